Background: an optimization exercise with open tools, aiming at small area and a short achievable clock period. Do not read the settings as production practice.
Where RTL was checked, it was by simulation tests only, not by an equivalence proof against the original.
Runs are listed by start time; runs that overlapped did not see each other's results, and the first one shown may already differ from the original design.
The series may have gaps, and a smaller design here may also do less where the tests do not look.
For runs 2 to 10, 18 to 21, 23 to 30, 36 to 43, 48, 49, 52, 56, 57, 64, 65, 69, 70 and 73 to 85, only the layout was checked, not whether the RTL still works.
No activity file was given, so power comes from the tool's default toggle rates.

==> design/flow/config.mk <==
export PLATFORM = sky130hd
export DESIGN_NAME = axis_Gauss_1x5
export DESIGN_NICKNAME = axis_Gauss_1x5
export VERILOG_FILES = /design/flow/design.v
export SDC_FILE = /design/flow/constraint.sdc
export NUM_CORES = 4
export LEC_CHECK = 0
export CAP_MARGIN = 20
export CORE_MARGIN = 2
export CORE_UTILIZATION = 40
export SLEW_MARGIN = 20
==> design/flow/constraint.sdc <==
create_clock -name core_clock -period 8.0 [get_ports {s_axis_aclk}]
set_input_delay 1.6000 -clock core_clock [delete_from_list [all_inputs] [get_ports {s_axis_aclk}]]
set_output_delay 1.6000 -clock core_clock [all_outputs]
set_load 0.01 [all_outputs]
==> design/flow/design.v <==
`timescale 1ns/1ns
module mult_coeff #(parameter COEFF_WIDTH = 10
                    )
				    (input  logic [3:0] a,
                     input  logic [COEFF_WIDTH - 1:0] coeff,
				     output logic [COEFF_WIDTH + 4 - 1:0] result);
always_comb begin
  result = a * coeff;
end
endmodule
module axis_Gauss_1x5 #(
                parameter DATA_WIDTH = 8,
                parameter COEFF_WIDTH = 10 
                )(
				  input  logic s_axis_aclk,
				  input  logic s_axis_arstn,
				  input  logic [DATA_WIDTH - 1:0] s_axis_tdata,
				  input  logic s_axis_tvalid,
				  input  logic s_axis_tlast,
				  output logic [DATA_WIDTH - 1:0] m_axis_tdata,
				  output logic m_axis_tvalid,
				  output logic m_axis_tlast
				);
logic [DATA_WIDTH - 1:0] s_axis_tdata_delayed [3:0];
logic s_axis_tvalid_delayed [3:0];
logic s_axis_tlast_delayed [3:0];
always @(posedge s_axis_aclk) begin
s_axis_tdata_delayed[0] <= s_axis_tdata;
s_axis_tvalid_delayed[0] <= s_axis_tvalid;
s_axis_tlast_delayed[0] <= s_axis_tlast;
  for (int i = 0; i < 3; i++) begin
    s_axis_tdata_delayed[i + 1] <= s_axis_tdata_delayed[i];
    s_axis_tvalid_delayed[i + 1] <= s_axis_tvalid_delayed[i];
    s_axis_tlast_delayed[i + 1] <= s_axis_tlast_delayed[i];
  end
end
logic [DATA_WIDTH + COEFF_WIDTH - 4 - 1:0] s5_low_d29;
logic [DATA_WIDTH + COEFF_WIDTH - 4 - 1:0] s5_high_d29;
logic [DATA_WIDTH + COEFF_WIDTH - 1:0] s5_d29;
logic [DATA_WIDTH + COEFF_WIDTH - 4 - 1:0] s4_low_d240;
logic [DATA_WIDTH + COEFF_WIDTH - 4 - 1:0] s4_high_d240;
logic [DATA_WIDTH + COEFF_WIDTH - 1:0] s4_d240;
logic [DATA_WIDTH + COEFF_WIDTH - 4 - 1:0] s3_low_d486;
logic [DATA_WIDTH + COEFF_WIDTH - 4 - 1:0] s3_high_d486;
logic [DATA_WIDTH + COEFF_WIDTH - 1:0] s3_d486;
logic [DATA_WIDTH + COEFF_WIDTH - 4 - 1:0] s2_low_d240;
logic [DATA_WIDTH + COEFF_WIDTH - 4 - 1:0] s2_high_d240;
logic [DATA_WIDTH + COEFF_WIDTH - 1:0] s2_d240;
logic [DATA_WIDTH + COEFF_WIDTH - 4 - 1:0] s1_low_d29;
logic [DATA_WIDTH + COEFF_WIDTH - 4 - 1:0] s1_high_d29;
logic [DATA_WIDTH + COEFF_WIDTH - 1:0] s1_d29;
logic [13:0] byte_cnt; 
 mult_coeff #(.COEFF_WIDTH(COEFF_WIDTH)
              ) mult_coeff_s5_low_d29(
			  .a(s_axis_tdata[DATA_WIDTH - 4 - 1:0]),
			  .coeff(10'd29),
			  .result(s5_low_d29)
			  );
 mult_coeff #(.COEFF_WIDTH(COEFF_WIDTH)
              ) mult_coeff_s5_high_d29(
			  .a(s_axis_tdata[DATA_WIDTH - 1:DATA_WIDTH - 4]),
			  .coeff(10'd29),
			  .result(s5_high_d29)
			  );
assign s5_d29 = (s5_high_d29 << 4) + s5_low_d29;
 mult_coeff #(.COEFF_WIDTH(COEFF_WIDTH)
              ) mult_coeff_s4_low_d240(
			  .a(s_axis_tdata_delayed[0][DATA_WIDTH - 4 - 1:0]),
			  .coeff(10'd240),
			  .result(s4_low_d240)
			  );
 mult_coeff #(.COEFF_WIDTH(COEFF_WIDTH)
              ) mult_coeff_s4_high_d240(
			  .a(s_axis_tdata_delayed[0][DATA_WIDTH - 1:DATA_WIDTH - 4]),
			  .coeff(10'd240),
			  .result(s4_high_d240)
			  );
assign s4_d240 = (s4_high_d240 << 4) + s4_low_d240;
 mult_coeff #(.COEFF_WIDTH(COEFF_WIDTH)
              ) mult_coeff_s3_low_d486(
			  .a(s_axis_tdata_delayed[1][DATA_WIDTH - 4 - 1:0]),
			  .coeff(10'd486),
			  .result(s3_low_d486)
			  );
 mult_coeff #(.COEFF_WIDTH(COEFF_WIDTH)
              ) mult_coeff_s3_high_d486(
			  .a(s_axis_tdata_delayed[1][DATA_WIDTH - 1:DATA_WIDTH - 4]),
			  .coeff(10'd486),
			  .result(s3_high_d486)
			  );
assign s3_d486 = (s3_high_d486 << 4) + s3_low_d486;
 mult_coeff #(.COEFF_WIDTH(COEFF_WIDTH)
              ) mult_coeff_s2_low_d240(
			  .a(s_axis_tdata_delayed[2][DATA_WIDTH - 4 - 1:0]),
			  .coeff(10'd240),
			  .result(s2_low_d240)
			  );
 mult_coeff #(.COEFF_WIDTH(COEFF_WIDTH)
              ) mult_coeff_s2_high_d240(
			  .a(s_axis_tdata_delayed[2][DATA_WIDTH - 1:DATA_WIDTH - 4]),
			  .coeff(10'd240),
			  .result(s2_high_d240)
			  );
assign s2_d240 = (s2_high_d240 << 4) + s2_low_d240;
 mult_coeff #(.COEFF_WIDTH(COEFF_WIDTH)
              ) mult_coeff_s1_low_d29(
			  .a(s_axis_tdata_delayed[3][DATA_WIDTH - 4 - 1:0]),
			  .coeff(10'd29),
			  .result(s1_low_d29)
			  );
 mult_coeff #(.COEFF_WIDTH(COEFF_WIDTH)
              ) mult_coeff_s1_high_d29(
			  .a(s_axis_tdata_delayed[3][DATA_WIDTH - 1:DATA_WIDTH - 4]),
			  .coeff(10'd29),
			  .result(s1_high_d29)
			  );
assign s1_d29 = (s1_high_d29 << 4) + s1_low_d29;
always @(posedge s_axis_aclk) begin
  if (!s_axis_arstn) begin
    byte_cnt <= 0;
  end else begin
    if (!s_axis_tlast) begin
	  if (s_axis_tvalid) begin
	    byte_cnt <= byte_cnt + 1;
	  end
	end else begin
	  byte_cnt <= 0;
	end
    if ((byte_cnt == 2) || (byte_cnt == 3)) begin
	  m_axis_tdata <= s_axis_tdata_delayed[1]; 
	  m_axis_tvalid <= s_axis_tvalid_delayed[1]; 
	  m_axis_tlast  <= 1'b0;
	end else begin
	  m_axis_tdata <= (s5_d29 + s4_d240 + s3_d486 + s2_d240 + s1_d29) >> 10; 
	  m_axis_tvalid <= s_axis_tvalid_delayed[1]; 
	  m_axis_tlast  <= s_axis_tlast_delayed[1];
	end
  end
end
endmodule
==> design/flow/run.sh <==
#!/bin/bash
# synth_recipe.tcl (not shown) runs the flow's synth.tcl, then flattens the netlist and writes it again
# the make line also repeats each setting of config.mk as NAME=value (left out here)
make -C /OpenROAD-flow-scripts/flow DESIGN_CONFIG=/design/flow/config.mk WORK_HOME=/design/flow/orfs CLKGATE_MAP_FILE= SYNTH_SCRIPT=/design/flow/synth_recipe.tcl finish
==> results of run 1 <==
[logic make-up after synthesis]
family                     count (synthesis)  share of synthesized area
adders and majority gates                278                      0.540
buffers and inverters                    163                     0.0783
AOI/OAI and AO/OA                        106                     0.0894
and+or+nand+nor                           77                     0.0508
xor gates and xnor gates                  66                     0.0735
DFF                                       60                      0.165
muxes                                      2                    0.00271
[path summary, 6_finish.rpt]
path / start / end / slack (ns) / cells past startpoint
setup / recovery: s_axis_tdata[2] / m_axis_tdata[4] / 0.30 / 24
hold / removal: s_axis_tvalid_delayed[0] / s_axis_tvalid_delayed[1] / 0.33 / 0
setup reg to reg: s_axis_tdata_delayed[1][2] / m_axis_tdata[7] / 1.26 / 24
hold reg to reg: s_axis_tvalid_delayed[0] / s_axis_tvalid_delayed[1] / 0.33 / 0
[worst max-delay path: stages]
cell and delay (ns):
dlygate4sd2_1 0.31, inv_1 0.11, fa_1 0.51, inv_1 0.04
ha_1 0.28, ha_1 0.33, buf_4 0.15, a21o_1 0.16
a21oi_2 0.16, xnor2_1 0.10, fa_1 0.54, inv_1 0.06
fa_1 0.48, fa_1 0.55, inv_1 0.06, fa_1 0.44
fa_2 0.55, ha_2 0.18, a211oi_2 0.06, o21a_1 0.14
o31ai_4 0.35, a21oi_2 0.12, and4b_1 0.19, or3_1 0.33
[layer usage]
layer / up-vias / wire length [um] / global-route usage / share of wire
met5: - / 0 / 0 / 0
li1: 2590 / - / - / -
met1: 2444 / 7270 / 0.230 / 0.48
met4: 0 / 261 / 0.0511 / 0.017
met2: 40 / 7090 / 0.273 / 0.47
met3: 16 / 396 / 0.0278 / 0.026
[Yosys cell counts, drive strengths merged, types with 2 or more instances]
cell type,count
a211oi,4
nand4,5
clkbuf,2
xor2,25
nand3,7
and3,4
nand2,8
fa,102
o21ai,8
a21oi,43
edfxtp,10
a21o,21
inv,160
o21a,4
and2,2
a31oi,4
nor4,4
dfxtp,50
nor2,27
or3,3
nor3,4
and4,3
o21bai,13
nor2b,3
ha,176
or2,2
o211ai,2
xnor2,41
[state kept, by name (all words and copies together), names as in the netlist]
signal                 count
m_axis_tlast               1
s_axis_tvalid_delayed      2
s_axis_tdata_delayed      32
m_axis_tvalid              1
byte_cnt                  14
s_axis_tlast_delayed       2
m_axis_tdata               8
[what timing repair did]
item,in CTS,in global routing
hold buffers,0,0
resized for setup,2,11
buffers inserted,1,0
pin swaps,3,10
endpoints found under the setup margin,2,7
[layout make-up]
type,count,area [sq um],area share
multi-input combinational,529,5990,0.665
sequential,60,1300,0.144
inverter,160,601,0.0666
timing repair buffer,58,492,0.0546
tap,265,332,0.0368
clock buffer,11,233,0.0258
clock inverter,5,62.6,0.00694
[per-stage QoR]
step	cells	setup WS [ns]	TNS, ns
after floorplan	752	0.353	0
after global placement	1071	-0.376	-1.78
after detailed placement	1071	-0.377	-1.97
after CTS	1088	0.000440	0
after global routing	1088	0.00304	0
final	1088	0.302	0
==> metrics list, run 1 <==
* Hold Vio Cnt, Final: 0
* First-pass DRT Iterations: 4
- The die covers 20800 sq um.
* Max-cap violations: 0
* Final-report setup violation count: 0
* Crit path DAT: around 8 ns
* Final global-route overflow total: 0
- After detailed routing, the number of vias per cell comes to 4.68.
- Counting along the longest clock path gives a buffer depth of 2.
- Total clock buffers created by CTS: 9
- Post-DP HPWL: 12.6 mm
- Flops & latches, synth: 60
* Cell Area, Synth: 7860 sq um
- Effective utilization at floorplan: 0.405
- In this run the clock root is driven by a clkbuf_16.
- Startpoint type of the worst setup path: input pin
* Leading cell type in the layout, fill and taps excluded: ha_1
- The net count of the finished layout is between 1k and 1.5k.
- For this run, the share of the core covered by cells in the final layout is 0.465.
* Share of layout cells above drive strength 1: 0.0838
* Clock tree from TritonCTS: built
- Share of the synthesized area in the top cell type: 0.280
* Chip Width: about 140 um
- Counting every net in the synthesized netlist gives 1042.
* Total Routed Length: 15.0 mm
- Commonest non-fill, non-tap cells in the layout: 174 x ha_1, 160 x inv_1, 100 x fa_1, 50 x dfxtp_1, 40 x xnor2_1
- Once layout is done, the placed cells without fillers occupy roughly 9000 sq um.
* Cell taking the most area after synthesis: ha_1
- Yosys Warn Count: 8
- The initial antenna violation count was 0.
- Chip Height: 144 um
- Worst hold slack: 0.328 ns
* Post-DR wirelength/cell: 13.8 um
- The layout has 1930 filler cells.
- The first routing iteration left 167 violations.
* Global routing usage summed across all routing layers: 0.168
* Highest clock rate: 130 MHz
* Layout overhead on the synthesized area: 14.6%
* Number of flops mapped to enable cells by yosys: 10
- By area the synthesized netlist is led by ha_1 28%, fa_1 26%, dfxtp_1 13%.
* Number of antenna cells inserted: 0
- Via total after detailed routing: 5090
* Mapped Cells: ~750
- In the routed design, unresolved DRC markers number 0.
- The clock reaches the later pin of the worst-skew pair after about 0.35 ns.
* Asr flop ratio synth: 0
* Slew at the pin closest to its max-slew limit: 0.520 ns
- The number of global-route vias before repair came to 5347.
- Final max-slew violation count: 0
* Number of clock sinks: 60
* Crit path required time: 8.10 ns
- Setup repair after global routing missed its margin: false
* Final worst path period need: 7.70 ns
* Average instance area after synthesis: 10.5 sq um
* Sequential-to-total area share from yosys stat: 0.165
* Area of the core: 19400 sq um
- Worst rel slew slack: 0.653
- Entering global routing, the biggest net connects 22 pins.
- Summing all placed instances gives a cell area of 8660 sq um.
- Buffers placed on the I/O ports in this run total 21.
* Count of standard-cell rows: 51
- Clk slew on worst S/H paths: 0.06 ns
- The flow ran to the end and the layout has no timing, DRC or antenna violations.
- In this run the worst hold path is classified as flip-flop to flip-flop.
- Largest clock skew in the final design: 0.00748 ns
- In the synthesized netlist the dominant register cell turns out to be dfxtp_1.
* H-Tree Level Count: 3
* Wire length of the first global-routing pass: between 20 and 30 mm
- Maximum net fanout on the critical path: 5
* Residual antenna-violating net count after detailed routing: 0
* CP endpoint kind: flip-flop
- Unique cell type count in the Yosys netlist: 45
- Top Ports: 22
* Placer's final routability congestion estimate: ~0.77
- In the finished design, the share of the clock period the worst path needs comes to 0.962.
- The critical path is of the input pin to flip-flop type.
Power of run 1 is not shown: default switching activity piles up to over one toggle a cycle in this logic, so the estimate is an artifact.
==> run 2, diff against run 1 <==
==> design/flow/design.v (replaced) <==
`timescale 1ns/1ns
module axis_Gauss_1x5 (
  input  logic       s_axis_aclk,
  input  logic       s_axis_arstn,
  input  logic [7:0] s_axis_tdata,
  input  logic       s_axis_tvalid,
  input  logic       s_axis_tlast,
  output logic [7:0] m_axis_tdata,
  output logic       m_axis_tvalid,
  output logic       m_axis_tlast
);
logic [7:0]  d1, d2, d3, d4;
logic        v1, v2, l1, l2;
logic [13:0] cnt;
always_ff @(posedge s_axis_aclk) begin
  d1 <= s_axis_tdata;
  d2 <= d1;
  d3 <= d2;
  d4 <= d3;
  v1 <= s_axis_tvalid;
  v2 <= v1;
  l1 <= s_axis_tlast;
  l2 <= l1;
end
always_ff @(posedge s_axis_aclk) begin
  if (!s_axis_arstn || s_axis_tlast)
    cnt <= '0;
  else if (s_axis_tvalid)
    cnt <= cnt + 14'd1;
end
wire edge_pt = (cnt[13:1] == 13'd1);
wire [8:0]  a = s_axis_tdata + d4;
wire [8:0]  b = d1 + d3;
wire [17:0] sum = 18'd29 * a + 18'd240 * b + 18'd486 * d2;
always_ff @(posedge s_axis_aclk) begin
  m_axis_tdata  <= edge_pt ? d2 : sum[17:10];
  m_axis_tvalid <= v2;
  m_axis_tlast  <= l2 & ~edge_pt;
end
endmodule
--- a/design/flow/config.mk
+++ b/design/flow/config.mk
@@ -7,2 +7,3 @@
 export LEC_CHECK = 0
+export ABC_CLOCK_PERIOD_IN_PS = 3000
 export CAP_MARGIN = 20
@@ -10,2 +11,3 @@
 export CORE_UTILIZATION = 40
+export SETUP_SLACK_MARGIN = 5
 export SLEW_MARGIN = 20
==> run 2 against run 1 <==
Critical path depth is 1 higher; sequential share of layout area is 1.9 points higher; flip-flop and latch count stayed put; register-to-register slack better by 0.35 ns; clock skew is 0.0013 ns lower; global-route usage hardly changed; synthesized cell count is 17% lower; design area is 17% lower; critical path type unchanged; critical endpoint is now m_axis_tdata[7]; largest cell class unchanged; highest routed layer unchanged.
==> metrics list, run 2 <==
- Critical path class: input pin to flip-flop
- Worst rel slew slack: 0.353 (-0.300)
- Well-Tap Cells: 184 (-31%)
- Clk slew on worst S/H paths: 0.06 ns (about the same)
* Non-clk buf share: 0.0591 (+0.00458)
- The global-route congestion overflow total is 0 (unchanged).
- The worst clock skew on the final layout is 0.00618 ns (-0.00129 ns).
- The number of sequential storage elements came to 60 (unchanged).
- The sequential cell area was 1220 sq um (-6.2%).
- Number of gates resized after CTS: 60 (+58)
* Most flop-heavy register: cnt
- Number of multi-input combinational cells: 413 (-22%)
- Cell type taking the most area: multi-input gates
- Gate family responsible for the most delay along the worst path: adder cells
- Share of layout cells above drive strength 1: 0.201 (+0.117)
- The multi-input gate area in the final layout was 4730 sq um (-21%).
- Final worst slack: 1.49 ns (+1.18 ns)
- Setup WS pre-CTS: 0.698 ns (+1.08 ns)
- Most instantiated flip-flop cell in the synthesis netlist: dfxtp_1
- The run finished with no timing, DRC or antenna violations.
- The share of Yosys cell area claimed by the top area cell type is 0.225 (-0.0555).
- The half-perimeter wire length after detailed placement was 9.96 mm (-21%).
* Wire length of the first global-routing pass: 21.2 mm (-21%)
- The initial core utilization was 0.411 (+0.00558).
* Met3 Routed Length: 389 um (-1.8%)
- Global routing usage summed across all routing layers: 0.168 (about the same)
* Net Count, Synth: 810 (-22%)
* Maximum buffer depth of the clock tree: 2 (unchanged)
- The detailed-routed wire length on met2 came to 6.57 mm (-7.3%).
- Hold Vio Cnt, Final: 0 (unchanged)
- Final-report setup violation count: 0 (unchanged)
* Via total after detailed routing: 4286 (-16%)
- Design area: 7470 sq um (-17%)
- Worst setup slack for register-to-register paths: 1.61 ns (+0.35 ns)
-- run 2: changes by cell type in the layout (fill, tap and decap cells not counted), sizes merged, moves of 11 or more --
cell	change
a21oi	-17
ha	-71
nor2	+11
fa	-35
xnor2	-19
-- run 2: worst register-to-register path: cells and delay by family (launching register included) --
family | cells | cell delay, ns
fa+ha+maj | 9 | 2.91
compound gates | 6 | 1.16
simple gates | 4 | 0.94
buf+inv | 6 | 0.48
flops | 1 | 0.36
mux | 1 | 0.25
xor+xnor | 2 | 0.16
-- run 2: logic make-up after synthesis --
| logic type | share of synthesized area |
|---|---|
| adders and majority gates | 0.445 |
| buffers and inverters | 0.0962 |
| and+or+nand+nor | 0.0880 |
| AOI/OAI and AO/OA | 0.0899 |
| DFF | 0.201 |
| xor gates and xnor gates | 0.0689 |
| muxes | 0.0113 |
-- run 2: worst paths after layout --
path                                       from               to  cells past startpoint
worst max-delay path            s_axis_tdata[2]  m_axis_tdata[7]                     25
worst max register to register            d2[5]  m_axis_tdata[7]                     28
worst min register to register               v2    m_axis_tvalid                      0
worst min-delay path                         v2    m_axis_tvalid                      0
-- run 2: metal layers --
layer	global-route usage	vias up
met5	0	-
met4	0.0569	0
met3	0.0370	19
met2	0.278	57
met1	0.217	2105
li1	-	2105
Power of run 2 is left out for the same reason.
==> run 3, diff against run 2 <==
--- a/design/flow/config.mk
+++ b/design/flow/config.mk
@@ -7,3 +7,2 @@
 export LEC_CHECK = 0
-export ABC_CLOCK_PERIOD_IN_PS = 3000
 export CAP_MARGIN = 20
@@ -11,3 +10,2 @@
 export CORE_UTILIZATION = 40
-export SETUP_SLACK_MARGIN = 5
 export SLEW_MARGIN = 20
==> run 3 against run 2 <==
Cell count is 2.9% lower; critical path depth is 1 higher; still clean; non-clock buffer count is 25 lower; first-iteration DRC count is 21% lower; area after synthesis stayed put; routed wire length is 9.1% lower; global-route usage is 0.83 points lower; critical endpoint unchanged; fmax is 13% lower; largest cell class unchanged; clock skew is 0.0030 ns lower; via count is 4.6% lower.
==> metrics list, run 3 <==
- The flow ran to the end and the layout has no timing, DRC or antenna violations.
- Most instantiated flip-flop cell in the synthesis netlist: dfxtp_1
- Post-DP HPWL: 9.92 mm (-0.40%)
- The critical path is of the input pin to flip-flop type.
- Maximum buffer depth of the clock tree: 2 (unchanged)
- Sequential-to-total area share from yosys stat: 0.201
* Worst setup slack for register-to-register paths: 1.06 ns (-0.55 ns)
- The share of Yosys cell area claimed by the top area cell type is 0.225 (unchanged).
- The worst clock skew on the final layout was 0.00316 ns (-0.00303 ns).
- STA classifies the critical path endpoint as a flip-flop.
- On the critical path the largest part of the delay comes from adder cells.
* Final-report setup violation count: 0 (unchanged)
* Worst rel slew slack: 0.428 (+0.0752)
* Count of input and output buffers: 21
* Clk slew on worst S/H paths: 0.06 ns (about the same)
- The fraction of final layout cells sized beyond drive strength 1 was 0.0424 (-0.159).
- The global-route congestion overflow total came to 0 (unchanged).
* Largest net degree at the start of global routing: 16
* Most flop-heavy register: cnt
* Crit path DAT: 7.72 ns
* Setup WS pre-CTS: 0.0646 ns (-0.633 ns)
- Number of gates resized after CTS: 0 (-100%)
* Global routing usage summed across all routing layers: 0.159 (-0.00827)
* Hold Vio Cnt, Final: 0 (unchanged)
- The setup slack after layout was 0.501 ns (-0.985 ns).
- The H-tree generated during clock tree synthesis spans 3 levels.
- After floorplanning, the core was divided into 44 placement rows.
* Net Count, Synth: 810 (unchanged)
- Via total after detailed routing: 4089 (-4.6%)
* Final max-slew violation count: 0
- The initial antenna violation count is 0.
* Wire length of the first global-routing pass: 20.0 mm (-5.6%)
* Design area: 6740 sq um (-9.8%)
* Effective utilization at floorplan: 0.411 (unchanged)
-- run 3: cell counts after synthesis --
No cell type changed its count.
-- run 3: cell type report --
| cell class | instances | area [sq um] |
|---|---|---|
| fill | 1414 | 7790 |
| multi-input combinational | 413 | 4200 |
| sequential | 60 | 1200 |
| inverter | 150 | 563 |
| tap | 184 | 230 |
| clock buffer | 9 | 225 |
| timing repair buffer | 22 | 218 |
| clock inverter | 7 | 98.8 |
-- run 3: worst paths after layout --
path | from | endpoint | cells past startpoint
min | v2 | m_axis_tvalid | 0
min reg2reg | v2 | m_axis_tvalid | 0
max reg2reg | d2[6] | m_axis_tdata[7] | 23
max | s_axis_tdata[0] | m_axis_tdata[7] | 26
-- run 3: kinds of logic (layout without fill, tap and decap cells) --
family	Yosys count	after routing	share of synthesized area
adder cells (fa/ha/maj)	172	172	0.445
multiplexers	6	6	0.0113
flip-flops	60	60	0.201
buffers and inverters	153	188	0.0962
AO/OA/AOI/OAI	82	82	0.0899
XOR/XNOR	47	47	0.0689
AND/OR/NAND/NOR	106	106	0.0880
-- run 3: routing by layer --
metal,share of wire,wire length [um],global-route usage
met4,0.019,218,0.0485
met3,0.033,387,0.0344
met2,0.47,5490,0.256
met5,0,0,0
met1,0.48,5660,0.216
Power of run 3 is left out for the same reason.
--- run 4: outline of the changes from run 3 ---
design/flow/design.v: 40 -> 366 lines; modules unchanged: 0
  axis_Gauss_1x5: edited, 39 -> 346 lines, not shown
  gha: new, 9 lines
  gfa: new, 10 lines, not shown
==> module gha as of run 4 <==
module gha (
  input  logic a,
  input  logic b,
  output logic s,
  output logic co
);
assign s  = a ^ b;
assign co = a & b;
endmodule
--- a/design/flow/config.mk
+++ b/design/flow/config.mk
@@ -10,2 +10,5 @@
 export CORE_UTILIZATION = 40
+export SETUP_SLACK_MARGIN = 5
 export SLEW_MARGIN = 20
+export SYNTH_HIERARCHICAL = 1
+export SYNTH_MINIMUM_KEEP_SIZE = 0
==> run 4 against run 3 <==
Cell count is 34% lower; core utilization rose by 2.2 points; die area is 27% lower; flip-flop and latch count up 19; fmax up 84%; critical path depth decreased by 11; area after synthesis decreased by 27%; setup slack better by 3.4 ns; routed wire length is 29% lower; design area fell by 23%; largest cell class unchanged.
==> metrics list, run 4 <==
* Setup WS pre-CTS: 3.47 ns (+3.41 ns)
- The max-slew headroom at the worst pin is 0.444 (+0.0156).
- Final worst slack: 3.93 ns (+3.42 ns)
* Layer with the highest usage after global routing: met2
- Post-synthesis simple-gate area fraction: 0.0916 (+0.00365)
- Adder and majority cell fraction of the synthesized area: 0.393 (-0.0521)
* Crit path DAT: 4.35 ns (-3.37 ns)
- Final global-route overflow total: 0 (unchanged)
* Metal2 WL: 3.76 mm (-31%)
- The half-perimeter wire length after detailed placement came to 6.69 mm (-33%).
* Sum of routed wire segments on met1: 4.15 mm (-27%)
* Final-report setup violation count: 0 (unchanged)
- Sequential-to-total area share from yosys stat: 0.364 (+0.163)
- Effective utilization at floorplan: 0.406 (-0.00505)
- Share of the synthesized area in the top cell type: 0.364 (+0.140)
- The maximum root-to-sink buffer count came to 2 (unchanged).
- Result of the run: complete, no violations
- The met3 track utilization from global routing is 0.0452 (+0.0108).
- The met2 demand-to-capacity share in global routing is 0.252 (-0.00351).
- Counting flops per register, the top entry is cnt.
- The maximum number of pins on one net before global-route repair came to 23 (+7).
- Met3 Routed Length: 377 um (-2.6%)
- The initial antenna violation count came to 0 (unchanged).
- Final max-slew violation count: 0 (unchanged)
- Share of layout cells above drive strength 1: 0.261 (+0.219)
* Count of standard-cell rows: 38 (-14%)
* Global routing usage summed across all routing layers: 0.168 (+0.00900)
* Count of input and output buffers: 21 (unchanged)
* Clk slew on worst S/H paths: 0.08 ns (+0.02 ns)
- Critical path class: flip-flop to flip-flop
- H-Tree Level Count: 3 (unchanged)
- The number of hold violations in the final report came to 0 (unchanged).
* Most instantiated flip-flop cell in the synthesis netlist: dfxtp_1
- Net Count, Synth: 480 (-41%)
[run 4: cell count changes after synthesis, moves of 13 or more]
cell | before | now
xor2_1 | 25 | 9
ha_1 | 105 | 29
nor2_1 | 38 | 25
dfxtp_1 | 60 | 79
inv_1 | 150 | 59
xnor2_1 | 22 | 9
a21oi_1 | 25 | 10
[run 4: path summary, 6_finish.rpt]
check | startpoint | to | slack (ns) | depth (start not counted)
worst max-delay path | d2[3] | oc | 3.93 | 15
worst min-delay path | d3[3] | d4[3] | 0.33 | 0
worst max register to register | d2[3] | oc | 3.93 | 15
worst min register to register | d3[3] | d4[3] | 0.33 | 0
[run 4: timing repair]
action / 4_1_cts / 5_1_grt
gates resized for setup: 72 / 24
gates cloned: 0 / 0
buffers inserted: 9 / 7
pin swaps: 21 / 13
endpoints found under the setup margin: 21 / 18
[run 4: layout make-up]
type / instances / area, sq um / area share
clock buffer: 10 / 138 / 0.0265
multi-input combinational: 230 / 2710 / 0.521
clock inverter: 6 / 43.8 / 0.00842
inverter: 59 / 221 / 0.0426
tap: 140 / 175 / 0.0337
sequential: 79 / 1620 / 0.311
timing repair buffer: 37 / 295 / 0.0568
[run 4: modules after synthesis (local to each module, per instance)]
module	times used	cells inside
gha	6	1
gfa	61	1
axis_Gauss_1x5	1	305
Power of run 4 is not shown: the default activity estimate is doubtful for this run.
==> run 5, diff against run 4 <==
--- a/design/flow/config.mk
+++ b/design/flow/config.mk
@@ -10,3 +10,2 @@
 export CORE_UTILIZATION = 40
-export SETUP_SLACK_MARGIN = 5
 export SLEW_MARGIN = 20
==> run 5 against run 4 <==
Still clean on timing, DRC and antenna; critical path depth down 7; design area down 4.8%; clock-buffer cell count unchanged; flip-flop and latch count unchanged; die area unchanged; fmax down 9.3%; non-clock buffer count down 16; synthesized cell count unchanged; first-iteration DRC count down 31%; via count down 2.2%; hold slack better by 0.0031 ns; routed wire length down 3.1%; critical path type is now flip-flop to output pin; critical endpoint is now m_axis_tdata[6]; largest cell class unchanged.
==> metrics list, run 5 <==
* Share of the synthesized area in the top cell type: 0.364 (unchanged)
- The total global routing track utilization was 0.160 (-0.00884).
- The run finished with no timing, DRC or antenna violations.
* Worst setup slack for register-to-register paths: 3.61 ns (-0.32 ns)
* Final-report setup violation count: 0 (unchanged)
- Final global-route overflow total: 0 (unchanged)
- The number of levels in the clock H-tree is 3 (unchanged).
* Largest net degree at the start of global routing: 23 (unchanged)
* Antenna violations before repair: 0 (unchanged)
* Endpoint of the most critical setup path: m_axis_tdata[6]
- Final max-slew violation count: 0 (unchanged)
- Path depth of the worst reg2reg path: 15 (unchanged)
- Met3 usage: 0.0356 (-0.00964)
* Endpoint of the lowest-slack register-to-register path: oc
* Floorplan die area: 11700 sq um
- Start point of the critical path: oa[0]
- The fraction of final layout cells sized beyond drive strength 1 came to 0.0545 (-0.207).
- Post-synthesis simple-gate area fraction: 0.0916 (unchanged)
* Post-DP HPWL: 6.67 mm (-0.38%)
- Max-cap violations: 0
- The path with the worst hold slack has its endpoint at v2.
* Multi-input gate area in the final layout: 2520 sq um (-7.0%)
- The number of hold violations in the final report came to 0 (unchanged).
* Crit path required time: ~6.4 ns
- Startpoint type of the worst setup path: flip-flop
- The initial core utilization is 0.406 (unchanged).
- Number of clock sinks: 79
- Number of cells on the worst hold path: 0 (unchanged)
- Adder and majority cell fraction of the synthesized area: 0.393 (unchanged)
- Worst rel slew slack: 0.441 (-0.00278)
- Count of standard-cell rows: 38 (unchanged)
* Number of flops mapped to enable cells by yosys: 0
- Critical path class: flip-flop to output pin
- The met2 demand-to-capacity share in global routing is 0.235 (-0.0166).
- The synthesized netlist net count was 480 (unchanged).
* Critical path depth: 8 (-7)
- Count of input and output buffers: 21 (unchanged)
- In this run the most critical hold path is launched from v1.
- P per Cell Area: 427 nW/um^2
- Most instantiated flip-flop cell in the synthesis netlist: dfxtp_1
- Layer with the highest usage after global routing: met1
- Origin of the critical flop-to-flop path: d2[2]
- Maximum buffer depth of the clock tree: 2 (unchanged)
- Sequential cell area: 1580 sq um (-2.2%)
- Highest clock rate: 222 MHz
- Most flop-heavy register: cnt
- Max FFs per register: 14
* Sequential-to-total area share from yosys stat: 0.364 (unchanged)
- The critical path data arrival time came to 2.89 ns (-1.46 ns).
[run 5: cell counts after synthesis]
No cell type changed its count.
[run 5: cell type report]
type                            count  share of cell area
Multi-Input combinational cell    230               0.509
Sequential cell                    79               0.319
Inverter                           59              0.0447
Timing Repair Buffer               21              0.0425
Tap cell                          140              0.0354
Clock buffer                       10              0.0278
Clock inverter                      5              0.0215
[run 5: per-stage QoR]
step	setup slack [ns]	util	hold WS, ns	cells
floorplan	4.01	-	0.310	372
global placement	3.53	0.440	0.310	529
detailed placement	3.43	0.440	0.312	529
CTS	3.41	0.463	0.331	544
global route	3.22	0.463	0.336	544
finish	3.51	0.463	0.329	544
[run 5: modules after synthesis (local to each module, per instance)]
module,cell area (sq um),flip-flops and latches,times used
gha,12.5,0,6
gfa,20.0,0,61
axis_Gauss_1x5,3050,79,1
[run 5: power breakdown]
part           total, mW  switching [mW]  internal (mW)
Sequential         0.525          0.0499          0.475
Clock              0.358           0.144          0.214
Combinational       1.23           0.613          0.620
[run 5: layer usage]
layer,wire [um],vias to the layer above
li1,-,1242
met3,353,11
met4,95,0
met5,0,-
met1,4050,1295
met2,3620,43
--- run 6: outline of the changes from run 5 ---
design/flow/design.v: 366 -> 554 lines; modules unchanged: 2
  axis_Gauss_1x5: edited, 346 -> 534 lines, not shown
removed: design/flow/run.sh
==> design/flow/flow/run.sh (new file) <==
#!/bin/bash
# Layout flow: the standard flow, with the port buffers made from plain buffers.
export BUFFER_PORTS_ARGS="-buffer_cell sky130_fd_sc_hd__buf_2"
bash standard.sh > standard.log 2>&1
==> design/flow/standard.sh (new file) <==
#!/bin/bash
# synth_recipe.tcl (not shown) runs the flow's synth.tcl, then flattens the netlist and writes it again
# the make line also repeats each setting of config.mk as NAME=value (left out here)
make -C /OpenROAD-flow-scripts/flow DESIGN_CONFIG=/design/flow/config.mk WORK_HOME=/design/flow/orfs CLKGATE_MAP_FILE= SYNTH_SCRIPT=/design/flow/synth_recipe.tcl "${@:-finish}"
--- a/design/flow/config.mk
+++ b/design/flow/config.mk
@@ -10,2 +10,3 @@
 export CORE_UTILIZATION = 40
+export SETUP_SLACK_MARGIN = 5
 export SLEW_MARGIN = 20
==> run 6 against run 5 <==
Synthesized cell count grew 25%; non-clock buffer count grew 31; via count grew 32%; register-to-register slack lost 0.03 ns; setup slack lost 0.087 ns; cell count grew 29%; largest cell class unchanged.
==> metrics list, run 6 <==
- The total global routing track utilization is 0.169 (+0.00972).
- The setup slack of the worst register-to-register path was 3.58 ns (-0.03 ns).
* Worst rel slew slack: 0.626 (+0.185)
* Endpoint of the most critical setup path: oc[2]
- Startpoint type of the worst setup path: input pin
- The share of Yosys cell area claimed by the top area cell type was 0.316 (-0.0478).
- Count of standard-cell rows: 41 (+7.9%)
- The initial antenna violation count came to 0 (unchanged).
- Hold Vio Cnt, Final: 0 (unchanged)
- H-Tree Level Count: 3 (unchanged)
* Hold Crit Endpoint: l2
- Critical path depth: 16 (+8)
- The multi-input gate area in the final layout came to 3650 sq um (+45%).
* Endpoint of the lowest-slack register-to-register path: oc[2]
- Final global-route overflow total: 0 (unchanged)
- Start point of the critical path: s_axis_tdata[6]
* Met2 track utilization from global routing: 0.300 (+0.0642)
- The maximum root-to-sink buffer count is 2 (unchanged).
- Met3 usage: 0.0332 (-0.00235)
- Number of clock sinks: 80 (+1.3%)
- The synthesized netlist net count is 596 (+24%).
- Metal2 WL: 5.49 mm (+52%)
- Result of the run: complete, no violations
- The final number of max-transition violations came to 0 (unchanged).
- Crit path DAT: 4.81 ns (+1.92 ns)
- Layer with the highest usage after global routing: met2
* Max-cap violations: 0 (unchanged)
* Sum of routed wire segments on met1: 4.57 mm (+13%)
- The worst setup path is of the input pin to flip-flop kind.
- The total met3 wirelength after detailed routing is 231 um (-35%).
- Post-Layout Cell Count: 703 (+29%)
* Number of flops mapped to enable cells by yosys: 0 (unchanged)
* Share of layout cells above drive strength 1: 0.321 (+0.266)
- The startpoint identified for the worst hold timing path is l1.
- The cell count of the worst hold path came to 0 (unchanged).
- Highest clock rate: 218 MHz (-1.9%)
- The initial core utilization was 0.406 (about the same).
- The sequential cell area was 1650 sq um (+4.3%).
* Largest net degree at the start of global routing: 15 (-35%)
- The required time at the endpoint of the critical path came to 8.22 ns (+1.82 ns).
- For this run, the leading register cell type out of synthesis is dfxtp_1.
* Final core utilization: 0.518 (+0.0547)
* Sequential-to-total area share from yosys stat: 0.316 (-0.0478)
- Path depth of the worst reg2reg path: 18 (+3)
- Origin of the critical flop-to-flop path: f[5]
- Setup WS pre-CTS: 2.87 ns (-0.554 ns)
* Final-report setup violation count: 0 (unchanged)
- The worst slack on hold paths was 0.327 ns (-0.00280 ns).
* Placed cells: 655 (+24%)
## run 6: cell count changes in the layout (fill, tap and decap cells not counted), sizes merged, moves of 9 or more
cell | previous run | this run
xnor2 | 9 | 18
nand2 | 9 | 19
a21oi | 10 | 21
xor2 | 9 | 23
buf | 0 | 51
ha | 29 | 60
a21o | 0 | 10
clkdlybuf4s50 | 21 | 0
## run 6: timing repair
action,in CTS,in global routing
setup endpoints to repair,22,21
cloned,0,0
gates resized for setup,65,45
pin swaps,42,27
hold endpoints to repair,0,0
hold buffers,0,0
setup buffers,22,9
## run 6: layout make-up
cell class	count	share of cell area
Inverter	65	0.0386
Clock buffer	12	0.0367
Timing Repair Buffer	52	0.0615
Multi-Input combinational cell	317	0.566
Sequential cell	80	0.256
Clock inverter	4	0.00834
Antenna cell	1	0.000388
Tap cell	172	0.0334
## run 6: Yosys stat by module, one instance, submodules excluded
| module | cells | times used |
|---|---|---|
| axis_Gauss_1x5 | 403 | 1 |
| gha | 1 | 13 |
| gfa | 1 | 48 |
## run 6: cells by family after synthesis
logic type | count (synthesis)
AO/OA/AOI/OAI | 66
XOR/XNOR | 41
adder cells (fa/ha/maj) | 120
buffers and inverters | 67
flip-flops | 80
multiplexers | 3
AND/OR/NAND/NOR | 87
Power of run 6 is not shown: default switching activity piles up to over one toggle a cycle in this logic, so the estimate is an artifact.
## Run 7: large edit since run 6, in outline
design/flow/design.v: 554 -> 404 lines; modules unchanged: 2
  axis_Gauss_1x5: edited, 534 -> 384 lines, not shown
==> design/flow/flow/run.sh (replaced) <==
#!/bin/bash
# Layout flow: the standard flow, with plain buffers on the ports and a clock
# tree without dummy loads.
export BUFFER_PORTS_ARGS="-buffer_cell sky130_fd_sc_hd__buf_2"
export CTS_ARGS="-sink_clustering_enable -repair_clock_nets -dont_use_dummy_load"
bash standard.sh > standard.log 2>&1
==> run 7 against run 6 <==
First-iteration DRC count is 13% lower; core utilization down 4.6 points; cell count decreased by 23%; clock skew rose by 0.0089 ns; still clean; register-to-register slack better by 0.37 ns; synthesized cell count decreased by 20%; flip-flop and latch count increased by 6; die area fell by 10%; area after synthesis down 11%; fmax rose by 13%.
==> metrics list, run 7 <==
- The required time at the endpoint of the critical path is 8.21 ns (about the same).
- Highest clock rate: 247 MHz (+13%)
- Sequential-to-total area share from yosys stat: 0.382 (+0.0651)
* Net Count, Synth: 484 (-19%)
- Hold Crit Endpoint: l2
* Endpoint of the most critical setup path: olo[0]
- Share of layout cells above drive strength 1: 0.179 (-0.142)
- In the synthesized netlist the dominant register cell turns out to be dfxtp_1.
* Origin of the critical flop-to-flop path: b[1]
* Count of standard-cell rows: 38 (-7.3%)
* Critical path depth: 13 (-3)
- The multi-input gate area in the final layout came to 2680 sq um (-26%).
* Worst setup slack for register-to-register paths: 3.95 ns (+0.37 ns)
* Result of the run: complete, no violations
* Sequential cell area: 1730 sq um (+4.7%)
- Final max-slew violation count: 0 (unchanged)
* Worst min-delay path startpoint: l1
* Share of the synthesized area in the top cell type: 0.382 (+0.0651)
* Number of flops mapped to enable cells by yosys: 0 (unchanged)
- The critical path is of the flip-flop to flip-flop type.
- Number of clock sinks: 86 (+7.5%)
- The final core utilization came to 0.472 (-0.0458).
- Start point of the critical path: b[1]
- The number of antenna cells inserted came to 0 (-1).
* Endpoint of the lowest-slack register-to-register path: olo[0]
- The post-cts sizing count is 18 (-72%).
* Number of buffers inserted for hold repair after clock tree synthesis: 0 (unchanged)
- H-Tree Level Count: 3 (unchanged)
* Hold Vio Cnt, Final: 0 (unchanged)
- Crit path DAT: 4.27 ns (-0.54 ns)
- The initial core utilization came to 0.413 (+0.00658).
- Path depth of the worst reg2reg path: 13 (-5)
* Max-cap violations: 0 (unchanged)
- Antenna violations before repair: 0 (unchanged)
## run 7: changes by cell type after synthesis, sizes merged, moves of 5 or more
| cell | delta |
|---|---|
| a21oi | -6 |
| inv | -24 |
| xor2 | -9 |
| ha | -22 |
| fa | +5 |
| dfxtp | +6 |
| xnor2 | -11 |
## run 7: metal layers
metal / wire [um] / vias to the layer above / GRT usage / part of all wire
li1: - / 1270 / - / -
met1: 3980 / 1278 / 0.207 / 0.49
met2: 3810 / 31 / 0.254 / 0.47
met3: 227 / 8 / 0.0370 / 0.028
met4: 100 / 0 / 0.0455 / 0.012
met5: 0 / - / 0 / 0
## run 7: through the flow
stage               setup WS [ns]  std cells
floorplan                    4.06        369
global placement             3.74        527
detailed placement           3.70        527
CTS                          3.91        540
global route                 3.76        543
finish                       3.95        543
## run 7: cell type report
class                           instances  share of cell area
Inverter                               41              0.0298
Clock buffer                            9              0.0437
Multi-Input combinational cell        239               0.520
Sequential cell                        86               0.335
Tap cell                              140              0.0340
Timing Repair Buffer                   28              0.0376
## run 7: modules after synthesis (local to each module, per instance)
module | cells inside | flops+latches | copies in the design | area, sq um
axis_Gauss_1x5 | 294 | 86 | 1 | 3120
gfa | 1 | 0 | 60 | 20.0
gha | 1 | 0 | 15 | 12.5
Power of run 7 is left out for the same reason.
==> run 8, diff against run 7 <==
==> design/flow/flow/run.sh (replaced) <==
#!/bin/bash
# Layout flow: the standard flow, with the port buffers made from plain buffers.
export BUFFER_PORTS_ARGS="-buffer_cell sky130_fd_sc_hd__buf_2"
bash standard.sh > standard.log 2>&1
==> run 8 against run 7 <==
Flip-flop and latch count stayed put; design area is 1.8% higher; highest routed layer unchanged; critical endpoint unchanged; first-iteration DRC count is 8.3% lower; core utilization is 0.84 points higher; hold slack better by 0.0014 ns; cell count is 1.3% higher; register-to-register slack hardly changed; setup slack better by 0.0092 ns.
==> metrics list, run 8 <==
* Most instantiated flip-flop cell in the synthesis netlist: dfxtp_1
- Number of antenna cells inserted: 0 (unchanged)
- The final number of max-transition violations came to 0 (unchanged).
- Number of flops mapped to enable cells by yosys: 0 (unchanged)
- Tightest Hold Check Type: flip-flop to flip-flop
- The final standard cell count with taps included and fillers excluded was 550 (+1.3%).
- In this design, the largest share of critical-path delay is due to adder cells.
* Critical path depth: 13 (unchanged)
- Hold Vio Cnt, Final: 0 (unchanged)
- After routing, the total negative slack on setup checks comes to 0 ns.
- Share of layout cells above drive strength 1: 0.193 (+0.0140)
- Largest net degree at the start of global routing: 17
- Crit path DAT: 4.27 ns (about the same)
- Placed cells: 527 (unchanged)
- Crit path required time: 8.23 ns (+0.02 ns)
- The flow ran to the end and the layout has no timing, DRC or antenna violations.
- The number of global-route vias before repair was 2834.
- Placer's final routability congestion estimate: 0.806
- Path depth of the worst reg2reg path: 13 (unchanged)
- After detailed routing, the average wire length per cell comes to 14.9 um.
- Share of the synthesized area in the top cell type: 0.382 (unchanged)
* Origin of the critical flop-to-flop path: b[1]
- Synth Area in XOR/XNOR: 0.0408
- Antenna violations before repair: 0 (unchanged)
* Effective utilization at floorplan: 0.413 (unchanged)
* Count of standard-cell rows: 38 (unchanged)
* Max-cap violations: 0 (unchanged)
- Measured along the y axis, the die boundary spans 110 um.
* Mapped Cells: ~370
- Number of nets in the finished design: 520
- In this run the cell area of the synthesized design comes to 4510 sq um.
- Final worst slack: 3.96 ns (+0.00918 ns)
* Clock tree from TritonCTS: built
* Worst min-delay path startpoint: l1
- After synthesis, the share of flip-flops with an asynchronous set or reset is 0.
- The synthesized netlist net count came to 484 (unchanged).
- Highest clock rate: 247 MHz (+0.23%)
- Clock tree root driver cell: clkbuf_16
- Start point of the critical path: b[1]
- Total clock buffers created by CTS: 9
- Setup WS pre-CTS: 3.70 ns (unchanged)
- Clock latency on the worst-skew pair, taken at its later pin, is roughly 0.34 ns.
- Mux cell area share after synthesis: 0.00693
* Average instance area after synthesis: 12.2 sq um
- Final core utilization: 0.480 (+0.00835)
* Number of clock sinks: 86 (unchanged)
* Top-count cell post-synth: dfxtp_1
* Sequential-to-total area share from yosys stat: 0.382 (unchanged)
- Critical path class: flip-flop to flip-flop
==> run 8: routing by layer <==
metal	up-vias	share of wire	track usage
li1	1276	-	-
met1	1302	0.48	0.207
met2	44	0.47	0.255
met3	8	0.040	0.0423
met4	0	0.010	0.0375
met5	-	0	0
==> run 8: cell type report <==
cell class / count / area (sq um) / share of cell area
Inverter: 41 / 154 / 0.0293
Sequential cell: 86 / 1730 / 0.329
Clock inverter: 6 / 76.3 / 0.0145
Tap cell: 140 / 175 / 0.0334
Timing Repair Buffer: 28 / 194 / 0.0369
Clock buffer: 10 / 239 / 0.0455
Multi-Input combinational cell: 239 / 2690 / 0.512
==> run 8: worst paths after layout <==
| check | end | slack, ns |
|---|---|---|
| min reg2reg | l2 | 0.33 |
| max reg2reg | olo[0] | 3.96 |
| min | l2 | 0.33 |
| max | olo[0] | 3.96 |
==> run 8: modules after synthesis (local to each module, per instance) <==
module / cells / area, sq um
axis_Gauss_1x5: 294 / 3120
gfa: 1 / 20.0
gha: 1 / 12.5
==> run 8: repair_timing <==
| action | 4_1_cts | 5_1_grt |
|---|---|---|
| setup endpoints to repair | 12 | 13 |
| hold buffers | 0 | 0 |
| pin swaps | 13 | 14 |
| gates resized for setup | 18 | 12 |
| setup buffers | 4 | 3 |
Power of run 8 is left out for the same reason.
## Run 9: large edit since run 8, in outline
design/flow/design.v: 404 -> 398 lines; modules unchanged: 2
  axis_Gauss_1x5: edited, 384 -> 378 lines, not shown
==> design/flow/flow/run.sh (replaced) <==
#!/bin/bash
# Layout flow: the standard flow, with plain buffers on the ports and a clock
# tree of small buffers without dummy loads.
export BUFFER_PORTS_ARGS="-buffer_cell sky130_fd_sc_hd__buf_2"
export CTS_ARGS="-sink_clustering_enable -repair_clock_nets -dont_use_dummy_load -buf_list sky130_fd_sc_hd__clkbuf_4"
bash standard.sh > standard.log 2>&1
==> run 9 against run 8 <==
Non-clock buffer count rose by 9; via count fell by 9.0%; synthesized cell count decreased by 12%; register-to-register slack got worse by 0.91 ns; flip-flop and latch count shrank 15; core utilization grew 1.5 points; routed wire length fell by 2.8%; clock skew up 0.034 ns; die area decreased by 9.3%; largest cell class unchanged.
==> metrics list, run 9 <==
- Placed cells: 474 (-10%)
- The maximum number of pins on one net before global-route repair came to 15 (-2).
- The clock latency on the worst-skew pair is 0.44 ns (+0.10 ns).
- Crit path DAT: 5.31 ns (+1.04 ns)
* Placer's final routability congestion estimate: 0.820 (+1.7%)
- The number of global-route vias before repair was 2575 (-9.1%).
- Share of layout cells above drive strength 1: 0.287 (+0.0942)
* Critical path depth: 14 (+1)
- The final core utilization came to 0.495 (+0.0151).
* Final max-slew violation count: 0 (unchanged)
* Tightest Hold Check Type: flip-flop to flip-flop
* Origin of the critical flop-to-flop path: b[0]
* Number of flops mapped to enable cells by yosys: 0 (unchanged)
- Count of standard-cell rows: 36 (-5.3%)
* Chip Height: 105 um (-4.8%)
- Endpoint of the most critical setup path: olo[6]
- The critical path starts at b[0].
- Post-Layout Cell Count: 499 (-9.3%)
- Hold Crit Endpoint: d2[3]
- The number of nets in the layout came to 475 (-8.7%).
- Most instantiated flip-flop cell in the synthesis netlist: dfxtp_1
- The required time at the endpoint of the critical path was 8.35 ns (+0.12 ns).
- The share of Yosys cell area claimed by the top area cell type came to 0.349 (-0.0329).
- Met3 usage: 0.0487 (+0.00633)
- The worst register-to-register path ends at olo[6].
* Result of the run: complete, no violations
* Synth Area in XOR/XNOR: 0.0516 (+0.0108)
* Setup WS pre-CTS: 2.77 ns (-0.924 ns)
- Among cell families on the critical path, the largest total delay comes from adder cells.
- Mapped Cells: 323 (-12%)
- Met2 track utilization from global routing: 0.247 (-0.00785)
- The routing usage on met1 came to 0.213 (+0.00530).
* Clock tree from TritonCTS: built
- The cell area after technology mapping came to 4080 sq um (-9.7%).
==> run 9: changes by cell type in the layout (fill, tap and decap cells not counted), moves of 7 or more <==
cell and delta:
mux2_4 +8, dfxtp_1 -28, a21oi_1 -10, dfxtp_4 +9
buf_4 +10, o21ai_0 -7, nand2_1 -9, clkbuf_4 +9
buf_2 -7, buf_6 +7, clkbuf_16 -9, ha_1 -14
==> run 9: per-module statistics from Yosys, one instance, submodules excluded <==
module          cells inside  cell area, sq um  times used
gha                        1              12.5           6
gfa                        1              20.0          61
axis_Gauss_1x5           256              2780           1
==> run 9: routing by layer <==
layer | up-vias | routed length, um
met1 | 1212 | 3590
li1 | 1125 | -
met4 | 0 | 178
met2 | 44 | 3770
met3 | 12 | 415
met5 | - | 0
==> run 9: final cells by class <==
class / count / area [sq um] / share of cell area
clock buffer: 9 / 67.6 / 0.0139
inverter: 44 / 165 / 0.0340
multi-input combinational: 205 / 2710 / 0.557
sequential: 71 / 1460 / 0.301
tap: 133 / 166 / 0.0342
timing repair buffer: 37 / 293 / 0.0602
==> run 9: repair_timing <==
action	CTS	global route
pin swaps	15	21
setup buffers	9	7
setup endpoints to repair	19	19
resized for setup	48	21
Power of run 9 is left out for the same reason.
==> run 10, diff against run 9 <==
--- a/design/flow/design.v
+++ b/design/flow/design.v
@@ -273,101 +273,42 @@
 wire p171 = h121_c ^ f130_s;
-wire g172 = f137_s & f130_c;
-wire p173 = f137_s ^ f130_c;
-wire g174 = f140_s & f137_c;
-wire p175 = f140_s ^ f137_c;
-wire g176 = f144_s & f140_c;
-wire p177 = f144_s ^ f140_c;
-wire g178 = f147_s & f144_c;
-wire p179 = f147_s ^ f144_c;
-wire g180 = f149_s & f147_c;
-wire p181 = f149_s ^ f147_c;
-wire g182 = i142 & f149_c;
-wire p183 = i142 ^ f149_c;
-wire g184 = i145 & b[7];
-wire p185 = i145 ^ b[7];
-wire g186 = i148 & b[8];
-wire p187 = i148 ^ b[8];
-wire G188 = g154 | (p155 & g152);
-wire P189 = p155 & p153;
-wire G190 = g158 | (p159 & g156);
-wire P191 = p159 & p157;
-wire G192 = g162 | (p163 & g160);
-wire P193 = p163 & p161;
-wire G194 = g166 | (p167 & g164);
-wire P195 = p167 & p165;
-wire G196 = g170 | (p171 & g168);
-wire P197 = p171 & p169;
-wire G198 = g174 | (p175 & g172);
-wire P199 = p175 & p173;
-wire G200 = g178 | (p179 & g176);
-wire P201 = p179 & p177;
-wire G202 = g182 | (p183 & g180);
-wire P203 = p183 & p181;
-wire G204 = g186 | (p187 & g184);
-wire P205 = p187 & p185;
-wire G206 = g156 | (p157 & G188);
-wire P207 = p157 & P189;
-wire G208 = G190 | (P191 & G188);
-wire P209 = P191 & P189;
-wire G210 = g164 | (p165 & G192);
-wire P211 = p165 & P193;
-wire G212 = G194 | (P195 & G192);
-wire P213 = P195 & P193;
-wire G214 = g172 | (p173 & G196);
-wire P215 = p173 & P197;
-wire G216 = G198 | (P199 & G196);
-wire P217 = P199 & P197;
-wire G218 = g180 | (p181 & G200);
-wire P219 = p181 & P201;
-wire G220 = G202 | (P203 & G200);
-wire P221 = P203 & P201;
-wire G222 = g160 | (p161 & G208);
-wire P223 = p161 & P209;
-wire G224 = G192 | (P193 & G208);
-wire P225 = P193 & P209;
-wire G226 = G210 | (P211 & G208);
-wire P227 = P211 & P209;
-wire G228 = G212 | (P213 & G208);
-wire P229 = P213 & P209;
-wire G230 = g176 | (p177 & G216);
-wire P231 = p177 & P217;
-wire G232 = G200 | (P201 & G216);
-wire P233 = P201 & P217;
-wire G234 = G218 | (P219 & G216);
-wire P235 = P219 & P217;
-wire G236 = G220 | (P221 & G216);
-wire P237 = P221 & P217;
-wire G238 = g168 | (p169 & G228);
-wire P239 = p169 & P229;
-wire G240 = G196 | (P197 & G228);
-wire P241 = P197 & P229;
-wire G242 = G214 | (P215 & G228);
-wire P243 = P215 & P229;
-wire G244 = G216 | (P217 & G228);
-wire P245 = P217 & P229;
-wire G246 = G230 | (P231 & G228);
-wire P247 = P231 & P229;
-wire G248 = G232 | (P233 & G228);
-wire P249 = P233 & P229;
-wire G250 = G234 | (P235 & G228);
-wire P251 = P235 & P229;
-wire G252 = G236 | (P237 & G228);
-wire P253 = P237 & P229;
-wire G254 = g184 | (p185 & G252);
-wire P255 = p185 & P253;
-wire G256 = G204 | (P205 & G252);
-wire P257 = P205 & P253;
-wire r258 = p173 ^ G240;
-wire r259 = p175 ^ G242;
-wire r260 = p177 ^ G244;
-wire r261 = p179 ^ G246;
-wire r262 = p181 ^ G248;
-wire r263 = p183 ^ G250;
-wire r264 = p185 ^ G252;
-wire r265 = p187 ^ G254;
-wire [7:0] lo = {r265, r264, r263, r262, r261, r260, r259, r258};
-logic [7:0] olo;
+wire G172 = g154 | (p155 & g152);
+wire P173 = p155 & p153;
+wire G174 = g158 | (p159 & g156);
+wire P175 = p159 & p157;
+wire G176 = g162 | (p163 & g160);
+wire P177 = p163 & p161;
+wire G178 = g166 | (p167 & g164);
+wire P179 = p167 & p165;
+wire G180 = g170 | (p171 & g168);
+wire P181 = p171 & p169;
+wire G182 = g156 | (p157 & G172);
+wire P183 = p157 & P173;
+wire G184 = G174 | (P175 & G172);
+wire P185 = P175 & P173;
+wire G186 = g164 | (p165 & G176);
+wire P187 = p165 & P177;
+wire G188 = G178 | (P179 & G176);
+wire P189 = P179 & P177;
+wire G190 = g160 | (p161 & G184);
+wire P191 = p161 & P185;
+wire G192 = G176 | (P177 & G184);
+wire P193 = P177 & P185;
+wire G194 = G186 | (P187 & G184);
+wire P195 = P187 & P185;
+wire G196 = G188 | (P189 & G184);
+wire P197 = P189 & P185;
+wire G198 = g168 | (p169 & G196);
+wire P199 = p169 & P197;
+wire G200 = G180 | (P181 & G196);
+wire P201 = P181 & P197;
+wire [7:0] ua = {i148, i145, i142, f149_s, f147_s, f144_s, f140_s, f137_s};
+wire [7:0] ub = {b[8], b[7], f149_c, f147_c, f144_c, f140_c, f137_c, f130_c};
+wire uc = G200;
+logic [7:0] oa, ob;
+logic oc;
 logic       ept;
 always_ff @(posedge s_axis_aclk) begin
-  olo <= lo;
+  oa <= ua;
+  ob <= ub;
+  oc <= uc;
   ept <= edge_pt;
@@ -376,3 +317,3 @@
 end
-wire [7:0] fsum = olo;
+wire [7:0] fsum = {(oa[7] ^ ob[7]) ^ ((oa[6] & ob[6]) | (oa[6] ^ ob[6]) & (oa[5] & ob[5]) | (oa[6] ^ ob[6]) & (oa[5] ^ ob[5]) & (oa[4] & ob[4]) | (oa[6] ^ ob[6]) & (oa[5] ^ ob[5]) & (oa[4] ^ ob[4]) & (oa[3] & ob[3]) | (oa[6] ^ ob[6]) & (oa[5] ^ ob[5]) & (oa[4] ^ ob[4]) & (oa[3] ^ ob[3]) & (oa[2] & ob[2]) | (oa[6] ^ ob[6]) & (oa[5] ^ ob[5]) & (oa[4] ^ ob[4]) & (oa[3] ^ ob[3]) & (oa[2] ^ ob[2]) & (oa[1] & ob[1]) | (oa[6] ^ ob[6]) & (oa[5] ^ ob[5]) & (oa[4] ^ ob[4]) & (oa[3] ^ ob[3]) & (oa[2] ^ ob[2]) & (oa[1] ^ ob[1]) & (oa[0] & ob[0]) | (oa[6] ^ ob[6]) & (oa[5] ^ ob[5]) & (oa[4] ^ ob[4]) & (oa[3] ^ ob[3]) & (oa[2] ^ ob[2]) & (oa[1] ^ ob[1]) & (oa[0] ^ ob[0]) & oc), (oa[6] ^ ob[6]) ^ ((oa[5] & ob[5]) | (oa[5] ^ ob[5]) & (oa[4] & ob[4]) | (oa[5] ^ ob[5]) & (oa[4] ^ ob[4]) & (oa[3] & ob[3]) | (oa[5] ^ ob[5]) & (oa[4] ^ ob[4]) & (oa[3] ^ ob[3]) & (oa[2] & ob[2]) | (oa[5] ^ ob[5]) & (oa[4] ^ ob[4]) & (oa[3] ^ ob[3]) & (oa[2] ^ ob[2]) & (oa[1] & ob[1]) | (oa[5] ^ ob[5]) & (oa[4] ^ ob[4]) & (oa[3] ^ ob[3]) & (oa[2] ^ ob[2]) & (oa[1] ^ ob[1]) & (oa[0] & ob[0]) | (oa[5] ^ ob[5]) & (oa[4] ^ ob[4]) & (oa[3] ^ ob[3]) & (oa[2] ^ ob[2]) & (oa[1] ^ ob[1]) & (oa[0] ^ ob[0]) & oc), (oa[5] ^ ob[5]) ^ ((oa[4] & ob[4]) | (oa[4] ^ ob[4]) & (oa[3] & ob[3]) | (oa[4] ^ ob[4]) & (oa[3] ^ ob[3]) & (oa[2] & ob[2]) | (oa[4] ^ ob[4]) & (oa[3] ^ ob[3]) & (oa[2] ^ ob[2]) & (oa[1] & ob[1]) | (oa[4] ^ ob[4]) & (oa[3] ^ ob[3]) & (oa[2] ^ ob[2]) & (oa[1] ^ ob[1]) & (oa[0] & ob[0]) | (oa[4] ^ ob[4]) & (oa[3] ^ ob[3]) & (oa[2] ^ ob[2]) & (oa[1] ^ ob[1]) & (oa[0] ^ ob[0]) & oc), (oa[4] ^ ob[4]) ^ ((oa[3] & ob[3]) | (oa[3] ^ ob[3]) & (oa[2] & ob[2]) | (oa[3] ^ ob[3]) & (oa[2] ^ ob[2]) & (oa[1] & ob[1]) | (oa[3] ^ ob[3]) & (oa[2] ^ ob[2]) & (oa[1] ^ ob[1]) & (oa[0] & ob[0]) | (oa[3] ^ ob[3]) & (oa[2] ^ ob[2]) & (oa[1] ^ ob[1]) & (oa[0] ^ ob[0]) & oc), (oa[3] ^ ob[3]) ^ ((oa[2] & ob[2]) | (oa[2] ^ ob[2]) & (oa[1] & ob[1]) | (oa[2] ^ ob[2]) & (oa[1] ^ ob[1]) & (oa[0] & ob[0]) | (oa[2] ^ ob[2]) & (oa[1] ^ ob[1]) & (oa[0] ^ ob[0]) & oc), (oa[2] ^ ob[2]) ^ ((oa[1] & ob[1]) | (oa[1] ^ ob[1]) & (oa[0] & ob[0]) | (oa[1] ^ ob[1]) & (oa[0] ^ ob[0]) & oc), (oa[1] ^ ob[1]) ^ ((oa[0] & ob[0]) | (oa[0] ^ ob[0]) & oc), (oa[0] ^ ob[0]) ^ oc};
 assign m_axis_tdata = ept ? d3 : fsum;
==> design/flow/flow/run.sh (replaced) <==
#!/bin/bash
# Layout flow: the standard flow, with plain buffers on the ports and a clock
# tree of small buffers without dummy loads.
export BUFFER_PORTS_ARGS="-buffer_cell sky130_fd_sc_hd__buf_2"
export CTS_ARGS="-sink_clustering_enable -repair_clock_nets -dont_use_dummy_load -buf_list \"sky130_fd_sc_hd__clkbuf_4 sky130_fd_sc_hd__clkbuf_8\""
bash standard.sh > standard.log 2>&1
==> run 10 against run 9 <==
Still clean; non-clock buffer count is 4 lower; core utilization down 0.86 points; cell count is 7.0% higher; area after synthesis up 6.1%; clock skew fell by 0.0051 ns; clock-buffer cell count did not move; flip-flop and latch count is 9 higher; sequential share of layout area is 2.2 points higher.
==> metrics list, run 10 <==
* Sum of routed wire segments on met1: 3.50 mm (-2.3%)
- Crit path required time: 8.21 ns (-0.14 ns)
- The instance count after placement with tap cells included was 513 (+8.2%).
* Hold Crit Endpoint: m_axis_tvalid
* Met3 Routed Length: 193 um (-53%)
- The cell area after technology mapping was 4330 sq um (+6.1%).
- By area, the combinational part of the netlist is dominated by adder cells.
- Origin of the critical flop-to-flop path: d4[7]
- The fraction of final layout cells sized beyond drive strength 1 is 0.259 (-0.0281).
- Result of the run: complete, no violations
- Setup WS pre-CTS: 3.78 ns (+1.01 ns)
- In the synthesized netlist the dominant register cell turns out to be dfxtp_1.
- Max layer used: met4
* Final max-slew violation count: 0 (unchanged)
- Worst rel slew slack: 0.656
* Met2 track utilization from global routing: 0.278 (+0.0309)
* Share of the synthesized area in the top cell type: 0.370 (+0.0216)
- Crit path DAT: 4.08 ns (-1.23 ns)
- Commonest non-fill, non-tap cells in the layout: 60 x dfxtp_1, 53 x fa_1, 40 x inv_1, 22 x ha_1
* Cell taking the most area after synthesis: dfxtp_1
* Start point of the critical path: d4[7]
- Largest net degree at the start of global routing: 24 (+9)
* Number of nets in the finished design: 508 (+6.9%)
- The final standard cell count with taps included and fillers excluded is 534 (+7.0%).
- Met1 track utilization from global routing: 0.194 (-0.0190)
* Clock tree from TritonCTS: built
* Vias in the first global route: 2884 (+12%)
- The final core utilization is 0.487 (-0.00855).
* Endpoint of the lowest-slack register-to-register path: oc
- Met3 usage: 0.0344 (-0.0143)
- The clock latency on the worst-skew pair is 0.35 ns (-0.09 ns).
- The die extent in y was 108 um (+2.9%).
- In this run the worst hold path is classified as flip-flop to flip-flop.
* Number of flops mapped to enable cells by yosys: 0 (unchanged)
## run 10: repair_timing
action	in CTS	in global routing
resized for setup	43	23
endpoints found under the setup margin	12	13
cloned	0	0
pin swaps	21	15
hold endpoints to repair	0	0
setup buffers	7	5
## run 10: per-module statistics from Yosys (local to each module, per instance)
module / area (sq um) / copies in the design / flip-flops and latches / cells inside
gfa: 20.0 / 61 / 0 / 1
gha: 12.5 / 6 / 0 / 1
axis_Gauss_1x5: 3030 / 1 / 80 / 294
## run 10: area by class of cell
class,instances,area (sq um)
inverter,44,168
clock buffer,9,124
multi-input combinational,232,2760
timing repair buffer,33,206
fill,942,5350
sequential,80,1640
tap,136,170
## run 10: cell families after synthesis
group,count (synthesis)
buf+inv,49
compound gates,48
flops,80
xor+xnor,17
simple gates,70
mux,1
fa+ha+maj,96
## run 10: critical path: stages (launching register included)
cell and delay, ns:
dfxtp_4 0.36, fa_1 0.55, fa_1 0.44, fa_2 0.38
fa_1 0.46, fa_2 0.36, fa_2 0.54, ha_1 0.27
a2111oi_4 0.29, a21oi_1 0.10
## run 10: power by group
part	internal, mW	total, mW	leakage [nW]	switching [mW]
combinational	0.660	1.30	1.36	0.636
clock	0.101	0.224	0.0647	0.123
sequential	0.484	0.549	0.672	0.0651
## Run 11: large edit since run 10, in outline
design/flow/design.v: 339 -> 428 lines; modules unchanged: 2
  axis_Gauss_1x5: edited, 319 -> 386 lines, shown in part
  g_and2: new, 7 lines
  g_xor2: new, 7 lines
  g_ao21: new, 8 lines
==> module axis_Gauss_1x5 as of run 11, first 12 of 386 lines <==
module axis_Gauss_1x5 (
  input  logic       s_axis_aclk,
  input  logic       s_axis_arstn,
  input  logic [7:0] s_axis_tdata,
  input  logic       s_axis_tvalid,
  input  logic       s_axis_tlast,
  output logic [7:0] m_axis_tdata,
  output logic       m_axis_tvalid,
  output logic       m_axis_tlast
);
logic [7:0]  d1, d2, d3, d4;
logic        v1, v2, l1, l2;
==> module g_and2 as of run 11 <==
module g_and2 (
  input  logic a,
  input  logic b,
  output logic x
);
assign x = a & b;
endmodule
==> module g_xor2 as of run 11 <==
module g_xor2 (
  input  logic a,
  input  logic b,
  output logic x
);
assign x = a ^ b;
endmodule
==> module g_ao21 as of run 11 <==
module g_ao21 (
  input  logic a,
  input  logic b,
  input  logic c,
  output logic x
);
assign x = a | (b & c);
endmodule
==> run 11 against run 10 <==
Cell count rose by 0.75%; largest power group unchanged; non-clock buffer count down 2; total power decreased by 0.32%; sequential power rose by 1%; flip-flop and latch count is the same; setup slack better by 0.084 ns; largest cell class unchanged; clock skew fell by 0.016 ns; clock-buffer cell count unchanged; core utilization fell by 0.66 points; clock power hardly changed; critical endpoint unchanged; area after synthesis increased by 0.95%; hold slack worse by 0.0019 ns.
==> metrics list, run 11 <==
* Vias in the first global route: 2830 (-1.9%)
- The cell area after technology mapping is 4370 sq um (+0.95%).
- The reported net switching power came to 801 uW (-2.8%).
- Clock network fraction of total power: 0.109 (about the same)
- The fraction of final layout cells sized beyond drive strength 1 was 0.241 (-0.0176).
- The number of nets in the layout came to 507 (-0.20%).
* Fraction of power spent switching nets: 0.389 (-0.00972)
* Largest net degree at the start of global routing: 18 (-25%)
- Endpoint of the lowest-slack register-to-register path: oc
* Hold Crit Endpoint: m_axis_tvalid
- Clk pwr: 225 uW (about the same)
- Sum of routed wire segments on met1: 3.75 mm (+6.9%)
- Clock tree from TritonCTS: built
- The number of flops mapped to enable cells by yosys came to 0 (unchanged).
* Commonest non-fill, non-tap cells in the layout: 65 x dfxtp_1, 51 x fa_1, 36 x inv_1, 24 x ha_1, 23 x a21o_1
* Crit path required time: 8.23 ns (+0.02 ns)
* Proportion of power drawn by combinational gates: 0.622 (-0.004)
- The highest layer touched by signal routing is met4.
- Cell taking the most area after synthesis: dfxtp_1
- Chain of cells forming the critical path: buf_4 -> inv_2 -> fa_2 -> fa_2 -> fa_1 -> ha_4 -> and2_1 -> and2_1 -> a21o_1 -> a21o_1
- Sequential cell fraction of total power: 0.269 (+0.003)
- Pint: 1.26 mW (+1.3%)
- The die extent in y is 108 um (+0.46%).
- Result of the run: complete, no violations
* Slowest Stage Delay on Critical Path: 0.54 ns (about the same)
- Number of setup buffers added after CTS: 4 (-3)
* Combinational family with the most area after synthesis: adder cells
- The total met3 wirelength after detailed routing was 224 um (+16%).
- The routing usage on met1 came to 0.203 (+0.00945).
- Met2 track utilization from global routing: 0.266 (-0.0120)
* Total buffers and inverters traversed by the critical path: 2 (+2)
- Origin of the critical flop-to-flop path: d4[2]
- In the synthesized netlist the dominant register cell turns out to be dfxtp_1.
- Sequential Power: 555 uW (+1%)
## run 11: changes by cell type after synthesis, sizes merged, moves of 5 or more
cell	change
and2	+11
xor2	+5
o21ai	-5
a21o	+21
inv	-5
a21oi	-8
## run 11: worst max path at each step
stage | start | to | depth (start not counted)
2_1_floorplan | s_axis_tdata[7] | oc | 8
3_3_place_gp | s_axis_tdata[7] | oc | 8
3_5_place_dp | s_axis_tdata[4] | oc | 9
4_1_cts | s_axis_tdata[6] | oc | 8
5_1_grt | d2[2] | oc | 12
6_report | s_axis_tdata[4] | oc | 10
## run 11: final cells by class
cell class / instances / area [sq um]
flip-flops and latches: 80 / 1620
repair buffers: 31 / 233
multi-input cells: 239 / 2860
inverters: 39 / 146
fillers: 1008 / 5590
well taps: 140 / 175
clock buffers: 9 / 124
## run 11: metrics by stage
stage,util,instance area (sq um),setup WS (ns),std cells,hold WS (ns)
after floorplan,-,4500,4.05,362,0.310
after global placement,0.443,4760,3.79,519,0.312
after detailed placement,0.443,4760,3.78,519,0.312
after CTS,0.469,5040,4.18,532,0.330
after global routing,0.480,5160,4.11,538,0.341
final,0.480,5160,4.21,538,0.328
==> run 12, diff against run 11 <==
--- a/design/flow/config.mk
+++ b/design/flow/config.mk
@@ -10,3 +10,3 @@
 export CORE_UTILIZATION = 40
-export SETUP_SLACK_MARGIN = 5
+export SETUP_SLACK_MARGIN = 3
 export SLEW_MARGIN = 20
==> run 12 against run 11 <==
Still clean on timing, DRC and antenna; non-clock buffer count down 10; clock power about the same; register-to-register slack worse by 0.16 ns; routed wire length down 5.9%; clock skew up 0.0098 ns; fmax down 5.0%; critical endpoint unchanged; largest cell class unchanged.
==> metrics list, run 12 <==
* Result of the run: complete, no violations
- Layer with the highest usage after global routing: met2
- The die extent in y was 108 um (unchanged).
- Met1 track utilization from global routing: 0.182 (-0.0208)
- The number of flops mapped to enable cells by yosys was 0 (unchanged).
- The critical path goes through buf_2 -> inv_1 -> fa_1 -> fa_1 -> fa_1 -> fa_1 -> ha_1 -> a21o_1 -> a21o_1.
- Placed cells: 519 (unchanged)
- CP endpoint kind: flip-flop
* Hold Crit Endpoint: l2
- Clock tree from TritonCTS: built
- Summed over all instances, the cell type with the most area after synthesis is dfxtp_1.
- Cell Area, Synth: 4370 sq um (unchanged)
- Largest net degree at the start of global routing: 18 (unchanged)
- The layout filler cell count came to 1041 (+3.3%).
- The total met3 wirelength after detailed routing came to 163 um (-27%).
* Origin of the critical flop-to-flop path: d4[2]
* Post-DR wirelength/cell: between 10 and 15 um
- Combinational family with the most area after synthesis: adder cells
- Crit path required time: 8.23 ns (about the same)
- The met1 routed wirelength after detailed routing came to 3.36 mm (-10%).
- In this run the top signal layer used is met4.
* Number of setup buffers added after CTS: 0 (-4)
* Endpoint of the lowest-slack register-to-register path: oc
* Floorplan die area: 11800 sq um
- For this run, the leading register cell type out of synthesis is dfxtp_1.
- Asr flop ratio synth: 0
- Total buffers and inverters traversed by the critical path: 2 (unchanged)
* Met2 track utilization from global routing: 0.267 (+0.000893)
- The number of global-route vias before repair is 2831 (+0.035%).
- The library cells used most frequently in the layout, excluding fill and tap cells, are 80 x dfxtp_1, 62 x fa_1, 39 x inv_1, 33 x ha_1, 23 x a21o_1.
- Number of nets in the finished design: 497 (-2.0%)
* Mapped Cells: 362
- The fraction of final layout cells sized beyond drive strength 1 came to 0.0876 (-0.154).
- Highest clock rate: between 200 and 300 MHz
## run 12: final cells by class
class / count / area [sq um] / share of cell area
clock buffer: 9 / 124 / 0.0261
inverter: 39 / 146 / 0.0308
multi-input combinational: 239 / 2600 / 0.547
timing repair buffer: 21 / 105 / 0.0221
tap: 140 / 175 / 0.0368
sequential: 80 / 1600 / 0.337
## run 12: metrics by stage
stage               worst slack, ns   util  hold slack [ns]  area, sq um
floorplan                      3.98      -            0.310         4370
global placement               3.71  0.431            0.311         4630
detailed placement             3.66  0.431            0.314         4630
CTS                            4.03  0.442            0.338         4750
global route                   3.91  0.442            0.346         4750
finish                         4.01  0.442            0.334         4750
## run 12: report_power, final
group	switching (mW)	total (mW)	leakage (nW)	internal [mW]
Clock	0.122	0.223	0.0647	0.100
Combinational	0.507	1.00	1.44	0.495
Sequential	0.0550	0.538	0.669	0.483
## run 12: worst max-delay path by stage
stage / cells past startpoint / from / to
2_1_floorplan: 9 / s_axis_tdata[4] / oc
3_3_place_gp: 9 / s_axis_tdata[4] / oc
3_5_place_dp: 9 / s_axis_tdata[4] / oc
4_1_cts: 9 / s_axis_tdata[4] / oc
5_1_grt: 10 / s_axis_tdata[4] / oc
6_report: 9 / s_axis_tdata[4] / oc
==> run 13, diff against run 12 <==
==> design/flow/flow/run.sh (replaced) <==
#!/bin/bash
# Layout flow: the standard flow, with plain buffers on the ports and a clock
# tree of small buffers without dummy loads.
export BUFFER_PORTS_ARGS="-buffer_cell sky130_fd_sc_hd__buf_2"
export CTS_ARGS="-sink_clustering_enable -repair_clock_nets -dont_use_dummy_load -sink_clustering_size 30 -buf_list \"sky130_fd_sc_hd__clkbuf_4 sky130_fd_sc_hd__clkbuf_8\""
bash standard.sh > standard.log 2>&1
--- a/design/flow/config.mk
+++ b/design/flow/config.mk
@@ -10,3 +10,3 @@
 export CORE_UTILIZATION = 40
-export SETUP_SLACK_MARGIN = 3
+export SETUP_SLACK_MARGIN = 5
 export SLEW_MARGIN = 20
==> run 13 against run 12 <==
Design area is 8.5% higher; core utilization up 3.7 points; via count up 4.1%; still clean on timing, DRC and antenna; fmax is 5.3% higher; area after synthesis is the same; routed wire length rose by 6.3%; cell count increased by 1.9%; flip-flop and latch count did not move; synthesized cell count unchanged; clock-buffer cell count is the same; first-iteration DRC count up 53%; largest power group unchanged; sequential share of layout area down 2.2 points.
==> metrics list, run 13 <==
- Layer with the highest usage after global routing: met2
- The maximum number of pins on one net before global-route repair was 18 (unchanged).
- The fraction of final layout cells sized beyond drive strength 1 came to 0.241 (+0.154).
* Clk pwr: 225 uW (about the same)
- The combinational gate power is 1.28 mW (+28%).
- The cell area after technology mapping came to 4370 sq um (unchanged).
- Top Consumer: combinational cells
* Sequential cell fraction of total power: 0.269 (-0.036)
- The switching part of the total is 0.389 (about the same).
* Commonest non-fill, non-tap cells in the layout: 65 x dfxtp_1, 51 x fa_1, 36 x inv_1, 24 x ha_1, 23 x a21o_1
- The number of global-route vias before repair was 2830 (-0.035%).
* Worst hold slack: 0.328 ns (-0.00639 ns)
- The worst slack at placement came to 3.78 ns (+0.113 ns).
- The gate count after technology mapping came to 362 (unchanged).
- The number of nets in the layout came to 507 (+2.0%).
* Design area: 5160 sq um (+8.5%)
- Crit path required time: 8.23 ns (about the same)
- Fill cell instance count of the final layout: 1008 (-3.2%)
- The total met3 wirelength after detailed routing is 224 um (+37%).
- Floorplan die area: 11800 sq um (unchanged)
- Total buffers and inverters traversed by the critical path: 2 (unchanged)
- The number of flops mapped to enable cells by yosys came to 0 (unchanged).
* Chain of cells forming the critical path: buf_4 -> inv_2 -> fa_2 -> fa_2 -> fa_1 -> ha_4 -> and2_1 -> and2_1 -> a21o_1 -> a21o_1
- Proportion of power drawn by combinational gates: 0.622 (+0.054)
* Sequential Power: 555 uW (+3%)
* Asr flop ratio synth: 0 (unchanged)
- The setup slack after layout is 4.21 ns (+0.199 ns).
- Result of the run: complete, no violations
- The synthesized design spends more area on one cell type than any other, namely dfxtp_1.
- Number of setup buffers added after CTS: 4 (+4)
- TritonCTS built the clock tree.
- The met2 demand-to-capacity share in global routing came to 0.266 (-0.000893).
- Max layer used: met4
* Met1 track utilization from global routing: 0.203 (+0.0208)
==> run 13: kinds of logic (layout without fill, tap and decap cells) <==
kind of cell,Yosys count,after routing,synth area share
xor gates and xnor gates,24,24,0.0481
other,1,1,0.000859
AOI/OAI and AO/OA,46,46,0.0765
muxes,1,1,0.00229
and+or+nand+nor,72,72,0.0894
DFF,80,80,0.367
buffers and inverters,43,79,0.0372
adders and majority gates,95,95,0.379
==> run 13: stage by stage <==
step	total power, mW	util
3_3_place_gp	1.64	0.443
6_report	2.06	0.480
4_1_cts	2.03	0.469
5_1_grt	2.29	0.480
3_5_place_dp	1.67	0.443
2_1_floorplan	1.38	-
==> run 13: final timing paths <==
kind	start	endpoint	cells past startpoint
min	v2	m_axis_tvalid	0
max reg2reg	d4[2]	oc	11
min reg2reg	v2	m_axis_tvalid	0
max	s_axis_tdata[4]	oc	10
==> run 13: area by class of cell <==
type / instances / area, sq um / area share
flip-flops and latches: 80 / 1620 / 0.315
repair buffers: 31 / 233 / 0.0451
multi-input cells: 239 / 2860 / 0.554
clock buffers: 9 / 124 / 0.0240
well taps: 140 / 175 / 0.0340
inverters: 39 / 146 / 0.0284
==> run 14, diff against run 13 <==
==> design/flow/flow/run.sh (replaced) <==
#!/bin/bash
# Layout flow: the standard flow, with plain buffers on the ports and a clock
# tree of small buffers without dummy loads.
export BUFFER_PORTS_ARGS="-buffer_cell sky130_fd_sc_hd__buf_2"
export CTS_ARGS="-sink_clustering_enable -repair_clock_nets -dont_use_dummy_load -buf_list \"sky130_fd_sc_hd__clkbuf_4 sky130_fd_sc_hd__clkbuf_8\""
bash standard.sh > standard.log 2>&1
--- a/design/flow/config.mk
+++ b/design/flow/config.mk
@@ -9,3 +9,3 @@
 export CORE_MARGIN = 2
-export CORE_UTILIZATION = 40
+export CORE_UTILIZATION = 60
 export SETUP_SLACK_MARGIN = 5
==> run 14 against run 13 <==
Still clean; first-iteration DRC count increased by 43%; critical path depth down 1; clock-buffer cell count unchanged; critical path type unchanged; global-route usage up 6.6 points; die area shrank 32%; area after synthesis is the same; design area shrank 0.92%; clock skew grew 0.011 ns; via count increased by 1.6%; hold slack lost 0.0098 ns.
==> metrics list, run 14 <==
- Total buffers and inverters traversed by the critical path: 1 (-1)
* Vias in the first global route: 2670 (-5.7%)
- Well-Tap Cells: 99 (-29%)
- Count of inverters other than clock inverters in the layout: 39 (unchanged)
- The total met3 wirelength after detailed routing is 382 um (+71%).
- Total clock buffers created by CTS: 9
- The critical path goes through buf_4 -> fa_2 -> fa_1 -> fa_1 -> ha_1 -> and2_4 -> and2_1 -> a21o_1 -> a21o_1.
- Path depth of the worst reg2reg path: 10 (-1)
- The number of flops mapped to enable cells by yosys was 0 (unchanged).
- The sequential cell area share was 0.318 (+0.00366).
- The met2 demand-to-capacity share in global routing is 0.343 (+0.0778).
* Non-clk buf share: 0.0507 (+0.00556)
- The flow ran to the end and the layout has no timing, DRC or antenna violations.
- Asr flop ratio synth: 0 (unchanged)
* Non-clock buffer total of the final layout: 33 (+6.5%)
* Cell taking the most area after synthesis: dfxtp_1
* Commonest non-fill, non-tap cells in the layout: 64 x dfxtp_1, 51 x fa_1, 34 x inv_1, 25 x ha_1, 23 x a21o_1
- The maximum number of pins on one net before global-route repair was 18 (unchanged).
- Critical path depth: 9 (-1)
* Cell type taking the most area: multi-input gates
* Number of multi-input combinational cells: 239 (unchanged)
- Met1 track utilization from global routing: 0.331 (+0.128)
* Clock-cell share of area: 0.0242 (+0.000223)
* Sequential cell area: 1630 sq um (+0.23%)
- Layer with the highest usage after global routing: met2
- Number of clock buffers in the layout: 9 (unchanged)
* Share of layout cells above drive strength 1: 0.250 (+0.00879)
- Clock tree from TritonCTS: built
- The total die area came to 7980 sq um (-32%).
- Fill cell instance count of the final layout: 545 (-46%)
- Mapped Cells: 362 (unchanged)
- The fraction of area in multi-input gates is 0.553 (about the same).
- The required time at the endpoint of the critical path came to 8.23 ns (about the same).
- Post-layout power: 2.06 mW (-0.10%)
-- run 14: cell families after synthesis --
logic type | share of synthesized area
xor gates and xnor gates | 0.0481
muxes | 0.00229
other | 0.000859
and+or+nand+nor | 0.0894
adders and majority gates | 0.379
AOI/OAI and AO/OA | 0.0765
buffers and inverters | 0.0372
DFF | 0.367
-- run 14: timing repair --
item | 4_1_cts | 5_1_grt
setup endpoints to repair | 13 | 13
hold buffers | 0 | 0
pin swaps | 11 | 22
gates resized for setup | 29 | 31
buffers inserted | 5 | 7
-- run 14: per-stage QoR --
| step | worst slack, ns | instances | cell area, sq um |
|---|---|---|---|
| 6_report | 4.15 | 499 | 5110 |
| 5_1_grt | 4.12 | 499 | 5110 |
| 4_1_cts | 4.16 | 492 | 4990 |
| 3_5_place_dp | 3.75 | 478 | 4710 |
| 3_3_place_gp | 3.79 | 478 | 4710 |
| 2_1_floorplan | 4.05 | 362 | 4500 |
-- run 14: where the power goes --
part           internal, mW  total (mW)  switching (mW)  leakage (nW)
logic                 0.678        1.28           0.599          1.54
clock network         0.100       0.223           0.123        0.0647
registers             0.489       0.559          0.0700         0.671
-- run 14: final timing paths --
check / from / to
hold / removal: l1 / l2
setup reg to reg: d4[1] / oc
hold reg to reg: l1 / l2
setup / recovery: s_axis_tdata[6] / oc
--- run 15: outline of the changes from run 14 ---
design/flow/design.v: 428 -> 413 lines; modules unchanged: 5
  axis_Gauss_1x5: edited, 386 -> 356 lines, not shown
  g_maj3: new, 8 lines
  g_or2: new, 7 lines
==> module g_maj3 as of run 15 <==
module g_maj3 (
  input  logic a,
  input  logic b,
  input  logic c,
  output logic x
);
assign x = (a & b) | (a & c) | (b & c);
endmodule
==> module g_or2 as of run 15 <==
module g_or2 (
  input  logic a,
  input  logic b,
  output logic x
);
assign x = a | b;
endmodule
--- a/design/flow/config.mk
+++ b/design/flow/config.mk
@@ -9,4 +9,4 @@
 export CORE_MARGIN = 2
-export CORE_UTILIZATION = 60
-export SETUP_SLACK_MARGIN = 5
+export CORE_UTILIZATION = 40
+export SETUP_SLACK_MARGIN = 3
 export SLEW_MARGIN = 20
==> run 15 against run 14 <==
Register-to-register slack got worse by 0.10 ns; critical path type unchanged; highest routed layer unchanged; still clean on timing, DRC and antenna; sequential power is 4.1% lower; routed wire length shrank 9.0%.
==> metrics list, run 15 <==
* Result of the run: complete, no violations
- Largest net degree at the start of global routing: 18 (unchanged)
- Vias in the first global route: 2839 (+6.3%)
- The setup fix buffers added after clock tree synthesis came to 0 (-5).
* Floorplan die area: 11700 sq um (+47%)
- TritonCTS built the clock tree.
- The clock buffer instance count of the final layout was 9 (unchanged).
- The setup slack after layout was 4.00 ns (-0.152 ns).
* Cell taking the most area after synthesis: dfxtp_1
- The gate count after technology mapping came to 356 (-1.7%).
- Non-clock buffer total of the final layout: 21 (-36%)
- By area, multi-input gates come first.
* Chain of cells forming the critical path: buf_2 -> inv_1 -> fa_1 -> fa_1 -> fa_1 -> fa_1 -> ha_1 -> a21o_1 -> a21o_1
- The layout filler cell count is 1014 (+86%).
- The clock distribution area overhead in the final layout is 0.0262 (+0.00198).
- The fraction of final layout cells sized beyond drive strength 1 came to 0.0890 (-0.161).
- Worst min-delay path startpoint: v2
* Well-Tap Cells: 140 (+41%)
- The number of buffers and inverters on the critical path was 2 (+1).
* Post-layout power: 1.73 mW (-16%)
- Commonest non-fill, non-tap cells in the layout: 80 x dfxtp_1, 66 x fa_1, 39 x inv_1, 26 x ha_1, 21 x buf_2
- The instance count after placement with tap cells included is 513 (+7.3%).
- The final standard cell count with taps included and fillers excluded is 522 (+4.6%).
* Non-clk buf share: 0.0223 (-0.0284)
- Design area: 4720 sq um (-7.6%)
* Number of flops mapped to enable cells by yosys: 0 (unchanged)
* Number of gates resized after CTS: 0 (-100%)
* Origin of the critical flop-to-flop path: d4[2]
* Total placed instance area: 4600 sq um (-2.4%)
- The sequential cell area share was 0.339 (+0.0208).
- The fraction of area in multi-input gates is 0.544 (-0.00901).
- Setup WS pre-CTS: 3.63 ns (-0.115 ns)
* Start point of the critical path: s_axis_tdata[4]
* Crit path required time: 8.23 ns (about the same)
run 15: cell types whose count changed in the layout (fill, tap and decap cells not counted), sizes merged:
cell,before,now
a21o,24,20
and2,11,12
buf,33,21
fa,62,66
ha,33,26
run 15: final timing paths:
check	endpoint	slack (ns)	cells after the start
min	m_axis_tvalid	0.33	0
max	oc	4.00	9
max reg2reg	oc	4.11	10
min reg2reg	m_axis_tvalid	0.33	0
run 15: logic make-up (layout without fill, tap and decap cells):
family / after synthesis / count (layout) / share of synthesized area
multiplexers: 1 / 1 / 0.00231
buffers and inverters: 43 / 69 / 0.0375
AND/OR/NAND/NOR: 73 / 73 / 0.0915
flip-flops: 80 / 80 / 0.369
other: 1 / 1 / 0.000865
AO/OA/AOI/OAI: 42 / 42 / 0.0701
XOR/XNOR: 24 / 24 / 0.0485
adder cells (fa/ha/maj): 92 / 92 / 0.380
run 15: per-layer routing:
metal | GRT usage | share of wire
met5 | 0 | 0
met4 | 0.0476 | 0.015
met3 | 0.0332 | 0.025
met2 | 0.266 | 0.52
met1 | 0.169 | 0.44
run 15: power by group:
part           leakage [nW]  total [mW]  switching (mW)  internal [mW]
clock                0.0647       0.224           0.123          0.101
combinational          1.38       0.971           0.494          0.477
sequential            0.669       0.536          0.0534          0.483
==> run 16, diff against run 15 <==
--- a/design/flow/config.mk
+++ b/design/flow/config.mk
@@ -10,3 +10,3 @@
 export CORE_UTILIZATION = 40
-export SETUP_SLACK_MARGIN = 3
+export SETUP_SLACK_MARGIN = 4
 export SLEW_MARGIN = 20
==> run 16 against run 15 <==
Still clean; non-clock buffer count stayed put; global-route usage is 0.26 points higher; synthesized cell count stayed put; first-iteration DRC count is 21% lower; fmax is 2.5% higher; clock power hardly changed; combinational power is 1% higher; area after synthesis stayed put; die area stayed put; register-to-register slack better by 0.07 ns; routed wire length is 0.67% higher; clock-buffer cell count stayed put; largest power group unchanged.
==> metrics list, run 16 <==
- VDD sags by at most 191 uV.
- The met2 demand-to-capacity share in global routing is 0.270 (+0.00449).
* Sequential Power: 536 uW (about the same)
* Floorplan die area: 11700 sq um (unchanged)
- The post-place instance area was 4600 sq um (about the same).
* Clock network fraction of total power: 0.129 (about the same)
- The setup slack of the worst register-to-register path came to 4.18 ns (+0.07 ns).
- Design area: 4730 sq um (+0.13%)
- The group that draws the most power in this run is combinational cells.
- Number of flops mapped to enable cells by yosys: 0 (unchanged)
- The maximum number of pins on one net before global-route repair was 18 (unchanged).
- Fraction of power spent switching nets: 0.390 (+0.00233)
- The gate count after technology mapping came to 356 (unchanged).
* Met3 Routed Length: 148 um (-19%)
* Sum of routed wire segments on met1: 3.30 mm (+0.98%)
- Total buffers and inverters traversed by the critical path: 1 (-1)
- Cell taking the most area after synthesis: dfxtp_1
* Fill cell instance count of the final layout: 1015 (+0.099%)
- Commonest non-fill, non-tap cells in the layout: 79 x dfxtp_1, 65 x fa_1, 38 x inv_1, 26 x ha_1, 20 x buf_2
* Result of the run: complete, no violations
- The required time at the endpoint of the critical path was 8.23 ns (about the same).
- Layer with the highest usage after global routing: met2
- Sequential cell fraction of total power: 0.307 (-0.003)
* Metal2 WL: 3.90 mm (+1.2%)
- Traced cell by cell, the critical path runs through buf_2 -> fa_1 -> fa_1 -> fa_1 -> fa_1 -> ha_1 -> and2_1 -> a21o_1.
- In this run the top signal layer used is met4.
- Most instantiated flip-flop cell in the synthesis netlist: dfxtp_1
* Share of layout cells above drive strength 1: 0.0969 (+0.00785)
- Number of gates resized after CTS: 0 (unchanged)
- Summing all multi-input logic gate instances after layout gives ~2600 sq um.
- Proportion of power drawn by combinational gates: 0.563 (+0.002)
- Switching component of the power: 680 uW (+1.5%)
* Met1 track utilization from global routing: 0.172 (+0.00233)
* Vias in the first global route: 2794 (-1.6%)
[run 16: cell counts after synthesis]
Identical to the previous run, type by type.
[run 16: area by class of cell]
cell class / count / area share
multi-input combinational: 233 / 0.544
clock buffer: 9 / 0.0262
sequential: 80 / 0.339
timing repair buffer: 21 / 0.0228
tap: 140 / 0.0370
inverter: 39 / 0.0310
[run 16: cell families after synthesis]
group	count (synthesis)	synth area share
AO/OA/AOI/OAI	42	0.0701
XOR/XNOR	24	0.0485
adder cells (fa/ha/maj)	92	0.380
buffers and inverters	43	0.0375
flip-flops	80	0.369
multiplexers	1	0.00231
other	1	0.000865
AND/OR/NAND/NOR	73	0.0915
[run 16: path summary, 6_finish.rpt]
kind | start | to | cells after the start
worst max-delay path | s_axis_tdata[7] | oc | 8
worst min-delay path | v2 | m_axis_tvalid | 0
worst max register to register | d4[2] | oc | 10
worst min register to register | v2 | m_axis_tvalid | 0
[run 16: metrics by stage]
step | worst slack, ns | utilization | cells | power [mW]
2_1_floorplan | 4.03 | - | 356 | 1.28
3_3_place_gp | 3.73 | 0.430 | 513 | 1.51
3_5_place_dp | 3.67 | 0.430 | 513 | 1.55
4_1_cts | 4.04 | 0.442 | 522 | 1.78
5_1_grt | 4.03 | 0.442 | 522 | 1.95
6_report | 4.09 | 0.442 | 522 | 1.75
==> run 17, diff against run 16 <==
--- a/design/flow/config.mk
+++ b/design/flow/config.mk
@@ -10,3 +10,3 @@
 export CORE_UTILIZATION = 40
-export SETUP_SLACK_MARGIN = 4
+export SETUP_SLACK_MARGIN = 4.6
 export SLEW_MARGIN = 20
==> run 17 against run 16 <==
Global-route usage is 0.10 points lower; sequential power is 3% higher; flip-flop and latch count stayed put; register-to-register slack better by 0.19 ns; non-clock buffer count is 5 higher; first-iteration DRC count is 23% higher; synthesized cell count stayed put; still clean on timing, DRC and antenna; via count is 2.1% higher; core utilization is 2.2 points higher; die area stayed put; setup slack better by 0.21 ns.
==> metrics list, run 17 <==
* Post-Layout Cell Count: 527 (+0.96%)
- The simple-gate share of the synthesized area was 0.0915 (unchanged).
- Layer with the highest usage after global routing: met2
- Worst min-delay path startpoint: v2
* Most instantiated flip-flop cell in the synthesis netlist: dfxtp_1
- The cell depth of the worst setup path was 8 (unchanged).
* Result of the run: complete, no violations
- Origin of the critical flop-to-flop path: d4[6]
- The routing usage on met1 was 0.175 (+0.00351).
* Area fraction in compound gates after synthesis: 0.0701 (unchanged)
- Metal2 WL: 4.00 mm (+2.6%)
- Path depth of the worst reg2reg path: 9 (-1)
- The area share of fa/ha/maj cells after synthesis was 0.380 (unchanged).
- The multiplexer share of the synthesized area came to 0.00231 (unchanged).
- The worst vdd rail ir drop is 244 uV (+27%).
- The share of the synthesized netlist area taken by xor and xnor gates came to 0.0485 (unchanged).
- Total buffers and inverters traversed by the critical path: 1 (unchanged)
- The highest layer touched by signal routing is met4.
* Commonest non-fill, non-tap cells in the layout: 67 x dfxtp_1, 57 x fa_1, 38 x inv_1, 21 x ha_1, 19 x a21o_1
- The met1 routed wirelength after detailed routing came to 3.19 mm (-3.2%).
- Final core utilization: 0.464 (+0.0219)
- Chain of cells forming the critical path: buf_12 -> fa_1 -> fa_2 -> fa_2 -> fa_1 -> ha_4 -> a21o_1 -> a21o_1
* Hold Crit Endpoint: m_axis_tvalid
- Combinational family with the most area after synthesis: adder cells
* Start point of the critical path: s_axis_tdata[7]
- Largest net degree at the start of global routing: 18 (unchanged)
- Endpoint of the most critical setup path: oc
- The total die area came to 11700 sq um (unchanged).
* Endpoint of the lowest-slack register-to-register path: oc
- Met3 Routed Length: 300 um (+100%)
* Share of layout cells above drive strength 1: 0.194 (+0.0969)
* Number of flops mapped to enable cells by yosys: 0 (unchanged)
- Of all cell types, the one taking the most synthesized area is dfxtp_1.
- Crit path required time: 8.23 ns (about the same)
## run 17: cell counts after synthesis
Identical to the previous run, type by type.
## run 17: metrics by stage
stage | setup slack [ns] | power [mW] | area (sq um)
CTS | 4.31 | 1.84 | 4850
detailed placement | 3.85 | 1.54 | 4610
floorplan | 4.13 | 1.28 | 4340
global route | 4.23 | 2.16 | 4960
finish | 4.30 | 1.93 | 4960
global placement | 3.86 | 1.51 | 4610
## run 17: cell families after synthesis
family                   after synthesis
other                                  1
AO/OA/AOI/OAI                         42
flip-flops                            80
AND/OR/NAND/NOR                       73
multiplexers                           1
XOR/XNOR                              24
buffers and inverters                 43
adder cells (fa/ha/maj)               92
## run 17: repair_timing
item	4_1_cts	5_1_grt
setup endpoints to repair	7	7
hold endpoints to repair	0	0
gates resized for setup	28	25
buffers inserted	2	3
cloned	0	0
pin swaps	7	10
## run 17: cell type report
class | count | area, sq um
well taps | 140 | 175
repair buffers | 26 | 186
multi-input cells | 233 | 2710
inverters | 39 | 149
fillers | 1005 | 5730
flip-flops and latches | 80 | 1620
clock buffers | 9 | 124
## run 17: where the power goes
group          internal (mW)  total (mW)  switching [mW]
registers              0.487       0.552          0.0659
logic                  0.602        1.16           0.554
clock network          0.100       0.220           0.120
total                   1.19        1.93           0.740
--- run 18: outline of the changes from run 17 ---
design/flow/design.v: 413 -> 572 lines; modules unchanged: 7
  axis_Gauss_1x5: edited, 356 -> 515 lines, not shown
--- a/design/flow/config.mk
+++ b/design/flow/config.mk
@@ -10,3 +10,3 @@
 export CORE_UTILIZATION = 40
-export SETUP_SLACK_MARGIN = 4.6
+export SETUP_SLACK_MARGIN = 3
 export SLEW_MARGIN = 20
==> run 18 against run 17 <==
Setup slack got worse by 0.19 ns; via count grew 14%; die area grew 12%; clock-buffer cell count unchanged; cell count is 12% higher; area after synthesis grew 12%; combinational power barely moved; core utilization fell by 2.3 points; sequential power up 13%; largest cell class unchanged; largest power group unchanged.
==> metrics list, run 18 <==
* Critical path depth: 6 (-2)
- Crit path required time: 6.40 ns (-1.83 ns)
- The fraction of final layout cells sized beyond drive strength 1 is 0.0809 (-0.113).
* Post-Layout Cell Count: 592 (+12%)
- Total buffers and inverters traversed by the critical path: 1 (unchanged)
- In this run the worst setup path terminates at m_axis_tdata[7].
- The setup slack after layout is 4.11 ns (-0.193 ns).
* Reported combinational group power: 1.18 mW (about the same)
- Start point of the critical path: oa[0]
* Total placed instance area: 5150 sq um (+12%)
* Worst min-delay path startpoint: v2
- The count of cells along the worst register-to-register path was 11 (+2).
* Proportion of power drawn by combinational gates: 0.579 (-0.020)
- Leaving out fill and tap cells, the most frequent cells in the layout are 86 x dfxtp_1, 55 x fa_1, 49 x ha_1, 41 x a21o_1, 39 x inv_1.
- Clk pwr: 237 uW (+8%)
- Endpoint of the lowest-slack register-to-register path: gg[13]
- Among all flip-flop cells after synthesis, the most frequent one is dfxtp_1.
* Largest net degree at the start of global routing: 15 (-3)
* Sequential cell fraction of total power: 0.304 (+0.018)
* Chain of cells forming the critical path: ha_1 -> a211oi_4 -> nor3_2 -> or4_1 -> a31oi_1 -> buf_2
- Per report_power, the top consumer among the power groups is combinational cells.
* Hold Crit Endpoint: m_axis_tvalid
- In the synthesized netlist, the number of instances is 418.
* Number of setup buffers added after CTS: 0 (-2)
* Cell taking the most area after synthesis: dfxtp_1
* Final core utilization: 0.441 (-0.0232)
- Final global-route overflow total: 0
- Clock network fraction of total power: 0.116 (+0.002)
* Design area: 5270 sq um (+6.2%)
- In this run the critical register-to-register path is launched from d1[6].
- The flow ran to the end and the layout has no timing, DRC or antenna violations.
* Floorplan die area: 13100 sq um (+12%)
- The worst vdd rail ir drop is 117 uV (-52%).
* Pint: 1.22 mW (+2.4%)
[run 18: cell families (layout without fill, tap and decap cells)]
family,count (synthesis),in the layout,synth area share
mux,1,1,0.00205
flops,86,86,0.353
xor+xnor,36,36,0.0647
fa+ha+maj,105,105,0.354
other cells,1,1,0.000770
compound gates,65,65,0.0986
simple gates,82,82,0.0937
buf+inv,42,69,0.0326
[run 18: Yosys stat by module (local to each module, per instance)]
| module | cells inside | flip-flops and latches | cell area, sq um |
|---|---|---|---|
| g_and2 | 1 | 0 | 6.26 |
| gfa | 1 | 0 | 20.0 |
| g_maj3 | 1 | 0 | 11.3 |
| gha | 1 | 0 | 12.5 |
| g_ao21 | 1 | 0 | 7.51 |
| axis_Gauss_1x5 | 241 | 86 | 2660 |
| g_xor2 | 1 | 0 | 8.76 |
[run 18: cell type report]
type | instances | area [sq um]
Clock buffer | 9 | 124
Fill cell | 1084 | 6690
Inverter | 39 | 146
Multi-Input combinational cell | 290 | 2990
Sequential cell | 86 | 1720
Tap cell | 147 | 184
Timing Repair Buffer | 21 | 105
[run 18: routing by layer]
metal / wire length, um / share of wire / track usage
met1: 4260 / 0.47 / 0.204
met2: 4160 / 0.46 / 0.239
met3: 346 / 0.038 / 0.0381
met4: 231 / 0.026 / 0.0724
met5: 0 / 0 / 0
==> run 19, diff against run 18 <==
--- a/design/flow/config.mk
+++ b/design/flow/config.mk
@@ -10,3 +10,3 @@
 export CORE_UTILIZATION = 40
-export SETUP_SLACK_MARGIN = 3
+export SETUP_SLACK_MARGIN = 4.3
 export SLEW_MARGIN = 20
==> run 19 against run 18 <==
Clock skew about the same; synthesized cell count stayed put; hold slack barely moved; register-to-register slack about the same; core utilization is 1.5 points higher; sequential power rose by 3%; setup slack improved by 0.23 ns; cell count increased by 0.68%; fmax up 6.3%; sequential share of layout area decreased by 0.97 points.
==> metrics list, run 19 <==
* Final worst slack: 4.34 ns (+0.229 ns)
- The total die area was 13100 sq um (unchanged).
- The cell family contributing the most delay on the critical path is simple AND/OR/NAND/NOR gates.
* Pint: 1.32 mW (+8.5%)
* Number of setup buffers added after CTS: 3 (+3)
- dfxtp_1 takes more of the synthesized area than any other cell.
- Post-Layout Cell Count: 596 (+0.68%)
- The detailed router placed approximately 3k vias in this run.
- Data arrives at the worst endpoint at 2.06 ns.
- The number of buffers and inverters on the critical path is 1 (unchanged).
- Maximum ir drop on the vdd rail: 125 uV (+6.4%)
* Proportion of power drawn by combinational gates: 0.603 (+0.024)
- Traced cell by cell, the critical path runs through ha_4 -> a21oi_4 -> a21oi_2 -> or4_4 -> a31oi_4 -> buf_6.
- DRC errors left: 0
* Largest net degree at the start of global routing: 15 (unchanged)
* Final core utilization: 0.456 (+0.0147)
- Endpoint of the most critical setup path: m_axis_tdata[7]
- Among all flip-flop cells after synthesis, the most frequent one is dfxtp_1.
* Final global-route overflow total: 0 (unchanged)
* Total clock buffers created by CTS: 9
- Sequential cell fraction of total power: 0.289 (-0.015)
- The count of cells along the worst register-to-register path came to 11 (unchanged).
- The critical path starts at ob[4].
- The tool flagged a number of max-cap violations equal to 0.
- The flow ran to the end and the layout has no timing, DRC or antenna violations.
* Mapped Cells: 418 (unchanged)
* Design area: 5450 sq um (+3.3%)
* Endpoint of the lowest-slack register-to-register path: gg[13]
- Share of layout cells above drive strength 1: 0.134 (+0.0527)
- The clock group share of total power was 0.108 (-0.008).
- The worst hold path terminates at m_axis_tvalid.
* Total placed instance area: 5150 sq um (unchanged)
- Commonest non-fill, non-tap cells in the layout: 82 x dfxtp_1, 55 x fa_1, 43 x ha_1, 41 x a21o_1, 39 x inv_1
- In this run the critical register-to-register path is launched from d1[6].
[run 19: per-layer routing]
layer  track usage  vias up  wire length [um]
li1              -     1456                 -
met1         0.205     1443              4390
met2         0.244       49              4360
met3        0.0381       14               366
met4        0.0724        0               239
met5             0        -                 0
[run 19: cell type report]
| type | count | area, sq um |
|---|---|---|
| inverters | 39 | 146 |
| well taps | 147 | 184 |
| clock buffers | 9 | 124 |
| flip-flops and latches | 86 | 1730 |
| multi-input cells | 290 | 3120 |
| fillers | 1069 | 6510 |
| repair buffers | 25 | 148 |
[run 19: kinds of logic after synthesis]
logic type | share of synthesized area
compound gates | 0.0986
buf+inv | 0.0326
mux | 0.00205
xor+xnor | 0.0647
other cells | 0.000770
flops | 0.353
simple gates | 0.0937
fa+ha+maj | 0.354
[run 19: power groups by stage]
| stage | sequential [mW] | combinational [mW] | clock, mW |
|---|---|---|---|
| floorplan | 0.606 | 0.882 | 0 |
| global placement | 0.635 | 1.15 | 0 |
| detailed placement | 0.635 | 1.19 | 0 |
| CTS | 0.634 | 1.26 | 0.247 |
| global route | 0.652 | 1.51 | 0.265 |
| finish | 0.639 | 1.33 | 0.238 |
==> run 20: too many edits to list; what changed since run 19 <==
design/flow/design.v: 572 -> 465 lines; modules unchanged: 7
  axis_Gauss_1x5: edited, 515 -> 408 lines, not shown
==> run 20 against run 19 <==
Still clean; hold slack got worse by 0.0051 ns; register-to-register slack got worse by 0.21 ns; core utilization decreased by 0.072 points; die area is 10% lower; fmax down 2.1%; total power is 15% lower; synthesized cell count shrank 14%; critical endpoint is now oc; largest cell class unchanged; highest routed layer unchanged.
==> metrics list, run 20 <==
- Endpoint of the lowest-slack register-to-register path: oc
- The worst hold path terminates at v2.
* Max layer used: met4
- Synth Area in XOR/XNOR: 0.0483 (-0.0164)
* Total placed instance area: 4620 sq um (-10%)
* Fill cell instance count of the final layout: 1017 (-4.9%)
* Metal2 WL: 3.93 mm (-9.8%)
- The simple-gate share of the synthesized area came to 0.0855 (-0.00827).
* Sequential cell fraction of total power: 0.290 (about the same)
- The critical path data arrival time was 3.97 ns (+1.91 ns).
- The count of cells along the worst register-to-register path was 10 (-1).
- In this run the critical register-to-register path is launched from d4[2].
- DRC errors left: 0 (unchanged)
- Mapped Cells: 359 (-14%)
- Cell taking the most area after synthesis: dfxtp_1
- Final global-route overflow total: 0 (unchanged)
- Largest net degree at the start of global routing: 18 (+3)
- Met3 usage: 0.0488 (+0.0107)
- Total clock buffers created by CTS: 9 (unchanged)
- The fraction of final layout cells sized beyond drive strength 1 was 0.159 (+0.0258).
* Most instantiated flip-flop cell in the synthesis netlist: dfxtp_1
* Met3 Routed Length: 291 um (-20%)
- Chain of cells forming the critical path: buf_2 -> fa_2 -> fa_2 -> fa_1 -> ha_1 -> and2_1 -> a21o_1 -> a21o_1
- The run finished with no timing, DRC or antenna violations.
- The met2 demand-to-capacity share in global routing came to 0.262 (+0.0175).
- The number of violations of the max-capacitance limit is 0 (unchanged).
- The clock group share of total power was 0.118 (+0.010).
* Proportion of power drawn by combinational gates: 0.592 (-0.011)
- Start point of the critical path: s_axis_tdata[6]
- Sum of routed wire segments on met1: 3.46 mm (-21%)
- After synthesis, the largest family of logic cells by area is adder cells.
- The number of buffers and inverters on the critical path came to 1 (unchanged).
- Design area: 4890 sq um (-10%)
- The design internal power came to 1.16 mW (-12%).
-- run 20: cell count changes after synthesis, sizes merged, moves of 2 or more --
| cell | previous run | this run |
|---|---|---|
| xor2 | 29 | 17 |
| and2 | 21 | 8 |
| a21o | 42 | 24 |
| ha | 49 | 33 |
| fa | 55 | 62 |
| o21ai | 8 | 6 |
| dfxtp | 86 | 80 |
-- run 20: logic make-up after synthesis --
family,after synthesis
adder cells (fa/ha/maj),95
flip-flops,80
AND/OR/NAND/NOR,69
AO/OA/AOI/OAI,46
buffers and inverters,43
XOR/XNOR,24
other,1
multiplexers,1
-- run 20: layout make-up --
cell class,instances,area (sq um),share of cell area
sequential,80,1610,0.330
multi-input combinational,236,2670,0.546
inverter,39,146,0.0300
clock buffer,9,124,0.0253
tap,140,175,0.0358
timing repair buffer,25,159,0.0325
-- run 20: power groups by stage --
stage | combinational, mW | sequential (mW) | clock (mW)
floorplan | 0.749 | 0.529 | 0
global placement | 0.975 | 0.549 | 0
detailed placement | 1.01 | 0.548 | 0
CTS | 1.04 | 0.543 | 0.233
global route | 1.28 | 0.558 | 0.249
finish | 1.12 | 0.548 | 0.222
-- run 20: per-stage QoR --
step,std cells,utilization
finish,529,0.455
global route,529,0.455
CTS,528,0.448
detailed placement,516,0.430
global placement,516,0.430
floorplan,359,-
## Run 21: large edit since run 20, in outline
design/flow/design.v: 465 -> 433 lines; modules unchanged: 7
  axis_Gauss_1x5: edited, 408 -> 376 lines, not shown
==> run 21 against run 20 <==
Core utilization up 0.61 points; area after synthesis down 0.29%; synthesized cell count down 0.84%; cell count down 0.38%; die area down 0.28%; register-to-register slack worse by 0.11 ns; first-iteration DRC count up 17%; critical path type unchanged; critical endpoint unchanged; largest cell class unchanged; largest power group unchanged.
==> metrics list, run 21 <==
* Number of clock buffers in the layout: 9 (unchanged)
* Met2 track utilization from global routing: 0.255 (-0.00674)
* Proportion of power drawn by combinational gates: 0.598 (+0.006)
- Clock-cell share of area: 0.0251 (-0.000225)
- Sequential cell fraction of total power: 0.285 (-0.005)
- Maximum ir drop on the vdd rail: between 200 and 300 uV
* Fraction of standard cell area that is sequential: 0.327 (-0.00344)
- The clock group share of total power came to 0.118 (about the same).
- The post-place instance area came to 4620 sq um (about the same).
* Share of layout cells above drive strength 1: 0.168 (+0.00858)
- The met1 routed wirelength after detailed routing was 3.31 mm (-4.3%).
- Total buffers and inverters traversed by the critical path: 1 (unchanged)
- The number of multi-input logic gates came to 233 (-1.3%).
* Unique cell type count in the Yosys netlist: 41
- The sequential cell area is 1610 sq um (-0.15%).
* Fill cell instance count of the final layout: 994 (-2.3%)
- The critical path goes through clkbuf_4 -> fa_2 -> fa_1 -> fa_1 -> ha_1 -> and2_1 -> and2_1 -> a21o_1 -> a21o_1.
- The critical path data arrival time came to 4.04 ns (+0.07 ns).
- Most instantiated flip-flop cell in the synthesis netlist: dfxtp_1
- Non-clk buf share: 0.0350 (+0.00250)
- The number of buffers created by CTS was 9 (unchanged).
- Multi-input gate area in the final layout: 2700 sq um (+1.2%)
* Result of the run: complete, no violations
* Count of inverters other than clock inverters in the layout: 39 (unchanged)
* Metal2 WL: 3.96 mm (+0.66%)
* Cell type taking the most area: multi-input gates
* Design area: 4930 sq um (+0.90%)
- The register with the most flip-flops in the layout has 14 of them.
- Seq Cell Count: 80 (unchanged)
* Max layer used: met4
- Fraction of area in multi-input gates: 0.548 (+0.00175)
- Largest net degree at the start of global routing: 18 (unchanged)
* Pint: 1.19 mW (+2.3%)
- Post-Layout Cell Count: 527 (-0.38%)
-- run 21: cell count changes after synthesis, sizes merged --
cell  delta
and2     +4
fa       +4
ha       -7
a21o     -4
-- run 21: power groups by stage --
stage / clock network [mW] / registers, mW / logic (mW)
after floorplan: 0 / 0.529 / 0.774
after global placement: 0 / 0.548 / 1.00
after detailed placement: 0 / 0.549 / 1.04
after CTS: 0.236 / 0.545 / 1.12
after global routing: 0.252 / 0.562 / 1.34
final: 0.228 / 0.552 / 1.16
-- run 21: worst paths after layout --
| check | start | to | slack (ns) | depth (start not counted) |
|---|---|---|---|---|
| min | v2 | m_axis_tvalid | 0.34 | 0 |
| max | s_axis_tdata[6] | oc | 4.18 | 9 |
| min reg2reg | v2 | m_axis_tvalid | 0.34 | 0 |
| max reg2reg | d2[5] | oc | 4.24 | 10 |
-- run 21: cell families after synthesis --
logic type / synth area share
fa+ha+maj: 0.380
flops: 0.369
simple gates: 0.0915
buf+inv: 0.0375
compound gates: 0.0701
xor+xnor: 0.0485
other cells: 0.000865
mux: 0.00231
-- run 21: per-module statistics from Yosys (local to each module, per instance) --
module,flops+latches,cell area (sq um)
axis_Gauss_1x5,80,2530
g_and2,0,6.26
g_ao21,0,7.51
g_xor2,0,8.76
gfa,0,20.0
gha,0,12.5
==> run 22, diff against run 21 <==
--- a/design/flow/design.v
+++ b/design/flow/design.v
@@ -340,25 +340,5 @@
 g_and2 q169 (.a(q161_x), .b(q165_x), .x(q169_x));
-wire q170_x;
-g_ao21 q170 (.a(h153_c), .b(h153_s), .c(h152_c), .x(q170_x));
-wire q171_x;
-g_and2 q171 (.a(h153_s), .b(h152_s), .x(q171_x));
-wire q172_x;
-g_ao21 q172 (.a(h151_c), .b(h151_s), .c(h150_c), .x(q172_x));
-wire q173_x;
-g_and2 q173 (.a(h151_s), .b(h150_s), .x(q173_x));
-wire q174_x;
-g_ao21 q174 (.a(h154_c), .b(h154_s), .c(q170_x), .x(q174_x));
-wire q175_x;
-g_and2 q175 (.a(h154_s), .b(q171_x), .x(q175_x));
-wire q176_x;
-g_ao21 q176 (.a(q174_x), .b(q175_x), .c(q172_x), .x(q176_x));
-wire q177_x;
-g_and2 q177 (.a(q175_x), .b(q173_x), .x(q177_x));
-wire q178_x;
-g_ao21 q178 (.a(h155_c), .b(h155_s), .c(q176_x), .x(q178_x));
-wire q179_x;
-g_and2 q179 (.a(h155_s), .b(q177_x), .x(q179_x));
 wire [7:0] ua = {i148, i145, i142, f149_s, f147_s, f144_s, f137_c, f137_s};
 wire [7:0] ub = {b[8], b[7], f149_c, f147_c, f144_c, f140_c, f140_s, f129_c};
-wire uc = q178_x;
+wire uc = q168_x;
 logic [7:0] oa, ob;
==> run 22 against run 21 <==
Total power down 4.2%; critical path type unchanged; clock skew up 0.0063 ns; register-to-register slack better by 0.13 ns; cell count down 0.57%; critical endpoint unchanged; non-clock buffer count down 3; global-route usage about the same; fmax up 3.2%; critical path depth down 1; synthesized cell count unchanged.
==> metrics list, run 22 <==
* Largest net degree at the start of global routing: 18 (unchanged)
- Most instantiated flip-flop cell in the synthesis netlist: dfxtp_1
* Critical path depth: 8 (-1)
- The setup slack of the worst register-to-register path came to 4.37 ns (+0.13 ns).
- Sequential Power: 549 uW (about the same)
* Synth Area in XOR/XNOR: 0.0485 (unchanged)
- Sequential cell fraction of total power: 0.295 (+0.010)
* Proportion of power drawn by combinational gates: 0.586 (-0.012)
* Number of cells on the worst hold path: 0 (unchanged)
- For the worst-skew pair, the clock arrives at the later sink with an insertion delay of 0.34 ns.
* Area fraction in compound gates after synthesis: 0.0701 (unchanged)
* Endpoint of the lowest-slack register-to-register path: oc
* Pint: 1.14 mW (-3.7%)
- The worst hold path begins at v2.
- Endpoint of the most critical setup path: oc
* Clk pwr: 220 uW (-4%)
- Max FFs per register: 14 (unchanged)
- Mux cell area share after synthesis: 0.00231 (unchanged)
- Adder and majority cell fraction of the synthesized area: 0.380 (unchanged)
* Origin of the critical flop-to-flop path: d4[6]
- Start point of the critical path: s_axis_tdata[7]
- Post-synthesis simple-gate area fraction: 0.0915 (unchanged)
- The slowest stage of the critical path is the fa_1 cell.
* Share of layout cells above drive strength 1: 0.174 (+0.00652)
- The worst vdd rail ir drop is 243 uV (-6.1%).
* Reported combinational group power: 1.09 mW (-6%)
- Top Consumer: combinational cells
- Chain of cells forming the critical path: buf_12 -> fa_1 -> fa_2 -> fa_2 -> fa_1 -> ha_4 -> a21o_1 -> a21o_1
* Total buffers and inverters traversed by the critical path: 1 (unchanged)
- Design area: 4900 sq um (-0.58%)
- The number of unique standard cell types used by synthesis is 41 (unchanged).
- The flow ran to the end and the layout has no timing, DRC or antenna violations.
* Combinational family with the most area after synthesis: adder cells
- Hold Crit Endpoint: m_axis_tvalid
## run 22: changes by cell type in the layout (fill, tap and decap cells not counted), moves of 2 or more
cell	before	now
fa_2	4	10
buf_12	0	2
fa_1	62	56
ha_1	20	22
dfxtp_1	72	69
dfxtp_2	8	10
ha_4	6	4
clkbuf_4	3	0
## run 22: Yosys stat by module (local to each module, per instance)
| module | flip-flops and latches | cells inside | times used | area [sq um] |
|---|---|---|---|---|
| gha | 0 | 1 | 18 | 12.5 |
| g_and2 | 0 | 1 | 11 | 6.26 |
| g_xor2 | 0 | 1 | 9 | 8.76 |
| gfa | 0 | 1 | 65 | 20.0 |
| g_ao21 | 0 | 1 | 18 | 7.51 |
| axis_Gauss_1x5 | 80 | 235 | 1 | 2530 |
## run 22: layout make-up
class	count	area (sq um)
clock buffers	9	124
fillers	1008	5800
inverters	39	149
multi-input cells	233	2670
flip-flops and latches	80	1620
well taps	140	175
repair buffers	23	164
## run 22: per-layer routing
layer	GRT usage	wire (um)
met1	0.174	3220
met2	0.256	3910
met3	0.0380	262
met4	0.0559	136
met5	0	0
## run 22: repair_timing
action	4_1_cts	5_1_grt
pin swaps	5	7
setup buffers	1	1
endpoints found under the setup margin	2	4
gates resized for setup	15	31
## Run 23: large edit since run 22, in outline
design/flow/design.v: 413 -> 448 lines; modules unchanged: 7
  axis_Gauss_1x5: edited, 356 -> 391 lines, not shown
==> run 23 against run 22 <==
Non-clock buffer count shrank 2; critical path type unchanged; global-route usage decreased by 0.053 points; area after synthesis increased by 2.4%; first-iteration DRC count rose by 120%; synthesized cell count up 3.7%; via count down 0.71%; combinational power is 8% higher; largest power group unchanged; routed wire length grew 3.0%; hold slack worse by 0.019 ns; critical endpoint unchanged; setup slack got worse by 0.059 ns; still clean.
==> metrics list, run 23 <==
- The worst vdd rail ir drop came to 291 uV (+20%).
- Design area: 4910 sq um (+0.23%)
- Multi-input gate area in the final layout: 2720 sq um (+1.7%)
- The number of unique standard cell types used by synthesis is 41 (unchanged).
- Synth Area in XOR/XNOR: 0.0533 (+0.00477)
- Total buffers and inverters traversed by the critical path: 1 (unchanged)
- The fraction of area in multi-input gates was 0.553 (+0.00817).
- The count of inverters other than clock inverters in the layout was 37 (-5.1%).
- Worst min-delay path startpoint: l1
- Area fraction in compound gates after synthesis: 0.0665 (-0.00363)
- The cell count of the worst hold path was 0 (unchanged).
- The maximum number of pins on one net before global-route repair was 24 (+6).
- In this run the most used layer during global routing was met1.
- Max FFs per register: 14 (unchanged)
- The combinational gate power is 1.18 mW (+8%).
- The number of multi-input logic gates was 246 (+5.6%).
- The simple-gate share of the synthesized area is 0.0986 (+0.00713).
- The met2 demand-to-capacity share in global routing is 0.209 (-0.0471).
* Max layer used: met4
- Non-clk buf share: 0.0250 (-0.00848)
- By area, the combinational part of the netlist is dominated by adder cells.
- Worst setup slack for register-to-register paths: 4.30 ns (-0.07 ns)
- Proportion of power drawn by combinational gates: 0.604 (+0.018)
- The worst hold path terminates at l2.
* Sum of routed wire segments on met1: 3.96 mm (+23%)
* Met3 Routed Length: 199 um (-24%)
- Share of layout cells above drive strength 1: 0.152 (-0.0222)
- Result of the run: complete, no violations
- The number of sequential storage elements came to 81 (+1.3%).
- The multiplexer share of the synthesized area was 0.00986 (+0.00755).
- Endpoint of the lowest-slack register-to-register path: oc
- The routing usage on met1 was 0.211 (+0.0378).
- Number of setup buffers added after CTS: 0 (-1)
- In this run the worst setup path begins at s_axis_tdata[6].
## run 23: changes by cell type after synthesis, sizes merged, moves of 3 or more
cell / before / now
nor2: 16 / 23
and2: 12 / 19
fa: 66 / 61
ha: 26 / 33
nand2: 12 / 6
nor3: 3 / 8
mux2: 0 / 3
xnor2: 7 / 11
## run 23: worst max-delay path by stage
stage,endpoint,slack (ns),cells after the start
floorplan,oc,4.08,8
global placement,oc,3.83,10
detailed placement,oc,3.82,10
CTS,oc,4.23,9
global route,oc,4.18,9
finish,oc,4.24,9
## run 23: per-stage QoR
stage | hold WS [ns] | utilization | std cells | power [mW]
after global routing | 0.315 | 0.453 | 534 | 2.14
after detailed placement | 0.313 | 0.433 | 525 | 1.65
after CTS | 0.309 | 0.447 | 534 | 1.89
after global placement | 0.310 | 0.433 | 525 | 1.63
final | 0.308 | 0.453 | 534 | 1.95
after floorplan | 0.310 | - | 369 | 1.34
## run 23: per-module statistics from Yosys, one instance, submodules excluded
| module | copies in the design | cells inside | flops+latches |
|---|---|---|---|
| g_and2 | 6 | 1 | 0 |
| g_xor2 | 9 | 1 | 0 |
| gha | 24 | 1 | 0 |
| g_ao21 | 21 | 1 | 0 |
| gfa | 61 | 1 | 0 |
| axis_Gauss_1x5 | 1 | 248 | 81 |
--- run 24: outline of the changes from run 23 ---
design/flow/design.v: 448 -> 512 lines; modules unchanged: 7
  axis_Gauss_1x5: edited, 391 -> 455 lines, not shown
==> run 24 against run 23 <==
Core utilization shrank 0.14 points; still clean; via count decreased by 5.4%; routed wire length down 3.8%; register-to-register slack got worse by 0.13 ns; area after synthesis is 3.8% lower.
==> metrics list, run 24 <==
- Clk slew on worst S/H paths: roughly 0.07 ns
* Largest net degree at the start of global routing: 17 (-29%)
- The instance count after placement with tap cells included was 503 (-4.2%).
* Number of flops mapped to enable cells by yosys: 0
- Area fraction in compound gates after synthesis: 0.0633 (-0.00325)
- Mux cell area share after synthesis: 0.0129 (+0.00302)
- The cell count after synthesis came out at 350.
- Total buffers and inverters traversed by the critical path: 1 (unchanged)
- Average instance area after synthesis: 12.2 sq um
* Wire length of the first global-routing pass: around 13 mm
* Top-count cell post-synth: dfxtp_1
- Worst min-delay path startpoint: d3[5]
- Start point of the critical path: s_axis_tdata[7]
- In the global route stage, overall resource usage came out at 0.152.
- Combinational family with the most area after synthesis: adder cells
* Count of input and output buffers: 21
* Share of layout cells above drive strength 1: 0.152 (-0.000689)
- Number of clock sinks: 73
- Highest clock rate: 259 MHz
* Most instantiated flip-flop cell in the synthesis netlist: dfxtp_1
* Worst hold slack: 0.316 ns (+0.00749 ns)
- Final core utilization: 0.452 (-0.00140)
- Design area: 4690 sq um (-4.6%)
* Net Count, Synth: 458
- In this run the worst hold path is classified as flip-flop to flip-flop.
* Post-synthesis simple-gate area fraction: 0.0852 (-0.0134)
- Sequential cell area: 1470 sq um
- The number of unique standard cell types used by synthesis came to 30 (-27%).
- Most area-consuming cells after synthesis: dfxtp_1 34%, fa_1 29%, ha_1 10%
* Adder and majority cell fraction of the synthesized area: 0.390
- Crit path DAT: 4.11 ns
- DRC errors left: 0
- Summing over every cut layer, the via total after detailed routing is 2385.
* Commonest non-fill, non-tap cells in the layout: 65 x dfxtp_1, 55 x fa_1, 38 x inv_1, 32 x ha_1, 28 x a21o_1
* Clock tree from TritonCTS: built
* Multi-input gate area in the final layout: 2660 sq um (-2.0%)
* Max FFs per register: 14 (unchanged)
* Number of setup buffers added after CTS: 0 (unchanged)
- Counting flops per register, the top entry is cnt.
- Compared with the post-synthesis result, the final layout area differs by 9.66%.
- Antenna violations before repair: 0
- The floorplan step set the die height to between 100 and 150 um.
* Post-Layout Cell Count: 512 (-4.1%)
* Synth Area in XOR/XNOR: 0.0635 (+0.0103)
* Effective utilization at floorplan: 0.412
- Origin of the critical flop-to-flop path: d4[6]
- The flow ran to the end and the layout has no timing, DRC or antenna violations.
- The critical path is of the input pin to flip-flop type.
- For the pin with the worst max-slew slack, the measured transition is 0.554 ns.
[run 24: worst paths after layout]
| path | endpoint | cells past startpoint | slack, ns |
|---|---|---|---|
| max | oc | 9 | 4.13 |
| min reg2reg | d4[5] | 0 | 0.32 |
| min | d4[5] | 0 | 0.32 |
| max reg2reg | oc | 10 | 4.17 |
[run 24: area by class of cell]
class | instances | share of cell area
Multi-Input combinational cell | 234 | 0.568
Sequential cell | 73 | 0.314
Tap cell | 136 | 0.0363
Inverter | 39 | 0.0312
Clock buffer | 9 | 0.0264
Timing Repair Buffer | 21 | 0.0235
[run 24: Yosys stat by module (local to each module, per instance)]
module / flops+latches / area, sq um / cells inside / times used
g_and2: 0 / 6.26 / 1 / 8
g_xor2: 0 / 8.76 / 1 / 14
gha: 0 / 12.5 / 1 / 31
axis_Gauss_1x5: 73 / 2290 / 209 / 1
g_ao21: 0 / 7.51 / 1 / 27
gfa: 0 / 20.0 / 1 / 61
[run 24: metal layers]
metal / wire length [um] / vias up / track usage
met4: 145 / 0 / 0.0604
met2: 3570 / 18 / 0.248
met5: 0 / - / 0
li1: - / 1188 / -
met1: 3600 / 1169 / 0.197
met3: 147 / 10 / 0.0315
Power of run 24 is not shown: the default activity estimate is doubtful for this run.
## Run 25: large edit since run 24, in outline
design/flow/design.v: 512 -> 440 lines; modules unchanged: 7
  axis_Gauss_1x5: edited, 455 -> 383 lines, not shown
==> run 25 against run 24 <==
Still clean; via count up 9.4%; flip-flop and latch count rose by 10; non-clock buffer count is 1 higher; register-to-register slack gained 0.21 ns; first-iteration DRC count is the same; setup slack gained 0.062 ns; critical path depth down 3; core utilization grew 1.0 points; clock-buffer cell count unchanged; routed wire length is 11% higher; synthesized cell count increased by 6.9%; critical path type is now flip-flop to output pin; critical endpoint is now m_axis_tdata[5]; highest routed layer unchanged.
==> metrics list, run 25 <==
- After synthesis, the largest family of logic cells by area is adder cells.
- The total of buffers placed on input and output ports came to 21 (unchanged).
* Adder and majority cell fraction of the synthesized area: 0.365 (-0.0253)
- Max FFs per register: 14 (unchanged)
* Crit path DAT: 2.21 ns (-1.90 ns)
- Met2 track utilization from global routing: 0.250 (+0.00203)
- The number of vias after detailed routing came to 2610 (+9.4%).
- Post-Layout Cell Count: 541 (+5.7%)
* Average instance area after synthesis: 12.0 sq um (-1.9%)
* Origin of the critical flop-to-flop path: d4[6]
* Worst setup slack for register-to-register paths: 4.38 ns (+0.21 ns)
- Layout overhead on the synthesized area: 12.3%
* Met3 Routed Length: 247 um (+68%)
- In this run the top signal layer used is met4.
- DRC errors left: 0 (unchanged)
- In the layout the commonest cells are 72 x dfxtp_1, 59 x fa_1, 35 x inv_1, 27 x ha_1.
- Layer with the highest usage after global routing: met2
- Top-count cell post-synth: dfxtp_1
- The detailed-routed wire length on met2 came to 3.89 mm (+9.0%).
* Synth Area in XOR/XNOR: 0.0508 (-0.0127)
* Result of the run: complete, no violations
- Met1 track utilization from global routing: 0.216 (+0.0188)
- TritonCTS built the clock tree.
* Unique cell type count in the Yosys netlist: 38 (+27%)
- The post-synthesis compound-gate area fraction was 0.0709 (+0.00768).
- The highest clock rate came to 263 MHz (+1.6%).
* Placed cells: 531 (+5.6%)
- The critical path is of the flip-flop to output pin type.
- The met1 routed wirelength after detailed routing was 3.98 mm (+11%).
* Share of layout cells above drive strength 1: 0.160 (+0.00801)
- Wire length of the first global-routing pass: 14.1 mm (+7.8%)
- Post-synthesis simple-gate area fraction: 0.0983 (+0.0131)
- The gate count after technology mapping is 374 (+6.9%).
* Endpoint of the lowest-slack register-to-register path: oc
[run 25: cell types whose count changed after synthesis, moves of 4 or more]
cell / previous run / this run
a21oi_1: 2 / 7
and2_1: 12 / 22
o21ai_1: 4 / 0
dfxtp_1: 73 / 83
nor2_1: 15 / 21
a21o_1: 28 / 22
[run 25: worst max-delay path, delay by kind of cell, from the launching register on]
family                     cells  cell delay, ns
AOI/OAI and AO/OA              3            0.61
adders and majority gates      1            0.25
buffers and inverters          1            0.17
DFF                            1            0.34
and+or+nand+nor                1            0.48
[run 25: layout make-up]
type / count / area, sq um / area share
Timing Repair Buffer: 22 / 120 / 0.0239
Multi-Input combinational cell: 251 / 2800 / 0.556
Sequential cell: 83 / 1680 / 0.333
Inverter: 36 / 135 / 0.0269
Clock buffer: 9 / 124 / 0.0246
Tap cell: 140 / 175 / 0.0348
[run 25: what timing repair did]
action,4_1_cts,5_1_grt
resized for setup,10,24
pin swaps,1,7
gates cloned,0,0
endpoints found under the setup margin,4,6
setup buffers,0,1
[run 25: power breakdown]
part	internal, mW	total [mW]	switching, mW
Sequential	0.514	0.585	0.0710
Clock	0.100	0.224	0.123
Combinational	0.620	1.22	0.597
Total	1.23	2.03	0.791
## Run 26: large edit since run 25, in outline
design/flow/design.v: 440 -> 498 lines; modules unchanged: 7
  axis_Gauss_1x5: edited, 383 -> 441 lines, not shown
==> run 26 against run 25 <==
Total power is 1.2% lower; still clean; combinational power is 3% higher; cell count is 5.9% lower; highest routed layer unchanged; fmax is 1.3% lower; largest cell class unchanged; setup slack worse by 0.051 ns; hold slack worse by 0.011 ns; largest power group unchanged.
==> metrics list, run 26 <==
- The power consumed by the clock network came to 224 uW (about the same).
- Well-Tap Cells: 136 (-2.9%)
* Unique cell type count in the Yosys netlist: 35 (-7.9%)
- The total of buffers placed on input and output ports came to 21 (unchanged).
- The setup fix buffers added after clock tree synthesis was 0 (unchanged).
- Result of the run: complete, no violations
* Mapped Cells: 345 (-7.8%)
* Highest clock rate: 259 MHz (-1.3%)
- Sum of routed wire segments on met1: 3.64 mm (-8.6%)
- Origin of the critical flop-to-flop path: d4[2]
- The count of non-CTS buffers in the layout came to 21 (-4.5%).
- The met2 demand-to-capacity share in global routing is 0.240 (-0.00988).
* Top-count cell post-synth: dfxtp_1
- The number of flip-flops in the largest register came to 14 (unchanged).
- Max layer used: met4
- Reported combinational group power: 1.26 mW (+3%)
- TritonCTS built the clock tree.
- The endpoint identified for the worst register-to-register timing path is oc.
- Proportion of power drawn by combinational gates: 0.631 (+0.030)
- Metal2 WL: 3.65 mm (-6.3%)
- The part of the total power dissipated in sequential elements came to 0.257 (-0.032).
- The design internal power was 1.26 mW (+2.1%).
* Average instance area after synthesis: 12.4 sq um (+3.7%)
- Crit path DAT: 4.08 ns (+1.87 ns)
* Sequential Power: 515 uW (-12%)
* Multi-input gate area in the final layout: 2660 sq um (-5.1%)
* Fraction of standard cell area that is sequential: 0.323 (-0.0106)
- The clock buffer instance count of the final layout came to 9 (unchanged).
- The post-cts sizing count is 9 (-1).
- Fraction of area in multi-input gates: 0.563 (+0.00669)
* Layout overhead on the synthesized area: 10.0%
- Placed cells: 500 (-5.8%)
* Number of multi-input combinational cells: 233 (-7.2%)
* Met1 track utilization from global routing: 0.194 (-0.0216)
-- run 26: cells by family (layout without fill, tap and decap cells) --
| kind of cell | after synthesis | after routing | share of synthesized area |
|---|---|---|---|
| AOI/OAI and AO/OA | 38 | 38 | 0.0616 |
| xor gates and xnor gates | 32 | 32 | 0.0654 |
| adders and majority gates | 95 | 95 | 0.384 |
| buffers and inverters | 37 | 65 | 0.0342 |
| DFF | 75 | 75 | 0.350 |
| muxes | 9 | 9 | 0.0269 |
| other | 1 | 1 | 0.000875 |
| and+or+nand+nor | 58 | 58 | 0.0768 |
-- run 26: critical path, delay by kind of cell --
family | cells | cell delay, ns
AOI/OAI and AO/OA | 2 | 0.32
adders and majority gates | 4 | 1.68
and+or+nand+nor | 2 | 0.32
buffers and inverters | 1 | 0.16
-- run 26: metrics by stage --
step / utilization / total power [mW] / hold WS (ns) / cell area (sq um)
global placement: 0.439 / 1.76 / 0.310 / 4560
floorplan: - / 1.50 / 0.310 / 4300
CTS: 0.453 / 2.02 / 0.314 / 4700
finish: 0.455 / 2.00 / 0.312 / 4720
detailed placement: 0.439 / 1.78 / 0.312 / 4560
global route: 0.455 / 2.22 / 0.312 / 4720
--- run 27: outline of the changes from run 26 ---
design/flow/design.v: 498 -> 490 lines; modules unchanged: 7
  axis_Gauss_1x5: edited, 441 -> 433 lines, not shown
==> run 27 against run 26 <==
First-iteration DRC count grew 4.4%; flip-flop and latch count increased by 2; die area up 0.81%.
==> metrics list, run 27 <==
- TritonCTS built the clock tree.
- Layout overhead on the synthesized area: 11.1%
* Count of input and output buffers: 21 (unchanged)
* H-Tree Level Count: 3
- Largest clock skew in the final design: 0.0217 ns
- The number of buffers and inverters on the critical path was 1 (unchanged).
- The met2 demand-to-capacity share in global routing was 0.234 (-0.00629).
- Signal routing reaches up to met4.
* Leading cell type in the layout, fill and taps excluded: dfxtp_1
* Endpoint of the lowest-slack register-to-register path: oc
* Post-synthesis simple-gate area fraction: 0.0810 (+0.00428)
- Setup repair after global routing could not meet its margin everywhere.
- The worst slack on hold paths came to 0.323 ns (+0.0114 ns).
* Count of standard-cell rows: 37
- The finished layout holds 519 standard cells, fillers aside.
- Fill cell instance count of the final layout: 972
- Clock tree root driver cell: clkbuf_8
- Number of antenna cells inserted: 0
- The cell depth of the worst setup path is 7 (-2).
- Path depth of the worst reg2reg path: 9
* Final max-slew violation count: 0
* Net Count, Synth: ~460
- Synth Area in XOR/XNOR: 0.0648 (-0.000549)
- Commonest non-fill, non-tap cells in the layout: 67 x dfxtp_1, 56 x fa_1, 34 x inv_1, 31 x ha_1, 28 x xor2_1
- Met1 track utilization from global routing: 0.201 (+0.00632)
- Tightest Hold Check Type: flip-flop to flip-flop
- In the post-synthesis netlist, the cell with the most instances is dfxtp_1.
* Metal2 WL: 3.50 mm (-3.9%)
- The critical path data arrival time came to 2.05 ns (-2.03 ns).
- Mux cell area share after synthesis: 0.0162 (-0.0106)
- Average instance area after synthesis: 12.1 sq um (-2.5%)
- Once routing completed, OpenROAD measured the worst setup slack at around 4.3 ns.
- The met1 routed wirelength after detailed routing is 3.62 mm (-0.55%).
* Combinational family with the most area after synthesis: adder cells
- Result of the run: complete, no violations
- Total clock buffers created by CTS: 9
- Unique cell type count in the Yosys netlist: 32 (-8.6%)
- Chip Width: 108 um
* Adder and majority cell fraction of the synthesized area: 0.381 (-0.00322)
* Placed cells: 509 (+1.8%)
- The highest clock rate is 274 MHz (+5.6%).
* Max FFs per register: 14 (unchanged)
* Origin of the critical flop-to-flop path: d4[5]
- Maximum buffer depth of the clock tree: 2
* Most flop-heavy register: cnt
- Among cell families on the critical path, the largest total delay comes from compound AO/OA/AOI/OAI gates.
- Mapped Cells: 357 (+3.5%)
* Area fraction in compound gates after synthesis: 0.0631 (+0.00151)
* Wire length of the first global-routing pass: 12.9 mm
-- run 27: changes by cell type in the layout (fill, tap and decap cells not counted), sizes merged, moves of 3 or more --
cell	previous run	this run
nand3	3	6
a21oi	4	1
xor2	18	28
nor2	16	21
nand2	5	10
xnor2	14	4
mux2	8	4
-- run 27: per-module statistics from Yosys (local to each module, per instance) --
module          cell area (sq um)  flops+latches  cells inside  copies in the design
g_xor2                       8.76              0             1                    14
g_and2                       6.26              0             1                     7
gfa                          20.0              0             1                    61
axis_Gauss_1x5               2380             77           221                     1
gha                          12.5              0             1                    29
g_ao21                       7.51              0             1                    25
-- run 27: per-stage QoR --
| step | instance area [sq um] | utilization |
|---|---|---|
| floorplan | 4330 | - |
| global placement | 4580 | 0.440 |
| detailed placement | 4580 | 0.440 |
| CTS | 4730 | 0.454 |
| global route | 4800 | 0.461 |
| finish | 4800 | 0.461 |
-- run 27: what timing repair did --
item,in CTS,in global routing
setup buffers,0,1
gates resized for setup,8,19
endpoints found under the setup margin,7,8
pin swaps,0,8
-- run 27: cell type report --
class                           instances  area [sq um]  share of cell area
Multi-Input combinational cell        240          2700               0.562
Sequential cell                        77          1560               0.324
Tap cell                              136           170              0.0354
Inverter                               35           134              0.0279
Clock buffer                            9           124              0.0258
Timing Repair Buffer                   22           118              0.0245
Power of run 27 is not shown: the default activity estimate is doubtful for this run.
==> run 28, diff against run 27 <==
==> design/flow/design.v: back to that of run 24 <==
==> design/flow/flow/run.sh (replaced) <==
#!/bin/bash
# Layout flow: the standard flow, with plain buffers on the ports and a clock
# tree of small buffers without dummy loads.
export BUFFER_PORTS_ARGS="-buffer_cell sky130_fd_sc_hd__buf_2"
export CTS_ARGS="-sink_clustering_enable -repair_clock_nets -dont_use_dummy_load -sink_buffer_max_cap_derate 1.0 -sink_clustering_size 25 -sink_clustering_max_diameter 150 -buf_list \"sky130_fd_sc_hd__clkbuf_4 sky130_fd_sc_hd__clkbuf_8\""
bash standard.sh > standard.log 2>&1
==> run 28 against run 27 <==
Clock skew down 0.0015 ns; global-route usage up 0.078 points; still clean on timing, DRC and antenna; hold slack worse by 0.017 ns; flip-flop and latch count decreased by 4; die area decreased by 1.1%; highest routed layer unchanged; non-clock buffer count down 1; first-iteration DRC count down 24%; core utilization fell by 1.1 points; cell count decreased by 1.3%; fmax is 3.7% lower; routed wire length down 0.81%.
==> metrics list, run 28 <==
* Result of the run: complete, no violations
* Placed cells: 503 (-1.2%)
- The cell depth of the worst setup path was 9 (+2).
* Met2 track utilization from global routing: 0.242 (+0.00826)
* Final worst slack: 4.21 ns (-0.138 ns)
- The post-place instance area is 4530 sq um (-1.1%).
- Path depth of the worst reg2reg path: 10 (+1)
- Count of input and output buffers: 21 (unchanged)
- The highest clock rate was 264 MHz (-3.7%).
* Gate family responsible for the most delay along the worst path: adder cells
* Mapped Cells: 350 (-2.0%)
- The layout filler cell count is 1001 (+3.0%).
* Mux cell area share after synthesis: 0.0129 (-0.00332)
* Average instance area after synthesis: 12.2 sq um (+0.82%)
- The number of levels in the clock H-tree is 3 (unchanged).
- Synth Area in XOR/XNOR: 0.0635 (-0.00129)
- Count of standard-cell rows: 37 (unchanged)
- Origin of the critical flop-to-flop path: d4[6]
* Layout overhead on the synthesized area: 9.17%
- The worst slack on hold paths came to 0.306 ns (-0.0168 ns).
- The multi-input gate area in the final layout is 2680 sq um (-0.70%).
- Leaving out fill and tap cells, the most frequent cells in the layout are 61 x dfxtp_1, 51 x fa_1, 38 x inv_1, 32 x ha_1, 28 x a21o_1.
* Combinational family with the most area after synthesis: adder cells
* Met1 track utilization from global routing: 0.196 (-0.00431)
- Total buffers and inverters traversed by the critical path: 1 (unchanged)
* Wire length of the first global-routing pass: 13.1 mm (+1.4%)
* Maximum buffer depth of the clock tree: 2 (unchanged)
- Endpoint of the lowest-slack register-to-register path: oc
- TritonCTS built the clock tree.
- Final max-slew violation count: 0 (unchanged)
- Chip Width: 107 um (-0.56%)
- Top-count cell post-synth: dfxtp_1
* Net Count, Synth: 458 (-1.3%)
- Crit path DAT: 4.11 ns (+2.06 ns)
[run 28: cell types whose count changed in the layout (fill, tap and decap cells not counted), moves of 6 or more]
cell	change
dfxtp_1	-6
clkbuf_4	+7
clkbuf_8	-9
xor2_1	-9
fa_2	+6
xnor2_1	+9
[run 28: modules after synthesis, one instance, submodules excluded]
module          cells  flops+latches  area (sq um)
axis_Gauss_1x5    209             73          2290
g_and2              1              0          6.26
g_ao21              1              0          7.51
g_xor2              1              0          8.76
gfa                 1              0          20.0
gha                 1              0          12.5
[run 28: final cells by class]
| type | instances | area share |
|---|---|---|
| sequential | 73 | 0.319 |
| timing repair buffer | 21 | 0.0236 |
| inverter | 39 | 0.0314 |
| multi-input combinational | 234 | 0.575 |
| clock buffer | 9 | 0.0145 |
| tap | 136 | 0.0365 |
[run 28: kinds of logic after synthesis]
family | after synthesis
buf+inv | 43
fa+ha+maj | 96
flops | 73
mux | 5
xor+xnor | 31
other cells | 1
compound gates | 39
simple gates | 62
[run 28: layer usage]
layer  vias to the layer above  share of wire
met5                         -              0
li1                       1188              -
met1                      1180           0.48
met2                        26           0.47
met4                         0          0.021
met3                        11          0.025
[run 28: timing repair]
item                       CTS  global route
hold buffers                 0             0
resized for setup           16            12
buffers inserted             0             0
setup endpoints to repair    2             4
Power of run 28 is not shown: the default activity estimate is doubtful for this run.
==> run 29: too many edits to list; what changed since run 28 <==
design/flow/design.v: 512 -> 478 lines; modules unchanged: 7
  axis_Gauss_1x5: edited, 455 -> 421 lines, shown in part
==> module axis_Gauss_1x5, changes in run 29, first 11 of 222 lines <==
@@ -305,146 +305,112 @@
 gha h152 (.a(f90_c), .b(f101_s), .s(h152_s), .co(h152_c));
-wire h153_s, h153_c;
-gha h153 (.a(f111_s), .b(h112_s), .s(h153_s), .co(h153_c));
-wire h154_s, h154_c;
-gha h154 (.a(h112_c), .b(f122_s), .s(h154_s), .co(h154_c));
+wire q153_x;
+g_ao21 q153 (.a(h146_c), .b(h146_s), .c(h145_c), .x(q153_x));
+wire q154_x;
+g_and2 q154 (.a(h146_s), .b(h145_s), .x(q154_x));
 wire q155_x;
==> design/flow/flow/run.sh (replaced) <==
#!/bin/bash
# Layout flow: the standard flow, with plain buffers on the ports and a clock
# tree of small buffers without dummy loads.
export BUFFER_PORTS_ARGS="-buffer_cell sky130_fd_sc_hd__buf_2"
export CTS_ARGS="-sink_clustering_enable -repair_clock_nets -dont_use_dummy_load -buf_list \"sky130_fd_sc_hd__clkbuf_4 sky130_fd_sc_hd__clkbuf_8\""
bash standard.sh > standard.log 2>&1
==> run 29 against run 28 <==
Core utilization fell by 0.058 points; area after synthesis rose by 2.6%; hold slack improved by 0.016 ns; register-to-register slack improved by 0.14 ns; setup slack improved by 0.087 ns; still clean on timing, DRC and antenna; highest routed layer unchanged; die area rose by 2.5%; sequential share of layout area rose by 0.58 points; clock skew barely moved; critical path type unchanged; via count rose by 1.7%.
==> metrics list, run 29 <==
- The highest clock rate was 270 MHz (+2.3%).
- The maximum root-to-sink buffer count is 2 (unchanged).
- Among all cell types in the netlist, the one instantiated most often is dfxtp_1.
- The cell family contributing the most delay on the critical path is adder cells.
- The startpoint identified for the worst hold timing path is d3[4].
- Final worst path period need: ~3.7 ns
- Final max-slew violation count: 0 (unchanged)
- The synthesized netlist net count came to 462 (+0.87%).
- Result of the run: complete, no violations
* Average instance area after synthesis: 12.4 sq um (+1.2%)
- Number of buffers inserted for hold repair after clock tree synthesis: 0 (unchanged)
- Count of input and output buffers: 21 (unchanged)
- Path depth of the worst reg2reg path: 9 (-1)
* Layout overhead on the synthesized area: 10.1%
- The critical path data arrival time came to 3.93 ns (-0.18 ns).
- Of the total power, the clock network draws 0.117.
* Sequential-to-total area share from yosys stat: 0.356
- The design draws 1.90 mW.
- The setup slack after layout was 4.30 ns (+0.0867 ns).
- The cell depth of the worst setup path is 8 (-1).
- The count of standard-cell rows is 38 (+2.7%).
* Chip Width: 109 um (+1.3%)
* Total placed instance area: 4650 sq um (+2.6%)
* Wire length of the first global-routing pass: 13.5 mm (+3.3%)
- The number of levels in the clock H-tree was 3 (unchanged).
* Endpoint of the lowest-slack register-to-register path: oc
* Placed cells: 512 (+1.8%)
* Number of flops mapped to enable cells by yosys: 0
- The number of buffers and inverters on the critical path was 1 (unchanged).
- TritonCTS built the clock tree.
- Slowest cell on the critical path: fa_1
- Fill cell instance count of the final layout: 1031 (+3.0%)
- Mapped Cells: 355 (+1.4%)
* Most area-consuming cells after synthesis: dfxtp_1 36%, fa_1 28%, ha_1 9.7%
run 29: layout make-up:
type / instances / area, sq um / area share
inverter: 34 / 128 / 0.0264
tap: 140 / 175 / 0.0363
timing repair buffer: 23 / 143 / 0.0295
multi-input combinational: 239 / 2690 / 0.557
sequential: 78 / 1570 / 0.325
clock buffer: 9 / 124 / 0.0257
run 29: layer usage:
| layer | global-route usage | up-vias | part of all wire |
|---|---|---|---|
| li1 | - | 1206 | - |
| met1 | 0.207 | 1205 | 0.47 |
| met2 | 0.245 | 25 | 0.49 |
| met3 | 0.0311 | 9 | 0.029 |
| met4 | 0.0440 | 0 | 0.014 |
| met5 | 0 | - | 0 |
run 29: logic make-up (layout without fill, tap and decap cells):
logic type,Yosys count,after routing,synth area share
flip-flops,78,78,0.356
AO/OA/AOI/OAI,35,35,0.0554
multiplexers,9,9,0.0237
adder cells (fa/ha/maj),95,95,0.375
buffers and inverters,38,66,0.0342
XOR/XNOR,32,32,0.0639
AND/OR/NAND/NOR,67,67,0.0904
other,1,1,0.000855
run 29: repair_timing:
action	4_1_cts	5_1_grt
buffers inserted	0	2
setup endpoints to repair	5	4
endpoints found under the hold margin	0	0
gates resized for setup	7	12
pin swaps	0	7
==> run 30, diff against run 29 <==
==> design/flow/design.v: back to that of run 27 <==
==> design/flow/flow/run.sh (replaced) <==
#!/bin/bash
# Layout flow: the standard flow, with plain buffers on the ports and a clock
# tree of small buffers without dummy loads.
export BUFFER_PORTS_ARGS="-buffer_cell sky130_fd_sc_hd__buf_2"
export CTS_ARGS="-sink_clustering_enable -repair_clock_nets -dont_use_dummy_load -sink_buffer_max_cap_derate 1.0 -sink_clustering_size 25 -sink_clustering_max_diameter 150 -buf_list \"sky130_fd_sc_hd__clkbuf_4 sky130_fd_sc_hd__clkbuf_8\""
bash standard.sh > standard.log 2>&1
==> run 30 against run 29 <==
Still clean; setup slack improved by 0.018 ns; clock-buffer cell count unchanged; clock power decreased by 25%; critical path depth decreased by 1; area after synthesis decreased by 1.4%; global-route usage decreased by 0.22 points; register-to-register slack improved by 0.04 ns; via count increased by 0.20%; critical path type is now flip-flop to output pin; largest power group unchanged; highest routed layer unchanged.
==> metrics list, run 30 <==
- Count of input and output buffers: 21 (unchanged)
- The setup slack after layout came to 4.31 ns (+0.0182 ns).
* Gate family responsible for the most delay along the worst path: compound AO/OA/AOI/OAI gates
* Commonest non-fill, non-tap cells in the layout: 65 x dfxtp_1, 54 x fa_1, 34 x inv_1, 32 x ha_1, 28 x xor2_1
* Clock network fraction of total power: 0.085 (-0.032)
- The instance count after placement with tap cells included came to 509 (-0.59%).
- Top-count cell post-synth: dfxtp_1
- The horizontal extent of the die is 108 um (-0.69%).
- Final worst path period need: 3.69 ns (-0.0182 ns)
- Sequential Power: 535 uW
- Final-report setup violation count: 0
- Final max-slew violation count: 0 (unchanged)
- H-Tree Level Count: 3 (unchanged)
- Slowest cell on the critical path: dfxtp_2
- Total placed instance area: 4580 sq um (-1.4%)
- The met3 track utilization from global routing came to 0.0332 (+0.00207).
- The number of buffers and inverters on the critical path came to 1 (unchanged).
- The detailed-routed wire length on met2 was 3.55 mm (-2.6%).
- The layout filler cell count came to 992 (-3.8%).
* Layout overhead on the synthesized area: 10.5%
* Post-layout power: 1.96 mW (+3.4%)
- Mapped Cells: 357 (+0.56%)
* Met1 track utilization from global routing: 0.202 (-0.00575)
- The run finished with no timing, DRC or antenna violations.
* Count of standard-cell rows: 37 (-2.6%)
* Setup WS pre-CTS: 3.94 ns
- Average instance area after synthesis: 12.1 sq um (-2.0%)
* Maximum buffer depth of the clock tree: 2 (unchanged)
* Number of flops mapped to enable cells by yosys: 0 (unchanged)
* Post-DP HPWL: 6.15 mm
- Met2 track utilization from global routing: 0.235 (-0.0101)
- Sum of routed wire segments on met1: 3.65 mm (+3.1%)
- Max layer used: met4
* Net Count, Synth: 464 (+0.43%)
run 30: per-module statistics from Yosys (local to each module, per instance):
module          times used  flops+latches  area [sq um]
gfa                     61              0          20.0
gha                     29              0          12.5
g_and2                   7              0          6.26
axis_Gauss_1x5           1             77          2380
g_xor2                  14              0          8.76
g_ao21                  25              0          7.51
run 30: area by class of cell:
class,count,area [sq um],share of cell area
inverters,35,131,0.0275
flip-flops and latches,77,1560,0.327
well taps,136,170,0.0356
clock buffers,9,67.6,0.0141
multi-input cells,240,2700,0.565
repair buffers,26,143,0.0299
run 30: path summary, 6_finish.rpt:
check             startpoint         endpoint  cells after the start
setup / recovery       ob[0]  m_axis_tdata[6]                      7
hold / removal         d3[4]            d4[4]                      0
setup reg to reg        b[0]            oa[9]                     11
hold reg to reg        d3[4]            d4[4]                      0
run 30: kinds of logic after synthesis:
group	count (synthesis)	share of synthesized area
and+or+nand+nor	68	0.0810
DFF	77	0.357
buffers and inverters	40	0.0365
muxes	5	0.0162
AOI/OAI and AO/OA	39	0.0631
other	1	0.000867
xor gates and xnor gates	32	0.0648
adders and majority gates	95	0.381
run 30: timing repair:
| action | CTS | global route |
|---|---|---|
| setup endpoints to repair | 7 | 8 |
| resized for setup | 12 | 20 |
| pin swaps | 1 | 8 |
| buffers inserted | 0 | 5 |
--- run 31: outline of the changes from run 30 ---
design/flow/design.v: 490 -> 472 lines; modules unchanged: 7
  axis_Gauss_1x5: edited, 433 -> 415 lines, not shown
==> design/flow/flow/run.sh (replaced) <==
#!/bin/bash
# Layout flow: the standard flow, with plain buffers on the ports and a clock
# tree of small buffers without dummy loads.
export BUFFER_PORTS_ARGS="-buffer_cell sky130_fd_sc_hd__buf_2"
export CTS_ARGS="-sink_clustering_enable -repair_clock_nets -dont_use_dummy_load -buf_list \"sky130_fd_sc_hd__clkbuf_4 sky130_fd_sc_hd__clkbuf_8\""
bash standard.sh > standard.log 2>&1
--- a/design/flow/config.mk
+++ b/design/flow/config.mk
@@ -10,3 +10,3 @@
 export CORE_UTILIZATION = 40
-export SETUP_SLACK_MARGIN = 4.3
+export SETUP_SLACK_MARGIN = 4.1
 export SLEW_MARGIN = 20
==> run 31 against run 30 <==
Hold slack got worse by 0.0018 ns; routed wire length fell by 7.4%; cell count fell by 0.38%; flip-flop and latch count rose by 2; combinational power fell by 12%; total power fell by 4.1%; largest cell class unchanged; design area fell by 0.26%; register-to-register slack got worse by 0.09 ns; non-clock buffer count fell by 5; clock-buffer cell count did not move; global-route usage fell by 0.58 points.
==> metrics list, run 31 <==
* Start point of the critical path: s_axis_tdata[4]
* Number of setup buffers added after CTS: 0 (unchanged)
* Count of input and output buffers: 21 (unchanged)
- The met1 routed wirelength after detailed routing is 3.19 mm (-13%).
- The clock group share of total power is 0.119 (+0.034).
- Post-DP HPWL: 5.75 mm (-6.4%)
* Path depth of the worst reg2reg path: 11 (unchanged)
- Total buffers and inverters traversed by the critical path: 3 (+2)
* Critical path depth: 12 (+5)
* Most flop-heavy register: cnt
* Commonest non-fill, non-tap cells in the layout: 76 x dfxtp_1, 59 x fa_1, 34 x inv_1, 34 x ha_1, 24 x a21o_1
* Chip Width: 109 um (+0.53%)
* Number of cells on the worst hold path: 0 (unchanged)
- The shortest clock period the worst path allows after layout was 3.74 ns (+0.0520 ns).
* Maximum buffer depth of the clock tree: 2 (unchanged)
* H-Tree Level Count: 3 (unchanged)
* Number of flops mapped to enable cells by yosys: 0 (unchanged)
- The routing usage on met1 was 0.172 (-0.0302).
- The worst register-to-register path begins at d4[3].
* Met3 usage: 0.0380 (+0.00482)
- The final number of max-transition violations is 0 (unchanged).
- Worst min-delay path startpoint: d3[7]
- The post-cts sizing count was 0 (-12).
- Result of the run: complete, no violations
- Sequential Power: 547 uW (+2%)
- Number of buffers inserted for hold repair after clock tree synthesis: 0
* Mapped Cells: 355 (-0.56%)
* Gate family responsible for the most delay along the worst path: adder cells
- Endpoint of the most critical setup path: oa[10]
- Final-report setup violation count: 0 (unchanged)
- Count of standard-cell rows: 38 (+2.7%)
* Top-count cell post-synth: dfxtp_1
- Fill cell instance count of the final layout: 1040 (+4.8%)
- The detailed-routed wire length on met2 came to 3.51 mm (-1.0%).
-- run 31: cell type report --
cell class,count,area [sq um],area share
Tap cell,140,175,0.0368
Sequential cell,79,1590,0.334
Timing Repair Buffer,21,105,0.0221
Inverter,35,131,0.0276
Multi-Input combinational cell,237,2640,0.554
Clock buffer,9,124,0.0260
-- run 31: modules after synthesis, one instance, submodules excluded --
module | cells | flip-flops and latches | area [sq um] | copies in the design
axis_Gauss_1x5 | 222 | 79 | 2460 | 1
g_and2 | 1 | 0 | 6.26 | 6
g_ao21 | 1 | 0 | 7.51 | 24
g_xor2 | 1 | 0 | 8.76 | 14
gfa | 1 | 0 | 20.0 | 61
gha | 1 | 0 | 12.5 | 28
-- run 31: through the flow --
stage / total power, mW / cell area (sq um) / worst slack [ns]
3_3_place_gp: 1.68 / 4630 / 3.86
2_1_floorplan: 1.45 / 4370 / 4.13
5_1_grt: 2.14 / 4760 / 4.12
6_report: 1.88 / 4760 / 4.26
3_5_place_dp: 1.69 / 4630 / 3.85
4_1_cts: 1.92 / 4750 / 4.13
-- run 31: logic make-up after synthesis --
logic type,share of synthesized area
compound gates,0.0530
xor+xnor,0.0701
fa+ha+maj,0.377
buf+inv,0.0358
flops,0.362
mux,0.0143
other cells,0.000858
simple gates,0.0873
==> run 32, diff against run 31 <==
--- a/design/flow/config.mk
+++ b/design/flow/config.mk
@@ -10,3 +10,3 @@
 export CORE_UTILIZATION = 40
-export SETUP_SLACK_MARGIN = 4.1
+export SETUP_SLACK_MARGIN = 4.5
 export SLEW_MARGIN = 20
==> run 32 against run 31 <==
Core utilization is 1.6 points higher; clock power hardly changed; via count is 0.58% lower; still clean; non-clock buffer count is 7 higher; sequential power is 0.7% higher; design area is 3.6% higher; combinational power is 16% higher; first-iteration DRC count is 52% lower; global-route usage is 0.58 points lower; sequential share of layout area is 0.93 points lower; synthesized cell count stayed put; area after synthesis stayed put.
==> metrics list, run 32 <==
- The power after layout is 2.07 mW (+9.6%).
- The flow ran to the end and the layout has no timing, DRC or antenna violations.
* Worst min-delay path startpoint: d3[7]
- The routing usage on met1 was 0.164 (-0.00787).
- Top-count cell post-synth: dfxtp_1
- The total of buffers placed on input and output ports came to 21 (unchanged).
- Origin of the critical flop-to-flop path: b[0]
- The count of cells along the worst register-to-register path was 11 (unchanged).
* Start point of the critical path: ob[0]
* Met3 usage: 0.0368 (-0.00121)
- The cell count of the worst hold path was 0 (unchanged).
- The multi-input gate area in the final layout was 2710 sq um (+2.6%).
- The setup slack after layout was 4.34 ns (+0.0766 ns).
- The hold-fix buffer count after cts came to 0 (unchanged).
- The critical path ends at m_axis_tdata[7].
- Post-DP HPWL: 5.93 mm (+3.1%)
- The number of levels in the clock H-tree is 3 (unchanged).
- Number of flops mapped to enable cells by yosys: 0 (unchanged)
- Ratio of routed vias to standard cells: around 4.5
* Count of standard-cell rows: 38 (unchanged)
* Total placed instance area: 4640 sq um (+0.22%)
- The horizontal extent of the die came to 109 um (unchanged).
* Final max-slew violation count: 0 (unchanged)
* Sequential Power: 551 uW (+0.7%)
* Mapped Cells: 355 (unchanged)
- The met1 routed wirelength after detailed routing is 3.30 mm (+3.6%).
- The detailed-routed wire length on met2 was 3.72 mm (+5.9%).
* Design area: 4930 sq um (+3.6%)
* Number of clock sinks: 79
- For this run, the top clock speed supported by timing is ~270 MHz.
- The register with the most flip-flops in the final layout is cnt.
- The worst slack at placement was 3.96 ns (+0.108 ns).
* Final-report setup violation count: 0 (unchanged)
- The maximum root-to-sink buffer count is 2 (unchanged).
run 32: cell count changes in the layout (fill, tap and decap cells not counted), sizes merged:
cell / previous run / this run
buf: 21 / 26
inv: 35 / 34
clkbuf: 9 / 11
clkinv: 0 / 1
run 32: kinds of logic after synthesis:
kind of cell | after synthesis | share of synthesized area
adder cells (fa/ha/maj) | 95 | 0.377
XOR/XNOR | 35 | 0.0701
AO/OA/AOI/OAI | 32 | 0.0530
flip-flops | 79 | 0.362
AND/OR/NAND/NOR | 69 | 0.0873
buffers and inverters | 39 | 0.0358
other | 1 | 0.000858
multiplexers | 5 | 0.0143
run 32: final cells by class:
type | instances | area share
flip-flops and latches | 79 | 0.325
inverters | 35 | 0.0292
clock buffers | 9 | 0.0251
well taps | 140 | 0.0355
repair buffers | 28 | 0.0373
multi-input cells | 237 | 0.548
run 32: what timing repair did:
action	CTS	global route
endpoints found under the setup margin	10	11
resized for setup	7	35
gates cloned	0	0
pin swaps	4	18
hold endpoints to repair	0	0
buffers inserted	1	6
run 32: critical path: stages (launching register included):
cell      delay (ns)
dfxtp_2         0.33
ha_4            0.24
a211oi_4        0.23
nor2_2          0.06
o41a_1          0.44
nand4_1         0.16
xnor2_1         0.12
buf_2           0.15
==> run 33, diff against run 32 <==
--- a/design/flow/config.mk
+++ b/design/flow/config.mk
@@ -10,3 +10,3 @@
 export CORE_UTILIZATION = 40
-export SETUP_SLACK_MARGIN = 4.5
+export SETUP_SLACK_MARGIN = 4.3
 export SLEW_MARGIN = 20
==> run 33 against run 32 <==
Still clean on timing, DRC and antenna; sequential power about the same; core utilization down 1.1 points; sequential share of layout area up 0.65 points; register-to-register slack better by 0.03 ns; synthesized cell count unchanged; first-iteration DRC count up 110%; total power down 6.3%; clock-buffer cell count unchanged; design area down 2.4%; critical endpoint unchanged; largest cell class unchanged; highest routed layer unchanged.
==> metrics list, run 33 <==
* Top-count cell post-synth: dfxtp_1
* Count of input and output buffers: 21 (unchanged)
- Total buffers and inverters traversed by the critical path: 1 (unchanged)
* Ratio of routed vias to standard cells: 4.50 (-0.69%)
* Most flop-heavy register: cnt
- Multi-input gate area in the final layout: 2670 sq um (-1.4%)
- Origin of the critical flop-to-flop path: d4[2]
* Mapped Cells: 355 (unchanged)
- The routing usage on met1 came to 0.171 (+0.00761).
- Number of clock buffers in the layout: 9 (unchanged)
- The worst hold path begins at d3[3].
* Slowest cell on the critical path: o41a_1
- Result of the run: complete, no violations
- Count of standard-cell rows: 38 (unchanged)
- Number of flops mapped to enable cells by yosys: 0 (unchanged)
- The number of clock sinks seen by CTS was 79 (unchanged).
- The count of non-CTS buffers in the layout came to 23 (-18%).
* Path depth of the worst reg2reg path: 9 (-2)
* H-Tree Level Count: 3 (unchanged)
- Number of cells on the worst hold path: 0 (unchanged)
- Post-synthesis simple-gate area fraction: 0.0873 (unchanged)
- Well-Tap Cells: 140 (unchanged)
- Mux cell area share after synthesis: 0.0143 (unchanged)
- Gate family responsible for the most delay along the worst path: compound AO/OA/AOI/OAI gates
* Number of buffers inserted for hold repair after clock tree synthesis: 0 (unchanged)
- Fraction of standard cell area that is sequential: 0.331 (+0.00654)
* Slowest Stage Delay on Critical Path: 0.43 ns (about the same)
- Chip Width: 109 um (unchanged)
- The sequential-cell power consumption was 551 uW (about the same).
- By area, the combinational part of the netlist is dominated by adder cells.
- The half-perimeter wire length after detailed placement was 5.78 mm (-2.5%).
* Area fraction in compound gates after synthesis: 0.0530 (unchanged)
- Final-report setup violation count: 0 (unchanged)
* Count of inverters other than clock inverters in the layout: 35 (unchanged)
==> run 33: cell counts after synthesis <==
Identical to the previous run, type by type.
==> run 33: worst max path at each step <==
stage	from	cells after the start	end	slack, ns
final	ob[0]	7	m_axis_tdata[7]	4.37
after global routing	ob[0]	7	m_axis_tdata[7]	4.21
after CTS	oa[0]	7	m_axis_tdata[7]	4.27
after detailed placement	s_axis_tdata[4]	12	oa[10]	3.99
after global placement	s_axis_tdata[4]	12	oa[10]	4.01
after floorplan	s_axis_tdata[4]	11	oa[10]	4.26
==> run 33: Yosys stat by module (local to each module, per instance) <==
| module | cells inside | copies in the design | flip-flops and latches |
|---|---|---|---|
| g_and2 | 1 | 6 | 0 |
| g_ao21 | 1 | 24 | 0 |
| gha | 1 | 28 | 0 |
| gfa | 1 | 61 | 0 |
| g_xor2 | 1 | 14 | 0 |
| axis_Gauss_1x5 | 222 | 1 | 79 |
==> run 33: layer usage <==
metal  vias up  wire length (um)
li1       1190                 -
met5         -                 0
met3        13               212
met1      1127              3190
met2        23              3410
met4         0               178
==> run 33: what timing repair did <==
item / in CTS / in global routing
setup endpoints to repair: 6 / 7
gates resized for setup: 4 / 12
pin swaps: 5 / 13
endpoints found under the hold margin: 0 / 0
buffers inserted: 1 / 1
==> run 34, diff against run 33 <==
--- a/design/flow/config.mk
+++ b/design/flow/config.mk
@@ -7,2 +7,3 @@
 export LEC_CHECK = 0
+export ABC_CLOCK_PERIOD_IN_PS = 3000
 export CAP_MARGIN = 20
==> run 34 against run 33 <==
Clock-buffer cell count stayed put; die area stayed put; core utilization stayed put; first-iteration DRC count stayed put; routed wire length stayed put; hold slack stayed put; cell count stayed put; sequential power hardly changed; via count stayed put; critical path depth stayed put.
==> metrics list, run 34 <==
- Result of the run: complete, no violations
* Met3 Routed Length: 212 um (unchanged)
* Slowest cell on the critical path: o41a_1
- Number of clock sinks: 79 (unchanged)
* Start point of the critical path: ob[0]
* Path depth of the worst reg2reg path: 9 (unchanged)
* Number of flops mapped to enable cells by yosys: 0 (unchanged)
- Origin of the critical flop-to-flop path: d4[2]
- Startpoint type of the worst setup path: flip-flop
- The via density per instance was 4.50 (unchanged).
- Highest clock rate: 275 MHz
- In the post-synthesis netlist, the cell with the most instances is dfxtp_1.
- Mapped Cells: 355 (unchanged)
- The detailed-routed wire length on met2 came to 3.41 mm (unchanged).
* Sequential Power: 551 uW (about the same)
- In this run the top signal layer used is met4.
* Multi-input gate area in the final layout: 2670 sq um (unchanged)
* Final-report setup violation count: 0 (unchanged)
- Post-DP HPWL: 5.78 mm (unchanged)
- Maximum ir drop on the vdd rail: roughly 230 uV
- The horizontal extent of the die came to 109 um (unchanged).
- The sequential cell area share came to 0.331 (unchanged).
- Number of clock buffers in the layout: 9 (unchanged)
- The count of inverters other than clock inverters in the layout is 35 (unchanged).
- Number of buffers inserted for hold repair after clock tree synthesis: 0 (unchanged)
- Count of input and output buffers: 21 (unchanged)
- The largest stage delay on the critical path came to 0.43 ns (about the same).
- CP endpoint kind: output pin
- Well-Tap Cells: 140 (unchanged)
* Total placed instance area: approximately 4600 sq um
- H-Tree Level Count: 3 (unchanged)
- The register with the most flip-flops in the final layout is cnt.
* Sum of routed wire segments on met1: 3.19 mm (unchanged)
* Met1 track utilization from global routing: 0.171 (unchanged)
[run 34: cell counts after synthesis]
No cell type changed its count.
[run 34: repair_timing]
action / in CTS / in global routing
setup endpoints to repair: 6 / 7
resized for setup: 4 / 12
pin swaps: 5 / 13
setup buffers: 1 / 1
[run 34: how the worst min path moves through the flow]
stage          start  endpoint  slack (ns)  cells past startpoint
2_1_floorplan  d3[0]     d4[0]        0.31                      0
3_3_place_gp   d3[4]     d4[4]        0.31                      0
3_5_place_dp   d3[2]     d4[2]        0.31                      0
4_1_cts        d3[3]     d4[3]        0.32                      0
5_1_grt        d3[3]     d4[3]        0.32                      0
6_report       d3[3]     d4[3]        0.32                      0
[run 34: logic make-up after synthesis]
family | count (synthesis) | synth area share
other | 1 | 0.000858
multiplexers | 5 | 0.0143
AO/OA/AOI/OAI | 32 | 0.0530
flip-flops | 79 | 0.362
XOR/XNOR | 35 | 0.0701
buffers and inverters | 39 | 0.0358
AND/OR/NAND/NOR | 69 | 0.0873
adder cells (fa/ha/maj) | 95 | 0.377
[run 34: critical path, delay by kind of cell (launching register included)]
family                     cells  cell delay, ns
AOI/OAI and AO/OA              2            0.66
DFF                            1            0.32
adders and majority gates      1            0.23
and+or+nand+nor                2            0.22
buffers and inverters          1            0.15
xor gates and xnor gates       1            0.12
==> run 35, diff against run 34 <==
--- a/design/flow/config.mk
+++ b/design/flow/config.mk
@@ -7,3 +7,2 @@
 export LEC_CHECK = 0
-export ABC_CLOCK_PERIOD_IN_PS = 3000
 export CAP_MARGIN = 20
@@ -11,2 +10,3 @@
 export CORE_UTILIZATION = 40
+export GPL_TIMING_DRIVEN = 1
 export SETUP_SLACK_MARGIN = 4.3
==> run 35 against run 34 <==
Still clean; die area unchanged; first-iteration DRC count is the same; flip-flop and latch count unchanged; critical path depth stayed put; sequential power hardly changed; clock power is essentially flat; non-clock buffer count did not move; combinational power is essentially flat; core utilization is the same; design area stayed put; sequential share of layout area did not move; critical path type unchanged; largest power group unchanged; highest routed layer unchanged.
==> metrics list, run 35 <==
* Sequential Power: 551 uW (about the same)
- Seq Cell Count: 79
- The hold-fix buffer count after cts is 0 (unchanged).
- Highest clock rate: 275 MHz (unchanged)
- Result of the run: complete, no violations
* Slowest Stage Delay on Critical Path: 0.43 ns (about the same)
- The area share of fa/ha/maj cells after synthesis came to 0.377 (unchanged).
- Path depth of the worst reg2reg path: 9 (unchanged)
- Number of gates resized after CTS: 4 (unchanged)
- Number of clock sinks: 79 (unchanged)
- Final-report setup violation count: 0 (unchanged)
- The setup fix buffers added after clock tree synthesis came to 1 (unchanged).
- Mapped Cells: 355 (unchanged)
- The synthesized design contains 79 register bits.
- The multiplexer share of the synthesized area came to 0.0143 (unchanged).
- Slowest cell on the critical path: o41a_1
* Well-Tap Cells: 140 (unchanged)
* Number of flops mapped to enable cells by yosys: 0 (unchanged)
- The worst setup path is captured at an output pin.
* Most frequent cells after synthesis: 79 x dfxtp_1, 61 x fa_1, 35 x inv_1
* Ratio of routed vias to standard cells: 4.50 (unchanged)
- Startpoint type of the worst setup path: flip-flop
* H-Tree Level Count: 3 (unchanged)
- After synthesis, the largest family of logic cells by area is adder cells.
* Origin of the critical flop-to-flop path: d4[2]
- The multi-input gate area in the final layout came to 2670 sq um (unchanged).
- Start point of the critical path: ob[0]
- The share of the synthesized netlist area taken by xor and xnor gates is 0.0701 (unchanged).
- Area fraction in compound gates after synthesis: 0.0530 (unchanged)
- Maximum ir drop on the vdd rail: 230 uV (unchanged)
- Count of inverters other than clock inverters in the layout: 35 (unchanged)
- The clock buffer instance count of the final layout is 9 (unchanged).
* Fraction of standard cell area that is sequential: 0.331 (unchanged)
- The total of buffers placed on input and output ports was 21 (unchanged).
run 35: cell counts after synthesis:
Identical to the previous run, type by type.
run 35: how the worst min path moves through the flow:
stage	to	slack [ns]	cells past startpoint
6_report	d4[3]	0.32	0
5_1_grt	d4[3]	0.32	0
4_1_cts	d4[3]	0.32	0
3_5_place_dp	d4[2]	0.31	0
3_3_place_gp	d4[4]	0.31	0
2_1_floorplan	d4[0]	0.31	0
run 35: stage by stage:
stage                     cell area, sq um  setup WS (ns)
after floorplan                       4380           4.26
after global placement                4630           4.01
after detailed placement              4630           3.99
after CTS                             4770           4.27
after global routing                  4810           4.21
final                                 4810           4.37
run 35: worst max-delay path: cells and delay by family (launching register included):
kind | cells | cell delay, ns
adder cells (fa/ha/maj) | 1 | 0.23
flip-flops | 1 | 0.32
AND/OR/NAND/NOR | 2 | 0.22
XOR/XNOR | 1 | 0.12
AO/OA/AOI/OAI | 2 | 0.66
buffers and inverters | 1 | 0.15
run 35: per-layer routing:
layer,track usage,vias up,share of wire
met1,0.171,1127,0.46
met2,0.221,23,0.49
li1,-,1190,-
met3,0.0386,13,0.030
met4,0.0696,0,0.025
met5,0,-,0
--- run 36: outline of the changes from run 35 ---
design/flow/design.v: 472 -> 482 lines; modules unchanged: 7
  axis_Gauss_1x5: edited, 415 -> 425 lines, not shown
--- a/design/flow/config.mk
+++ b/design/flow/config.mk
@@ -10,3 +10,2 @@
 export CORE_UTILIZATION = 40
-export GPL_TIMING_DRIVEN = 1
 export SETUP_SLACK_MARGIN = 4.3
==> run 36 against run 35 <==
Sequential power is 0.9% higher; non-clock buffer count is 2 lower; fmax hardly changed; first-iteration DRC count is 41% lower; global-route usage hardly changed; clock skew is 0.0050 ns lower; area after synthesis is 0.46% lower; via count is 3.1% higher; clock power is 2% lower; clock-buffer cell count stayed put; combinational power is 3% higher; total power is 1.7% higher; critical path type is now input pin to flip-flop.
==> metrics list, run 36 <==
- Yosys Warn Count: 7
- The total met3 wirelength after detailed routing was 219 um (+3.3%).
- Number of flops mapped to enable cells by yosys: 0 (unchanged)
- The count of cells along the worst register-to-register path is 9 (unchanged).
* Adder and majority cell fraction of the synthesized area: 0.378 (+0.00173)
* Combinational family with the most area after synthesis: adder cells
* Highest clock rate: 275 MHz (about the same)
* CP endpoint kind: flip-flop
* Area fraction in compound gates after synthesis: 0.0661 (+0.0132)
- Multi-input gate area in the final layout: 2660 sq um (-0.28%)
* Startpoint type of the worst setup path: input pin
- Mux cell area share after synthesis: 0.0127 (-0.00166)
- The via density per instance was 4.63 (+2.9%).
- After synthesis, the most frequently instantiated cells are 79 x dfxtp_1, 61 x fa_1, 34 x ha_1.
- Count of input and output buffers: 21 (unchanged)
* Sequential Power: 556 uW (+0.9%)
* Met1 track utilization from global routing: 0.170 (-0.00134)
- The share of the synthesized netlist area taken by xor and xnor gates came to 0.0604 (-0.00974).
- The number of levels in the clock H-tree is 3 (unchanged).
- Sum of routed wire segments on met1: 3.24 mm (+1.8%)
- Number of buffers inserted for hold repair after clock tree synthesis: 0 (unchanged)
* Result of the run: complete, no violations
- Mapped Cells: 359 (+1.1%)
- Final-report setup violation count: 0 (unchanged)
- The die is 108 um wide.
- The met2 demand-to-capacity share in global routing came to 0.229 (+0.00768).
- Met3 usage: 0.0386 (unchanged)
- Final worst path period need: 3.63 ns
- Top Ports: 22
- Hold Crit Endpoint: d4[1]
- The global routing stage identified its most utilized layer as met2.
- The number of clock sinks seen by CTS came to 79 (unchanged).
- The worst vdd rail ir drop was 223 uV (-3.0%).
- The highest layer touched by signal routing is met4.
run 36: critical path, cell delays in order:
cell and delay, ns:
clkbuf_4 0.16, fa_1 0.47, fa_2 0.36, fa_2 0.35, fa_1 0.36, ha_1 0.27, mux2_2 0.27
run 36: timing repair:
| item | CTS | global route |
|---|---|---|
| endpoints found under the setup margin | 2 | 3 |
| pin swaps | 0 | 0 |
| gates resized for setup | 4 | 5 |
| setup buffers | 0 | 0 |
run 36: metrics by stage:
stage / std cells / total power [mW] / cell area (sq um) / worst slack [ns] / utilization
global placement: 515 / 1.76 / 4660 / 3.97 / 0.433
finish: 524 / 1.97 / 4800 / 4.37 / 0.447
detailed placement: 515 / 1.78 / 4660 / 3.93 / 0.433
CTS: 524 / 2.02 / 4790 / 4.33 / 0.446
floorplan: 359 / 1.51 / 4400 / 4.27 / -
global route: 524 / 2.21 / 4800 / 4.31 / 0.447
run 36: cell type report:
| cell class | count | share of cell area |
|---|---|---|
| inverters | 33 | 0.0292 |
| clock buffers | 9 | 0.0258 |
| flip-flops and latches | 79 | 0.331 |
| well taps | 140 | 0.0365 |
| multi-input cells | 242 | 0.554 |
| repair buffers | 21 | 0.0229 |
--- run 37: outline of the changes from run 36 ---
design/flow/design.v: 482 -> 472 lines; modules unchanged: 7
  axis_Gauss_1x5: edited, 425 -> 415 lines, not shown
==> run 37 against run 36 <==
Core utilization increased by 0.24 points; clock power increased by 4%; critical endpoint is now oa[11]; area after synthesis increased by 1.1%; hold slack improved by 0.0018 ns; critical path depth increased by 5; fmax decreased by 1.2%; largest power group unchanged; via count increased by 0.78%; register-to-register slack got worse by 0.04 ns; synthesized cell count increased by 0.56%.
==> metrics list, run 37 <==
- CP endpoint kind: flip-flop
* Number of flops mapped to enable cells by yosys: 0 (unchanged)
- Met1 track utilization from global routing: 0.179 (+0.00906)
* Number of setup buffers added after CTS: 0 (unchanged)
* Startpoint type of the worst setup path: input pin
* Final worst path period need: 3.68 ns (+0.0445 ns)
- Result of the run: complete, no violations
* Multi-input gate area in the final layout: 2660 sq um (about the same)
- Total buffers and inverters traversed by the critical path: 3 (+2)
- The total met3 wirelength after detailed routing is 243 um (+11%).
- The hold-fix buffer count after cts is 0 (unchanged).
- The post-place instance area was 4700 sq um (+0.99%).
* Chain of cells forming the critical path: clkbuf_4 -> inv_16 -> fa_2 -> inv_2 -> fa_2 -> fa_2 -> ha_4 -> a21o_1 -> a21o_1 -> a21o_1 -> xor2_1 -> mux2_4
- Critical path depth: 12 (+5)
* Placed cells: 518 (+0.58%)
* Gate family responsible for the most delay along the worst path: adder cells
* Maximum ir drop on the vdd rail: 235 uV (+5.4%)
* Chip Width: 109 um (+0.54%)
* Top Ports: 22 (unchanged)
- The met2 demand-to-capacity share in global routing came to 0.257 (+0.0282).
* Max layer used: met4
- Sorting the synthesized cells by how often they occur yields 81 x dfxtp_1, 61 x fa_1, 34 x ha_1, 34 x inv_1, 24 x xor2_1.
* Hold Crit Endpoint: d4[1]
- Area fraction in compound gates after synthesis: 0.0538 (-0.0124)
* Highest clock rate: 272 MHz (-1.2%)
- The gate count after technology mapping is 361 (+0.56%).
- The power after layout is 1.99 mW (+1.3%).
- The setup slack after layout came to 4.32 ns (-0.0445 ns).
- After synthesis, the largest family of logic cells by area is adder cells.
- After global routing, the most crowded layer is met2.
* Final-report setup violation count: 0 (unchanged)
- Yosys Warn Count: 7 (unchanged)
- Path depth of the worst reg2reg path: 11 (+2)
- Number of gates resized after CTS: 4 (unchanged)
## run 37: cell count changes in the layout (fill, tap and decap cells not counted), moves of 2 or more
cell	change
or3_1	-2
nand3_1	+5
and3_1	+2
nand2_1	-3
nor3b_1	-2
xor2_1	-2
and2_1	+2
o21ai_0	-2
nor2_1	-4
nand4_1	+2
xnor2_1	+5
## run 37: Yosys stat by module (local to each module, per instance)
module | area [sq um] | flops+latches | cells | times used
g_xor2 | 8.76 | 0 | 1 | 14
g_ao21 | 7.51 | 0 | 1 | 23
axis_Gauss_1x5 | 2430 | 81 | 224 | 1
gfa | 20.0 | 0 | 1 | 61
g_and2 | 6.26 | 0 | 1 | 6
gha | 12.5 | 0 | 1 | 33
## run 37: final cells by class
class / instances / area share
Inverter: 34 / 0.0297
Timing Repair Buffer: 21 / 0.0222
Tap cell: 140 / 0.0361
Sequential cell: 81 / 0.337
Multi-Input combinational cell: 242 / 0.549
Clock buffer: 9 / 0.0256
## run 37: power by group
group / switching [mW] / total (mW) / internal, mW
logic: 0.564 / 1.20 / 0.636
clock network: 0.126 / 0.226 / 0.101
registers: 0.0604 / 0.569 / 0.508
## Run 38: large edit since run 37, in outline
design/flow/design.v: 472 -> 498 lines; modules unchanged: 7
  axis_Gauss_1x5: edited, 415 -> 441 lines, not shown
==> run 38 against run 37 <==
Sequential share of layout area down 0.87 points; first-iteration DRC count down 19%; global-route usage shrank 0.70 points; fmax is 0.57% lower; largest cell class unchanged.
==> metrics list, run 38 <==
- Antenna violations before repair: 0
* Leading cell type in the layout, fill and taps excluded: dfxtp_1
- The setup fix buffers added after clock tree synthesis was 0 (unchanged).
* Top Consumer: combinational cells
* Tightest Hold Check Type: flip-flop to flip-flop
- Number of buffers inserted for hold repair after clock tree synthesis: 0 (unchanged)
- Excluding fillers, the count of instances in the completed layout stands at 518.
- Met2 track utilization from global routing: 0.227 (-0.0305)
- The part of the total power dissipated in sequential elements was 0.274 (-0.011).
- Clock network fraction of total power: 0.112 (about the same)
- In the final timing run, aggregate negative setup slack is 0 ns.
- The net count of the finished layout is 491.
* Met1 track utilization from global routing: 0.189 (+0.00972)
- Sequential Power: 540 uW (-5.1%)
* Top Ports: 22 (unchanged)
- Layer with the highest usage after global routing: met2
- The post-place instance area came to 4580 sq um (-2.6%).
* Result of the run: complete, no violations
- Standby leakage power: 2.23 nW
* Chip Height: approximately 110 um
- The worst setup path is of the input pin to flip-flop kind.
* Startpoint type of the worst setup path: input pin
* Yosys Warn Count: 7 (unchanged)
- Sum of routed wire segments on met1: 3.47 mm
- Multi-input gate area in the final layout: 2650 sq um (-0.38%)
- Highest clock rate: 270 MHz (-0.57%)
* Final worst slack: 4.30 ns (-0.0209 ns)
* Final worst path period need: 3.70 ns (+0.0209 ns)
- Final-report setup violation count: 0 (unchanged)
- The number of global-route vias before repair is 2570.
- The reported net switching power was 739 uW (-1.4%).
* Clk pwr: 221 uW (-2%)
* Number of flops mapped to enable cells by yosys: 0 (unchanged)
- The highest metal layer carrying signal wires in the routed design is met4.
- Average instance area after synthesis: 12.1 sq um
- The combinational gate power came to 1.21 mW (about the same).
- The combinational cell fraction of total power is 0.615 (+0.014).
- Fraction of power spent switching nets: 0.374 (-0.00151)
- CP endpoint kind: flip-flop
- Post-layout power: 1.97 mW (-1.0%)
- Maximum ir drop on the vdd rail: 207 uV (-12%)
- Met3 Routed Length: 181 um (-26%)
- Pint: 1.23 mW (-0.81%)
* Sequential cell area: around 1600 sq um
- Chip Width: 108 um (-0.84%)
- Most frequent cells after synthesis: 77 x dfxtp_1, 61 x fa_1, 35 x inv_1
- Number of gates resized after CTS: 5 (+1)
- Mapped Cells: 357 (-1.1%)
- Placed cells: 509 (-1.7%)
==> run 38: changes by cell type after synthesis, moves of 4 or more <==
cell,before,now
mux2_4,0,4
nor2_1,15,21
dfxtp_1,81,77
xor2_1,24,28
xnor2_1,9,4
mux2_2,4,0
==> run 38: layout make-up <==
type,instances,area share
multi-input combinational,240,0.558
sequential,77,0.328
tap,136,0.0358
inverter,35,0.0277
clock buffer,9,0.0261
timing repair buffer,21,0.0237
==> run 38: worst max-delay path, cell delays in order <==
cell and delay (ns):
buf_4 0.15, fa_1 0.46, fa_1 0.52, fa_1 0.42, ha_1 0.29, and2_1 0.16, a21o_1 0.18, and2_1 0.13
==> run 38: logic make-up after synthesis <==
kind of cell / count (synthesis) / synth area share
AOI/OAI and AO/OA: 39 / 0.0631
xor gates and xnor gates: 32 / 0.0648
adders and majority gates: 95 / 0.381
buffers and inverters: 40 / 0.0365
DFF: 77 / 0.357
muxes: 5 / 0.0162
other: 1 / 0.000867
and+or+nand+nor: 68 / 0.0810
==> run 38: worst paths after layout <==
path                end  slack [ns]  cells after the start
hold reg to reg   d4[1]        0.32                      0
setup reg to reg     oc        4.40                      9
hold / removal    d4[1]        0.32                      0
setup / recovery     oc        4.30                      8
## Run 39: large edit since run 38, in outline
design/flow/design.v: 498 -> 462 lines; modules unchanged: 7
  axis_Gauss_1x5: edited, 441 -> 405 lines, not shown
==> run 39 against run 38 <==
Still clean on timing, DRC and antenna; design area is 1.7% higher; total power shrank 4.1%; non-clock buffer count did not move; cell count increased by 2.7%; setup slack better by 0.071 ns; combinational power is 11% lower.
==> metrics list, run 39 <==
- The flow ran to the end and the layout has no timing, DRC or antenna violations.
* Number of nets in the finished design: 501 (+2.0%)
- Total buffers and inverters traversed by the critical path: 2 (+1)
* Placed cells: 523 (+2.8%)
- Chip Width: 109 um (+1.2%)
* Endpoint of the lowest-slack register-to-register path: oa[4]
- Hold Crit Endpoint: d4[0]
- Clock network fraction of total power: 0.120 (+0.008)
* Highest clock rate: 276 MHz (+2.0%)
- The initial antenna violation count was 0 (unchanged).
- Clock-cell share of area: 0.0256 (-0.000439)
* Yosys Warn Count: 7 (unchanged)
- Non-clock buffer total of the final layout: 21 (unchanged)
- The setup fix buffers added after clock tree synthesis was 0 (unchanged).
- Worst setup slack for register-to-register paths: 4.44 ns (+0.04 ns)
* Met1 track utilization from global routing: 0.186 (-0.00292)
* Post-layout power: 1.89 mW (-4.1%)
- The clock buffer instance count of the final layout is 9 (unchanged).
- The part of the total power dissipated in sequential elements was 0.308 (+0.034).
- Max layer used: met4
* Cell type taking the most area: multi-input gates
- Post-Layout Cell Count: 532 (+2.7%)
* Reported combinational group power: 1.08 mW (-11%)
* Most frequent cells after synthesis: 82 x dfxtp_1, 61 x fa_1, 35 x inv_1
- Number of multi-input combinational cells: 245 (+2.1%)
- Average instance area after synthesis: 12.1 sq um (+0.21%)
- Pint: 1.18 mW (-4.4%)
- Fraction of area in multi-input gates: 0.549 (-0.00966)
* Non-clk buf share: 0.0218 (-0.00195)
* Chain of cells forming the critical path: buf_2 -> inv_1 -> fa_2 -> fa_2 -> fa_2 -> fa_1 -> ha_1 -> mux2_2
- Fraction of standard cell area that is sequential: 0.340 (+0.0121)
- Clk pwr: 228 uW (+3%)
* Path depth of the worst reg2reg path: 9 (unchanged)
- The total negative setup slack came to 0 ns (unchanged).
## run 39: cell types whose count changed after synthesis, sizes merged, moves of 2 or more
cell / delta
nand4: +2
nand2: +5
nor2: -7
nand3: -6
or3: +3
o21ai: +3
a21oi: +6
clkbuf: -2
and2: +4
a211oi: -2
dfxtp: +5
xor2: -4
xnor2: +2
## run 39: kinds of logic (layout without fill, tap and decap cells)
logic type,count (synthesis),count (layout),share of synthesized area
fa+ha+maj,95,95,0.372
flops,82,82,0.371
simple gates,68,68,0.0836
compound gates,46,46,0.0689
buf+inv,38,65,0.0325
xor+xnor,30,30,0.0593
mux,5,5,0.0124
other cells,1,1,0.000847
## run 39: worst register-to-register path: cells and delay by family (launching register included)
family / cells / cell delay (ns)
DFF: 1 / 0.39
adders and majority gates: 7 / 2.74
buffers and inverters: 1 / 0.08
muxes: 1 / 0.26
## run 39: worst max-delay path by stage
stage / start / end / slack, ns / cells after the start
global placement: s_axis_tdata[4] / oa[4] / 4.00 / 8
floorplan: s_axis_tdata[7] / oa[4] / 4.28 / 6
global route: s_axis_tdata[4] / oa[4] / 4.30 / 8
detailed placement: s_axis_tdata[4] / oa[4] / 3.98 / 8
finish: s_axis_tdata[4] / oa[4] / 4.37 / 8
CTS: d4[2] / oa[4] / 4.34 / 9
==> run 40: too many edits to list; what changed since run 39 <==
design/flow/design.v: 462 -> 509 lines; modules unchanged: 7
  axis_Gauss_1x5: edited, 405 -> 452 lines, not shown
==> run 40 against run 39 <==
First-iteration DRC count grew 28%; global-route usage decreased by 0.72 points; register-to-register slack better by 0.11 ns; clock skew rose by 0.0067 ns; routed wire length is 3.8% higher; setup slack better by 0.079 ns; critical path type unchanged; critical endpoint is now oa[9].
==> metrics list, run 40 <==
- Counting every net in the synthesized netlist gives about 480.
- Number of clock sinks: 90
- The count of non-CTS buffers in the layout is 21 (unchanged).
* Number of clock buffers in the layout: 9 (unchanged)
- The area share of fa/ha/maj cells after synthesis came to 0.375 (+0.00281).
- The fraction of area in multi-input gates was 0.541 (-0.00788).
* Fraction of standard cell area that is sequential: 0.357 (+0.0170)
- Of the synthesized area, sequential elements account for 0.388.
- The setup slack of the worst register-to-register path is 4.55 ns (+0.11 ns).
- Combinational family with the most area after synthesis: adder cells
- The simple-gate share of the synthesized area is 0.0698 (-0.0138).
- Number of cells on the worst hold path: 0
- The post-synthesis compound-gate area fraction was 0.0620 (-0.00695).
* Average instance area after synthesis: 12.7 sq um (+4.5%)
* Non-clk buf share: 0.0208 (-0.000912)
* Top Ports: 22
- In this run the critical register-to-register path is captured at oa[9].
- Antenna violations before repair: 0 (unchanged)
- Most frequent cells after synthesis: 90 x dfxtp_1, 60 x fa_1, 43 x ha_1
- Ranked by total cell area, the synthesized netlist is headed by dfxtp_1 39%, fa_1 26%, ha_1 12%.
- The highest clock rate is 282 MHz (+2.2%).
- Number of multi-input combinational cells: 245 (unchanged)
* Yosys Warn Count: 7 (unchanged)
- The horizontal extent of the die is 112 um (+2.3%).
- Residual antenna-violating net count after detailed routing: 0
* Mux cell area share after synthesis: 0.0232 (+0.0107)
- The path with the worst hold slack has its endpoint at m_axis_tvalid.
- Cell type taking the most area: multi-input gates
- Result of the run: complete, no violations
* Chain of cells forming the critical path: buf_2 -> fa_1 -> ha_1 -> ha_1 -> a21o_1 -> a21o_1 -> a21o_1 -> xor2_1 -> mux2_2
- Post-Layout Cell Count: 536 (+0.75%)
* Sum of negative setup slack: 0 ns (unchanged)
* Path depth of the worst reg2reg path: 11 (+2)
- The instance count after placement with tap cells included was 527 (+0.76%).
-- run 40: cell types whose count changed after synthesis, sizes merged, moves of 2 or more --
cell	delta
nand2	-5
dfxtp	+8
a21oi	-3
inv	-7
nand3	+2
and2	-4
xnor2	-2
mux2	+4
o21ai	-4
nand4	-2
ha	+9
nor2	+5
a211oi	+2
-- run 40: how the worst max path moves through the flow --
stage	start	to	slack (ns)
floorplan	s_axis_tdata[7]	oa[9]	4.36
global placement	s_axis_tdata[7]	oa[9]	4.12
detailed placement	s_axis_tdata[7]	oa[9]	4.07
CTS	oc	m_axis_tdata[7]	4.35
global route	oc	m_axis_tdata[7]	4.32
finish	s_axis_tdata[7]	oa[9]	4.45
-- run 40: critical path: cells and delay by family --
kind            cells  cell delay, ns
compound gates      3            0.57
xor+xnor            1            0.15
mux                 1            0.26
fa+ha+maj           3            1.05
buf+inv             1            0.16
-- run 40: routing by layer --
layer,vias up,part of all wire,GRT usage
met5,-,0,0
met4,0,0.016,0.0527
met3,9,0.020,0.0267
met2,22,0.48,0.235
met1,1216,0.48,0.191
li1,1250,-,-
-- run 40: timing repair --
action                     4_1_cts  5_1_grt
setup endpoints to repair        0        5
hold endpoints to repair         0        0
resized for setup                0        2
buffers inserted                 0        0
hold buffers                     0        0
Power of run 40 is not shown: the default activity estimate is doubtful for this run.
--- run 41: outline of the changes from run 40 ---
design/flow/design.v: 509 -> 517 lines; modules unchanged: 7
  axis_Gauss_1x5: edited, 452 -> 460 lines, not shown
==> run 41 against run 40 <==
Sequential share of layout area down 0.49 points; design area down 0.87%; die area down 0.75%; core utilization fell by 0.20 points; clock-buffer cell count did not move; critical endpoint is now oc; largest cell class unchanged.
==> metrics list, run 41 <==
- Top Ports: 22 (unchanged)
* Post-Layout Cell Count: 531 (-0.93%)
* Most frequent cells after synthesis: 88 x dfxtp_1, 60 x fa_1, 43 x ha_1
- The path with the worst hold slack has its endpoint at l2.
- Sequential-to-total area share from yosys stat: 0.382 (-0.00563)
- Final worst slack: approximately 4.5 ns
- Met1 track utilization from global routing: 0.172 (-0.0191)
- The count of cells along the worst register-to-register path was 11 (unchanged).
- The detailed-routed wire length on met2 came to 3.77 mm (-0.84%).
* Residual antenna-violating net count after detailed routing: 0 (unchanged)
* Met3 usage: 0.0284 (+0.00176)
- The cell family contributing the most delay on the critical path is adder cells.
* Average instance area after synthesis: 12.8 sq um (+0.59%)
- Antenna violations before repair: 0 (unchanged)
- Sum of negative setup slack: 0 ns (unchanged)
- Count of standard-cell rows: 39
* Result of the run: complete, no violations
- Yosys Warn Count: 7 (unchanged)
* Number of setup buffers added after CTS: 0 (unchanged)
* Worst setup slack for register-to-register paths: 4.54 ns (about the same)
- Number of cells on the worst hold path: 0 (unchanged)
- Sorting the synthesized cells by area gives the leading types as dfxtp_1 38%, fa_1 26%, ha_1 12%.
- The number of clock sinks seen by CTS is 88 (-2.2%).
- The critical path starts at s_axis_tdata[6].
- Total buffers and inverters traversed by the critical path: 1 (unchanged)
- Routed signal wires occupy layers up through met4.
* Sum of routed wire segments on met1: 3.58 mm (-5.3%)
- Walking the worst path, the cells encountered are buf_2 -> fa_1 -> fa_1 -> fa_1 -> ha_1 -> and2_1 -> a21o_1 -> and2_1.
* Placed cells: 522 (-0.95%)
* Endpoint of the lowest-slack register-to-register path: oa[8]
- The synthesized netlist net count came to 476 (-1.0%).
- Endpoint of the most critical setup path: oc
- Number of buffers inserted for hold repair after clock tree synthesis: 0 (unchanged)
- TritonCTS built the clock tree.
run 41: kinds of logic (layout without fill, tap and decap cells):
| logic type | Yosys count | count (layout) | synth area share |
|---|---|---|---|
| adders and majority gates | 103 | 103 | 0.378 |
| and+or+nand+nor | 60 | 60 | 0.0736 |
| AOI/OAI and AO/OA | 37 | 37 | 0.0546 |
| DFF | 88 | 88 | 0.382 |
| buffers and inverters | 32 | 59 | 0.0272 |
| other | 1 | 1 | 0.000814 |
| muxes | 9 | 9 | 0.0250 |
| xor gates and xnor gates | 31 | 31 | 0.0589 |
run 41: cell type report:
cell class	instances	area, sq um	area share
timing repair buffer	21	105	0.0210
clock buffer	9	124	0.0248
inverter	29	109	0.0218
sequential	88	1760	0.352
multi-input combinational	241	2720	0.544
tap	143	179	0.0358
run 41: per-module statistics from Yosys (local to each module, per instance):
| module | copies in the design | flip-flops and latches | cell area (sq um) | cells inside |
|---|---|---|---|---|
| g_xor2 | 14 | 0 | 8.76 | 1 |
| gha | 42 | 0 | 12.5 | 1 |
| g_ao21 | 26 | 0 | 7.51 | 1 |
| g_and2 | 8 | 0 | 6.26 | 1 |
| axis_Gauss_1x5 | 1 | 88 | 2510 | 211 |
| gfa | 60 | 0 | 20.0 | 1 |
Power of run 41 is not shown: the default activity estimate is doubtful for this run.
--- run 42: outline of the changes from run 41 ---
design/flow/design.v: 517 -> 476 lines; modules unchanged: 7
  axis_Gauss_1x5: edited, 460 -> 413 lines, not shown
  g_lut29: new, 6 lines
==> module g_lut29 as of run 42 <==
module g_lut29 (
  input  logic [3:0] a,
  output logic [8:0] x
);
assign x = 9'd29 * a;
endmodule
==> run 42 against run 41 <==
Clock skew fell by 0.016 ns; register-to-register slack got worse by 1.1 ns; cell count rose by 16%; global-route usage rose by 2.3 points; sequential share of layout area fell by 8.4 points; via count rose by 19%; critical endpoint is now oa[1].
==> metrics list, run 42 <==
- Number of cells on the worst hold path: 0 (unchanged)
- The instance count after placement with tap cells included came to 598 (+15%).
* Number of flops mapped to enable cells by yosys: 0
* Critical path class: flip-flop to flip-flop
* Total buffers and inverters traversed by the critical path: 1 (unchanged)
- Endpoint of the lowest-slack register-to-register path: oa[1]
* Post-Layout Cell Count: 618 (+16%)
- Worst setup slack for register-to-register paths: 3.41 ns (-1.13 ns)
- The setup slack after layout was 3.41 ns (-1.04 ns).
- The flow ran to the end and the layout has no timing, DRC or antenna violations.
- The I/O pin total was 22 (unchanged).
* Area fraction in compound gates after synthesis: 0.0680 (+0.0135)
- Most area-consuming cells after synthesis: dfxtp_1 32%, fa_1 25%, ha_1 16%
- The most critical setup path has its endpoint at oa[1].
- By count the netlist is led by 79 x dfxtp_1, 65 x ha_1, 63 x fa_1.
- Asr flop ratio synth: 0
* Count of standard-cell rows: 40 (+2.6%)
- The share of the synthesized netlist area taken by xor and xnor gates was 0.0680 (+0.00911).
- The area share of fa/ha/maj cells after synthesis came to 0.413 (+0.0357).
- The multiplexer share of the synthesized area came to 0.0177 (-0.00729).
* Sum of negative setup slack: 0 ns (unchanged)
- The total of warnings raised by yosys came to 7 (unchanged).
* Sequential-to-total area share from yosys stat: 0.315 (-0.0673)
- Start point of the critical path: d4[1]
- Gate family responsible for the most delay along the worst path: adder cells
* Post-synthesis simple-gate area fraction: 0.0842 (+0.0106)
- Walking the worst path, the cells encountered are buf_6 -> ha_4 -> fa_2 -> ha_4 -> a211oi_2 -> or4b_1 -> o2111ai_2 -> fa_2 -> fa_2 -> fa_2 -> fa_2 -> ha_1 -> and2_1.
* Residual antenna-violating net count after detailed routing: 0 (unchanged)
- The synthesized netlist net count was 555 (+17%).
- Clock tree from TritonCTS: built
- The number of clock sinks seen by CTS was 79 (-10%).
- The count of cells along the worst register-to-register path is 13 (+2).
- The path with the worst hold slack has its endpoint at d4[0].
- After synthesis, the largest family of logic cells by area is adder cells.
==> run 42: changes by cell type after synthesis, sizes merged, moves of 4 or more <==
| cell | previous run | this run |
|---|---|---|
| nor3b | 0 | 6 |
| dfxtp | 88 | 79 |
| nor2 | 14 | 21 |
| xnor2 | 13 | 9 |
| xor2 | 18 | 30 |
| ha | 43 | 65 |
==> run 42: repair_timing <==
item / in CTS / in global routing
gates resized for setup: 18 / 13
setup buffers: 9 / 2
hold buffers: 0 / 0
setup endpoints to repair: 17 / 23
cloned: 0 / 0
pin swaps: 15 / 23
==> run 42: area by class of cell <==
type	instances	area (sq um)	share of cell area
flip-flops and latches	79	1600	0.268
repair buffers	33	206	0.0345
well taps	168	210	0.0352
multi-input cells	298	3710	0.622
inverters	31	116	0.0195
clock buffers	9	124	0.0207
==> run 42: metal layers <==
layer  routed length (um)  part of all wire  vias up  track usage
met4                  144             0.015        0       0.0492
met3                  294             0.031       12       0.0350
met2                 4750              0.50       43        0.272
li1                     -                 -     1453            -
met5                    0                 0        -            0
met1                 4340              0.46     1503        0.211
Power of run 42 is not shown: the default activity estimate is doubtful for this run.
--- run 43: outline of the changes from run 42 ---
design/flow/design.v: 476 -> 455 lines; modules unchanged: 8
  axis_Gauss_1x5: edited, 413 -> 392 lines, not shown
==> run 43 against run 42 <==
Still clean; core utilization decreased by 0.95 points; clock-buffer cell count did not move; fmax down 12%; sequential share of layout area fell by 3.1 points; first-iteration DRC count is 37% higher; register-to-register slack got worse by 0.65 ns; critical path depth rose by 4; hold slack improved by 0.026 ns.
==> metrics list, run 43 <==
- Sum of routed wire segments on met1: 4.98 mm (+15%)
- Sum of negative setup slack: 0 ns (unchanged)
* Non-clk buf share: 0.0408 (+0.00622)
- Seq Cell Count: 79 (unchanged)
* Layer with the highest usage after global routing: met2
- Residual antenna-violating net count after detailed routing: 0 (unchanged)
- Top Ports: 22 (unchanged)
* Max layer used: met4
- The part of the Yosys area used for sequential elements came to 0.281 (-0.0344).
- The share of flip-flops with an asynchronous set or reset after synthesis is 0 (unchanged).
- The number of buffers and inverters on the critical path came to 0 (-1).
* Critical path class: flip-flop to flip-flop
- Worst setup slack for register-to-register paths: 2.76 ns (-0.65 ns)
- In this run the worst setup path terminates at oa[10].
* Clock-cell share of area: 0.0185 (-0.00221)
- The critical path starts at d4[1].
- The count of standard-cell rows came to 43 (+7.5%).
- The cell count of the worst hold path was 0 (unchanged).
* Number of flops mapped to enable cells by yosys: 0 (unchanged)
* Clock tree from TritonCTS: built
- Result of the run: complete, no violations
- The count of non-CTS buffers in the layout was 38 (+15%).
- Number of clock sinks: 79 (unchanged)
- Multi-input gate area in the final layout: 4370 sq um (+18%)
- The clock buffer instance count of the final layout came to 9 (unchanged).
- Well-Tap Cells: 180 (+7.1%)
- The synthesized netlist net count was 642 (+16%).
- The count of cells along the worst register-to-register path is 17 (+4).
- Cell type taking the most area: multi-input gates
- Met2 track utilization from global routing: 0.265 (-0.00723)
* Met3 usage: 0.0321 (-0.00298)
* Fraction of area in multi-input gates: 0.654 (+0.0320)
- The count of inverters other than clock inverters in the layout is 28 (-9.7%).
- The signal on the critical path passes through fa_1 -> ha_4 -> ha_4 -> o21ai_4 -> or4b_4 -> o2111ai_4 -> fa_1 -> fa_2 -> fa_2 -> fa_2 -> fa_2 -> ha_4 -> a21o_1 -> a21o_1 -> a21o_1 -> xor2_1 -> mux2_2.
[run 43: cell count changes in the layout (fill, tap and decap cells not counted), sizes merged, moves of 3 or more]
cell    change
inv         -3
a21o        +4
xnor2       +4
a21oi       +8
o211ai      +4
and3b       +4
ha         +28
nor3b       -4
buf         +5
nor2        +9
[run 43: what timing repair did]
| action | CTS | global route |
|---|---|---|
| gates resized for setup | 22 | 22 |
| setup endpoints to repair | 17 | 22 |
| hold buffers | 0 | 0 |
| pin swaps | 22 | 15 |
| buffers inserted | 10 | 7 |
[run 43: kinds of logic (layout without fill, tap and decap cells)]
group | count (synthesis) | count (layout) | share of synthesized area
AOI/OAI and AO/OA | 66 | 66 | 0.0839
xor gates and xnor gates | 45 | 45 | 0.0699
adders and majority gates | 154 | 154 | 0.423
buffers and inverters | 39 | 75 | 0.0329
DFF | 79 | 79 | 0.281
muxes | 9 | 9 | 0.0178
other | 1 | 1 | 0.000665
and+or+nand+nor | 83 | 83 | 0.0910
[run 43: per-stage QoR]
stage                     instance area, sq um  setup WS [ns]  std cells  hold WS [ns]
after floorplan                           5950           2.70        476         0.310
after global placement                    6200           2.37        666         0.310
after detailed placement                  6200           2.29        666         0.312
after CTS                                 6520           2.77        685         0.327
after global routing                      6690           2.61        692         0.332
final                                     6690           2.76        692         0.327
Power of run 43 is not shown: the default activity estimate is doubtful for this run.
--- run 44: outline of the changes from run 43 ---
design/flow/design.v: 455 -> 472 lines; modules unchanged: 7
  axis_Gauss_1x5: edited, 392 -> 415 lines, not shown
  removed: g_lut29
==> design/flow/flow/run.sh (replaced) <==
#!/bin/bash
# Layout flow: the standard flow, with plain buffers on the ports and a clock
# tree without dummy loads.
export BUFFER_PORTS_ARGS="-buffer_cell sky130_fd_sc_hd__buf_2"
export CTS_ARGS="-repair_clock_nets -dont_use_dummy_load -buf_list sky130_fd_sc_hd__clkbuf_8"
bash standard.sh > standard.log 2>&1
==> run 44 against run 43 <==
Via count shrank 29%; cell count fell by 24%; still clean; critical path depth is 10 lower; sequential share of layout area is 9.9 points higher; routed wire length is 31% lower; synthesized cell count fell by 25%; largest cell class unchanged; area after synthesis shrank 22%.
==> metrics list, run 44 <==
* Result of the run: complete, no violations
- Met3 usage: 0.0383 (+0.00619)
- Worst hold slack: 0.325 ns (-0.00169 ns)
* Switching component of the power: 699 uW
- Critical path class: input pin to flip-flop
* Multi-input gate area in the final layout: 2640 sq um (-40%)
- The met2 demand-to-capacity share in global routing is 0.250 (-0.0145).
* Clock tree from TritonCTS: built
* Slowest Stage Delay on Critical Path: 0.46 ns
* Worst setup slack for register-to-register paths: 4.42 ns (+1.66 ns)
- Setup WS pre-CTS: 3.99 ns (+1.70 ns)
- Start point of the critical path: s_axis_tdata[7]
* Layer with the highest usage after global routing: met2
- Sequential-to-total area share from yosys stat: 0.365 (+0.0847)
* Placed cells: 515 (-23%)
- Placer's final routability congestion estimate: 0.798
* Clk pwr: 226 uW
* Max layer used: met4
- Largest clock skew in the final design: 0.0334 ns
- Share of the synthesized area in the top cell type: 0.365
- The signal on the critical path passes through buf_2 -> fa_1 -> fa_2 -> fa_2 -> fa_1 -> ha_1 -> mux2_2.
- Path depth of the worst reg2reg path: 9 (-8)
- Number of gates resized after CTS: 0 (-100%)
* Sum of negative setup slack: 0 ns (unchanged)
- Sum of routed wire segments on met1: 3.32 mm (-33%)
- Entering global routing, the biggest net connects 24 pins.
* Number of clock sinks: 80 (+1.3%)
* Count of standard-cell rows: 38 (-12%)
- The share of flip-flops with an asynchronous set or reset after synthesis was 0 (unchanged).
- Final worst slack: 4.37 ns (+1.61 ns)
* Design area: 4780 sq um (-29%)
- Post-Layout Cell Count: 524 (-24%)
- The hold-fix buffer count after cts came to 0 (unchanged).
* Setup repair after global routing missed its margin: false
- Following the worst setup path forward leads to its endpoint at oa[3].
- The cell count of the worst hold path was 0 (unchanged).
* Met1 track utilization from global routing: 0.176
* Net Count, Synth: 465 (-28%)
- Once detailed placement completed, the half-perimeter wirelength came to 6.03 mm.
- Number of flops mapped to enable cells by yosys: 0 (unchanged)
- Clk slew on worst S/H paths: 0.07 ns
- Top Ports: 22 (unchanged)
- Number of setup buffers added after CTS: 0 (-10)
* Residual antenna-violating net count after detailed routing: 0 (unchanged)
- Clock tree synthesis selected as its root buffer the cell clkbuf_8.
- Total buffers and inverters traversed by the critical path: 1 (+1)
- The post-place instance area came to 4650 sq um (-25%).
- Power spread over the standard cell area amounts to roughly 390 nW/um^2.
* Yosys Warn Count: 7
[run 44: changes by cell type in the layout (fill, tap and decap cells not counted), sizes merged, moves of 7 or more]
cell	previous run	this run
a21oi	13	3
buf	38	21
ha	93	34
inv	28	35
nor2	30	17
xor2	32	23
[run 44: modules after synthesis (local to each module, per instance)]
module,cells inside,times used,area [sq um],flops+latches
axis_Gauss_1x5,222,1,2430,80
gfa,1,61,20.0,0
gha,1,33,12.5,0
g_xor2,1,13,8.76,0
g_ao21,1,23,7.51,0
g_and2,1,6,6.26,0
[run 44: area by class of cell]
| cell class | instances | share of cell area |
|---|---|---|
| timing repair buffer | 21 | 0.0220 |
| inverter | 35 | 0.0275 |
| tap | 140 | 0.0367 |
| clock buffer | 9 | 0.0259 |
| multi-input combinational | 239 | 0.552 |
| sequential | 80 | 0.336 |
[run 44: cells by family (layout without fill, tap and decap cells)]
kind of cell               count (synthesis)  in the layout  synth area share
AOI/OAI and AO/OA                         36             36            0.0571
xor gates and xnor gates                  34             34            0.0679
adders and majority gates                 95             95             0.376
buffers and inverters                     39             65            0.0354
DFF                                       80             80             0.365
muxes                                      5              5            0.0134
other                                      1              1          0.000855
and+or+nand+nor                           68             68            0.0845
==> run 45, diff against run 44 <==
==> design/flow/flow/run.sh (replaced) <==
#!/bin/bash
# Layout flow: the standard flow, with plain buffers on the ports and a clock
# tree without dummy loads.
export BUFFER_PORTS_ARGS="-buffer_cell sky130_fd_sc_hd__buf_2"
export CTS_ARGS="-sink_clustering_enable -sink_clustering_size 40 -sink_clustering_levels 1 -repair_clock_nets -dont_use_dummy_load -buf_list sky130_fd_sc_hd__clkbuf_8"
bash standard.sh > standard.log 2>&1
==> run 45 against run 44 <==
Largest power group unchanged; register-to-register slack about the same; cell count unchanged; still clean; non-clock buffer count unchanged; combinational power about the same; critical path depth unchanged; critical endpoint unchanged; sequential power about the same; highest routed layer unchanged.
==> metrics list, run 45 <==
* Non-clk buf share: 0.0220 (unchanged)
* Met3 usage: 0.0383 (unchanged)
- The clock buffer instance count of the final layout was 9 (unchanged).
- Sum of negative setup slack: 0 ns (unchanged)
* Path depth of the worst reg2reg path: 9 (unchanged)
- Cell type taking the most area: multi-input gates
- Setup repair after global routing missed its margin: false
- The cell sitting at the root of the clock tree is a clkbuf_8.
- Yosys Warn Count: 7 (unchanged)
- Max layer used: met4
* Number of clock sinks: 80 (unchanged)
- The number of flops mapped to enable cells by yosys was 0 (unchanged).
- Number of buffers inserted for hold repair after clock tree synthesis: 0 (unchanged)
- The number of well taps is 140 (unchanged).
- Number of gates resized after CTS: 0 (unchanged)
* Result of the run: complete, no violations
- The number of multi-input logic gates was 239 (unchanged).
- The maximum number of pins on one net before global-route repair was 24 (unchanged).
- The part of the Yosys area used for sequential elements came to 0.365 (unchanged).
* Count of standard-cell rows: 38 (unchanged)
* Critical path class: input pin to flip-flop
* Residual antenna-violating net count after detailed routing: 0 (unchanged)
- Total buffers and inverters traversed by the critical path: 1 (unchanged)
- The share of Yosys cell area claimed by the top area cell type was 0.365 (unchanged).
- The met2 demand-to-capacity share in global routing was 0.250 (unchanged).
* Net Count, Synth: 465 (unchanged)
* Clock-cell share of area: 0.0259 (unchanged)
- Endpoint of the most critical setup path: oa[3]
- The sequential cell area share came to 0.336 (unchanged).
* Clk pwr: 226 uW (about the same)
- Met1 track utilization from global routing: 0.176 (unchanged)
- Multi-input gate area in the final layout: 2640 sq um (unchanged)
- Start point of the critical path: s_axis_tdata[7]
- Post-DP HPWL: 6.03 mm (unchanged)
## run 45: cell counts in the layout (fill, tap and decap cells not counted)
No cell type changed its count.
## run 45: modules after synthesis (local to each module, per instance)
module | copies in the design | flops+latches
g_and2 | 6 | 0
gfa | 61 | 0
gha | 33 | 0
g_ao21 | 23 | 0
g_xor2 | 13 | 0
axis_Gauss_1x5 | 1 | 80
## run 45: through the flow
step / instance area [sq um] / setup slack (ns) / instances / hold slack, ns
detailed placement: 4650 / 3.99 / 515 / 0.312
finish: 4780 / 4.37 / 524 / 0.325
global placement: 4650 / 4.01 / 515 / 0.310
global route: 4780 / 4.31 / 524 / 0.335
CTS: 4770 / 4.34 / 524 / 0.326
floorplan: 4390 / 4.28 / 358 / 0.310
## run 45: cell families (layout without fill, tap and decap cells)
| group | after synthesis | in the layout | share of synthesized area |
|---|---|---|---|
| adder cells (fa/ha/maj) | 95 | 95 | 0.376 |
| AND/OR/NAND/NOR | 68 | 68 | 0.0845 |
| buffers and inverters | 39 | 65 | 0.0354 |
| flip-flops | 80 | 80 | 0.365 |
| other | 1 | 1 | 0.000855 |
| multiplexers | 5 | 5 | 0.0134 |
| AO/OA/AOI/OAI | 36 | 36 | 0.0571 |
| XOR/XNOR | 34 | 34 | 0.0679 |
==> run 46, diff against run 45 <==
==> design/flow/flow/run.sh (replaced) <==
#!/bin/bash
# Layout flow: the standard flow, with plain buffers on the ports and a clock
# tree of small buffers without dummy loads.
export BUFFER_PORTS_ARGS="-buffer_cell sky130_fd_sc_hd__buf_2"
export CTS_ARGS="-sink_clustering_enable -repair_clock_nets -dont_use_dummy_load -buf_list \"sky130_fd_sc_hd__clkbuf_4 sky130_fd_sc_hd__clkbuf_8\""
bash standard.sh > standard.log 2>&1
==> run 46 against run 45 <==
Via count unchanged; cell count stayed put; total power unchanged; largest cell class unchanged; flip-flop and latch count unchanged; synthesized cell count is the same; die area stayed put.
==> metrics list, run 46 <==
- The flow ran to the end and the layout has no timing, DRC or antenna violations.
- The post-place instance area came to 4650 sq um (unchanged).
- Post-Layout Cell Count: 524 (unchanged)
- The number of buffers and inverters on the critical path came to 1 (unchanged).
* Path depth of the worst reg2reg path: 9 (unchanged)
- Start point of the critical path: s_axis_tdata[7]
- The total negative setup slack came to 0 ns (unchanged).
- First-pass DRT Iterations: 4
- Met3 usage: 0.0383 (unchanged)
- The setup slack after layout was 4.37 ns (unchanged).
- During placement, the flow inserted port buffers numbering 21.
- Max-cap violations in this run came to 0.
- The share of Yosys cell area claimed by the top area cell type was 0.365 (unchanged).
- Post-DP HPWL: 6.03 mm (unchanged)
* Critical path class: input pin to flip-flop
* Hold Crit Endpoint: d4[0]
- Total Routed Length: 7.31 mm
* Number of flops mapped to enable cells by yosys: 0 (unchanged)
- The core region is 10700 sq um.
- The synthesized netlist net count came to 465 (unchanged).
- Setup repair after global routing missed its margin: false
- Synthesis handed over a netlist of 358 instances.
* Fraction of power spent switching nets: 0.373
* Placed cells: 515 (unchanged)
* Setup WS pre-CTS: 3.99 ns (unchanged)
- The number of different library cells used by synthesis comes to 32.
* Met2 track utilization from global routing: 0.250 (unchanged)
- Initial detailed-routing violation count: a little over 70
- Largest clock skew in the final design: 0.0334 ns
- The part of the Yosys area used for sequential elements came to 0.365 (unchanged).
* Largest net degree at the start of global routing: 24 (unchanged)
* Residual antenna-violating net count after detailed routing: 0 (unchanged)
- Number of clock sinks: 80 (unchanged)
- The count of standard-cell rows is 38 (unchanged).
- The total of warnings raised by yosys is 7 (unchanged).
* Global routing usage summed across all routing layers: 0.148
- In the final layout, the registers with the most flip-flops are cnt (14), oa (11), b (10).
- Number of antenna cells inserted: 0
- Met1 track utilization from global routing: 0.176 (unchanged)
- Clock tree root driver cell: clkbuf_8
* Placer's final routability congestion estimate: 0.798
- Max layer used: met4
- Following the worst setup path forward leads to its endpoint at oa[3].
* Design area: 4780 sq um (unchanged)
- For this run the aggregate overflow at the end of global routing stands at 0.
* Source-to-sink clock delay at the later pin of the worst-skew pair: 0.37 ns
* Clk pwr: 226 uW (about the same)
* Asr flop ratio synth: 0
- Final worst path period need: roughly 3.6 ns
[run 46: cell counts after synthesis]
Identical to the previous run, type by type.
[run 46: layout make-up]
cell class,count,area (sq um),share of cell area
Clock buffer,9,124,0.0259
Inverter,35,131,0.0275
Multi-Input combinational cell,239,2640,0.552
Sequential cell,80,1610,0.336
Tap cell,140,175,0.0367
Timing Repair Buffer,21,105,0.0220
[run 46: cells by family (layout without fill, tap and decap cells)]
| family | Yosys count | in the layout | share of synthesized area |
|---|---|---|---|
| other | 1 | 1 | 0.000855 |
| adders and majority gates | 95 | 95 | 0.376 |
| and+or+nand+nor | 68 | 68 | 0.0845 |
| buffers and inverters | 39 | 65 | 0.0354 |
| DFF | 80 | 80 | 0.365 |
| xor gates and xnor gates | 34 | 34 | 0.0679 |
| muxes | 5 | 5 | 0.0134 |
| AOI/OAI and AO/OA | 36 | 36 | 0.0571 |
[run 46: repair_timing]
action	in CTS	in global routing
setup endpoints to repair	0	3
hold buffers	0	0
resized for setup	0	5
[run 46: per-stage QoR]
step                      hold WS (ns)  total power [mW]  utilization
final                            0.325              1.88        0.445
after global routing             0.335              2.14        0.445
after CTS                        0.326              1.91        0.444
after detailed placement         0.312              1.67        0.433
after global placement           0.310              1.65        0.433
after floorplan                  0.310              1.42            -
==> run 47, diff against run 46 <==
--- a/design/flow/config.mk
+++ b/design/flow/config.mk
@@ -10,3 +10,3 @@
 export CORE_UTILIZATION = 40
-export SETUP_SLACK_MARGIN = 4.3
+export SETUP_SLACK_MARGIN = 4.2
 export SLEW_MARGIN = 20
==> run 47 against run 46 <==
Hold slack about the same; die area is the same; clock-buffer cell count stayed put; setup slack worse by 0.079 ns; cell count stayed put; design area down 0.16%; non-clock buffer count stayed put; largest power group unchanged.
==> metrics list, run 47 <==
- Result of the run: complete, no violations
* Net Count, Synth: 465 (unchanged)
* Mux cell area share after synthesis: 0.0134 (unchanged)
* First-pass DRT Iterations: 4 (unchanged)
- Number of gates resized after CTS: 0 (unchanged)
- Count of standard-cell rows: 38 (unchanged)
- Final global-route overflow total: 0 (unchanged)
- The number of clock sinks seen by CTS came to 80 (unchanged).
- The total of warnings raised by yosys is 7 (unchanged).
* Sum of negative setup slack: 0 ns (unchanged)
- Combinational family with the most area after synthesis: adder cells
- The critical path ends at oa[3].
- The share of the synthesized netlist area taken by xor and xnor gates came to 0.0679 (unchanged).
* Area of the core: 10700 sq um (unchanged)
* Total placed instance area: 4650 sq um (about the same)
- The multi-input gate area in the final layout was 2630 sq um (about the same).
- Initial detailed-routing violation count: 76 (+5.6%)
- Share of the synthesized area in the top cell type: 0.365 (unchanged)
* Fraction of power spent switching nets: 0.373 (about the same)
* Design area: 4770 sq um (-0.16%)
- Mapped Cells: 358 (unchanged)
- The half-perimeter wire length after detailed placement was 5.96 mm (-1.1%).
- The worst clock skew on the final layout was 0.0212 ns (-0.0121 ns).
* Global routing usage summed across all routing layers: 0.145 (-0.00300)
- Critical path class: input pin to flip-flop
- Count of input and output buffers: 21 (unchanged)
- Number of buffers inserted for hold repair after clock tree synthesis: 0 (unchanged)
- The final RePlAce weighted congestion came to 0.795 (-0.39%).
- Hold Crit Endpoint: d4[0]
* Max-cap violations: 0 (unchanged)
- The most critical setup path has its startpoint at s_axis_tdata[4].
- Final worst path period need: 3.71 ns (+0.0793 ns)
- The setup slack after layout came to 4.29 ns (-0.0793 ns).
- Biggest regs: cnt (14), oa (11), b (10)
- The area share of fa/ha/maj cells after synthesis is 0.376 (unchanged).
- The tree is rooted in a clkbuf_8.
- Of the total power, registers draw 0.298.
- The clock latency on the worst-skew pair came to 0.36 ns (about the same).
* Post-synthesis simple-gate area fraction: 0.0845 (unchanged)
* Total Routed Length: 7.25 mm (-0.89%)
* Area fraction in compound gates after synthesis: 0.0571 (unchanged)
- Max layer used: met4
- Startpoint type of the worst setup path: input pin
* Setup repair after global routing missed its margin: false
* Final core utilization: 0.444 (-0.000699)
- Post-layout power: 1.87 mW (-0.23%)
* Unique cell type count in the Yosys netlist: 32 (unchanged)
* Clk pwr: 224 uW (about the same)
* Post-Layout Cell Count: 524 (unchanged)
-- run 47: cell counts after synthesis --
Identical to the previous run, type by type.
-- run 47: cell type report --
class,count,share of cell area
Inverter,35,0.0275
Timing Repair Buffer,21,0.0220
Clock buffer,9,0.0260
Multi-Input combinational cell,239,0.552
Sequential cell,80,0.336
Tap cell,140,0.0367
-- run 47: metal layers --
layer | vias to the layer above | track usage
li1 | 1196 | -
met1 | 1193 | 0.162
met2 | 28 | 0.256
met3 | 13 | 0.0406
met4 | 0 | 0.0623
met5 | - | 0
-- run 47: modules after synthesis, one instance, submodules excluded --
module / cells / flops+latches / cell area, sq um / copies in the design
gfa: 1 / 0 / 20.0 / 61
axis_Gauss_1x5: 222 / 80 / 2430 / 1
g_and2: 1 / 0 / 6.26 / 6
gha: 1 / 0 / 12.5 / 33
g_xor2: 1 / 0 / 8.76 / 13
g_ao21: 1 / 0 / 7.51 / 23
-- run 47: critical path, delay by kind of cell --
family / cells / cell delay [ns]
multiplexers: 1 / 0.26
adder cells (fa/ha/maj): 5 / 1.83
buffers and inverters: 2 / 0.27
## Run 48: large edit since run 47, in outline
design/flow/design.v: 472 -> 405 lines; modules unchanged: 7
  axis_Gauss_1x5: edited, 415 -> 342 lines, shown in part
  g_lut29: new, 6 lines
==> module axis_Gauss_1x5 as of run 48, first 11 of 342 lines <==
module axis_Gauss_1x5 (
  input  logic       s_axis_aclk,
  input  logic       s_axis_arstn,
  input  logic [7:0] s_axis_tdata,
  input  logic       s_axis_tvalid,
  input  logic       s_axis_tlast,
  output logic [7:0] m_axis_tdata,
  output logic       m_axis_tvalid,
  output logic       m_axis_tlast
);
logic [7:0]  d1, d2, d3, d4;
==> module g_lut29 as of run 48 <==
module g_lut29 (
  input  logic [3:0] a,
  output logic [8:0] x
);
assign x = 9'd29 * a;
endmodule
--- a/design/flow/config.mk
+++ b/design/flow/config.mk
@@ -7,2 +7,3 @@
 export LEC_CHECK = 0
+export ABC_CLOCK_PERIOD_IN_PS = 8000
 export CAP_MARGIN = 20
@@ -10,3 +11,3 @@
 export CORE_UTILIZATION = 40
-export SETUP_SLACK_MARGIN = 4.2
+export SETUP_SLACK_MARGIN = 4.3
 export SLEW_MARGIN = 20
==> run 48 against run 47 <==
Critical path depth is the same; sequential power barely moved; cell count grew 0.19%; total power down 3.8%; critical path type unchanged; synthesized cell count up 0.28%; highest routed layer unchanged; still clean on timing, DRC and antenna; clock-buffer cell count did not move; global-route usage shrank 0.20 points; critical endpoint unchanged.
==> metrics list, run 48 <==
- The run finished with no timing, DRC or antenna violations.
- The gate count after technology mapping was 359 (+0.28%).
- The synthesized netlist net count was 467 (+0.43%).
- The routing usage on met1 came to 0.174 (+0.0114).
- Met3 usage: 0.0392 (-0.00147)
* Fraction of standard cell area that is sequential: 0.337 (+0.000969)
* Area fraction in compound gates after synthesis: 0.0327 (-0.0244)
- The fraction of area in multi-input gates came to 0.540 (-0.0115).
- Final worst slack: 4.36 ns (+0.0690 ns)
- The switching part of the total is 0.374 (+0.00112).
- Well-Tap Cells: 140 (unchanged)
- Yosys Warn Count: 7 (unchanged)
* Cell type taking the most area: multi-input gates
* Startpoint type of the worst setup path: input pin
- The number of violations of the max-capacitance limit came to 0 (unchanged).
* Sum of negative setup slack: 0 ns (unchanged)
* Placer's final routability congestion estimate: 0.870 (+9.4%)
- The number of multi-input logic gates was 227 (-5.0%).
* Share of the synthesized area in the top cell type: 0.367 (+0.00168)
- Clock-cell share of area: 0.0260 (+0.0000546)
* Non-clock buffer total of the final layout: 21 (unchanged)
- The portion of the layout cell area used by non-clock buffers came to 0.0221 (+0.0000463).
* Gate family responsible for the most delay along the worst path: adder cells
* Hold Crit Endpoint: v2
* Number of buffers inserted for hold repair after clock tree synthesis: 0 (unchanged)
* Post-DP HPWL: 5.99 mm (+0.61%)
* Count of inverters other than clock inverters in the layout: 48 (+37%)
* Adder and majority cell fraction of the synthesized area: 0.390 (+0.0149)
- The floorplan core area came to 10700 sq um (unchanged).
- Seq Cell Count: 80 (unchanged)
* Biggest regs: cnt (14), oa (11), b (10)
- Clk pwr: 227 uW (about the same)
- Total Routed Length: 7.28 mm (+0.48%)
- Total placed instance area: 4630 sq um (-0.35%)
==> run 48: cell count changes after synthesis, moves of 3 or more <==
cell	previous run	this run
a21oi_1	3	8
and2_1	17	12
a21o_1	26	1
fa_1	61	67
xnor2_1	11	8
nor2b_1	0	5
nor2_1	17	23
inv_1	35	48
ha_1	34	29
xor2_1	23	18
and4_1	1	4
==> run 48: worst reg2reg max path, cell delays in order, from the launching register on <==
cell and delay (ns):
dfxtp_1 0.49, fa_1 0.49, fa_1 0.41, fa_1 0.49
fa_2 0.36, fa_2 0.35, fa_1 0.38, ha_1 0.28
mux2_2 0.26
==> run 48: repair_timing <==
| item | in CTS | in global routing |
|---|---|---|
| resized for setup | 0 | 3 |
| setup endpoints to repair | 0 | 5 |
| hold endpoints to repair | 0 | 0 |
==> run 48: how the worst max path moves through the flow <==
stage | endpoint | slack [ns] | start | depth (start not counted)
after floorplan | oa[3] | 4.28 | s_axis_tdata[7] | 6
after global placement | oa[3] | 4.01 | s_axis_tdata[4] | 8
after detailed placement | oa[3] | 3.97 | s_axis_tdata[4] | 8
after CTS | oa[3] | 4.32 | d4[2] | 9
after global routing | oa[3] | 4.28 | d2[5] | 8
final | oa[3] | 4.36 | s_axis_tdata[4] | 8
==> run 49, diff against run 48 <==
--- a/design/flow/config.mk
+++ b/design/flow/config.mk
@@ -7,3 +7,3 @@
 export LEC_CHECK = 0
-export ABC_CLOCK_PERIOD_IN_PS = 8000
+export ABC_CLOCK_PERIOD_IN_PS = 3000
 export CAP_MARGIN = 20
==> run 49 against run 48 <==
Still clean; total power unchanged; clock power about the same; via count unchanged; cell count unchanged; fmax unchanged; sequential power about the same; combinational power about the same.
==> metrics list, run 49 <==
- Following the worst setup path forward leads to its endpoint at oa[3].
- Of the total power, the clock network draws 0.126.
* Most instantiated flip-flop cell in the synthesis netlist: dfxtp_1
- Met1 track utilization from global routing: 0.174 (unchanged)
- The synthesized netlist net count came to 467 (unchanged).
- Leading cell type in the layout, fill and taps excluded: dfxtp_1
* Post-layout power: 1.80 mW
* Met2 track utilization from global routing: 0.243
- The total negative setup slack came to 0 ns (unchanged).
- The routed wire length is 7.28 mm (unchanged).
- Final-report setup violation count: 0
- Most repeated library cell on the critical path: fa_2
- Number of antenna cells inserted: 0
- The share of Yosys cell area claimed by the top area cell type came to 0.367 (unchanged).
- Fraction of power spent switching nets: 0.374 (unchanged)
- Number of flops mapped to enable cells by yosys: 0
- Data arrives at the worst endpoint at a little under 4 ns.
- Total placed instance area: 4630 sq um (unchanged)
* Clk pwr: 227 uW (about the same)
- The flow ran to the end and the layout has no timing, DRC or antenna violations.
- The cell depth of the worst setup path came to 8 (unchanged).
- Setup repair after global routing could not meet its margin everywhere.
- Biggest regs: cnt (14), oa (11), b (10)
- The worst setup path is launched from an input pin.
* H-Tree Level Count: 3
- Post-DP HPWL: 5.99 mm (unchanged)
- Max FFs per register: 14
* Max layer used: met4
- The path with the worst hold slack has its endpoint at v2.
- The final RePlAce weighted congestion was 0.870 (unchanged).
- IR analysis of the VDD net gives a maximum drop of 144 uV.
* Start point of the critical path: s_axis_tdata[4]
* Metal2 WL: 3.64 mm
* Final worst slack: 4.36 ns (unchanged)
- Hold Vio Cnt, Final: 0
- Counting flops with an async set or reset pin after synthesis yields a share of 0.
* Final global-route overflow total: 0
- Yosys Warn Count: 7 (unchanged)
* Average instance area after synthesis: about 12 sq um
* Mapped Cells: 359 (unchanged)
- Static timing analysis puts the maximum clock frequency at 274 MHz.
- Area of the core: 10700 sq um (unchanged)
- In this run the register-to-register setup slack is 4.39 ns.
* Worst hold slack: roughly 0.30 ns
- P per Cell Area: 378 nW/um^2
* Max-cap violations: 0 (unchanged)
- Sequential cell fraction of total power: 0.309
* Met3 usage: 0.0392 (unchanged)
- In this design, the largest share of critical-path delay is due to adder cells.
-- run 49: cell counts in the layout (fill, tap and decap cells not counted) --
No cell type changed its count.
-- run 49: cell families (layout without fill, tap and decap cells) --
| logic type | count (synthesis) | after routing | share of synthesized area |
|---|---|---|---|
| compound gates | 23 | 23 | 0.0327 |
| xor+xnor | 26 | 26 | 0.0522 |
| fa+ha+maj | 96 | 96 | 0.390 |
| buf+inv | 52 | 78 | 0.0464 |
| flops | 80 | 80 | 0.367 |
| mux | 6 | 6 | 0.0158 |
| simple gates | 76 | 76 | 0.0955 |
-- run 49: per-module statistics from Yosys (local to each module, per instance) --
module / flops+latches / area (sq um) / cells inside
axis_Gauss_1x5: 80 / 2990 / 286
gfa: 0 / 20.0 / 1
gha: 0 / 12.5 / 1
-- run 49: area by class of cell --
class	instances	area, sq um	area share
clock buffers	9	124	0.0260
inverters	48	180	0.0379
multi-input cells	227	2570	0.540
flip-flops and latches	80	1600	0.337
well taps	140	175	0.0368
repair buffers	21	105	0.0221
-- run 49: what timing repair did --
action | CTS | global route
hold buffers | 0 | 0
gates resized for setup | 0 | 3
endpoints found under the setup margin | 0 | 5
endpoints found under the hold margin | 0 | 0
==> run 50, diff against run 49 <==
==> design/flow/design.v: back to that of run 44 <==
--- a/design/flow/config.mk
+++ b/design/flow/config.mk
@@ -7,3 +7,2 @@
 export LEC_CHECK = 0
-export ABC_CLOCK_PERIOD_IN_PS = 3000
 export CAP_MARGIN = 20
@@ -11,3 +10,3 @@
 export CORE_UTILIZATION = 40
-export SETUP_SLACK_MARGIN = 4.3
+export SETUP_SLACK_MARGIN = 4.6
 export SLEW_MARGIN = 20
==> run 50 against run 49 <==
Via count decreased by 1.1%; design area increased by 3.8%; setup slack better by 0.11 ns; non-clock buffer count is 3 higher; total power is 10% higher; global-route usage grew 0.45 points; fmax up 3.0%; critical endpoint unchanged; largest cell class unchanged.
==> metrics list, run 50 <==
- Clk pwr: 227 uW (about the same)
- Non-clock buffer total of the final layout: 24 (+14%)
* Post-layout power: 1.98 mW (+10%)
- The global-route congestion overflow total is 0 (unchanged).
* Fraction of area in multi-input gates: 0.550 (+0.00964)
- The library cell used most frequently in the layout, excluding fill and tap cells, is dfxtp_1.
- The worst vdd rail ir drop was 164 uV (+14%).
- Fraction of standard cell area that is sequential: 0.328 (-0.00916)
* Number of clock buffers in the layout: 9 (unchanged)
* H-Tree Level Count: 3 (unchanged)
* Biggest regs: cnt (14), oa (11), b (10)
- The number of hold violations in the final report came to 0 (unchanged).
- The post-place instance area came to 4700 sq um (+1.6%).
- Met3 usage: 0.0436 (+0.00445)
- Asr flop ratio synth: 0 (unchanged)
- Met2 track utilization from global routing: 0.243 (unchanged)
* Met1 track utilization from global routing: 0.175 (+0.00151)
- The switching part of the total came to 0.372 (-0.00152).
* Count of inverters other than clock inverters in the layout: 35 (-27%)
- The total of warnings raised by yosys is 7 (unchanged).
- The synthesized area per cell came to 12.2 sq um (+0.74%).
- The power density relative to cell area is 401 nW/um^2 (+6.0%).
- Highest clock rate: 283 MHz (+3.0%)
* Clock network fraction of total power: 0.114 (-0.012)
- Result of the run: complete, no violations
- The critical path starts at s_axis_tdata[4].
- Number of buffers inserted for hold repair after clock tree synthesis: 0 (unchanged)
- Worst hold slack: 0.327 ns (+0.0298 ns)
* Final worst slack: 4.46 ns (+0.107 ns)
* Max FFs per register: 14 (unchanged)
- Crit path DAT: 3.78 ns (-0.11 ns)
- Share of the synthesized area in the top cell type: 0.365 (-0.00168)
* Most instantiated flip-flop cell in the synthesis netlist: dfxtp_1
- Max layer used: met4
==> run 50: cell types whose count changed in the layout (fill, tap and decap cells not counted), sizes merged, moves of 5 or more <==
| cell | before | now |
|---|---|---|
| a21oi | 8 | 3 |
| nor2 | 23 | 17 |
| xor2 | 18 | 23 |
| and2 | 12 | 17 |
| a21o | 1 | 26 |
| inv | 48 | 35 |
| ha | 29 | 34 |
| fa | 67 | 61 |
| nor2b | 5 | 0 |
==> run 50: kinds of logic after synthesis <==
family,after synthesis,synth area share
adder cells (fa/ha/maj),95,0.376
other,1,0.000855
AND/OR/NAND/NOR,68,0.0845
buffers and inverters,39,0.0354
AO/OA/AOI/OAI,36,0.0571
XOR/XNOR,34,0.0679
flip-flops,80,0.365
multiplexers,5,0.0134
==> run 50: critical path, stage by stage <==
cell and delay (ns):
buf_8 0.12, inv_12 0.04, fa_2 0.38, fa_2 0.37, fa_2 0.35, fa_1 0.37
ha_1 0.27, mux2_2 0.26
==> run 50: worst min path at each step <==
stage / to / slack (ns) / from
after floorplan: d4[0] / 0.31 / d3[0]
after global placement: d4[0] / 0.31 / d3[0]
after detailed placement: d4[1] / 0.31 / d3[1]
after CTS: d4[1] / 0.33 / d3[1]
after global routing: m_axis_tvalid / 0.34 / v2
final: d4[1] / 0.33 / d3[1]
==> run 51, diff against run 50 <==
--- a/design/flow/config.mk
+++ b/design/flow/config.mk
@@ -10,3 +10,3 @@
 export CORE_UTILIZATION = 40
-export SETUP_SLACK_MARGIN = 4.6
+export SETUP_SLACK_MARGIN = 4.75
 export SLEW_MARGIN = 20
==> run 51 against run 50 <==
Total power is 4.7% higher; first-iteration DRC count is 17% lower; hold slack worse by 0.0017 ns; design area is 2.9% higher; register-to-register slack worse by 0.02 ns; die area stayed put; fmax is 0.15% lower; via count is 1.8% higher; global-route usage is 0.14 points lower; setup slack worse by 0.0055 ns; core utilization is 1.3 points higher; clock-buffer cell count stayed put; largest power group unchanged; highest routed layer unchanged.
==> metrics list, run 51 <==
- Result of the run: complete, no violations
* H-Tree Level Count: 3 (unchanged)
- Post-layout power: 2.08 mW (+4.7%)
- The routing usage on met1 came to 0.177 (+0.00157).
- Area of the core: 10700 sq um
- Chain of cells forming the critical path: buf_12 -> fa_1 -> fa_2 -> fa_2 -> fa_2 -> ha_2 -> and2_1
- Average instance area after synthesis: 12.2 sq um (unchanged)
- Tracing the worst setup path back leads to its startpoint at s_axis_tdata[7].
* Worst min-delay path startpoint: d3[3]
* Max FFs per register: 14 (unchanged)
- Biggest regs: cnt (14), oa (11), b (10)
- The hold-fix buffer count after cts came to 0 (unchanged).
- Post-DP HPWL: 6.03 mm
- The share of Yosys cell area claimed by the top area cell type was 0.365 (unchanged).
- Hold Vio Cnt, Final: 0 (unchanged)
- Met3 usage: 0.0359 (-0.00777)
* Final worst slack: 4.46 ns (-0.00546 ns)
- Yosys Warn Count: 7 (unchanged)
- P per Cell Area: 408 nW/um^2 (+1.7%)
- The met2 demand-to-capacity share in global routing was 0.249 (+0.00536).
- The largest stage delay on the critical path came to 0.53 ns (+0.15 ns).
* Hold Crit Endpoint: d4[3]
- Most instantiated flip-flop cell in the synthesis netlist: dfxtp_1
- Leading cell type in the layout, fill and taps excluded: dfxtp_1
* Number of cells on the worst hold path: 0
- The highest clock rate is 282 MHz (-0.15%).
* Final global-route overflow total: 0 (unchanged)
- The critical path data arrival time was 3.79 ns (about the same).
- Total buffers and inverters traversed by the critical path: 1 (-1)
- Critical path depth: 7 (-1)
- Clock network fraction of total power: 0.108 (-0.006)
* Fraction of power spent switching nets: 0.373 (+0.000729)
- The detailed router used layers up to and including met4.
- Most repeated library cell on the critical path: fa_2
==> run 51: kinds of logic (layout without fill, tap and decap cells) <==
kind of cell,after synthesis,after routing,share of synthesized area
fa+ha+maj,95,95,0.376
other cells,1,1,0.000855
flops,80,80,0.365
xor+xnor,34,34,0.0679
buf+inv,39,71,0.0354
simple gates,68,68,0.0845
compound gates,36,36,0.0571
mux,5,5,0.0134
==> run 51: layout make-up <==
type	count	area, sq um	share of cell area
Sequential cell	80	1630	0.320
Inverter	35	144	0.0283
Tap cell	140	175	0.0344
Clock buffer	9	124	0.0244
Multi-Input combinational cell	239	2810	0.553
Timing Repair Buffer	27	201	0.0396
==> run 51: worst reg2reg max path: cells and delay by family, from the launching register on <==
family	cells	cell delay, ns
AND/OR/NAND/NOR	1	0.13
flip-flops	1	0.35
adder cells (fa/ha/maj)	7	2.90
==> run 51: stage by stage <==
step / hold slack [ns] / instance area (sq um) / instances
after floorplan: 0.310 / 4480 / 358
after global placement: 0.310 / 4740 / 515
after detailed placement: 0.312 / 4740 / 515
after CTS: 0.327 / 4990 / 527
after global routing: 0.333 / 5080 / 530
final: 0.325 / 5080 / 530
==> run 52, diff against run 51 <==
--- a/design/flow/design.v
+++ b/design/flow/design.v
@@ -26,2 +26,21 @@
 end
+wire [14:0] cc;
+wire [13:0] cs;
+wire cc_lo;
+assign cc[0] = s_axis_tvalid;
+gha cnt_ha0 (.a(cnt[0]), .b(cc[0]), .s(cs[0]), .co(cc[1]));
+gha cnt_ha1 (.a(cnt[1]), .b(cc[1]), .s(cs[1]), .co(cc[2]));
+gha cnt_ha2 (.a(cnt[2]), .b(cc[2]), .s(cs[2]), .co(cc[3]));
+gha cnt_ha3 (.a(cnt[3]), .b(cc[3]), .s(cs[3]), .co(cc[4]));
+gha cnt_ha4 (.a(cnt[4]), .b(cc[4]), .s(cs[4]), .co(cc[5]));
+gha cnt_ha5 (.a(cnt[5]), .b(cc[5]), .s(cs[5]), .co(cc[6]));
+gha cnt_ha6 (.a(cnt[6]), .b(cc[6]), .s(cs[6]), .co(cc_lo));
+gha cnt_ha7 (.a(cnt[7]), .b(cc[7]), .s(cs[7]), .co(cc[8]));
+gha cnt_ha8 (.a(cnt[8]), .b(cc[8]), .s(cs[8]), .co(cc[9]));
+gha cnt_ha9 (.a(cnt[9]), .b(cc[9]), .s(cs[9]), .co(cc[10]));
+gha cnt_ha10 (.a(cnt[10]), .b(cc[10]), .s(cs[10]), .co(cc[11]));
+gha cnt_ha11 (.a(cnt[11]), .b(cc[11]), .s(cs[11]), .co(cc[12]));
+gha cnt_ha12 (.a(cnt[12]), .b(cc[12]), .s(cs[12]), .co(cc[13]));
+gha cnt_ha13 (.a(cnt[13]), .b(cc[13]), .s(cs[13]), .co(cc[14]));
+assign cc[7] = s_axis_tvalid & (&cnt[6:0]);
 always_ff @(posedge s_axis_aclk) begin
@@ -29,4 +48,4 @@
     cnt <= '0;
-  else if (s_axis_tvalid)
-    cnt <= cnt + 14'd1;
+  else
+    cnt <= cs;
 end
@@ -416,17 +435,2 @@
 endmodule
-module g_maj3 (
-  input  logic a,
-  input  logic b,
-  input  logic c,
-  output logic x
-);
-assign x = (a & b) | (a & c) | (b & c);
-endmodule
-module g_or2 (
-  input  logic a,
-  input  logic b,
-  output logic x
-);
-assign x = a | b;
-endmodule
 module g_and2 (
--- a/design/flow/config.mk
+++ b/design/flow/config.mk
@@ -10,3 +10,3 @@
 export CORE_UTILIZATION = 40
-export SETUP_SLACK_MARGIN = 4.75
+export SETUP_SLACK_MARGIN = 4.45
 export SLEW_MARGIN = 20
==> run 52 against run 51 <==
Design area shrank 5.2%; sequential power down 1%; largest power group unchanged; cell count down 4.5%; still clean on timing, DRC and antenna; critical endpoint unchanged; largest cell class unchanged.
==> metrics list, run 52 <==
* Result of the run: complete, no violations
- Number of antenna cells inserted: 0
- Final worst slack: 4.45 ns (-0.00222 ns)
* Worst hold slack: 0.326 ns (+0.00109 ns)
- Start point of the critical path: s_axis_tdata[7]
* Fill cell instance count of the final layout: 1022
- H-Tree Level Count: 3 (unchanged)
- The number of flip-flops in the largest register is 14 (unchanged).
* Worst min-delay path startpoint: d3[5]
- Sequential cell area: 1610 sq um (-0.92%)
* Highest clock rate: 282 MHz (about the same)
- The final standard cell count with taps included and fillers excluded came to 506 (-4.5%).
- Hold Vio Cnt, Final: 0 (unchanged)
- The floorplan core area came to 10700 sq um (unchanged).
- The hold-fix buffer count after cts came to 0 (unchanged).
- The synthesized area per cell came to 12.9 sq um (+5.3%).
- Design area: 4820 sq um (-5.2%)
- Crit path DAT: 3.80 ns (about the same)
- Placed cells: 497 (-3.5%)
* Yosys Warn Count: 7 (unchanged)
* Slowest Stage Delay on Critical Path: 0.53 ns (about the same)
- Among the stages of the critical path, the cell type that occurs most often is fa_2.
- Clock network fraction of total power: 0.119 (+0.011)
- The power density relative to cell area came to 396 nW/um^2 (-2.9%).
- Chain of cells forming the critical path: buf_6 -> fa_1 -> fa_2 -> fa_2 -> fa_2 -> ha_2 -> and2_1
- Wire length of the first global-routing pass: 12.3 mm
- Most area-consuming cells after synthesis: dfxtp_1 37%, fa_1 28%, ha_1 13%
- Post-DP HPWL: 5.88 mm (-2.6%)
- Biggest regs: cnt (14), oa (11), b (10)
- Leading cell type in the layout, fill and taps excluded: dfxtp_1
- Post-layout power: 1.91 mW (-8.0%)
- The number of buffers and inverters on the critical path was 1 (unchanged).
- Critical path depth: 7 (unchanged)
- The routing usage on met1 is 0.169 (-0.00743).
[run 52: final cells by class]
cell class,count,area share
repair buffers,21,0.0257
inverters,33,0.0257
well taps,140,0.0364
flip-flops and latches,80,0.335
multi-input cells,223,0.552
clock buffers,9,0.0257
[run 52: worst min path at each step]
stage                  to  slack (ns)  cells after the start
detailed placement  d4[0]        0.31                      0
floorplan           d4[0]        0.31                      0
finish              d4[5]        0.33                      0
global route        d4[6]        0.34                      0
global placement    d4[0]        0.31                      0
CTS                 d4[0]        0.33                      0
[run 52: repair_timing]
action	in CTS	in global routing
setup endpoints to repair	3	3
resized for setup	6	12
pin swaps	0	1
[run 52: cells by family after synthesis]
family | count (synthesis) | synth area share
AOI/OAI and AO/OA | 36 | 0.0572
xor gates and xnor gates | 21 | 0.0421
adders and majority gates | 108 | 0.414
buffers and inverters | 36 | 0.0326
DFF | 80 | 0.366
muxes | 4 | 0.0112
other | 1 | 0.000858
and+or+nand+nor | 53 | 0.0761
[run 52: Yosys stat by module, one instance, submodules excluded]
module / cells / times used / flops+latches
axis_Gauss_1x5: 189 / 1 / 80
gfa: 1 / 61 / 0
g_ao21: 1 / 23 / 0
gha: 1 / 47 / 0
g_xor2: 1 / 13 / 0
g_and2: 1 / 6 / 0
==> run 53, diff against run 52 <==
--- a/design/flow/design.v
+++ b/design/flow/design.v
@@ -26,21 +26,2 @@
 end
-wire [14:0] cc;
-wire [13:0] cs;
-wire cc_lo;
-assign cc[0] = s_axis_tvalid;
-gha cnt_ha0 (.a(cnt[0]), .b(cc[0]), .s(cs[0]), .co(cc[1]));
-gha cnt_ha1 (.a(cnt[1]), .b(cc[1]), .s(cs[1]), .co(cc[2]));
-gha cnt_ha2 (.a(cnt[2]), .b(cc[2]), .s(cs[2]), .co(cc[3]));
-gha cnt_ha3 (.a(cnt[3]), .b(cc[3]), .s(cs[3]), .co(cc[4]));
-gha cnt_ha4 (.a(cnt[4]), .b(cc[4]), .s(cs[4]), .co(cc[5]));
-gha cnt_ha5 (.a(cnt[5]), .b(cc[5]), .s(cs[5]), .co(cc[6]));
-gha cnt_ha6 (.a(cnt[6]), .b(cc[6]), .s(cs[6]), .co(cc_lo));
-gha cnt_ha7 (.a(cnt[7]), .b(cc[7]), .s(cs[7]), .co(cc[8]));
-gha cnt_ha8 (.a(cnt[8]), .b(cc[8]), .s(cs[8]), .co(cc[9]));
-gha cnt_ha9 (.a(cnt[9]), .b(cc[9]), .s(cs[9]), .co(cc[10]));
-gha cnt_ha10 (.a(cnt[10]), .b(cc[10]), .s(cs[10]), .co(cc[11]));
-gha cnt_ha11 (.a(cnt[11]), .b(cc[11]), .s(cs[11]), .co(cc[12]));
-gha cnt_ha12 (.a(cnt[12]), .b(cc[12]), .s(cs[12]), .co(cc[13]));
-gha cnt_ha13 (.a(cnt[13]), .b(cc[13]), .s(cs[13]), .co(cc[14]));
-assign cc[7] = s_axis_tvalid & (&cnt[6:0]);
 always_ff @(posedge s_axis_aclk) begin
@@ -48,4 +29,4 @@
     cnt <= '0;
-  else
-    cnt <= cs;
+  else if (s_axis_tvalid)
+    cnt <= cnt + 14'd1;
 end
@@ -435,2 +416,17 @@
 endmodule
+module g_maj3 (
+  input  logic a,
+  input  logic b,
+  input  logic c,
+  output logic x
+);
+assign x = (a & b) | (a & c) | (b & c);
+endmodule
+module g_or2 (
+  input  logic a,
+  input  logic b,
+  output logic x
+);
+assign x = a | b;
+endmodule
 module g_and2 (
==> run 53 against run 52 <==
Hold slack barely moved; routed wire length rose by 0.73%; fmax fell by 0.43%; synthesized cell count up 5.6%; area after synthesis up 0.26%; highest routed layer unchanged; largest cell class unchanged; critical path type unchanged; sequential share of layout area hardly changed; combinational power hardly changed; core utilization is the same; critical path depth unchanged.
==> metrics list, run 53 <==
- The run finished with no timing, DRC or antenna violations.
* Seq Cell Count: 80 (unchanged)
- The largest stage delay on the critical path was 0.45 ns (-0.08 ns).
- The sequential cell area share is 0.335 (about the same).
* Area of the core: 10700 sq um (unchanged)
* Number of clock buffers in the layout: 9 (unchanged)
- Fill cell instance count of the final layout: 1022 (unchanged)
- Crit path DAT: 3.79 ns (about the same)
- The power density relative to cell area was 392 nW/um^2 (-0.94%).
- Number of cells on the worst hold path: 0 (unchanged)
* Cell type taking the most area: multi-input gates
- Worst min-delay path startpoint: d3[1]
- Fraction of area in multi-input gates: 0.552 (about the same)
* Highest clock rate: 281 MHz (-0.43%)
- The cell depth of the worst setup path was 7 (unchanged).
- The count of inverters other than clock inverters in the layout came to 35 (+6.1%).
* Number of buffers inserted for hold repair after clock tree synthesis: 0 (unchanged)
* Met1 track utilization from global routing: 0.171 (+0.00220)
- The worst hold path terminates at d4[1].
* Total buffers and inverters traversed by the critical path: 1 (unchanged)
- Max FFs per register: 14 (unchanged)
- Leading cell type in the layout, fill and taps excluded: dfxtp_1
- The global-route wire length before repair came to 12.4 mm (+0.72%).
- The final standard cell count with taps included and fillers excluded is 524 (+3.6%).
* Post-layout power: 1.89 mW (-0.94%)
- Hold Vio Cnt, Final: 0 (unchanged)
- Number of gates resized after CTS: 7 (+1)
- The synthesized area per cell was 12.2 sq um (-5.1%).
- Final worst slack: 4.44 ns (-0.0155 ns)
* Number of multi-input combinational cells: 239 (+7.2%)
- After synthesis, the cell types taking the most area are dfxtp_1 37%, fa_1 28%, ha_1 9.7%.
* Biggest regs: cnt (14), oa (11), b (10)
- Clock-cell share of area: 0.0257 (unchanged)
- The number of levels in the clock H-tree is 3 (unchanged).
-- run 53: changes by cell type after synthesis, moves of 4 or more --
cell,delta
xor2_1,+9
xnor2_1,+4
ha_1,-13
nand3_1,+5
nand2_1,+4
and2_1,-14
nor2_1,+14
-- run 53: cells by family (layout without fill, tap and decap cells) --
group | after synthesis | after routing | share of synthesized area
AOI/OAI and AO/OA | 36 | 36 | 0.0571
xor gates and xnor gates | 34 | 34 | 0.0679
adders and majority gates | 95 | 95 | 0.376
buffers and inverters | 39 | 65 | 0.0354
DFF | 80 | 80 | 0.365
muxes | 5 | 5 | 0.0134
other | 1 | 1 | 0.000855
and+or+nand+nor | 68 | 68 | 0.0845
-- run 53: worst register-to-register path, delay by kind of cell, from the launching register on --
family,cells,cell delay (ns)
flops,1,0.44
fa+ha+maj,7,2.72
mux,1,0.26
-- run 53: per-module statistics from Yosys, one instance, submodules excluded --
module | area, sq um | cells | copies in the design | flip-flops and latches
gfa | 20.0 | 1 | 61 | 0
gha | 12.5 | 1 | 33 | 0
g_xor2 | 8.76 | 1 | 13 | 0
axis_Gauss_1x5 | 2430 | 222 | 1 | 80
g_ao21 | 7.51 | 1 | 23 | 0
g_and2 | 6.26 | 1 | 6 | 0
==> run 54, diff against run 53 <==
--- a/design/flow/design.v
+++ b/design/flow/design.v
@@ -26,2 +26,21 @@
 end
+wire [14:0] cc;
+wire [13:0] cs;
+wire cc_lo;
+assign cc[0] = s_axis_tvalid;
+gha cnt_ha0 (.a(cnt[0]), .b(cc[0]), .s(cs[0]), .co(cc[1]));
+gha cnt_ha1 (.a(cnt[1]), .b(cc[1]), .s(cs[1]), .co(cc[2]));
+gha cnt_ha2 (.a(cnt[2]), .b(cc[2]), .s(cs[2]), .co(cc[3]));
+gha cnt_ha3 (.a(cnt[3]), .b(cc[3]), .s(cs[3]), .co(cc[4]));
+gha cnt_ha4 (.a(cnt[4]), .b(cc[4]), .s(cs[4]), .co(cc[5]));
+gha cnt_ha5 (.a(cnt[5]), .b(cc[5]), .s(cs[5]), .co(cc[6]));
+gha cnt_ha6 (.a(cnt[6]), .b(cc[6]), .s(cs[6]), .co(cc_lo));
+gha cnt_ha7 (.a(cnt[7]), .b(cc[7]), .s(cs[7]), .co(cc[8]));
+gha cnt_ha8 (.a(cnt[8]), .b(cc[8]), .s(cs[8]), .co(cc[9]));
+gha cnt_ha9 (.a(cnt[9]), .b(cc[9]), .s(cs[9]), .co(cc[10]));
+gha cnt_ha10 (.a(cnt[10]), .b(cc[10]), .s(cs[10]), .co(cc[11]));
+gha cnt_ha11 (.a(cnt[11]), .b(cc[11]), .s(cs[11]), .co(cc[12]));
+gha cnt_ha12 (.a(cnt[12]), .b(cc[12]), .s(cs[12]), .co(cc[13]));
+gha cnt_ha13 (.a(cnt[13]), .b(cc[13]), .s(cs[13]), .co(cc[14]));
+assign cc[7] = s_axis_tvalid & (&cnt[6:0]);
 always_ff @(posedge s_axis_aclk) begin
@@ -29,4 +48,4 @@
     cnt <= '0;
-  else if (s_axis_tvalid)
-    cnt <= cnt + 14'd1;
+  else
+    cnt <= cs;
 end
@@ -407,6 +426,8 @@
 logic oc;
+logic       ept;
 always_ff @(posedge s_axis_aclk) begin
-  oa <= edge_pt ? {d2, 3'd0} : ua;
-  ob <= edge_pt ? 11'd0 : ub;
-  oc <= ~edge_pt & uc;
+  oa <= ua;
+  ob <= ub;
+  oc <= uc;
+  ept <= edge_pt;
   m_axis_tvalid <= v2;
@@ -414,18 +435,4 @@
 end
-assign m_axis_tdata = {oa[10] ^ (1'b0 | oa[9] & 1'b0 | oa[9] & oa[8] & 1'b0 | oa[9] & oa[8] & oa[7] & 1'b0 | oa[9] & oa[8] & oa[7] & oa[6] & ob[5] | oa[9] & oa[8] & oa[7] & oa[6] & oa[5] & ob[4] | oa[9] & oa[8] & oa[7] & oa[6] & oa[5] & oa[4] & ob[3] | oa[9] & oa[8] & oa[7] & oa[6] & oa[5] & oa[4] & oa[3] & ob[2] | oa[9] & oa[8] & oa[7] & oa[6] & oa[5] & oa[4] & oa[3] & oa[2] & ob[1] | oa[9] & oa[8] & oa[7] & oa[6] & oa[5] & oa[4] & oa[3] & oa[2] & oa[1] & ob[0] | oa[9] & oa[8] & oa[7] & oa[6] & oa[5] & oa[4] & oa[3] & oa[2] & oa[1] & oa[0] & oc), oa[9] ^ (1'b0 | oa[8] & 1'b0 | oa[8] & oa[7] & 1'b0 | oa[8] & oa[7] & oa[6] & ob[5] | oa[8] & oa[7] & oa[6] & oa[5] & ob[4] | oa[8] & oa[7] & oa[6] & oa[5] & oa[4] & ob[3] | oa[8] & oa[7] & oa[6] & oa[5] & oa[4] & oa[3] & ob[2] | oa[8] & oa[7] & oa[6] & oa[5] & oa[4] & oa[3] & oa[2] & ob[1] | oa[8] & oa[7] & oa[6] & oa[5] & oa[4] & oa[3] & oa[2] & oa[1] & ob[0] | oa[8] & oa[7] & oa[6] & oa[5] & oa[4] & oa[3] & oa[2] & oa[1] & oa[0] & oc), oa[8] ^ (1'b0 | oa[7] & 1'b0 | oa[7] & oa[6] & ob[5] | oa[7] & oa[6] & oa[5] & ob[4] | oa[7] & oa[6] & oa[5] & oa[4] & ob[3] | oa[7] & oa[6] & oa[5] & oa[4] & oa[3] & ob[2] | oa[7] & oa[6] & oa[5] & oa[4] & oa[3] & oa[2] & ob[1] | oa[7] & oa[6] & oa[5] & oa[4] & oa[3] & oa[2] & oa[1] & ob[0] | oa[7] & oa[6] & oa[5] & oa[4] & oa[3] & oa[2] & oa[1] & oa[0] & oc), oa[7] ^ (1'b0 | oa[6] & ob[5] | oa[6] & oa[5] & ob[4] | oa[6] & oa[5] & oa[4] & ob[3] | oa[6] & oa[5] & oa[4] & oa[3] & ob[2] | oa[6] & oa[5] & oa[4] & oa[3] & oa[2] & ob[1] | oa[6] & oa[5] & oa[4] & oa[3] & oa[2] & oa[1] & ob[0] | oa[6] & oa[5] & oa[4] & oa[3] & oa[2] & oa[1] & oa[0] & oc), oa[6] ^ (ob[5] | oa[5] & ob[4] | oa[5] & oa[4] & ob[3] | oa[5] & oa[4] & oa[3] & ob[2] | oa[5] & oa[4] & oa[3] & oa[2] & ob[1] | oa[5] & oa[4] & oa[3] & oa[2] & oa[1] & ob[0] | oa[5] & oa[4] & oa[3] & oa[2] & oa[1] & oa[0] & oc), oa[5] ^ (ob[4] | oa[4] & ob[3] | oa[4] & oa[3] & ob[2] | oa[4] & oa[3] & oa[2] & ob[1] | oa[4] & oa[3] & oa[2] & oa[1] & ob[0] | oa[4] & oa[3] & oa[2] & oa[1] & oa[0] & oc), oa[4] ^ (ob[3] | oa[3] & ob[2] | oa[3] & oa[2] & ob[1] | oa[3] & oa[2] & oa[1] & ob[0] | oa[3] & oa[2] & oa[1] & oa[0] & oc), oa[3] ^ (ob[2] | oa[2] & ob[1] | oa[2] & oa[1] & ob[0] | oa[2] & oa[1] & oa[0] & oc)};
-endmodule
-module g_maj3 (
-  input  logic a,
-  input  logic b,
-  input  logic c,
-  output logic x
-);
-assign x = (a & b) | (a & c) | (b & c);
-endmodule
-module g_or2 (
-  input  logic a,
-  input  logic b,
-  output logic x
-);
-assign x = a | b;
+wire [7:0] fsum = {oa[10] ^ (1'b0 | oa[9] & 1'b0 | oa[9] & oa[8] & 1'b0 | oa[9] & oa[8] & oa[7] & 1'b0 | oa[9] & oa[8] & oa[7] & oa[6] & ob[5] | oa[9] & oa[8] & oa[7] & oa[6] & oa[5] & ob[4] | oa[9] & oa[8] & oa[7] & oa[6] & oa[5] & oa[4] & ob[3] | oa[9] & oa[8] & oa[7] & oa[6] & oa[5] & oa[4] & oa[3] & ob[2] | oa[9] & oa[8] & oa[7] & oa[6] & oa[5] & oa[4] & oa[3] & oa[2] & ob[1] | oa[9] & oa[8] & oa[7] & oa[6] & oa[5] & oa[4] & oa[3] & oa[2] & oa[1] & ob[0] | oa[9] & oa[8] & oa[7] & oa[6] & oa[5] & oa[4] & oa[3] & oa[2] & oa[1] & oa[0] & oc), oa[9] ^ (1'b0 | oa[8] & 1'b0 | oa[8] & oa[7] & 1'b0 | oa[8] & oa[7] & oa[6] & ob[5] | oa[8] & oa[7] & oa[6] & oa[5] & ob[4] | oa[8] & oa[7] & oa[6] & oa[5] & oa[4] & ob[3] | oa[8] & oa[7] & oa[6] & oa[5] & oa[4] & oa[3] & ob[2] | oa[8] & oa[7] & oa[6] & oa[5] & oa[4] & oa[3] & oa[2] & ob[1] | oa[8] & oa[7] & oa[6] & oa[5] & oa[4] & oa[3] & oa[2] & oa[1] & ob[0] | oa[8] & oa[7] & oa[6] & oa[5] & oa[4] & oa[3] & oa[2] & oa[1] & oa[0] & oc), oa[8] ^ (1'b0 | oa[7] & 1'b0 | oa[7] & oa[6] & ob[5] | oa[7] & oa[6] & oa[5] & ob[4] | oa[7] & oa[6] & oa[5] & oa[4] & ob[3] | oa[7] & oa[6] & oa[5] & oa[4] & oa[3] & ob[2] | oa[7] & oa[6] & oa[5] & oa[4] & oa[3] & oa[2] & ob[1] | oa[7] & oa[6] & oa[5] & oa[4] & oa[3] & oa[2] & oa[1] & ob[0] | oa[7] & oa[6] & oa[5] & oa[4] & oa[3] & oa[2] & oa[1] & oa[0] & oc), oa[7] ^ (1'b0 | oa[6] & ob[5] | oa[6] & oa[5] & ob[4] | oa[6] & oa[5] & oa[4] & ob[3] | oa[6] & oa[5] & oa[4] & oa[3] & ob[2] | oa[6] & oa[5] & oa[4] & oa[3] & oa[2] & ob[1] | oa[6] & oa[5] & oa[4] & oa[3] & oa[2] & oa[1] & ob[0] | oa[6] & oa[5] & oa[4] & oa[3] & oa[2] & oa[1] & oa[0] & oc), oa[6] ^ (ob[5] | oa[5] & ob[4] | oa[5] & oa[4] & ob[3] | oa[5] & oa[4] & oa[3] & ob[2] | oa[5] & oa[4] & oa[3] & oa[2] & ob[1] | oa[5] & oa[4] & oa[3] & oa[2] & oa[1] & ob[0] | oa[5] & oa[4] & oa[3] & oa[2] & oa[1] & oa[0] & oc), oa[5] ^ (ob[4] | oa[4] & ob[3] | oa[4] & oa[3] & ob[2] | oa[4] & oa[3] & oa[2] & ob[1] | oa[4] & oa[3] & oa[2] & oa[1] & ob[0] | oa[4] & oa[3] & oa[2] & oa[1] & oa[0] & oc), oa[4] ^ (ob[3] | oa[3] & ob[2] | oa[3] & oa[2] & ob[1] | oa[3] & oa[2] & oa[1] & ob[0] | oa[3] & oa[2] & oa[1] & oa[0] & oc), oa[3] ^ (ob[2] | oa[2] & ob[1] | oa[2] & oa[1] & ob[0] | oa[2] & oa[1] & oa[0] & oc)};
+assign m_axis_tdata = ept ? d3 : fsum;
 endmodule
==> run 54 against run 53 <==
Die area fell by 0.68%; sequential share of layout area rose by 0.49 points; routed wire length rose by 1.9%; clock-buffer cell count did not move; via count fell by 1.6%; sequential power rose by 4%; hold slack improved by 0.0090 ns; synthesized cell count fell by 5.9%; combinational power fell by 15%; clock power rose by 2%; still clean on timing, DRC and antenna.
==> metrics list, run 54 <==
* Result of the run: complete, no violations
- Vias in the first global route: 2611
- Cell type taking the most area: multi-input gates
- The clock distribution area overhead in the final layout was 0.0259 (+0.000215).
* Crit path DAT: 1.90 ns (-1.89 ns)
- Biggest regs: cnt (14), oa (11), b (10)
- The clock buffer instance count of the final layout was 9 (unchanged).
- Area of the core: 10700 sq um (unchanged)
* Wire length of the first global-routing pass: 12.9 mm (+3.4%)
- Slowest Stage Delay on Critical Path: 0.35 ns (-0.10 ns)
- The number of sequential storage elements came to 81 (+1.3%).
* Fraction of standard cell area that is sequential: 0.340 (+0.00490)
* Average instance area after synthesis: 12.9 sq um (+5.5%)
- Most area-consuming cells after synthesis: dfxtp_1 37%, fa_1 28%, ha_1 14%
- Fraction of area in multi-input gates: 0.544 (-0.00742)
- Hold Vio Cnt, Final: 0 (unchanged)
- Detailed routing placed a total of 3.72 mm of wire on met2.
- The final standard cell count with taps included and fillers excluded was 506 (-3.4%).
- Global routing usage summed across all routing layers: 0.148
- Total buffers and inverters traversed by the critical path: 2 (+1)
- The highest clock rate is 286 MHz (+1.9%).
- Fill cell instance count of the final layout: 1029 (+0.68%)
- Post-layout power: 1.75 mW (-7.6%)
* Max FFs per register: 14 (unchanged)
- The count of inverters other than clock inverters in the layout was 35 (unchanged).
* H-Tree Level Count: 3 (unchanged)
- For met3 alone, demand over resource in global routing was 0.0350.
- Leading cell type in the layout, fill and taps excluded: dfxtp_1
* Count of input and output buffers: 21
- The number of multi-input logic gates was 218 (-8.8%).
* DRC errors left: 0
* Setup repair after global routing missed its margin: true
- The routing usage on met1 was 0.181 (+0.00974).
* Slowest cell on the critical path: dfxtp_2
[run 54: what timing repair did]
action                     4_1_cts  5_1_grt
buffers inserted                 2        0
hold buffers                     0        0
gates resized for setup          3        1
pin swaps                        3        0
setup endpoints to repair        5        4
cloned                           0        0
[run 54: power by group through the flow]
stage               logic (mW)  clock network (mW)  registers, mW
floorplan                0.705                   0          0.566
global placement         0.915                   0          0.586
detailed placement       0.949                   0          0.588
CTS                      0.970               0.235          0.580
global route              1.12               0.253          0.591
finish                   0.942               0.227          0.578
[run 54: kinds of logic after synthesis]
logic type / Yosys count / synth area share
AO/OA/AOI/OAI: 41 / 0.0765
XOR/XNOR: 17 / 0.0342
adder cells (fa/ha/maj): 108 / 0.416
buffers and inverters: 38 / 0.0331
flip-flops: 81 / 0.373
multiplexers: 2 / 0.00517
other: 1 / 0.000861
AND/OR/NAND/NOR: 49 / 0.0621
[run 54: final timing paths]
| check | startpoint | endpoint | slack [ns] | depth (start not counted) |
|---|---|---|---|---|
| worst max-delay path | oa[3] | m_axis_tdata[5] | 4.50 | 7 |
| worst min-delay path | l1 | l2 | 0.33 | 0 |
| worst max register to register | d4[2] | oa[2] | 4.57 | 8 |
| worst min register to register | l1 | l2 | 0.33 | 0 |
==> run 55, diff against run 54 <==
--- a/design/flow/design.v
+++ b/design/flow/design.v
@@ -435,4 +435,3 @@
 end
-wire [7:0] fsum = {oa[10] ^ (1'b0 | oa[9] & 1'b0 | oa[9] & oa[8] & 1'b0 | oa[9] & oa[8] & oa[7] & 1'b0 | oa[9] & oa[8] & oa[7] & oa[6] & ob[5] | oa[9] & oa[8] & oa[7] & oa[6] & oa[5] & ob[4] | oa[9] & oa[8] & oa[7] & oa[6] & oa[5] & oa[4] & ob[3] | oa[9] & oa[8] & oa[7] & oa[6] & oa[5] & oa[4] & oa[3] & ob[2] | oa[9] & oa[8] & oa[7] & oa[6] & oa[5] & oa[4] & oa[3] & oa[2] & ob[1] | oa[9] & oa[8] & oa[7] & oa[6] & oa[5] & oa[4] & oa[3] & oa[2] & oa[1] & ob[0] | oa[9] & oa[8] & oa[7] & oa[6] & oa[5] & oa[4] & oa[3] & oa[2] & oa[1] & oa[0] & oc), oa[9] ^ (1'b0 | oa[8] & 1'b0 | oa[8] & oa[7] & 1'b0 | oa[8] & oa[7] & oa[6] & ob[5] | oa[8] & oa[7] & oa[6] & oa[5] & ob[4] | oa[8] & oa[7] & oa[6] & oa[5] & oa[4] & ob[3] | oa[8] & oa[7] & oa[6] & oa[5] & oa[4] & oa[3] & ob[2] | oa[8] & oa[7] & oa[6] & oa[5] & oa[4] & oa[3] & oa[2] & ob[1] | oa[8] & oa[7] & oa[6] & oa[5] & oa[4] & oa[3] & oa[2] & oa[1] & ob[0] | oa[8] & oa[7] & oa[6] & oa[5] & oa[4] & oa[3] & oa[2] & oa[1] & oa[0] & oc), oa[8] ^ (1'b0 | oa[7] & 1'b0 | oa[7] & oa[6] & ob[5] | oa[7] & oa[6] & oa[5] & ob[4] | oa[7] & oa[6] & oa[5] & oa[4] & ob[3] | oa[7] & oa[6] & oa[5] & oa[4] & oa[3] & ob[2] | oa[7] & oa[6] & oa[5] & oa[4] & oa[3] & oa[2] & ob[1] | oa[7] & oa[6] & oa[5] & oa[4] & oa[3] & oa[2] & oa[1] & ob[0] | oa[7] & oa[6] & oa[5] & oa[4] & oa[3] & oa[2] & oa[1] & oa[0] & oc), oa[7] ^ (1'b0 | oa[6] & ob[5] | oa[6] & oa[5] & ob[4] | oa[6] & oa[5] & oa[4] & ob[3] | oa[6] & oa[5] & oa[4] & oa[3] & ob[2] | oa[6] & oa[5] & oa[4] & oa[3] & oa[2] & ob[1] | oa[6] & oa[5] & oa[4] & oa[3] & oa[2] & oa[1] & ob[0] | oa[6] & oa[5] & oa[4] & oa[3] & oa[2] & oa[1] & oa[0] & oc), oa[6] ^ (ob[5] | oa[5] & ob[4] | oa[5] & oa[4] & ob[3] | oa[5] & oa[4] & oa[3] & ob[2] | oa[5] & oa[4] & oa[3] & oa[2] & ob[1] | oa[5] & oa[4] & oa[3] & oa[2] & oa[1] & ob[0] | oa[5] & oa[4] & oa[3] & oa[2] & oa[1] & oa[0] & oc), oa[5] ^ (ob[4] | oa[4] & ob[3] | oa[4] & oa[3] & ob[2] | oa[4] & oa[3] & oa[2] & ob[1] | oa[4] & oa[3] & oa[2] & oa[1] & ob[0] | oa[4] & oa[3] & oa[2] & oa[1] & oa[0] & oc), oa[4] ^ (ob[3] | oa[3] & ob[2] | oa[3] & oa[2] & ob[1] | oa[3] & oa[2] & oa[1] & ob[0] | oa[3] & oa[2] & oa[1] & oa[0] & oc), oa[3] ^ (ob[2] | oa[2] & ob[1] | oa[2] & oa[1] & ob[0] | oa[2] & oa[1] & oa[0] & oc)};
-assign m_axis_tdata = ept ? d3 : fsum;
+assign m_axis_tdata = {(ept ? d3[7] : oa[10]) ^ (~ept & (1'b0 | oa[9] & 1'b0 | oa[9] & oa[8] & 1'b0 | oa[9] & oa[8] & oa[7] & 1'b0 | oa[9] & oa[8] & oa[7] & oa[6] & ob[5] | oa[9] & oa[8] & oa[7] & oa[6] & oa[5] & ob[4] | oa[9] & oa[8] & oa[7] & oa[6] & oa[5] & oa[4] & ob[3] | oa[9] & oa[8] & oa[7] & oa[6] & oa[5] & oa[4] & oa[3] & ob[2] | oa[9] & oa[8] & oa[7] & oa[6] & oa[5] & oa[4] & oa[3] & oa[2] & ob[1] | oa[9] & oa[8] & oa[7] & oa[6] & oa[5] & oa[4] & oa[3] & oa[2] & oa[1] & ob[0] | oa[9] & oa[8] & oa[7] & oa[6] & oa[5] & oa[4] & oa[3] & oa[2] & oa[1] & oa[0] & oc)), (ept ? d3[6] : oa[9]) ^ (~ept & (1'b0 | oa[8] & 1'b0 | oa[8] & oa[7] & 1'b0 | oa[8] & oa[7] & oa[6] & ob[5] | oa[8] & oa[7] & oa[6] & oa[5] & ob[4] | oa[8] & oa[7] & oa[6] & oa[5] & oa[4] & ob[3] | oa[8] & oa[7] & oa[6] & oa[5] & oa[4] & oa[3] & ob[2] | oa[8] & oa[7] & oa[6] & oa[5] & oa[4] & oa[3] & oa[2] & ob[1] | oa[8] & oa[7] & oa[6] & oa[5] & oa[4] & oa[3] & oa[2] & oa[1] & ob[0] | oa[8] & oa[7] & oa[6] & oa[5] & oa[4] & oa[3] & oa[2] & oa[1] & oa[0] & oc)), (ept ? d3[5] : oa[8]) ^ (~ept & (1'b0 | oa[7] & 1'b0 | oa[7] & oa[6] & ob[5] | oa[7] & oa[6] & oa[5] & ob[4] | oa[7] & oa[6] & oa[5] & oa[4] & ob[3] | oa[7] & oa[6] & oa[5] & oa[4] & oa[3] & ob[2] | oa[7] & oa[6] & oa[5] & oa[4] & oa[3] & oa[2] & ob[1] | oa[7] & oa[6] & oa[5] & oa[4] & oa[3] & oa[2] & oa[1] & ob[0] | oa[7] & oa[6] & oa[5] & oa[4] & oa[3] & oa[2] & oa[1] & oa[0] & oc)), (ept ? d3[4] : oa[7]) ^ (~ept & (1'b0 | oa[6] & ob[5] | oa[6] & oa[5] & ob[4] | oa[6] & oa[5] & oa[4] & ob[3] | oa[6] & oa[5] & oa[4] & oa[3] & ob[2] | oa[6] & oa[5] & oa[4] & oa[3] & oa[2] & ob[1] | oa[6] & oa[5] & oa[4] & oa[3] & oa[2] & oa[1] & ob[0] | oa[6] & oa[5] & oa[4] & oa[3] & oa[2] & oa[1] & oa[0] & oc)), (ept ? d3[3] : oa[6]) ^ (~ept & (ob[5] | oa[5] & ob[4] | oa[5] & oa[4] & ob[3] | oa[5] & oa[4] & oa[3] & ob[2] | oa[5] & oa[4] & oa[3] & oa[2] & ob[1] | oa[5] & oa[4] & oa[3] & oa[2] & oa[1] & ob[0] | oa[5] & oa[4] & oa[3] & oa[2] & oa[1] & oa[0] & oc)), (ept ? d3[2] : oa[5]) ^ (~ept & (ob[4] | oa[4] & ob[3] | oa[4] & oa[3] & ob[2] | oa[4] & oa[3] & oa[2] & ob[1] | oa[4] & oa[3] & oa[2] & oa[1] & ob[0] | oa[4] & oa[3] & oa[2] & oa[1] & oa[0] & oc)), (ept ? d3[1] : oa[4]) ^ (~ept & (ob[3] | oa[3] & ob[2] | oa[3] & oa[2] & ob[1] | oa[3] & oa[2] & oa[1] & ob[0] | oa[3] & oa[2] & oa[1] & oa[0] & oc)), (ept ? d3[0] : oa[3]) ^ (~ept & (ob[2] | oa[2] & ob[1] | oa[2] & oa[1] & ob[0] | oa[2] & oa[1] & oa[0] & oc))};
 endmodule
==> run 55 against run 54 <==
Design area shrank 0.73%; total power shrank 2.3%; critical path type is now flip-flop to flip-flop; clock skew rose by 0.0090 ns; first-iteration DRC count is 17% lower; synthesized cell count down 1.5%; cell count down 1.8%; still clean; setup slack better by 0.039 ns; fmax up 1.1%; largest cell class unchanged; clock power is essentially flat.
==> metrics list, run 55 <==
* Worst min-delay path startpoint: v2
- The number of sequential storage elements was 81 (unchanged).
- Post-synthesis simple-gate area fraction: 0.0628 (+0.000704)
* Slowest Stage Delay on Critical Path: 0.54 ns (+0.19 ns)
- Mux cell area share after synthesis: 0 (-0.00517)
* Area of the core: 10400 sq um (-3.5%)
- Setup repair after global routing left no endpoint under its margin.
- Path depth of the worst reg2reg path: 8 (unchanged)
- Sequential Power: 576 uW (about the same)
- In this run the critical register-to-register path is launched from d4[2].
- Global routing usage summed across all routing layers: 0.143 (-0.00458)
- The run finished with no timing, DRC or antenna violations.
- The global-route wire length before repair was 12.2 mm (-5.0%).
* Fraction of standard cell area that is sequential: 0.343 (+0.00277)
- The area share of fa/ha/maj cells after synthesis was 0.420 (+0.00471).
* Total buffers and inverters traversed by the critical path: 1 (-1)
* H-Tree Level Count: 3 (unchanged)
- Leaving out fill and tap cells, the most frequent cell in the layout is dfxtp_1.
- Reported combinational group power: 905 uW (-3.9%)
- Post-layout power: 1.71 mW (-2.3%)
- Of all power groups, the one with the highest power is combinational cells.
- The layout filler cell count is 967 (-6.0%).
- The total of buffers placed on input and output ports came to 21 (unchanged).
- Hold Vio Cnt, Final: 0 (unchanged)
- Crit path DAT: 3.67 ns (+1.77 ns)
- The final standard cell count with taps included and fillers excluded is 497 (-1.8%).
* Number of clock buffers in the layout: 9 (unchanged)
* Clock-cell share of area: 0.0261 (+0.000191)
- The setup slack of the worst register-to-register path was 4.54 ns (-0.03 ns).
- Fraction of area in multi-input gates: 0.546 (+0.00138)
- The cell count of the worst hold path came to 0 (unchanged).
* Cell type taking the most area: multi-input gates
* Slowest cell on the critical path: fa_1
* Count of inverters other than clock inverters in the layout: 33 (-5.7%)
## run 55: changes by cell type in the layout (fill, tap and decap cells not counted), moves of 2 or more
cell     change
a31oi_1      -2
mux2_2       -2
inv_1        -2
o21ai_0      -3
nand2_1      +2
nor2_1       -3
a21oi_4      +2
o21ai_1      +6
## run 55: per-module statistics from Yosys, one instance, submodules excluded
| module | cell area [sq um] | flip-flops and latches | times used | cells |
|---|---|---|---|---|
| gfa | 20.0 | 0 | 61 | 1 |
| g_xor2 | 8.76 | 0 | 13 | 1 |
| axis_Gauss_1x5 | 2170 | 81 | 1 | 182 |
| gha | 12.5 | 0 | 47 | 1 |
| g_and2 | 6.26 | 0 | 6 | 1 |
| g_ao21 | 7.51 | 0 | 23 | 1 |
## run 55: per-layer routing
metal  vias up  wire length, um  GRT usage
met2        15             3530      0.241
met3         9              168     0.0387
met5         -                0          0
met4         0              122     0.0549
met1      1131             3190      0.175
li1       1140                -          -
## run 55: repair_timing
action / CTS / global route
gates resized for setup: 0 / 7
setup endpoints to repair: 0 / 5
buffers inserted: 0 / 1
## run 55: worst register-to-register path: cells and delay by family (launching register included)
family	cells	cell delay (ns)
fa+ha+maj	6	2.61
flops	1	0.44
compound gates	1	0.17
buf+inv	1	0.10
==> run 56: too many edits to list; what changed since run 55 <==
design/flow/design.v: 478 -> 468 lines; modules unchanged: 5
  axis_Gauss_1x5: edited, 436 -> 426 lines, not shown
==> run 56 against run 55 <==
Still clean; total power rose by 2.6%; die area up 2.9%; sequential share of layout area down 0.061 points; first-iteration DRC count grew 93%; routed wire length up 8.3%; hold slack got worse by 0.0017 ns; clock skew down 0.0059 ns; sequential power up 4.9%; design area rose by 3.0%; synthesized cell count increased by 4.5%; via count grew 6.8%; area after synthesis up 3.1%; critical path type is now flip-flop to output pin; highest routed layer unchanged.
==> metrics list, run 56 <==
- The total of buffers placed on input and output ports came to 21 (unchanged).
- Worst min-delay path startpoint: v2
- Number of buffers inserted for hold repair after clock tree synthesis: 0
- Origin of the critical flop-to-flop path: b[0]
- The multiplexer share of the synthesized area was 0 (unchanged).
- The met3 track utilization from global routing is 0.0391 (+0.000382).
- The sequential-cell power consumption is 604 uW (+4.9%).
- The largest stage delay on the critical path is 0.36 ns (-0.18 ns).
- Metal2 WL: 3.77 mm (+6.8%)
* Ratio of final minimum period to clock period: 0.432
* Max layer used: met4
- Number of cells on the worst hold path: 0 (unchanged)
* Leading cell type in the layout, fill and taps excluded: dfxtp_1
- The simple-gate share of the synthesized area came to 0.0753 (+0.0125).
- Met1 track utilization from global routing: 0.185 (+0.0104)
- Largest net degree at the start of global routing: 23
- The setup slack of the worst register-to-register path came to 4.63 ns (+0.09 ns).
- Reported combinational group power: 923 uW (+2%)
* Result of the run: complete, no violations
* Area of the core: 10800 sq um (+4.5%)
- Share of the synthesized area in the top cell type: 0.375
- The total global routing track utilization is 0.151 (+0.00749).
- The number of hold violations in the final report is 0 (unchanged).
- Sum of routed wire segments on met1: 3.41 mm (+7.1%)
* Adder and majority cell fraction of the synthesized area: 0.408 (-0.0125)
- The setup fix buffers added after clock tree synthesis is 0 (unchanged).
* Area fraction in compound gates after synthesis: 0.0795
- The count of cells along the worst register-to-register path was 7 (-1).
* Total buffers and inverters traversed by the critical path: 1 (unchanged)
- The global-route wire length before repair is 13.1 mm (+7.1%).
- The layout filler cell count was 1004 (+3.8%).
- For this run, the post-layout net count is ~500.
- Clock tree root driver cell: clkbuf_8
* Met3 Routed Length: 244 um (+45%)
==> run 56: changes by cell type after synthesis, moves of 3 or more <==
cell | previous run | this run
o21ai_1 | 6 | 0
o21ai_0 | 0 | 8
a21o_1 | 26 | 22
nor2_1 | 3 | 6
nand2_1 | 10 | 7
==> run 56: final cells by class <==
class | instances | area, sq um | share of cell area
well taps | 140 | 175 | 0.0359
flip-flops and latches | 83 | 1670 | 0.342
inverters | 35 | 131 | 0.0269
repair buffers | 21 | 105 | 0.0215
clock buffers | 9 | 124 | 0.0254
multi-input cells | 226 | 2680 | 0.548
==> run 56: repair_timing <==
action / 4_1_cts / 5_1_grt
endpoints found under the setup margin: 3 / 5
gates resized for setup: 1 / 12
pin swaps: 0 / 5
==> run 56: per-stage QoR <==
| stage | setup slack, ns | area [sq um] | instances | power [mW] |
|---|---|---|---|---|
| finish | 4.54 | 4880 | 514 | 1.75 |
| global route | 4.45 | 4880 | 514 | 1.96 |
| CTS | 4.48 | 4840 | 514 | 1.77 |
| detailed placement | 4.20 | 4710 | 505 | 1.54 |
| global placement | 4.23 | 4710 | 505 | 1.51 |
| floorplan | 4.45 | 4440 | 347 | 1.28 |
==> run 57: too many edits to list; what changed since run 56 <==
design/flow/design.v: 468 -> 494 lines; modules unchanged: 5
  axis_Gauss_1x5: edited, 426 -> 452 lines, not shown
==> run 57 against run 56 <==
Clock-buffer cell count stayed put; via count increased by 0.29%; first-iteration DRC count down 18%; setup slack worse by 0.063 ns; fmax down 1.8%; sequential power is 5.8% lower; hold slack worse by 0.019 ns; sequential share of layout area fell by 1.0 points; cell count fell by 0.58%; largest power group unchanged.
==> metrics list, run 57 <==
- Result of the run: complete, no violations
* Largest net degree at the start of global routing: 23 (unchanged)
- Global routing usage summed across all routing layers: 0.155 (+0.00430)
- The share of the clock period used by the worst path after layout was 0.440 (+0.00781).
- The highest metal layer carrying signal wires in the routed design is met4.
- The area of all placed cells without fillers came to 4820 sq um (-1.3%).
- The startpoint identified for the worst register-to-register timing path is d4[2].
- The hold-fix buffer count after cts was 0 (unchanged).
- Hold Vio Cnt, Final: 0 (unchanged)
- IR analysis of the VDD net gives a maximum drop of between 200 and 250 uV.
- Met1 track utilization from global routing: 0.187 (+0.00209)
* Wire length of the first global-routing pass: 13.5 mm (+3.4%)
* Vias in the first global route: 2788
* Number of nets in the finished design: 493 (-0.60%)
- The total met3 wirelength after detailed routing was 276 um (+13%).
* Met3 usage: 0.0392 (+0.0000575)
* Sum of routed wire segments on met1: 3.29 mm (-3.8%)
- The setup fix buffers added after clock tree synthesis was 0 (unchanged).
- In this run the most critical hold path is launched from v2.
- Slowest Stage Delay on Critical Path: 0.54 ns (+0.18 ns)
- The count of cells along the worst register-to-register path is 9 (+2).
- Fill cell instance count of the final layout: 1037 (+3.3%)
* Metal2 WL: 3.75 mm (-0.53%)
- The worst slack at placement was 4.06 ns (-0.149 ns).
- Number of gates resized after CTS: 3 (+2)
* Number of cells on the worst hold path: 0 (unchanged)
- Clock tree root driver cell: clkbuf_8
- The final standard cell count with taps included and fillers excluded is 511 (-0.58%).
- The floorplan core area came to 10700 sq um (-0.88%).
* Post-DR wirelength/cell: about 15 um
- The instance count after placement with tap cells included is 502 (-0.59%).
* Leading cell type in the layout, fill and taps excluded: dfxtp_1
- Worst setup slack for register-to-register paths: 4.56 ns (-0.07 ns)
- The share of Yosys cell area claimed by the top area cell type was 0.363 (-0.0117).
## run 57: worst max path at each step
stage	slack, ns	start	end
floorplan	4.34	s_axis_tdata[7]	oc
global placement	4.12	s_axis_tdata[7]	oc
detailed placement	4.06	s_axis_tdata[4]	oa[1]
CTS	4.45	oa[5]	m_axis_tdata[6]
global route	4.40	oa[0]	m_axis_tdata[6]
finish	4.48	s_axis_tdata[6]	oc
## run 57: layout make-up
class                           instances  area (sq um)  share of cell area
Multi-Input combinational cell        228          2670               0.553
Tap cell                              140           175              0.0363
Sequential cell                        79          1600               0.332
Clock buffer                            9           124              0.0257
Inverter                               34           128              0.0265
Timing Repair Buffer                   21           128              0.0265
## run 57: cells by family after synthesis
kind of cell             synth area share
adder cells (fa/ha/maj)             0.415
flip-flops                          0.363
AND/OR/NAND/NOR                    0.0830
AO/OA/AOI/OAI                      0.0749
buffers and inverters              0.0330
XOR/XNOR                           0.0301
other                            0.000861
## run 57: power breakdown
part / switching (mW) / internal [mW]
combinational: 0.487 / 0.476
sequential: 0.0796 / 0.490
clock: 0.121 / 0.101
total: 0.688 / 1.07
## run 57: worst max-delay path, delay by kind of cell
kind                       cells  cell delay [ns]
adders and majority gates      4             1.67
AOI/OAI and AO/OA              2             0.32
buffers and inverters          1             0.16
==> run 58, diff against run 57 <==
==> design/flow/design.v: back to that of run 55 <==
--- a/design/flow/config.mk
+++ b/design/flow/config.mk
@@ -10,3 +10,3 @@
 export CORE_UTILIZATION = 40
-export SETUP_SLACK_MARGIN = 4.45
+export SETUP_SLACK_MARGIN = 4.3
 export SLEW_MARGIN = 20
==> run 58 against run 57 <==
Still clean on timing, DRC and antenna; sequential share of layout area up 1.4 points; first-iteration DRC count down 27%; design area down 2.6%; critical path depth unchanged; fmax down 2.6%; synthesized cell count down 3.8%; setup slack worse by 0.092 ns; register-to-register slack worse by 0.07 ns.
==> metrics list, run 58 <==
- Met1 track utilization from global routing: 0.170 (-0.0170)
- The met1 routed wirelength after detailed routing was 3.20 mm (-2.6%).
- The layout filler cell count was 976 (-5.9%).
- The hold-fix buffer count after cts was 0 (unchanged).
- Post-DR wirelength/cell: 14.4 um (-2.2%)
* Area of the core: 10400 sq um (-3.5%)
- The post-cts sizing count is 0 (-3).
* Wire length of the first global-routing pass: 12.4 mm (-8.6%)
* Path depth of the worst reg2reg path: 8 (-1)
- Sequential cell area: 1620 sq um (+1.4%)
- Met3 usage: 0.0375 (-0.00165)
- The total global routing track utilization was 0.144 (-0.0114).
- Total buffers and inverters traversed by the critical path: 2 (+1)
- Leaving out fill and tap cells, the most frequent cell in the layout is dfxtp_1.
* Start point of the critical path: s_axis_tdata[4]
- Proportion of power drawn by combinational gates: 0.528 (-0.021)
- Ratio of final minimum period to clock period: 0.451 (+0.0115)
* Combinational family with the most area after synthesis: adder cells
- Synth Area in XOR/XNOR: 0.0346 (+0.00445)
- Multi-input gate area in the final layout: 2550 sq um (-4.3%)
- Worst setup slack for register-to-register paths: 4.49 ns (-0.07 ns)
- Clock tree root driver cell: clkbuf_8
- The maximum number of pins on one net before global-route repair was 17 (-26%).
* Endpoint of the most critical setup path: oa[2]
- The switching part of the total is 0.381 (-0.0110).
* Number of nets in the finished design: 482 (-2.2%)
* Maximum ir drop on the vdd rail: 161 uV (-35%)
- The design internal power is 1.04 mW (-2.2%).
- The reported net switching power came to 642 uW (-6.6%).
* Placed cells: 487 (-3.0%)
* Post-synthesis simple-gate area fraction: 0.0628 (-0.0202)
- Result of the run: complete, no violations
- The cell depth of the worst setup path was 7 (unchanged).
- Number of cells on the worst hold path: 0 (unchanged)
-- run 58: power by group through the flow --
stage               clock (mW)  sequential, mW  combinational (mW)
floorplan                    0           0.562               0.675
CTS                      0.235           0.573               0.916
global route             0.254           0.582                1.06
finish                   0.226           0.569               0.889
global placement             0           0.581               0.874
detailed placement           0           0.582               0.902
-- run 58: through the flow --
| stage | worst slack [ns] | total power, mW | util | instance area, sq um |
|---|---|---|---|---|
| CTS | 4.38 | 1.72 | 0.453 | 4700 |
| global route | 4.31 | 1.89 | 0.453 | 4700 |
| finish | 4.39 | 1.68 | 0.453 | 4700 |
| global placement | 4.04 | 1.45 | 0.441 | 4570 |
| floorplan | 4.30 | 1.24 | - | 4300 |
| detailed placement | 4.00 | 1.48 | 0.441 | 4570 |
-- run 58: modules after synthesis (local to each module, per instance) --
module          cells inside  flops+latches
gfa                        1              0
g_ao21                     1              0
axis_Gauss_1x5           182             81
g_xor2                     1              0
gha                        1              0
g_and2                     1              0
-- run 58: final cells by class --
type | count | share of cell area
repair buffers | 21 | 0.0224
inverters | 33 | 0.0264
clock buffers | 9 | 0.0264
flip-flops and latches | 81 | 0.345
multi-input cells | 216 | 0.543
well taps | 136 | 0.0362
==> run 59, diff against run 58 <==
--- a/design/flow/config.mk
+++ b/design/flow/config.mk
@@ -10,3 +10,3 @@
 export CORE_UTILIZATION = 40
-export SETUP_SLACK_MARGIN = 4.3
+export SETUP_SLACK_MARGIN = 4.6
 export SLEW_MARGIN = 20
==> run 59 against run 58 <==
Still clean; critical path depth down 1; die area unchanged; synthesized cell count unchanged; sequential share of layout area down 0.43 points; non-clock buffer count up 2; critical path type unchanged.
==> metrics list, run 59 <==
- The flow ran to the end and the layout has no timing, DRC or antenna violations.
- Worst setup slack for register-to-register paths: 4.68 ns (+0.19 ns)
- Crit path required time: 8.21 ns
- Ratio of final minimum period to clock period: 0.427 (-0.0246)
- Synth Area in XOR/XNOR: 0.0346 (unchanged)
- The post-cts sizing count came to 9 (+9).
- After synthesis, the largest family of logic cells by area is adder cells.
* Area of the core: 10400 sq um (unchanged)
- Total placed instance area: 4580 sq um (+0.22%)
- The critical path is of the input pin to flip-flop type.
- Multi-input gate area in the final layout: 2610 sq um (+2.4%)
- The number of nets in the layout came to 484 (+0.41%).
- Startpoint type of the worst setup path: input pin
- The worst slack at placement was 4.21 ns (+0.211 ns).
- The setup slack after layout was 4.59 ns (+0.196 ns).
* Final core utilization: 0.462 (+0.00965)
- Share of the synthesized area in the top cell type: 0.377
- The hold-fix buffer count after cts is 0 (unchanged).
* Number of antenna cells inserted: 0
* Global routing usage summed across all routing layers: 0.142 (-0.00172)
- The tree is rooted in a clkbuf_8.
* Post-DR wirelength/cell: 14.3 um (-0.64%)
* Design area: 4800 sq um (+2.1%)
- The power after layout came to 1.72 mW (+2.2%).
- Final max-slew violation count: 0
- Leading cell type in the layout, fill and taps excluded: dfxtp_1
- Post-synthesis simple-gate area fraction: 0.0628 (unchanged)
- The layout filler cell count came to 982 (+0.61%).
- Maximum ir drop on the vdd rail: 194 uV (+20%)
- Wire length of the first global-routing pass: 12.2 mm (-1.3%)
- The instance count after placement with tap cells included came to 487 (unchanged).
* Ratio of routed vias to standard cells: 4.61
* Final-report setup violation count: 0
* Sequential cell area: 1640 sq um (+0.85%)
## run 59: cell counts after synthesis
No cell type changed its count.
## run 59: report_power, final
| part | internal, mW | switching (mW) | total [mW] |
|---|---|---|---|
| Combinational | 0.459 | 0.462 | 0.921 |
| Sequential | 0.507 | 0.0713 | 0.578 |
| Clock | 0.100 | 0.122 | 0.223 |
| Total | 1.07 | 0.656 | 1.72 |
## run 59: path summary, 6_finish.rpt
path | depth (start not counted) | start | to
worst max-delay path | 6 | s_axis_tdata[6] | oc
worst min-delay path | 0 | d3[3] | d4[3]
worst max register to register | 8 | d4[2] | oc
worst min register to register | 0 | d3[3] | d4[3]
## run 59: routing by layer
metal / global-route usage / share of wire / up-vias
li1: - / - / 1136
met1: 0.171 / 0.45 / 1125
met2: 0.241 / 0.50 / 22
met3: 0.0291 / 0.019 / 13
met4: 0.0696 / 0.030 / 0
met5: 0 / 0 / -
## run 59: layout make-up
class / count / area share
well taps: 136 / 0.0355
inverters: 33 / 0.0258
repair buffers: 23 / 0.0274
clock buffers: 9 / 0.0258
flip-flops and latches: 81 / 0.341
multi-input cells: 216 / 0.544
## run 59: worst max-delay path, cell delays in order
cell      delay, ns
clkbuf_4       0.16
fa_2           0.54
fa_1           0.42
fa_1           0.45
ha_1           0.28
a21o_1         0.17
==> run 60, diff against run 59 <==
--- a/design/flow/config.mk
+++ b/design/flow/config.mk
@@ -10,3 +10,3 @@
 export CORE_UTILIZATION = 40
-export SETUP_SLACK_MARGIN = 4.6
+export SETUP_SLACK_MARGIN = 4.75
 export SLEW_MARGIN = 20
==> run 60 against run 59 <==
Total power increased by 7.2%; die area unchanged; synthesized cell count unchanged; still clean; critical path depth rose by 1; clock-buffer cell count stayed put; setup slack better by 0.018 ns; highest routed layer unchanged; clock skew down 0.020 ns; fmax rose by 0.53%; routed wire length grew 1.3%; first-iteration DRC count grew 44%; area after synthesis unchanged; cell count is 1.0% higher.
==> metrics list, run 60 <==
* Setup WS pre-CTS: 4.21 ns (-0.00163 ns)
* Clock tree root driver cell: clkbuf_8
- The run finished with no timing, DRC or antenna violations.
* Number of nets in the finished design: 489 (+1.0%)
- The global-route wire length before repair was 12.9 mm (+5.8%).
- The hold-fix buffer count after cts is 0 (unchanged).
- Ratio of routed vias to standard cells: 4.65 (+0.77%)
* Endpoint of the lowest-slack register-to-register path: oa[2]
- Layer with the highest usage after global routing: met2
- The final core utilization was 0.477 (+0.0146).
- Counting stages on the worst path, the most repeated cell is a21oi_4.
- The portion of the layout cell area used by non-clock buffers is 0.0379 (+0.0105).
* Max layer used: met4
* Share of the synthesized area in the top cell type: 0.377 (unchanged)
* Endpoint of the most critical setup path: m_axis_tdata[4]
* Multi-input gate area in the final layout: 2700 sq um (+3.5%)
- The met2 demand-to-capacity share in global routing is 0.247 (+0.00584).
- The clock distribution area overhead in the final layout was 0.0250 (-0.000790).
- The share of the clock period used by the worst path after layout came to 0.424 (-0.00223).
- Fill cell instance count of the final layout: 963 (-1.9%)
- Total buffers and inverters traversed by the critical path: 1 (unchanged)
- Fraction of standard cell area that is sequential: 0.331 (-0.00993)
* Critical path class: flip-flop to output pin
- Number of clock buffers in the layout: 9 (unchanged)
- Area of the core: 10400 sq um (unchanged)
- Total placed instance area: 4610 sq um (+0.66%)
* Final max-slew violation count: 0 (unchanged)
* Maximum ir drop on the vdd rail: 179 uV (-7.4%)
- Global routing usage summed across all routing layers: 0.150 (+0.00774)
* Number of antenna cells inserted: 0 (unchanged)
* Metal2 WL: 3.52 mm (-1.0%)
* Start point of the critical path: oa[2]
* Seq Cell Count: 81 (unchanged)
- The required time at the endpoint of the critical path is 6.40 ns (-1.81 ns).
-- run 60: cell counts after synthesis --
Identical to the previous run, type by type.
-- run 60: logic make-up (layout without fill, tap and decap cells) --
logic type,after synthesis,in the layout,share of synthesized area
AND/OR/NAND/NOR,47,47,0.0628
buffers and inverters,35,70,0.0305
XOR/XNOR,17,17,0.0346
flip-flops,81,81,0.377
other,1,1,0.000871
AO/OA/AOI/OAI,43,43,0.0741
adder cells (fa/ha/maj),108,108,0.420
-- run 60: power by group --
group	internal, mW	switching [mW]	leakage [nW]
combinational	0.535	0.510	1.59
sequential	0.507	0.0710	0.677
clock	0.100	0.123	0.0647
-- run 60: timing repair --
action                                  CTS  global route
resized for setup                        28            12
gates cloned                              0             0
pin swaps                                14            13
setup buffers                             2             5
endpoints found under the setup margin   15            16
-- run 60: how the worst min path moves through the flow --
stage / slack [ns] / to / depth (start not counted) / start
6_report: 0.34 / v2 / 0 / v1
5_1_grt: 0.35 / v2 / 0 / v1
4_1_cts: 0.34 / v2 / 0 / v1
3_5_place_dp: 0.31 / v2 / 0 / v1
3_3_place_gp: 0.31 / v2 / 0 / v1
2_1_floorplan: 0.31 / l2 / 0 / l1
==> run 61, diff against run 60 <==
--- a/design/flow/config.mk
+++ b/design/flow/config.mk
@@ -10,3 +10,3 @@
 export CORE_UTILIZATION = 40
-export SETUP_SLACK_MARGIN = 4.75
+export SETUP_SLACK_MARGIN = 4.9
 export SLEW_MARGIN = 20
==> run 61 against run 60 <==
Clock skew rose by 0.0031 ns; critical path depth fell by 1; total power rose by 0.26%; non-clock buffer count rose by 1; sequential power barely moved; hold slack got worse by 0.0041 ns; cell count rose by 0.20%; synthesized cell count did not move; combinational power barely moved; area after synthesis did not move; design area rose by 3.0%; flip-flop and latch count did not move; critical path type is now input pin to flip-flop; critical endpoint is now oc; largest cell class unchanged.
==> metrics list, run 61 <==
- Result of the run: complete, no violations
- The final core utilization came to 0.491 (+0.0144).
- Setup repair after global routing could not meet its margin everywhere.
- Switching component of the power: 707 uW (+0.50%)
* Synth Area in XOR/XNOR: 0.0346 (unchanged)
- Area of the core: 10400 sq um (unchanged)
- The final number of max-transition violations was 0 (unchanged).
- The post-synthesis compound-gate area fraction is 0.0741 (unchanged).
- Number of nets in the finished design: 490 (+0.20%)
- Tracing the worst setup path back leads to its startpoint at s_axis_tdata[6].
- In this design, the critical path's most frequently occurring cell is fa_2.
- The share of Yosys cell area claimed by the top area cell type is 0.377 (unchanged).
* Critical path class: input pin to flip-flop
* Worst min-delay path startpoint: v1
* Clock network fraction of total power: 0.121 (about the same)
* Ratio of routed vias to standard cells: 4.69 (+0.87%)
- Crit path required time: 8.23 ns (+1.83 ns)
- The power consumed by the clock network came to 224 uW (about the same).
- Maximum ir drop on the vdd rail: 182 uV (+1.5%)
- The smallest clock period supported by the final layout is computed as 3.42 ns.
- Clock tree root driver cell: clkbuf_8
- Sequential Power: 579 uW (about the same)
- The combinational gate power is 1.05 mW (about the same).
* Pint: 1.14 mW (+0.11%)
* Number of antenna cells inserted: 0 (unchanged)
- The global-route wire length before repair is 13.5 mm (+4.7%).
- Ratio of final minimum period to clock period: 0.428 (+0.00315)
- The simple-gate share of the synthesized area is 0.0628 (unchanged).
* Global routing usage summed across all routing layers: 0.157 (+0.00687)
- The part of the total power dissipated in sequential elements is 0.313 (about the same).
* Total Routed Length: 7.62 mm
- The combinational cell fraction of total power was 0.566 (about the same).
* Total placed instance area: 4720 sq um (+2.4%)
- Mux cell area share after synthesis: 0 (unchanged)
[run 61: cell counts after synthesis]
Identical to the previous run, type by type.
[run 61: Yosys stat by module, one instance, submodules excluded]
module / cells inside / times used / flops+latches / cell area, sq um
axis_Gauss_1x5: 182 / 1 / 81 / 2170
gfa: 1 / 61 / 0 / 20.0
gha: 1 / 47 / 0 / 12.5
g_xor2: 1 / 13 / 0 / 8.76
g_ao21: 1 / 23 / 0 / 7.51
g_and2: 1 / 6 / 0 / 6.26
[run 61: layout make-up]
type	count	area (sq um)
clock buffers	9	124
fillers	952	5270
inverters	33	136
multi-input cells	216	2820
flip-flops and latches	81	1640
well taps	136	170
repair buffers	29	208
[run 61: path summary, 6_finish.rpt]
path         end  slack, ns  cells past startpoint
min reg2reg   v2       0.33                      0
min           v2       0.33                      0
max           oc       4.58                      6
max reg2reg   oc       4.69                      9
[run 61: what timing repair did]
item	in CTS	in global routing
pin swaps	20	10
resized for setup	37	10
setup buffers	5	3
endpoints found under the setup margin	18	19
hold buffers	0	0
[run 61: metal layers]
layer,global-route usage,share of wire
met4,0.0568,0.015
met3,0.0333,0.018
met5,0,0
met2,0.269,0.52
met1,0.194,0.45
==> run 62, diff against run 61 <==
--- a/design/flow/config.mk
+++ b/design/flow/config.mk
@@ -9,4 +9,4 @@
 export CORE_MARGIN = 2
-export CORE_UTILIZATION = 40
-export SETUP_SLACK_MARGIN = 4.9
+export CORE_UTILIZATION = 30
+export SETUP_SLACK_MARGIN = 4.6
 export SLEW_MARGIN = 20
==> run 62 against run 61 <==
Critical path type is now flip-flop to output pin; largest power group unchanged; largest cell class unchanged; register-to-register slack lost 0.02 ns; setup slack lost 0.014 ns; clock power is essentially flat; global-route usage shrank 4.5 points; flip-flop and latch count is the same.
==> metrics list, run 62 <==
* Result of the run: complete, no violations
- Final worst path period need: 3.43 ns (+0.0140 ns)
* Number of nets in the finished design: 485 (-1.0%)
- The routed wire length was 7.32 mm (-4.0%).
- The cell count of the worst hold path was 0 (unchanged).
- Endpoint of the lowest-slack register-to-register path: oa[2]
- Met3 Routed Length: 292 um (+120%)
* Max layer used: met4
- Number of gates resized after CTS: 10 (-73%)
* Worst setup slack for register-to-register paths: 4.67 ns (-0.02 ns)
- The met2 demand-to-capacity share in global routing was 0.188 (-0.0816).
- Critical path class: flip-flop to output pin
- Layer with the highest usage after global routing: met2
* Final max-slew violation count: 0 (unchanged)
* Clock network fraction of total power: 0.132 (+0.011)
- The count of cells along the worst register-to-register path is 7 (-2).
* Met3 usage: 0.0366 (+0.00334)
- The via density per instance came to 4.32 (-7.9%).
* Wire length of the first global-routing pass: 12.4 mm (-8.0%)
* Endpoint of the most critical setup path: m_axis_tdata[2]
- Worst min-delay path startpoint: l1
* Switching component of the power: 654 uW (-7.6%)
- Sum of routed wire segments on met1: 3.19 mm (-6.7%)
- Share of the synthesized area in the top cell type: 0.377 (unchanged)
- Metal2 WL: 3.67 mm (-7.2%)
* Area of the core: 13900 sq um (+34%)
- Final core utilization: 0.348 (-0.143)
- Proportion of power drawn by combinational gates: 0.531 (-0.035)
- Hold Crit Endpoint: l2
* Total placed instance area: 4640 sq um (-1.9%)
- Global routing usage summed across all routing layers: 0.111 (-0.0451)
* Number of buffers inserted for hold repair after clock tree synthesis: 0 (unchanged)
- The design internal power came to 1.06 mW (-7.2%).
- The number of antenna cells inserted is 0 (unchanged).
## run 62: cell count changes in the layout (fill, tap and decap cells not counted), sizes merged
| cell | previous run | this run |
|---|---|---|
| clkbuf | 9 | 11 |
| buf | 29 | 22 |
## run 62: power by group through the flow
stage               combinational, mW  sequential (mW)  clock [mW]
floorplan                       0.681            0.562           0
global placement                0.878            0.581           0
detailed placement              0.906            0.583           0
CTS                             0.930            0.578       0.238
global route                     1.10            0.590       0.258
finish                          0.911            0.577       0.227
## run 62: cell families after synthesis
| logic type | count (synthesis) | share of synthesized area |
|---|---|---|
| flip-flops | 81 | 0.377 |
| AO/OA/AOI/OAI | 43 | 0.0741 |
| XOR/XNOR | 17 | 0.0346 |
| AND/OR/NAND/NOR | 47 | 0.0628 |
| buffers and inverters | 35 | 0.0305 |
| adder cells (fa/ha/maj) | 108 | 0.420 |
| other | 1 | 0.000871 |
## run 62: critical path: stages, from the launching register on
cell and delay, ns:
dfxtp_2 0.32, a21o_1 0.20, a21oi_4 0.21, a21boi_2 0.09, o21a_1 0.21, o31ai_1 0.28
buf_2 0.19
## run 62: final cells by class
class	count	area [sq um]
Inverter	33	124
Clock buffer	9	124
Multi-Input combinational cell	216	2610
Sequential cell	81	1630
Timing Repair Buffer	24	135
Fill cell	1377	9080
Tap cell	180	225
==> run 63, diff against run 62 <==
--- a/design/flow/config.mk
+++ b/design/flow/config.mk
@@ -9,3 +9,3 @@
 export CORE_MARGIN = 2
-export CORE_UTILIZATION = 30
+export CORE_UTILIZATION = 50
 export SETUP_SLACK_MARGIN = 4.6
==> run 63 against run 62 <==
Combinational power about the same; clock skew shrank 0.0012 ns; register-to-register slack worse by 0.06 ns; routed wire length shrank 3.0%.
==> metrics list, run 63 <==
- The multiplexer share of the synthesized area was 0 (unchanged).
- The total global routing track utilization was 0.172 (+0.0607).
* Post-synthesis simple-gate area fraction: 0.0628 (unchanged)
- Endpoint of the lowest-slack register-to-register path: oa[2]
* Result of the run: complete, no violations
- Number of nets in the finished design: 484 (-0.21%)
* Clock network fraction of total power: 0.128 (-0.004)
- Number of buffers inserted for hold repair after clock tree synthesis: 0 (unchanged)
- Non-clk buf share: 0.0268 (-0.000993)
* Fraction of area in multi-input gates: 0.550 (+0.0119)
- Slowest Stage Delay on Critical Path: 0.47 ns (+0.15 ns)
- Total buffers and inverters traversed by the critical path: 1 (unchanged)
* Ratio of routed vias to standard cells: 4.92 (+14%)
* Worst setup slack for register-to-register paths: 4.61 ns (-0.06 ns)
- Synth Area in XOR/XNOR: 0.0346 (unchanged)
- Seq Cell Count: 81 (unchanged)
* Total placed instance area: 4540 sq um (-2.0%)
- Slowest cell on the critical path: fa_1
* Non-clock buffer total of the final layout: 23 (-4.2%)
* Area fraction in compound gates after synthesis: 0.0741 (unchanged)
- The multi-input gate area in the final layout came to 2620 sq um (about the same).
* Number of antenna cells inserted: 0 (unchanged)
* Number of gates resized after CTS: 8 (-2)
- Path depth of the worst reg2reg path: 7 (unchanged)
* Critical path depth: 6 (unchanged)
- The critical path is of the input pin to flip-flop type.
- The shortest clock period the worst path allows after layout was 3.46 ns (+0.0289 ns).
- Worst min-delay path startpoint: v1
- Proportion of power drawn by combinational gates: 0.534 (+0.003)
* Final core utilization: 0.573 (+0.224)
- Clock-cell share of area: 0.0261 (+0.000537)
- The layout filler cell count came to 697 (-49%).
- Traced cell by cell, the critical path runs through buf_4 -> fa_1 -> fa_2 -> fa_2 -> fa_1 -> ha_1.
- Count of inverters other than clock inverters in the layout: 33 (unchanged)
[run 63: cell counts after synthesis]
No cell type changed its count.
[run 63: kinds of logic (layout without fill, tap and decap cells)]
| logic type | Yosys count | after routing |
|---|---|---|
| buffers and inverters | 35 | 65 |
| XOR/XNOR | 17 | 17 |
| adder cells (fa/ha/maj) | 108 | 108 |
| AO/OA/AOI/OAI | 43 | 43 |
| AND/OR/NAND/NOR | 47 | 47 |
| flip-flops | 81 | 81 |
| other | 1 | 1 |
[run 63: power by group through the flow]
stage	Clock [mW]	Combinational, mW	Sequential, mW
global route	0.244	1.10	0.592
global placement	0	0.872	0.582
floorplan	0	0.681	0.562
finish	0.218	0.913	0.580
CTS	0.230	0.921	0.580
detailed placement	0	0.889	0.583
[run 63: through the flow]
stage / hold slack, ns / cells
4_1_cts: 0.331 / 466
5_1_grt: 0.335 / 467
6_report: 0.328 / 467
3_3_place_gp: 0.312 / 456
3_5_place_dp: 0.315 / 456
2_1_floorplan: 0.310 / 332
[run 63: metal layers]
layer | share of wire | GRT usage | wire length, um
met4 | 0.019 | 0.0661 | 134
met5 | 0 | 0 | 0
met1 | 0.46 | 0.225 | 3300
met3 | 0.022 | 0.0275 | 153
met2 | 0.50 | 0.290 | 3520
## Run 64: large edit since run 63, in outline
design/flow/design.v: 478 -> 479 lines; modules unchanged: 5
  axis_Gauss_1x5: edited, 436 -> 430 lines, not shown
  g_or2: new, 7 lines
==> module g_or2 as of run 64 <==
module g_or2 (
  input  logic a,
  input  logic b,
  output logic x
);
assign x = a | b;
endmodule
--- a/design/flow/config.mk
+++ b/design/flow/config.mk
@@ -9,3 +9,3 @@
 export CORE_MARGIN = 2
-export CORE_UTILIZATION = 50
+export CORE_UTILIZATION = 40
 export SETUP_SLACK_MARGIN = 4.6
==> run 64 against run 63 <==
Routed wire length rose by 7.1%; sequential share of layout area fell by 1.8 points; design area rose by 5.9%; synthesized cell count rose by 7.5%; combinational power rose by 22%; flip-flop and latch count fell by 1; setup slack got worse by 0.063 ns; fmax fell by 1.8%; critical path type is now flip-flop to output pin; highest routed layer unchanged.
==> metrics list, run 64 <==
- Result of the run: complete, no violations
- Ratio of routed vias to standard cells: 4.70 (-4.4%)
- Layout overhead on the synthesized area: 15.0%
* Final worst path period need: 3.53 ns (+0.0634 ns)
* Worst setup slack for register-to-register paths: 4.69 ns (+0.08 ns)
- For this design the static power due to leakage is 2.36 nW.
- Yosys mapped a number of flops with a built-in enable equal to 0.
- 22 I/O pins were placed.
- Initial detailed-routing violation count: 83
- Number of gates resized after CTS: 19 (+11)
* Number of nets in the finished design: 505 (+4.3%)
* Sequential Power: 580 uW (about the same)
- Critical path class: flip-flop to output pin
* Pint: 1.18 mW
* CP endpoint kind: output pin
- In this run the tightest slew margin relative to its limit is 0.508.
* Number of antenna cells inserted: 0 (unchanged)
* Final core utilization: 0.469 (-0.104)
- Antenna violations before repair: 0
- Clk slew on worst S/H paths: 0.09 ns
* Chain of cells forming the critical path: o21ai_4 -> or4b_4 -> a2111o_1 -> nand3_1 -> buf_2
- Slew at the pin closest to its max-slew limit: around 0.74 ns
- Highest clock rate: 284 MHz
- Global routing usage summed across all routing layers: 0.148 (-0.0244)
- The worst slack on hold paths came to 0.335 ns (+0.00746 ns).
* Total buffers and inverters traversed by the critical path: 1 (unchanged)
- Slowest Stage Delay on Critical Path: 0.55 ns (+0.08 ns)
- Total placed instance area: 4680 sq um (+2.9%)
- The netlist uses 35 different library cells.
- Post-Layout Cell Count: 533 (+14%)
* Count of standard-cell rows: 38
* Flops & latches, synth: 80
- For this design, the slowest cell found on the critical path is or4b_4.
- Reported combinational group power: 1.11 mW (+22%)
- The instance count after placement with tap cells included was 514 (+13%).
- Maximum buffer depth of the clock tree: 2
- Tightest Hold Check Type: flip-flop to flip-flop
* Clock network fraction of total power: 0.116 (-0.012)
- The cell depth of the worst setup path is 5 (-1).
- Effective utilization at floorplan: 0.408
- The number of global-route vias before repair came to 2720.
- The hold-fix buffer count after cts came to 0 (unchanged).
- The combinational cell fraction of total power was 0.580 (+0.046).
* Sum of negative setup slack: 0 ns
- Crit path DAT: 1.93 ns
* Most flop-heavy register: cnt
- Clk pwr: 220 uW (about the same)
* Top Consumer: combinational cells
- Path depth of the worst reg2reg path: 10 (+3)
-- run 64: cell count changes in the layout (fill, tap and decap cells not counted), sizes merged, moves of 3 or more --
cell	delta
a2111o	+3
a21oi	-4
a22oi	+4
and2	+10
buf	+9
ha	-10
nand2	-3
nand3	+5
nand4b	+4
or2	+10
xor2	-3
-- run 64: kinds of logic (layout without fill, tap and decap cells) --
group / Yosys count / after routing / share of synthesized area
AOI/OAI and AO/OA: 42 / 42 / 0.0720
xor gates and xnor gates: 15 / 15 / 0.0300
adders and majority gates: 98 / 98 / 0.385
buffers and inverters: 40 / 76 / 0.0346
DFF: 80 / 80 / 0.366
other: 1 / 1 / 0.000856
and+or+nand+nor: 81 / 81 / 0.112
-- run 64: worst paths after layout --
check | start | endpoint
max | ob[1] | m_axis_tdata[5]
min | l1 | l2
max reg2reg | b[0] | oa[10]
min reg2reg | l1 | l2
-- run 64: routing by layer --
layer | wire (um) | global-route usage
met4 | 80 | 0.0467
met1 | 3540 | 0.185
met2 | 3780 | 0.251
met5 | 0 | 0
met3 | 204 | 0.0371
-- run 64: layout make-up --
cell class,count,area [sq um]
Tap cell,140,175
Fill cell,1025,5710
Timing Repair Buffer,31,218
Sequential cell,80,1640
Multi-Input combinational cell,237,2730
Clock buffer,9,124
Inverter,36,148
--- run 65: outline of the changes from run 64 ---
design/flow/design.v: 479 -> 463 lines; modules unchanged: 6
  axis_Gauss_1x5: edited, 430 -> 414 lines, shown in part
==> module axis_Gauss_1x5, changes in run 65, first 18 of 108 lines <==
@@ -349,69 +349,53 @@
 wire h165_s, h165_c;
-gha h165 (.a(f137_s), .b(f133_c), .s(h165_s), .co(h165_c));
+gha h165 (.a(f142_s), .b(f140_c), .s(h165_s), .co(h165_c));
 wire h166_s, h166_c;
-gha h166 (.a(f140_s), .b(f137_c), .s(h166_s), .co(h166_c));
+gha h166 (.a(i135), .b(f142_c), .s(h166_s), .co(h166_c));
 wire h167_s, h167_c;
-gha h167 (.a(f142_s), .b(f140_c), .s(h167_s), .co(h167_c));
+gha h167 (.a(i138), .b(b[7]), .s(h167_s), .co(h167_c));
 wire h168_s, h168_c;
-gha h168 (.a(i135), .b(f142_c), .s(h168_s), .co(h168_c));
-wire h169_s, h169_c;
-gha h169 (.a(i138), .b(b[7]), .s(h169_s), .co(h169_c));
-wire h170_s, h170_c;
-gha h170 (.a(i141), .b(b[8]), .s(h170_s), .co(h170_c));
+gha h168 (.a(i141), .b(b[8]), .s(h168_s), .co(h168_c));
+wire q169_x;
==> run 65 against run 64 <==
Still clean; register-to-register slack improved by 0.05 ns; clock power grew 5%; hold slack got worse by 0.00080 ns; area after synthesis is 0.66% lower; clock-buffer cell count unchanged; design area down 4.9%; die area shrank 0.63%; via count decreased by 4.4%; total power down 9.0%; first-iteration DRC count decreased by 29%; core utilization shrank 2.3 points; non-clock buffer count fell by 9; critical path type unchanged; critical endpoint is now m_axis_tdata[6]; highest routed layer unchanged.
==> metrics list, run 65 <==
- Worst min-delay path startpoint: v2
- Global routing usage summed across all routing layers: 0.149 (+0.000865)
- Tightest Hold Check Type: flip-flop to flip-flop
- The number of nets in the layout is 486 (-3.8%).
* CP endpoint kind: output pin
- The initial core utilization is 0.405 (-0.00268).
* Top Ports: 22 (unchanged)
* Layout overhead on the synthesized area: 10.1%
- Worst rel slew slack: 0.525 (+0.0176)
- The total negative setup slack was 0 ns (unchanged).
- Slew at the pin closest to its max-slew limit: 0.710 ns (-0.0263 ns)
* Fill cell instance count of the final layout: 1050 (+2.4%)
- Post-Layout Cell Count: 514 (-3.6%)
- Critical path class: flip-flop to output pin
- The cell depth of the worst setup path was 6 (+1).
- Slowest cell on the critical path: a211oi_4
- Non-clock buffer total of the final layout: 22 (-29%)
- Endpoint of the most critical setup path: m_axis_tdata[6]
* Worst setup slack for register-to-register paths: 4.74 ns (+0.05 ns)
- Antenna violations before repair: 0 (unchanged)
* Sequential cell area: 1650 sq um (+0.92%)
* Number of flops mapped to enable cells by yosys: 0 (unchanged)
- In this run the worst setup path begins at oa[2].
- Clk pwr: 230 uW (+5%)
* Number of clock buffers in the layout: 9 (unchanged)
- The clock group share of total power came to 0.133 (+0.017).
- Chain of cells forming the critical path: a21o_1 -> a22o_4 -> a211oi_4 -> o21ai_1 -> a31oi_1 -> buf_2
- The fraction of area in multi-input gates was 0.541 (-0.00172).
- Number of buffers inserted for hold repair after clock tree synthesis: 0 (unchanged)
- The number of multi-input logic gates was 226 (-4.6%).
- The combinational gate power is 922 uW (-17%).
- The count of standard-cell rows was 38 (unchanged).
- The flow ran to the end and the layout has no timing, DRC or antenna violations.
* Top Consumer: combinational cells
[run 65: metrics by stage]
| step | hold WS, ns | utilization |
|---|---|---|
| 2_1_floorplan | 0.310 | - |
| 3_3_place_gp | 0.311 | 0.431 |
| 3_5_place_dp | 0.314 | 0.431 |
| 4_1_cts | 0.340 | 0.444 |
| 5_1_grt | 0.346 | 0.446 |
| 6_report | 0.334 | 0.446 |
[run 65: what timing repair did]
item / 4_1_cts / 5_1_grt
gates resized for setup: 6 / 12
setup buffers: 1 / 0
setup endpoints to repair: 6 / 9
pin swaps: 8 / 3
cloned: 0 / 0
[run 65: kinds of logic (layout without fill, tap and decap cells)]
kind of cell	count (synthesis)	count (layout)	synth area share
AO/OA/AOI/OAI	42	42	0.0802
adder cells (fa/ha/maj)	98	98	0.387
buffers and inverters	37	66	0.0331
XOR/XNOR	16	16	0.0322
AND/OR/NAND/NOR	69	69	0.0892
flip-flops	82	82	0.377
other	1	1	0.000862
[run 65: layer usage]
layer  routed length [um]  GRT usage  share of wire  vias to the layer above
li1                     -          -              -                     1162
met4                  120     0.0577          0.016                        0
met1                 3280      0.176           0.45                     1197
met3                  186     0.0398          0.026                       11
met2                 3700      0.257           0.51                       23
met5                    0          0              0                        -
--- run 66: outline of the changes from run 65 ---
design/flow/design.v: 463 -> 469 lines; modules unchanged: 6
  axis_Gauss_1x5: edited, 414 -> 420 lines, shown in part
==> module axis_Gauss_1x5, changes in run 66, first 18 of 97 lines <==
@@ -349,53 +349,59 @@
 wire h165_s, h165_c;
-gha h165 (.a(f142_s), .b(f140_c), .s(h165_s), .co(h165_c));
+gha h165 (.a(f140_s), .b(f137_c), .s(h165_s), .co(h165_c));
 wire h166_s, h166_c;
-gha h166 (.a(i135), .b(f142_c), .s(h166_s), .co(h166_c));
+gha h166 (.a(f142_s), .b(f140_c), .s(h166_s), .co(h166_c));
 wire h167_s, h167_c;
-gha h167 (.a(i138), .b(b[7]), .s(h167_s), .co(h167_c));
+gha h167 (.a(i135), .b(f142_c), .s(h167_s), .co(h167_c));
 wire h168_s, h168_c;
-gha h168 (.a(i141), .b(b[8]), .s(h168_s), .co(h168_c));
-wire q169_x;
-g_ao21 q169 (.a(h166_c), .b(h166_s), .c(h165_c), .x(q169_x));
+gha h168 (.a(i138), .b(b[7]), .s(h168_s), .co(h168_c));
+wire h169_s, h169_c;
+gha h169 (.a(i141), .b(b[8]), .s(h169_s), .co(h169_c));
 wire q170_x;
==> run 66 against run 65 <==
Flip-flop and latch count down 1; still clean on timing, DRC and antenna; highest routed layer unchanged; combinational power is essentially flat; cell count fell by 1.4%.
==> metrics list, run 66 <==
- The run finished with no timing, DRC or antenna violations.
- The met3 track utilization from global routing is 0.0369 (-0.00286).
* Worst rel slew slack: 0.503 (-0.0221)
* Start point of the critical path: oa[2]
* Sum of routed wire segments on met1: 3.36 mm (+2.3%)
- The area share of fa/ha/maj cells after synthesis is 0.392 (+0.00473).
- Count of standard-cell rows: 37 (-2.6%)
* Fill cell instance count of the final layout: 952 (-9.3%)
- The total negative setup slack came to 0 ns (unchanged).
- The number of nets in the layout was 483 (-0.62%).
- Layout overhead on the synthesized area: 10.6%
- STA classifies the critical path endpoint as an output pin.
- Met2 track utilization from global routing: 0.248 (-0.00943)
- Combinational family with the most area after synthesis: adder cells
- Chain of cells forming the critical path: a21o_1 -> a21oi_4 -> a21oi_4 -> or3_1 -> nand2_1 -> o21ai_1 -> buf_2
- Layer with the highest usage after global routing: met2
- The number of flops mapped to enable cells by yosys is 0 (unchanged).
* Antenna violations before repair: 0 (unchanged)
- Worst setup slack for register-to-register paths: 4.69 ns (-0.05 ns)
- Number of buffers inserted for hold repair after clock tree synthesis: 0 (unchanged)
* Endpoint of the most critical setup path: m_axis_tdata[4]
* Met1 track utilization from global routing: 0.175 (-0.00104)
- Worst min-delay path startpoint: v2
- Max layer used: met4
* Fraction of area in multi-input gates: 0.545 (+0.00334)
- Critical path depth: 7 (+1)
- The initial core utilization was 0.414 (+0.00959).
- In this run the worst hold path is classified as flip-flop to flip-flop.
- Number of multi-input combinational cells: 225 (-0.44%)
* Global routing usage summed across all routing layers: 0.143 (-0.00531)
- The total met3 wirelength after detailed routing was 144 um (-23%).
- Area fraction in compound gates after synthesis: 0.0742 (-0.00601)
* Top Ports: 22 (unchanged)
- The share of the synthesized netlist area taken by xor and xnor gates came to 0.0346 (+0.00243).
run 66: changes by cell type in the layout (fill, tap and decap cells not counted), sizes merged, moves of 2 or more:
cell	delta
a211oi	-2
a21o	+2
a31oi	-2
buf	+2
inv	-2
nor2	-3
nor3	+2
xnor2	-2
xor2	+3
run 66: timing repair:
| item | CTS | global route |
|---|---|---|
| pin swaps | 9 | 6 |
| buffers inserted | 2 | 0 |
| setup endpoints to repair | 6 | 12 |
| resized for setup | 5 | 4 |
run 66: where the power goes:
part	leakage [nW]	switching, mW	total [mW]	internal (mW)
combinational	1.52	0.455	0.924	0.468
clock	0.0647	0.127	0.228	0.101
sequential	0.677	0.0699	0.571	0.502
run 66: logic make-up after synthesis:
kind of cell / count (synthesis)
fa+ha+maj: 98
flops: 81
buf+inv: 35
compound gates: 43
simple gates: 66
other cells: 1
xor+xnor: 17
run 66: per-stage QoR:
stage          setup slack, ns  instance area, sq um  utilization  std cells  hold WS, ns
2_1_floorplan             4.52                  4310            -        341        0.310
3_3_place_gp              4.30                  4580        0.441        496        0.311
3_5_place_dp              4.27                  4580        0.441        496        0.314
4_1_cts                   4.56                  4750        0.458        507        0.339
5_1_grt                   4.45                  4750        0.458        507        0.340
6_report                  4.61                  4750        0.458        507        0.335
==> run 67, diff against run 66 <==
--- a/design/flow/config.mk
+++ b/design/flow/config.mk
@@ -10,3 +10,3 @@
 export CORE_UTILIZATION = 40
-export SETUP_SLACK_MARGIN = 4.6
+export SETUP_SLACK_MARGIN = 4.5
 export SLEW_MARGIN = 20
==> run 67 against run 66 <==
Routed wire length up 0.22%; first-iteration DRC count down 37%; critical path type unchanged; still clean on timing, DRC and antenna; total power up 0.53%; via count up 2.0%; core utilization up 0.060 points; register-to-register slack worse by 0.02 ns; die area unchanged.
==> metrics list, run 67 <==
- The share of the synthesized netlist area taken by xor and xnor gates came to 0.0346 (unchanged).
- The post-synthesis compound-gate area fraction came to 0.0742 (unchanged).
- Endpoint of the most critical setup path: m_axis_tdata[3]
- The post-place instance area came to 4570 sq um (-0.11%).
- The number of flops mapped to enable cells by yosys was 0 (unchanged).
- Critical path depth: 7 (unchanged)
- Count of standard-cell rows: 37 (unchanged)
- Antenna violations before repair: 0 (unchanged)
- The power consumed by the clock network came to 227 uW (about the same).
- Proportion of power drawn by combinational gates: 0.538 (+0.002)
- The flow ran to the end and the layout has no timing, DRC or antenna violations.
- The number of nets in the layout came to 484 (+0.21%).
- Chain of cells forming the critical path: a21o_1 -> nand4_4 -> a21boi_2 -> o21a_1 -> nor3_1 -> o41ai_2 -> buf_2
- Pint: 1.07 mW (+0.22%)
- The sequential-cell power consumption came to 574 uW (about the same).
* Layout overhead on the synthesized area: 10.7%
- CP endpoint kind: output pin
- Clock network fraction of total power: 0.131 (about the same)
- The setup slack after layout was 4.53 ns (-0.0787 ns).
- Combinational family with the most area after synthesis: adder cells
* Top Consumer: combinational cells
- The routing usage on met1 was 0.183 (+0.00844).
* Reported combinational group power: 931 uW (+0.8%)
- Design area: 4760 sq um (+0.13%)
- Met3 Routed Length: 162 um (+13%)
- The setup slack of the worst register-to-register path is 4.67 ns (-0.02 ns).
* Sum of negative setup slack: 0 ns (unchanged)
* Switching component of the power: 659 uW (+1.0%)
- The met3 track utilization from global routing came to 0.0297 (-0.00726).
- Start point of the critical path: oa[0]
- The instance count after placement with tap cells included came to 496 (unchanged).
* Worst hold slack: 0.336 ns (+0.000432 ns)
* Top Ports: 22 (unchanged)
* Sum of routed wire segments on met1: 3.26 mm (-2.9%)
run 67: what timing repair did:
item / 4_1_cts / 5_1_grt
buffers inserted: 2 / 1
endpoints found under the setup margin: 5 / 10
gates resized for setup: 4 / 5
pin swaps: 6 / 11
run 67: worst min path at each step:
stage          startpoint       endpoint  slack, ns
3_3_place_gp           v2  m_axis_tvalid       0.31
2_1_floorplan          l1             l2       0.31
6_report               v2  m_axis_tvalid       0.34
3_5_place_dp           v1             v2       0.31
5_1_grt                v1             v2       0.35
4_1_cts                v1             v2       0.33
run 67: final cells by class:
cell class | instances | area share
clock buffer | 9 | 0.0260
inverter | 33 | 0.0260
multi-input combinational | 225 | 0.544
sequential | 81 | 0.341
tap | 136 | 0.0358
timing repair buffer | 24 | 0.0268
run 67: worst reg2reg max path, delay by kind of cell, from the launching register on:
kind / cells / cell delay (ns)
flip-flops: 1 / 0.52
AND/OR/NAND/NOR: 1 / 0.24
adder cells (fa/ha/maj): 5 / 2.27
AO/OA/AOI/OAI: 1 / 0.17
run 67: per-module statistics from Yosys (local to each module, per instance):
module / cells / flip-flops and latches
axis_Gauss_1x5: 182 / 81
gha: 1 / 0
g_xor2: 1 / 0
gfa: 1 / 0
g_or2: 1 / 0
g_and2: 1 / 0
g_ao21: 1 / 0
==> run 68, diff against run 67 <==
--- a/design/flow/config.mk
+++ b/design/flow/config.mk
@@ -10,3 +10,3 @@
 export CORE_UTILIZATION = 40
-export SETUP_SLACK_MARGIN = 4.5
+export SETUP_SLACK_MARGIN = 4.7
 export SLEW_MARGIN = 20
==> run 68 against run 67 <==
Clock skew grew 0.0080 ns; area after synthesis did not move; setup slack better by 0.056 ns; fmax is 1.6% higher; flip-flop and latch count did not move; synthesized cell count unchanged; design area grew 1.6%; clock power hardly changed.
==> metrics list, run 68 <==
- The flow ran to the end and the layout has no timing, DRC or antenna violations.
- The share of the synthesized netlist area taken by xor and xnor gates was 0.0346 (unchanged).
* Met1 track utilization from global routing: 0.182 (-0.000999)
- The cell depth of the worst setup path was 7 (unchanged).
- The I/O pin total came to 22 (unchanged).
- Source-to-sink clock delay at the later pin of the worst-skew pair: 0.35 ns
- The portion of synthesized area spent on multiplexers is 0.
- Average instance area after synthesis: 12.6 sq um
- Critical path class: flip-flop to output pin
- Flops & latches, synth: 81
- Sum of negative setup slack: 0 ns (unchanged)
- The met3 track utilization from global routing was 0.0363 (+0.00666).
- Final worst slack: 4.59 ns (+0.0558 ns)
- Layout overhead on the synthesized area: 12.5%
- Antenna violations before repair: 0 (unchanged)
* Hold Vio Cnt, Final: 0
- Clk slew on worst S/H paths: roughly 0.09 ns
- Worst min-delay path startpoint: v2
- Total clock buffers created by CTS: 9
- Tightest Hold Check Type: flip-flop to flip-flop
* Area fraction in compound gates after synthesis: 0.0742 (unchanged)
- Number of flops mapped to enable cells by yosys: 0 (unchanged)
- By count the netlist is led by 81 x dfxtp_1, 61 x fa_1, 37 x ha_1.
* Total placed instance area: 4580 sq um (+0.16%)
* Slew at the pin closest to its max-slew limit: 0.701 ns
- The register with the most flip-flops in the layout has 14 of them.
* Asr flop ratio synth: 0
- Setup violations remaining at the end of the flow were counted as 0.
- Max-cap violations: 0
- The slowest stage of the critical path is the dfxtp_2 cell.
* Metal2 WL: between 3 and 4 mm
- Measured in cells, the most critical reg-to-reg path has a length of 8.
- Start point of the critical path: oa[2]
* Placed cells: 496 (unchanged)
* Design area: 4830 sq um (+1.6%)
* Worst hold slack: 0.335 ns (-0.000670 ns)
- Count of standard-cell rows: 37 (unchanged)
- The number of nets in the layout was 485 (+0.21%).
- CP endpoint kind: output pin
- Sum of routed wire segments on met1: 3.22 mm (-1.2%)
* Most area-consuming cells after synthesis: dfxtp_1 38%, fa_1 28%, ha_1 11%
- Total buffers and inverters traversed by the critical path: 1
- Timing analysis after detailed placement gives a worst setup slack of around 4.3 ns.
- Layer with the highest usage after global routing: met2
* DRC errors left: 0
* Combinational family with the most area after synthesis: adder cells
* Met3 Routed Length: 175 um (+8.0%)
- Cell taking the most area after synthesis: dfxtp_1
- Chain of cells forming the critical path: a21o_1 -> a21oi_4 -> a21oi_4 -> o2111ai_2 -> xor2_1 -> o21ai_1 -> buf_2
run 68: power breakdown:
part           switching [mW]  total [mW]  internal (mW)
Clock                   0.123       0.224          0.101
Sequential             0.0715       0.575          0.503
Combinational           0.471       0.958          0.487
Total                   0.666        1.76           1.09
run 68: worst paths after layout:
kind,slack [ns],endpoint
setup / recovery,4.59,m_axis_tdata[7]
hold / removal,0.34,m_axis_tvalid
setup reg to reg,4.71,oc
hold reg to reg,0.34,m_axis_tvalid
run 68: cells by family (layout without fill, tap and decap cells):
logic type	after synthesis	in the layout
compound gates	43	43
buf+inv	35	67
fa+ha+maj	98	98
xor+xnor	17	17
simple gates	66	66
flops	81	81
other cells	1	1
run 68: area by class of cell:
type | count | area, sq um
multi-input cells | 225 | 2620
fillers | 977 | 5540
flip-flops and latches | 81 | 1640
clock buffers | 9 | 124
well taps | 136 | 170
inverters | 33 | 124
repair buffers | 25 | 161
run 68: repair_timing:
| action | in CTS | in global routing |
|---|---|---|
| cloned | 0 | 0 |
| setup buffers | 2 | 2 |
| pin swaps | 11 | 13 |
| setup endpoints to repair | 12 | 13 |
| resized for setup | 20 | 11 |
--- run 69: outline of the changes from run 68 ---
design/flow/design.v: 469 -> 473 lines; modules unchanged: 6
  axis_Gauss_1x5: edited, 420 -> 424 lines, not shown
--- a/design/flow/config.mk
+++ b/design/flow/config.mk
@@ -10,3 +10,3 @@
 export CORE_UTILIZATION = 40
-export SETUP_SLACK_MARGIN = 4.7
+export SETUP_SLACK_MARGIN = 4.6
 export SLEW_MARGIN = 20
==> run 69 against run 68 <==
Highest routed layer unchanged; clock power is 4% lower; routed wire length rose by 0.48%; still clean on timing, DRC and antenna; clock skew increased by 0.00095 ns; core utilization is 1.7 points lower; area after synthesis increased by 1.2%; sequential share of layout area is 0.72 points lower.
==> metrics list, run 69 <==
* Total buffers and inverters traversed by the critical path: 1 (unchanged)
- The number of hold violations in the final report came to 0 (unchanged).
* Number of flops mapped to enable cells by yosys: 0 (unchanged)
- Max FFs per register: 14 (unchanged)
- Worst setup slack for register-to-register paths: 4.57 ns (-0.14 ns)
- The switching part of the total is 0.381 (+0.00176).
- Layout overhead on the synthesized area: 11.0%
- The detailed-routed wire length on met2 was 3.84 mm (-0.18%).
* Switching component of the power: 668 uW (+0.31%)
- Chain of cells forming the critical path: buf_4 -> fa_1 -> fa_1 -> fa_1 -> or2_1 -> and2_1 -> a21o_1
- The number of buffers created by CTS came to 9 (unchanged).
* Layer with the highest usage after global routing: met2
- Sum of negative setup slack: 0 ns (unchanged)
- The post-cts sizing count is 16 (-20%).
- Worst hold slack: 0.350 ns (+0.0144 ns)
* Total placed instance area: 4620 sq um (+0.76%)
* Sum of routed wire segments on met1: 3.24 mm (+0.47%)
- The clock latency on the worst-skew pair is 0.35 ns (about the same).
- In this run the most critical hold path is launched from d3[4].
* Count of standard-cell rows: 38 (+2.7%)
- Result of the run: complete, no violations
- Critical path class: input pin to flip-flop
- Pint: 1.09 mW (-0.44%)
* CP endpoint kind: flip-flop
- Clk slew on worst S/H paths: 0.07 ns (-0.02 ns)
* Flops & latches, synth: 79 (-2.5%)
* Met3 usage: 0.0410 (+0.00467)
- The area of all placed cells without fillers is 4830 sq um (-0.18%).
- The critical path starts at s_axis_tdata[7].
* Number of nets in the finished design: 493 (+1.6%)
* Antenna violations before repair: 0 (unchanged)
* Final-report setup violation count: 0 (unchanged)
- The part of the total power dissipated in sequential elements was 0.322 (-0.005).
- The routing usage on met1 was 0.174 (-0.00887).
[run 69: metrics by stage]
stage	utilization	setup slack, ns	cells
final	0.449	4.52	521
after CTS	0.447	4.54	521
after global placement	0.430	4.14	511
after detailed placement	0.430	4.13	511
after floorplan	-	4.39	354
after global routing	0.449	4.48	521
[run 69: cell families (layout without fill, tap and decap cells)]
| kind of cell | Yosys count | count (layout) | share of synthesized area |
|---|---|---|---|
| AO/OA/AOI/OAI | 45 | 45 | 0.0751 |
| XOR/XNOR | 15 | 15 | 0.0302 |
| adder cells (fa/ha/maj) | 98 | 98 | 0.387 |
| AND/OR/NAND/NOR | 78 | 78 | 0.110 |
| other | 1 | 1 | 0.000862 |
| buffers and inverters | 38 | 65 | 0.0331 |
| flip-flops | 79 | 79 | 0.364 |
[run 69: area by class of cell]
class / count / area (sq um) / area share
Multi-Input combinational cell: 237 / 2680 / 0.554
Sequential cell: 79 / 1600 / 0.331
Tap cell: 140 / 175 / 0.0363
Inverter: 34 / 128 / 0.0264
Timing Repair Buffer: 22 / 126 / 0.0262
Clock buffer: 9 / 124 / 0.0257
[run 69: path summary, 6_finish.rpt]
kind,to,cells after the start
max,oc,7
min reg2reg,d4[4],0
max reg2reg,oc,8
min,d4[4],0
--- run 70: outline of the changes from run 69 ---
design/flow/design.v: 473 -> 450 lines; modules unchanged: 6
  axis_Gauss_1x5: edited, 424 -> 401 lines, not shown
==> run 70 against run 69 <==
Still clean on timing, DRC and antenna; clock-buffer cell count did not move; flip-flop and latch count increased by 2; combinational power hardly changed; sequential share of layout area rose by 0.48 points; clock skew is 0.0068 ns lower; register-to-register slack better by 0.14 ns; first-iteration DRC count up 20%; fmax grew 0.91%; hold slack got worse by 0.015 ns; cell count up 2.1%; design area is 1.3% higher.
==> metrics list, run 70 <==
* Result of the run: complete, no violations
- After synthesis, the largest family of logic cells by area is adder cells.
- The number of well taps came to 136 (-2.9%).
* Non-clock buffer total of the final layout: 27 (+23%)
* Worst hold slack: 0.335 ns (-0.0151 ns)
* Chain of cells forming the critical path: nand4_1 -> a21oi_4 -> o21ai_4 -> or4_4 -> nand3_2 -> buf_6
- The clock buffer instance count of the final layout came to 9 (unchanged).
- The post-cts sizing count was 11 (-5).
- Final core utilization: 0.469 (+0.0201)
- The area of all placed cells without fillers is 4890 sq um (+1.3%).
- Layout overhead on the synthesized area: 13.3%
- Source-to-sink clock delay at the later pin of the worst-skew pair: 0.35 ns (about the same)
* Max FFs per register: 14 (unchanged)
- Multi-input gate area in the final layout: 2650 sq um (-1.1%)
* Critical path class: flip-flop to output pin
- Count of inverters other than clock inverters in the layout: 34 (unchanged)
- The setup slack after layout came to 4.55 ns (+0.0314 ns).
* Clock-cell share of area: 0.0253 (-0.000322)
- The cell depth of the worst setup path came to 6 (-1).
* Setup WS pre-CTS: 4.27 ns (+0.142 ns)
- The multiplexer share of the synthesized area was 0.00232 (+0.00232).
- Endpoint of the most critical setup path: m_axis_tdata[7]
- Total buffers and inverters traversed by the critical path: 1 (unchanged)
* Non-clk buf share: 0.0364 (+0.0102)
* Path depth of the worst reg2reg path: 7 (-1)
- Final-report setup violation count: 0 (unchanged)
* Seq Cell Count: 81 (+2.5%)
* Endpoint of the lowest-slack register-to-register path: oa[2]
* Fraction of standard cell area that is sequential: 0.336 (+0.00481)
* Count of standard-cell rows: 37 (-2.6%)
* Worst setup slack for register-to-register paths: 4.71 ns (+0.14 ns)
- Post-Layout Cell Count: 532 (+2.1%)
* Cell type taking the most area: multi-input gates
- The number of buffers created by CTS is 9 (unchanged).
==> run 70: cell count changes in the layout (fill, tap and decap cells not counted), sizes merged, moves of 3 or more <==
| cell | previous run | this run |
|---|---|---|
| nand4 | 3 | 6 |
| or3 | 0 | 3 |
| nor2 | 6 | 14 |
| xor2 | 14 | 26 |
| a22oi | 3 | 0 |
| and2 | 31 | 16 |
| buf | 21 | 27 |
| o21ai | 7 | 10 |
| ha | 37 | 24 |
| nand2 | 6 | 14 |
| or4b | 3 | 0 |
==> run 70: worst min path at each step <==
stage,startpoint,endpoint,slack (ns),cells past startpoint
3_5_place_dp,v2,m_axis_tvalid,0.31,0
6_report,d3[4],d4[4],0.33,0
4_1_cts,d3[4],d4[4],0.34,0
2_1_floorplan,l1,l2,0.31,0
3_3_place_gp,l1,l2,0.32,0
5_1_grt,d3[4],d4[4],0.34,0
==> run 70: per-layer routing <==
layer  vias to the layer above  wire length [um]  GRT usage
li1                       1243                 -          -
met1                      1257              3690      0.204
met2                        18              3800      0.248
met3                         8               177     0.0351
met4                         0                99     0.0458
met5                         -                 0          0
==> run 70: power breakdown <==
part           switching [mW]  internal, mW  leakage (nW)
Clock                   0.125         0.101        0.0647
Sequential             0.0778         0.506         0.678
Combinational           0.480         0.496          1.43
Total                   0.682          1.10          2.18
==> run 71, diff against run 70 <==
--- a/design/flow/design.v
+++ b/design/flow/design.v
@@ -26,2 +26,21 @@
 end
+wire [14:0] cc;
+wire [13:0] cs;
+wire cc_lo;
+assign cc[0] = s_axis_tvalid;
+gha cnt_ha0 (.a(cnt[0]), .b(cc[0]), .s(cs[0]), .co(cc[1]));
+gha cnt_ha1 (.a(cnt[1]), .b(cc[1]), .s(cs[1]), .co(cc[2]));
+gha cnt_ha2 (.a(cnt[2]), .b(cc[2]), .s(cs[2]), .co(cc[3]));
+gha cnt_ha3 (.a(cnt[3]), .b(cc[3]), .s(cs[3]), .co(cc[4]));
+gha cnt_ha4 (.a(cnt[4]), .b(cc[4]), .s(cs[4]), .co(cc[5]));
+gha cnt_ha5 (.a(cnt[5]), .b(cc[5]), .s(cs[5]), .co(cc[6]));
+gha cnt_ha6 (.a(cnt[6]), .b(cc[6]), .s(cs[6]), .co(cc_lo));
+gha cnt_ha7 (.a(cnt[7]), .b(cc[7]), .s(cs[7]), .co(cc[8]));
+gha cnt_ha8 (.a(cnt[8]), .b(cc[8]), .s(cs[8]), .co(cc[9]));
+gha cnt_ha9 (.a(cnt[9]), .b(cc[9]), .s(cs[9]), .co(cc[10]));
+gha cnt_ha10 (.a(cnt[10]), .b(cc[10]), .s(cs[10]), .co(cc[11]));
+gha cnt_ha11 (.a(cnt[11]), .b(cc[11]), .s(cs[11]), .co(cc[12]));
+gha cnt_ha12 (.a(cnt[12]), .b(cc[12]), .s(cs[12]), .co(cc[13]));
+gha cnt_ha13 (.a(cnt[13]), .b(cc[13]), .s(cs[13]), .co(cc[14]));
+assign cc[7] = s_axis_tvalid & (&cnt[6:0]);
 always_ff @(posedge s_axis_aclk) begin
@@ -29,4 +48,4 @@
     cnt <= '0;
-  else if (s_axis_tvalid)
-    cnt <= cnt + 14'd1;
+  else
+    cnt <= cs;
 end
--- a/design/flow/config.mk
+++ b/design/flow/config.mk
@@ -10,2 +10,3 @@
 export CORE_UTILIZATION = 40
+export PLACE_DENSITY = 0.45
 export SETUP_SLACK_MARGIN = 4.6
==> run 71 against run 70 <==
Register-to-register slack barely moved; global-route usage down 0.20 points; highest routed layer unchanged; first-iteration DRC count decreased by 15%; still clean; combinational power down 4.8%; flip-flop and latch count unchanged; hold slack got worse by 0.0072 ns; critical path type unchanged.
==> metrics list, run 71 <==
* Result of the run: complete, no violations
* Post-Layout Cell Count: 507 (-4.7%)
- The biggest slice of the area belongs to multi-input gates.
- The met3 track utilization from global routing was 0.0387 (+0.00363).
- Non-clock buffer total of the final layout: 23 (-15%)
* Worst setup slack for register-to-register paths: 4.72 ns (about the same)
- After detailed routing, no signal wire sits above met4.
- The combinational gate power was 929 uW (-4.8%).
* Sum of routed wire segments on met1: 3.52 mm (-4.7%)
* Met3 Routed Length: 203 um (+15%)
* Count of inverters other than clock inverters in the layout: 33 (-2.9%)
* Sequential cell fraction of total power: 0.334 (+0.007)
- The final core utilization came to 0.460 (-0.00913).
- Clk pwr: 224 uW (about the same)
- Met1 track utilization from global routing: 0.186 (-0.0173)
- Clock network fraction of total power: 0.129 (+0.003)
- Critical path class: flip-flop to output pin
* Fraction of power spent switching nets: 0.380 (-0.00260)
* Endpoint of the lowest-slack register-to-register path: oa[2]
* Worst min-delay path startpoint: v2
* Met2 track utilization from global routing: 0.247 (-0.00135)
* Well-Tap Cells: 136 (unchanged)
- Switching component of the power: 658 uW (-3.6%)
* Final-report setup violation count: 0 (unchanged)
- Chain of cells forming the critical path: a21o_1 -> a21oi_4 -> a21oi_4 -> or3_1 -> nand2_1 -> o21ai_1 -> buf_2
- Sequential Power: 579 uW (-0.9%)
* Worst hold slack: 0.327 ns (-0.00716 ns)
- Layer with the highest usage after global routing: met2
- Total buffers and inverters traversed by the critical path: 1 (unchanged)
* Hold Crit Endpoint: m_axis_tvalid
- Non-clk buf share: 0.0257 (-0.0107)
- Final worst slack: 4.63 ns (+0.0720 ns)
- Number of clock buffers in the layout: 9 (unchanged)
- The count of standard-cell rows came to 37 (unchanged).
==> run 71: cell count changes after synthesis, sizes merged, moves of 5 or more <==
cell / before / now
and2: 16 / 30
ha: 24 / 37
xor2: 26 / 17
nand3: 7 / 2
nor2: 14 / 3
==> run 71: worst max path at each step <==
stage,end,slack [ns],cells after the start
2_1_floorplan,oa[2],4.52,5
3_3_place_gp,oa[2],4.25,6
3_5_place_dp,oa[2],4.23,6
4_1_cts,m_axis_tdata[4],4.60,7
5_1_grt,m_axis_tdata[4],4.51,7
6_report,m_axis_tdata[4],4.63,7
==> run 71: what timing repair did <==
action	in CTS	in global routing
gates cloned	0	0
gates resized for setup	7	10
buffers inserted	1	1
setup endpoints to repair	6	11
endpoints found under the hold margin	0	0
pin swaps	8	7
==> run 71: cells by family after synthesis <==
logic type	count (synthesis)	share of synthesized area
simple gates	66	0.0905
buf+inv	35	0.0306
flops	81	0.377
fa+ha+maj	98	0.392
compound gates	43	0.0742
xor+xnor	17	0.0346
other cells	1	0.000873
==> run 71: modules after synthesis, one instance, submodules excluded <==
module,flip-flops and latches,cells,cell area [sq um]
gha,0,1,12.5
g_and2,0,1,6.26
g_or2,0,1,6.26
g_ao21,0,1,7.51
gfa,0,1,20.0
axis_Gauss_1x5,81,182,2170
g_xor2,0,1,8.76
==> run 72, diff against run 71 <==
--- a/design/flow/config.mk
+++ b/design/flow/config.mk
@@ -10,3 +10,3 @@
 export CORE_UTILIZATION = 40
-export PLACE_DENSITY = 0.45
+export PLACE_DENSITY = 0.8
 export SETUP_SLACK_MARGIN = 4.6
==> run 72 against run 71 <==
Critical endpoint is now m_axis_tdata[6]; fmax shrank 2.0%; first-iteration DRC count increased by 55%; total power rose by 2.4%; area after synthesis unchanged; still clean on timing, DRC and antenna; flip-flop and latch count is the same; critical path type unchanged; setup slack lost 0.070 ns; routed wire length is 4.6% lower; combinational power up 5.0%.
==> metrics list, run 72 <==
- Clk slew on worst S/H paths: 0.07 ns
* Sequential cell fraction of total power: 0.324 (-0.010)
* Endpoint of the lowest-slack register-to-register path: oa[2]
* Area fraction in compound gates after synthesis: 0.0742 (unchanged)
- The routed design has 7.29 mm of wire.
- Number of gates resized after CTS: 9 (+2)
* Count of standard-cell rows: 37 (unchanged)
- Final core utilization: 0.464 (+0.00350)
- Total buffers and inverters traversed by the critical path: 1 (unchanged)
* Post-synthesis simple-gate area fraction: 0.0905 (unchanged)
- Chain of cells forming the critical path: a21o_1 -> nand4_4 -> a21oi_4 -> o211ai_1 -> xor2_1 -> o21ai_1 -> buf_2
- Sequential Power: 575 uW (-0.7%)
* Clock network fraction of total power: 0.127 (-0.002)
- Switching component of the power: 681 uW (+3.6%)
* Final worst slack: 4.56 ns (-0.0697 ns)
* Most frequent cells after synthesis: 81 x dfxtp_1, 61 x fa_1, 37 x ha_1
- Adder and majority cell fraction of the synthesized area: 0.392 (unchanged)
- Initial detailed-routing violation count: 87
- The power consumed by the clock network came to 225 uW (about the same).
* Yosys Warn Count: 7
* Synth Area in XOR/XNOR: 0.0346 (unchanged)
- H-Tree Level Count: 3
- After synthesis, the largest family of logic cells by area is adder cells.
* Hold Crit Endpoint: m_axis_tvalid
* Fraction of power spent switching nets: 0.384 (+0.00442)
- The min-delay analysis places its worst path in the category flip-flop to flip-flop.
- Worst hold slack: 0.327 ns (-0.000331 ns)
- The combinational gate power is 975 uW (+5.0%).
- Final max-slew violation count: 0
- The repair_antennas step left the layout with diodes totalling 0.
* Result of the run: complete, no violations
- The worst hold path begins at v2.
- Ratio of routed vias to standard cells: 4.72
* Final-report setup violation count: 0 (unchanged)
## run 72: how the worst max path moves through the flow
stage / depth (start not counted) / end
after global placement: 6 / oa[2]
after CTS: 7 / m_axis_tdata[4]
after floorplan: 5 / oa[2]
final: 7 / m_axis_tdata[6]
after detailed placement: 6 / oa[2]
after global routing: 7 / m_axis_tdata[6]
## run 72: Yosys stat by module, one instance, submodules excluded
module          copies in the design  flops+latches
g_or2                              9              0
gfa                               61              0
g_xor2                            13              0
g_and2                            16              0
g_ao21                            23              0
axis_Gauss_1x5                     1             81
gha                               37              0
## run 72: routing by layer
layer | global-route usage | share of wire
met5 | 0 | 0
met4 | 0.0595 | 0.022
met3 | 0.0387 | 0.030
met2 | 0.254 | 0.52
met1 | 0.167 | 0.43
## run 72: through the flow
step           power, mW  cell area, sq um  instances
2_1_floorplan       1.26              4310        341
3_3_place_gp        1.46              4580        496
3_5_place_dp        1.51              4580        496
4_1_cts             1.78              4770        508
5_1_grt             1.96              4810        509
6_report            1.77              4810        509
## run 72: cell type report
cell class | instances | area [sq um]
Inverter | 33 | 124
Multi-Input combinational cell | 225 | 2620
Sequential cell | 81 | 1630
Fill cell | 914 | 5560
Clock buffer | 9 | 124
Tap cell | 136 | 170
Timing Repair Buffer | 25 | 141
--- run 73: outline of the changes from run 72 ---
design/flow/design.v: 469 -> 507 lines; modules unchanged: 6
  axis_Gauss_1x5: edited, 420 -> 430 lines, not shown
  g_inv: new, 6 lines
  g_nand2: new, 7 lines, not shown
  g_nor2: new, 7 lines
  g_oai21: new, 8 lines, not shown
==> module g_inv as of run 73 <==
module g_inv (
  input  logic a,
  output logic x
);
assign x = ~a;
endmodule
==> module g_nor2 as of run 73 <==
module g_nor2 (
  input  logic a,
  input  logic b,
  output logic x
);
assign x = ~(a | b);
endmodule
--- a/design/flow/config.mk
+++ b/design/flow/config.mk
@@ -10,3 +10,2 @@
 export CORE_UTILIZATION = 40
-export PLACE_DENSITY = 0.8
 export SETUP_SLACK_MARGIN = 4.6
==> run 73 against run 72 <==
Sequential power is 0.7% lower; setup slack better by 0.0034 ns; register-to-register slack hardly changed; cell count rose by 0.79%; total power is 3.3% lower; design area decreased by 1.4%; clock power is essentially flat; largest power group unchanged; global-route usage up 0.44 points; via count decreased by 1.4%; fmax hardly changed; routed wire length is 1.0% lower.
==> metrics list, run 73 <==
- Metal2 WL: 3.58 mm (-5.8%)
- Post-synthesis simple-gate area fraction: 0.0835 (-0.00701)
- Adder and majority cell fraction of the synthesized area: 0.394 (+0.00264)
- Clk slew on worst S/H paths: 0.08 ns (about the same)
- Final-report setup violation count: 0 (unchanged)
* Yosys Warn Count: 7 (unchanged)
- Tightest Hold Check Type: flip-flop to flip-flop
- The worst slack on hold paths was 0.317 ns (-0.00997 ns).
* Fraction of power spent switching nets: 0.381 (-0.00278)
- Ratio of routed vias to standard cells: 4.62 (-2.1%)
- Total placed instance area: 4550 sq um (-0.63%)
- The area of all placed cells without fillers came to 4740 sq um (-1.4%).
* Layer with the highest usage after global routing: met2
- Signal routing reaches up to met4.
- Final worst slack: 4.56 ns (+0.00337 ns)
- Met3 Routed Length: 225 um (+2.3%)
- The routed wire length came to 7.21 mm (-1.0%).
- Fill cell instance count of the final layout: 962 (+5.3%)
* Sequential cell area: 1630 sq um (about the same)
- Met1 track utilization from global routing: 0.177 (+0.0102)
* Hold Crit Endpoint: m_axis_tvalid
- Sequential cell fraction of total power: 0.333 (+0.009)
* Chain of cells forming the critical path: a21o_1 -> a21oi_4 -> a21oi_4 -> buf_4 -> o41ai_2 -> buf_2
- Final core utilization: 0.459 (-0.00447)
* Result of the run: complete, no violations
- Sum of routed wire segments on met1: 3.20 mm (+3.0%)
* Critical path depth: 6 (-1)
- Clock network fraction of total power: 0.132 (+0.005)
- Multi-input gate area in the final layout: 2540 sq um (-2.8%)
- The sequential-cell power consumption came to 571 uW (-0.7%).
- Post-layout power: 1.71 mW (-3.3%)
* Final max-slew violation count: 0 (unchanged)
- Met3 usage: 0.0448 (+0.00605)
* Placed cells: 501 (+1.0%)
==> run 73: worst reg2reg max path, cell delays in order (launching register included) <==
cell and delay [ns]:
dfxtp_2 0.39, inv_1 0.08, fa_1 0.45, fa_1 0.42
fa_1 0.46, fa_2 0.42, fa_2 0.35, fa_2 0.41
or2_1 0.23
==> run 73: per-module statistics from Yosys (local to each module, per instance) <==
module | copies in the design | cells inside | area [sq um]
g_ao21 | 17 | 1 | 7.51
gfa | 61 | 1 | 20.0
g_oai21 | 6 | 1 | 5.00
gha | 37 | 1 | 12.5
g_or2 | 3 | 1 | 6.26
axis_Gauss_1x5 | 1 | 182 | 2170
g_nor2 | 6 | 1 | 3.75
g_and2 | 9 | 1 | 6.26
g_nand2 | 7 | 1 | 3.75
g_inv | 5 | 1 | 3.75
g_xor2 | 13 | 1 | 8.76
==> run 73: area by class of cell <==
type,count,share of cell area
repair buffers,24,0.0275
clock buffers,9,0.0261
flip-flops and latches,81,0.343
well taps,136,0.0359
inverters,38,0.0301
multi-input cells,225,0.537
==> run 73: what timing repair did <==
| action | CTS | global route |
|---|---|---|
| endpoints found under the setup margin | 5 | 11 |
| gates resized for setup | 4 | 7 |
| buffers inserted | 1 | 2 |
| gates cloned | 0 | 0 |
| pin swaps | 8 | 7 |
==> run 74, diff against run 73 <==
--- a/design/flow/design.v
+++ b/design/flow/design.v
@@ -398,13 +398,13 @@
 wire q189_x;
-g_or2 q189 (.a(f90_c), .b(f101_s), .x(q189_x));
+g_nor2 q189 (.a(f90_c), .b(f101_s), .x(q189_x));
 wire q190_x;
-g_and2 q190 (.a(f90_c), .b(f101_s), .x(q190_x));
+g_nand2 q190 (.a(f90_c), .b(f101_s), .x(q190_x));
 wire q191_x;
-g_or2 q191 (.a(f111_s), .b(h112_s), .x(q191_x));
+g_nor2 q191 (.a(f111_s), .b(h112_s), .x(q191_x));
 wire q192_x;
-g_and2 q192 (.a(f111_s), .b(h112_s), .x(q192_x));
+g_nand2 q192 (.a(f111_s), .b(h112_s), .x(q192_x));
 wire q193_x;
-g_or2 q193 (.a(h112_c), .b(f122_s), .x(q193_x));
+g_nor2 q193 (.a(h112_c), .b(f122_s), .x(q193_x));
 wire q194_x;
-g_and2 q194 (.a(h112_c), .b(f122_s), .x(q194_x));
+g_nand2 q194 (.a(h112_c), .b(f122_s), .x(q194_x));
 wire h195_s, h195_c;
@@ -429,10 +429,3 @@
 end
-assign m_axis_tdata = {(ept ? d3[7] : oa[10]) ^ (~ept & (1'b0 | oa[9] & 1'b0 | oa[9] & oa[8] & 1'b0 | oa[9] & oa[8] & oa[7] & 1'b0 | oa[9] & oa[8] & oa[7] & oa[6] & ob[5] | oa[9] & oa[8] & oa[7] & oa[6] & oa[5] & ob[4] | oa[9] & oa[8] & oa[7] & oa[6] & oa[5] & oa[4] & ob[3] | oa[9] & oa[8] & oa[7] & oa[6] & oa[5] & oa[4] & oa[3] & ob[2] | oa[9] & oa[8] & oa[7] & oa[6] & oa[5] & oa[4] & oa[3] & oa[2] & ob[1] | oa[9] & oa[8] & oa[7] & oa[6] & oa[5] & oa[4] & oa[3] & oa[2] & oa[1] & ob[0] | oa[9] & oa[8] & oa[7] & oa[6] & oa[5] & oa[4] & oa[3] & oa[2] & oa[1] & oa[0] & oc)), (ept ? d3[6] : oa[9]) ^ (~ept & (1'b0 | oa[8] & 1'b0 | oa[8] & oa[7] & 1'b0 | oa[8] & oa[7] & oa[6] & ob[5] | oa[8] & oa[7] & oa[6] & oa[5] & ob[4] | oa[8] & oa[7] & oa[6] & oa[5] & oa[4] & ob[3] | oa[8] & oa[7] & oa[6] & oa[5] & oa[4] & oa[3] & ob[2] | oa[8] & oa[7] & oa[6] & oa[5] & oa[4] & oa[3] & oa[2] & ob[1] | oa[8] & oa[7] & oa[6] & oa[5] & oa[4] & oa[3] & oa[2] & oa[1] & ob[0] | oa[8] & oa[7] & oa[6] & oa[5] & oa[4] & oa[3] & oa[2] & oa[1] & oa[0] & oc)), (ept ? d3[5] : oa[8]) ^ (~ept & (1'b0 | oa[7] & 1'b0 | oa[7] & oa[6] & ob[5] | oa[7] & oa[6] & oa[5] & ob[4] | oa[7] & oa[6] & oa[5] & oa[4] & ob[3] | oa[7] & oa[6] & oa[5] & oa[4] & oa[3] & ob[2] | oa[7] & oa[6] & oa[5] & oa[4] & oa[3] & oa[2] & ob[1] | oa[7] & oa[6] & oa[5] & oa[4] & oa[3] & oa[2] & oa[1] & ob[0] | oa[7] & oa[6] & oa[5] & oa[4] & oa[3] & oa[2] & oa[1] & oa[0] & oc)), (ept ? d3[4] : oa[7]) ^ (~ept & (1'b0 | oa[6] & ob[5] | oa[6] & oa[5] & ob[4] | oa[6] & oa[5] & oa[4] & ob[3] | oa[6] & oa[5] & oa[4] & oa[3] & ob[2] | oa[6] & oa[5] & oa[4] & oa[3] & oa[2] & ob[1] | oa[6] & oa[5] & oa[4] & oa[3] & oa[2] & oa[1] & ob[0] | oa[6] & oa[5] & oa[4] & oa[3] & oa[2] & oa[1] & oa[0] & oc)), (ept ? d3[3] : oa[6]) ^ (~ept & (ob[5] | oa[5] & ob[4] | oa[5] & oa[4] & ob[3] | oa[5] & oa[4] & oa[3] & ob[2] | oa[5] & oa[4] & oa[3] & oa[2] & ob[1] | oa[5] & oa[4] & oa[3] & oa[2] & oa[1] & ob[0] | oa[5] & oa[4] & oa[3] & oa[2] & oa[1] & oa[0] & oc)), (ept ? d3[2] : oa[5]) ^ (~ept & (ob[4] | oa[4] & ob[3] | oa[4] & oa[3] & ob[2] | oa[4] & oa[3] & oa[2] & ob[1] | oa[4] & oa[3] & oa[2] & oa[1] & ob[0] | oa[4] & oa[3] & oa[2] & oa[1] & oa[0] & oc)), (ept ? d3[1] : oa[4]) ^ (~ept & (ob[3] | oa[3] & ob[2] | oa[3] & oa[2] & ob[1] | oa[3] & oa[2] & oa[1] & ob[0] | oa[3] & oa[2] & oa[1] & oa[0] & oc)), (ept ? d3[0] : oa[3]) ^ (~ept & (ob[2] | oa[2] & ob[1] | oa[2] & oa[1] & ob[0] | oa[2] & oa[1] & oa[0] & oc))};
-endmodule
-module g_or2 (
-  input  logic a,
-  input  logic b,
-  output logic x
-);
-assign x = a | b;
+assign m_axis_tdata = {(ept ? d3[7] : oa[10]) ^ (~ept & (1'b0 | oa[9] & 1'b0 | oa[9] & oa[8] & 1'b0 | oa[9] & oa[8] & oa[7] & 1'b0 | oa[9] & oa[8] & oa[7] & oa[6] & ob[5] | oa[9] & oa[8] & oa[7] & oa[6] & oa[5] & ob[4] | oa[9] & oa[8] & oa[7] & oa[6] & oa[5] & oa[4] & ob[3] | oa[9] & oa[8] & oa[7] & oa[6] & oa[5] & oa[4] & oa[3] & ~ob[2] | oa[9] & oa[8] & oa[7] & oa[6] & oa[5] & oa[4] & oa[3] & ~oa[2] & ~ob[1] | oa[9] & oa[8] & oa[7] & oa[6] & oa[5] & oa[4] & oa[3] & ~oa[2] & ~oa[1] & ~ob[0] | oa[9] & oa[8] & oa[7] & oa[6] & oa[5] & oa[4] & oa[3] & ~oa[2] & ~oa[1] & ~oa[0] & oc)), (ept ? d3[6] : oa[9]) ^ (~ept & (1'b0 | oa[8] & 1'b0 | oa[8] & oa[7] & 1'b0 | oa[8] & oa[7] & oa[6] & ob[5] | oa[8] & oa[7] & oa[6] & oa[5] & ob[4] | oa[8] & oa[7] & oa[6] & oa[5] & oa[4] & ob[3] | oa[8] & oa[7] & oa[6] & oa[5] & oa[4] & oa[3] & ~ob[2] | oa[8] & oa[7] & oa[6] & oa[5] & oa[4] & oa[3] & ~oa[2] & ~ob[1] | oa[8] & oa[7] & oa[6] & oa[5] & oa[4] & oa[3] & ~oa[2] & ~oa[1] & ~ob[0] | oa[8] & oa[7] & oa[6] & oa[5] & oa[4] & oa[3] & ~oa[2] & ~oa[1] & ~oa[0] & oc)), (ept ? d3[5] : oa[8]) ^ (~ept & (1'b0 | oa[7] & 1'b0 | oa[7] & oa[6] & ob[5] | oa[7] & oa[6] & oa[5] & ob[4] | oa[7] & oa[6] & oa[5] & oa[4] & ob[3] | oa[7] & oa[6] & oa[5] & oa[4] & oa[3] & ~ob[2] | oa[7] & oa[6] & oa[5] & oa[4] & oa[3] & ~oa[2] & ~ob[1] | oa[7] & oa[6] & oa[5] & oa[4] & oa[3] & ~oa[2] & ~oa[1] & ~ob[0] | oa[7] & oa[6] & oa[5] & oa[4] & oa[3] & ~oa[2] & ~oa[1] & ~oa[0] & oc)), (ept ? d3[4] : oa[7]) ^ (~ept & (1'b0 | oa[6] & ob[5] | oa[6] & oa[5] & ob[4] | oa[6] & oa[5] & oa[4] & ob[3] | oa[6] & oa[5] & oa[4] & oa[3] & ~ob[2] | oa[6] & oa[5] & oa[4] & oa[3] & ~oa[2] & ~ob[1] | oa[6] & oa[5] & oa[4] & oa[3] & ~oa[2] & ~oa[1] & ~ob[0] | oa[6] & oa[5] & oa[4] & oa[3] & ~oa[2] & ~oa[1] & ~oa[0] & oc)), (ept ? d3[3] : oa[6]) ^ (~ept & (ob[5] | oa[5] & ob[4] | oa[5] & oa[4] & ob[3] | oa[5] & oa[4] & oa[3] & ~ob[2] | oa[5] & oa[4] & oa[3] & ~oa[2] & ~ob[1] | oa[5] & oa[4] & oa[3] & ~oa[2] & ~oa[1] & ~ob[0] | oa[5] & oa[4] & oa[3] & ~oa[2] & ~oa[1] & ~oa[0] & oc)), (ept ? d3[2] : oa[5]) ^ (~ept & (ob[4] | oa[4] & ob[3] | oa[4] & oa[3] & ~ob[2] | oa[4] & oa[3] & ~oa[2] & ~ob[1] | oa[4] & oa[3] & ~oa[2] & ~oa[1] & ~ob[0] | oa[4] & oa[3] & ~oa[2] & ~oa[1] & ~oa[0] & oc)), (ept ? d3[1] : oa[4]) ^ (~ept & (ob[3] | oa[3] & ~ob[2] | oa[3] & ~oa[2] & ~ob[1] | oa[3] & ~oa[2] & ~oa[1] & ~ob[0] | oa[3] & ~oa[2] & ~oa[1] & ~oa[0] & oc)), (ept ? d3[0] : oa[3]) ^ (~ept & (~ob[2] | ~oa[2] & ~ob[1] | ~oa[2] & ~oa[1] & ~ob[0] | ~oa[2] & ~oa[1] & ~oa[0] & oc))};
 endmodule
==> run 74 against run 73 <==
First-iteration DRC count is 19% higher; sequential share of layout area grew 0.28 points; largest power group unchanged; still clean on timing, DRC and antenna; non-clock buffer count is 1 lower; critical endpoint is now m_axis_tdata[6]; fmax down 4.3%; combinational power down 0.9%; clock-buffer cell count unchanged; largest cell class unchanged.
==> metrics list, run 74 <==
* Ratio of routed vias to standard cells: 4.59 (-0.74%)
- STA classifies the critical path endpoint as an output pin.
* Worst hold slack: 0.304 ns (-0.0128 ns)
- The final core utilization came to 0.454 (-0.00473).
* Total placed instance area: 4540 sq um (-0.30%)
* Hold Crit Endpoint: l2
- The area of all placed cells without fillers is 4690 sq um (-1.0%).
* Final-report setup violation count: 0 (unchanged)
- In this run the most used layer during global routing was met2.
* Fraction of standard cell area that is sequential: 0.346 (+0.00277)
- The instance count after placement with tap cells included is 503 (+0.40%).
- Non-clk buf share: 0.0256 (-0.00185)
- The multi-input gate area in the final layout is 2510 sq um (-1.5%).
* Number of setup buffers added after CTS: 1 (unchanged)
- Met3 usage: 0.0315 (-0.0133)
- The layout filler cell count came to 941 (-2.2%).
- The routed wire length came to 7.14 mm (-1.0%).
- The sequential cell area was 1620 sq um (-0.23%).
- The count of non-CTS buffers in the layout was 23 (-4.2%).
- The clock slew seen by the registers of the worst setup and hold paths is 0.10 ns (+0.02 ns).
* Final worst slack: 4.40 ns (-0.155 ns)
- The post-cts sizing count came to 3 (-1).
- Chain of cells forming the critical path: nand2b_4 -> a2111o_1 -> a21oi_4 -> o211ai_1 -> xor2_1 -> o21ai_1 -> buf_2
- Clock-cell share of area: 0.0264 (+0.000272)
- The number of well taps was 136 (unchanged).
* Critical path depth: 7 (+1)
- Number of clock buffers in the layout: 9 (unchanged)
- The count of inverters other than clock inverters in the layout is 39 (+2.6%).
- Result of the run: complete, no violations
- Post-layout power: 1.70 mW (-0.69%)
* Tightest Hold Check Type: flip-flop to flip-flop
- Seq Cell Count: 81 (unchanged)
- The total of warnings raised by yosys was 7 (unchanged).
- Among all cell classes, the greatest summed area belongs to multi-input gates.
## run 74: changes by cell type in the layout (fill, tap and decap cells not counted), sizes merged, moves of 2 or more
cell   previous run  this run
nand2            17        20
and2             23        20
nor2              9        12
or2               3         0
a21o             20        17
o21ai            12        14
## run 74: logic make-up (layout without fill, tap and decap cells)
| group | count (synthesis) | in the layout | synth area share |
|---|---|---|---|
| adders and majority gates | 98 | 98 | 0.395 |
| DFF | 81 | 81 | 0.380 |
| and+or+nand+nor | 67 | 67 | 0.0807 |
| AOI/OAI and AO/OA | 43 | 43 | 0.0713 |
| buffers and inverters | 41 | 71 | 0.0370 |
| xor gates and xnor gates | 17 | 17 | 0.0349 |
| other | 1 | 1 | 0.000879 |
## run 74: where the power goes
group          switching, mW  internal [mW]  total, mW
clock network          0.125          0.100      0.225
registers             0.0662          0.502      0.568
logic                  0.467          0.443      0.910
## run 74: worst reg2reg max path: cells and delay by family (launching register included)
kind	cells	cell delay, ns
adder cells (fa/ha/maj)	7	2.73
flip-flops	1	0.45
## run 74: routing by layer
layer | vias to the layer above | wire [um]
met2 | 16 | 3590
met4 | 0 | 153
met5 | - | 0
met1 | 1159 | 3230
met3 | 12 | 159
li1 | 1170 | -
## Run 75: large edit since run 74, in outline
design/flow/design.v: 500 -> 484 lines; modules unchanged: 5
  axis_Gauss_1x5: edited, 430 -> 435 lines, not shown
  g_or2: new, 7 lines
  removed: g_inv, g_nand2, g_nor2, g_oai21
==> module g_or2 as of run 75 <==
module g_or2 (
  input  logic a,
  input  logic b,
  output logic x
);
assign x = a | b;
endmodule
==> run 75 against run 74 <==
Clock-buffer cell count stayed put; area after synthesis is 9.7% higher; still clean; core utilization is 0.59 points lower; global-route usage down 0.47 points; highest routed layer unchanged; routed wire length rose by 9.4%; non-clock buffer count decreased by 1.
==> metrics list, run 75 <==
- The sequential cell area is 1850 sq um (+14%).
- The met1 routed wirelength after detailed routing is 3.51 mm (+8.7%).
- For this run, global-route usage on met2 was measured as 0.239.
- Non-clock buffer total of the final layout: 22 (-4.3%)
* Layer with the highest usage after global routing: met2
- The layout filler cell count was 1056 (+12%).
- The count of inverters other than clock inverters in the layout was 27 (-31%).
- The post-synthesis compound-gate area fraction is 0.0698 (-0.00146).
* Number of gates resized after CTS: 7 (+4)
- Among all flip-flop cells after synthesis, the most frequent one is dfxtp_1.
- Number of clock buffers in the layout: 9 (unchanged)
- In this run the cell area of the synthesized design comes to 4680 sq um.
- Fraction of standard cell area that is sequential: 0.360 (+0.0141)
* Tightest Hold Check Type: flip-flop to flip-flop
- The portion of the layout cell area used by non-clock buffers is 0.0227 (-0.00288).
- Result of the run: complete, no violations
- Seq Cell Count: 92 (+14%)
- Leading cell type in the layout, fill and taps excluded: dfxtp_1
- Final-report setup violation count: 0 (unchanged)
- Mux cell area share after synthesis: 0 (unchanged)
* Met3 Routed Length: 219 um (+38%)
- The number of well taps is 143 (+5.1%).
- For this run, the detailed router's first-pass iteration total came to 4.
- Cell type taking the most area: multi-input gates
- The total of warnings raised by yosys came to 7 (unchanged).
* Top-count cell post-synth: dfxtp_1
- The clock slew seen by the registers of the worst setup and hold paths came to 0.09 ns (about the same).
- The multi-input gate area in the final layout is 2760 sq um (+9.9%).
- The setup fix buffers added after clock tree synthesis was 1 (unchanged).
- The first routing iteration left between 70 and 80 violations.
- Synth Area in XOR/XNOR: 0.0281 (-0.00682)
- Metal2 WL: 3.90 mm (+8.6%)
* CP endpoint kind: output pin
- Chain of cells forming the critical path: a211oi_4 -> buf_6 -> nor3_4 -> or4b_1 -> nand3_1 -> buf_2
[run 75: cell types whose count changed after synthesis, sizes merged, moves of 7 or more]
| cell | before | now |
|---|---|---|
| or2 | 0 | 9 |
| o21ai | 14 | 7 |
| inv | 39 | 27 |
| nand2 | 20 | 6 |
| and2 | 20 | 31 |
| ha | 37 | 46 |
| a21o | 17 | 25 |
| dfxtp | 81 | 92 |
[run 75: through the flow]
stage	instance area [sq um]	util	hold slack, ns	instances	setup WS [ns]
floorplan	4680	-	0.310	368	4.63
global placement	4940	0.433	0.310	528	4.39
detailed placement	4940	0.433	0.312	528	4.37
CTS	5110	0.448	0.337	538	4.54
global route	5120	0.448	0.353	538	4.47
finish	5120	0.448	0.334	538	4.58
[run 75: cell families (layout without fill, tap and decap cells)]
kind of cell,count (synthesis),in the layout
xor+xnor,15,15
flops,92,92
other cells,1,1
fa+ha+maj,106,106
compound gates,45,45
buf+inv,31,58
simple gates,78,78
[run 75: path summary, 6_finish.rpt]
check        start               to  slack (ns)  cells after the start
max          oa[0]  m_axis_tdata[4]        4.58                      6
min             v1               v2        0.33                      0
max reg2reg   b[8]            oa[9]        4.80                     10
min reg2reg     v1               v2        0.33                      0
Power of run 75 is not shown: the default activity estimate is doubtful for this run.
==> run 76: too many edits to list; what changed since run 75 <==
design/flow/design.v: 484 -> 488 lines; modules unchanged: 6
  axis_Gauss_1x5: edited, 435 -> 439 lines, not shown
==> run 76 against run 75 <==
Hold slack better by 0.0027 ns; design area down 1.6%; critical endpoint is now oc; routed wire length down 2.8%; sequential share of layout area down 0.17 points; flip-flop and latch count down 2; fmax up 1.8%.
==> metrics list, run 76 <==
* Result of the run: complete, no violations
- Area fraction in compound gates after synthesis: 0.0658 (-0.00407)
- The number of well taps was 143 (unchanged).
- The worst slack on hold paths came to 0.337 ns (+0.00275 ns).
- The number of global-route vias before repair is between 2k and 3k.
- First-pass DRT Iterations: 4 (unchanged)
- Final worst path period need: 3.36 ns
- The final setup violation count is 0 (unchanged).
- The count of routing violations after the opening detailed-route iteration came to 90 (+15%).
- Number of gates resized after CTS: 4 (-3)
* Mux cell area share after synthesis: 0 (unchanged)
* Leading cell type in the layout, fill and taps excluded: dfxtp_1
- Layer with the highest usage after global routing: met2
- The met1 routed wirelength after detailed routing was 3.64 mm (+3.4%).
- The total met3 wirelength after detailed routing is 249 um (+14%).
- In the final design, more cell area goes to multi-input gates than to any other class.
* Number of setup buffers added after CTS: 3 (+2)
* Seq Cell Count: 90 (-2.2%)
* Most instantiated flip-flop cell in the synthesis netlist: dfxtp_1
- Multi-input gate area in the final layout: 2650 sq um (-3.8%)
- Top-count cell post-synth: dfxtp_1
- Max FFs per register: 22
- Number of clock buffers in the layout: 9 (unchanged)
- The min-delay analysis places its worst path in the category flip-flop to flip-flop.
- The share of the synthesized netlist area taken by xor and xnor gates is 0.0307 (+0.00260).
* Fraction of standard cell area that is sequential: 0.359 (-0.00172)
- The layout filler cell count is 1042 (-1.3%).
* CP endpoint kind: flip-flop
* Sequential cell area: 1810 sq um (-2.0%)
- The count of non-CTS buffers in the layout is 27 (+23%).
- The clock slew seen by the registers of the worst setup and hold paths was 0.10 ns (about the same).
- The cell area after technology mapping is 4570 sq um (-2.4%).
- The met2 demand-to-capacity share in global routing came to 0.231 (-0.00747).
* Setup repair after global routing missed its margin: true
==> run 76: per-stage QoR <==
step	utilization	power [mW]	instances	worst slack (ns)	area [sq um]
CTS	0.443	2.06	534	4.61	4990
finish	0.447	2.03	537	4.64	5040
floorplan	-	1.51	360	4.53	4570
global placement	0.429	1.74	522	4.31	4840
detailed placement	0.429	1.79	522	4.28	4840
global route	0.447	2.28	537	4.58	5040
==> run 76: worst paths after layout <==
| path | slack, ns | from | to | cells past startpoint |
|---|---|---|---|---|
| worst max-delay path | 4.64 | s_axis_tdata[6] | oc | 7 |
| worst min-delay path | 0.34 | v1 | v2 | 0 |
| worst max register to register | 4.84 | b[1] | oc | 9 |
| worst min register to register | 0.34 | v1 | v2 | 0 |
==> run 76: per-module statistics from Yosys, one instance, submodules excluded <==
module | cell area, sq um | flops+latches | cells inside
g_or2 | 6.26 | 0 | 1
gha | 12.5 | 0 | 1
gfa | 20.0 | 0 | 1
g_and2 | 6.26 | 0 | 1
g_xor2 | 8.76 | 0 | 1
axis_Gauss_1x5 | 2320 | 90 | 189
g_ao21 | 7.51 | 0 | 1
==> run 76: worst max-delay path, cell delays in order <==
cell and delay, ns:
buf_12 0.11, fa_2 0.36, fa_1 0.51, fa_1 0.44
or2_1 0.24, a21o_1 0.19, a21o_1 0.15
## Run 77: large edit since run 76, in outline
design/flow/design.v: 488 -> 474 lines; modules unchanged: 6
  axis_Gauss_1x5: edited, 439 -> 425 lines, not shown
==> run 77 against run 76 <==
Critical path type unchanged; setup slack worse by 0.049 ns; sequential share of layout area shrank 2.3 points; highest routed layer unchanged; clock power shrank 6%.
==> metrics list, run 77 <==
- Total clock buffers created by CTS: 9
- Final-report setup violation count: 0 (unchanged)
* Vias in the first global route: 2701 (-2.7%)
- Post-Layout Cell Count: 522 (-2.8%)
- Slowest Stage Delay on Critical Path: 0.53 ns (+0.02 ns)
- The library cell used most frequently in the layout, excluding fill and tap cells, is dfxtp_1.
- The post-place instance area was 4610 sq um (-4.8%).
- Ratio of final minimum period to clock period: 0.426
* Adder and majority cell fraction of the synthesized area: 0.389
- Max FFs per register: 14 (-36%)
* DRC errors left: 0
- Slew at the pin closest to its max-slew limit: 0.717 ns
* Worst hold slack: 0.314 ns (-0.0226 ns)
- The share of total power dissipated in sequential elements is 0.329.
* Chain of cells forming the critical path: buf_8 -> inv_8 -> fa_2 -> inv_2 -> fa_2 -> fa_1 -> or2_1 -> a21o_1
- Of the total power, the share spent switching nets is 0.383.
* First-pass DRT Iterations: 4 (unchanged)
- The flow ran to the end and the layout has no timing, DRC or antenna violations.
* Post-synthesis simple-gate area fraction: 0.0983
- Among cell families on the critical path, the largest total delay comes from adder cells.
* Most repeated library cell on the critical path: fa_2
- The area of all placed cells without fillers came to 4880 sq um (-3.3%).
* Most instantiated flip-flop cell in the synthesis netlist: dfxtp_1
- Highest clock rate: 294 MHz
* Final core utilization: 0.468 (+0.0210)
- The layout filler cell count is 947 (-9.1%).
- The count of routing violations after the opening detailed-route iteration came to 73 (-19%).
- Placed cells: 507 (-2.9%)
* Setup WS pre-CTS: 4.13 ns (-0.144 ns)
- The post-cts sizing count was 19 (+15).
- Cell Area, Synth: 4330 sq um (-5.2%)
- Top Consumer: combinational cells
* Final worst path period need: 3.41 ns (+0.0488 ns)
- CP endpoint kind: flip-flop
- Number of setup buffers added after CTS: 6 (+3)
- Area fraction in compound gates after synthesis: 0.0668 (+0.00101)
* Mux cell area share after synthesis: 0 (unchanged)
* Setup repair after global routing missed its margin: true
- Synth Area in XOR/XNOR: 0.0344 (+0.00371)
- Effective utilization at floorplan: 0.415
* Slowest cell on the critical path: fa_2
- Final worst slack: 4.59 ns (-0.0488 ns)
* Clk slew on worst S/H paths: 0.09 ns (about the same)
- The power after layout is 1.78 mW (-12%).
* Chip Height: 108 um
- In this run the worst hold path is classified as flip-flop to flip-flop.
- The share of the Yosys chip area taken by registers is 0.375.
- Total buffers and inverters traversed by the critical path: 3 (+2)
* Top-count cell post-synth: dfxtp_1
run 77: cell types whose count changed after synthesis, sizes merged, moves of 3 or more:
cell	previous run	this run
xor2	13	17
inv	30	38
dfxtp	90	81
xnor2	3	0
ha	46	37
run 77: final cells by class:
type | instances | area (sq um) | share of cell area
multi-input cells | 231 | 2620 | 0.538
flip-flops and latches | 81 | 1640 | 0.335
repair buffers | 27 | 171 | 0.0351
well taps | 136 | 170 | 0.0349
inverters | 38 | 153 | 0.0313
clock buffers | 9 | 124 | 0.0254
run 77: worst reg2reg max path: cells and delay by family, from the launching register on:
| kind | cells | cell delay, ns |
|---|---|---|
| AOI/OAI and AO/OA | 1 | 0.15 |
| adders and majority gates | 5 | 2.24 |
| buffers and inverters | 1 | 0.10 |
| DFF | 1 | 0.45 |
| and+or+nand+nor | 1 | 0.22 |
run 77: worst paths after layout:
check	start	to	slack (ns)	cells past startpoint
max	s_axis_tdata[6]	oc	4.59	8
min reg2reg	v2	m_axis_tvalid	0.31	0
min	v2	m_axis_tvalid	0.31	0
max reg2reg	d4[2]	oc	4.74	8
run 77: layer usage:
metal / wire (um) / track usage
met2: 3750 / 0.254
met3: 169 / 0.0338
met4: 79 / 0.0522
met1: 3500 / 0.186
met5: 0 / 0
==> run 78, diff against run 77 <==
--- a/design/flow/design.v
+++ b/design/flow/design.v
@@ -315,100 +315,110 @@
 wire q150_x;
-g_and2 q150 (.a(d4[0]), .b(x0[0]), .x(q150_x));
+g_nand2 q150 (.a(d4[0]), .b(x0[0]), .x(q150_x));
 wire q151_x;
-g_or2 q151 (.a(d4[0]), .b(x0[0]), .x(q151_x));
+g_nor2 q151 (.a(d4[0]), .b(x0[0]), .x(q151_x));
 wire q152_x;
-g_and2 q152 (.a(h52_s), .b(x0[1]), .x(q152_x));
+g_nand2 q152 (.a(h52_s), .b(x0[1]), .x(q152_x));
 wire q153_x;
-g_or2 q153 (.a(h52_s), .b(x0[1]), .x(q153_x));
+g_nor2 q153 (.a(h52_s), .b(x0[1]), .x(q153_x));
 wire q154_x;
-g_and2 q154 (.a(i146), .b(h56_s), .x(q154_x));
+g_nand2 q154 (.a(i146), .b(h56_s), .x(q154_x));
 wire q155_x;
-g_or2 q155 (.a(i146), .b(h56_s), .x(q155_x));
+g_nor2 q155 (.a(i146), .b(h56_s), .x(q155_x));
 wire q156_x;
-g_and2 q156 (.a(f62_s), .b(h63_s), .x(q156_x));
+g_nand2 q156 (.a(f62_s), .b(h63_s), .x(q156_x));
 wire q157_x;
-g_or2 q157 (.a(f62_s), .b(h63_s), .x(q157_x));
+g_nor2 q157 (.a(f62_s), .b(h63_s), .x(q157_x));
 wire q158_x;
-g_and2 q158 (.a(f70_s), .b(f71_s), .x(q158_x));
+g_nand2 q158 (.a(f70_s), .b(f71_s), .x(q158_x));
 wire q159_x;
-g_or2 q159 (.a(f70_s), .b(f71_s), .x(q159_x));
+g_nor2 q159 (.a(f70_s), .b(f71_s), .x(q159_x));
 wire q160_x;
-g_and2 q160 (.a(f79_s), .b(h80_s), .x(q160_x));
+g_nand2 q160 (.a(f79_s), .b(h80_s), .x(q160_x));
 wire q161_x;
-g_or2 q161 (.a(f79_s), .b(h80_s), .x(q161_x));
+g_nor2 q161 (.a(f79_s), .b(h80_s), .x(q161_x));
 wire q162_x;
-g_and2 q162 (.a(h80_c), .b(f91_s), .x(q162_x));
+g_nand2 q162 (.a(h80_c), .b(f91_s), .x(q162_x));
 wire q163_x;
-g_or2 q163 (.a(h80_c), .b(f91_s), .x(q163_x));
+g_nor2 q163 (.a(h80_c), .b(f91_s), .x(q163_x));
 wire q164_x;
-g_ao21 q164 (.a(q152_x), .b(q153_x), .c(q150_x), .x(q164_x));
+g_oai21 q164 (.a(q153_x), .b(q150_x), .c(q152_x), .x(q164_x));
 wire q165_x;
-g_ao21 q165 (.a(q154_x), .b(q155_x), .c(q164_x), .x(q165_x));
+g_inv q165 (.a(q164_x), .x(q165_x));
 wire q166_x;
-g_ao21 q166 (.a(q156_x), .b(q157_x), .c(q165_x), .x(q166_x));
+g_oai21 q166 (.a(q155_x), .b(q165_x), .c(q154_x), .x(q166_x));
 wire q167_x;
-g_ao21 q167 (.a(q158_x), .b(q159_x), .c(q166_x), .x(q167_x));
+g_inv q167 (.a(q166_x), .x(q167_x));
 wire q168_x;
-g_ao21 q168 (.a(q160_x), .b(q161_x), .c(q167_x), .x(q168_x));
+g_oai21 q168 (.a(q157_x), .b(q167_x), .c(q156_x), .x(q168_x));
 wire q169_x;
-g_ao21 q169 (.a(q162_x), .b(q163_x), .c(q168_x), .x(q169_x));
-wire h170_s, h170_c;
-gha h170 (.a(f143_s), .b(f140_c), .s(h170_s), .co(h170_c));
-wire h171_s, h171_c;
-gha h171 (.a(f145_s), .b(f143_c), .s(h171_s), .co(h171_c));
-wire h172_s, h172_c;
-gha h172 (.a(i138), .b(f145_c), .s(h172_s), .co(h172_c));
-wire h173_s, h173_c;
-gha h173 (.a(i141), .b(b[7]), .s(h173_s), .co(h173_c));
-wire h174_s, h174_c;
-gha h174 (.a(i144), .b(b[8]), .s(h174_s), .co(h174_c));
-wire q175_x;
-g_ao21 q175 (.a(h171_c), .b(h171_s), .c(h170_c), .x(q175_x));
-wire q176_x;
-g_and2 q176 (.a(h171_s), .b(h170_s), .x(q176_x));
-wire q177_x;
-g_ao21 q177 (.a(h173_c), .b(h173_s), .c(h172_c), .x(q177_x));
-wire q178_x;
-g_and2 q178 (.a(h173_s), .b(h172_s), .x(q178_x));
-wire q179_x;
-g_ao21 q179 (.a(h172_c), .b(h172_s), .c(q175_x), .x(q179_x));
+g_inv q169 (.a(q168_x), .x(q169_x));
+wire q170_x;
+g_oai21 q170 (.a(q159_x), .b(q169_x), .c(q158_x), .x(q170_x));
+wire q171_x;
+g_inv q171 (.a(q170_x), .x(q171_x));
+wire q172_x;
+g_oai21 q172 (.a(q161_x), .b(q171_x), .c(q160_x), .x(q172_x));
+wire q173_x;
+g_inv q173 (.a(q172_x), .x(q173_x));
+wire q174_x;
+g_oai21 q174 (.a(q163_x), .b(q173_x), .c(q162_x), .x(q174_x));
+wire h175_s, h175_c;
+gha h175 (.a(f143_s), .b(f140_c), .s(h175_s), .co(h175_c));
+wire h176_s, h176_c;
+gha h176 (.a(f145_s), .b(f143_c), .s(h176_s), .co(h176_c));
+wire h177_s, h177_c;
+gha h177 (.a(i138), .b(f145_c), .s(h177_s), .co(h177_c));
+wire h178_s, h178_c;
+gha h178 (.a(i141), .b(b[7]), .s(h178_s), .co(h178_c));
+wire h179_s, h179_c;
+gha h179 (.a(i144), .b(b[8]), .s(h179_s), .co(h179_c));
 wire q180_x;
-g_and2 q180 (.a(h172_s), .b(q176_x), .x(q180_x));
+g_ao21 q180 (.a(h176_c), .b(h176_s), .c(h175_c), .x(q180_x));
 wire q181_x;
-g_ao21 q181 (.a(q177_x), .b(q178_x), .c(q175_x), .x(q181_x));
+g_and2 q181 (.a(h176_s), .b(h175_s), .x(q181_x));
 wire q182_x;
-g_and2 q182 (.a(q178_x), .b(q176_x), .x(q182_x));
+g_ao21 q182 (.a(h178_c), .b(h178_s), .c(h177_c), .x(q182_x));
 wire q183_x;
-g_ao21 q183 (.a(h174_c), .b(h174_s), .c(q181_x), .x(q183_x));
+g_and2 q183 (.a(h178_s), .b(h177_s), .x(q183_x));
 wire q184_x;
-g_and2 q184 (.a(h174_s), .b(q182_x), .x(q184_x));
+g_ao21 q184 (.a(h177_c), .b(h177_s), .c(q180_x), .x(q184_x));
 wire q185_x;
-g_xor2 q185 (.a(h171_s), .b(h170_c), .x(q185_x));
+g_and2 q185 (.a(h177_s), .b(q181_x), .x(q185_x));
 wire q186_x;
-g_xor2 q186 (.a(h172_s), .b(q175_x), .x(q186_x));
+g_ao21 q186 (.a(q182_x), .b(q183_x), .c(q180_x), .x(q186_x));
 wire q187_x;
-g_xor2 q187 (.a(h173_s), .b(q179_x), .x(q187_x));
+g_and2 q187 (.a(q183_x), .b(q181_x), .x(q187_x));
 wire q188_x;
-g_xor2 q188 (.a(h174_s), .b(q181_x), .x(q188_x));
+g_ao21 q188 (.a(h179_c), .b(h179_s), .c(q186_x), .x(q188_x));
 wire q189_x;
-g_or2 q189 (.a(f91_c), .b(f103_s), .x(q189_x));
+g_and2 q189 (.a(h179_s), .b(q187_x), .x(q189_x));
 wire q190_x;
-g_and2 q190 (.a(f91_c), .b(f103_s), .x(q190_x));
+g_xor2 q190 (.a(h176_s), .b(h175_c), .x(q190_x));
 wire q191_x;
-g_or2 q191 (.a(i147), .b(h114_s), .x(q191_x));
+g_xor2 q191 (.a(h177_s), .b(q180_x), .x(q191_x));
 wire q192_x;
-g_and2 q192 (.a(i147), .b(h114_s), .x(q192_x));
+g_xor2 q192 (.a(h178_s), .b(q184_x), .x(q192_x));
 wire q193_x;
-g_or2 q193 (.a(h114_c), .b(f125_s), .x(q193_x));
+g_xor2 q193 (.a(h179_s), .b(q186_x), .x(q193_x));
 wire q194_x;
-g_and2 q194 (.a(h114_c), .b(f125_s), .x(q194_x));
-wire h195_s, h195_c;
-gha h195 (.a(i148), .b(f125_c), .s(h195_s), .co(h195_c));
-wire h196_s, h196_c;
-gha h196 (.a(f136_s), .b(i149), .s(h196_s), .co(h196_c));
-wire h197_s, h197_c;
-gha h197 (.a(f140_s), .b(f136_c), .s(h197_s), .co(h197_c));
-wire [10:0] ua = {q188_x, q187_x, q186_x, q185_x, h170_s, h197_s, h196_s, h195_s, q193_x, q191_x, q189_x};
-wire [10:0] ub = {1'b0, 1'b0, 1'b0, 1'b0, 1'b0, h197_c, h196_c, h195_c, q194_x, q192_x, q190_x};
-wire uc = q169_x;
+g_or2 q194 (.a(f91_c), .b(f103_s), .x(q194_x));
+wire q195_x;
+g_and2 q195 (.a(f91_c), .b(f103_s), .x(q195_x));
+wire q196_x;
+g_or2 q196 (.a(i147), .b(h114_s), .x(q196_x));
+wire q197_x;
+g_and2 q197 (.a(i147), .b(h114_s), .x(q197_x));
+wire q198_x;
+g_or2 q198 (.a(h114_c), .b(f125_s), .x(q198_x));
+wire q199_x;
+g_and2 q199 (.a(h114_c), .b(f125_s), .x(q199_x));
+wire h200_s, h200_c;
+gha h200 (.a(i148), .b(f125_c), .s(h200_s), .co(h200_c));
+wire h201_s, h201_c;
+gha h201 (.a(f136_s), .b(i149), .s(h201_s), .co(h201_c));
+wire h202_s, h202_c;
+gha h202 (.a(f140_s), .b(f136_c), .s(h202_s), .co(h202_c));
+wire [10:0] ua = {q193_x, q192_x, q191_x, q190_x, h175_s, h202_s, h201_s, h200_s, q198_x, q196_x, q194_x};
+wire [10:0] ub = {1'b0, 1'b0, 1'b0, 1'b0, 1'b0, h202_c, h201_c, h200_c, q199_x, q197_x, q195_x};
+wire uc = q174_x;
 logic [10:0] oa, ob;
@@ -433,2 +443,30 @@
 endmodule
+module g_inv (
+  input  logic a,
+  output logic x
+);
+assign x = ~a;
+endmodule
+module g_nand2 (
+  input  logic a,
+  input  logic b,
+  output logic x
+);
+assign x = ~(a & b);
+endmodule
+module g_nor2 (
+  input  logic a,
+  input  logic b,
+  output logic x
+);
+assign x = ~(a | b);
+endmodule
+module g_oai21 (
+  input  logic a,
+  input  logic b,
+  input  logic c,
+  output logic x
+);
+assign x = ~((a | b) & c);
+endmodule
 module g_and2 (
==> run 78 against run 77 <==
Clock power about the same; core utilization up 0.44 points; via count up 2.0%; setup slack better by 0.0013 ns; combinational power up 6%; design area up 0.49%; critical endpoint is now m_axis_tdata[7].
==> metrics list, run 78 <==
- Total buffers and inverters traversed by the critical path: 2 (-1)
- The instance count after placement with tap cells included was 512 (+0.99%).
- Seq Cell Count: 81 (unchanged)
- Cell Area, Synth: 4300 sq um (-0.66%)
- Ratio of final minimum period to clock period: 0.425 (about the same)
- Most instantiated flip-flop cell in the synthesis netlist: dfxtp_1
- For this design, the slowest cell found on the critical path is or4_1.
* Final worst slack: 4.60 ns (+0.00133 ns)
- The power after layout came to 1.83 mW (+2.9%).
* Number of multi-input combinational cells: 231 (unchanged)
- Effective utilization at floorplan: 0.415 (-0.000920)
- The number of global-route vias before repair was 2718 (+0.63%).
- Tightest Hold Check Type: flip-flop to flip-flop
* Result of the run: complete, no violations
- Leaving out fill and tap cells, the most frequent cell in the layout is dfxtp_1.
* DRC errors left: 0 (unchanged)
- The area of all placed cells without fillers came to 4900 sq um (+0.49%).
* Chain of cells forming the critical path: a21oi_2 -> buf_4 -> a21oi_4 -> o21ai_2 -> or4_1 -> nand3_2 -> buf_6
- Well-Tap Cells: 136 (unchanged)
* Sequential-to-total area share from yosys stat: 0.377 (+0.00251)
- Setup repair after global routing missed its margin: true
- The final standard cell count with taps included and fillers excluded is 529 (+1.3%).
- Total placed instance area: 4580 sq um (-0.68%)
* Cell type taking the most area: multi-input gates
- The highest clock rate came to 294 MHz (about the same).
- Top-count cell post-synth: dfxtp_1
- The worst-margin pin slew is 0.687 ns (-0.0297 ns).
- The clock slew seen by the registers of the worst setup and hold paths came to 0.09 ns (about the same).
* Sequential cell area: 1630 sq um (-0.23%)
- Sum of routed wire segments on met1: 3.48 mm (-0.69%)
- The largest stage delay on the critical path was 0.41 ns (-0.12 ns).
- The startpoint identified for the worst register-to-register timing path is d4[3].
- Number of clock buffers in the layout: 9 (unchanged)
- First-pass DRT Iterations: 4 (unchanged)
==> run 78: cell types whose count changed after synthesis <==
cell / before / now
inv_1: 38 / 43
nand2_1: 9 / 16
nor2_1: 4 / 10
or2_1: 9 / 3
and2_1: 30 / 23
a21o_1: 23 / 17
o21ai_1: 0 / 6
==> run 78: routing by layer <==
metal / track usage / up-vias
met1: 0.183 / 1247
met4: 0.0632 / 0
li1: - / 1212
met5: 0 / -
met3: 0.0285 / 9
met2: 0.261 / 26
==> run 78: worst paths after layout <==
| path | cells after the start | slack, ns | end |
|---|---|---|---|
| max | 7 | 4.60 | m_axis_tdata[7] |
| min | 0 | 0.33 | v2 |
| max reg2reg | 8 | 4.76 | oa[2] |
| min reg2reg | 0 | 0.33 | v2 |
==> run 78: kinds of logic after synthesis <==
kind of cell,synth area share
buf+inv,0.0405
xor+xnor,0.0346
simple gates,0.0914
compound gates,0.0637
flops,0.377
fa+ha+maj,0.392
other cells,0.000872
==> run 78: timing repair <==
| item | in CTS | in global routing |
|---|---|---|
| endpoints found under the setup margin | 8 | 11 |
| pin swaps | 3 | 16 |
| gates resized for setup | 17 | 18 |
| setup buffers | 3 | 5 |
==> run 78: power breakdown <==
group	internal (mW)	switching [mW]
sequential	0.506	0.0747
combinational	0.511	0.516
clock	0.101	0.123
## Run 79: large edit since run 78, in outline
design/flow/design.v: 512 -> 477 lines; modules unchanged: 6
  axis_Gauss_1x5: edited, 435 -> 428 lines, not shown
  removed: g_inv, g_nand2, g_nor2, g_oai21
==> run 79 against run 78 <==
Sequential share of layout area rose by 0.45 points; total power is 2.3% lower; largest cell class unchanged; critical path type unchanged; routed wire length is 3.1% lower; still clean; area after synthesis up 0.93%.
==> metrics list, run 79 <==
* Endpoint of the lowest-slack register-to-register path: oa[3]
- The worst-margin pin slew was 0.690 ns (+0.00265 ns).
- The cell count of the worst hold path was 0 (unchanged).
* DRC errors left: 0 (unchanged)
* Result of the run: complete, no violations
- Area fraction in compound gates after synthesis: 0.0666 (+0.00287)
- Placed cells: 514 (+0.39%)
- Tightest Hold Check Type: flip-flop to flip-flop
* Vias in the first global route: 2677 (-1.5%)
- Synth Area in XOR/XNOR: 0.0343 (-0.000320)
* Total placed instance area: 4620 sq um (+0.98%)
- Chain of cells forming the critical path: nand4_1 -> a21oi_4 -> o21ai_2 -> or4_1 -> nand3_2 -> buf_2
- The setup slack after layout came to 4.54 ns (-0.0537 ns).
- Cell Area, Synth: 4340 sq um (+0.93%)
- Ratio of final minimum period to clock period: 0.432 (+0.00672)
- Among all flip-flop cells after synthesis, the most frequent one is dfxtp_1.
* Hold Crit Endpoint: m_axis_tvalid
- The area of all placed cells without fillers is 4870 sq um (-0.71%).
- Post-layout power: 1.79 mW (-2.3%)
* Number of multi-input combinational cells: 231 (unchanged)
- The count of cells along the worst register-to-register path is 8 (unchanged).
* Top-count cell post-synth: dfxtp_1
* Leading cell type in the layout, fill and taps excluded: dfxtp_1
- The first-pass detailed-route iteration total was 4 (unchanged).
- Post-synthesis simple-gate area fraction: 0.0980 (+0.00665)
- Clk slew on worst S/H paths: 0.08 ns (about the same)
- The final standard cell count with taps included and fillers excluded is 526 (-0.57%).
- Slowest Stage Delay on Critical Path: 0.48 ns (+0.07 ns)
- The number of buffers and inverters on the critical path is 1 (-1).
* Seq Cell Count: 81 (unchanged)
- Sequential-to-total area share from yosys stat: 0.374 (-0.00348)
- Effective utilization at floorplan: 0.406 (-0.00896)
* Setup repair after global routing missed its margin: true
- The setup slack of the worst register-to-register path was 4.71 ns (-0.05 ns).
-- run 79: cell count changes after synthesis --
cell     change
inv_1        -2
nor2_1       -6
o21ai_1      -6
a21o_1       +6
and2_1       +7
or2_1        +6
nand2_1      -7
-- run 79: report_power, final --
part / internal (mW) / switching [mW]
registers: 0.506 / 0.0765
clock network: 0.100 / 0.125
logic: 0.490 / 0.490
total: 1.10 / 0.692
-- run 79: worst max path at each step --
stage	startpoint	to	slack [ns]	cells after the start
after floorplan	s_axis_tdata[7]	oa[1]	4.50	7
after global placement	s_axis_tdata[7]	oa[2]	4.24	8
after detailed placement	s_axis_tdata[7]	oa[2]	4.21	8
after CTS	oa[4]	m_axis_tdata[7]	4.54	6
after global routing	oa[5]	m_axis_tdata[7]	4.47	6
final	oa[5]	m_axis_tdata[7]	4.54	6
-- run 79: what timing repair did --
item,in CTS,in global routing
setup endpoints to repair,10,13
buffers inserted,3,0
gates resized for setup,14,18
hold buffers,0,0
pin swaps,5,16
-- run 79: per-layer routing --
layer	global-route usage	up-vias	wire length, um
met1	0.182	1180	3340
met4	0.0604	0	118
li1	-	1199	-
met5	0	-	0
met3	0.0319	12	169
met2	0.253	19	3820
==> run 80, diff against run 79 <==
--- a/design/flow/design.v
+++ b/design/flow/design.v
@@ -318,100 +318,110 @@
 wire q153_x;
-g_and2 q153 (.a(d4[0]), .b(x0[0]), .x(q153_x));
+g_nand2 q153 (.a(d4[0]), .b(x0[0]), .x(q153_x));
 wire q154_x;
-g_or2 q154 (.a(d4[0]), .b(x0[0]), .x(q154_x));
+g_nor2 q154 (.a(d4[0]), .b(x0[0]), .x(q154_x));
 wire q155_x;
-g_and2 q155 (.a(h52_s), .b(x0[1]), .x(q155_x));
+g_nand2 q155 (.a(h52_s), .b(x0[1]), .x(q155_x));
 wire q156_x;
-g_or2 q156 (.a(h52_s), .b(x0[1]), .x(q156_x));
+g_nor2 q156 (.a(h52_s), .b(x0[1]), .x(q156_x));
 wire q157_x;
-g_and2 q157 (.a(i147), .b(h56_s), .x(q157_x));
+g_nand2 q157 (.a(i147), .b(h56_s), .x(q157_x));
 wire q158_x;
-g_or2 q158 (.a(i147), .b(h56_s), .x(q158_x));
+g_nor2 q158 (.a(i147), .b(h56_s), .x(q158_x));
 wire q159_x;
-g_and2 q159 (.a(f62_s), .b(h63_s), .x(q159_x));
+g_nand2 q159 (.a(f62_s), .b(h63_s), .x(q159_x));
 wire q160_x;
-g_or2 q160 (.a(f62_s), .b(h63_s), .x(q160_x));
+g_nor2 q160 (.a(f62_s), .b(h63_s), .x(q160_x));
 wire q161_x;
-g_and2 q161 (.a(i148), .b(f70_s), .x(q161_x));
+g_nand2 q161 (.a(i148), .b(f70_s), .x(q161_x));
 wire q162_x;
-g_or2 q162 (.a(i148), .b(f70_s), .x(q162_x));
+g_nor2 q162 (.a(i148), .b(f70_s), .x(q162_x));
 wire q163_x;
-g_and2 q163 (.a(i149), .b(h79_s), .x(q163_x));
+g_nand2 q163 (.a(i149), .b(h79_s), .x(q163_x));
 wire q164_x;
-g_or2 q164 (.a(i149), .b(h79_s), .x(q164_x));
+g_nor2 q164 (.a(i149), .b(h79_s), .x(q164_x));
 wire q165_x;
-g_and2 q165 (.a(h79_c), .b(f91_s), .x(q165_x));
+g_nand2 q165 (.a(h79_c), .b(f91_s), .x(q165_x));
 wire q166_x;
-g_or2 q166 (.a(h79_c), .b(f91_s), .x(q166_x));
+g_nor2 q166 (.a(h79_c), .b(f91_s), .x(q166_x));
 wire q167_x;
-g_ao21 q167 (.a(q155_x), .b(q156_x), .c(q153_x), .x(q167_x));
+g_oai21 q167 (.a(q156_x), .b(q153_x), .c(q155_x), .x(q167_x));
 wire q168_x;
-g_ao21 q168 (.a(q157_x), .b(q158_x), .c(q167_x), .x(q168_x));
+g_inv q168 (.a(q167_x), .x(q168_x));
 wire q169_x;
-g_ao21 q169 (.a(q159_x), .b(q160_x), .c(q168_x), .x(q169_x));
+g_oai21 q169 (.a(q158_x), .b(q168_x), .c(q157_x), .x(q169_x));
 wire q170_x;
-g_ao21 q170 (.a(q161_x), .b(q162_x), .c(q169_x), .x(q170_x));
+g_inv q170 (.a(q169_x), .x(q170_x));
 wire q171_x;
-g_ao21 q171 (.a(q163_x), .b(q164_x), .c(q170_x), .x(q171_x));
+g_oai21 q171 (.a(q160_x), .b(q170_x), .c(q159_x), .x(q171_x));
 wire q172_x;
-g_ao21 q172 (.a(q165_x), .b(q166_x), .c(q171_x), .x(q172_x));
-wire h173_s, h173_c;
-gha h173 (.a(f144_s), .b(f141_c), .s(h173_s), .co(h173_c));
-wire h174_s, h174_c;
-gha h174 (.a(f146_s), .b(f144_c), .s(h174_s), .co(h174_c));
-wire h175_s, h175_c;
-gha h175 (.a(i139), .b(f146_c), .s(h175_s), .co(h175_c));
-wire h176_s, h176_c;
-gha h176 (.a(i142), .b(b[7]), .s(h176_s), .co(h176_c));
-wire h177_s, h177_c;
-gha h177 (.a(i145), .b(b[8]), .s(h177_s), .co(h177_c));
-wire q178_x;
-g_ao21 q178 (.a(h174_c), .b(h174_s), .c(h173_c), .x(q178_x));
-wire q179_x;
-g_and2 q179 (.a(h174_s), .b(h173_s), .x(q179_x));
-wire q180_x;
-g_ao21 q180 (.a(h176_c), .b(h176_s), .c(h175_c), .x(q180_x));
-wire q181_x;
-g_and2 q181 (.a(h176_s), .b(h175_s), .x(q181_x));
-wire q182_x;
-g_ao21 q182 (.a(h175_c), .b(h175_s), .c(q178_x), .x(q182_x));
+g_inv q172 (.a(q171_x), .x(q172_x));
+wire q173_x;
+g_oai21 q173 (.a(q162_x), .b(q172_x), .c(q161_x), .x(q173_x));
+wire q174_x;
+g_inv q174 (.a(q173_x), .x(q174_x));
+wire q175_x;
+g_oai21 q175 (.a(q164_x), .b(q174_x), .c(q163_x), .x(q175_x));
+wire q176_x;
+g_inv q176 (.a(q175_x), .x(q176_x));
+wire q177_x;
+g_oai21 q177 (.a(q166_x), .b(q176_x), .c(q165_x), .x(q177_x));
+wire h178_s, h178_c;
+gha h178 (.a(f144_s), .b(f141_c), .s(h178_s), .co(h178_c));
+wire h179_s, h179_c;
+gha h179 (.a(f146_s), .b(f144_c), .s(h179_s), .co(h179_c));
+wire h180_s, h180_c;
+gha h180 (.a(i139), .b(f146_c), .s(h180_s), .co(h180_c));
+wire h181_s, h181_c;
+gha h181 (.a(i142), .b(b[7]), .s(h181_s), .co(h181_c));
+wire h182_s, h182_c;
+gha h182 (.a(i145), .b(b[8]), .s(h182_s), .co(h182_c));
 wire q183_x;
-g_and2 q183 (.a(h175_s), .b(q179_x), .x(q183_x));
+g_ao21 q183 (.a(h179_c), .b(h179_s), .c(h178_c), .x(q183_x));
 wire q184_x;
-g_ao21 q184 (.a(q180_x), .b(q181_x), .c(q178_x), .x(q184_x));
+g_and2 q184 (.a(h179_s), .b(h178_s), .x(q184_x));
 wire q185_x;
-g_and2 q185 (.a(q181_x), .b(q179_x), .x(q185_x));
+g_ao21 q185 (.a(h181_c), .b(h181_s), .c(h180_c), .x(q185_x));
 wire q186_x;
-g_ao21 q186 (.a(h177_c), .b(h177_s), .c(q184_x), .x(q186_x));
+g_and2 q186 (.a(h181_s), .b(h180_s), .x(q186_x));
 wire q187_x;
-g_and2 q187 (.a(h177_s), .b(q185_x), .x(q187_x));
+g_ao21 q187 (.a(h180_c), .b(h180_s), .c(q183_x), .x(q187_x));
 wire q188_x;
-g_xor2 q188 (.a(h174_s), .b(h173_c), .x(q188_x));
+g_and2 q188 (.a(h180_s), .b(q184_x), .x(q188_x));
 wire q189_x;
-g_xor2 q189 (.a(h175_s), .b(q178_x), .x(q189_x));
+g_ao21 q189 (.a(q185_x), .b(q186_x), .c(q183_x), .x(q189_x));
 wire q190_x;
-g_xor2 q190 (.a(h176_s), .b(q182_x), .x(q190_x));
+g_and2 q190 (.a(q186_x), .b(q184_x), .x(q190_x));
 wire q191_x;
-g_xor2 q191 (.a(h177_s), .b(q184_x), .x(q191_x));
+g_ao21 q191 (.a(h182_c), .b(h182_s), .c(q189_x), .x(q191_x));
 wire q192_x;
-g_or2 q192 (.a(f91_c), .b(f103_s), .x(q192_x));
+g_and2 q192 (.a(h182_s), .b(q190_x), .x(q192_x));
 wire q193_x;
-g_and2 q193 (.a(f91_c), .b(f103_s), .x(q193_x));
+g_xor2 q193 (.a(h179_s), .b(h178_c), .x(q193_x));
 wire q194_x;
-g_or2 q194 (.a(i150), .b(h115_s), .x(q194_x));
+g_xor2 q194 (.a(h180_s), .b(q183_x), .x(q194_x));
 wire q195_x;
-g_and2 q195 (.a(i150), .b(h115_s), .x(q195_x));
+g_xor2 q195 (.a(h181_s), .b(q187_x), .x(q195_x));
 wire q196_x;
-g_or2 q196 (.a(h115_c), .b(f126_s), .x(q196_x));
+g_xor2 q196 (.a(h182_s), .b(q189_x), .x(q196_x));
 wire q197_x;
-g_and2 q197 (.a(h115_c), .b(f126_s), .x(q197_x));
-wire h198_s, h198_c;
-gha h198 (.a(i151), .b(f126_c), .s(h198_s), .co(h198_c));
-wire h199_s, h199_c;
-gha h199 (.a(f137_s), .b(i152), .s(h199_s), .co(h199_c));
-wire h200_s, h200_c;
-gha h200 (.a(f141_s), .b(f137_c), .s(h200_s), .co(h200_c));
-wire [10:0] ua = {q191_x, q190_x, q189_x, q188_x, h173_s, h200_s, h199_s, h198_s, q196_x, q194_x, q192_x};
-wire [10:0] ub = {1'b0, 1'b0, 1'b0, 1'b0, 1'b0, h200_c, h199_c, h198_c, q197_x, q195_x, q193_x};
-wire uc = q172_x;
+g_or2 q197 (.a(f91_c), .b(f103_s), .x(q197_x));
+wire q198_x;
+g_and2 q198 (.a(f91_c), .b(f103_s), .x(q198_x));
+wire q199_x;
+g_or2 q199 (.a(i150), .b(h115_s), .x(q199_x));
+wire q200_x;
+g_and2 q200 (.a(i150), .b(h115_s), .x(q200_x));
+wire q201_x;
+g_or2 q201 (.a(h115_c), .b(f126_s), .x(q201_x));
+wire q202_x;
+g_and2 q202 (.a(h115_c), .b(f126_s), .x(q202_x));
+wire h203_s, h203_c;
+gha h203 (.a(i151), .b(f126_c), .s(h203_s), .co(h203_c));
+wire h204_s, h204_c;
+gha h204 (.a(f137_s), .b(i152), .s(h204_s), .co(h204_c));
+wire h205_s, h205_c;
+gha h205 (.a(f141_s), .b(f137_c), .s(h205_s), .co(h205_c));
+wire [10:0] ua = {q196_x, q195_x, q194_x, q193_x, h178_s, h205_s, h204_s, h203_s, q201_x, q199_x, q197_x};
+wire [10:0] ub = {1'b0, 1'b0, 1'b0, 1'b0, 1'b0, h205_c, h204_c, h203_c, q202_x, q200_x, q198_x};
+wire uc = q177_x;
 logic [10:0] oa, ob;
@@ -436,2 +446,30 @@
 endmodule
+module g_inv (
+  input  logic a,
+  output logic x
+);
+assign x = ~a;
+endmodule
+module g_nand2 (
+  input  logic a,
+  input  logic b,
+  output logic x
+);
+assign x = ~(a & b);
+endmodule
+module g_nor2 (
+  input  logic a,
+  input  logic b,
+  output logic x
+);
+assign x = ~(a | b);
+endmodule
+module g_oai21 (
+  input  logic a,
+  input  logic b,
+  input  logic c,
+  output logic x
+);
+assign x = ~((a | b) & c);
+endmodule
 module g_and2 (
==> run 80 against run 79 <==
Sequential power rose by 1%; combinational power about the same; critical path depth is the same; global-route usage is 0.57 points higher; area after synthesis is 0.66% lower; routed wire length up 1.2%; clock-buffer cell count unchanged; die area shrank 0.65%; register-to-register slack about the same; via count fell by 0.62%.
==> metrics list, run 80 <==
- The number of sequential storage elements was 81 (unchanged).
* Total placed instance area: 4590 sq um (-0.73%)
* H-Tree Level Count: 3
- Top-count cell post-synth: dfxtp_1
- Start point of the critical path: oa[5]
* Sum of routed wire segments on met1: 3.51 mm (+5.0%)
- The number of global-route vias before repair was 2667 (-0.37%).
- Met3 Routed Length: 133 um (-21%)
* Endpoint of the most critical setup path: m_axis_tdata[7]
- Sequential cell area: 1640 sq um
- The worst hold path terminates at m_axis_tvalid.
- Path depth of the worst reg2reg path: 9 (+1)
* Antenna violations before repair: 0
* Clk slew on worst S/H paths: 0.10 ns (+0.02 ns)
- The cell area after technology mapping is 4310 sq um (-0.66%).
* Total buffers and inverters traversed by the critical path: 1 (unchanged)
* Asr flop ratio synth: 0
* Leading cell type in the layout, fill and taps excluded: dfxtp_1
- Max layer used: met4
- The worst hold path belongs to the class flip-flop to flip-flop.
- The cell depth of the worst setup path is 6 (unchanged).
- Ranked by flip-flop count, first place goes to cnt.
* Synth Area in XOR/XNOR: 0.0345 (+0.000229)
* Met1 track utilization from global routing: 0.192 (+0.0102)
* Number of multi-input combinational cells: 231 (unchanged)
- Post-layout power: 1.79 mW (about the same)
- Number of cells on the worst hold path: 0 (unchanged)
- Metal2 WL: 3.79 mm (-0.79%)
- The instance count after placement with tap cells included was 515 (+0.19%).
- DRC errors left: 0 (unchanged)
- Floorplan die area: 11600 sq um
- The largest stage delay on the critical path came to 0.42 ns (-0.06 ns).
- Number of clock sinks: 81
- In the synthesized netlist the dominant register cell turns out to be dfxtp_1.
- Met3 usage: 0.0315 (-0.000470)
- Number of buffers inserted for hold repair after clock tree synthesis: 0 (unchanged)
* First-pass DRT Iterations: 5 (+1)
- The initial core utilization came to 0.414 (+0.00820).
* Post-Layout Cell Count: 526 (unchanged)
- The setup slack of the worst register-to-register path was 4.70 ns (about the same).
* Maximum ir drop on the vdd rail: about 250 uV
* Layer with the highest usage after global routing: met2
- Area fraction in compound gates after synthesis: 0.0636 (-0.00304)
- Endpoint of the lowest-slack register-to-register path: oa[1]
- Result of the run: complete, no violations
- Post-synthesis simple-gate area fraction: 0.0911 (-0.00689)
- Slowest cell on the critical path: or4_4
- The worst-margin pin slew was 0.721 ns (+0.0312 ns).
- The met2 demand-to-capacity share in global routing was 0.264 (+0.0112).
==> run 80: cell count changes after synthesis <==
cell,delta
and2_1,-7
nand2_1,+7
a21o_1,-6
nor2_1,+6
o21ai_1,+6
or2_1,-6
inv_1,+5
==> run 80: Yosys stat by module (local to each module, per instance), a selection <==
| module | times used | cells | flops+latches | area (sq um) |
|---|---|---|---|---|
| g_or2 | 3 | 1 | 0 | 6.26 |
| g_and2 | 9 | 1 | 0 | 6.26 |
| g_inv | 5 | 1 | 0 | 3.75 |
| axis_Gauss_1x5 | 1 | 196 | 81 | 2210 |
| gfa | 61 | 1 | 0 | 20.0 |
| gha | 37 | 1 | 0 | 12.5 |
| g_nand2 | 7 | 1 | 0 | 3.75 |
| g_oai21 | 6 | 1 | 0 | 5.00 |
| g_ao21 | 17 | 1 | 0 | 7.51 |
| g_xor2 | 13 | 1 | 0 | 8.76 |
==> run 80: report_power, final <==
part	internal, mW	switching (mW)
combinational	0.480	0.496
clock	0.101	0.124
sequential	0.507	0.0821
==> run 80: timing repair <==
item	in CTS	in global routing
setup endpoints to repair	10	12
gates resized for setup	19	16
hold endpoints to repair	0	0
pin swaps	6	10
buffers inserted	2	0
## Run 81: large edit since run 80, in outline
design/flow/design.v: 515 -> 469 lines; modules unchanged: 6
  axis_Gauss_1x5: edited, 438 -> 420 lines, not shown
  removed: g_inv, g_nand2, g_nor2, g_oai21
==> run 81 against run 80 <==
Combinational power is 5.3% lower; still clean; highest routed layer unchanged; sequential share of layout area is 0.11 points higher; sequential power shrank 3%.
==> metrics list, run 81 <==
- Sequential cell area: 1630 sq um (-0.76%)
* Pint: 1.07 mW (-1.3%)
- Max layer used: met4
- Slowest Stage Delay on Critical Path: 0.32 ns (-0.10 ns)
* Sequential Power: 571 uW (-3%)
* Total placed instance area: 4580 sq um (-0.27%)
- The tightest min-delay check is of the flip-flop to flip-flop type.
- The cell count of the worst hold path is 0 (unchanged).
- Post-synthesis simple-gate area fraction: 0.0905 (-0.000608)
* Cell Area, Synth: 4300 sq um (-0.29%)
- The power after layout was 1.72 mW (-3.7%).
* Most flop-heavy register: cnt
- Met2 track utilization from global routing: 0.246 (-0.0184)
- The setup fix buffers added after clock tree synthesis was 2 (unchanged).
* DRC errors left: 0 (unchanged)
- The slowest stage of the critical path belongs to the cell dfxtp_2.
- The setup slack of the worst register-to-register path is 4.72 ns (+0.02 ns).
- Sum of routed wire segments on met1: 3.27 mm (-6.8%)
* Placed cells: 496 (-3.7%)
- The initial antenna violation count was 0 (unchanged).
* Clock network fraction of total power: 0.132 (+0.006)
* Number of clock sinks: 81 (unchanged)
- The cell depth of the worst setup path came to 6 (unchanged).
- Result of the run: complete, no violations
- Total buffers and inverters traversed by the critical path: 2 (+1)
* Top-count cell post-synth: dfxtp_1
* Post-Layout Cell Count: 509 (-3.2%)
- After global routing, the most crowded layer is met2.
* Most instantiated flip-flop cell in the synthesis netlist: dfxtp_1
- Once detail routing completed, the nets flagged for antenna violations numbered 0.
* Endpoint of the lowest-slack register-to-register path: oa[2]
* H-Tree Level Count: 3 (unchanged)
- The routing usage on met1 came to 0.180 (-0.0127).
- The combinational cell fraction of total power is 0.537 (-0.009).
- Effective utilization at floorplan: 0.414 (+0.000641)
- The post-cts sizing count was 9 (-10).
* Floorplan die area: 11600 sq um (-0.28%)
* Sequential cell fraction of total power: 0.331 (+0.002)
- Number of multi-input combinational cells: 225 (-2.6%)
- The combinational gate power is 925 uW (-5.3%).
* Maximum ir drop on the vdd rail: 170 uV (-32%)
- Leaving out fill and tap cells, the most frequent cell in the layout is dfxtp_1.
- Metal2 WL: 3.67 mm (-3.1%)
* Clk pwr: 228 uW (about the same)
- The number of global-route vias before repair came to 2677 (+0.37%).
* Met3 usage: 0.0375 (+0.00605)
- Synth Area in XOR/XNOR: 0.0346 (+0.000101)
* Seq Cell Count: 81 (unchanged)
- For hold timing, the worst endpoint is m_axis_tvalid.
==> run 81: cell types whose count changed in the layout (fill, tap and decap cells not counted), sizes merged, moves of 2 or more <==
cell | previous run | this run
and2 | 23 | 30
inv | 46 | 33
or2 | 3 | 9
nand3 | 6 | 2
a21o | 17 | 26
o21ai | 14 | 6
buf | 23 | 25
nor2 | 10 | 3
nand2 | 16 | 10
==> run 81: worst max-delay path by stage <==
| stage | from | endpoint | slack (ns) |
|---|---|---|---|
| floorplan | s_axis_tdata[7] | oa[2] | 4.52 |
| global placement | s_axis_tdata[4] | oa[2] | 4.30 |
| detailed placement | s_axis_tdata[4] | oa[2] | 4.28 |
| CTS | oa[0] | m_axis_tdata[7] | 4.56 |
| global route | oa[0] | m_axis_tdata[7] | 4.47 |
| finish | ob[1] | m_axis_tdata[1] | 4.57 |
==> run 81: modules after synthesis (local to each module, per instance) <==
module          cells inside  cell area (sq um)  copies in the design  flops+latches
g_or2                      1               6.26                     9              0
gfa                        1               20.0                    61              0
axis_Gauss_1x5           182               2170                     1             81
g_xor2                     1               8.76                    13              0
gha                        1               12.5                    37              0
g_ao21                     1               7.51                    23              0
g_and2                     1               6.26                    16              0
==> run 82, diff against run 81 <==
--- a/design/flow/design.v
+++ b/design/flow/design.v
@@ -310,100 +310,110 @@
 wire q145_x;
-g_and2 q145 (.a(d4[0]), .b(x0[0]), .x(q145_x));
+g_nand2 q145 (.a(d4[0]), .b(x0[0]), .x(q145_x));
 wire q146_x;
-g_or2 q146 (.a(d4[0]), .b(x0[0]), .x(q146_x));
+g_nor2 q146 (.a(d4[0]), .b(x0[0]), .x(q146_x));
 wire q147_x;
-g_and2 q147 (.a(h52_s), .b(x0[1]), .x(q147_x));
+g_nand2 q147 (.a(h52_s), .b(x0[1]), .x(q147_x));
 wire q148_x;
-g_or2 q148 (.a(h52_s), .b(x0[1]), .x(q148_x));
+g_nor2 q148 (.a(h52_s), .b(x0[1]), .x(q148_x));
 wire q149_x;
-g_and2 q149 (.a(i144), .b(h56_s), .x(q149_x));
+g_nand2 q149 (.a(i144), .b(h56_s), .x(q149_x));
 wire q150_x;
-g_or2 q150 (.a(i144), .b(h56_s), .x(q150_x));
+g_nor2 q150 (.a(i144), .b(h56_s), .x(q150_x));
 wire q151_x;
-g_and2 q151 (.a(h63_s), .b(f62_s), .x(q151_x));
+g_nand2 q151 (.a(h63_s), .b(f62_s), .x(q151_x));
 wire q152_x;
-g_or2 q152 (.a(h63_s), .b(f62_s), .x(q152_x));
+g_nor2 q152 (.a(h63_s), .b(f62_s), .x(q152_x));
 wire q153_x;
-g_and2 q153 (.a(f70_s), .b(f71_s), .x(q153_x));
+g_nand2 q153 (.a(f70_s), .b(f71_s), .x(q153_x));
 wire q154_x;
-g_or2 q154 (.a(f70_s), .b(f71_s), .x(q154_x));
+g_nor2 q154 (.a(f70_s), .b(f71_s), .x(q154_x));
 wire q155_x;
-g_and2 q155 (.a(f79_s), .b(h80_s), .x(q155_x));
+g_nand2 q155 (.a(f79_s), .b(h80_s), .x(q155_x));
 wire q156_x;
-g_or2 q156 (.a(f79_s), .b(h80_s), .x(q156_x));
+g_nor2 q156 (.a(f79_s), .b(h80_s), .x(q156_x));
 wire q157_x;
-g_and2 q157 (.a(h80_c), .b(f91_s), .x(q157_x));
+g_nand2 q157 (.a(h80_c), .b(f91_s), .x(q157_x));
 wire q158_x;
-g_or2 q158 (.a(h80_c), .b(f91_s), .x(q158_x));
+g_nor2 q158 (.a(h80_c), .b(f91_s), .x(q158_x));
 wire q159_x;
-g_ao21 q159 (.a(q147_x), .b(q148_x), .c(q145_x), .x(q159_x));
+g_oai21 q159 (.a(q148_x), .b(q145_x), .c(q147_x), .x(q159_x));
 wire q160_x;
-g_ao21 q160 (.a(q149_x), .b(q150_x), .c(q159_x), .x(q160_x));
+g_inv q160 (.a(q159_x), .x(q160_x));
 wire q161_x;
-g_ao21 q161 (.a(q151_x), .b(q152_x), .c(q160_x), .x(q161_x));
+g_oai21 q161 (.a(q150_x), .b(q160_x), .c(q149_x), .x(q161_x));
 wire q162_x;
-g_ao21 q162 (.a(q153_x), .b(q154_x), .c(q161_x), .x(q162_x));
+g_inv q162 (.a(q161_x), .x(q162_x));
 wire q163_x;
-g_ao21 q163 (.a(q155_x), .b(q156_x), .c(q162_x), .x(q163_x));
+g_oai21 q163 (.a(q152_x), .b(q162_x), .c(q151_x), .x(q163_x));
 wire q164_x;
-g_ao21 q164 (.a(q157_x), .b(q158_x), .c(q163_x), .x(q164_x));
-wire h165_s, h165_c;
-gha h165 (.a(f141_s), .b(f138_c), .s(h165_s), .co(h165_c));
-wire h166_s, h166_c;
-gha h166 (.a(f143_s), .b(f141_c), .s(h166_s), .co(h166_c));
-wire h167_s, h167_c;
-gha h167 (.a(i136), .b(f143_c), .s(h167_s), .co(h167_c));
-wire h168_s, h168_c;
-gha h168 (.a(i139), .b(b[7]), .s(h168_s), .co(h168_c));
-wire h169_s, h169_c;
-gha h169 (.a(i142), .b(b[8]), .s(h169_s), .co(h169_c));
-wire q170_x;
-g_ao21 q170 (.a(h166_c), .b(h166_s), .c(h165_c), .x(q170_x));
-wire q171_x;
-g_and2 q171 (.a(h166_s), .b(h165_s), .x(q171_x));
-wire q172_x;
-g_ao21 q172 (.a(h168_c), .b(h168_s), .c(h167_c), .x(q172_x));
-wire q173_x;
-g_and2 q173 (.a(h168_s), .b(h167_s), .x(q173_x));
-wire q174_x;
-g_ao21 q174 (.a(h167_c), .b(h167_s), .c(q170_x), .x(q174_x));
+g_inv q164 (.a(q163_x), .x(q164_x));
+wire q165_x;
+g_oai21 q165 (.a(q154_x), .b(q164_x), .c(q153_x), .x(q165_x));
+wire q166_x;
+g_inv q166 (.a(q165_x), .x(q166_x));
+wire q167_x;
+g_oai21 q167 (.a(q156_x), .b(q166_x), .c(q155_x), .x(q167_x));
+wire q168_x;
+g_inv q168 (.a(q167_x), .x(q168_x));
+wire q169_x;
+g_oai21 q169 (.a(q158_x), .b(q168_x), .c(q157_x), .x(q169_x));
+wire h170_s, h170_c;
+gha h170 (.a(f141_s), .b(f138_c), .s(h170_s), .co(h170_c));
+wire h171_s, h171_c;
+gha h171 (.a(f143_s), .b(f141_c), .s(h171_s), .co(h171_c));
+wire h172_s, h172_c;
+gha h172 (.a(i136), .b(f143_c), .s(h172_s), .co(h172_c));
+wire h173_s, h173_c;
+gha h173 (.a(i139), .b(b[7]), .s(h173_s), .co(h173_c));
+wire h174_s, h174_c;
+gha h174 (.a(i142), .b(b[8]), .s(h174_s), .co(h174_c));
 wire q175_x;
-g_and2 q175 (.a(h167_s), .b(q171_x), .x(q175_x));
+g_ao21 q175 (.a(h171_c), .b(h171_s), .c(h170_c), .x(q175_x));
 wire q176_x;
-g_ao21 q176 (.a(q172_x), .b(q173_x), .c(q170_x), .x(q176_x));
+g_and2 q176 (.a(h171_s), .b(h170_s), .x(q176_x));
 wire q177_x;
-g_and2 q177 (.a(q173_x), .b(q171_x), .x(q177_x));
+g_ao21 q177 (.a(h173_c), .b(h173_s), .c(h172_c), .x(q177_x));
 wire q178_x;
-g_ao21 q178 (.a(h169_c), .b(h169_s), .c(q176_x), .x(q178_x));
+g_and2 q178 (.a(h173_s), .b(h172_s), .x(q178_x));
 wire q179_x;
-g_and2 q179 (.a(h169_s), .b(q177_x), .x(q179_x));
+g_ao21 q179 (.a(h172_c), .b(h172_s), .c(q175_x), .x(q179_x));
 wire q180_x;
-g_xor2 q180 (.a(h166_s), .b(h165_c), .x(q180_x));
+g_and2 q180 (.a(h172_s), .b(q176_x), .x(q180_x));
 wire q181_x;
-g_xor2 q181 (.a(h167_s), .b(q170_x), .x(q181_x));
+g_ao21 q181 (.a(q177_x), .b(q178_x), .c(q175_x), .x(q181_x));
 wire q182_x;
-g_xor2 q182 (.a(h168_s), .b(q174_x), .x(q182_x));
+g_and2 q182 (.a(q178_x), .b(q176_x), .x(q182_x));
 wire q183_x;
-g_xor2 q183 (.a(h169_s), .b(q176_x), .x(q183_x));
+g_ao21 q183 (.a(h174_c), .b(h174_s), .c(q181_x), .x(q183_x));
 wire q184_x;
-g_or2 q184 (.a(f91_c), .b(f102_s), .x(q184_x));
+g_and2 q184 (.a(h174_s), .b(q182_x), .x(q184_x));
 wire q185_x;
-g_and2 q185 (.a(f91_c), .b(f102_s), .x(q185_x));
+g_xor2 q185 (.a(h171_s), .b(h170_c), .x(q185_x));
 wire q186_x;
-g_or2 q186 (.a(f112_s), .b(h113_s), .x(q186_x));
+g_xor2 q186 (.a(h172_s), .b(q175_x), .x(q186_x));
 wire q187_x;
-g_and2 q187 (.a(f112_s), .b(h113_s), .x(q187_x));
+g_xor2 q187 (.a(h173_s), .b(q179_x), .x(q187_x));
 wire q188_x;
-g_or2 q188 (.a(h113_c), .b(f123_s), .x(q188_x));
+g_xor2 q188 (.a(h174_s), .b(q181_x), .x(q188_x));
 wire q189_x;
-g_and2 q189 (.a(h113_c), .b(f123_s), .x(q189_x));
-wire h190_s, h190_c;
-gha h190 (.a(f131_s), .b(f123_c), .s(h190_s), .co(h190_c));
-wire h191_s, h191_c;
-gha h191 (.a(f131_c), .b(f134_s), .s(h191_s), .co(h191_c));
-wire h192_s, h192_c;
-gha h192 (.a(f138_s), .b(f134_c), .s(h192_s), .co(h192_c));
-wire [10:0] ua = {q183_x, q182_x, q181_x, q180_x, h165_s, h192_s, h191_s, h190_s, q188_x, q186_x, q184_x};
-wire [10:0] ub = {1'b0, 1'b0, 1'b0, 1'b0, 1'b0, h192_c, h191_c, h190_c, q189_x, q187_x, q185_x};
-wire uc = q164_x;
+g_or2 q189 (.a(f91_c), .b(f102_s), .x(q189_x));
+wire q190_x;
+g_and2 q190 (.a(f91_c), .b(f102_s), .x(q190_x));
+wire q191_x;
+g_or2 q191 (.a(f112_s), .b(h113_s), .x(q191_x));
+wire q192_x;
+g_and2 q192 (.a(f112_s), .b(h113_s), .x(q192_x));
+wire q193_x;
+g_or2 q193 (.a(h113_c), .b(f123_s), .x(q193_x));
+wire q194_x;
+g_and2 q194 (.a(h113_c), .b(f123_s), .x(q194_x));
+wire h195_s, h195_c;
+gha h195 (.a(f131_s), .b(f123_c), .s(h195_s), .co(h195_c));
+wire h196_s, h196_c;
+gha h196 (.a(f131_c), .b(f134_s), .s(h196_s), .co(h196_c));
+wire h197_s, h197_c;
+gha h197 (.a(f138_s), .b(f134_c), .s(h197_s), .co(h197_c));
+wire [10:0] ua = {q188_x, q187_x, q186_x, q185_x, h170_s, h197_s, h196_s, h195_s, q193_x, q191_x, q189_x};
+wire [10:0] ub = {1'b0, 1'b0, 1'b0, 1'b0, 1'b0, h197_c, h196_c, h195_c, q194_x, q192_x, q190_x};
+wire uc = q169_x;
 logic [10:0] oa, ob;
@@ -428,2 +438,30 @@
 endmodule
+module g_inv (
+  input  logic a,
+  output logic x
+);
+assign x = ~a;
+endmodule
+module g_nand2 (
+  input  logic a,
+  input  logic b,
+  output logic x
+);
+assign x = ~(a & b);
+endmodule
+module g_nor2 (
+  input  logic a,
+  input  logic b,
+  output logic x
+);
+assign x = ~(a | b);
+endmodule
+module g_oai21 (
+  input  logic a,
+  input  logic b,
+  input  logic c,
+  output logic x
+);
+assign x = ~((a | b) & c);
+endmodule
 module g_and2 (
==> run 82 against run 81 <==
Still clean; area after synthesis decreased by 0.67%; register-to-register slack improved by 0.02 ns; fmax increased by 0.21%; sequential share of layout area increased by 0.27 points; design area decreased by 0.94%; flip-flop and latch count unchanged.
==> metrics list, run 82 <==
- Result of the run: complete, no violations
- The power consumed by the clock network came to 226 uW (about the same).
* Layer with the highest usage after global routing: met2
- The largest total area in the synthesized netlist belongs to dfxtp_1.
* Most flop-heavy register: cnt
- Share of the synthesized area in the top cell type: 0.380
- Proportion of power drawn by combinational gates: 0.533 (-0.004)
- The instance count after placement with tap cells included was 501 (+1.0%).
* CP endpoint kind: output pin
- The met3 track utilization from global routing came to 0.0309 (-0.00666).
- The floorplan has 37 rows.
- The worst vdd rail ir drop was 206 uV (+21%).
- Antenna violations before repair: 0 (unchanged)
* Total buffers and inverters traversed by the critical path: 2 (unchanged)
- In this run the critical register-to-register path is captured at oa[2].
- Buffers inserted during clock tree synthesis total 9.
- The detailed-routed wire length on met2 is 3.57 mm (-2.8%).
- Post-Layout Cell Count: 512 (+0.59%)
* Sum of routed wire segments on met1: 3.17 mm (-3.1%)
- The number of clock sinks seen by CTS is 81 (unchanged).
- The library cell used most frequently in the layout, excluding fill and tap cells, is dfxtp_1.
- The slowest stage of the critical path belongs to the cell dfxtp_2.
- H-Tree Level Count: 3 (unchanged)
* Via total after detailed routing: 2362
* Max layer used: met4
- The share of the synthesized netlist area taken by xor and xnor gates came to 0.0349 (+0.000234).
* Worst setup slack for register-to-register paths: 4.74 ns (+0.02 ns)
- Floorplan die area: 11500 sq um (-0.64%)
* Total placed instance area: 4550 sq um (-0.63%)
* Number of gates resized after CTS: 6 (-3)
- The tool flagged a number of max-cap violations equal to 0.
* Post-synthesis simple-gate area fraction: 0.0835 (-0.00701)
* Met1 track utilization from global routing: 0.185 (+0.00507)
- Sequential cell fraction of total power: 0.335 (+0.004)
- Cell Area, Synth: 4270 sq um (-0.67%)
* Sequential Power: 575 uW (+0.7%)
- DRC errors left: 0 (unchanged)
* Start point of the critical path: oa[2]
- Pint: 1.06 mW (-1.4%)
* Residual antenna-violating net count after detailed routing: 0 (unchanged)
- Met2 track utilization from global routing: 0.246 (about the same)
- Most instantiated flip-flop cell in the synthesis netlist: dfxtp_1
- The power after layout was 1.72 mW (-0.42%).
* Number of setup buffers added after CTS: 1 (-1)
- The number of global-route vias before repair came to 2604 (-2.7%).
* Standby leakage power: 2.25 nW
- The combinational gate power came to 915 uW (-1%).
- By instance count, the leading cell after synthesis is dfxtp_1.
- The cell depth of the worst setup path came to 6 (unchanged).
==> run 82: worst min path at each step <==
stage | start | endpoint | slack (ns) | cells past startpoint
2_1_floorplan | l1 | l2 | 0.31 | 0
3_3_place_gp | v1 | v2 | 0.31 | 0
3_5_place_dp | v1 | v2 | 0.32 | 0
4_1_cts | v1 | v2 | 0.34 | 0
5_1_grt | l1 | l2 | 0.35 | 0
6_report | l1 | l2 | 0.34 | 0
==> run 82: layout make-up <==
cell class,instances,area [sq um]
Inverter,38,143
Clock buffer,9,124
Tap cell,136,170
Timing Repair Buffer,23,123
Sequential cell,81,1630
Fill cell,939,5580
Multi-Input combinational cell,225,2560
==> run 82: Yosys stat by module, one instance, submodules excluded, a selection <==
module	copies in the design	flops+latches	cells
g_xor2	13	0	1
gha	37	0	1
g_nor2	6	0	1
g_and2	9	0	1
gfa	61	0	1
g_nand2	7	0	1
axis_Gauss_1x5	1	81	182
g_oai21	6	0	1
g_or2	3	0	1
g_ao21	17	0	1
==> run 82: worst reg2reg max path: stages, from the launching register on <==
cell     delay [ns]
dfxtp_1        0.45
fa_1           0.48
fa_1           0.40
fa_1           0.49
fa_2           0.36
fa_2           0.35
fa_2           0.41
or2_1          0.23
## Run 83: large edit since run 82, in outline
design/flow/design.v: 507 -> 541 lines; modules unchanged: 6
  axis_Gauss_1x5: edited, 430 -> 492 lines, not shown
  removed: g_inv, g_nand2, g_nor2, g_oai21
==> run 83 against run 82 <==
Critical path type is now input pin to flip-flop; cell count rose by 0.59%; highest routed layer unchanged; synthesized cell count did not move; combinational power rose by 3.0%; total power rose by 0.30%; routed wire length fell by 2.0%; critical path depth did not move; first-iteration DRC count rose by 41%.
==> metrics list, run 83 <==
* Leading cell type in the layout, fill and taps excluded: dfxtp_1
- Result of the run: complete, no violations
- Start point of the critical path: s_axis_tdata[7]
* Number of setup buffers added after CTS: 1 (unchanged)
- Sequential Power: 559 uW (-3%)
- Once routing completed, OpenROAD measured the worst setup slack at 4.64 ns.
- The routing usage on met1 came to 0.171 (-0.0141).
- Design area: roughly 4800 sq um
- Sum of routed wire segments on met1: 3.20 mm (+0.85%)
- In the synthesized netlist the dominant register cell turns out to be dfxtp_1.
- H-Tree Level Count: 3 (unchanged)
- Final core utilization: 0.446
* Number of buffers inserted for hold repair after clock tree synthesis: 0
* Maximum ir drop on the vdd rail: 176 uV (-14%)
- By instance count, the leading cell after synthesis is dfxtp_1.
* Cell Area, Synth: 4340 sq um (+1.7%)
- The leakage component of the power came to 2.31 nW (+2.8%).
- Most frequent cells after synthesis: 81 x dfxtp_1, 61 x fa_1, 41 x and2_1
* Via total after detailed routing: 2317 (-1.9%)
* Total placed instance area: 4620 sq um (+1.6%)
- Share of layout cells above drive strength 1: 0.125
- The startpoint identified for the worst hold timing path is l1.
* Count of standard-cell rows: 38 (+2.7%)
- The largest total area in the synthesized netlist belongs to dfxtp_1.
- The met2 demand-to-capacity share in global routing was 0.239 (-0.00649).
* Clk pwr: 221 uW (-2%)
* Max layer used: met4
- Hold Crit Endpoint: l2
* DRC errors left: 0 (unchanged)
- Proportion of power drawn by combinational gates: 0.547 (+0.014)
- The design internal power came to 1.09 mW (+2.8%).
- The post-cts sizing count came to 4 (-2).
* Floorplan die area: 11700 sq um (+1.6%)
- Number of clock sinks: 81 (unchanged)
- Metal2 WL: 3.45 mm (-3.4%)
- Endpoint of the most critical setup path: oa[2]
* Share of the synthesized area in the top cell type: 0.374 (-0.00624)
- The cell count of the worst hold path came to 0 (unchanged).
- Residual antenna-violating net count after detailed routing: 0 (unchanged)
* Worst setup slack for register-to-register paths: 4.72 ns (-0.02 ns)
- The initial antenna violation count came to 0 (unchanged).
- Met3 usage: 0.0313 (+0.000473)
- CP endpoint kind: flip-flop
- The power after layout is 1.72 mW (+0.30%).
- The combinational gate power was 942 uW (+3.0%).
- Placed cells: 505 (+0.80%)
* Sequential cell fraction of total power: 0.325 (-0.010)
- Post-Layout Cell Count: 515 (+0.59%)
* Max-cap violations: 0 (unchanged)
-- run 83: critical path: stages --
cell	delay, ns
clkbuf_4	0.17
fa_1	0.46
fa_2	0.36
fa_2	0.35
fa_2	0.41
or2_1	0.23
-- run 83: cells by family (layout without fill, tap and decap cells) --
family | count (synthesis) | after routing | synth area share
xor+xnor | 21 | 21 | 0.0424
fa+ha+maj | 98 | 98 | 0.388
other cells | 1 | 1 | 0.000864
flops | 81 | 81 | 0.374
simple gates | 67 | 67 | 0.0951
compound gates | 42 | 42 | 0.0683
buf+inv | 36 | 65 | 0.0317
-- run 83: modules after synthesis (local to each module, per instance) --
module | area (sq um) | copies in the design | cells inside
axis_Gauss_1x5 | 2070 | 1 | 166
g_or2 | 6.26 | 9 | 1
g_xor2 | 8.76 | 13 | 1
g_ao21 | 7.51 | 33 | 1
gha | 12.5 | 37 | 1
gfa | 20.0 | 61 | 1
g_and2 | 6.26 | 27 | 1
-- run 83: final cells by class --
type                            count  area [sq um]
Inverter                           34           128
Sequential cell                    81          1630
Timing Repair Buffer               22           118
Multi-Input combinational cell    229          2600
Tap cell                          140           175
Clock buffer                        9           124
Fill cell                        1001          5920
==> run 84, diff against run 83 <==
--- a/design/flow/config.mk
+++ b/design/flow/config.mk
@@ -10,3 +10,3 @@
 export CORE_UTILIZATION = 40
-export SETUP_SLACK_MARGIN = 4.6
+export SETUP_SLACK_MARGIN = 4.7
 export SLEW_MARGIN = 20
==> run 84 against run 83 <==
Non-clock buffer count increased by 7; cell count grew 1.4%; sequential power up 0.7%; largest cell class unchanged; largest power group unchanged; highest routed layer unchanged.
==> metrics list, run 84 <==
- The run finished with no timing, DRC or antenna violations.
- The slowest stage of the critical path is the dfxtp_2 cell.
* Number of clock sinks: 81 (unchanged)
- The area of all placed cells without fillers is 4880 sq um (+2.3%).
- Via total after detailed routing: 2346 (+1.3%)
- Clk slew on worst S/H paths: ~0.070 ns
* Most repeated library cell on the critical path: a21o_1
- The layout filler cell count is 991 (-1.0%).
* Clk pwr: 222 uW (about the same)
- Of the total power, the share spent switching nets is 0.369.
- Worst min-delay path startpoint: v1
- Reported combinational group power: 1.01 mW (+7%)
* Start point of the critical path: oa[4]
- Met3 usage: 0.0356 (+0.00422)
- Summed over all layers, the routed wires come to 7.16 mm.
- Max layer used: met4
- Pint: 1.13 mW (+4.1%)
- Proportion of power drawn by combinational gates: 0.563 (+0.016)
* Setup WS pre-CTS: 4.28 ns
- Biggest regs: cnt (14), oa (11), b (10)
- In this design, the largest share of critical-path delay is due to compound AO/OA/AOI/OAI gates.
- Sum of routed wire segments on met1: 3.35 mm (+4.8%)
- Post-layout power: 1.80 mW (+4.3%)
- Max-cap violations: 0 (unchanged)
* H-Tree Level Count: 3 (unchanged)
- The largest stage delay on the critical path came to 0.33 ns (-0.13 ns).
- Post-Layout Cell Count: 522 (+1.4%)
- Leading cell type in the layout, fill and taps excluded: dfxtp_1
* CP endpoint kind: output pin
- Cell Area, Synth: 4340 sq um (unchanged)
- The post-place instance area was 4630 sq um (about the same).
- Worst setup slack for register-to-register paths: 4.74 ns (+0.02 ns)
- Floorplan die area: 11700 sq um (unchanged)
- Sequential Power: 563 uW (+0.7%)
* Top-count cell post-synth: dfxtp_1
- The worst vdd rail ir drop came to 170 uV (-3.7%).
- Sequential cell fraction of total power: 0.313 (-0.012)
- The initial antenna violation count came to 0 (unchanged).
- The fraction of final layout cells sized beyond drive strength 1 is 0.170 (+0.0448).
* DRC errors left: 0 (unchanged)
* Cell taking the most area after synthesis: dfxtp_1
* Placed cells: 505 (unchanged)
- In the synthesized netlist, the cells that appear most often are 81 x dfxtp_1, 61 x fa_1, 41 x and2_1.
- Standby leakage power: 2.35 nW (+1.5%)
* Critical path depth: 7 (+1)
- Most instantiated flip-flop cell in the synthesis netlist: dfxtp_1
* Share of the synthesized area in the top cell type: 0.374 (unchanged)
- The detailed-routed wire length on met2 is 3.51 mm (+1.7%).
- The setup slack after layout is 4.58 ns (-0.0553 ns).
[run 84: cell count changes in the layout (fill, tap and decap cells not counted), sizes merged]
| cell | delta |
|---|---|
| clkbuf | -1 |
| buf | +8 |
[run 84: what timing repair did]
action                                  CTS  global route
hold buffers                              0             0
buffers inserted                          3             5
gates resized for setup                   9            21
pin swaps                                 1             8
endpoints found under the setup margin   10            12
[run 84: cells by family (layout without fill, tap and decap cells)]
kind of cell / Yosys count / in the layout / synth area share
fa+ha+maj: 98 / 98 / 0.388
flops: 81 / 81 / 0.374
simple gates: 67 / 67 / 0.0951
compound gates: 42 / 42 / 0.0683
buf+inv: 36 / 72 / 0.0317
xor+xnor: 21 / 21 / 0.0424
other cells: 1 / 1 / 0.000864
[run 84: worst paths after layout]
path / endpoint
max: m_axis_tdata[7]
min reg2reg: v2
max reg2reg: oc
min: v2
[run 84: final cells by class]
cell class                 instances  area (sq um)  share of cell area
multi-input combinational        229          2630               0.539
sequential                        81          1640               0.335
timing repair buffer              29           188              0.0384
tap                              140           175              0.0359
inverter                          34           128              0.0261
clock buffer                       9           124              0.0254
==> run 85, diff against run 84 <==
--- a/design/flow/config.mk
+++ b/design/flow/config.mk
@@ -10,3 +10,3 @@
 export CORE_UTILIZATION = 40
-export SETUP_SLACK_MARGIN = 4.7
+export SETUP_SLACK_MARGIN = 4.5
 export SLEW_MARGIN = 20
==> run 85 against run 84 <==
Setup slack gained 0.0054 ns; clock power hardly changed; sequential power fell by 0.7%; hold slack improved by 0.0082 ns; cell count decreased by 1.3%; total power shrank 4.0%; highest routed layer unchanged; die area did not move; area after synthesis stayed put; via count shrank 0.72%; global-route usage is 0.32 points lower; flip-flop and latch count did not move; routed wire length down 2.5%.
==> metrics list, run 85 <==
- The run finished with no timing, DRC or antenna violations.
- Cell Area, Synth: 4340 sq um (unchanged)
- Antenna violations before repair: 0 (unchanged)
* Number of setup buffers added after CTS: 0 (-3)
- Sequential cell area: 1620 sq um (-0.84%)
- Most instantiated flip-flop cell in the synthesis netlist: dfxtp_1
- The layout filler cell count came to 1014 (+2.3%).
- The DRC violations left is 0 (unchanged).
- Top-count cell post-synth: dfxtp_1
* Max-cap violations: 0 (unchanged)
- The number of vias after detailed routing was 2329 (-0.72%).
* Synth Area in XOR/XNOR: 0.0424 (unchanged)
- Total Routed Length: 6.98 mm (-2.5%)
- Slowest cell on the critical path: fa_1
- The number of clock sinks seen by CTS came to 81 (unchanged).
- The share of Yosys cell area claimed by the top area cell type is 0.374 (unchanged).
- STA classifies the critical path endpoint as a flip-flop.
- The post-synthesis compound-gate area fraction came to 0.0683 (unchanged).
- Metal2 WL: 3.50 mm (-0.14%)
- The sequential-cell power consumption came to 559 uW (-0.7%).
- Sum of routed wire segments on met1: 3.24 mm (-3.3%)
- Floorplan die area: 11700 sq um (unchanged)
- The clock slew seen by the registers of the worst setup and hold paths was 0.09 ns (+0.02 ns).
* Cell taking the most area after synthesis: dfxtp_1
- The multi-input gate area in the final layout was 2600 sq um (-1.1%).
- The worst slack at placement was 4.24 ns (-0.0445 ns).
- Post-synthesis simple-gate area fraction: 0.0951 (unchanged)
- Max layer used: met4
- The leakage component of the power is 2.31 nW (-1.4%).
* Leading cell type in the layout, fill and taps excluded: dfxtp_1
- Clk pwr: 223 uW (about the same)
- Proportion of power drawn by combinational gates: 0.546 (-0.017)
- The path with the worst hold slack has its endpoint at v2.
- H-Tree Level Count: 3 (unchanged)
[run 85: how the worst max path moves through the flow]
stage,end,startpoint,depth (start not counted),slack [ns]
floorplan,oa[2],s_axis_tdata[7],5,4.50
finish,oa[1],s_axis_tdata[7],6,4.59
global placement,oa[2],s_axis_tdata[7],6,4.24
global route,m_axis_tdata[5],oa[2],7,4.47
detailed placement,oa[2],s_axis_tdata[7],6,4.24
CTS,m_axis_tdata[5],oa[2],7,4.50
[run 85: per-stage QoR]
stage	utilization	cell area, sq um	hold WS, ns	cells	power (mW)
final	0.445	4770	0.334	515	1.72
after global routing	0.445	4770	0.348	515	1.93
after CTS	0.443	4740	0.337	514	1.74
after detailed placement	0.432	4620	0.314	505	1.51
after global placement	0.432	4620	0.310	505	1.50
after floorplan	-	4350	0.310	346	1.28
[run 85: layout make-up]
cell class              count  area share
clock buffers               9      0.0260
inverters                  34      0.0268
multi-input cells         229       0.546
flip-flops and latches     81       0.341
well taps                 140      0.0368
repair buffers             22      0.0236
[run 85: kinds of logic (layout without fill, tap and decap cells)]
family                     Yosys count  in the layout
AOI/OAI and AO/OA                   42             42
xor gates and xnor gates            21             21
adders and majority gates           98             98
buffers and inverters               36             65
other                                1              1
and+or+nand+nor                     67             67
DFF                                 81             81

static timing again, ports no longer ideal:
No port has a modelled driver above. Below, the same layouts with a new extraction and two added sets of constraints.
Step 1 sets driving cells, clkbuf_16 on the clock port and buf_2 on the other inputs (assumed; they add their load-dependent delay and slew).
Step 2 moves the port delays by t, midway between the first and last clock arrival at a register: inputs arrive t later, outputs are due t later. That takes back most of the time a late clock gives input paths.
a / b / c = no drivers / after step 1 / after step 2; a / b = the first two.
| run | t (ns) | slack for setup (ns) | worst setup path at the end | worst register clock-pin slew, ns |
|---|---|---|---|---|
| run 1 | 0.390 | 0.302 / 0.325 / -0.065 | input to register | 0.06 / 0.06 |
| run 2 | 0.377 | 1.487 / 1.493 / 1.117 | input to register | 0.06 / 0.06 |
| run 3 | 0.378 | 0.501 / 0.511 / 0.133 | input to register | 0.06 / 0.06 |
| run 4 | 0.378 | 3.925 / 3.925 / 3.845 | input to register | 0.08 / 0.08 |
| run 5 | 0.382 | 3.505 / 3.476 / 3.419 | input to register | 0.08 / 0.08 |
| run 6 | 0.365 | 3.418 / 3.389 / 3.023 | input to register | 0.06 / 0.06 |
| run 7 | 0.364 | 3.946 / 3.946 / 3.735 | input to register | 0.06 / 0.06 |
| run 8 | 0.370 | 3.955 / 3.955 / 3.723 | input to register | 0.07 / 0.07 |
| run 9 | 0.450 | 3.041 / 3.041 / 2.795 | input to register | 0.12 / 0.12 |
| run 10 | 0.364 | 4.124 / 4.124 / 3.798 | input to register | 0.09 / 0.09 |
| run 11 | 0.375 | 4.208 / 4.192 / 3.817 | input to register | 0.08 / 0.08 |
| run 12 | 0.368 | 4.009 / 4.002 / 3.634 | input to register | 0.09 / 0.09 |
| run 13 | 0.375 | 4.208 / 4.192 / 3.817 | input to register | 0.08 / 0.08 |
| run 14 | 0.367 | 4.147 / 4.142 / 3.775 | input to register | 0.09 / 0.09 |
| run 15 | 0.354 | 3.995 / 4.003 / 3.650 | input to register | 0.09 / 0.09 |
| run 16 | 0.361 | 4.093 / 4.102 / 3.741 | input to register | 0.09 / 0.09 |
| run 17 | 0.361 | 4.301 / 4.285 / 3.924 | input to register | 0.08 / 0.08 |
| run 18 | 0.378 | 4.108 / 4.078 / 4.089 | input to register | 0.08 / 0.08 |
| run 19 | 0.381 | 4.337 / 4.307 / 4.077 | input to register | 0.08 / 0.08 |
| run 20 | 0.370 | 4.259 / 4.256 / 3.886 | input to register | 0.09 / 0.09 |
| run 21 | 0.369 | 4.182 / 4.193 / 3.824 | input to register | 0.08 / 0.08 |
| run 22 | 0.361 | 4.299 / 4.284 / 3.923 | input to register | 0.08 / 0.08 |
| run 23 | 0.385 | 4.239 / 4.236 / 3.851 | input to register | 0.08 / 0.08 |
| run 24 | 0.373 | 4.133 / 4.143 / 3.770 | input to register | 0.07 / 0.07 |
| run 25 | 0.369 | 4.195 / 4.163 / 3.963 | input to register | 0.08 / 0.08 |
| run 26 | 0.376 | 4.143 / 4.154 / 3.778 | input to register | 0.10 / 0.10 |
| run 27 | 0.377 | 4.348 / 4.315 / 3.988 | input to register | 0.07 / 0.07 |
| run 28 | 0.435 | 4.209 / 4.218 / 3.782 | input to register | 0.11 / 0.11 |
| run 29 | 0.366 | 4.296 / 4.282 / 3.915 | input to register | 0.08 / 0.08 |
| run 30 | 0.440 | 4.314 / 4.286 / 3.956 | input to register | 0.12 / 0.12 |
| run 31 | 0.364 | 4.262 / 4.276 / 3.912 | input to register | 0.09 / 0.09 |
| run 32 | 0.373 | 4.339 / 4.307 / 3.981 | input to register | 0.08 / 0.08 |
| run 33 | 0.380 | 4.367 / 4.334 / 4.013 | input to register | 0.08 / 0.08 |
| run 34 | 0.380 | 4.367 / 4.334 / 4.013 | input to register | 0.08 / 0.08 |
| run 35 | 0.380 | 4.367 / 4.334 / 4.013 | input to register | 0.08 / 0.08 |
| run 36 | 0.373 | 4.368 / 4.381 / 4.008 | input to register | 0.08 / 0.08 |
| run 37 | 0.380 | 4.323 / 4.334 / 3.954 | input to register | 0.09 / 0.09 |
| run 38 | 0.371 | 4.302 / 4.313 / 3.942 | input to register | 0.07 / 0.07 |
| run 39 | 0.382 | 4.373 / 4.386 / 4.004 | input to register | 0.08 / 0.08 |
| run 40 | 0.369 | 4.452 / 4.465 / 4.096 | input to register | 0.08 / 0.08 |
| run 41 | 0.377 | 4.451 / 4.459 / 4.082 | input to register | 0.10 / 0.10 |
| run 42 | 0.373 | 3.413 / 3.413 / 3.413 | register to register | 0.08 / 0.08 |
| run 43 | 0.394 | 2.760 / 2.760 / 2.399 | input to register | 0.07 / 0.07 |
| run 44 | 0.383 | 4.366 / 4.380 / 3.997 | input to register | 0.10 / 0.10 |
| run 45 | 0.383 | 4.366 / 4.380 / 3.997 | input to register | 0.10 / 0.10 |
| run 46 | 0.383 | 4.366 / 4.380 / 3.997 | input to register | 0.10 / 0.10 |
| run 47 | 0.384 | 4.287 / 4.296 / 3.913 | input to register | 0.09 / 0.09 |
| run 48 | 0.381 | 4.356 / 4.364 / 3.983 | input to register | 0.09 / 0.09 |
| run 49 | 0.381 | 4.356 / 4.364 / 3.983 | input to register | 0.09 / 0.09 |
| run 50 | 0.375 | 4.462 / 4.446 / 4.071 | input to register | 0.08 / 0.08 |
| run 51 | 0.368 | 4.457 / 4.440 / 4.072 | input to register | 0.08 / 0.08 |
| run 52 | 0.383 | 4.455 / 4.456 / 4.073 | input to register | 0.10 / 0.10 |
| run 53 | 0.376 | 4.439 / 4.439 / 4.063 | input to register | 0.09 / 0.09 |
| run 54 | 0.378 | 4.504 / 4.475 / 4.196 | input to register | 0.09 / 0.09 |
| run 55 | 0.378 | 4.543 / 4.513 / 4.196 | input to register | 0.10 / 0.10 |
| run 56 | 0.379 | 4.545 / 4.514 / 4.202 | input to register | 0.09 / 0.09 |
| run 57 | 0.364 | 4.482 / 4.468 / 4.118 | input to register | 0.09 / 0.09 |
| run 58 | 0.381 | 4.390 / 4.387 / 4.006 | input to register | 0.10 / 0.10 |
| run 59 | 0.372 | 4.587 / 4.566 / 4.227 | input to register | 0.10 / 0.10 |
| run 60 | 0.384 | 4.605 / 4.569 / 4.226 | input to register | 0.10 / 0.10 |
| run 61 | 0.373 | 4.579 / 4.553 / 4.217 | input to register | 0.08 / 0.08 |
| run 62 | 0.387 | 4.565 / 4.530 / 4.222 | input to register | 0.08 / 0.08 |
| run 63 | 0.354 | 4.536 / 4.549 / 4.195 | input to register | 0.09 / 0.09 |
| run 64 | 0.376 | 4.473 / 4.439 / 4.213 | input to register | 0.09 / 0.09 |
| run 65 | 0.385 | 4.486 / 4.455 / 4.289 | input to register | 0.09 / 0.09 |
| run 66 | 0.368 | 4.612 / 4.582 / 4.283 | input to register | 0.10 / 0.10 |
| run 67 | 0.382 | 4.533 / 4.501 / 4.255 | input to register | 0.10 / 0.10 |
| run 68 | 0.365 | 4.589 / 4.554 / 4.233 | input to register | 0.09 / 0.09 |
| run 69 | 0.366 | 4.523 / 4.528 / 4.161 | input to register | 0.09 / 0.09 |
| run 70 | 0.371 | 4.554 / 4.522 / 4.259 | input to register | 0.08 / 0.08 |
| run 71 | 0.368 | 4.626 / 4.593 / 4.278 | input to register | 0.09 / 0.09 |
| run 72 | 0.381 | 4.556 / 4.524 / 4.263 | input to register | 0.08 / 0.08 |
| run 73 | 0.383 | 4.560 / 4.528 / 4.280 | input to register | 0.08 / 0.08 |
| run 74 | 0.381 | 4.404 / 4.373 / 4.282 | input to register | 0.10 / 0.10 |
| run 75 | 0.390 | 4.584 / 4.551 / 4.367 | input to register | 0.09 / 0.09 |
| run 76 | 0.382 | 4.644 / 4.629 / 4.247 | input to register | 0.10 / 0.10 |
| run 77 | 0.371 | 4.595 / 4.570 / 4.199 | input to register | 0.09 / 0.09 |
| run 78 | 0.364 | 4.596 / 4.564 / 4.211 | input to register | 0.09 / 0.09 |
| run 79 | 0.375 | 4.542 / 4.513 / 4.284 | input to register | 0.08 / 0.08 |
| run 80 | 0.372 | 4.591 / 4.559 / 4.257 | input to register | 0.10 / 0.10 |
| run 81 | 0.380 | 4.566 / 4.534 / 4.272 | input to register | 0.10 / 0.10 |
| run 82 | 0.380 | 4.573 / 4.542 / 4.299 | input to register | 0.10 / 0.10 |
| run 83 | 0.366 | 4.639 / 4.625 / 4.283 | input to register | 0.08 / 0.08 |
| run 84 | 0.373 | 4.583 / 4.551 / 4.318 | input to register | 0.08 / 0.08 |
| run 85 | 0.373 | 4.589 / 4.560 / 4.228 | input to register | 0.09 / 0.09 |
Met with ideal ports but missed after step 2: setup timing in run 1. For run 28, which loses most, drivers alone change the setup slack by +0.009 ns; drivers and shift together by -0.427 ns.
